Background: an optimization exercise with open tools, aiming at small area. Do not read the settings as production practice. Where RTL was checked, it was by simulation tests only, not by an equivalence proof against the original. Order is by start time. A run may have started before the one above it ended, and the first run may already hold edits. Some runs may be left out. An edit can pass the tests and still lose a function that they never use. No functional check of the RTL was part of runs 13 and 14.

<file path="config.mk">
export PLATFORM = sky130hd
export DESIGN_NAME = sin_gen
export DESIGN_NICKNAME = sin_gen
export VERILOG_FILES = /design/flow/design.v
export SDC_FILE = /design/flow/constraint.sdc
export NUM_CORES = 4
export LEC_CHECK = 0
export CAP_MARGIN = 20
export CELL_PAD_IN_SITES_DETAIL_PLACEMENT = 2
export CELL_PAD_IN_SITES_GLOBAL_PLACEMENT = 4
export CORE_MARGIN = 2
export CORE_UTILIZATION = 30
export SLEW_MARGIN = 20
export SYNTH_MEMORY_MAX_BITS = 16384
</file>
<file path="constraint.sdc">
create_clock -name core_clock -period 10.0 [get_ports {clk}]
set_input_delay 2.0000 -clock core_clock [delete_from_list [all_inputs] [get_ports {clk}]]
set_output_delay 2.0000 -clock core_clock [all_outputs]
set_load 0.01 [all_outputs]
</file>
<file path="design.v">
module sin_gen #(
  parameter phase_width     = 9,
  parameter data_width      = 16,
  parameter sampling_f      = 4535,    
  parameter clock_cnt_width = 13
)(
  input                        clk,         
  input                        rst,         
  input      [phase_width-1:0] phase_incr,  
  output     [phase_width-1:0] phase_out,
  output reg [data_width-1:0]  signal_out,
  output                       fs_out       
);
  reg [phase_width-1:0] phase_cnt;
  reg [clock_cnt_width-1:0] clock_cnt;
  reg clock_out;
  reg [data_width-1:0] rom_data;
  always @* begin
    case (phase_cnt)
      9'd0: rom_data = 16'h0000;
      9'd1: rom_data = 16'h00c9;
      9'd2: rom_data = 16'h0192;
      9'd3: rom_data = 16'h025b;
      9'd4: rom_data = 16'h0324;
      9'd5: rom_data = 16'h03ed;
      9'd6: rom_data = 16'h04b5;
      9'd7: rom_data = 16'h057e;
      9'd8: rom_data = 16'h0646;
      9'd9: rom_data = 16'h070e;
      9'd10: rom_data = 16'h07d6;
      9'd11: rom_data = 16'h089d;
      9'd12: rom_data = 16'h0964;
      9'd13: rom_data = 16'h0a2b;
      9'd14: rom_data = 16'h0af1;
      9'd15: rom_data = 16'h0bb7;
      9'd16: rom_data = 16'h0c7c;
      9'd17: rom_data = 16'h0d41;
      9'd18: rom_data = 16'h0e06;
      9'd19: rom_data = 16'h0eca;
      9'd20: rom_data = 16'h0f8d;
      9'd21: rom_data = 16'h1050;
      9'd22: rom_data = 16'h1112;
      9'd23: rom_data = 16'h11d3;
      9'd24: rom_data = 16'h1294;
      9'd25: rom_data = 16'h1354;
      9'd26: rom_data = 16'h1413;
      9'd27: rom_data = 16'h14d2;
      9'd28: rom_data = 16'h1590;
      9'd29: rom_data = 16'h164d;
      9'd30: rom_data = 16'h1709;
      9'd31: rom_data = 16'h17c4;
      9'd32: rom_data = 16'h187e;
      9'd33: rom_data = 16'h1937;
      9'd34: rom_data = 16'h19f0;
      9'd35: rom_data = 16'h1aa7;
      9'd36: rom_data = 16'h1b5d;
      9'd37: rom_data = 16'h1c12;
      9'd38: rom_data = 16'h1cc7;
      9'd39: rom_data = 16'h1d7a;
      9'd40: rom_data = 16'h1e2b;
      9'd41: rom_data = 16'h1edc;
      9'd42: rom_data = 16'h1f8c;
      9'd43: rom_data = 16'h203a;
      9'd44: rom_data = 16'h20e7;
      9'd45: rom_data = 16'h2193;
      9'd46: rom_data = 16'h223e;
      9'd47: rom_data = 16'h22e7;
      9'd48: rom_data = 16'h238f;
      9'd49: rom_data = 16'h2435;
      9'd50: rom_data = 16'h24da;
      9'd51: rom_data = 16'h257e;
      9'd52: rom_data = 16'h2620;
      9'd53: rom_data = 16'h26c1;
      9'd54: rom_data = 16'h2760;
      9'd55: rom_data = 16'h27fe;
      9'd56: rom_data = 16'h289a;
      9'd57: rom_data = 16'h2935;
      9'd58: rom_data = 16'h29ce;
      9'd59: rom_data = 16'h2a65;
      9'd60: rom_data = 16'h2afb;
      9'd61: rom_data = 16'h2b8f;
      9'd62: rom_data = 16'h2c22;
      9'd63: rom_data = 16'h2cb2;
      9'd64: rom_data = 16'h2d41;
      9'd65: rom_data = 16'h2dcf;
      9'd66: rom_data = 16'h2e5a;
      9'd67: rom_data = 16'h2ee4;
      9'd68: rom_data = 16'h2f6c;
      9'd69: rom_data = 16'h2ff2;
      9'd70: rom_data = 16'h3076;
      9'd71: rom_data = 16'h30f9;
      9'd72: rom_data = 16'h3179;
      9'd73: rom_data = 16'h31f8;
      9'd74: rom_data = 16'h3274;
      9'd75: rom_data = 16'h32ef;
      9'd76: rom_data = 16'h3368;
      9'd77: rom_data = 16'h33df;
      9'd78: rom_data = 16'h3453;
      9'd79: rom_data = 16'h34c6;
      9'd80: rom_data = 16'h3537;
      9'd81: rom_data = 16'h35a6;
      9'd82: rom_data = 16'h3612;
      9'd83: rom_data = 16'h367d;
      9'd84: rom_data = 16'h36e5;
      9'd85: rom_data = 16'h374b;
      9'd86: rom_data = 16'h37b0;
      9'd87: rom_data = 16'h3812;
      9'd88: rom_data = 16'h3872;
      9'd89: rom_data = 16'h38cf;
      9'd90: rom_data = 16'h392b;
      9'd91: rom_data = 16'h3984;
      9'd92: rom_data = 16'h39db;
      9'd93: rom_data = 16'h3a30;
      9'd94: rom_data = 16'h3a83;
      9'd95: rom_data = 16'h3ad3;
      9'd96: rom_data = 16'h3b21;
      9'd97: rom_data = 16'h3b6d;
      9'd98: rom_data = 16'h3bb6;
      9'd99: rom_data = 16'h3bfd;
      9'd100: rom_data = 16'h3c42;
      9'd101: rom_data = 16'h3c85;
      9'd102: rom_data = 16'h3cc5;
      9'd103: rom_data = 16'h3d03;
      9'd104: rom_data = 16'h3d3f;
      9'd105: rom_data = 16'h3d78;
      9'd106: rom_data = 16'h3daf;
      9'd107: rom_data = 16'h3de3;
      9'd108: rom_data = 16'h3e15;
      9'd109: rom_data = 16'h3e45;
      9'd110: rom_data = 16'h3e72;
      9'd111: rom_data = 16'h3e9d;
      9'd112: rom_data = 16'h3ec5;
      9'd113: rom_data = 16'h3eeb;
      9'd114: rom_data = 16'h3f0f;
      9'd115: rom_data = 16'h3f30;
      9'd116: rom_data = 16'h3f4f;
      9'd117: rom_data = 16'h3f6b;
      9'd118: rom_data = 16'h3f85;
      9'd119: rom_data = 16'h3f9c;
      9'd120: rom_data = 16'h3fb1;
      9'd121: rom_data = 16'h3fc4;
      9'd122: rom_data = 16'h3fd4;
      9'd123: rom_data = 16'h3fe1;
      9'd124: rom_data = 16'h3fec;
      9'd125: rom_data = 16'h3ff5;
      9'd126: rom_data = 16'h3ffb;
      9'd127: rom_data = 16'h3fff;
      9'd128: rom_data = 16'h4000;
      9'd129: rom_data = 16'h3fff;
      9'd130: rom_data = 16'h3ffb;
      9'd131: rom_data = 16'h3ff5;
      9'd132: rom_data = 16'h3fec;
      9'd133: rom_data = 16'h3fe1;
      9'd134: rom_data = 16'h3fd4;
      9'd135: rom_data = 16'h3fc4;
      9'd136: rom_data = 16'h3fb1;
      9'd137: rom_data = 16'h3f9c;
      9'd138: rom_data = 16'h3f85;
      9'd139: rom_data = 16'h3f6b;
      9'd140: rom_data = 16'h3f4f;
      9'd141: rom_data = 16'h3f30;
      9'd142: rom_data = 16'h3f0f;
      9'd143: rom_data = 16'h3eeb;
      9'd144: rom_data = 16'h3ec5;
      9'd145: rom_data = 16'h3e9d;
      9'd146: rom_data = 16'h3e72;
      9'd147: rom_data = 16'h3e45;
      9'd148: rom_data = 16'h3e15;
      9'd149: rom_data = 16'h3de3;
      9'd150: rom_data = 16'h3daf;
      9'd151: rom_data = 16'h3d78;
      9'd152: rom_data = 16'h3d3f;
      9'd153: rom_data = 16'h3d03;
      9'd154: rom_data = 16'h3cc5;
      9'd155: rom_data = 16'h3c85;
      9'd156: rom_data = 16'h3c42;
      9'd157: rom_data = 16'h3bfd;
      9'd158: rom_data = 16'h3bb6;
      9'd159: rom_data = 16'h3b6d;
      9'd160: rom_data = 16'h3b21;
      9'd161: rom_data = 16'h3ad3;
      9'd162: rom_data = 16'h3a83;
      9'd163: rom_data = 16'h3a30;
      9'd164: rom_data = 16'h39db;
      9'd165: rom_data = 16'h3984;
      9'd166: rom_data = 16'h392b;
      9'd167: rom_data = 16'h38cf;
      9'd168: rom_data = 16'h3872;
      9'd169: rom_data = 16'h3812;
      9'd170: rom_data = 16'h37b0;
      9'd171: rom_data = 16'h374b;
      9'd172: rom_data = 16'h36e5;
      9'd173: rom_data = 16'h367d;
      9'd174: rom_data = 16'h3612;
      9'd175: rom_data = 16'h35a6;
      9'd176: rom_data = 16'h3537;
      9'd177: rom_data = 16'h34c6;
      9'd178: rom_data = 16'h3453;
      9'd179: rom_data = 16'h33df;
      9'd180: rom_data = 16'h3368;
      9'd181: rom_data = 16'h32ef;
      9'd182: rom_data = 16'h3274;
      9'd183: rom_data = 16'h31f8;
      9'd184: rom_data = 16'h3179;
      9'd185: rom_data = 16'h30f9;
      9'd186: rom_data = 16'h3076;
      9'd187: rom_data = 16'h2ff2;
      9'd188: rom_data = 16'h2f6c;
      9'd189: rom_data = 16'h2ee4;
      9'd190: rom_data = 16'h2e5a;
      9'd191: rom_data = 16'h2dcf;
      9'd192: rom_data = 16'h2d41;
      9'd193: rom_data = 16'h2cb2;
      9'd194: rom_data = 16'h2c22;
      9'd195: rom_data = 16'h2b8f;
      9'd196: rom_data = 16'h2afb;
      9'd197: rom_data = 16'h2a65;
      9'd198: rom_data = 16'h29ce;
      9'd199: rom_data = 16'h2935;
      9'd200: rom_data = 16'h289a;
      9'd201: rom_data = 16'h27fe;
      9'd202: rom_data = 16'h2760;
      9'd203: rom_data = 16'h26c1;
      9'd204: rom_data = 16'h2620;
      9'd205: rom_data = 16'h257e;
      9'd206: rom_data = 16'h24da;
      9'd207: rom_data = 16'h2435;
      9'd208: rom_data = 16'h238f;
      9'd209: rom_data = 16'h22e7;
      9'd210: rom_data = 16'h223e;
      9'd211: rom_data = 16'h2193;
      9'd212: rom_data = 16'h20e7;
      9'd213: rom_data = 16'h203a;
      9'd214: rom_data = 16'h1f8c;
      9'd215: rom_data = 16'h1edc;
      9'd216: rom_data = 16'h1e2b;
      9'd217: rom_data = 16'h1d7a;
      9'd218: rom_data = 16'h1cc7;
      9'd219: rom_data = 16'h1c12;
      9'd220: rom_data = 16'h1b5d;
      9'd221: rom_data = 16'h1aa7;
      9'd222: rom_data = 16'h19f0;
      9'd223: rom_data = 16'h1937;
      9'd224: rom_data = 16'h187e;
      9'd225: rom_data = 16'h17c4;
      9'd226: rom_data = 16'h1709;
      9'd227: rom_data = 16'h164d;
      9'd228: rom_data = 16'h1590;
      9'd229: rom_data = 16'h14d2;
      9'd230: rom_data = 16'h1413;
      9'd231: rom_data = 16'h1354;
      9'd232: rom_data = 16'h1294;
      9'd233: rom_data = 16'h11d3;
      9'd234: rom_data = 16'h1112;
      9'd235: rom_data = 16'h1050;
      9'd236: rom_data = 16'h0f8d;
      9'd237: rom_data = 16'h0eca;
      9'd238: rom_data = 16'h0e06;
      9'd239: rom_data = 16'h0d41;
      9'd240: rom_data = 16'h0c7c;
      9'd241: rom_data = 16'h0bb7;
      9'd242: rom_data = 16'h0af1;
      9'd243: rom_data = 16'h0a2b;
      9'd244: rom_data = 16'h0964;
      9'd245: rom_data = 16'h089d;
      9'd246: rom_data = 16'h07d6;
      9'd247: rom_data = 16'h070e;
      9'd248: rom_data = 16'h0646;
      9'd249: rom_data = 16'h057e;
      9'd250: rom_data = 16'h04b5;
      9'd251: rom_data = 16'h03ed;
      9'd252: rom_data = 16'h0324;
      9'd253: rom_data = 16'h025b;
      9'd254: rom_data = 16'h0192;
      9'd255: rom_data = 16'h00c9;
      9'd256: rom_data = 16'h0000;
      9'd257: rom_data = 16'hff37;
      9'd258: rom_data = 16'hfe6e;
      9'd259: rom_data = 16'hfda5;
      9'd260: rom_data = 16'hfcdc;
      9'd261: rom_data = 16'hfc13;
      9'd262: rom_data = 16'hfb4b;
      9'd263: rom_data = 16'hfa82;
      9'd264: rom_data = 16'hf9ba;
      9'd265: rom_data = 16'hf8f2;
      9'd266: rom_data = 16'hf82b;
      9'd267: rom_data = 16'hf763;
      9'd268: rom_data = 16'hf69c;
      9'd269: rom_data = 16'hf5d5;
      9'd270: rom_data = 16'hf50f;
      9'd271: rom_data = 16'hf449;
      9'd272: rom_data = 16'hf384;
      9'd273: rom_data = 16'hf2bf;
      9'd274: rom_data = 16'hf1fa;
      9'd275: rom_data = 16'hf136;
      9'd276: rom_data = 16'hf073;
      9'd277: rom_data = 16'hefb0;
      9'd278: rom_data = 16'heeee;
      9'd279: rom_data = 16'hee2d;
      9'd280: rom_data = 16'hed6c;
      9'd281: rom_data = 16'hecac;
      9'd282: rom_data = 16'hebed;
      9'd283: rom_data = 16'heb2e;
      9'd284: rom_data = 16'hea71;
      9'd285: rom_data = 16'he9b4;
      9'd286: rom_data = 16'he8f8;
      9'd287: rom_data = 16'he83c;
      9'd288: rom_data = 16'he782;
      9'd289: rom_data = 16'he6c9;
      9'd290: rom_data = 16'he611;
      9'd291: rom_data = 16'he559;
      9'd292: rom_data = 16'he4a3;
      9'd293: rom_data = 16'he3ee;
      9'd294: rom_data = 16'he33a;
      9'd295: rom_data = 16'he287;
      9'd296: rom_data = 16'he1d5;
      9'd297: rom_data = 16'he124;
      9'd298: rom_data = 16'he074;
      9'd299: rom_data = 16'hdfc6;
      9'd300: rom_data = 16'hdf19;
      9'd301: rom_data = 16'hde6d;
      9'd302: rom_data = 16'hddc3;
      9'd303: rom_data = 16'hdd1a;
      9'd304: rom_data = 16'hdc72;
      9'd305: rom_data = 16'hdbcb;
      9'd306: rom_data = 16'hdb26;
      9'd307: rom_data = 16'hda82;
      9'd308: rom_data = 16'hd9e0;
      9'd309: rom_data = 16'hd93f;
      9'd310: rom_data = 16'hd8a0;
      9'd311: rom_data = 16'hd802;
      9'd312: rom_data = 16'hd766;
      9'd313: rom_data = 16'hd6cc;
      9'd314: rom_data = 16'hd633;
      9'd315: rom_data = 16'hd59b;
      9'd316: rom_data = 16'hd505;
      9'd317: rom_data = 16'hd471;
      9'd318: rom_data = 16'hd3df;
      9'd319: rom_data = 16'hd34e;
      9'd320: rom_data = 16'hd2bf;
      9'd321: rom_data = 16'hd232;
      9'd322: rom_data = 16'hd1a6;
      9'd323: rom_data = 16'hd11c;
      9'd324: rom_data = 16'hd094;
      9'd325: rom_data = 16'hd00e;
      9'd326: rom_data = 16'hcf8a;
      9'd327: rom_data = 16'hcf08;
      9'd328: rom_data = 16'hce87;
      9'd329: rom_data = 16'hce09;
      9'd330: rom_data = 16'hcd8c;
      9'd331: rom_data = 16'hcd11;
      9'd332: rom_data = 16'hcc98;
      9'd333: rom_data = 16'hcc22;
      9'd334: rom_data = 16'hcbad;
      9'd335: rom_data = 16'hcb3a;
      9'd336: rom_data = 16'hcac9;
      9'd337: rom_data = 16'hca5b;
      9'd338: rom_data = 16'hc9ee;
      9'd339: rom_data = 16'hc984;
      9'd340: rom_data = 16'hc91b;
      9'd341: rom_data = 16'hc8b5;
      9'd342: rom_data = 16'hc851;
      9'd343: rom_data = 16'hc7ef;
      9'd344: rom_data = 16'hc78f;
      9'd345: rom_data = 16'hc731;
      9'd346: rom_data = 16'hc6d6;
      9'd347: rom_data = 16'hc67c;
      9'd348: rom_data = 16'hc625;
      9'd349: rom_data = 16'hc5d0;
      9'd350: rom_data = 16'hc57e;
      9'd351: rom_data = 16'hc52d;
      9'd352: rom_data = 16'hc4df;
      9'd353: rom_data = 16'hc493;
      9'd354: rom_data = 16'hc44a;
      9'd355: rom_data = 16'hc403;
      9'd356: rom_data = 16'hc3be;
      9'd357: rom_data = 16'hc37b;
      9'd358: rom_data = 16'hc33b;
      9'd359: rom_data = 16'hc2fd;
      9'd360: rom_data = 16'hc2c2;
      9'd361: rom_data = 16'hc288;
      9'd362: rom_data = 16'hc252;
      9'd363: rom_data = 16'hc21d;
      9'd364: rom_data = 16'hc1eb;
      9'd365: rom_data = 16'hc1bb;
      9'd366: rom_data = 16'hc18e;
      9'd367: rom_data = 16'hc163;
      9'd368: rom_data = 16'hc13b;
      9'd369: rom_data = 16'hc115;
      9'd370: rom_data = 16'hc0f1;
      9'd371: rom_data = 16'hc0d0;
      9'd372: rom_data = 16'hc0b1;
      9'd373: rom_data = 16'hc095;
      9'd374: rom_data = 16'hc07b;
      9'd375: rom_data = 16'hc064;
      9'd376: rom_data = 16'hc04f;
      9'd377: rom_data = 16'hc03d;
      9'd378: rom_data = 16'hc02d;
      9'd379: rom_data = 16'hc01f;
      9'd380: rom_data = 16'hc014;
      9'd381: rom_data = 16'hc00b;
      9'd382: rom_data = 16'hc005;
      9'd383: rom_data = 16'hc001;
      9'd384: rom_data = 16'hc000;
      9'd385: rom_data = 16'hc001;
      9'd386: rom_data = 16'hc005;
      9'd387: rom_data = 16'hc00b;
      9'd388: rom_data = 16'hc014;
      9'd389: rom_data = 16'hc01f;
      9'd390: rom_data = 16'hc02d;
      9'd391: rom_data = 16'hc03d;
      9'd392: rom_data = 16'hc04f;
      9'd393: rom_data = 16'hc064;
      9'd394: rom_data = 16'hc07b;
      9'd395: rom_data = 16'hc095;
      9'd396: rom_data = 16'hc0b1;
      9'd397: rom_data = 16'hc0d0;
      9'd398: rom_data = 16'hc0f1;
      9'd399: rom_data = 16'hc115;
      9'd400: rom_data = 16'hc13b;
      9'd401: rom_data = 16'hc163;
      9'd402: rom_data = 16'hc18e;
      9'd403: rom_data = 16'hc1bb;
      9'd404: rom_data = 16'hc1eb;
      9'd405: rom_data = 16'hc21d;
      9'd406: rom_data = 16'hc252;
      9'd407: rom_data = 16'hc288;
      9'd408: rom_data = 16'hc2c2;
      9'd409: rom_data = 16'hc2fd;
      9'd410: rom_data = 16'hc33b;
      9'd411: rom_data = 16'hc37b;
      9'd412: rom_data = 16'hc3be;
      9'd413: rom_data = 16'hc403;
      9'd414: rom_data = 16'hc44a;
      9'd415: rom_data = 16'hc493;
      9'd416: rom_data = 16'hc4df;
      9'd417: rom_data = 16'hc52d;
      9'd418: rom_data = 16'hc57e;
      9'd419: rom_data = 16'hc5d0;
      9'd420: rom_data = 16'hc625;
      9'd421: rom_data = 16'hc67c;
      9'd422: rom_data = 16'hc6d6;
      9'd423: rom_data = 16'hc731;
      9'd424: rom_data = 16'hc78f;
      9'd425: rom_data = 16'hc7ef;
      9'd426: rom_data = 16'hc851;
      9'd427: rom_data = 16'hc8b5;
      9'd428: rom_data = 16'hc91b;
      9'd429: rom_data = 16'hc984;
      9'd430: rom_data = 16'hc9ee;
      9'd431: rom_data = 16'hca5b;
      9'd432: rom_data = 16'hcac9;
      9'd433: rom_data = 16'hcb3a;
      9'd434: rom_data = 16'hcbad;
      9'd435: rom_data = 16'hcc22;
      9'd436: rom_data = 16'hcc98;
      9'd437: rom_data = 16'hcd11;
      9'd438: rom_data = 16'hcd8c;
      9'd439: rom_data = 16'hce09;
      9'd440: rom_data = 16'hce87;
      9'd441: rom_data = 16'hcf08;
      9'd442: rom_data = 16'hcf8a;
      9'd443: rom_data = 16'hd00e;
      9'd444: rom_data = 16'hd094;
      9'd445: rom_data = 16'hd11c;
      9'd446: rom_data = 16'hd1a6;
      9'd447: rom_data = 16'hd232;
      9'd448: rom_data = 16'hd2bf;
      9'd449: rom_data = 16'hd34e;
      9'd450: rom_data = 16'hd3df;
      9'd451: rom_data = 16'hd471;
      9'd452: rom_data = 16'hd505;
      9'd453: rom_data = 16'hd59b;
      9'd454: rom_data = 16'hd633;
      9'd455: rom_data = 16'hd6cc;
      9'd456: rom_data = 16'hd766;
      9'd457: rom_data = 16'hd802;
      9'd458: rom_data = 16'hd8a0;
      9'd459: rom_data = 16'hd93f;
      9'd460: rom_data = 16'hd9e0;
      9'd461: rom_data = 16'hda82;
      9'd462: rom_data = 16'hdb26;
      9'd463: rom_data = 16'hdbcb;
      9'd464: rom_data = 16'hdc72;
      9'd465: rom_data = 16'hdd1a;
      9'd466: rom_data = 16'hddc3;
      9'd467: rom_data = 16'hde6d;
      9'd468: rom_data = 16'hdf19;
      9'd469: rom_data = 16'hdfc6;
      9'd470: rom_data = 16'he074;
      9'd471: rom_data = 16'he124;
      9'd472: rom_data = 16'he1d5;
      9'd473: rom_data = 16'he287;
      9'd474: rom_data = 16'he33a;
      9'd475: rom_data = 16'he3ee;
      9'd476: rom_data = 16'he4a3;
      9'd477: rom_data = 16'he559;
      9'd478: rom_data = 16'he611;
      9'd479: rom_data = 16'he6c9;
      9'd480: rom_data = 16'he782;
      9'd481: rom_data = 16'he83c;
      9'd482: rom_data = 16'he8f8;
      9'd483: rom_data = 16'he9b4;
      9'd484: rom_data = 16'hea71;
      9'd485: rom_data = 16'heb2e;
      9'd486: rom_data = 16'hebed;
      9'd487: rom_data = 16'hecac;
      9'd488: rom_data = 16'hed6c;
      9'd489: rom_data = 16'hee2d;
      9'd490: rom_data = 16'heeee;
      9'd491: rom_data = 16'hefb0;
      9'd492: rom_data = 16'hf073;
      9'd493: rom_data = 16'hf136;
      9'd494: rom_data = 16'hf1fa;
      9'd495: rom_data = 16'hf2bf;
      9'd496: rom_data = 16'hf384;
      9'd497: rom_data = 16'hf449;
      9'd498: rom_data = 16'hf50f;
      9'd499: rom_data = 16'hf5d5;
      9'd500: rom_data = 16'hf69c;
      9'd501: rom_data = 16'hf763;
      9'd502: rom_data = 16'hf82b;
      9'd503: rom_data = 16'hf8f2;
      9'd504: rom_data = 16'hf9ba;
      9'd505: rom_data = 16'hfa82;
      9'd506: rom_data = 16'hfb4b;
      9'd507: rom_data = 16'hfc13;
      9'd508: rom_data = 16'hfcdc;
      9'd509: rom_data = 16'hfda5;
      9'd510: rom_data = 16'hfe6e;
      9'd511: rom_data = 16'hff37;
      default: rom_data = 16'h0000;
    endcase
  end
  assign phase_out = phase_cnt;
  assign fs_out = clock_out;
  always @(posedge clk) begin
    if (rst == 1'b1) begin
      phase_cnt <= {phase_width{1'b0}};
      clock_cnt <= {clock_cnt_width{1'b0}};
      clock_out <= 1'b1;
    end else begin
      if (clock_cnt <= sampling_f) begin
        clock_cnt <= clock_cnt + 1'b1;
        if (clock_cnt == (sampling_f - 1) / 2)
          clock_out <= ~clock_out;
      end else begin
        phase_cnt <= phase_cnt + phase_incr;
        clock_cnt <= {clock_cnt_width{1'b0}};
        clock_out <= ~clock_out;
      end
    end
  end
  always @(posedge clk) begin
    if (rst == 1'b1)
      signal_out <= {data_width{1'b0}};
    else
      signal_out <= rom_data;
  end
endmodule
</file>
<file path="run.sh">
#!/bin/bash
# synth_recipe.tcl (not shown) runs the flow's synth.tcl, then flattens the netlist and writes it again
# the make line also repeats each setting of config.mk as NAME=value (left out here)
make -C /OpenROAD-flow-scripts/flow DESIGN_CONFIG=/design/flow/config.mk WORK_HOME=/design/flow/orfs CLKGATE_MAP_FILE= SYNTH_SCRIPT=/design/flow/synth_recipe.tcl finish
</file>
==> summary.txt, run 1 <==
CTS
  – Post-CTS setup-driven buffer insertion count: 0
  – Number of resized instances in the post-cts repair step: 0
  – CTS H-tree depth: 2
  – CTS tree: built
  – Cell chosen for the clock root: clkbuf_16
  – CTS Hold Bufs: 0
  – Number of buffers created by CTS: 5
  – Sinks on the clock net: 39
  – Clock latency reported for the late side of the worst-skew pair: 340 ps
  – Max clock buf depth: 2
  – Worst-path clk slew: 100 ps

Setup path
  – Family with the most delay on the worst path: compound AO/OA/AOI/OAI gates
  – Cell with the largest stage delay on the worst path: a2111oi_0
  – Type of origin of the critical path: flop
  – Series of cell instances along the critical path: inv_1, ha_1, buf_4, nor2_2, nor3_1, a2111oi_0, nor3_1, a2111oi_2, o22ai_1
  – Biggest fanout along the worst timing path: 28
  – Delay of the slowest critical-path stage: ~720 ps
  – Cell seen most often among critical-path stages: nor3_1
  – Arrival @ worst endpoint: about 4500 ps
  – Path type of the worst setup path: flop to flop
  – Critical path capture point type: flop
  – Required time at the worst-slack endpoint: roughly 10000 ps
  – Sum of buffers and inverters on the critical path: 2

Yosys
  – Dominant combinational cell family by area after synthesis: compound AO/OA/AOI/OAI gates
  – Flip-flop cell with the highest count after synthesis: dfxtp_1
  – Area share of xor/xnor cells in the synthesized design: 1.94%
  – Cell area after synthesis: roughly 0.0095 mm²
  – EDFF count, synth: 0
  – Synthesized area per cell: between 6 and 7 µm²
  – Yosys synthesis warning count: 1
  – Async S/R FF share, synth: 0%
  – Post-synthesis share of cell area spent on and, or, nand and nor gates: between 20% and 30%
  – Area share of fa/ha/maj cells after synthesis: 4.92%
  – Mapped Nets: 1510
  – Mux cell area share after synthesis: less than 1%
  – Synthesized instance count: between 1000 and 1500
  – Complex-gate fraction of the synthesized area: between 40% and 50%
  – Number of distinct library cells after synthesis: 88
  – Number of storage elements in the synthesis netlist: 39
  – Fraction of the yosys area taken by sequential cells: 8.25%

Outcome
  – Result of the run: complete, no violations

Timing
  – Unrepaired setup endpoints after global routing: false
  – Worst Hold Slack: 467 ps
  – Setup Total Neg Slack: 0 ps
  – Final Cycle Share: 43.5%
  – Worst-margin pin slew: 1230 ps
  – Final worst clock skew: 23.8 ps
  – Total count of hold-check failures in the final report: 0
  – Slew margin rel.: 16.7%
  – Count of endpoints failing setup in the final report: 0
  – Min cycle time layout: approximately 4300 ps
  – Timing-limited maximum frequency: between 200 and 250 MHz
  – Max Transition Viols Final: 0

Global routing
  – Number of global-route vias before repair: about 13000
  – Global-route wire length before repair: roughly 110000 µm
  – Maximum number of pins on one net before global-route repair: approximately 150
  – Residual overflow from global routing: 0
  – Global-route usage over all layers: 45.0%
  – Number of antenna violations at the first check in global routing: 5

Floorplanning
  – Die H: between 150 and 200 µm
  – Number of core rows: 65
  – Starting density of the core: 30.2%
  – Die area: 0.0330 mm²
  – Area of the core: 0.0313 mm²
  – Die span in x: 182 µm
  – I/O pin count: 37

Finish
  – Total Nets Final: ~1400
  – Layout cells sized above 1: 7.33%
  – Area occupied by multi-input gates: 0.00772 mm²
  – Sequential cell area: roughly 800 µm²
  – Final non-filler cell area: 0.0100 mm²
  – Fillcell total: roughly 3900
  – Area overhead of the layout relative to synthesis: 6.08%

Route
  – DRC violation count after routing: 0
  – 1st-iter DRT viols: around 2300
  – Wire length after detailed routing: between 70000 and 80000 µm
  – Average wire per standard cell: ~43 µm
  – Via density: 7.62
  – Antenna-violating nets left: 0
  – Total iterations of the first detailed-routing run: 6
  – Routed via count: 13573

Placement
  – Post-place instance area: between 0.009 and 0.01 mm²
  – Routability Congestion: 1.06
  – Number of port buffers: 36
  – Total half-perimeter wirelength after legalization and detailed placement: 53200 µm

Min path
  – Hold Path Class: flop to flop

Job
  – Number of violations of the max-capacitance limit: 0
==> per-stage QoR <==
step | setup slack, ps | util, % | instances
2_1_floorplan | 6310 | - | 1464
3_3_place_gp | 5580 | 31.6 | 1771
3_5_place_dp | 5590 | 31.6 | 1771
4_1_cts | 5940 | 32.0 | 1779
5_1_grt | 5770 | 32.0 | 1779
6_report | 5650 | 32.0 | 1781
==> final cells by class <==
| type | count | area share, % |
|---|---|---|
| inverter | 22 | 0.823 |
| clock buffer | 5 | 1.25 |
| timing repair buffer | 88 | 7.73 |
| multi-input combinational | 1220 | 76.9 |
| clock inverter | 3 | 0.224 |
| tap | 402 | 5.01 |
| sequential | 39 | 7.98 |
| antenna | 2 | 0.0499 |
==> metal layers <==
layer	GRT usage (%)	vias to the layer above	part of all wire (%)
li1	-	5436	-
met1	59.7	6750	40
met2	63.9	1103	40
met3	15.0	280	13
met4	24.2	4	6.6
met5	0	-	0.030
==> layout by cell type (no fill, tap or decap), types with 10 or more instances in the layout <==
master and n:
buf_4 50, o22ai_1 22, o41ai_1 11, nand2b_1 47, nand4_1 12, nor2_1 127
nand3_1 57, a211oi_1 35, or3_1 11, o211ai_1 38, a2111oi_0 10, o311a_1 13
a311oi_1 29, ha_1 34, o221ai_1 15, o311ai_0 31, nor2b_1 40, a21oi_1 115
nand2_1 99, xnor2_1 12, and3_1 11, o21ai_0 129, dfxtp_1 31, or2_2 11
and2_1 21, o31ai_1 13, nor3_1 66, clkdlybuf4s50_1 36, a31oi_1 33, inv_1 18
==> flip-flops by register name, summed over array words and instances, names as in the netlist <==
register	flops
clock_cnt	13
signal_out	16
phase_cnt	9
clock_out	1
==> final timing paths <==
kind | from | to | slack [ps] | cells after the start
setup / recovery | phase_cnt[0] | signal_out[3] | 5650 | 9
hold / removal | clock_cnt[0] | clock_cnt[0] | 470 | 1
setup reg to reg | phase_cnt[0] | signal_out[3] | 5650 | 9
hold reg to reg | clock_cnt[0] | clock_cnt[0] | 470 | 1
==> synthesized netlist by cell type, drive strengths merged (13+ instances only) <==
library cell	count	area [µm²]
o31ai	13	97.6
a21oi	116	581
o221ai	15	131
o21ai	131	659
a31oi	33	206
and2	23	144
nor2b	42	263
nor2	128	483
a311oi	29	254
ha	34	425
inv	20	75.1
buf	111	614
clkbuf	72	270
nor3	66	330
or2	13	81.3
nand2b	47	294
dfxtp	39	781
nand3	57	285
a211oi	35	263
o22ai	22	138
o311a	13	130
o211ai	38	285
o311ai	31	272
nand2	99	372
==> kinds of logic after synthesis <==
kind of cell | after synthesis
mux | 7
flops | 39
fa+ha+maj | 37
compound gates | 603
simple gates | 552
xor+xnor | 21
buf+inv | 205
Power of run 1 is not shown: the default activity estimate is doubtful for this run.
==> run 2, diff against run 1 <==
==> design.v (replaced) <==
module sin_gen #(
  parameter phase_width     = 9,
  parameter data_width      = 16,
  parameter sampling_f      = 4535,    
  parameter clock_cnt_width = 13
)(
  input                        clk,         
  input                        rst,         
  input      [phase_width-1:0] phase_incr,  
  output     [phase_width-1:0] phase_out,
  output     [data_width-1:0]  signal_out,
  output                       fs_out       
);
  reg  [8:0]  phase_cnt;    
  reg  [8:0]  ph_d;         
  reg  [11:0] c;            
  reg         clock_out;    
  wire term = (c & 12'h27f) == 12'h07f;    
  wire fb   = ~(c[11] ^ c[10]);
  always @(posedge clk) begin
    if (rst) begin
      phase_cnt <= 9'd0;
      ph_d      <= 9'd0;
      c         <= 12'h0e5;
      clock_out <= 1'b1;
    end else begin
      ph_d <= phase_cnt;
      if (term) begin
        c         <= clock_out ? 12'h072 : 12'h0e5;
        clock_out <= ~clock_out;
        if (!clock_out)
          phase_cnt <= phase_cnt + phase_incr;
      end else begin
        c <= {c[10:0], fb};
      end
    end
  end
  assign phase_out = phase_cnt;
  assign fs_out    = clock_out;
  wire [8:0]  p = ph_d;
  wire [15:0] rom;
  wire n26, n27, n28, n29, n30, n31, n32, n33, n34, n35, n36, n37, n38, n39, n40, n41, n42, n43, n44, n45, n46, n47, n48, n49, n50, n51, n52, n53, n54, n55, n56, n57, n58, n59, n60, n61, n62, n63, n64, n65, n66, n67, n68, n69, n70, n71, n72, n73, n74, n75, n76, n77, n78, n79, n80, n81, n82, n83, n84, n85, n86, n87, n88, n89, n90, n91, n92, n93, n94, n95, n96, n97, n98, n99, n100, n101, n102, n103, n104, n105, n106, n107, n108, n109, n110, n111, n112, n113, n114, n115, n116, n117, n118, n119, n120, n121, n122, n123, n124, n125, n126, n127, n128, n129, n130, n131, n132, n133, n134, n135, n136, n137, n138, n139, n140, n141, n142, n143, n144, n145, n146, n147, n148, n149, n150, n151, n152, n153, n154, n155, n156, n157, n158, n159, n160, n161, n162, n163, n164, n165, n166, n167, n168, n169, n170, n171, n172, n173, n174, n175, n176, n177, n178, n179, n180, n181, n183, n184, n185, n186, n187, n188, n189, n190, n191, n192, n193, n194, n195, n196, n197, n198, n199, n200, n201, n202, n203, n204, n205, n206, n207, n208, n209, n210, n211, n212, n213, n214, n215, n216, n217, n218, n219, n220, n221, n222, n223, n224, n225, n226, n227, n228, n229, n230, n231, n232, n233, n234, n235, n237, n238, n239, n240, n241, n242, n243, n244, n245, n246, n247, n248, n249, n250, n251, n252, n253, n254, n255, n256, n257, n258, n259, n260, n261, n262, n263, n264, n265, n266, n267, n268, n269, n270, n271, n272, n273, n274, n275, n276, n277, n278, n279, n280, n281, n282, n283, n284, n286, n287, n288, n289, n290, n291, n292, n293, n294, n295, n296, n297, n298, n299, n300, n301, n302, n303, n304, n305, n306, n307, n308, n309, n310, n311, n312, n313, n314, n315, n316, n317, n318, n319, n320, n321, n322, n324, n325, n326, n327, n328, n329, n330, n331, n332, n333, n334, n335, n336, n337, n338, n339, n340, n341, n342, n343, n344, n345, n346, n347, n348, n349, n350, n351, n352, n353, n354, n355, n356, n357, n358, n359, n360, n361, n362, n363, n364, n365, n366, n367, n369, n370, n371, n372, n373, n374, n375, n376, n377, n378, n379, n380, n381, n382, n383, n384, n385, n386, n387, n388, n389, n390, n391, n392, n393, n394, n395, n397, n398, n399, n400, n401, n402, n403, n404, n405, n406, n407, n408, n409, n410, n411, n412, n413, n414, n415, n416, n417, n418, n419, n420, n421, n422, n424, n425, n426, n427, n428, n429, n430, n431, n432, n433, n434, n435, n436, n437, n438, n439, n440, n441, n442, n443, n444, n445, n446, n448, n449, n450, n451, n452, n453, n454, n455, n456, n457, n458, n459, n460, n461, n462, n463, n464, n465, n466, n467, n468, n469, n470, n471, n472, n473, n474, n476, n477, n478, n479, n480, n481, n482, n483, n484, n485, n486, n487, n488, n489, n490, n491, n492, n493, n494, n495, n496, n498, n499, n500, n501, n502, n503, n504, n505, n506, n507, n508, n509, n510, n511, n512, n513, n514, n515, n516, n517, n518, n519, n520, n521, n522, n523, n525, n526, n527, n528, n529, n530, n531, n532, n533, n534, n535, n537, n538, n539, n540, n542, n543, n545;
  assign n26 = ~p[0] & ~p[1];
  assign n27 = ~p[2] & n26;
  assign n28 = ~p[3] & n27;
  assign n29 = p[7] & ~n28;
  assign n30 = p[4] & ~n29;
  assign n31 = ~p[4] & n29;
  assign n32 = ~n30 & ~n31;
  assign n33 = p[7] & ~n27;
  assign n34 = p[3] & ~n33;
  assign n35 = ~p[3] & n33;
  assign n36 = ~n34 & ~n35;
  assign n37 = p[7] & ~n26;
  assign n38 = p[2] & ~n37;
  assign n39 = ~p[2] & n37;
  assign n40 = ~n38 & ~n39;
  assign n41 = p[1] & ~p[7];
  assign n42 = ~p[1] & p[7];
  assign n43 = ~n41 & ~n42;
  assign n44 = p[0] & ~n43;
  assign n45 = ~n40 & n44;
  assign n46 = n36 & ~n45;
  assign n47 = ~p[0] & p[1];
  assign n48 = ~n44 & ~n47;
  assign n49 = n40 & n48;
  assign n50 = n46 & ~n49;
  assign n51 = ~n26 & ~n44;
  assign n52 = n40 & n51;
  assign n53 = p[0] & n43;
  assign n54 = ~n40 & ~n53;
  assign n55 = ~n47 & n54;
  assign n56 = ~n52 & ~n55;
  assign n57 = ~n36 & ~n56;
  assign n58 = ~n50 & ~n57;
  assign n59 = n32 & ~n58;
  assign n60 = n40 & ~n44;
  assign n61 = ~n40 & ~n48;
  assign n62 = n36 & ~n61;
  assign n63 = ~n60 & n62;
  assign n64 = ~n32 & ~n63;
  assign n65 = ~n36 & n52;
  assign n66 = ~n36 & n54;
  assign n67 = ~n28 & ~n66;
  assign n68 = ~n65 & n67;
  assign n69 = n64 & n68;
  assign n70 = ~p[4] & n28;
  assign n71 = p[7] & ~n70;
  assign n72 = p[5] & p[7];
  assign n73 = ~n71 & ~n72;
  assign n74 = p[6] & ~n73;
  assign n75 = ~p[6] & n73;
  assign n76 = ~n74 & ~n75;
  assign n77 = ~n69 & n76;
  assign n78 = ~n59 & n77;
  assign n79 = ~n26 & ~n60;
  assign n80 = ~n36 & ~n79;
  assign n81 = ~p[0] & n40;
  assign n82 = ~n55 & ~n81;
  assign n83 = n36 & ~n82;
  assign n84 = ~n80 & ~n83;
  assign n85 = n32 & ~n84;
  assign n86 = n36 & ~n56;
  assign n87 = ~n81 & n86;
  assign n88 = p[0] & n40;
  assign n89 = ~n36 & ~n88;
  assign n90 = ~n32 & ~n89;
  assign n91 = ~n32 & ~n51;
  assign n92 = ~n90 & ~n91;
  assign n93 = ~n87 & ~n92;
  assign n94 = ~n76 & ~n93;
  assign n95 = ~n85 & n94;
  assign n96 = ~n78 & ~n95;
  assign n97 = p[5] & ~n71;
  assign n98 = ~p[5] & n71;
  assign n99 = ~n97 & ~n98;
  assign n100 = ~n96 & n99;
  assign n101 = n40 & n47;
  assign n102 = p[0] & ~n40;
  assign n103 = n36 & ~n102;
  assign n104 = ~n101 & n103;
  assign n105 = ~n27 & n104;
  assign n106 = ~n47 & n89;
  assign n107 = ~n105 & ~n106;
  assign n108 = n32 & ~n107;
  assign n109 = ~n26 & ~n40;
  assign n110 = n36 & ~n109;
  assign n111 = ~n49 & n110;
  assign n112 = ~n36 & n81;
  assign n113 = ~n32 & ~n61;
  assign n114 = ~n112 & n113;
  assign n115 = ~n111 & n114;
  assign n116 = ~n76 & ~n115;
  assign n117 = ~n108 & n116;
  assign n118 = ~n36 & n51;
  assign n119 = ~n102 & n118;
  assign n120 = ~n49 & ~n109;
  assign n121 = ~n44 & n120;
  assign n122 = n119 & ~n121;
  assign n123 = ~n44 & n111;
  assign n124 = n32 & ~n123;
  assign n125 = ~n122 & n124;
  assign n126 = n36 & n44;
  assign n127 = ~n32 & ~n126;
  assign n128 = ~n27 & n80;
  assign n129 = n127 & ~n128;
  assign n130 = n76 & ~n129;
  assign n131 = ~n125 & n130;
  assign n132 = ~n99 & ~n131;
  assign n133 = ~n117 & n132;
  assign n134 = ~n100 & ~n133;
  assign n135 = ~n40 & ~n44;
  assign n136 = ~n32 & ~n36;
  assign n137 = n135 & n136;
  assign n138 = n36 & n40;
  assign n139 = n32 & ~n138;
  assign n140 = n101 & n139;
  assign n141 = ~n137 & ~n140;
  assign n142 = n99 & ~n141;
  assign n143 = ~n45 & ~n47;
  assign n144 = n36 & ~n143;
  assign n145 = ~n36 & ~n40;
  assign n146 = ~n48 & n145;
  assign n147 = n32 & ~n146;
  assign n148 = ~n144 & n147;
  assign n149 = ~n28 & ~n32;
  assign n150 = ~n119 & n149;
  assign n151 = ~n99 & ~n150;
  assign n152 = ~n148 & n151;
  assign n153 = ~n142 & ~n152;
  assign n154 = ~n76 & ~n153;
  assign n155 = n36 & n61;
  assign n156 = ~n40 & ~n47;
  assign n157 = ~p[0] & n36;
  assign n158 = p[0] & ~n36;
  assign n159 = ~n157 & ~n158;
  assign n160 = ~n156 & n159;
  assign n161 = ~n155 & ~n160;
  assign n162 = ~n32 & ~n161;
  assign n163 = ~n49 & ~n55;
  assign n164 = n36 & n163;
  assign n165 = ~n36 & ~n48;
  assign n166 = ~n135 & n165;
  assign n167 = n32 & ~n166;
  assign n168 = ~n164 & n167;
  assign n169 = p[0] & n168;
  assign n170 = n99 & ~n169;
  assign n171 = ~n162 & n170;
  assign n172 = n32 & n112;
  assign n173 = n52 & n136;
  assign n174 = ~n99 & ~n173;
  assign n175 = ~n172 & n174;
  assign n176 = n76 & ~n175;
  assign n177 = ~n171 & n176;
  assign n178 = ~n154 & ~n177;
  assign n179 = p[8] & ~n178;
  assign n180 = n134 & ~n179;
  assign n181 = ~n134 & n179;
  assign rom[0] = ~n180 & ~n181;
  assign n183 = ~n134 & n178;
  assign n184 = p[8] & n183;
  assign n185 = ~n81 & ~n156;
  assign n186 = ~n27 & n36;
  assign n187 = ~n185 & n186;
  assign n188 = ~n56 & n187;
  assign n189 = ~n52 & ~n156;
  assign n190 = ~n36 & n189;
  assign n191 = n32 & ~n190;
  assign n192 = ~n112 & n191;
  assign n193 = ~n188 & n192;
  assign n194 = n40 & ~n51;
  assign n195 = n62 & ~n194;
  assign n196 = ~n32 & ~n146;
  assign n197 = ~n195 & n196;
  assign n198 = ~n99 & ~n197;
  assign n199 = ~n193 & n198;
  assign n200 = n36 & ~n189;
  assign n201 = ~n66 & ~n200;
  assign n202 = ~n110 & ~n201;
  assign n203 = ~n32 & ~n60;
  assign n204 = ~n202 & n203;
  assign n205 = ~n36 & n79;
  assign n206 = n36 & n51;
  assign n207 = n32 & ~n206;
  assign n208 = ~n205 & n207;
  assign n209 = n99 & ~n208;
  assign n210 = ~n204 & n209;
  assign n211 = ~n199 & ~n210;
  assign n212 = n76 & ~n211;
  assign n213 = ~n65 & n124;
  assign n214 = n88 & ~n111;
  assign n215 = n36 & n135;
  assign n216 = ~n32 & ~n215;
  assign n217 = ~n214 & n216;
  assign n218 = ~n99 & ~n217;
  assign n219 = ~n213 & n218;
  assign n220 = ~n36 & ~n60;
  assign n221 = ~n102 & n220;
  assign n222 = n32 & ~n215;
  assign n223 = n36 & n48;
  assign n224 = n222 & ~n223;
  assign n225 = ~n221 & n224;
  assign n226 = ~n36 & n109;
  assign n227 = ~n32 & ~n226;
  assign n228 = ~n48 & n227;
  assign n229 = n99 & ~n228;
  assign n230 = ~n225 & n229;
  assign n231 = ~n76 & ~n230;
  assign n232 = ~n219 & n231;
  assign n233 = ~n212 & ~n232;
  assign n234 = n184 & ~n233;
  assign n235 = ~n184 & n233;
  assign rom[1] = ~n234 & ~n235;
  assign n237 = ~n183 & n233;
  assign n238 = p[8] & ~n237;
  assign n239 = n157 & ~n185;
  assign n240 = ~n36 & ~n120;
  assign n241 = ~n221 & n240;
  assign n242 = ~n239 & ~n241;
  assign n243 = ~n32 & ~n242;
  assign n244 = ~n44 & n226;
  assign n245 = n139 & ~n244;
  assign n246 = ~n243 & ~n245;
  assign n247 = n99 & ~n246;
  assign n248 = n32 & ~n105;
  assign n249 = n68 & n248;
  assign n250 = n48 & n138;
  assign n251 = ~n27 & ~n36;
  assign n252 = ~n54 & n251;
  assign n253 = n127 & ~n252;
  assign n254 = ~n250 & n253;
  assign n255 = ~n99 & ~n254;
  assign n256 = ~n249 & n255;
  assign n257 = ~n247 & ~n256;
  assign n258 = ~n76 & ~n257;
  assign n259 = ~n54 & n118;
  assign n260 = n40 & n53;
  assign n261 = n259 & ~n260;
  assign n262 = ~n105 & ~n166;
  assign n263 = ~n261 & n262;
  assign n264 = n32 & ~n263;
  assign n265 = ~n60 & ~n109;
  assign n266 = n36 & ~n265;
  assign n267 = ~n49 & n266;
  assign n268 = n90 & ~n267;
  assign n269 = n99 & ~n268;
  assign n270 = ~n264 & n269;
  assign n271 = ~n32 & n36;
  assign n272 = ~n55 & n186;
  assign n273 = ~n47 & n145;
  assign n274 = ~n272 & ~n273;
  assign n275 = ~n271 & ~n274;
  assign n276 = p[0] & ~n54;
  assign n277 = n271 & ~n276;
  assign n278 = ~n275 & ~n277;
  assign n279 = n175 & n278;
  assign n280 = n76 & ~n279;
  assign n281 = ~n270 & n280;
  assign n282 = ~n258 & ~n281;
  assign n283 = ~n238 & n282;
  assign n284 = n238 & ~n282;
  assign rom[2] = ~n283 & ~n284;
  assign n286 = n237 & n282;
  assign n287 = p[8] & ~n286;
  assign n288 = p[0] & n164;
  assign n289 = ~n32 & ~n128;
  assign n290 = ~n288 & n289;
  assign n291 = n32 & ~n86;
  assign n292 = ~n36 & n143;
  assign n293 = n291 & ~n292;
  assign n294 = n99 & ~n293;
  assign n295 = ~n290 & n294;
  assign n296 = n32 & ~n159;
  assign n297 = ~n139 & ~n296;
  assign n298 = ~n51 & n110;
  assign n299 = ~n244 & ~n298;
  assign n300 = ~n61 & n220;
  assign n301 = ~n266 & ~n300;
  assign n302 = n299 & n301;
  assign n303 = ~n297 & ~n302;
  assign n304 = ~n32 & n201;
  assign n305 = ~n99 & ~n304;
  assign n306 = ~n303 & n305;
  assign n307 = ~n295 & ~n306;
  assign n308 = n76 & ~n307;
  assign n309 = ~n146 & n217;
  assign n310 = n32 & n274;
  assign n311 = ~n99 & ~n310;
  assign n312 = ~n309 & n311;
  assign n313 = ~n32 & ~n299;
  assign n314 = p[0] & n32;
  assign n315 = ~n146 & n314;
  assign n316 = n99 & ~n315;
  assign n317 = ~n313 & n316;
  assign n318 = ~n76 & ~n317;
  assign n319 = ~n312 & n318;
  assign n320 = ~n308 & ~n319;
  assign n321 = ~n287 & n320;
  assign n322 = n287 & ~n320;
  assign rom[3] = ~n321 & ~n322;
  assign n324 = n286 & n320;
  assign n325 = p[8] & ~n324;
  assign n326 = ~n112 & ~n118;
  assign n327 = n32 & n326;
  assign n328 = ~n267 & n327;
  assign n329 = ~n32 & ~n223;
  assign n330 = ~n251 & n329;
  assign n331 = ~n106 & n149;
  assign n332 = ~n330 & n331;
  assign n333 = n76 & ~n332;
  assign n334 = ~n328 & n333;
  assign n335 = n32 & ~n48;
  assign n336 = ~n109 & n186;
  assign n337 = n227 & ~n336;
  assign n338 = ~n335 & ~n337;
  assign n339 = ~n76 & ~n338;
  assign n340 = n99 & ~n339;
  assign n341 = ~n334 & n340;
  assign n342 = ~n87 & ~n223;
  assign n343 = n36 & n60;
  assign n344 = n32 & ~n343;
  assign n345 = ~n36 & n82;
  assign n346 = n344 & ~n345;
  assign n347 = n342 & n346;
  assign n348 = ~n36 & ~n163;
  assign n349 = ~n135 & n186;
  assign n350 = ~n32 & ~n349;
  assign n351 = ~n348 & n350;
  assign n352 = ~n76 & ~n351;
  assign n353 = ~n347 & n352;
  assign n354 = ~n49 & ~n61;
  assign n355 = n32 & ~n354;
  assign n356 = ~n139 & ~n355;
  assign n357 = ~n66 & ~n348;
  assign n358 = ~n356 & n357;
  assign n359 = n89 & ~n265;
  assign n360 = n127 & ~n359;
  assign n361 = n76 & ~n360;
  assign n362 = ~n358 & n361;
  assign n363 = ~n99 & ~n362;
  assign n364 = ~n353 & n363;
  assign n365 = ~n341 & ~n364;
  assign n366 = ~n325 & n365;
  assign n367 = n325 & ~n365;
  assign rom[4] = n366 | n367;
  assign n369 = n324 & ~n365;
  assign n370 = p[8] & ~n369;
  assign n371 = n32 & ~n40;
  assign n372 = ~n160 & n371;
  assign n373 = n174 & ~n277;
  assign n374 = ~n372 & n373;
  assign n375 = ~n104 & ~n359;
  assign n376 = n196 & ~n375;
  assign n377 = ~n226 & n344;
  assign n378 = ~n376 & ~n377;
  assign n379 = n99 & ~n378;
  assign n380 = n76 & ~n379;
  assign n381 = ~n374 & n380;
  assign n382 = ~n337 & ~n371;
  assign n383 = ~n32 & ~n110;
  assign n384 = n99 & ~n383;
  assign n385 = ~n382 & n384;
  assign n386 = ~n54 & ~n88;
  assign n387 = ~n32 & ~n386;
  assign n388 = n222 & ~n259;
  assign n389 = ~n387 & ~n388;
  assign n390 = ~n99 & ~n389;
  assign n391 = ~n76 & ~n390;
  assign n392 = ~n385 & n391;
  assign n393 = ~n381 & ~n392;
  assign n394 = ~n370 & n393;
  assign n395 = n370 & ~n393;
  assign rom[5] = n394 | n395;
  assign n397 = n369 & ~n393;
  assign n398 = p[8] & ~n397;
  assign n399 = ~p[0] & n149;
  assign n400 = ~n296 & ~n399;
  assign n401 = ~n76 & ~n400;
  assign n402 = n64 & n76;
  assign n403 = ~n348 & n402;
  assign n404 = n99 & ~n403;
  assign n405 = ~n401 & n404;
  assign n406 = n36 & n276;
  assign n407 = ~n244 & ~n406;
  assign n408 = n192 & n407;
  assign n409 = ~n111 & ~n240;
  assign n410 = ~n32 & n409;
  assign n411 = ~n40 & n410;
  assign n412 = ~n76 & ~n228;
  assign n413 = ~n411 & n412;
  assign n414 = ~n408 & n413;
  assign n415 = n248 & ~n345;
  assign n416 = ~n330 & ~n415;
  assign n417 = n76 & ~n416;
  assign n418 = ~n99 & ~n417;
  assign n419 = ~n414 & n418;
  assign n420 = ~n405 & ~n419;
  assign n421 = ~n398 & n420;
  assign n422 = n398 & ~n420;
  assign rom[6] = ~n421 & ~n422;
  assign n424 = n191 & n342;
  assign n425 = ~n32 & ~n185;
  assign n426 = ~n105 & n425;
  assign n427 = ~n99 & ~n426;
  assign n428 = ~n424 & n427;
  assign n429 = ~n165 & ~n206;
  assign n430 = n32 & ~n429;
  assign n431 = n91 & ~n343;
  assign n432 = n99 & ~n431;
  assign n433 = ~n430 & n432;
  assign n434 = ~n76 & ~n433;
  assign n435 = ~n428 & n434;
  assign n436 = n271 & n354;
  assign n437 = ~n168 & ~n436;
  assign n438 = ~n99 & ~n437;
  assign n439 = n127 & ~n386;
  assign n440 = n99 & ~n314;
  assign n441 = ~n439 & n440;
  assign n442 = n76 & ~n441;
  assign n443 = ~n438 & n442;
  assign n444 = ~n435 & ~n443;
  assign n445 = ~n398 & n444;
  assign n446 = n398 & ~n444;
  assign rom[7] = ~n445 & ~n446;
  assign n448 = ~n126 & n409;
  assign n449 = ~n32 & ~n448;
  assign n450 = n99 & ~n335;
  assign n451 = ~n449 & n450;
  assign n452 = ~n126 & n371;
  assign n453 = n49 & n271;
  assign n454 = ~n99 & ~n453;
  assign n455 = ~n452 & n454;
  assign n456 = n76 & ~n455;
  assign n457 = ~n451 & n456;
  assign n458 = ~n261 & n291;
  assign n459 = n36 & ~n195;
  assign n460 = ~n32 & ~n259;
  assign n461 = ~n459 & n460;
  assign n462 = ~n99 & ~n461;
  assign n463 = ~n458 & n462;
  assign n464 = n32 & ~n187;
  assign n465 = ~n57 & n464;
  assign n466 = ~n54 & ~n260;
  assign n467 = ~n32 & n466;
  assign n468 = n99 & ~n467;
  assign n469 = ~n465 & n468;
  assign n470 = ~n76 & ~n469;
  assign n471 = ~n463 & n470;
  assign n472 = ~n457 & ~n471;
  assign n473 = ~n398 & n472;
  assign n474 = n398 & ~n472;
  assign rom[8] = n473 | n474;
  assign n476 = ~n50 & n227;
  assign n477 = ~n355 & ~n476;
  assign n478 = n99 & ~n477;
  assign n479 = ~n99 & ~n145;
  assign n480 = n139 & n479;
  assign n481 = ~n478 & ~n480;
  assign n482 = n76 & ~n481;
  assign n483 = ~n63 & n326;
  assign n484 = n147 & n483;
  assign n485 = n99 & ~n410;
  assign n486 = ~n484 & n485;
  assign n487 = ~n52 & ~n301;
  assign n488 = n216 & ~n487;
  assign n489 = n32 & ~n301;
  assign n490 = ~n99 & ~n489;
  assign n491 = ~n488 & n490;
  assign n492 = ~n76 & ~n491;
  assign n493 = ~n486 & n492;
  assign n494 = ~n482 & ~n493;
  assign n495 = ~n398 & n494;
  assign n496 = n398 & ~n494;
  assign rom[9] = n495 | n496;
  assign n498 = n32 & n62;
  assign n499 = n99 & n498;
  assign n500 = n76 & ~n499;
  assign n501 = ~n32 & ~n46;
  assign n502 = ~n498 & ~n501;
  assign n503 = ~n147 & n502;
  assign n504 = ~n99 & ~n138;
  assign n505 = ~n503 & ~n504;
  assign n506 = n500 & n505;
  assign n507 = ~n110 & ~n145;
  assign n508 = ~n165 & n507;
  assign n509 = ~n32 & ~n508;
  assign n510 = n32 & ~n220;
  assign n511 = n99 & ~n510;
  assign n512 = ~n509 & n511;
  assign n513 = ~n146 & ~n186;
  assign n514 = ~n32 & ~n513;
  assign n515 = ~n110 & n510;
  assign n516 = ~n99 & ~n515;
  assign n517 = ~n514 & n516;
  assign n518 = ~n499 & ~n517;
  assign n519 = ~n512 & n518;
  assign n520 = ~n76 & ~n519;
  assign n521 = ~n506 & ~n520;
  assign n522 = n398 & ~n521;
  assign n523 = ~n398 & n521;
  assign rom[10] = n522 | n523;
  assign n525 = ~n383 & ~n510;
  assign n526 = n99 & ~n525;
  assign n527 = ~n99 & ~n510;
  assign n528 = ~n76 & ~n527;
  assign n529 = ~n136 & ~n528;
  assign n530 = ~n526 & ~n529;
  assign n531 = n99 & n502;
  assign n532 = n76 & ~n531;
  assign n533 = ~n530 & ~n532;
  assign n534 = ~n398 & n533;
  assign n535 = n398 & ~n533;
  assign rom[11] = ~n534 & ~n535;
  assign n537 = ~n384 & n528;
  assign n538 = ~n500 & ~n537;
  assign n539 = ~n398 & n538;
  assign n540 = n398 & ~n538;
  assign rom[12] = ~n539 & ~n540;
  assign n542 = ~n398 & n528;
  assign n543 = n398 & ~n528;
  assign rom[13] = ~n542 & ~n543;
  assign n545 = p[7] & n397;
  assign rom[14] = n398 | n545;
  assign rom[15] = p[8] & rom[14];
  assign signal_out = rom;
endmodule
--- a/config.mk
+++ b/config.mk
@@ -6,4 +6,5 @@
 export NUM_CORES = 4
 export LEC_CHECK = 0
+export ABC_AREA = 1
 export CAP_MARGIN = 20
 export CELL_PAD_IN_SITES_DETAIL_PLACEMENT = 2
==> summary.txt, run 2 <==
Outcome
  – Result of the run: complete, no violations

Global routing
  – Global-route wire length before repair: 27100 µm
  – Maximum number of pins on one net before global-route repair: 37
  – Number of antenna violations at the first check in global routing: 0
  – Number of global-route vias before repair: 4669
  – Global-route usage over all layers: 27.0%
  – Residual overflow from global routing: 0

Setup path
  – Biggest fanout along the worst timing path: 15
  – R2R cell count: 14
  – Launch instance of the worst register-to-register path: phase_cnt[2]
  – Critical path capture point type: output port
  – Arrival @ worst endpoint: ~4700 ps
  – Series of cell instances along the critical path: inv_1, nand2_1, nand3_1, ha_1, nand2_1, nand2_2, a21oi_1, o21ai_0, nand3_1, nand2_1, nand2_1, nand2_1, nor2_4, nand3_2, nand2_2, nand2_1, nand2_1, clkdlybuf4s50_1
  – Required time at the worst-slack endpoint: 8000 ps
  – Delay of the slowest critical-path stage: 790 ps
  – Type of origin of the critical path: flop
  – Cell with the largest stage delay on the worst path: dfxtp_1
  – Cell seen most often among critical-path stages: nand2_1
  – Origin of the worst setup path: ph_d[7]
  – Path type of the worst setup path: flop to output port

Min path
  – Hold Path Class: flop to flop
  – Cells on Worst Hold Path: 2
  – Worst Hold Launch: c[7]

Timing
  – Count of endpoints failing setup in the final report: 0
  – Max Transition Viols Final: 0
  – Total count of hold-check failures in the final report: 0
  – Setup Total Neg Slack: 0 ps
  – Final worst clock skew: 8.04 ps
  – Timing-limited maximum frequency: approximately 150 MHz
  – Slew margin rel.: 28.0%
  – Unrepaired setup endpoints after global routing: false
  – Final Cycle Share: 66.7%
  – Worst-margin pin slew: around 1100 ps
  – Min cycle time layout: approximately 6700 ps

Finish
  – Total Nets Final: between 600 and 700
  – Largest registers: c (12), ph_d (9), phase_cnt (9)
  – Fillcell total: 1531
  – N_diodes: 0
  – Layout cells sized above 1: roughly a tenth
  – Leading cell types in the layout, fill and taps excluded: nand2_1 (181), inv_1 (74), nand3_1 (74), nor2_1 (58), clkdlybuf4s50_1 (36)
  – Area overhead of the layout relative to synthesis: 16.2%
  – Number of flip-flops under the largest register name: 12
  – Most common cell after layout, fill and taps aside: nand2_1
  – Largest reg by FF count: c

Yosys
  – Flip-flop cell with the highest count after synthesis: dfxtp_1
  – Leading area contributor after synthesis: nand2_1
  – Most used standard cells in the synthesized netlist: nand2_1 (181), inv_1 (74), nand3_1 (74)
  – Synthesized instance count: 628
  – Top cells by area in the synthesized netlist: nand2_1 (18%), dfxtp_1 (17%), nand3_1 (10%)
  – EDFF count, synth: 0
  – Cell area after synthesis: 0.00368 mm²
  – Fraction of the yosys area taken by sequential cells: 16.8%
  – Top cell type's share of synthesized area: 18.4%
  – Synthesized area per cell: 5.87 µm²
  – Mapped Nets: 653
  – Number of distinct library cells after synthesis: 46
  – Most used standard cell by instance count after synthesis: nand2_1
  – Yosys synthesis warning count: 1
  – Async S/R FF share, synth: 0%
  – Number of storage elements in the synthesis netlist: 31

Route
  – Routed via count: 4396
  – Wire length after detailed routing: 17200 µm
  – Average wire per standard cell: 21.6 µm
  – 1st-iter DRT viols: roughly 220
  – Antenna-violating nets left: 0
  – Via density: 5.51
  – DRC violation count after routing: 0
  – Total iterations of the first detailed-routing run: 5

CTS
  – CTS tree: built
  – Max clock buf depth: 2
  – Number of buffers created by CTS: 5
  – CTS Hold Bufs: 0
  – Post-CTS setup-driven buffer insertion count: 0
  – Number of resized instances in the post-cts repair step: 0
  – Clock latency reported for the late side of the worst-skew pair: 280 ps
  – Cell chosen for the clock root: clkbuf_16
  – CTS H-tree depth: 2
  – Worst-path clk slew: around 50 ps
  – Sinks on the clock net: 31

Floorplanning
  – Number of core rows: 40
  – Die area: 0.0132 mm²
  – Die span in x: approximately 110 µm
  – Starting density of the core: 30.7%
  – Area of the core: 0.0120 mm²
  – Die H: approximately 110 µm
  – I/O pin count: 37

Job
  – Number of violations of the max-capacitance limit: 0

Placement
  – Number of port buffers: 36
  – Routability Congestion: around 0.95
  – Total half-perimeter wirelength after legalization and detailed placement: 13600 µm
## run 2: changes by cell type after synthesis, moves of 47 or more
| cell | previous run | this run |
|---|---|---|
| a21oi_1 | 116 | 31 |
| inv_1 | 19 | 74 |
| buf_2 | 80 | 8 |
| nor3_1 | 66 | 3 |
| nand2_1 | 99 | 181 |
| nand2b_1 | 47 | 0 |
| clkbuf_1 | 72 | 3 |
| o21ai_0 | 129 | 29 |
| nor2_1 | 127 | 58 |
## run 2: cells by family after synthesis
kind of cell	after synthesis	share of synthesized area (%)
AOI/OAI and AO/OA	93	14.5
xor gates and xnor gates	12	3.57
adders and majority gates	14	4.96
buffers and inverters	107	12.7
DFF	31	16.8
and+or+nand+nor	371	47.5
## run 2: critical path, delay by kind of cell (launching register included)
family | cells | cell delay (ps)
flip-flops | 1 | 790
adder cells (fa/ha/maj) | 1 | 380
buffers and inverters | 2 | 810
AO/OA/AOI/OAI | 2 | 520
AND/OR/NAND/NOR | 13 | 1870
## run 2: metal layers
layer / GRT usage [%] / share of wire, % / vias to the layer above
li1: - / - / 2078
met1: 33.5 / 42 / 2157
met2: 48.8 / 51 / 130
met3: 2.00 / 3.9 / 31
met4: 10.1 / 3.5 / 0
met5: 0 / 0 / -
## run 2: per-stage QoR
stage	setup WS [ps]	hold slack, ps	utilization [%]	std cells	instance area [µm²]
detailed placement	3570	413	34.1	790	4090
CTS	3280	422	35.6	798	4280
global route	2880	437	35.6	798	4280
floorplan	5590	394	-	628	3680
finish	3330	416	35.6	798	4280
global placement	3660	399	34.1	790	4090
## run 2: cell type report
type	instances	area (µm²)	area share, %
tap	147	184	4.30
sequential	31	621	14.5
inverter	85	323	7.54
multi-input combinational	490	2600	60.7
clock buffer	6	129	3.01
timing repair buffer	37	368	8.59
clock inverter	2	60.1	1.40
## run 2: worst paths after layout
| path | slack [ps] | end |
|---|---|---|
| setup / recovery | 3330 | signal_out[7] |
| setup reg to reg | 7600 | phase_cnt[7] |
| hold reg to reg | 420 | c[8] |
| hold / removal | 420 | c[8] |
Power of run 2 is not shown: the default activity estimate is doubtful for this run.
==> run 3, diff against run 2 <==
==> flow/run.sh (new file) <==
#!/bin/bash
set -euo pipefail
W=$PWD
mkdir -p "$W/myscripts"
cp -r "$FLOW_HOME/scripts/." "$W/myscripts/"
cp "$W/flow/abc_area.script" "$W/myscripts/abc_area.script"
bash standard.sh "SCRIPTS_DIR=$W/myscripts" "ADDER_MAP_FILE=" synth > "$W/synth.log" 2>&1
bash standard.sh "BUFFER_PORTS_ARGS=-buffer_cell sky130_fd_sc_hd__buf_1" \
  "CTS_ARGS=-sink_clustering_enable -repair_clock_nets -buf_list sky130_fd_sc_hd__clkbuf_4 -dont_use_dummy_load" \
  finish > "$W/layout.log" 2>&1
==> flow/abc_area.script (new file) <==
strash
&get -n
&dch -f
&nf -R 1000
&put
topo
==> standard.sh (new file) <==
#!/bin/bash
# synth_recipe.tcl (not shown) runs the flow's synth.tcl, then flattens the netlist and writes it again
# the make line also repeats each setting of config.mk as NAME=value (left out here)
make -C /OpenROAD-flow-scripts/flow DESIGN_CONFIG=/design/flow/config.mk WORK_HOME=/design/flow/orfs CLKGATE_MAP_FILE= SYNTH_SCRIPT=/design/flow/synth_recipe.tcl "${@:-finish}"
removed: run.sh
==> summary.txt, run 3 <==
Timing
  – Final worst clock skew: 17.2 ps
  – Unrepaired setup endpoints after global routing: false
  – Max Transition Viols Final: 0
  – Timing-limited maximum frequency: roughly 140 MHz
  – Min cycle time layout: roughly 7300 ps
  – Final Cycle Share: 73.1%
  – Setup Total Neg Slack: 0 ps
  – Total count of hold-check failures in the final report: 0
  – Count of endpoints failing setup in the final report: 0
  – Worst-margin pin slew: 1000 ps
  – Slew margin rel.: between 30% and 40%

Global routing
  – Number of global-route vias before repair: 3802
  – Number of antenna violations at the first check in global routing: 0
  – Met1 track demand over resource in global routing: roughly a third
  – Global-route wire length before repair: 21500 µm
  – Maximum number of pins on one net before global-route repair: 29
  – Global-route usage over all layers: 27.8%
  – GR Util met3: 2.58%
  – Layer with the highest usage after global routing: met2
  – Global-route track usage on met2: about half
  – Residual overflow from global routing: 0

Finish
  – Layout cells sized above 1: 5.16%
  – Area overhead of the layout relative to synthesis: 16.2%
  – Post-layout instance count excluding filler cells: about 580
  – Largest registers: c (12), ph_d (9), phase_cnt (9)
  – N_diodes: 0
  – Most common cell after layout, fill and taps aside: nand2_1
  – Largest reg by FF count: c
  – Number of flip-flops under the largest register name: 12
  – Leading cell types in the layout, fill and taps excluded: nand2_1 (65), nor2_1 (48), a21oi_1 (47), o21ai_0 (42), buf_1 (36)
  – Total Nets Final: 478

Setup path
  – Path type of the worst setup path: flop to output port
  – Cell with the largest stage delay on the worst path: xnor2_1
  – Sum of buffers and inverters on the critical path: 2
  – FF-to-FF setup slack: 6150 ps
  – Cell seen most often among critical-path stages: nand2_1
  – Arrival @ worst endpoint: 5310 ps
  – Family with the most delay on the worst path: simple AND/OR/NAND/NOR gates
  – Delay of the slowest critical-path stage: 840 ps
  – Type of origin of the critical path: flop
  – Series of cell instances along the critical path: buf_4, o21ai_0, xnor2_1, nand2_1, nand2_1, nor2_1, o31ai_1, nand3_1, a22o_1, or3_1, nor2_1, nand2_1, o21ai_2, o31ai_1, and2_0, buf_1
  – Critical path capture point type: output port
  – Required time at the worst-slack endpoint: 8000 ps
  – Biggest fanout along the worst timing path: 26

Route
  – 1st-iter DRT viols: 196
  – Via density: 6.20
  – Average wire per standard cell: 23.5 µm
  – Routed via count: 3573
  – Wire length after detailed routing: between 10000 and 15000 µm
  – Total iterations of the first detailed-routing run: 4
  – DRC violation count after routing: 0
  – Antenna-violating nets left: 0

Placement
  – Count of placed standard cells including taps: 571
  – Total half-perimeter wirelength after legalization and detailed placement: between 10000 and 15000 µm
  – Routability Congestion: 0.992
  – Number of port buffers: 36

CTS
  – CTS H-tree depth: 2
  – Number of buffers created by CTS: 5
  – Post-CTS setup-driven buffer insertion count: 0
  – Max clock buf depth: 2
  – Sinks on the clock net: 31
  – CTS Hold Bufs: 0
  – Worst-path clk slew: ~90 ps
  – Clock latency reported for the late side of the worst-skew pair: around 320 ps
  – CTS tree: built
  – Number of resized instances in the post-cts repair step: 0
  – Cell chosen for the clock root: clkbuf_4

Floorplanning
  – Die span in x: 100 µm
  – I/O pin count: 37
  – Die area: 0.0101 mm²
  – Die H: around 100 µm
  – Area of the core: between 0.009 and 0.01 mm²
  – Starting density of the core: a little under a third
  – Number of core rows: 35

Yosys
  – Top cells by area in the synthesized netlist: dfxtp_1 (22%), nand2_1 (8.8%), a21oi_1 (8.5%)
  – Mapped Nets: ~420
  – Number of storage elements in the synthesis netlist: 31
  – Number of distinct library cells after synthesis: 38
  – Async S/R FF share, synth: 0%
  – Synthesized instance count: 410
  – Leading area contributor after synthesis: dfxtp_1
  – Synthesized area per cell: 6.79 µm²
  – Cell area after synthesis: 0.00278 mm²
  – EDFF count, synth: 0
  – Top cell type's share of synthesized area: ~22%
  – Most used standard cell by instance count after synthesis: nand2_1
  – Yosys synthesis warning count: 1
  – Fraction of the yosys area taken by sequential cells: around 22%
  – Most used standard cells in the synthesized netlist: nand2_1 (65), nor2_1 (48), a21oi_1 (47)
  – Flip-flop cell with the highest count after synthesis: dfxtp_1

Job
  – Number of violations of the max-capacitance limit: 0

Outcome
  – Result of the run: complete, no violations

Min path
  – Hold Path Class: flop to flop
run 3: cell count changes after synthesis, moves of 9 or more:
| cell | change |
|---|---|
| xor2_1 | +12 |
| ha_1 | -13 |
| nor3_1 | +9 |
| nor2b_1 | +12 |
| xnor2_1 | +20 |
| and2_0 | +9 |
| nand2_1 | -116 |
| nand2_2 | -15 |
| nand3_1 | -61 |
| o21ai_0 | +14 |
| nor2_1 | -10 |
| a21oi_1 | +16 |
| nand2_4 | -9 |
| inv_1 | -74 |
run 3: path summary, 6_finish.rpt:
kind                     start              to  cells after the start
setup / recovery       ph_d[0]  signal_out[15]                     16
hold reg to reg           c[4]            c[5]                      1
setup reg to reg  phase_cnt[1]    phase_cnt[8]                     12
hold / removal            c[4]            c[5]                      1
run 3: worst reg2reg max path, cell delays in order (launching register included):
cell and delay [ps]:
dfxtp_1 350, xnor2_1 230, o21ai_0 170, maj3_1 420
maj3_1 400, maj3_1 430, maj3_1 420, maj3_1 410
maj3_1 390, o21ai_0 190, a21oi_1 90, a21oi_1 150
o21a_1 130
run 3: cells by family after synthesis:
family	after synthesis	share of synthesized area [%]
buffers and inverters	1	0.135
AO/OA/AOI/OAI	157	34.4
adder cells (fa/ha/maj)	6	2.16
flip-flops	31	22.3
XOR/XNOR	42	13.2
AND/OR/NAND/NOR	173	27.8
run 3: layout make-up:
type | instances | area (µm²)
multi-input combinational | 378 | 2190
clock buffer | 5 | 37.5
sequential | 31 | 621
tap | 111 | 139
timing repair buffer | 50 | 240
inverter | 1 | 3.75
fill | 1141 | 5880
run 3: routing by layer:
metal,wire length (µm),vias up
met5,0,-
met4,897,0
met3,607,52
met2,6670,150
met1,5350,1733
li1,-,1638
run 3: through the flow:
stage	utilization (%)	worst slack, ps	hold WS [ps]	cell area, µm²
2_1_floorplan	-	2130	407	2780
3_3_place_gp	35.0	2760	422	3190
3_5_place_dp	35.0	2710	428	3190
4_1_cts	35.5	2330	447	3230
5_1_grt	35.5	2270	455	3230
6_report	35.5	2690	436	3230
Power of run 3 is not shown: the default activity estimate is doubtful for this run.
==> run 4, diff against run 3 <==
==> flow/run.sh (replaced) <==
#!/bin/bash
set -euo pipefail
W=$PWD
mkdir -p "$W/myscripts"
cp -r "$FLOW_HOME/scripts/." "$W/myscripts/"
cp "$W/flow/abc_area.script" "$W/myscripts/abc_area.script"
bash standard.sh "SCRIPTS_DIR=$W/myscripts" "ADDER_MAP_FILE=" synth > "$W/synth.log" 2>&1
bash standard.sh "BUFFER_PORTS_ARGS=-buffer_cell sky130_fd_sc_hd__buf_1" \
  "CTS_ARGS=-sink_clustering_enable -repair_clock_nets -buf_list sky130_fd_sc_hd__clkbuf_8 -sink_clustering_size 50 -sink_clustering_max_diameter 300 -dont_use_dummy_load" \
  finish > "$W/layout.log" 2>&1
--- a/config.mk
+++ b/config.mk
@@ -12,4 +12,5 @@
 export CORE_MARGIN = 2
 export CORE_UTILIZATION = 30
+export GPL_TIMING_DRIVEN = 0
 export SLEW_MARGIN = 20
 export SYNTH_MEMORY_MAX_BITS = 16384
==> summary.txt, run 4 <==
Outcome
  – Result of the run: complete, no violations

CTS
  – Number of resized instances in the post-cts repair step: 0
  – Clock latency reported for the late side of the worst-skew pair: approximately 280 ps
  – CTS Hold Bufs: 0
  – CTS tree: built
  – Sinks on the clock net: 31
  – Cell chosen for the clock root: clkbuf_8
  – Max clock buf depth: 2
  – Worst-path clk slew: approximately 60 ps
  – CTS H-tree depth: 2
  – Post-CTS setup-driven buffer insertion count: 0
  – Number of buffers created by CTS: 5

Min path
  – Worst Hold Launch: c[8]
  – Cells on Worst Hold Path: 1
  – Endpoint of the worst hold path: c[9]
  – Hold Path Class: flop to flop

Route
  – Wire length after detailed routing: 13000 µm
  – Average wire per standard cell: about 23 µm
  – 1st-iter DRT viols: 182
  – DRC violation count after routing: 0
  – Antenna-violating nets left: 0
  – Total iterations of the first detailed-routing run: 4
  – Via density: 6.10
  – Routed via count: 3469

Yosys
  – Most used standard cell by instance count after synthesis: nand2_1
  – Number of storage elements in the synthesis netlist: 31
  – Leading area contributor after synthesis: dfxtp_1
  – Top cell type's share of synthesized area: 22.3%
  – Synthesized instance count: 410
  – Yosys synthesis warning count: 1
  – Mapped Nets: 421
  – Number of distinct library cells after synthesis: 38
  – Async S/R FF share, synth: 0%
  – Fraction of the yosys area taken by sequential cells: about 22%
  – Most used standard cells in the synthesized netlist: nand2_1 (65), nor2_1 (48), a21oi_1 (47)
  – Cell area after synthesis: about 0.0028 mm²
  – Flip-flop cell with the highest count after synthesis: dfxtp_1
  – Synthesized area per cell: 6.79 µm²
  – Top cells by area in the synthesized netlist: dfxtp_1 (22%), nand2_1 (8.8%), a21oi_1 (8.5%)
  – EDFF count, synth: 0

Finish
  – N_diodes: 0
  – Largest reg by FF count: c
  – Largest registers: c (12), ph_d (9), phase_cnt (9)
  – Total Nets Final: roughly 470
  – Area overhead of the layout relative to synthesis: 20.1%
  – Most common cell after layout, fill and taps aside: nand2_1
  – Layout cells sized above 1: under 10%
  – Leading cell types in the layout, fill and taps excluded: nand2_1 (65), a21oi_1 (47), nor2_1 (47), o21ai_0 (42), buf_1 (36)
  – Number of flip-flops under the largest register name: 12

Timing
  – Unrepaired setup endpoints after global routing: false
  – Count of endpoints failing setup in the final report: 0
  – Worst Hold Slack: 426 ps
  – Final worst clock skew: 6.59 ps
  – Max Transition Viols Final: 0
  – Min cycle time layout: approximately 7900 ps
  – Timing-limited maximum frequency: 126 MHz
  – Worst-margin pin slew: 968 ps
  – Final Cycle Share: 79.4%
  – Total count of hold-check failures in the final report: 0
  – Slew margin rel.: 35.4%

Setup path
  – Critical path capture point type: output port
  – FF-to-FF setup slack: slightly above 6000 ps
  – Series of cell instances along the critical path: o21ai_0, xor2_2, nor2_1, nor2_1, nand2_1, a41oi_1, o21ai_0, a21oi_1, a31oi_1, and2_0, or3_1, nor2_1, nand2_1, o21ai_2, o31ai_1, and2_0, buf_1
  – Launch instance of the worst register-to-register path: phase_cnt[1]
  – Cell with the largest stage delay on the worst path: dfxtp_1
  – Required time at the worst-slack endpoint: 8000 ps
  – Path type of the worst setup path: flop to output port
  – Arrival @ worst endpoint: a little under 6000 ps
  – Cell seen most often among critical-path stages: nor2_1
  – Delay of the slowest critical-path stage: approximately 950 ps
  – Type of origin of the critical path: flop
  – Endpoint of the most critical register-to-register path: phase_cnt[8]
  – R2R cell count: 12
  – Origin of the worst setup path: ph_d[0]
  – Biggest fanout along the worst timing path: 26

Global routing
  – Residual overflow from global routing: 0
  – Global-route usage over all layers: 27.0%
  – Number of antenna violations at the first check in global routing: 0
  – Number of global-route vias before repair: roughly 3700
  – Global-route wire length before repair: just over 20000 µm
  – Maximum number of pins on one net before global-route repair: 28

Floorplanning
  – Die span in x: 100 µm
  – I/O pin count: 37
  – Die H: 100 µm
  – Starting density of the core: 30.5%
  – Die area: 0.0101 mm²
  – Number of core rows: 35
  – Area of the core: 0.00911 mm²

Placement
  – Routability Congestion: 0.962
  – Total half-perimeter wirelength after legalization and detailed placement: 10200 µm
  – Number of port buffers: 36

Job
  – Number of violations of the max-capacitance limit: 0
-- run 4: cell types whose count changed in the layout (fill, tap and decap cells not counted), sizes merged --
cell and delta:
buf -7
-- run 4: layout make-up --
class | count | area, µm²
multi-input cells | 378 | 2270
inverters | 1 | 3.75
clock buffers | 5 | 68.8
flip-flops and latches | 31 | 621
repair buffers | 43 | 238
well taps | 111 | 139
fillers | 1128 | 5770
-- run 4: per-layer routing --
layer	share of wire, %	track usage [%]
met1	41	31.6
met2	51	48.3
met4	4.0	13.2
met3	4.2	3.41
met5	0	0
-- run 4: per-stage QoR --
stage | utilization (%) | cells | area [µm²] | setup TNS (ps) | worst slack, ps
floorplan | - | 410 | 2780 | 0 | 2130
global placement | 33.6 | 557 | 3060 | -3650 | -568
detailed placement | 35.9 | 564 | 3270 | 0 | 2500
CTS | 36.7 | 569 | 3340 | 0 | 2180
global route | 36.7 | 569 | 3340 | 0 | 1620
finish | 36.7 | 569 | 3340 | 0 | 2060
-- run 4: cells by family after synthesis --
logic type / after synthesis / synth area share [%]
buffers and inverters: 1 / 0.135
AO/OA/AOI/OAI: 157 / 34.4
adder cells (fa/ha/maj): 6 / 2.16
flip-flops: 31 / 22.3
XOR/XNOR: 42 / 13.2
AND/OR/NAND/NOR: 173 / 27.8
-- run 4: worst max path at each step --
stage / endpoint
after detailed placement: signal_out[15]
after global placement: signal_out[15]
after floorplan: signal_out[15]
after CTS: signal_out[15]
final: signal_out[15]
after global routing: signal_out[15]
-- run 4: critical path: cells and delay by family (launching register included) --
kind	cells	cell delay, ps
AND/OR/NAND/NOR	8	1920
AO/OA/AOI/OAI	7	1870
buffers and inverters	1	120
flip-flops	1	950
XOR/XNOR	1	780
Power of run 4 is not shown: the default activity estimate is doubtful for this run.
==> run 5, diff against run 4 <==
==> flow/run.sh (replaced) <==
#!/bin/bash
set -euo pipefail
W=$PWD
mkdir -p "$W/myscripts"
cp -r "$FLOW_HOME/scripts/." "$W/myscripts/"
cp "$W/flow/abc_area.script" "$W/myscripts/abc_area.script"
bash standard.sh "SCRIPTS_DIR=$W/myscripts" "ADDER_MAP_FILE=" synth > "$W/synth.log" 2>&1
bash standard.sh "BUFFER_PORTS_ARGS=-buffer_cell sky130_fd_sc_hd__buf_1" \
  "CTS_ARGS=-sink_clustering_enable -repair_clock_nets -buf_list sky130_fd_sc_hd__clkbuf_4 -dont_use_dummy_load" \
  finish > "$W/layout.log" 2>&1
--- a/config.mk
+++ b/config.mk
@@ -7,10 +7,9 @@
 export LEC_CHECK = 0
 export ABC_AREA = 1
-export CAP_MARGIN = 20
+export CAP_MARGIN = 0
 export CELL_PAD_IN_SITES_DETAIL_PLACEMENT = 2
 export CELL_PAD_IN_SITES_GLOBAL_PLACEMENT = 4
 export CORE_MARGIN = 2
 export CORE_UTILIZATION = 30
-export GPL_TIMING_DRIVEN = 0
-export SLEW_MARGIN = 20
+export SLEW_MARGIN = 0
 export SYNTH_MEMORY_MAX_BITS = 16384
==> summary.txt, run 5 <==
Route
  – Antenna-violating nets left: 0
  – 1st-iter DRT viols: between 200 and 250
  – Average wire per standard cell: roughly 24 µm
  – Via density: 6.21
  – DRC violation count after routing: 0
  – Wire length after detailed routing: 13500 µm
  – Routed via count: 3576
  – Total iterations of the first detailed-routing run: 5

Setup path
  – Critical path capture point type: output port
  – Path type of the worst setup path: flop to output port
  – Delay of the slowest critical-path stage: 880 ps
  – Endpoint of the most critical register-to-register path: phase_cnt[8]
  – Series of cell instances along the critical path: buf_4, o21ai_0, xnor2_1, nor2_1, o21ai_0, o32ai_1, a22oi_1, o21ai_0, a22o_1, or3_1, nor2_1, nand2_1, o21ai_1, o31ai_1, and2_0, buf_1
  – Cell seen most often among critical-path stages: o21ai_0
  – Cell with the largest stage delay on the worst path: o21ai_1
  – FF-to-FF setup slack: 6150 ps
  – Type of origin of the critical path: flop
  – Arrival @ worst endpoint: 5610 ps
  – Origin of the worst setup path: ph_d[0]
  – Worst Setup EP: signal_out[15]
  – R2R cell count: 12
  – Required time at the worst-slack endpoint: 8000 ps
  – Biggest fanout along the worst timing path: 26
  – Launch instance of the worst register-to-register path: phase_cnt[1]

Finish
  – Number of flip-flops under the largest register name: 12
  – Largest registers: c (12), ph_d (9), phase_cnt (9)
  – Layout cells sized above 1: 4.95%
  – Largest reg by FF count: c
  – Sequential cell area: 621 µm²
  – Area occupied by multi-input gates: 0.00219 mm²
  – Utilization of the core after routing: ~35%
  – N_diodes: 0
  – Fillcell total: 1139
  – Most common cell after layout, fill and taps aside: nand2_1
  – Total Nets Final: 478
  – Final non-filler cell area: 0.00323 mm²
  – Leading cell types in the layout, fill and taps excluded: nand2_1 (65), nor2_1 (48), a21oi_1 (47), o21ai_0 (42), buf_1 (36)
  – Area overhead of the layout relative to synthesis: 16.1%

Floorplanning
  – Die span in x: 100 µm
  – Number of core rows: 35
  – Die H: around 100 µm
  – Starting density of the core: 30.5%
  – I/O pin count: 37
  – Die area: 0.0101 mm²
  – Area of the core: 0.00911 mm²

Timing
  – Min cycle time layout: 7610 ps
  – Timing-limited maximum frequency: approximately 130 MHz
  – Max Transition Viols Final: 0
  – Total count of hold-check failures in the final report: 0
  – Final Cycle Share: 76.1%
  – Setup Total Neg Slack: 0 ps
  – Unrepaired setup endpoints after global routing: false
  – Count of endpoints failing setup in the final report: 0
  – Worst-margin pin slew: around 1100 ps
  – Slew margin rel.: 27.4%
  – Final worst clock skew: 17.2 ps

CTS
  – Clock latency reported for the late side of the worst-skew pair: 320 ps
  – CTS Hold Bufs: 0
  – Post-CTS setup-driven buffer insertion count: 0
  – Cell chosen for the clock root: clkbuf_4
  – Number of buffers created by CTS: 5
  – Number of resized instances in the post-cts repair step: 0
  – CTS tree: built
  – Worst-path clk slew: around 90 ps
  – Max clock buf depth: 2
  – CTS H-tree depth: 2
  – Sinks on the clock net: 31

Global routing
  – Global-route usage over all layers: 27.8%
  – Global-route wire length before repair: 21500 µm
  – Number of antenna violations at the first check in global routing: 0
  – Maximum number of pins on one net before global-route repair: 29
  – Number of global-route vias before repair: 3802
  – Residual overflow from global routing: 0

Min path
  – Hold Path Class: flop to flop
  – Worst Hold Launch: c[4]

Yosys
  – Fraction of the yosys area taken by sequential cells: 22.3%
  – Async S/R FF share, synth: 0%
  – Number of distinct library cells after synthesis: 38
  – EDFF count, synth: 0
  – Cell area after synthesis: 0.00278 mm²
  – Most used standard cell by instance count after synthesis: nand2_1
  – Synthesized instance count: 410
  – Yosys synthesis warning count: 1
  – Top cells by area in the synthesized netlist: dfxtp_1 (22%), nand2_1 (8.8%), a21oi_1 (8.5%)
  – Most used standard cells in the synthesized netlist: nand2_1 (65), nor2_1 (48), a21oi_1 (47)
  – Number of storage elements in the synthesis netlist: 31
  – Top cell type's share of synthesized area: 22.3%
  – Synthesized area per cell: 6.79 µm²
  – Leading area contributor after synthesis: dfxtp_1
  – Flip-flop cell with the highest count after synthesis: dfxtp_1
  – Mapped Nets: 421

Placement
  – Number of port buffers: 36
  – Post-place instance area: 0.00319 mm²
  – Total half-perimeter wirelength after legalization and detailed placement: 10400 µm
  – Routability Congestion: between 0.9 and 1

Job
  – Number of violations of the max-capacitance limit: 0

Outcome
  – Result of the run: complete, no violations
-- run 5: cell type report --
| class | count | area share [%] |
|---|---|---|
| well taps | 111 | 4.30 |
| flip-flops and latches | 31 | 19.2 |
| multi-input cells | 378 | 67.8 |
| clock buffers | 5 | 1.16 |
| repair buffers | 50 | 7.44 |
| inverters | 1 | 0.116 |
-- run 5: stage by stage --
stage	instances	setup slack, ps	hold WS [ps]
global placement	571	2760	422
global route	576	1910	455
finish	576	2390	436
CTS	576	2330	447
floorplan	410	2130	407
detailed placement	571	2710	428
-- run 5: per-layer routing --
layer | up-vias | GRT usage [%] | share of wire (%)
li1 | 1639 | - | -
met1 | 1741 | 33.0 | 40
met2 | 145 | 48.5 | 50
met3 | 51 | 2.58 | 4.3
met4 | 0 | 17.0 | 6.5
met5 | - | 0 | 0
-- run 5: worst max-delay path: cells and delay by family (launching register included) --
| kind | cells | cell delay (ps) |
|---|---|---|
| buffers and inverters | 2 | 400 |
| DFF | 1 | 310 |
| AOI/OAI and AO/OA | 8 | 2590 |
| and+or+nand+nor | 5 | 1160 |
| xor gates and xnor gates | 1 | 830 |
-- run 5: worst min path at each step --
| stage | to | slack [ps] | depth (start not counted) |
|---|---|---|---|
| floorplan | c[8] | 410 | 1 |
| global placement | c[8] | 420 | 1 |
| detailed placement | c[9] | 430 | 1 |
| CTS | c[5] | 450 | 1 |
| global route | c[8] | 460 | 1 |
| finish | c[5] | 440 | 1 |
-- run 5: cells by family (layout without fill, tap and decap cells) --
kind of cell / Yosys count / in the layout / share of synthesized area [%]
adders and majority gates: 6 / 6 / 2.16
and+or+nand+nor: 173 / 173 / 27.8
DFF: 31 / 31 / 22.3
AOI/OAI and AO/OA: 157 / 157 / 34.4
buffers and inverters: 1 / 56 / 0.135
xor gates and xnor gates: 42 / 42 / 13.2
Power of run 5 is not shown: the default activity estimate is doubtful for this run.
==> run 6, diff against run 5 <==
--- a/config.mk
+++ b/config.mk
@@ -7,9 +7,9 @@
 export LEC_CHECK = 0
 export ABC_AREA = 1
-export CAP_MARGIN = 0
+export CAP_MARGIN = 10
 export CELL_PAD_IN_SITES_DETAIL_PLACEMENT = 2
 export CELL_PAD_IN_SITES_GLOBAL_PLACEMENT = 4
 export CORE_MARGIN = 2
 export CORE_UTILIZATION = 30
-export SLEW_MARGIN = 0
+export SLEW_MARGIN = 10
 export SYNTH_MEMORY_MAX_BITS = 16384
==> summary.txt, run 6 <==
Outcome
  – Result of the run: complete, no violations

CTS
  – Max clock buf depth: 2
  – Number of buffers created by CTS: 5
  – CTS Hold Bufs: 0
  – Post-CTS setup-driven buffer insertion count: 0
  – Number of resized instances in the post-cts repair step: 0
  – Clock latency reported for the late side of the worst-skew pair: around 320 ps
  – CTS H-tree depth: 2
  – Worst-path clk slew: 90 ps
  – CTS tree: built
  – Cell chosen for the clock root: clkbuf_4
  – Sinks on the clock net: 31

Timing
  – Slew margin rel.: 27.4%
  – Unrepaired setup endpoints after global routing: false
  – Final Cycle Share: 76.1%
  – Final worst clock skew: 17.2 ps
  – Setup Total Neg Slack: 0 ps
  – Worst-margin pin slew: about 1100 ps
  – Total count of hold-check failures in the final report: 0
  – Timing-limited maximum frequency: between 100 and 150 MHz
  – Count of endpoints failing setup in the final report: 0
  – Max Transition Viols Final: 0
  – Min cycle time layout: 7610 ps

Setup path
  – Origin of the worst setup path: ph_d[0]
  – FF-to-FF setup slack: 6150 ps
  – Required time at the worst-slack endpoint: around 8000 ps
  – Path type of the worst setup path: flop to output port
  – Arrival @ worst endpoint: 5610 ps
  – R2R cell count: 12
  – Launch instance of the worst register-to-register path: phase_cnt[1]
  – Endpoint of the most critical register-to-register path: phase_cnt[8]
  – Biggest fanout along the worst timing path: 26
  – Critical path capture point type: output port
  – Worst Setup EP: signal_out[15]
  – Type of origin of the critical path: flop

Min path
  – Worst Hold Launch: c[4]
  – Hold Path Class: flop to flop

Yosys
  – Top cell type's share of synthesized area: 22.3%
  – Synthesized instance count: 410
  – Mapped Nets: 421
  – Flip-flop cell with the highest count after synthesis: dfxtp_1
  – Synthesized area per cell: 6.79 µm²
  – Fraction of the yosys area taken by sequential cells: roughly 22%
  – Async S/R FF share, synth: 0%
  – Most used standard cells in the synthesized netlist: nand2_1 (65), nor2_1 (48), a21oi_1 (47)
  – Number of distinct library cells after synthesis: 38
  – Yosys synthesis warning count: 1
  – Cell area after synthesis: 0.00278 mm²
  – Most used standard cell by instance count after synthesis: nand2_1
  – Top cells by area in the synthesized netlist: dfxtp_1 (22%), nand2_1 (8.8%), a21oi_1 (8.5%)
  – EDFF count, synth: 0
  – Leading area contributor after synthesis: dfxtp_1
  – Number of storage elements in the synthesis netlist: 31

Route
  – Via density: 6.21
  – Average wire per standard cell: 23.5 µm
  – 1st-iter DRT viols: approximately 220
  – DRC violation count after routing: 0
  – Wire length after detailed routing: 13500 µm
  – Total iterations of the first detailed-routing run: 5
  – Antenna-violating nets left: 0
  – Routed via count: 3576

Global routing
  – Global-route usage over all layers: between 20% and 30%
  – Residual overflow from global routing: 0
  – Maximum number of pins on one net before global-route repair: 29
  – Number of global-route vias before repair: 3802
  – Number of antenna violations at the first check in global routing: 0
  – Global-route wire length before repair: 21500 µm

Finish
  – Fillcell total: 1139
  – Number of flip-flops under the largest register name: 12
  – Layout cells sized above 1: under 10%
  – Leading cell types in the layout, fill and taps excluded: nand2_1 (65), nor2_1 (48), a21oi_1 (47), o21ai_0 (42), buf_1 (36)
  – Total Nets Final: 478
  – Area overhead of the layout relative to synthesis: 16.1%
  – N_diodes: 0
  – Most common cell after layout, fill and taps aside: nand2_1
  – Largest reg by FF count: c
  – Largest registers: c (12), ph_d (9), phase_cnt (9)

Job
  – Number of violations of the max-capacitance limit: 0

Floorplanning
  – Die area: roughly 0.010 mm²
  – Die span in x: 100 µm
  – Die H: 100 µm
  – I/O pin count: 37
  – Area of the core: 0.00911 mm²
  – Number of core rows: 35
  – Starting density of the core: a little under a third

Placement
  – Routability Congestion: 0.992
  – Number of port buffers: 36
  – Total half-perimeter wirelength after legalization and detailed placement: about 10000 µm
## run 6: cell counts after synthesis
Identical to the previous run, type by type.
## run 6: layout make-up
type                            count  area, µm²  area share [%]
Timing Repair Buffer               50        240            7.44
Tap cell                          111        139            4.30
Clock buffer                        5       37.5            1.16
Sequential cell                    31        621            19.2
Multi-Input combinational cell    378       2190            67.8
Inverter                            1       3.75           0.116
## run 6: kinds of logic (layout without fill, tap and decap cells)
logic type,count (synthesis),after routing,synth area share (%)
buffers and inverters,1,56,0.135
XOR/XNOR,42,42,13.2
adder cells (fa/ha/maj),6,6,2.16
AND/OR/NAND/NOR,173,173,27.8
AO/OA/AOI/OAI,157,157,34.4
flip-flops,31,31,22.3
## run 6: how the worst min path moves through the flow
stage          slack [ps]    to  depth (start not counted)
5_1_grt               460  c[8]                          1
6_report              440  c[5]                          1
3_5_place_dp          430  c[9]                          1
2_1_floorplan         410  c[8]                          1
3_3_place_gp          420  c[8]                          1
4_1_cts               450  c[5]                          1
## run 6: critical path, cell delays in order, from the launching register on
cell     delay [ps]
dfxtp_1         310
buf_4           280
o21ai_0         210
xnor2_1         830
nor2_1          340
o21ai_0         480
o32ai_1         170
a22oi_1         210
o21ai_0         140
a22o_1          290
or3_1           360
nor2_1          140
nand2_1         100
o21ai_1         880
o31ai_1         210
and2_0          220
buf_1           120
## run 6: per-stage QoR
step / util (%) / instance area [µm²] / std cells / hold WS [ps] / setup WS, ps
floorplan: - / 2780 / 410 / 407 / 2130
global placement: 35.0 / 3190 / 571 / 422 / 2760
detailed placement: 35.0 / 3190 / 571 / 428 / 2710
CTS: 35.5 / 3230 / 576 / 447 / 2330
global route: 35.5 / 3230 / 576 / 455 / 1910
finish: 35.5 / 3230 / 576 / 436 / 2390
## run 6: layer usage
layer | vias to the layer above | global-route usage (%) | part of all wire [%]
met5 | - | 0 | 0
met2 | 145 | 48.5 | 50
met3 | 51 | 2.58 | 4.3
met1 | 1741 | 33.0 | 40
met4 | 0 | 17.0 | 6.5
li1 | 1639 | - | -
Power of run 6 is not shown: the default activity estimate is doubtful for this run.
==> run 7, diff against run 6 <==
--- a/config.mk
+++ b/config.mk
@@ -7,9 +7,11 @@
 export LEC_CHECK = 0
 export ABC_AREA = 1
-export CAP_MARGIN = 10
+export CAP_MARGIN = 20
 export CELL_PAD_IN_SITES_DETAIL_PLACEMENT = 2
 export CELL_PAD_IN_SITES_GLOBAL_PLACEMENT = 4
 export CORE_MARGIN = 2
-export CORE_UTILIZATION = 30
-export SLEW_MARGIN = 10
+export CORE_UTILIZATION = 60
+export GPL_TIMING_DRIVEN = 1
+export PLACE_DENSITY = 0.75
+export SLEW_MARGIN = 20
 export SYNTH_MEMORY_MAX_BITS = 16384
==> summary.txt, run 7 <==
Outcome
  – Result of the run: stopped before the end
  – Step where the flow halted: global placement without I/O (3_1_place_gp_skip_io)
  – Error msg: [ERROR GPL-0301] Utilization 171.726 % exceeds 100%.

Yosys
  – Most used standard cell by instance count after synthesis: nand2_1
  – Number of storage elements in the synthesis netlist: 31
  – Fraction of the yosys area taken by sequential cells: 22.3%
  – Flip-flop cell with the highest count after synthesis: dfxtp_1
  – Dominant combinational cell family by area after synthesis: compound AO/OA/AOI/OAI gates
  – Top cell type's share of synthesized area: 22.3%
  – Number of distinct library cells after synthesis: 38
  – Leading area contributor after synthesis: dfxtp_1
  – Top cells by area in the synthesized netlist: dfxtp_1 (22%), nand2_1 (8.8%), a21oi_1 (8.5%)
  – EDFF count, synth: 0
  – Synthesized instance count: 410
  – Post-synthesis share of cell area spent on and, or, nand and nor gates: 27.8%
  – Mux cell area share after synthesis: 0%
  – Yosys synthesis warning count: 1
  – Complex-gate fraction of the synthesized area: approximately a third
  – Area share of fa/ha/maj cells after synthesis: 2.16%
  – Area share of xor/xnor cells in the synthesized design: 13.2%
  – Most used standard cells in the synthesized netlist: nand2_1 (65), nor2_1 (48), a21oi_1 (47)
  – Mapped Nets: around 420
  – Synthesized area per cell: just under 7 µm²
  – Async S/R FF share, synth: 0%
  – Cell area after synthesis: 0.00278 mm²

Floorplanning
  – Die H: 72.1 µm
  – Die span in x: 72.1 µm
  – Starting density of the core: 63.0%
  – Number of core rows: 24
run 7: cell counts after synthesis:
Identical to the previous run, type by type.
run 7: logic make-up after synthesis:
family,after synthesis
adders and majority gates,6
DFF,31
buffers and inverters,1
AOI/OAI and AO/OA,157
xor gates and xnor gates,42
and+or+nand+nor,173
==> run 8, diff against run 7 <==
--- a/config.mk
+++ b/config.mk
@@ -12,5 +12,5 @@
 export CORE_MARGIN = 2
 export CORE_UTILIZATION = 60
-export GPL_TIMING_DRIVEN = 1
+export GPL_TIMING_DRIVEN = 0
 export PLACE_DENSITY = 0.75
 export SLEW_MARGIN = 20
==> summary.txt, run 8 <==
Yosys
  – Most used standard cells in the synthesized netlist: nand2_1 (65), nor2_1 (48), a21oi_1 (47)
  – Async S/R FF share, synth: 0%
  – Synthesized area per cell: 6.79 µm²
  – Top cells by area in the synthesized netlist: dfxtp_1 (22%), nand2_1 (8.8%), a21oi_1 (8.5%)
  – Number of storage elements in the synthesis netlist: 31
  – Number of distinct library cells after synthesis: 38
  – Leading area contributor after synthesis: dfxtp_1
  – Yosys synthesis warning count: 1
  – Synthesized instance count: 410
  – Cell area after synthesis: 0.00278 mm²
  – Fraction of the yosys area taken by sequential cells: 22.3%
  – Most used standard cell by instance count after synthesis: nand2_1
  – Top cell type's share of synthesized area: 22.3%
  – EDFF count, synth: 0
  – Mapped Nets: 421
  – Flip-flop cell with the highest count after synthesis: dfxtp_1

Floorplanning
  – Die span in x: 72.1 µm
  – Number of core rows: 24
  – Die H: slightly above 70 µm
  – Starting density of the core: between 60% and 70%

Outcome
  – Result of the run: stopped before the end
  – Step where the flow halted: global placement without I/O (3_1_place_gp_skip_io)
  – Error msg: [ERROR GPL-0301] Utilization 171.726 % exceeds 100%.
run 8: cell families after synthesis:
| logic type | Yosys count | synth area share [%] |
|---|---|---|
| XOR/XNOR | 42 | 13.2 |
| AND/OR/NAND/NOR | 173 | 27.8 |
| buffers and inverters | 1 | 0.135 |
| AO/OA/AOI/OAI | 157 | 34.4 |
| adder cells (fa/ha/maj) | 6 | 2.16 |
| flip-flops | 31 | 22.3 |
==> run 9, diff against run 8 <==
==> config.mk (replaced) <==
export PLATFORM = sky130hd
export DESIGN_NAME = sin_gen
export DESIGN_NICKNAME = sin_gen
export VERILOG_FILES = /design/flow/design.v
export SDC_FILE = /design/flow/constraint.sdc
export NUM_CORES = 4
export LEC_CHECK = 0
export ABC_AREA = 1
export CAP_MARGIN = 20
export CELL_PAD_IN_SITES_DETAIL_PLACEMENT = 0
export CELL_PAD_IN_SITES_GLOBAL_PLACEMENT = 1
export CORE_MARGIN = 2
export CORE_UTILIZATION = 50
export GPL_TIMING_DRIVEN = 1
export SLEW_MARGIN = 20
export SYNTH_MEMORY_MAX_BITS = 16384
==> summary.txt, run 9 <==
Finish
  – Area overhead of the layout relative to synthesis: 13.4%
  – Area occupied by multi-input gates: between 0.002 and 0.0025 mm²
  – Sequential cell area: a little over 600 µm²
  – Post-layout instance count excluding filler cells: 534
  – Most common cell after layout, fill and taps aside: nand2_1
  – Number of flip-flops under the largest register name: 12
  – Largest registers: c (12), ph_d (9), phase_cnt (9)
  – Largest reg by FF count: c
  – Total Nets Final: around 480
  – N_diodes: 0
  – Layout cells sized above 1: 4.33%
  – Fillcell total: 565
  – Leading cell types in the layout, fill and taps excluded: nand2_1 (65), nor2_1 (48), a21oi_1 (47), o21ai_0 (42), buf_1 (36)

Yosys
  – Yosys synthesis warning count: 1
  – EDFF count, synth: 0
  – Post-synthesis share of cell area spent on and, or, nand and nor gates: 27.8%
  – Cell area after synthesis: around 0.0028 mm²
  – Fraction of the yosys area taken by sequential cells: between 20% and 30%
  – Area share of xor/xnor cells in the synthesized design: between 10% and 20%
  – Complex-gate fraction of the synthesized area: 34.4%
  – Area share of fa/ha/maj cells after synthesis: about 2.2%
  – Synthesized instance count: 410
  – Flip-flop cell with the highest count after synthesis: dfxtp_1
  – Mapped Nets: 421
  – Leading area contributor after synthesis: dfxtp_1
  – Synthesized area per cell: between 6 and 7 µm²
  – Number of storage elements in the synthesis netlist: 31
  – Mux cell area share after synthesis: 0%
  – Most used standard cell by instance count after synthesis: nand2_1
  – Dominant combinational cell family by area after synthesis: compound AO/OA/AOI/OAI gates
  – Number of distinct library cells after synthesis: 38
  – Most used standard cells in the synthesized netlist: nand2_1 (65), nor2_1 (48), a21oi_1 (47)
  – Top cell type's share of synthesized area: 22.3%
  – Top cells by area in the synthesized netlist: dfxtp_1 (22%), nand2_1 (8.8%), a21oi_1 (8.5%)
  – Async S/R FF share, synth: 0%

Route
  – Via density: between 6 and 7
  – Average wire per standard cell: 19.1 µm
  – Antenna-violating nets left: 0
  – DRC violation count after routing: 0
  – Routed via count: 3662
  – Total iterations of the first detailed-routing run: 10
  – Wire length after detailed routing: 10200 µm
  – 1st-iter DRT viols: ~760

Timing
  – Unrepaired setup endpoints after global routing: false
  – Final worst clock skew: slightly below 30 ps
  – Count of endpoints failing setup in the final report: 0
  – Worst-margin pin slew: 1040 ps
  – Slew margin rel.: 30.8%
  – Min cycle time layout: 7410 ps
  – Timing-limited maximum frequency: 135 MHz
  – Final Cycle Share: 74.1%
  – Setup Total Neg Slack: 0 ps
  – Total count of hold-check failures in the final report: 0
  – Max Transition Viols Final: 0

Setup path
  – Type of origin of the critical path: flop
  – Biggest fanout along the worst timing path: 26
  – Required time at the worst-slack endpoint: 8000 ps
  – Arrival @ worst endpoint: 5410 ps
  – Origin of the worst setup path: ph_d[0]
  – Critical path capture point type: output port
  – Launch instance of the worst register-to-register path: phase_cnt[1]
  – Path type of the worst setup path: flop to output port

Placement
  – Total half-perimeter wirelength after legalization and detailed placement: 7300 µm
  – Number of port buffers: 36
  – Routability Congestion: 1.18
  – Count of placed standard cells including taps: 529

Global routing
  – Maximum number of pins on one net before global-route repair: 38
  – Number of antenna violations at the first check in global routing: 0
  – Number of global-route vias before repair: 3181
  – Global-route usage over all layers: between 30% and 40%
  – Global-route wire length before repair: 16200 µm
  – Residual overflow from global routing: 0

CTS
  – Max clock buf depth: 2
  – CTS H-tree depth: 2
  – Sinks on the clock net: 31
  – CTS tree: built
  – Number of buffers created by CTS: 5
  – Cell chosen for the clock root: clkbuf_4
  – Post-CTS setup-driven buffer insertion count: 0
  – Number of resized instances in the post-cts repair step: 0
  – Worst-path clk slew: roughly 90 ps
  – Clock latency reported for the late side of the worst-skew pair: 330 ps
  – CTS Hold Bufs: 0

Outcome
  – Result of the run: complete, no violations

Min path
  – Hold Path Class: flop to flop
  – Worst Hold Launch: c[8]

Floorplanning
  – Die area: 0.00618 mm²
  – Die H: 78.6 µm
  – I/O pin count: 37
  – Die span in x: 78.6 µm
  – Area of the core: 0.00544 mm²
  – Starting density of the core: 51.2%
  – Number of core rows: 27

Job
  – Number of violations of the max-capacitance limit: 0
==> run 9: cell counts after synthesis <==
No cell type changed its count.
==> run 9: layout make-up <==
| class | instances | share of cell area, % |
|---|---|---|
| clock buffers | 5 | 1.19 |
| inverters | 1 | 0.119 |
| multi-input cells | 378 | 69.3 |
| flip-flops and latches | 31 | 19.7 |
| well taps | 72 | 2.86 |
| repair buffers | 47 | 6.90 |
==> run 9: final timing paths <==
path | endpoint | slack (ps) | cells after the start
setup / recovery | signal_out[15] | 2590 | 18
hold / removal | c[9] | 430 | 1
setup reg to reg | phase_cnt[8] | 6180 | 12
hold reg to reg | c[9] | 430 | 1
==> run 9: cells by family (layout without fill, tap and decap cells) <==
| logic type | count (synthesis) | count (layout) |
|---|---|---|
| AND/OR/NAND/NOR | 173 | 173 |
| AO/OA/AOI/OAI | 157 | 157 |
| XOR/XNOR | 42 | 42 |
| flip-flops | 31 | 31 |
| adder cells (fa/ha/maj) | 6 | 6 |
| buffers and inverters | 1 | 53 |
==> run 9: stage by stage <==
step	area, µm²	setup slack (ps)	utilization (%)	hold slack [ps]
detailed placement	3110	2750	57.2	417
finish	3150	2590	58.0	434
global placement	3110	2480	57.1	411
global route	3150	2220	58.0	475
floorplan	2780	2130	-	407
CTS	3150	2360	57.9	439
==> run 9: metal layers <==
metal / global-route usage, % / up-vias / share of wire (%)
met3: 5.52 / 92 / 11
met1: 40.7 / 1615 / 36
met2: 54.5 / 319 / 46
li1: - / 1636 / -
met4: 20.4 / 0 / 7.2
met5: 0 / - / 0
==> run 9: critical path, cell delays in order, from the launching register on <==
cell     delay, ps
dfxtp_1        300
buf_4          210
or3_1          410
nand2_1        150
xor2_2         820
nand2_1        320
nor2_1         230
a21oi_1        110
a221o_1        340
a21oi_1        150
a31oi_1         80
and2_0         220
or3_1          420
nor2_1         140
nand2_1        110
o21ai_2        570
o31ai_1        190
and2_0         190
buf_1          120
Power of run 9 is not shown: the default activity estimate is doubtful for this run.
==> run 10, diff against run 9 <==
==> flow/run.sh (replaced) <==
#!/bin/bash
set -euo pipefail
W=$PWD
mkdir -p "$W/myscripts"
cp -r "$FLOW_HOME/scripts/." "$W/myscripts/"
cp "$W/flow/abc_area.script" "$W/myscripts/abc_area.script"
bash standard.sh "SCRIPTS_DIR=$W/myscripts" "ADDER_MAP_FILE=" synth > "$W/synth.log" 2>&1
bash standard.sh "BUFFER_PORTS_ARGS=-buffer_cell sky130_fd_sc_hd__buf_1" \
  "CTS_ARGS=-sink_clustering_enable -sink_clustering_size 32 -sink_clustering_max_diameter 500 -repair_clock_nets -buf_list {sky130_fd_sc_hd__clkbuf_4 sky130_fd_sc_hd__clkbuf_8} -dont_use_dummy_load" \
  finish > "$W/layout.log" 2>&1
--- a/config.mk
+++ b/config.mk
@@ -8,8 +8,8 @@
 export ABC_AREA = 1
 export CAP_MARGIN = 20
-export CELL_PAD_IN_SITES_DETAIL_PLACEMENT = 0
-export CELL_PAD_IN_SITES_GLOBAL_PLACEMENT = 1
+export CELL_PAD_IN_SITES_DETAIL_PLACEMENT = 1
+export CELL_PAD_IN_SITES_GLOBAL_PLACEMENT = 2
 export CORE_MARGIN = 2
-export CORE_UTILIZATION = 50
+export CORE_UTILIZATION = 40
 export GPL_TIMING_DRIVEN = 1
 export SLEW_MARGIN = 20
==> summary.txt, run 10 <==
Outcome
  – Result of the run: complete, no violations

Yosys
  – Yosys synthesis warning count: 1
  – Most used standard cell by instance count after synthesis: nand2_1
  – Top cells by area in the synthesized netlist: dfxtp_1 (22%), nand2_1 (8.8%), a21oi_1 (8.5%)
  – Cell area after synthesis: 0.00278 mm²
  – Most used standard cells in the synthesized netlist: nand2_1 (65), nor2_1 (48), a21oi_1 (47)
  – EDFF count, synth: 0
  – Flip-flop cell with the highest count after synthesis: dfxtp_1
  – Top cell type's share of synthesized area: 22.3%
  – Leading area contributor after synthesis: dfxtp_1
  – Synthesized instance count: 410
  – Mapped Nets: 421
  – Number of storage elements in the synthesis netlist: 31
  – Async S/R FF share, synth: 0%
  – Number of distinct library cells after synthesis: 38
  – Fraction of the yosys area taken by sequential cells: 22.3%
  – Synthesized area per cell: 6.79 µm²

Finish
  – Area overhead of the layout relative to synthesis: 15.2%
  – Sequential cell area: 621 µm²
  – Leading cell types in the layout, fill and taps excluded: nand2_1 (65), nor2_1 (48), a21oi_1 (47), o21ai_0 (42), buf_1 (36)
  – Number of flip-flops under the largest register name: 12
  – Largest reg by FF count: c
  – Final non-filler cell area: 0.00321 mm²
  – Largest registers: c (12), ph_d (9), phase_cnt (9)
  – Layout cells sized above 1: 4.53%
  – Total Nets Final: ~480
  – N_diodes: 0
  – Most common cell after layout, fill and taps aside: nand2_1
  – Area occupied by multi-input gates: 0.00218 mm²
  – Fillcell total: 917

Floorplanning
  – Number of core rows: 30
  – Starting density of the core: 41.2%
  – I/O pin count: 37
  – Die span in x: 87.4 µm
  – Area of the core: between 0.006 and 0.007 mm²
  – Die H: slightly below 90 µm
  – Die area: 0.00764 mm²

CTS
  – CTS H-tree depth: 2
  – CTS tree: built
  – CTS Hold Bufs: 0
  – Number of resized instances in the post-cts repair step: 0
  – Worst-path clk slew: 60 ps
  – Max clock buf depth: 2
  – Sinks on the clock net: 31
  – Clock latency reported for the late side of the worst-skew pair: 280 ps
  – Cell chosen for the clock root: clkbuf_8
  – Number of buffers created by CTS: 5
  – Post-CTS setup-driven buffer insertion count: 0

Setup path
  – Cell seen most often among critical-path stages: o21ai_0
  – Biggest fanout along the worst timing path: 26
  – Required time at the worst-slack endpoint: 8000 ps
  – Critical path capture point type: output port
  – Origin of the worst setup path: ph_d[0]
  – Cell with the largest stage delay on the worst path: dfxtp_1
  – Launch instance of the worst register-to-register path: phase_cnt[1]
  – Series of cell instances along the critical path: o21ai_0, xnor2_1, buf_4, nor2_1, o21ai_0, o32ai_1, a22oi_1, o21ai_0, a22o_1, or3_1, nor2_1, nand2_1, o21ai_1, o31ai_1, and2_0, buf_1
  – Sum of buffers and inverters on the critical path: 2
  – Type of origin of the critical path: flop
  – Arrival @ worst endpoint: around 5700 ps
  – Delay of the slowest critical-path stage: 880 ps
  – Family with the most delay on the worst path: compound AO/OA/AOI/OAI gates
  – Path type of the worst setup path: flop to output port

Job
  – Number of violations of the max-capacitance limit: 0

Min path
  – Hold Path Class: flop to flop
  – Worst Hold Launch: c[7]

Route
  – 1st-iter DRT viols: 391
  – Routed via count: 3587
  – Antenna-violating nets left: 0
  – Total iterations of the first detailed-routing run: 5
  – Wire length after detailed routing: 11800 µm
  – Average wire per standard cell: 21.7 µm
  – Via density: ~6.6
  – DRC violation count after routing: 0

Placement
  – Routability Congestion: between 0.9 and 1
  – Number of port buffers: 36
  – Post-place instance area: 0.00314 mm²
  – Total half-perimeter wirelength after legalization and detailed placement: about 9000 µm

Global routing
  – Number of global-route vias before repair: 3671
  – Maximum number of pins on one net before global-route repair: 39
  – Number of antenna violations at the first check in global routing: 0
  – Global-route wire length before repair: approximately 19000 µm
  – Global-route usage over all layers: 32.2%
  – Residual overflow from global routing: 0

Timing
  – Setup Total Neg Slack: 0 ps
  – Count of endpoints failing setup in the final report: 0
  – Max Transition Viols Final: 0
  – Final Cycle Share: 77.3%
  – Unrepaired setup endpoints after global routing: false
  – Slew margin rel.: 29.1%
  – Total count of hold-check failures in the final report: 0
  – Timing-limited maximum frequency: 129 MHz
  – Final worst clock skew: 15.8 ps
  – Worst-margin pin slew: 1060 ps
  – Min cycle time layout: 7730 ps
==> run 10: cell count changes in the layout (fill, tap and decap cells not counted) <==
cell and delta:
o21ai_2 -1, buf_4 +2, clkbuf_4 -5, o21ai_1 +1
clkbuf_8 +5
==> run 10: worst paths after layout <==
check	to	slack, ps	depth (start not counted)
worst max-delay path	signal_out[15]	2270	16
worst min-delay path	c[8]	440	1
worst max register to register	phase_cnt[8]	6150	12
worst min register to register	c[8]	440	1
==> run 10: cells by family (layout without fill, tap and decap cells) <==
kind of cell | Yosys count | after routing | share of synthesized area, %
compound gates | 157 | 157 | 34.4
buf+inv | 1 | 55 | 0.135
xor+xnor | 42 | 42 | 13.2
simple gates | 173 | 173 | 27.8
flops | 31 | 31 | 22.3
fa+ha+maj | 6 | 6 | 2.16
==> run 10: metal layers <==
| metal | vias to the layer above | track usage [%] | wire [µm] |
|---|---|---|---|
| met2 | 208 | 55.1 | 5740 |
| met5 | - | 0 | 0 |
| met4 | 0 | 19.3 | 800 |
| met3 | 60 | 4.74 | 877 |
| met1 | 1673 | 37.8 | 4410 |
| li1 | 1646 | - | - |
==> run 10: layout make-up <==
type	count	share of cell area [%]
Clock buffer	5	2.15
Inverter	1	0.117
Multi-Input combinational cell	378	68.0
Sequential cell	31	19.4
Tap cell	80	3.12
Timing Repair Buffer	49	7.26
==> run 10: stage by stage <==
stage               hold WS [ps]  util, %  instances  setup slack, ps
floorplan                    407        -        410             2130
global placement             408     46.4        539             2660
detailed placement           425     46.4        539             2590
CTS                          439     47.5        544             2300
global route                 449     47.5        544             1820
finish                       439     47.5        544             2270
Power of run 10 is not shown: the default activity estimate is doubtful for this run.
==> run 11, diff against run 10 <==
==> flow/run.sh (replaced) <==
#!/bin/bash
set -euo pipefail
W=$PWD
mkdir -p "$W/myscripts"
cp -r "$FLOW_HOME/scripts/." "$W/myscripts/"
cp "$W/flow/abc_area.script" "$W/myscripts/abc_area.script"
bash standard.sh "SCRIPTS_DIR=$W/myscripts" "ADDER_MAP_FILE=" synth > "$W/synth.log" 2>&1
bash standard.sh "BUFFER_PORTS_ARGS=-buffer_cell sky130_fd_sc_hd__buf_1" \
  "CTS_ARGS=-repair_clock_nets -buf_list sky130_fd_sc_hd__clkbuf_8 -dont_use_dummy_load" \
  finish > "$W/layout.log" 2>&1
==> summary.txt, run 11 <==
Placement
  – Number of port buffers: 36
  – Total half-perimeter wirelength after legalization and detailed placement: 9010 µm
  – Routability Congestion: roughly 0.98

Finish
  – Leading cell types in the layout, fill and taps excluded: nand2_1 (65), nor2_1 (48), a21oi_1 (47), o21ai_0 (42), buf_1 (36)
  – Fillcell total: approximately 920
  – Number of flip-flops under the largest register name: 12
  – N_diodes: 0
  – Most common cell after layout, fill and taps aside: nand2_1
  – Total Nets Final: 477
  – Layout cells sized above 1: 4.53%
  – Largest reg by FF count: c
  – Utilization of the core after routing: 47.5%
  – Area overhead of the layout relative to synthesis: 15.2%
  – Largest registers: c (12), ph_d (9), phase_cnt (9)

Setup path
  – Required time at the worst-slack endpoint: 8000 ps
  – Family with the most delay on the worst path: compound AO/OA/AOI/OAI gates
  – R2R cell count: 12
  – Critical path capture point type: output port
  – Critical Path Stages: 16
  – FF-to-FF setup slack: 6150 ps
  – Sum of buffers and inverters on the critical path: 2
  – Endpoint of the most critical register-to-register path: phase_cnt[8]
  – Origin of the worst setup path: ph_d[0]
  – Biggest fanout along the worst timing path: 26
  – Cell seen most often among critical-path stages: o21ai_0
  – Worst Setup EP: signal_out[15]
  – Delay of the slowest critical-path stage: 880 ps
  – Launch instance of the worst register-to-register path: phase_cnt[1]
  – Arrival @ worst endpoint: 5730 ps
  – Type of origin of the critical path: flop
  – Cell with the largest stage delay on the worst path: dfxtp_1
  – Path type of the worst setup path: flop to output port
  – Series of cell instances along the critical path: o21ai_0, xnor2_1, buf_4, nor2_1, o21ai_0, o32ai_1, a22oi_1, o21ai_0, a22o_1, or3_1, nor2_1, nand2_1, o21ai_1, o31ai_1, and2_0, buf_1

Floorplanning
  – Area of the core: about 0.0068 mm²
  – Number of core rows: 30
  – Die area: 0.00764 mm²
  – I/O pin count: 37
  – Die H: 87.4 µm
  – Die span in x: ~87 µm
  – Starting density of the core: 41.2%

Yosys
  – Flip-flop cell with the highest count after synthesis: dfxtp_1
  – Synthesized area per cell: 6.79 µm²
  – EDFF count, synth: 0
  – Top cell type's share of synthesized area: roughly 22%
  – Mapped Nets: between 400 and 500
  – Top cells by area in the synthesized netlist: dfxtp_1 (22%), nand2_1 (8.8%), a21oi_1 (8.5%)
  – Leading area contributor after synthesis: dfxtp_1
  – Fraction of the yosys area taken by sequential cells: 22.3%
  – Most used standard cell by instance count after synthesis: nand2_1
  – Most used standard cells in the synthesized netlist: nand2_1 (65), nor2_1 (48), a21oi_1 (47)
  – Number of storage elements in the synthesis netlist: 31
  – Async S/R FF share, synth: 0%
  – Number of distinct library cells after synthesis: 38
  – Cell area after synthesis: between 0.002 and 0.003 mm²
  – Synthesized instance count: 410
  – Yosys synthesis warning count: 1

Timing
  – Final worst clock skew: about 16 ps
  – Worst Hold Slack: 439 ps
  – Setup Total Neg Slack: 0 ps
  – Timing-limited maximum frequency: around 130 MHz
  – Count of endpoints failing setup in the final report: 0
  – Final Cycle Share: 77.3%
  – Slew margin rel.: about 29%
  – Max Transition Viols Final: 0
  – Min cycle time layout: 7730 ps
  – Total count of hold-check failures in the final report: 0
  – Unrepaired setup endpoints after global routing: false
  – Worst-margin pin slew: between 1000 and 1500 ps

CTS
  – Number of resized instances in the post-cts repair step: 0
  – Clock latency reported for the late side of the worst-skew pair: ~280 ps
  – Sinks on the clock net: 31
  – CTS Hold Bufs: 0
  – CTS tree: built
  – CTS H-tree depth: 2
  – Post-CTS setup-driven buffer insertion count: 0
  – Cell chosen for the clock root: clkbuf_8
  – Number of buffers created by CTS: 5
  – Worst-path clk slew: 60 ps
  – Max clock buf depth: 2

Global routing
  – Global-route wire length before repair: about 19000 µm
  – Number of global-route vias before repair: 3671
  – Residual overflow from global routing: 0
  – Maximum number of pins on one net before global-route repair: 39
  – Global-route usage over all layers: 32.2%
  – Number of antenna violations at the first check in global routing: 0

Route
  – DRC violation count after routing: 0
  – Antenna-violating nets left: 0
  – 1st-iter DRT viols: 391
  – Routed via count: 3587
  – Average wire per standard cell: 21.7 µm
  – Total iterations of the first detailed-routing run: 5
  – Wire length after detailed routing: about 12000 µm
  – Via density: 6.59

Min path
  – Hold Path Class: flop to flop

Outcome
  – Result of the run: complete, no violations

Job
  – Number of violations of the max-capacitance limit: 0
## run 11: cell counts in the layout (fill, tap and decap cells not counted)
No cell type changed its count.
## run 11: metrics by stage
| step | cell area [µm²] | setup slack (ps) | std cells |
|---|---|---|---|
| finish | 3210 | 2270 | 544 |
| global route | 3210 | 1820 | 544 |
| CTS | 3210 | 2300 | 544 |
| detailed placement | 3140 | 2590 | 539 |
| global placement | 3140 | 2660 | 539 |
| floorplan | 2780 | 2130 | 410 |
## run 11: final cells by class
type | count | area (µm²) | share of cell area (%)
well taps | 80 | 100 | 3.12
multi-input cells | 378 | 2180 | 68.0
clock buffers | 5 | 68.8 | 2.15
inverters | 1 | 3.75 | 0.117
flip-flops and latches | 31 | 621 | 19.4
repair buffers | 49 | 233 | 7.26
## run 11: logic make-up (layout without fill, tap and decap cells)
family | Yosys count | count (layout) | synth area share, %
DFF | 31 | 31 | 22.3
buffers and inverters | 1 | 55 | 0.135
AOI/OAI and AO/OA | 157 | 157 | 34.4
and+or+nand+nor | 173 | 173 | 27.8
adders and majority gates | 6 | 6 | 2.16
xor gates and xnor gates | 42 | 42 | 13.2
## run 11: how the worst min path moves through the flow
stage | from | end | slack (ps) | cells past startpoint
after floorplan | c[7] | c[8] | 410 | 1
final | c[7] | c[8] | 440 | 1
after global placement | c[8] | c[9] | 410 | 1
after detailed placement | c[7] | c[8] | 420 | 1
after CTS | c[7] | c[8] | 440 | 1
after global routing | c[7] | c[8] | 450 | 1
## run 11: layer usage
metal / vias to the layer above / routed length (µm) / global-route usage, %
met4: 0 / 800 / 19.3
met5: - / 0 / 0
li1: 1646 / - / -
met2: 208 / 5740 / 55.1
met3: 60 / 877 / 4.74
met1: 1673 / 4410 / 37.8
Power of run 11 is not shown: the default activity estimate is doubtful for this run.
==> run 12, diff against run 11 <==
--- a/flow/run.sh
+++ b/flow/run.sh
@@ -7,4 +7,4 @@
 bash standard.sh "SCRIPTS_DIR=$W/myscripts" "ADDER_MAP_FILE=" synth > "$W/synth.log" 2>&1
 bash standard.sh "BUFFER_PORTS_ARGS=-buffer_cell sky130_fd_sc_hd__buf_1" \
-  "CTS_ARGS=-repair_clock_nets -buf_list sky130_fd_sc_hd__clkbuf_8 -dont_use_dummy_load" \
+  "CTS_ARGS=-sink_clustering_enable -repair_clock_nets -buf_list sky130_fd_sc_hd__clkbuf_4 -dont_use_dummy_load" \
   finish > "$W/layout.log" 2>&1
==> summary.txt, run 12 <==
Outcome
  – Result of the run: complete, no violations

Global routing
  – Number of global-route vias before repair: 3658
  – Maximum number of pins on one net before global-route repair: 39
  – Number of antenna violations at the first check in global routing: 0
  – Residual overflow from global routing: 0
  – Global-route usage over all layers: 31.9%
  – Global-route wire length before repair: around 19000 µm

Job
  – Number of violations of the max-capacitance limit: 0

CTS
  – Number of buffers created by CTS: 5
  – Cell chosen for the clock root: clkbuf_4
  – CTS Hold Bufs: 0
  – Post-CTS setup-driven buffer insertion count: 0
  – Number of resized instances in the post-cts repair step: 0
  – CTS tree: built
  – Clock latency reported for the late side of the worst-skew pair: 330 ps
  – CTS H-tree depth: 2
  – Max clock buf depth: 2
  – Worst-path clk slew: 100 ps
  – Sinks on the clock net: 31

Floorplanning
  – Number of core rows: 30
  – Starting density of the core: between 40 and 50%
  – Die H: 87.4 µm
  – Area of the core: 0.00676 mm²
  – Die area: approximately 0.0076 mm²
  – I/O pin count: 37
  – Die span in x: 87.4 µm

Setup path
  – Critical path capture point type: output port
  – Cell with the largest stage delay on the worst path: dfxtp_1
  – Delay of the slowest critical-path stage: 900 ps
  – Series of cell instances along the critical path: o21ai_0, xnor2_1, buf_4, nor2_1, o21ai_0, o32ai_1, a22oi_1, o21ai_0, a22o_1, or3_1, nor2_1, nand2_1, o21ai_1, o31ai_1, and2_0, buf_1
  – Type of origin of the critical path: flop
  – Required time at the worst-slack endpoint: around 8000 ps
  – Arrival @ worst endpoint: 5800 ps
  – Cell seen most often among critical-path stages: o21ai_0
  – Biggest fanout along the worst timing path: 26
  – Path type of the worst setup path: flop to output port

Timing
  – Final Cycle Share: 78.0%
  – Worst-margin pin slew: 1070 ps
  – Unrepaired setup endpoints after global routing: false
  – Max Transition Viols Final: 0
  – Total count of hold-check failures in the final report: 0
  – Setup Total Neg Slack: 0 ps
  – Slew margin rel.: 28.4%
  – Count of endpoints failing setup in the final report: 0
  – Final worst clock skew: 25.2 ps
  – Timing-limited maximum frequency: 128 MHz
  – Min cycle time layout: a little under 8000 ps

Yosys
  – Yosys synthesis warning count: 1
  – Mapped Nets: 421
  – Flip-flop cell with the highest count after synthesis: dfxtp_1
  – Leading area contributor after synthesis: dfxtp_1
  – Top cell type's share of synthesized area: 22.3%
  – Async S/R FF share, synth: 0%
  – Synthesized instance count: 410
  – Cell area after synthesis: 0.00278 mm²
  – Most used standard cells in the synthesized netlist: nand2_1 (65), nor2_1 (48), a21oi_1 (47)
  – Top cells by area in the synthesized netlist: dfxtp_1 (22%), nand2_1 (8.8%), a21oi_1 (8.5%)
  – Synthesized area per cell: a little under 7 µm²
  – EDFF count, synth: 0
  – Fraction of the yosys area taken by sequential cells: 22.3%
  – Most used standard cell by instance count after synthesis: nand2_1
  – Number of storage elements in the synthesis netlist: 31
  – Number of distinct library cells after synthesis: 38

Finish
  – Largest reg by FF count: c
  – Number of flip-flops under the largest register name: 12
  – Most common cell after layout, fill and taps aside: nand2_1
  – Total Nets Final: around 480
  – Leading cell types in the layout, fill and taps excluded: nand2_1 (65), nor2_1 (48), a21oi_1 (47), o21ai_0 (42), buf_1 (36)
  – Fillcell total: 924
  – Largest registers: c (12), ph_d (9), phase_cnt (9)
  – Area overhead of the layout relative to synthesis: 14.1%
  – Utilization of the core after routing: a little under half
  – N_diodes: 0
  – Layout cells sized above 1: 4.53%

Route
  – Wire length after detailed routing: 11700 µm
  – Average wire per standard cell: 21.6 µm
  – Total iterations of the first detailed-routing run: 5
  – Routed via count: 3625
  – Via density: 6.66
  – Antenna-violating nets left: 0
  – DRC violation count after routing: 0
  – 1st-iter DRT viols: between 300 and 400

Min path
  – Hold Path Class: flop to flop

Placement
  – Total half-perimeter wirelength after legalization and detailed placement: 9010 µm
  – Number of port buffers: 36
  – Routability Congestion: 0.979
==> run 12: worst max-delay path, delay by kind of cell (launching register included) <==
family | cells | cell delay (ps)
AO/OA/AOI/OAI | 8 | 2550
XOR/XNOR | 1 | 620
buffers and inverters | 2 | 440
flip-flops | 1 | 900
AND/OR/NAND/NOR | 5 | 970
==> run 12: final cells by class <==
type | count | area [µm²] | share of cell area, %
multi-input combinational | 378 | 2180 | 68.7
tap | 80 | 100 | 3.15
inverter | 1 | 3.75 | 0.118
timing repair buffer | 49 | 233 | 7.33
sequential | 31 | 621 | 19.5
clock buffer | 5 | 37.5 | 1.18
==> run 12: per-layer routing <==
metal	GRT usage, %	vias to the layer above	wire (µm)
met2	54.1	229	5780
met3	4.83	53	902
li1	-	1645	-
met4	19.6	0	714
met1	37.6	1698	4340
met5	0	-	0
==> run 12: kinds of logic (layout without fill, tap and decap cells) <==
kind of cell	Yosys count	after routing	synth area share (%)
xor gates and xnor gates	42	42	13.2
AOI/OAI and AO/OA	157	157	34.4
buffers and inverters	1	55	0.135
and+or+nand+nor	173	173	27.8
DFF	31	31	22.3
adders and majority gates	6	6	2.16
==> run 12: worst paths after layout <==
kind                start              to  slack, ps  cells past startpoint
max               ph_d[0]  signal_out[15]       2200                     16
min                  c[7]            c[8]        450                      1
max reg2reg  phase_cnt[1]    phase_cnt[8]       6140                     12
min reg2reg          c[7]            c[8]        450                      1
==> run 12: stage by stage <==
step / hold slack (ps) / setup slack [ps] / cell area [µm²] / cells
floorplan: 407 / 2130 / 2780 / 410
global placement: 408 / 2660 / 3140 / 539
detailed placement: 425 / 2590 / 3140 / 539
CTS: 447 / 2240 / 3180 / 544
global route: 460 / 1760 / 3180 / 544
finish: 445 / 2200 / 3180 / 544
Power of run 12 is not shown: the default activity estimate is doubtful for this run.
==> run 13, diff against run 12 <==
==> design.v (replaced) <==
module sin_gen #(
  parameter phase_width     = 9,
  parameter data_width      = 16,
  parameter sampling_f      = 4535,    
  parameter clock_cnt_width = 13
)(
  input                        clk,         
  input                        rst,         
  input      [phase_width-1:0] phase_incr,  
  output     [phase_width-1:0] phase_out,
  output     [data_width-1:0]  signal_out,
  output                       fs_out       
);
  reg  [8:0]  phase_cnt;    
  reg         ph_s;
  reg         ph_r;
  reg  [6:0]  ph_i;
  reg  [11:0] c;            
  reg         clock_out;    
  wire term = (c & 12'h27f) == 12'h07f;    
  wire fb   = ~(c[11] ^ c[10]);
  always @(posedge clk)
    ph_s <= phase_cnt[8];
  always @(posedge clk) begin
    if (rst) begin
      phase_cnt <= 9'd0;
      ph_r      <= 1'b0;
      ph_i      <= 7'd0;
      c         <= 12'h0e5;
      clock_out <= 1'b1;
    end else begin
      ph_r <= phase_cnt[7];
      ph_i <= phase_cnt[7] ? 7'd0 - phase_cnt[6:0] : phase_cnt[6:0];
      if (term) begin
        c         <= clock_out ? 12'h072 : 12'h0e5;
        clock_out <= ~clock_out;
        if (!clock_out)
          phase_cnt <= phase_cnt + phase_incr;
      end else begin
        c <= {c[10:0], fb};
      end
    end
  end
  assign phase_out = phase_cnt;
  assign fs_out    = clock_out;
  wire [8:0]  p = {ph_s, ph_r, ph_i};
  wire [15:0] rom;
  wire n26, n27, n28, n29, n30, n31, n32, n33, n34, n35, n36, n37, n38, n39, n40, n41, n42, n43, n44, n45, n46, n47, n48, n49, n50, n51, n52, n53, n54, n55, n56, n57, n58, n59, n60, n61, n62, n63, n64, n65, n66, n67, n68, n69, n70, n71, n72, n73, n74, n75, n76, n77, n78, n79, n80, n81, n82, n83, n84, n85, n86, n87, n88, n89, n90, n91, n92, n93, n94, n95, n96, n97, n98, n99, n100, n101, n102, n103, n104, n105, n106, n107, n108, n109, n110, n111, n112, n113, n114, n115, n116, n117, n118, n119, n120, n121, n122, n123, n124, n125, n126, n127, n128, n129, n130, n131, n132, n133, n134, n135, n136, n137, n138, n139, n140, n141, n142, n143, n144, n145, n146, n147, n148, n149, n151, n152, n153, n154, n155, n156, n157, n158, n159, n160, n161, n162, n163, n164, n165, n166, n167, n168, n169, n170, n171, n172, n173, n174, n175, n176, n177, n178, n179, n180, n181, n182, n183, n184, n185, n186, n187, n188, n189, n190, n191, n192, n193, n194, n195, n196, n197, n198, n200, n201, n202, n203, n204, n205, n206, n207, n208, n209, n210, n211, n212, n213, n214, n215, n216, n217, n218, n219, n220, n221, n222, n223, n224, n225, n226, n227, n228, n229, n230, n231, n232, n233, n234, n235, n236, n237, n238, n239, n240, n241, n243, n244, n245, n246, n247, n248, n249, n250, n251, n252, n253, n254, n255, n256, n257, n258, n259, n260, n261, n262, n263, n264, n265, n266, n267, n268, n269, n270, n271, n272, n273, n274, n275, n276, n277, n278, n280, n281, n282, n283, n284, n285, n286, n287, n288, n289, n290, n291, n292, n293, n294, n295, n296, n297, n298, n299, n300, n301, n302, n303, n304, n305, n306, n307, n308, n309, n310, n311, n312, n313, n314, n315, n316, n317, n319, n320, n321, n322, n323, n324, n325, n326, n327, n328, n329, n330, n331, n332, n333, n334, n335, n336, n337, n338, n339, n340, n341, n342, n343, n344, n345, n347, n348, n349, n350, n351, n352, n353, n354, n355, n356, n357, n358, n359, n360, n361, n362, n363, n364, n365, n366, n367, n368, n369, n370, n371, n372, n373, n374, n375, n376, n377, n378, n379, n380, n382, n383, n384, n385, n386, n387, n388, n389, n390, n391, n392, n393, n394, n395, n396, n397, n398, n399, n400, n401, n402, n403, n404, n405, n406, n407, n408, n409, n411, n412, n413, n414, n415, n416, n417, n418, n419, n420, n421, n422, n423, n424, n425, n426, n427, n428, n429, n430, n431, n432, n433, n434, n436, n437, n438, n439, n440, n441, n442, n443, n444, n445, n446, n447, n448, n449, n450, n451, n452, n453, n454, n455, n456, n457, n458, n459, n460, n462, n463, n464, n465, n466, n467, n468, n469, n470, n471, n472, n473, n474, n475, n476, n477, n478, n479, n480, n481, n482, n483, n484, n485, n487, n488, n489, n490, n491, n492, n493, n494, n495, n496, n497, n498, n499, n501, n502, n503, n504, n505, n506, n507, n509, n510, n511, n513;
  assign n26 = ~p[0] & p[1];
  assign n27 = p[0] & ~p[1];
  assign n28 = ~n26 & ~n27;
  assign n29 = p[3] & ~n28;
  assign n30 = ~p[1] & ~p[2];
  assign n31 = p[4] & ~n30;
  assign n32 = n29 & n31;
  assign n33 = ~p[0] & ~p[2];
  assign n34 = ~p[0] & ~p[1];
  assign n35 = ~p[4] & ~n34;
  assign n36 = p[0] & p[1];
  assign n37 = ~p[0] & p[2];
  assign n38 = p[0] & ~p[2];
  assign n39 = ~n37 & ~n38;
  assign n40 = ~n36 & n39;
  assign n41 = p[2] & p[3];
  assign n42 = ~p[1] & n41;
  assign n43 = ~p[3] & n36;
  assign n44 = ~n33 & ~n43;
  assign n45 = ~n42 & n44;
  assign n46 = ~n40 & ~n45;
  assign n47 = ~p[2] & n29;
  assign n48 = ~n46 & ~n47;
  assign n49 = n35 & n48;
  assign n50 = p[1] & p[2];
  assign n51 = ~n30 & ~n50;
  assign n52 = p[0] & n51;
  assign n53 = ~n26 & ~n52;
  assign n54 = ~p[3] & p[4];
  assign n55 = n53 & n54;
  assign n56 = ~p[3] & n35;
  assign n57 = p[2] & ~n26;
  assign n58 = ~n27 & n57;
  assign n59 = n56 & ~n58;
  assign n60 = ~n55 & ~n59;
  assign n61 = ~n49 & n60;
  assign n62 = ~n33 & ~n61;
  assign n63 = ~n32 & ~n62;
  assign n64 = ~p[5] & ~n63;
  assign n65 = ~p[3] & ~n39;
  assign n66 = ~p[4] & ~n65;
  assign n67 = p[3] & n28;
  assign n68 = p[1] & ~p[2];
  assign n69 = n67 & ~n68;
  assign n70 = ~n42 & ~n69;
  assign n71 = n66 & n70;
  assign n72 = ~p[2] & ~p[3];
  assign n73 = n34 & n72;
  assign n74 = p[4] & ~n73;
  assign n75 = p[3] & ~n50;
  assign n76 = ~n39 & n75;
  assign n77 = ~n27 & ~n76;
  assign n78 = n74 & n77;
  assign n79 = p[5] & ~n78;
  assign n80 = ~n71 & n79;
  assign n81 = ~n64 & ~n80;
  assign n82 = ~p[6] & ~n81;
  assign n83 = n29 & ~n39;
  assign n84 = ~p[0] & ~p[3];
  assign n85 = n51 & n84;
  assign n86 = ~p[4] & ~n85;
  assign n87 = ~n83 & n86;
  assign n88 = p[4] & n48;
  assign n89 = ~n87 & ~n88;
  assign n90 = p[5] & ~n89;
  assign n91 = ~n33 & n53;
  assign n92 = ~p[2] & n26;
  assign n93 = ~n91 & ~n92;
  assign n94 = p[3] & ~n93;
  assign n95 = p[1] & n72;
  assign n96 = p[2] & ~p[3];
  assign n97 = ~n36 & n96;
  assign n98 = ~n95 & ~n97;
  assign n99 = ~n94 & n98;
  assign n100 = ~p[4] & ~n99;
  assign n101 = ~n47 & ~n83;
  assign n102 = n74 & n101;
  assign n103 = ~p[2] & ~n36;
  assign n104 = ~p[3] & ~n50;
  assign n105 = ~n103 & n104;
  assign n106 = ~n94 & ~n105;
  assign n107 = n102 & n106;
  assign n108 = ~p[5] & ~n107;
  assign n109 = ~n100 & n108;
  assign n110 = ~n90 & ~n109;
  assign n111 = p[6] & ~n110;
  assign n112 = ~n82 & ~n111;
  assign n113 = ~p[4] & ~n50;
  assign n114 = n68 & n84;
  assign n115 = n113 & ~n114;
  assign n116 = ~n102 & ~n115;
  assign n117 = p[5] & ~n116;
  assign n118 = p[2] & ~n36;
  assign n119 = p[3] & p[4];
  assign n120 = n118 & n119;
  assign n121 = p[3] & ~p[4];
  assign n122 = n33 & n121;
  assign n123 = p[1] & n122;
  assign n124 = ~p[5] & ~n123;
  assign n125 = ~n120 & n124;
  assign n126 = ~n117 & ~n125;
  assign n127 = ~p[6] & ~n126;
  assign n128 = p[4] & n47;
  assign n129 = ~n122 & ~n128;
  assign n130 = p[5] & ~n129;
  assign n131 = ~p[2] & p[3];
  assign n132 = ~n38 & ~n50;
  assign n133 = ~n131 & n132;
  assign n134 = p[4] & ~p[5];
  assign n135 = p[0] & p[3];
  assign n136 = n134 & ~n135;
  assign n137 = ~n133 & n136;
  assign n138 = ~p[4] & ~p[5];
  assign n139 = p[0] & n138;
  assign n140 = p[1] & p[3];
  assign n141 = n139 & ~n140;
  assign n142 = n98 & n141;
  assign n143 = p[6] & ~n142;
  assign n144 = ~n137 & n143;
  assign n145 = ~n130 & n144;
  assign n146 = p[8] & ~n145;
  assign n147 = ~n127 & n146;
  assign n148 = n112 & n147;
  assign n149 = ~n112 & ~n147;
  assign rom[0] = n148 | n149;
  assign n151 = p[8] & n149;
  assign n152 = p[2] & ~n34;
  assign n153 = ~n103 & ~n152;
  assign n154 = ~n96 & ~n131;
  assign n155 = ~n153 & n154;
  assign n156 = p[1] & n155;
  assign n157 = ~p[1] & ~n33;
  assign n158 = n54 & ~n157;
  assign n159 = ~n119 & ~n158;
  assign n160 = ~n156 & ~n159;
  assign n161 = ~n26 & n154;
  assign n162 = n26 & n96;
  assign n163 = ~n27 & ~n162;
  assign n164 = ~n161 & n163;
  assign n165 = ~p[4] & ~n164;
  assign n166 = ~n160 & ~n165;
  assign n167 = p[5] & ~n166;
  assign n168 = p[4] & ~n37;
  assign n169 = ~n119 & ~n168;
  assign n170 = n52 & ~n96;
  assign n171 = ~n169 & ~n170;
  assign n172 = ~p[5] & ~n171;
  assign n173 = ~n49 & n172;
  assign n174 = ~n167 & ~n173;
  assign n175 = p[6] & ~n174;
  assign n176 = ~p[4] & n45;
  assign n177 = p[1] & ~n176;
  assign n178 = p[3] & ~n37;
  assign n179 = ~n68 & n178;
  assign n180 = ~n177 & ~n179;
  assign n181 = p[1] & ~p[3];
  assign n182 = p[4] & ~n181;
  assign n183 = ~n68 & n182;
  assign n184 = ~p[5] & ~n183;
  assign n185 = ~n180 & n184;
  assign n186 = ~n47 & n86;
  assign n187 = ~p[3] & ~n36;
  assign n188 = ~n33 & n187;
  assign n189 = p[4] & ~n38;
  assign n190 = ~n54 & ~n189;
  assign n191 = ~n188 & ~n190;
  assign n192 = ~n186 & ~n191;
  assign n193 = p[5] & ~n192;
  assign n194 = ~p[6] & ~n193;
  assign n195 = ~n185 & n194;
  assign n196 = ~n175 & ~n195;
  assign n197 = n151 & n196;
  assign n198 = ~n151 & ~n196;
  assign rom[1] = ~n197 & ~n198;
  assign n200 = p[8] & ~n198;
  assign n201 = ~p[3] & n34;
  assign n202 = n189 & ~n201;
  assign n203 = ~n30 & n178;
  assign n204 = n66 & ~n203;
  assign n205 = ~n202 & ~n204;
  assign n206 = ~p[5] & ~n205;
  assign n207 = ~n57 & n93;
  assign n208 = n119 & ~n207;
  assign n209 = ~p[3] & ~n52;
  assign n210 = n189 & n209;
  assign n211 = n57 & n121;
  assign n212 = p[5] & ~n211;
  assign n213 = ~n59 & n212;
  assign n214 = ~n122 & n213;
  assign n215 = ~n210 & n214;
  assign n216 = ~n208 & n215;
  assign n217 = ~n206 & ~n216;
  assign n218 = p[6] & ~n217;
  assign n219 = p[3] & n53;
  assign n220 = ~n95 & ~n219;
  assign n221 = ~n83 & n220;
  assign n222 = ~n188 & n221;
  assign n223 = n189 & ~n222;
  assign n224 = n66 & ~n201;
  assign n225 = n101 & n224;
  assign n226 = ~n94 & n225;
  assign n227 = p[5] & ~n226;
  assign n228 = ~n223 & n227;
  assign n229 = ~p[4] & n154;
  assign n230 = ~n219 & n229;
  assign n231 = p[4] & ~n85;
  assign n232 = ~p[3] & n33;
  assign n233 = ~n179 & ~n232;
  assign n234 = n231 & n233;
  assign n235 = ~p[5] & ~n234;
  assign n236 = ~n230 & n235;
  assign n237 = ~p[6] & ~n236;
  assign n238 = ~n228 & n237;
  assign n239 = ~n218 & ~n238;
  assign n240 = n200 & n239;
  assign n241 = ~n200 & ~n239;
  assign rom[2] = ~n240 & ~n241;
  assign n243 = p[8] & ~n241;
  assign n244 = p[4] & n45;
  assign n245 = n213 & ~n244;
  assign n246 = n154 & ~n187;
  assign n247 = ~n34 & ~n246;
  assign n248 = n134 & ~n247;
  assign n249 = ~n139 & ~n248;
  assign n250 = ~n69 & ~n249;
  assign n251 = ~n245 & ~n250;
  assign n252 = ~p[6] & ~n251;
  assign n253 = ~n91 & n168;
  assign n254 = ~n106 & n253;
  assign n255 = ~p[3] & ~n93;
  assign n256 = ~p[1] & p[3];
  assign n257 = ~n255 & ~n256;
  assign n258 = ~p[4] & ~n257;
  assign n259 = n76 & ~n253;
  assign n260 = ~p[5] & ~n259;
  assign n261 = ~n258 & n260;
  assign n262 = ~n254 & n261;
  assign n263 = p[2] & ~n84;
  assign n264 = ~n170 & n263;
  assign n265 = ~n255 & ~n264;
  assign n266 = p[4] & ~n265;
  assign n267 = ~n38 & n209;
  assign n268 = ~p[4] & ~n267;
  assign n269 = n75 & ~n103;
  assign n270 = ~n118 & ~n269;
  assign n271 = n268 & n270;
  assign n272 = p[5] & ~n271;
  assign n273 = ~n266 & n272;
  assign n274 = p[6] & ~n273;
  assign n275 = ~n262 & n274;
  assign n276 = ~n252 & ~n275;
  assign n277 = ~n243 & n276;
  assign n278 = n243 & ~n276;
  assign rom[3] = ~n277 & ~n278;
  assign n280 = p[8] & ~n277;
  assign n281 = p[4] & n37;
  assign n282 = ~n253 & ~n281;
  assign n283 = n220 & ~n282;
  assign n284 = n51 & ~n152;
  assign n285 = ~n154 & ~n284;
  assign n286 = n106 & ~n285;
  assign n287 = p[1] & ~n263;
  assign n288 = ~p[3] & ~n287;
  assign n289 = ~p[4] & ~n288;
  assign n290 = ~n83 & n289;
  assign n291 = ~n286 & n290;
  assign n292 = ~n283 & ~n291;
  assign n293 = p[5] & ~n292;
  assign n294 = ~n34 & n154;
  assign n295 = n231 & ~n294;
  assign n296 = p[1] & ~p[4];
  assign n297 = ~p[5] & ~n296;
  assign n298 = ~n295 & n297;
  assign n299 = ~n293 & ~n298;
  assign n300 = ~p[6] & ~n299;
  assign n301 = ~p[4] & ~n221;
  assign n302 = p[4] & ~n187;
  assign n303 = ~n76 & n302;
  assign n304 = p[5] & ~n303;
  assign n305 = ~n301 & n304;
  assign n306 = ~n26 & ~n29;
  assign n307 = ~n285 & n306;
  assign n308 = ~p[4] & ~n307;
  assign n309 = ~p[5] & ~n158;
  assign n310 = ~n308 & n309;
  assign n311 = ~n305 & ~n310;
  assign n312 = ~n70 & n134;
  assign n313 = p[6] & ~n312;
  assign n314 = ~n311 & n313;
  assign n315 = ~n300 & ~n314;
  assign n316 = ~n280 & ~n315;
  assign n317 = n280 & n315;
  assign rom[4] = ~n316 & ~n317;
  assign n319 = p[8] & ~n316;
  assign n320 = ~p[4] & ~n97;
  assign n321 = n29 & ~n37;
  assign n322 = n320 & ~n321;
  assign n323 = p[4] & ~n40;
  assign n324 = p[5] & ~n323;
  assign n325 = ~n322 & n324;
  assign n326 = p[4] & n73;
  assign n327 = p[2] & ~p[4];
  assign n328 = ~p[5] & ~n327;
  assign n329 = ~n326 & n328;
  assign n330 = ~n325 & ~n329;
  assign n331 = ~p[6] & ~n330;
  assign n332 = ~n83 & n327;
  assign n333 = ~n128 & ~n210;
  assign n334 = ~n332 & n333;
  assign n335 = p[5] & ~n334;
  assign n336 = ~n114 & ~n190;
  assign n337 = ~n264 & n336;
  assign n338 = ~p[4] & ~n155;
  assign n339 = ~p[5] & ~n338;
  assign n340 = ~n337 & n339;
  assign n341 = ~n335 & ~n340;
  assign n342 = p[6] & ~n341;
  assign n343 = ~n331 & ~n342;
  assign n344 = ~n319 & n343;
  assign n345 = n319 & ~n343;
  assign rom[5] = n344 | n345;
  assign n347 = ~p[6] & n138;
  assign n348 = n73 & n347;
  assign n349 = p[8] & ~n348;
  assign n350 = ~p[0] & ~n121;
  assign n351 = ~n326 & n350;
  assign n352 = p[0] & n121;
  assign n353 = ~p[5] & ~n352;
  assign n354 = ~n351 & n353;
  assign n355 = p[3] & ~n284;
  assign n356 = ~p[3] & ~n152;
  assign n357 = n51 & n356;
  assign n358 = ~n355 & ~n357;
  assign n359 = ~n337 & n358;
  assign n360 = n183 & ~n359;
  assign n361 = p[3] & n91;
  assign n362 = n268 & ~n361;
  assign n363 = p[5] & ~n362;
  assign n364 = ~n360 & n363;
  assign n365 = ~n354 & ~n364;
  assign n366 = ~p[6] & ~n365;
  assign n367 = ~n39 & ~n42;
  assign n368 = ~n170 & ~n367;
  assign n369 = ~p[4] & ~n368;
  assign n370 = n34 & n131;
  assign n371 = n182 & ~n370;
  assign n372 = p[5] & ~n371;
  assign n373 = ~n369 & n372;
  assign n374 = ~n105 & n134;
  assign n375 = ~n219 & n374;
  assign n376 = p[6] & ~n375;
  assign n377 = ~n373 & n376;
  assign n378 = ~n366 & ~n377;
  assign n379 = ~n349 & n378;
  assign n380 = n349 & ~n378;
  assign rom[6] = ~n379 & ~n380;
  assign n382 = ~n56 & ~n296;
  assign n383 = ~n43 & ~n382;
  assign n384 = n28 & n74;
  assign n385 = ~p[6] & ~n384;
  assign n386 = ~n383 & n385;
  assign n387 = n31 & ~n140;
  assign n388 = p[0] & ~n387;
  assign n389 = p[6] & ~n281;
  assign n390 = ~n388 & n389;
  assign n391 = ~n386 & ~n390;
  assign n392 = ~p[5] & ~n391;
  assign n393 = n51 & n54;
  assign n394 = n39 & n45;
  assign n395 = ~p[4] & ~n287;
  assign n396 = ~n394 & n395;
  assign n397 = ~n393 & ~n396;
  assign n398 = p[6] & ~n397;
  assign n399 = p[3] & n207;
  assign n400 = n289 & ~n399;
  assign n401 = n37 & ~n256;
  assign n402 = n189 & ~n401;
  assign n403 = ~p[6] & ~n402;
  assign n404 = ~n400 & n403;
  assign n405 = ~n398 & ~n404;
  assign n406 = p[5] & ~n405;
  assign n407 = ~n392 & ~n406;
  assign n408 = n349 & ~n407;
  assign n409 = ~n349 & n407;
  assign rom[7] = n408 | n409;
  assign n411 = ~n67 & n160;
  assign n412 = ~n122 & ~n258;
  assign n413 = ~n219 & ~n412;
  assign n414 = ~n411 & ~n413;
  assign n415 = p[5] & ~n414;
  assign n416 = p[2] & n368;
  assign n417 = n186 & ~n416;
  assign n418 = ~p[5] & ~n253;
  assign n419 = ~n417 & n418;
  assign n420 = ~n415 & ~n419;
  assign n421 = ~p[6] & ~n420;
  assign n422 = ~n43 & n358;
  assign n423 = p[4] & ~n422;
  assign n424 = ~n296 & ~n423;
  assign n425 = ~p[5] & ~n424;
  assign n426 = ~n41 & n320;
  assign n427 = p[5] & ~n119;
  assign n428 = ~n31 & n427;
  assign n429 = ~n426 & n428;
  assign n430 = p[6] & ~n429;
  assign n431 = ~n425 & n430;
  assign n432 = ~n421 & ~n431;
  assign n433 = ~n349 & n432;
  assign n434 = n349 & ~n432;
  assign rom[8] = ~n433 & ~n434;
  assign n436 = n86 & n133;
  assign n437 = n74 & ~n96;
  assign n438 = ~n269 & n437;
  assign n439 = ~n436 & ~n438;
  assign n440 = p[5] & ~n439;
  assign n441 = p[3] & ~n153;
  assign n442 = ~p[4] & ~n105;
  assign n443 = ~n441 & n442;
  assign n444 = n134 & n358;
  assign n445 = ~n443 & ~n444;
  assign n446 = ~n440 & n445;
  assign n447 = ~p[6] & ~n446;
  assign n448 = ~p[4] & p[5];
  assign n449 = ~n154 & n448;
  assign n450 = ~p[4] & ~n51;
  assign n451 = p[3] & n152;
  assign n452 = p[4] & n98;
  assign n453 = ~n451 & n452;
  assign n454 = ~n450 & ~n453;
  assign n455 = ~p[5] & ~n454;
  assign n456 = ~n449 & ~n455;
  assign n457 = p[6] & ~n456;
  assign n458 = ~n447 & ~n457;
  assign n459 = n349 & ~n458;
  assign n460 = ~n349 & n458;
  assign rom[9] = n459 | n460;
  assign n462 = p[3] & ~n103;
  assign n463 = ~p[4] & ~n462;
  assign n464 = p[4] & ~n285;
  assign n465 = ~n463 & ~n464;
  assign n466 = ~p[3] & n113;
  assign n467 = ~p[5] & ~n466;
  assign n468 = ~n465 & n467;
  assign n469 = ~n356 & n463;
  assign n470 = n74 & ~n75;
  assign n471 = ~n469 & ~n470;
  assign n472 = p[5] & ~n471;
  assign n473 = ~n468 & ~n472;
  assign n474 = ~p[6] & ~n473;
  assign n475 = n50 & ~n281;
  assign n476 = ~p[3] & ~n475;
  assign n477 = n140 & n327;
  assign n478 = ~p[5] & ~n477;
  assign n479 = ~n476 & n478;
  assign n480 = n72 & n448;
  assign n481 = p[6] & ~n480;
  assign n482 = ~n479 & n481;
  assign n483 = ~n474 & ~n482;
  assign n484 = n349 & ~n483;
  assign n485 = ~n349 & n483;
  assign rom[10] = ~n484 & ~n485;
  assign n487 = ~n119 & ~n463;
  assign n488 = p[4] & ~n356;
  assign n489 = ~p[5] & ~n488;
  assign n490 = n487 & n489;
  assign n491 = p[5] & ~n487;
  assign n492 = ~p[6] & ~n491;
  assign n493 = ~n490 & n492;
  assign n494 = ~n72 & n302;
  assign n495 = p[6] & n467;
  assign n496 = ~n494 & n495;
  assign n497 = ~n493 & ~n496;
  assign n498 = ~n349 & n497;
  assign n499 = n349 & ~n497;
  assign rom[11] = n498 | n499;
  assign n501 = p[5] & ~n463;
  assign n502 = ~n489 & ~n501;
  assign n503 = ~p[6] & ~n502;
  assign n504 = ~p[5] & n466;
  assign n505 = ~n503 & ~n504;
  assign n506 = n349 & ~n505;
  assign n507 = ~n349 & n505;
  assign rom[12] = n506 | n507;
  assign n509 = ~p[6] & ~n501;
  assign n510 = n349 & ~n509;
  assign n511 = ~n349 & n509;
  assign rom[13] = ~n510 & ~n511;
  assign n513 = p[7] & n348;
  assign rom[14] = n349 | n513;
  assign rom[15] = p[8] & rom[14];
  assign signal_out = rom;
endmodule
==> summary.txt, run 13 <==
Timing
  – Worst-margin pin slew: ~1000 ps
  – Setup Total Neg Slack: 0 ps
  – Final worst clock skew: between 20 and 30 ps
  – Worst Hold Slack: 394 ps
  – Unrepaired setup endpoints after global routing: false
  – Total count of hold-check failures in the final report: 0
  – Max Transition Viols Final: 0
  – Min cycle time layout: between 6000 and 7000 ps
  – Timing-limited maximum frequency: between 150 and 200 MHz
  – Final Cycle Share: 63.5%
  – Count of endpoints failing setup in the final report: 0
  – Slew margin rel.: 32.8%

Route
  – DRC violation count after routing: 0
  – Via density: 6.30
  – Total iterations of the first detailed-routing run: 5
  – 1st-iter DRT viols: between 400 and 500
  – Average wire per standard cell: 20.3 µm
  – Antenna-violating nets left: 0
  – Routed via count: between 3000 and 4000
  – Wire length after detailed routing: 11500 µm

Yosys
  – Cell area after synthesis: ~0.0029 mm²
  – Leading area contributor after synthesis: dfxtp_1
  – Number of storage elements in the synthesis netlist: 31
  – Async S/R FF share, synth: 0%
  – EDFF count, synth: 0
  – Mapped Nets: 431
  – Top cell type's share of synthesized area: 21.8%
  – Most used standard cells in the synthesized netlist: nand2_1 (57), nor2_1 (57), a21oi_1 (45)
  – Fraction of the yosys area taken by sequential cells: 21.8%
  – Synthesized instance count: 420
  – Yosys synthesis warning count: 1
  – Top cells by area in the synthesized netlist: dfxtp_1 (22%), a21oi_1 (7.9%), nand2_1 (7.5%)
  – Synthesized area per cell: slightly below 7 µm²
  – Number of distinct library cells after synthesis: a little under 50
  – Flip-flop cell with the highest count after synthesis: dfxtp_1

Setup path
  – Arrival @ worst endpoint: 4350 ps
  – R2R cell count: 13
  – Cell with the largest stage delay on the worst path: dfxtp_1
  – Cell seen most often among critical-path stages: o21ai_0
  – Required time at the worst-slack endpoint: roughly 8000 ps
  – Type of origin of the critical path: flop
  – Critical path capture point type: output port
  – Series of cell instances along the critical path: nor2_1, nor2_1, nand2_1, nand3_1, o21ai_0, and2_0, nor2_1, nand2_1, o21ai_0, a32oi_1, nand3_1, nand2_1, o21ai_0, nand2b_1, o21ai_0, xor2_1, buf_1
  – Delay of the slowest critical-path stage: roughly 840 ps
  – Launch instance of the worst register-to-register path: phase_cnt[1]
  – Path type of the worst setup path: flop to output port
  – FF-to-FF setup slack: 6200 ps
  – Endpoint of the most critical register-to-register path: phase_cnt[8]
  – Biggest fanout along the worst timing path: 22

CTS
  – Cell chosen for the clock root: clkbuf_4
  – Number of resized instances in the post-cts repair step: 0
  – Clock latency reported for the late side of the worst-skew pair: 320 ps
  – Sinks on the clock net: 31
  – Number of buffers created by CTS: 5
  – Max clock buf depth: 2
  – CTS Hold Bufs: 0
  – CTS tree: built
  – CTS H-tree depth: 2
  – Worst-path clk slew: approximately 90 ps
  – Post-CTS setup-driven buffer insertion count: 0

Placement
  – Total half-perimeter wirelength after legalization and detailed placement: 8480 µm
  – Number of port buffers: 36
  – Routability Congestion: 1.01

Finish
  – Largest reg by FF count: c
  – Total Nets Final: a little under 500
  – Leading cell types in the layout, fill and taps excluded: nand2_1 (57), nor2_1 (57), a21oi_1 (45), o21ai_0 (37), buf_1 (36)
  – Layout cells sized above 1: under 10%
  – Area overhead of the layout relative to synthesis: 12.6%
  – N_diodes: 0
  – Number of flip-flops under the largest register name: 12
  – Fillcell total: about 960
  – Largest registers: c (12), phase_cnt (9), ph_i (7)

Floorplanning
  – Starting density of the core: 41.8%
  – Die H: 88.5 µm
  – I/O pin count: 37
  – Die area: 0.00782 mm²
  – Die span in x: about 88 µm
  – Area of the core: 0.00683 mm²
  – Number of core rows: 30

Outcome
  – Result of the run: complete, no violations

Global routing
  – Met1 track demand over resource in global routing: slightly below 40%
  – GR Util met3: 3.26%
  – Number of antenna violations at the first check in global routing: 0
  – Global-route wire length before repair: 18600 µm
  – Number of global-route vias before repair: 3497
  – Global-route track usage on met2: between 50 and 60%
  – Maximum number of pins on one net before global-route repair: 57
  – Global-route usage over all layers: 30.8%
  – Residual overflow from global routing: 0
  – Layer with the highest usage after global routing: met2

Min path
  – Cells on Worst Hold Path: 0
  – Endpoint of the worst hold path: ph_s
  – Worst Hold Launch: phase_cnt[8]
  – Hold Path Class: flop to flop

Job
  – Number of violations of the max-capacitance limit: 0
==> run 13: cell types whose count changed in the layout (fill, tap and decap cells not counted), sizes merged, moves of 5 or more <==
cell	delta
nand2b	+11
nor2	+9
nand2	-8
xnor2	-7
and3	+6
o211ai	-6
o21ai	-6
buf	-5
==> run 13: area by class of cell <==
cell class | count | area [µm²] | area share, %
multi-input cells | 386 | 2230 | 69.4
clock buffers | 5 | 37.5 | 1.17
repair buffers | 44 | 195 | 6.07
flip-flops and latches | 31 | 621 | 19.3
inverters | 3 | 11.3 | 0.350
well taps | 96 | 120 | 3.74
==> run 13: how the worst max path moves through the flow <==
| stage | from | end | slack [ps] | cells after the start |
|---|---|---|---|---|
| after detailed placement | ph_i[1] | signal_out[5] | 4080 | 17 |
| after global routing | ph_i[1] | signal_out[5] | 3270 | 17 |
| after floorplan | ph_i[3] | signal_out[15] | 4800 | 5 |
| after CTS | ph_i[1] | signal_out[5] | 3730 | 17 |
| final | ph_i[1] | signal_out[5] | 3650 | 17 |
| after global placement | ph_i[1] | signal_out[5] | 4140 | 17 |
==> run 13: logic make-up (layout without fill, tap and decap cells) <==
kind of cell | count (synthesis) | after routing | share of synthesized area [%]
AO/OA/AOI/OAI | 152 | 152 | 34.0
buffers and inverters | 3 | 52 | 0.395
XOR/XNOR | 32 | 32 | 9.82
flip-flops | 31 | 31 | 21.8
AND/OR/NAND/NOR | 197 | 197 | 32.3
adder cells (fa/ha/maj) | 5 | 5 | 1.75
==> run 13: worst max-delay path: cells and delay by family, from the launching register on <==
kind	cells	cell delay, ps
compound gates	5	920
buf+inv	1	170
xor+xnor	1	160
simple gates	10	1960
flops	1	840
==> run 13: metrics by stage <==
| stage | util (%) | cells | area (µm²) | setup slack [ps] |
|---|---|---|---|---|
| detailed placement | 46.5 | 560 | 3180 | 4080 |
| finish | 47.0 | 565 | 3210 | 3650 |
| global route | 47.0 | 565 | 3210 | 3270 |
| CTS | 47.0 | 565 | 3210 | 3730 |
| floorplan | - | 420 | 2850 | 4800 |
| global placement | 46.5 | 560 | 3180 | 4140 |
==> run 13: routing by layer <==
layer | share of wire (%) | vias up
met5 | 0 | -
met4 | 4.7 | 0
met3 | 6.5 | 46
met2 | 48 | 180
met1 | 41 | 1676
li1 | - | 1656
Power of run 13 is not shown: the default activity estimate is doubtful for this run.
==> run 14, diff against run 13 <==
--- a/design.v
+++ b/design.v
@@ -20,4 +20,12 @@
   wire term = (c & 12'h27f) == 12'h07f;    
   wire fb   = ~(c[11] ^ c[10]);
+  wire [6:0] fold;
+  wire [6:0] low_or;
+  assign low_or[0] = 1'b0;
+  genvar gi;
+  generate for (gi = 1; gi < 7; gi = gi + 1) begin : g_fold
+    assign low_or[gi] = low_or[gi-1] | phase_cnt[gi-1];
+  end endgenerate
+  assign fold = phase_cnt[6:0] ^ ({7{phase_cnt[7]}} & low_or);
   always @(posedge clk)
     ph_s <= phase_cnt[8];
@@ -31,5 +39,5 @@
     end else begin
       ph_r <= phase_cnt[7];
-      ph_i <= phase_cnt[7] ? 7'd0 - phase_cnt[6:0] : phase_cnt[6:0];
+      ph_i <= fold;
       if (term) begin
         c         <= clock_out ? 12'h072 : 12'h0e5;
==> summary.txt, run 14 <==
Outcome
  – Result of the run: complete, no violations

CTS
  – Sinks on the clock net: 31
  – Clock latency reported for the late side of the worst-skew pair: roughly 320 ps
  – Cell chosen for the clock root: clkbuf_4
  – Number of resized instances in the post-cts repair step: 0
  – Max clock buf depth: 2
  – CTS Hold Bufs: 0
  – Post-CTS setup-driven buffer insertion count: 0
  – Number of buffers created by CTS: 5
  – CTS H-tree depth: 2
  – CTS tree: built
  – Worst-path clk slew: ~90 ps

Yosys
  – Most used standard cell by instance count after synthesis: nand2_1
  – Mapped Nets: ~420
  – Number of distinct library cells after synthesis: 44
  – Flip-flop cell with the highest count after synthesis: dfxtp_1
  – Synthesized area per cell: around 6.9 µm²
  – Synthesized instance count: 408
  – Fraction of the yosys area taken by sequential cells: 22.0%
  – EDFF count, synth: 0
  – Async S/R FF share, synth: 0%
  – Yosys synthesis warning count: 1
  – Most used standard cells in the synthesized netlist: nand2_1 (59), nor2_1 (48), a21oi_1 (38)
  – Leading area contributor after synthesis: dfxtp_1
  – Number of storage elements in the synthesis netlist: 31
  – Top cells by area in the synthesized netlist: dfxtp_1 (22%), nand2_1 (7.9%), a21oi_1 (6.7%)
  – Cell area after synthesis: 0.00282 mm²
  – Top cell type's share of synthesized area: 22.0%

Job
  – Number of violations of the max-capacitance limit: 0

Route
  – Met3 Routed Length: 808 µm
  – Met2 Wirelength: 5410 µm
  – Highest routed layer: met4
  – Wire length after detailed routing: between 10000 and 15000 µm
  – Antenna-violating nets left: 0
  – Average wire per standard cell: 20.5 µm
  – Met1 layer wirelength in the final routing: 4310 µm
  – Routed via count: 3545
  – DRC violation count after routing: 0
  – Via density: 6.46
  – 1st-iter DRT viols: around 460
  – Total iterations of the first detailed-routing run: 6

Placement
  – Post-place instance area: 0.00311 mm²
  – Total half-perimeter wirelength after legalization and detailed placement: 8230 µm
  – Number of port buffers: 36
  – Routability Congestion: 1.03
  – Setup Slack @ Placement: 4060 ps

Setup path
  – Series of cell instances along the critical path: nand2b_1, and2_0, nor2_1, a21oi_1, and3_1, a311oi_1, o22ai_1, a211oi_1, a31oi_1, nand3_1, nand2_1, nand2_1, nand2b_1, o31ai_1, xor2_1, buf_1
  – Endpoint of the most critical register-to-register path: phase_cnt[8]
  – Arrival @ worst endpoint: 4390 ps
  – Delay of the slowest critical-path stage: 860 ps
  – Critical path capture point type: output port
  – Critical Path Stages: 16
  – FF-to-FF setup slack: approximately 6200 ps
  – R2R cell count: 12
  – Launch instance of the worst register-to-register path: phase_cnt[1]
  – Required time at the worst-slack endpoint: roughly 8000 ps
  – Family with the most delay on the worst path: simple AND/OR/NAND/NOR gates
  – Sum of buffers and inverters on the critical path: 1
  – Path type of the worst setup path: flop to output port
  – Biggest fanout along the worst timing path: 24
  – Cell with the largest stage delay on the worst path: dfxtp_1
  – Type of origin of the critical path: flop

Finish
  – Most common cell after layout, fill and taps aside: nand2_1
  – Layout cells sized above 1: between 2 and 2.5%
  – Largest reg by FF count: c
  – Total Nets Final: 466
  – Final non-filler cell area: 0.00315 mm²
  – Utilization of the core after routing: 46.4%
  – Fillcell total: 919
  – Number of flip-flops under the largest register name: 12
  – Largest registers: c (12), phase_cnt (9), ph_i (7)
  – Area overhead of the layout relative to synthesis: 11.7%
  – N_diodes: 0
  – Leading cell types in the layout, fill and taps excluded: nand2_1 (59), nor2_1 (48), a21oi_1 (38), buf_1 (36), dfxtp_1 (31)

Timing
  – Final worst clock skew: 18.3 ps
  – Setup Total Neg Slack: 0 ps
  – Worst setup slack after layout: 3610 ps
  – Max Transition Viols Final: 0
  – Final Cycle Share: 63.9%
  – Total count of hold-check failures in the final report: 0
  – Count of endpoints failing setup in the final report: 0
  – Unrepaired setup endpoints after global routing: false
  – Worst-margin pin slew: 1000 ps
  – Min cycle time layout: 6390 ps
  – Timing-limited maximum frequency: 156 MHz
  – Slew margin rel.: 33.3%

Min path
  – Worst Hold Launch: phase_cnt[8]
  – Endpoint of the worst hold path: ph_s
  – Hold Path Class: flop to flop
  – Cells on Worst Hold Path: 0

Floorplanning
  – Area of the core: 0.00679 mm²
  – Starting density of the core: 41.5%
  – Die area: between 0.007 and 0.008 mm²
  – I/O pin count: 37
  – Number of core rows: 30
  – Die H: 88.0 µm
  – Die span in x: 88.0 µm

Global routing
  – Maximum number of pins on one net before global-route repair: 54
  – Global-route usage over all layers: 30.6%
  – Number of antenna violations at the first check in global routing: 0
  – Residual overflow from global routing: 0
  – Number of global-route vias before repair: 3490
  – Global-route wire length before repair: 18200 µm
-- run 14: changes by cell type after synthesis, sizes merged, moves of 3 or more --
cell,before,now
o21a,3,0
o22ai,3,6
nor2b,12,8
o21ai,37,30
a221oi,1,5
xor2,15,18
a21o,1,5
a221o,4,0
o211a,4,1
o211ai,2,7
a21oi,45,38
nor2,57,48
-- run 14: how the worst max path moves through the flow --
stage,start,end,slack [ps]
after global placement,ph_i[1],signal_out[5],4250
after floorplan,ph_i[4],signal_out[5],4660
final,ph_i[1],signal_out[5],3610
after global routing,ph_i[1],signal_out[5],3090
after detailed placement,ph_i[1],signal_out[5],4060
after CTS,ph_i[1],signal_out[5],3680
-- run 14: per-layer routing --
layer,GRT usage (%),vias to the layer above
li1,-,1621
met1,36.6,1666
met2,50.9,199
met3,5.75,59
met4,18.3,0
met5,0,-
-- run 14: per-stage QoR --
step	instances	hold WS (ps)
final	549	397
after global routing	549	410
after CTS	549	394
after detailed placement	544	382
after global placement	544	383
after floorplan	408	405
-- run 14: final cells by class --
type | count | area [µm²] | area share (%)
Multi-Input combinational cell | 372 | 2180 | 69.3
Sequential cell | 31 | 621 | 19.7
Inverter | 4 | 15.0 | 0.477
Timing Repair Buffer | 41 | 173 | 5.48
Clock buffer | 5 | 37.5 | 1.19
Tap cell | 96 | 120 | 3.81
-- run 14: cell families after synthesis --
family / count (synthesis) / share of synthesized area (%)
simple gates: 182 / 29.9
compound gates: 146 / 33.3
xor+xnor: 37 / 11.5
flops: 31 / 22.0
fa+ha+maj: 6 / 2.13
buf+inv: 5 / 0.799
mux: 1 / 0.355
Power of run 14 is not shown: the default activity estimate is doubtful for this run.
==> run 15, diff against run 14 <==
--- a/design.v
+++ b/design.v
@@ -28,9 +28,8 @@
   end endgenerate
   assign fold = phase_cnt[6:0] ^ ({7{phase_cnt[7]}} & low_or);
-  always @(posedge clk)
-    ph_s <= phase_cnt[8];
   always @(posedge clk) begin
     if (rst) begin
       phase_cnt <= 9'd0;
+      ph_s      <= 1'b0;
       ph_r      <= 1'b0;
       ph_i      <= 7'd0;
@@ -38,4 +37,5 @@
       clock_out <= 1'b1;
     end else begin
+      ph_s <= phase_cnt[8];
       ph_r <= phase_cnt[7];
       ph_i <= fold;
@@ -54,5 +54,44 @@
   wire [8:0]  p = {ph_s, ph_r, ph_i};
   wire [15:0] rom;
-  wire n26, n27, n28, n29, n30, n31, n32, n33, n34, n35, n36, n37, n38, n39, n40, n41, n42, n43, n44, n45, n46, n47, n48, n49, n50, n51, n52, n53, n54, n55, n56, n57, n58, n59, n60, n61, n62, n63, n64, n65, n66, n67, n68, n69, n70, n71, n72, n73, n74, n75, n76, n77, n78, n79, n80, n81, n82, n83, n84, n85, n86, n87, n88, n89, n90, n91, n92, n93, n94, n95, n96, n97, n98, n99, n100, n101, n102, n103, n104, n105, n106, n107, n108, n109, n110, n111, n112, n113, n114, n115, n116, n117, n118, n119, n120, n121, n122, n123, n124, n125, n126, n127, n128, n129, n130, n131, n132, n133, n134, n135, n136, n137, n138, n139, n140, n141, n142, n143, n144, n145, n146, n147, n148, n149, n151, n152, n153, n154, n155, n156, n157, n158, n159, n160, n161, n162, n163, n164, n165, n166, n167, n168, n169, n170, n171, n172, n173, n174, n175, n176, n177, n178, n179, n180, n181, n182, n183, n184, n185, n186, n187, n188, n189, n190, n191, n192, n193, n194, n195, n196, n197, n198, n200, n201, n202, n203, n204, n205, n206, n207, n208, n209, n210, n211, n212, n213, n214, n215, n216, n217, n218, n219, n220, n221, n222, n223, n224, n225, n226, n227, n228, n229, n230, n231, n232, n233, n234, n235, n236, n237, n238, n239, n240, n241, n243, n244, n245, n246, n247, n248, n249, n250, n251, n252, n253, n254, n255, n256, n257, n258, n259, n260, n261, n262, n263, n264, n265, n266, n267, n268, n269, n270, n271, n272, n273, n274, n275, n276, n277, n278, n280, n281, n282, n283, n284, n285, n286, n287, n288, n289, n290, n291, n292, n293, n294, n295, n296, n297, n298, n299, n300, n301, n302, n303, n304, n305, n306, n307, n308, n309, n310, n311, n312, n313, n314, n315, n316, n317, n319, n320, n321, n322, n323, n324, n325, n326, n327, n328, n329, n330, n331, n332, n333, n334, n335, n336, n337, n338, n339, n340, n341, n342, n343, n344, n345, n347, n348, n349, n350, n351, n352, n353, n354, n355, n356, n357, n358, n359, n360, n361, n362, n363, n364, n365, n366, n367, n368, n369, n370, n371, n372, n373, n374, n375, n376, n377, n378, n379, n380, n382, n383, n384, n385, n386, n387, n388, n389, n390, n391, n392, n393, n394, n395, n396, n397, n398, n399, n400, n401, n402, n403, n404, n405, n406, n407, n408, n409, n411, n412, n413, n414, n415, n416, n417, n418, n419, n420, n421, n422, n423, n424, n425, n426, n427, n428, n429, n430, n431, n432, n433, n434, n436, n437, n438, n439, n440, n441, n442, n443, n444, n445, n446, n447, n448, n449, n450, n451, n452, n453, n454, n455, n456, n457, n458, n459, n460, n462, n463, n464, n465, n466, n467, n468, n469, n470, n471, n472, n473, n474, n475, n476, n477, n478, n479, n480, n481, n482, n483, n484, n485, n487, n488, n489, n490, n491, n492, n493, n494, n495, n496, n497, n498, n499, n501, n502, n503, n504, n505, n506, n507, n509, n510, n511, n513;
+  wire n26, n27, n28, n29, n30, n31, n32, n33, n34, n35, n36, n37;
+  wire n38, n39, n40, n41, n42, n43, n44, n45, n46, n47, n48, n49;
+  wire n50, n51, n52, n53, n54, n55, n56, n57, n58, n59, n60, n61;
+  wire n62, n63, n64, n65, n66, n67, n68, n69, n70, n71, n72, n73;
+  wire n74, n75, n76, n77, n78, n79, n80, n81, n82, n83, n84, n85;
+  wire n86, n87, n88, n89, n90, n91, n92, n93, n94, n95, n96, n97;
+  wire n98, n99, n100, n101, n102, n103, n104, n105, n106, n107, n108, n109;
+  wire n110, n111, n112, n113, n114, n115, n116, n117, n118, n119, n120, n121;
+  wire n122, n123, n124, n125, n126, n127, n128, n129, n130, n131, n132, n133;
+  wire n134, n135, n136, n137, n138, n139, n140, n141, n142, n143, n144, n145;
+  wire n146, n147, n148, n149, n151, n152, n153, n154, n155, n156, n157, n158;
+  wire n159, n160, n161, n162, n163, n164, n165, n166, n167, n168, n169, n170;
+  wire n171, n172, n173, n174, n175, n176, n177, n178, n179, n180, n181, n182;
+  wire n183, n184, n185, n186, n187, n188, n189, n190, n191, n192, n193, n194;
+  wire n195, n196, n197, n198, n200, n201, n202, n203, n204, n205, n206, n207;
+  wire n208, n209, n210, n211, n212, n213, n214, n215, n216, n217, n218, n219;
+  wire n220, n221, n222, n223, n224, n225, n226, n227, n228, n229, n230, n231;
+  wire n232, n233, n234, n235, n236, n237, n238, n239, n240, n241, n243, n244;
+  wire n245, n246, n247, n248, n249, n250, n251, n252, n253, n254, n255, n256;
+  wire n257, n258, n259, n260, n261, n262, n263, n264, n265, n266, n267, n268;
+  wire n269, n270, n271, n272, n273, n274, n275, n276, n277, n278, n280, n281;
+  wire n282, n283, n284, n285, n286, n287, n288, n289, n290, n291, n292, n293;
+  wire n294, n295, n296, n297, n298, n299, n300, n301, n302, n303, n304, n305;
+  wire n306, n307, n308, n309, n310, n311, n312, n313, n314, n315, n316, n317;
+  wire n319, n320, n321, n322, n323, n324, n325, n326, n327, n328, n329, n330;
+  wire n331, n332, n333, n334, n335, n336, n337, n338, n339, n340, n341, n342;
+  wire n343, n344, n345, n347, n348, n349, n350, n351, n352, n353, n354, n355;
+  wire n356, n357, n358, n359, n360, n361, n362, n363, n364, n365, n366, n367;
+  wire n368, n369, n370, n371, n372, n373, n374, n375, n376, n377, n378, n379;
+  wire n380, n382, n383, n384, n385, n386, n387, n388, n389, n390, n391, n392;
+  wire n393, n394, n395, n396, n397, n398, n399, n400, n401, n402, n403, n404;
+  wire n405, n406, n407, n408, n409, n411, n412, n413, n414, n415, n416, n417;
+  wire n418, n419, n420, n421, n422, n423, n424, n425, n426, n427, n428, n429;
+  wire n430, n431, n432, n433, n434, n436, n437, n438, n439, n440, n441, n442;
+  wire n443, n444, n445, n446, n447, n448, n449, n450, n451, n452, n453, n454;
+  wire n455, n456, n457, n458, n459, n460, n462, n463, n464, n465, n466, n467;
+  wire n468, n469, n470, n471, n472, n473, n474, n475, n476, n477, n478, n479;
+  wire n480, n481, n482, n483, n484, n485, n487, n488, n489, n490, n491, n492;
+  wire n493, n494, n495, n496, n497, n498, n499, n501, n502, n503, n504, n505;
+  wire n506, n507, n509, n510, n511, n513;
   assign n26 = ~p[0] & p[1];
   assign n27 = p[0] & ~p[1];
==> summary.txt, run 15 <==
Route
  – Average wire per standard cell: 20.4 µm
  – DRC violation count after routing: 0
  – 1st-iter DRT viols: 472
  – Wire length after detailed routing: 11300 µm
  – Antenna-violating nets left: 0
  – Routed via count: 3581
  – Total iterations of the first detailed-routing run: 5
  – Via density: 6.43

Outcome
  – Result of the run: complete, no violations

Timing
  – Max Transition Viols Final: 0
  – Timing-limited maximum frequency: 152 MHz
  – Setup Total Neg Slack: 0 ps
  – Final worst clock skew: approximately 16 ps
  – Worst-margin pin slew: 979 ps
  – Count of endpoints failing setup in the final report: 0
  – Slew margin rel.: 34.5%
  – Min cycle time layout: 6580 ps
  – Total count of hold-check failures in the final report: 0
  – Final Cycle Share: 65.8%
  – Unrepaired setup endpoints after global routing: false

Finish
  – Most common cell after layout, fill and taps aside: nand2_1
  – Number of flip-flops under the largest register name: 12
  – Layout cells sized above 1: 3.25%
  – Leading cell types in the layout, fill and taps excluded: nand2_1 (58), nor2_1 (53), a21oi_1 (46), buf_1 (36), o21ai_0 (33)
  – Largest registers: c (12), phase_cnt (9), ph_i (7)
  – Total Nets Final: 474
  – N_diodes: 0
  – Area overhead of the layout relative to synthesis: 12.8%
  – Fillcell total: 925
  – Largest reg by FF count: c

Yosys
  – EDFF count, synth: 0
  – Flip-flop cell with the highest count after synthesis: dfxtp_1
  – Top cells by area in the synthesized netlist: dfxtp_1 (22%), a21oi_1 (8.2%), nand2_1 (7.8%)
  – Yosys synthesis warning count: 1
  – Mapped Nets: ~420
  – Cell area after synthesis: 0.00281 mm²
  – Most used standard cells in the synthesized netlist: nand2_1 (58), nor2_1 (53), a21oi_1 (46)
  – Top cell type's share of synthesized area: 22.1%
  – Number of storage elements in the synthesis netlist: 31
  – Async S/R FF share, synth: 0%
  – Leading area contributor after synthesis: dfxtp_1
  – Synthesized area per cell: between 6 and 7 µm²
  – Fraction of the yosys area taken by sequential cells: 22.1%
  – Synthesized instance count: 412
  – Number of distinct library cells after synthesis: 47
  – Most used standard cell by instance count after synthesis: nand2_1

CTS
  – Post-CTS setup-driven buffer insertion count: 0
  – Sinks on the clock net: 31
  – Number of buffers created by CTS: 5
  – CTS tree: built
  – Number of resized instances in the post-cts repair step: 0
  – Cell chosen for the clock root: clkbuf_4
  – Clock latency reported for the late side of the worst-skew pair: 330 ps
  – CTS Hold Bufs: 0
  – Max clock buf depth: 2
  – CTS H-tree depth: 2
  – Worst-path clk slew: 80 ps

Floorplanning
  – Die H: 87.8 µm
  – Area of the core: 0.00679 mm²
  – Number of core rows: 30
  – Die area: 0.00771 mm²
  – Starting density of the core: 41.3%
  – Die span in x: 87.8 µm
  – I/O pin count: 37

Setup path
  – Arrival @ worst endpoint: 4580 ps
  – Required time at the worst-slack endpoint: 8000 ps
  – Critical path capture point type: output port
  – Type of origin of the critical path: flop
  – Path type of the worst setup path: flop to output port
  – Biggest fanout along the worst timing path: 24

Job
  – Number of violations of the max-capacitance limit: 0

Placement
  – Total half-perimeter wirelength after legalization and detailed placement: 8230 µm
  – Routability Congestion: ~1.1
  – Number of port buffers: 36

Global routing
  – Number of antenna violations at the first check in global routing: 0
  – Global-route wire length before repair: about 18000 µm
  – Maximum number of pins on one net before global-route repair: 50
  – Residual overflow from global routing: 0
  – Global-route usage over all layers: between 20% and 30%
  – Number of global-route vias before repair: 3294

Min path
  – Hold Path Class: flop to flop
==> run 15: cell types whose count changed in the layout (fill, tap and decap cells not counted), sizes merged, moves of 4 or more <==
cell,change
nor2,+5
a21oi,+8
nand2b,-5
buf,+4
a31oi,-4
==> run 15: layer usage <==
metal | global-route usage (%) | share of wire (%) | up-vias
met3 | 3.96 | 8.4 | 58
met5 | 0 | 0 | -
li1 | - | - | 1639
met2 | 47.9 | 46 | 232
met1 | 38.9 | 41 | 1652
met4 | 16.2 | 5.0 | 0
==> run 15: kinds of logic (layout without fill, tap and decap cells) <==
family	after synthesis	after routing	share of synthesized area, %
buf+inv	8	57	1.20
compound gates	149	149	33.6
simple gates	181	181	29.3
flops	31	31	22.1
fa+ha+maj	6	6	2.14
mux	1	1	0.357
xor+xnor	36	36	11.2
==> run 15: layout make-up <==
class                   instances  area, µm²  share of cell area, %
flip-flops and latches         31        621                   19.6
repair buffers                 45        203                   6.40
inverters                       7       26.3                  0.829
well taps                      96        120                   3.79
multi-input cells             373       2160                   68.2
clock buffers                   5       37.5                   1.18
==> run 15: through the flow <==
step | cell area, µm² | hold slack, ps | setup WS, ps | util (%) | cells
after floorplan | 2810 | 407 | 4560 | - | 412
after global placement | 3130 | 412 | 3850 | 46.1 | 552
after detailed placement | 3130 | 423 | 3930 | 46.1 | 552
after CTS | 3170 | 447 | 3520 | 46.6 | 557
after global routing | 3170 | 460 | 3030 | 46.6 | 557
final | 3170 | 438 | 3420 | 46.6 | 557
==> run 15: worst max-delay path, stage by stage (launching register included) <==
cell	delay, ps
dfxtp_1	310
buf_4	290
clkinv_1	290
nor2_1	640
nor2_1	220
nand2_1	240
nand3_1	120
o21ai_0	310
a21o_1	270
nor3_1	50
or3_1	350
a21oi_1	210
nand3_1	150
nand2_1	90
nand2_1	80
nand2b_1	150
o21ai_0	120
xnor2_1	160
buf_1	160
==> run 15: worst paths after layout <==
check                    start            end  slack, ps  cells past startpoint
hold reg to reg           c[8]           c[9]        440                      1
setup / recovery       ph_i[2]  signal_out[4]       3420                     18
hold / removal            c[8]           c[9]        440                      1
setup reg to reg  phase_cnt[1]   phase_cnt[8]       6130                     12
Power of run 15 is not shown: the default activity estimate is doubtful for this run.
==> run 16, diff against run 15 <==
==> flow/run.sh (replaced) <==
#!/bin/bash
set -euo pipefail
W=$PWD
mkdir -p "$W/myscripts"
cp -r "$FLOW_HOME/scripts/." "$W/myscripts/"
cp "$W/flow/abc_area.script" "$W/myscripts/abc_area.script"
bash standard.sh "SCRIPTS_DIR=$W/myscripts" "ADDER_MAP_FILE=" synth > "$W/synth.log" 2>&1
R=$W/orfs/results/$FLOW_PLATFORM/sin_gen/base
python3 "$W/flow/upsize.py" "$R/1_2_yosys.v" > "$W/upsize.log" 2>&1
rm -f "$R/1_synth.odb" "$R/1_synth.sdc"
bash standard.sh "SCRIPTS_DIR=$W/myscripts" "ADDER_MAP_FILE=" synth > "$W/synth2.log" 2>&1
bash standard.sh "BUFFER_PORTS_ARGS=-buffer_cell sky130_fd_sc_hd__buf_1" \
  "CTS_ARGS=-sink_clustering_enable -sink_clustering_size 16 -sink_clustering_max_diameter 400 -repair_clock_nets -buf_list sky130_fd_sc_hd__clkbuf_4 -dont_use_dummy_load" \
  finish > "$W/layout.log" 2>&1
==> flow/upsize.py (new file) <==
#!/usr/bin/env python3
"""Give flip-flops that drive a large fanout a stronger drive (dfxtp_1 -> dfxtp_2/4)
in the synthesised netlist, instead of leaving the placer to buffer their nets.
Only the drive strength of a register's cell changes; its type and name stay."""
import re, sys
fn = sys.argv[1]
v = open(fn).read()
insts = re.findall(r'(sky130_fd_sc_hd__\w+)\s+(\\?\S+)\s*\((.*?)\);', v, re.S)
loads = {}
for typ, name, pins in insts:
    for pin, net in re.findall(r'\.(\w+)\(([^()]*)\)', pins):
        if pin not in ('X', 'Y', 'Q', 'Q_N', 'COUT', 'SUM'):
            loads[net.strip()] = loads.get(net.strip(), 0) + 1
out = v
for typ, name, pins in insts:
    if typ != 'sky130_fd_sc_hd__dfxtp_1':
        continue
    q = dict((a, b.strip()) for a, b in re.findall(r'\.(\w+)\(([^()]*)\)', pins))['Q']
    n = loads.get(q, 0)
    new = 'sky130_fd_sc_hd__dfxtp_4' if n > 24 else 'sky130_fd_sc_hd__dfxtp_2' if n > 12 else None
    if new:
        old = '%s %s' % (typ, name)
        assert out.count(old) == 1, old
        out = out.replace(old, '%s %s' % (new, name))
        print('%s: %d loads -> %s' % (name, n, new))
open(fn, 'w').write(out)
==> summary.txt, run 16 <==
Finish
  – Total Nets Final: 469
  – Layout cells sized above 1: 3.73%
  – Most common cell after layout, fill and taps aside: nand2_1
  – N_diodes: 0
  – Largest reg by FF count: c
  – Area overhead of the layout relative to synthesis: 11.4%
  – Post-layout instance count excluding filler cells: 552
  – Utilization of the core after routing: 46.1%
  – Fillcell total: 932
  – Number of flip-flops under the largest register name: 12
  – Largest registers: c (12), phase_cnt (9), ph_i (7)
  – Leading cell types in the layout, fill and taps excluded: nand2_1 (58), nor2_1 (53), a21oi_1 (46), buf_1 (36), o21ai_0 (33)

Setup path
  – Path type of the worst setup path: flop to output port
  – Required time at the worst-slack endpoint: ~8000 ps
  – Biggest fanout along the worst timing path: 24
  – Type of origin of the critical path: flop
  – Critical path capture point type: output port
  – Arrival @ worst endpoint: 4330 ps

Global routing
  – Global-route wire length before repair: 18200 µm
  – Global-route usage over all layers: 30.3%
  – Number of global-route vias before repair: 3460
  – Maximum number of pins on one net before global-route repair: 50
  – Number of antenna violations at the first check in global routing: 0
  – Residual overflow from global routing: 0

CTS
  – Post-CTS setup-driven buffer insertion count: 0
  – Worst-path clk slew: approximately 100 ps
  – CTS Hold Bufs: 0
  – Number of resized instances in the post-cts repair step: 0
  – CTS tree: built
  – Cell chosen for the clock root: clkbuf_4
  – Sinks on the clock net: 31
  – Max clock buf depth: 2
  – Clock latency reported for the late side of the worst-skew pair: 330 ps
  – Number of buffers created by CTS: 5
  – CTS H-tree depth: 2

Floorplanning
  – Die H: around 88 µm
  – Starting density of the core: 41.4%
  – Number of core rows: 30
  – Area of the core: approximately 0.0068 mm²
  – Die area: 0.00776 mm²
  – I/O pin count: 37
  – Die span in x: a little under 90 µm

Route
  – Routed via count: 3548
  – DRC violation count after routing: 0
  – Via density: roughly 6.4
  – Antenna-violating nets left: 0
  – Wire length after detailed routing: 11300 µm
  – Average wire per standard cell: 20.4 µm
  – Total iterations of the first detailed-routing run: 6
  – 1st-iter DRT viols: approximately 470

Yosys
  – Number of storage elements in the synthesis netlist: 31
  – Synthesized instance count: around 410
  – Cell area after synthesis: 0.00283 mm²
  – Most used standard cells in the synthesized netlist: nand2_1 (58), nor2_1 (53), a21oi_1 (46)
  – Fraction of the yosys area taken by sequential cells: 22.1%
  – YS chip area: 0.00281 mm²
  – Flip-flop cell with the highest count after synthesis: dfxtp_1
  – Synthesized area per cell: 6.87 µm²
  – Mapped Nets: 423
  – Most used standard cell by instance count after synthesis: nand2_1
  – Leading area contributor after synthesis: dfxtp_1
  – Top cell type's share of synthesized area: 22.1%
  – Async S/R FF share, synth: 0%
  – Top cells by area in the synthesized netlist: dfxtp_1 (22%), a21oi_1 (8.2%), nand2_1 (7.8%)
  – Number of distinct library cells after synthesis: 47
  – Yosys synthesis warning count: 1
  – EDFF count, synth: 0

Timing
  – Worst-margin pin slew: 983 ps
  – Final Cycle Share: 63.3%
  – Count of endpoints failing setup in the final report: 0
  – Min cycle time layout: between 6000 and 7000 ps
  – Timing-limited maximum frequency: between 150 and 200 MHz
  – Worst Hold Slack: between 400 and 500 ps
  – Slew margin rel.: between 30% and 40%
  – Max Transition Viols Final: 0
  – Setup Total Neg Slack: 0 ps
  – Unrepaired setup endpoints after global routing: false
  – Final worst clock skew: approximately 20 ps
  – Total count of hold-check failures in the final report: 0

Placement
  – Routability Congestion: 1.09
  – Count of placed standard cells including taps: roughly 550
  – Total half-perimeter wirelength after legalization and detailed placement: 8290 µm
  – Number of port buffers: 36

Outcome
  – Result of the run: complete, no violations

Job
  – Number of violations of the max-capacitance limit: 0

Min path
  – Hold Path Class: flop to flop
[run 16: cell count changes in the layout (fill, tap and decap cells not counted)]
cell / delta
dfxtp_1: -7
buf_4: -5
dfxtp_4: +5
dfxtp_2: +2
[run 16: cell type report]
cell class / instances / area, µm² / area share, %
well taps: 96 / 120 / 3.81
flip-flops and latches: 31 / 642 / 20.4
multi-input cells: 373 / 2160 / 68.6
inverters: 7 / 26.3 / 0.834
repair buffers: 40 / 165 / 5.24
clock buffers: 5 / 37.5 / 1.19
[run 16: cell families after synthesis]
group,Yosys count,share of synthesized area (%)
mux,1,0.357
xor+xnor,36,11.2
flops,31,22.1
compound gates,149,33.6
fa+ha+maj,6,2.14
simple gates,181,29.3
buf+inv,8,1.20
[run 16: path summary, 6_finish.rpt]
check | start | endpoint | slack [ps] | cells after the start
worst max-delay path | ph_i[2] | signal_out[5] | 3670 | 17
worst min-delay path | c[1] | c[2] | 450 | 2
worst max register to register | phase_cnt[1] | phase_cnt[8] | 6170 | 12
worst min register to register | c[1] | c[2] | 450 | 2
[run 16: stage by stage]
| step | cell area (µm²) | setup slack [ps] |
|---|---|---|
| after global placement | 3110 | 4240 |
| after floorplan | 2830 | 4830 |
| after detailed placement | 3110 | 4120 |
| after CTS | 3150 | 3700 |
| final | 3150 | 3670 |
| after global routing | 3150 | 3320 |
[run 16: worst max-delay path, stage by stage (launching register included)]
cell and delay [ps]:
dfxtp_2 640, clkinv_1 300, nor2_1 540, nor2_1 150, nand2_1 210, nand3_1 130
o21ai_0 250, a21o_1 230, nor3_1 50, or3_1 360, a21oi_1 220, nand3_1 150
nand2_1 90, nand2_1 80, nand2b_1 150, o31ai_1 110, xor2_1 180, buf_1 160
[run 16: layer usage]
metal,vias up,wire (µm),global-route usage [%]
met3,62,920,3.77
met4,0,743,20.1
met5,-,0,0
met1,1635,4560,39.0
li1,1631,-,-
met2,220,5070,47.5
Power of run 16 is not shown: the default activity estimate is doubtful for this run.
==> run 17, diff against run 16 <==
--- a/flow/run.sh
+++ b/flow/run.sh
@@ -11,4 +11,4 @@
 bash standard.sh "SCRIPTS_DIR=$W/myscripts" "ADDER_MAP_FILE=" synth > "$W/synth2.log" 2>&1
 bash standard.sh "BUFFER_PORTS_ARGS=-buffer_cell sky130_fd_sc_hd__buf_1" \
-  "CTS_ARGS=-sink_clustering_enable -sink_clustering_size 16 -sink_clustering_max_diameter 400 -repair_clock_nets -buf_list sky130_fd_sc_hd__clkbuf_4 -dont_use_dummy_load" \
+  "CTS_ARGS=-sink_clustering_enable -repair_clock_nets -buf_list sky130_fd_sc_hd__clkbuf_4 -dont_use_dummy_load" \
   finish > "$W/layout.log" 2>&1
==> summary.txt, run 17 <==
Yosys
  – Yosys synthesis warning count: 1
  – Number of distinct library cells after synthesis: 47
  – Fraction of the yosys area taken by sequential cells: 22.1%
  – Number of storage elements in the synthesis netlist: 31
  – Top cells by area in the synthesized netlist: dfxtp_1 (22%), a21oi_1 (8.2%), nand2_1 (7.8%)
  – Leading area contributor after synthesis: dfxtp_1
  – Async S/R FF share, synth: 0%
  – Cell area after synthesis: 0.00283 mm²
  – Top cell type's share of synthesized area: 22.1%
  – YS chip area: 0.00281 mm²
  – Most used standard cell by instance count after synthesis: nand2_1
  – Most used standard cells in the synthesized netlist: nand2_1 (58), nor2_1 (53), a21oi_1 (46)
  – EDFF count, synth: 0
  – Flip-flop cell with the highest count after synthesis: dfxtp_1
  – Synthesized instance count: 412
  – Synthesized area per cell: 6.87 µm²
  – Mapped Nets: 423

CTS
  – Number of buffers created by CTS: 5
  – Clock latency reported for the late side of the worst-skew pair: 330 ps
  – CTS H-tree depth: 2
  – Post-CTS setup-driven buffer insertion count: 0
  – Worst-path clk slew: 100 ps
  – Cell chosen for the clock root: clkbuf_4
  – Max clock buf depth: 2
  – Sinks on the clock net: 31
  – Number of resized instances in the post-cts repair step: 0
  – CTS tree: built
  – CTS Hold Bufs: 0

Route
  – Routed via count: 3548
  – Average wire per standard cell: 20.4 µm
  – Via density: 6.43
  – DRC violation count after routing: 0
  – Wire length after detailed routing: 11300 µm
  – Antenna-violating nets left: 0
  – Total iterations of the first detailed-routing run: 6
  – 1st-iter DRT viols: approximately 470

Global routing
  – Maximum number of pins on one net before global-route repair: 50
  – Number of antenna violations at the first check in global routing: 0
  – Number of global-route vias before repair: 3460
  – Global-route usage over all layers: 30.3%
  – Global-route wire length before repair: 18200 µm
  – Residual overflow from global routing: 0

Placement
  – Routability Congestion: 1.09
  – Post-place instance area: approximately 0.0031 mm²
  – Total half-perimeter wirelength after legalization and detailed placement: 8290 µm
  – Number of port buffers: 36

Timing
  – Min cycle time layout: roughly 6300 ps
  – Worst Hold Slack: between 400 and 500 ps
  – Final Cycle Share: 63.3%
  – Timing-limited maximum frequency: 158 MHz
  – Final worst clock skew: 19.5 ps
  – Slew margin rel.: 34.5%
  – Max Transition Viols Final: 0
  – Worst-margin pin slew: about 1000 ps
  – Count of endpoints failing setup in the final report: 0
  – Unrepaired setup endpoints after global routing: false
  – Setup Total Neg Slack: 0 ps
  – Total count of hold-check failures in the final report: 0

Finish
  – Layout cells sized above 1: under 10%
  – N_diodes: 0
  – Largest registers: c (12), phase_cnt (9), ph_i (7)
  – Final non-filler cell area: 0.00315 mm²
  – Area overhead of the layout relative to synthesis: 11.4%
  – Total Nets Final: between 400 and 500
  – Most common cell after layout, fill and taps aside: nand2_1
  – Leading cell types in the layout, fill and taps excluded: nand2_1 (58), nor2_1 (53), a21oi_1 (46), buf_1 (36), o21ai_0 (33)
  – Number of flip-flops under the largest register name: 12
  – Largest reg by FF count: c
  – Utilization of the core after routing: between 40% and 50%

Floorplanning
  – Die span in x: 88.1 µm
  – Area of the core: ~0.0068 mm²
  – I/O pin count: 37
  – Die H: 88.1 µm
  – Number of core rows: 30
  – Die area: between 0.007 and 0.008 mm²
  – Starting density of the core: approximately 41%

Setup path
  – Required time at the worst-slack endpoint: approximately 8000 ps
  – FF-to-FF setup slack: about 6200 ps
  – Launch instance of the worst register-to-register path: phase_cnt[1]
  – Endpoint of the most critical register-to-register path: phase_cnt[8]
  – Biggest fanout along the worst timing path: 24
  – Type of origin of the critical path: flop
  – Critical path capture point type: output port
  – Arrival @ worst endpoint: 4330 ps
  – Path type of the worst setup path: flop to output port
  – R2R cell count: 12

Min path
  – Endpoint of the worst hold path: c[2]
  – Worst Hold Launch: c[1]
  – Cells on Worst Hold Path: 2
  – Hold Path Class: flop to flop

Outcome
  – Result of the run: complete, no violations

Job
  – Number of violations of the max-capacitance limit: 0
==> run 17: routing by layer <==
metal  GRT usage, %  part of all wire, %  up-vias
met3           3.77                  8.2       62
met1           39.0                   40     1635
met4           20.1                  6.6        0
met2           47.5                   45      220
met5              0                    0        -
li1               -                    -     1631
==> run 17: critical path, stage by stage (launching register included) <==
cell	delay [ps]
dfxtp_2	640
clkinv_1	300
nor2_1	540
nor2_1	150
nand2_1	210
nand3_1	130
o21ai_0	250
a21o_1	230
nor3_1	50
or3_1	360
a21oi_1	220
nand3_1	150
nand2_1	90
nand2_1	80
nand2b_1	150
o31ai_1	110
xor2_1	180
buf_1	160
==> run 17: kinds of logic (layout without fill, tap and decap cells) <==
group | count (synthesis) | count (layout) | share of synthesized area (%)
and+or+nand+nor | 181 | 181 | 29.3
xor gates and xnor gates | 36 | 36 | 11.2
buffers and inverters | 8 | 52 | 1.20
DFF | 31 | 31 | 22.1
AOI/OAI and AO/OA | 149 | 149 | 33.6
muxes | 1 | 1 | 0.357
adders and majority gates | 6 | 6 | 2.14
==> run 17: area by class of cell <==
type	instances	area [µm²]
fillers	932	3680
inverters	7	26.3
flip-flops and latches	31	642
well taps	96	120
clock buffers	5	37.5
repair buffers	40	165
multi-input cells	373	2160
==> run 17: how the worst max path moves through the flow <==
stage / depth (start not counted) / from / end
detailed placement: 17 / ph_i[2] / signal_out[4]
global route: 17 / ph_i[2] / signal_out[4]
finish: 17 / ph_i[2] / signal_out[5]
global placement: 17 / ph_i[2] / signal_out[4]
floorplan: 12 / phase_incr[1] / phase_cnt[8]
CTS: 17 / ph_i[2] / signal_out[5]
==> run 17: through the flow <==
step,instances,worst slack [ps]
2_1_floorplan,412,4830
3_3_place_gp,547,4240
3_5_place_dp,547,4120
4_1_cts,552,3700
5_1_grt,552,3320
6_report,552,3670
Power of run 17 is not shown: the default activity estimate is doubtful for this run.
==> run 18, diff against run 17 <==
--- a/config.mk
+++ b/config.mk
@@ -11,5 +11,5 @@
 export CELL_PAD_IN_SITES_GLOBAL_PLACEMENT = 2
 export CORE_MARGIN = 2
-export CORE_UTILIZATION = 40
+export CORE_UTILIZATION = 50
 export GPL_TIMING_DRIVEN = 1
 export SLEW_MARGIN = 20
==> summary.txt, run 18 <==
Yosys
  – Fraction of the yosys area taken by sequential cells: 22.1%
  – YS chip area: 0.00281 mm²
  – Top cell type's share of synthesized area: 22.1%
  – EDFF count, synth: 0
  – Cell area after synthesis: ~0.0028 mm²
  – Number of storage elements in the synthesis netlist: 31
  – Number of distinct library cells after synthesis: 47
  – Async S/R FF share, synth: 0%
  – Flip-flop cell with the highest count after synthesis: dfxtp_1
  – Synthesized instance count: 412
  – Most used standard cell by instance count after synthesis: nand2_1
  – Leading area contributor after synthesis: dfxtp_1
  – Most used standard cells in the synthesized netlist: nand2_1 (58), nor2_1 (53), a21oi_1 (46)
  – Top cells by area in the synthesized netlist: dfxtp_1 (22%), a21oi_1 (8.2%), nand2_1 (7.8%)
  – Synthesized area per cell: 6.87 µm²
  – Mapped Nets: 423
  – Yosys synthesis warning count: 1

Floorplanning
  – Number of core rows: 27
  – Die H: 79.2 µm
  – Starting density of the core: 51.7%
  – Die span in x: about 79 µm

Outcome
  – Step where the flow halted: global placement without I/O (3_1_place_gp_skip_io)
  – Error msg: [ERROR GPL-0301] Utilization 101.172 % exceeds 100%.
  – Result of the run: stopped before the end
run 18: cell counts after synthesis:
No cell type changed its count.
run 18: kinds of logic after synthesis:
family	share of synthesized area, %
xor+xnor	11.2
simple gates	29.3
mux	0.357
flops	22.1
compound gates	33.6
fa+ha+maj	2.14
buf+inv	1.20
==> run 19, diff against run 18 <==
--- a/config.mk
+++ b/config.mk
@@ -11,6 +11,7 @@
 export CELL_PAD_IN_SITES_GLOBAL_PLACEMENT = 2
 export CORE_MARGIN = 2
-export CORE_UTILIZATION = 50
+export CORE_UTILIZATION = 40
 export GPL_TIMING_DRIVEN = 1
+export PLACE_DENSITY = 0.6
 export SLEW_MARGIN = 20
 export SYNTH_MEMORY_MAX_BITS = 16384
==> summary.txt, run 19 <==
Route
  – Total iterations of the first detailed-routing run: 6
  – 1st-iter DRT viols: 471
  – Routed via count: 3548
  – Via density: ~6.4
  – Average wire per standard cell: 20.4 µm
  – Wire length after detailed routing: 11300 µm
  – DRC violation count after routing: 0
  – Antenna-violating nets left: 0

Yosys
  – Most used standard cell by instance count after synthesis: nand2_1
  – Number of distinct library cells after synthesis: 47
  – Top cell type's share of synthesized area: between 20% and 30%
  – Number of storage elements in the synthesis netlist: 31
  – Synthesized instance count: 412
  – Fraction of the yosys area taken by sequential cells: 22.1%
  – Mapped Nets: between 400 and 500
  – Async S/R FF share, synth: 0%
  – Most used standard cells in the synthesized netlist: nand2_1 (58), nor2_1 (53), a21oi_1 (46)
  – Synthesized area per cell: 6.87 µm²
  – Top cells by area in the synthesized netlist: dfxtp_1 (22%), a21oi_1 (8.2%), nand2_1 (7.8%)
  – Cell area after synthesis: ~0.0028 mm²
  – Flip-flop cell with the highest count after synthesis: dfxtp_1
  – EDFF count, synth: 0
  – YS chip area: 0.00281 mm²
  – Yosys synthesis warning count: 1
  – Leading area contributor after synthesis: dfxtp_1

Setup path
  – R2R cell count: 12
  – Critical Path Stages: 17
  – Type of origin of the critical path: flop
  – Arrival @ worst endpoint: 4330 ps
  – Required time at the worst-slack endpoint: 8000 ps
  – Family with the most delay on the worst path: simple AND/OR/NAND/NOR gates
  – Delay of the slowest critical-path stage: approximately 640 ps
  – Series of cell instances along the critical path: clkinv_1, nor2_1, nor2_1, nand2_1, nand3_1, o21ai_0, a21o_1, nor3_1, or3_1, a21oi_1, nand3_1, nand2_1, nand2_1, nand2b_1, o31ai_1, xor2_1, buf_1
  – Critical path capture point type: output port
  – Cell with the largest stage delay on the worst path: dfxtp_2
  – Endpoint of the most critical register-to-register path: phase_cnt[8]
  – Launch instance of the worst register-to-register path: phase_cnt[1]
  – Path type of the worst setup path: flop to output port
  – Cell seen most often among critical-path stages: nand2_1
  – FF-to-FF setup slack: roughly 6200 ps
  – Biggest fanout along the worst timing path: 24
  – Sum of buffers and inverters on the critical path: 2

Job
  – Number of violations of the max-capacitance limit: 0

Finish
  – Area overhead of the layout relative to synthesis: 11.4%
  – Largest reg by FF count: c
  – Fillcell total: 932
  – N_diodes: 0
  – Leading cell types in the layout, fill and taps excluded: nand2_1 (58), nor2_1 (53), a21oi_1 (46), buf_1 (36), o21ai_0 (33)
  – Layout cells sized above 1: 3.73%
  – Area occupied by multi-input gates: around 0.0022 mm²
  – Total Nets Final: between 400 and 500
  – Final non-filler cell area: 0.00315 mm²
  – Largest registers: c (12), phase_cnt (9), ph_i (7)
  – Sequential cell area: around 640 µm²
  – Number of flip-flops under the largest register name: 12
  – Most common cell after layout, fill and taps aside: nand2_1

CTS
  – CTS H-tree depth: 2
  – Post-CTS setup-driven buffer insertion count: 0
  – Sinks on the clock net: 31
  – CTS tree: built
  – Clock latency reported for the late side of the worst-skew pair: roughly 330 ps
  – Number of resized instances in the post-cts repair step: 0
  – Number of buffers created by CTS: 5
  – Worst-path clk slew: roughly 100 ps
  – CTS Hold Bufs: 0
  – Max clock buf depth: 2
  – Cell chosen for the clock root: clkbuf_4

Global routing
  – Number of antenna violations at the first check in global routing: 0
  – Number of global-route vias before repair: 3460
  – Maximum number of pins on one net before global-route repair: 50
  – Global-route usage over all layers: 30.3%
  – Residual overflow from global routing: 0
  – Global-route wire length before repair: 18200 µm

Outcome
  – Result of the run: complete, no violations

Timing
  – Total count of hold-check failures in the final report: 0
  – Setup Total Neg Slack: 0 ps
  – Timing-limited maximum frequency: roughly 160 MHz
  – Min cycle time layout: ~6300 ps
  – Unrepaired setup endpoints after global routing: false
  – Final Cycle Share: a little over three fifths
  – Final worst clock skew: between 15 and 20 ps
  – Max Transition Viols Final: 0
  – Count of endpoints failing setup in the final report: 0
  – Worst-margin pin slew: 983 ps
  – Slew margin rel.: 34.5%

Floorplanning
  – Die H: 88.1 µm
  – Number of core rows: 30
  – Die span in x: 88.1 µm
  – I/O pin count: 37
  – Starting density of the core: ~41%
  – Area of the core: between 0.006 and 0.007 mm²
  – Die area: 0.00776 mm²

Placement
  – Routability Congestion: between 1 and 1.5
  – Total half-perimeter wirelength after legalization and detailed placement: 8290 µm
  – Number of port buffers: 36
  – Post-place instance area: 0.00311 mm²

Min path
  – Endpoint of the worst hold path: c[2]
  – Worst Hold Launch: c[1]
  – Cells on Worst Hold Path: 2
  – Hold Path Class: flop to flop
run 19: cell type report:
type	instances	area share, %
repair buffers	40	5.24
inverters	7	0.834
clock buffers	5	1.19
well taps	96	3.81
flip-flops and latches	31	20.4
multi-input cells	373	68.6
run 19: kinds of logic (layout without fill, tap and decap cells):
family | after synthesis | in the layout | share of synthesized area, %
compound gates | 149 | 149 | 33.6
xor+xnor | 36 | 36 | 11.2
fa+ha+maj | 6 | 6 | 2.14
buf+inv | 8 | 52 | 1.20
flops | 31 | 31 | 22.1
mux | 1 | 1 | 0.357
simple gates | 181 | 181 | 29.3
run 19: worst max path at each step:
stage | start | end | slack [ps]
finish | ph_i[2] | signal_out[5] | 3670
CTS | ph_i[2] | signal_out[5] | 3700
floorplan | phase_incr[1] | phase_cnt[8] | 4830
global route | ph_i[2] | signal_out[4] | 3320
global placement | ph_i[2] | signal_out[4] | 4240
detailed placement | ph_i[2] | signal_out[4] | 4120
run 19: routing by layer:
| metal | part of all wire (%) | track usage, % | up-vias |
|---|---|---|---|
| met5 | 0 | 0 | - |
| met1 | 40 | 39.0 | 1635 |
| met4 | 6.6 | 20.1 | 0 |
| met2 | 45 | 47.5 | 220 |
| li1 | - | - | 1631 |
| met3 | 8.2 | 3.77 | 62 |
run 19: through the flow:
stage                     util, %  cells  setup slack (ps)  hold slack (ps)
after global routing         46.1    552              3320              474
after detailed placement     45.6    547              4120              439
after global placement       45.6    547              4240              411
after floorplan                 -    412              4830              407
final                        46.1    552              3670              452
after CTS                    46.1    552              3700              454
run 19: worst min-delay path, stage by stage, from the launching register on:
cell     delay, ps
dfxtp_1        320
nand2_1         50
nand2_1         40
Power of run 19 is not shown: the default activity estimate is doubtful for this run.
==> run 20, diff against run 19 <==
--- a/flow/run.sh
+++ b/flow/run.sh
@@ -11,4 +11,4 @@
 bash standard.sh "SCRIPTS_DIR=$W/myscripts" "ADDER_MAP_FILE=" synth > "$W/synth2.log" 2>&1
 bash standard.sh "BUFFER_PORTS_ARGS=-buffer_cell sky130_fd_sc_hd__buf_1" \
-  "CTS_ARGS=-sink_clustering_enable -repair_clock_nets -buf_list sky130_fd_sc_hd__clkbuf_4 -dont_use_dummy_load" \
+  "CTS_ARGS=-sink_clustering_enable -sink_clustering_size 40 -repair_clock_nets -buf_list sky130_fd_sc_hd__clkbuf_16 -dont_use_dummy_load" \
   finish > "$W/layout.log" 2>&1
--- a/config.mk
+++ b/config.mk
@@ -13,5 +13,4 @@
 export CORE_UTILIZATION = 40
 export GPL_TIMING_DRIVEN = 1
-export PLACE_DENSITY = 0.6
 export SLEW_MARGIN = 20
 export SYNTH_MEMORY_MAX_BITS = 16384
==> summary.txt, run 20 <==
Outcome
  – Result of the run: complete, no violations

Global routing
  – Maximum number of pins on one net before global-route repair: 50
  – Number of antenna violations at the first check in global routing: 0
  – Residual overflow from global routing: 0
  – Global-route wire length before repair: 18400 µm
  – Global-route usage over all layers: 30.6%
  – Number of global-route vias before repair: 3443

Yosys
  – Yosys synthesis warning count: 1
  – Fraction of the yosys area taken by sequential cells: 22.1%
  – Top cell type's share of synthesized area: 22.1%
  – Leading area contributor after synthesis: dfxtp_1
  – Flip-flop cell with the highest count after synthesis: dfxtp_1
  – Synthesized area per cell: roughly 7 µm²
  – EDFF count, synth: 0
  – Most used standard cell by instance count after synthesis: nand2_1
  – Top cells by area in the synthesized netlist: dfxtp_1 (22%), a21oi_1 (8.2%), nand2_1 (7.8%)
  – Number of distinct library cells after synthesis: 47
  – Cell area after synthesis: 0.00283 mm²
  – Number of storage elements in the synthesis netlist: 31
  – YS chip area: 0.00281 mm²
  – Async S/R FF share, synth: 0%
  – Synthesized instance count: 412
  – Mapped Nets: 423
  – Most used standard cells in the synthesized netlist: nand2_1 (58), nor2_1 (53), a21oi_1 (46)

Finish
  – Largest reg by FF count: c
  – Leading cell types in the layout, fill and taps excluded: nand2_1 (58), nor2_1 (53), a21oi_1 (46), buf_1 (36), o21ai_0 (33)
  – Area overhead of the layout relative to synthesis: 14.5%
  – Final non-filler cell area: 0.00324 mm²
  – Total Nets Final: 469
  – Layout cells sized above 1: roughly 3.7%
  – Most common cell after layout, fill and taps aside: nand2_1
  – Number of flip-flops under the largest register name: 12
  – N_diodes: 0
  – Largest registers: c (12), phase_cnt (9), ph_i (7)
  – Fillcell total: 919
  – Area occupied by multi-input gates: 0.00216 mm²
  – Sequential cell area: 642 µm²

Timing
  – Slew margin rel.: 34.4%
  – Worst-margin pin slew: just under 1000 ps
  – Count of endpoints failing setup in the final report: 0
  – Timing-limited maximum frequency: ~160 MHz
  – Min cycle time layout: 6320 ps
  – Max Transition Viols Final: 0
  – Total count of hold-check failures in the final report: 0
  – Final worst clock skew: 11.7 ps
  – Unrepaired setup endpoints after global routing: false
  – Final Cycle Share: 63.2%
  – Setup Total Neg Slack: 0 ps

Floorplanning
  – Die area: between 0.007 and 0.008 mm²
  – I/O pin count: 37
  – Area of the core: 0.00683 mm²
  – Die span in x: ~90 µm
  – Number of core rows: 30
  – Die H: 88.1 µm
  – Starting density of the core: 41.4%

Route
  – Via density: 6.54
  – Average wire per standard cell: 20.7 µm
  – Routed via count: roughly 3600
  – DRC violation count after routing: 0
  – Met3 Routed Length: 935 µm
  – Antenna-violating nets left: 0
  – Met1 layer wirelength in the final routing: 4710 µm
  – Wire length after detailed routing: between 10000 and 15000 µm
  – Met2 Wirelength: just over 5000 µm
  – Total iterations of the first detailed-routing run: 5
  – Highest routed layer: met4
  – 1st-iter DRT viols: 405

Min path
  – Cells on Worst Hold Path: 1
  – Hold Path Class: flop to flop
  – Endpoint of the worst hold path: c[6]
  – Worst Hold Launch: c[5]

CTS
  – Number of resized instances in the post-cts repair step: 0
  – Number of buffers created by CTS: 5
  – Cell chosen for the clock root: clkbuf_16
  – CTS tree: built
  – CTS H-tree depth: 2
  – CTS Hold Bufs: 0
  – Max clock buf depth: 2
  – Worst-path clk slew: 50 ps
  – Clock latency reported for the late side of the worst-skew pair: 280 ps
  – Post-CTS setup-driven buffer insertion count: 0
  – Sinks on the clock net: 31

Setup path
  – Required time at the worst-slack endpoint: 8000 ps
  – Cell with the largest stage delay on the worst path: dfxtp_2
  – Arrival @ worst endpoint: 4320 ps
  – Path type of the worst setup path: flop to output port
  – Endpoint of the most critical register-to-register path: phase_cnt[8]
  – Cell seen most often among critical-path stages: nand2_1
  – FF-to-FF setup slack: 6150 ps
  – R2R cell count: 12
  – Delay of the slowest critical-path stage: between 600 and 700 ps
  – Biggest fanout along the worst timing path: 24
  – Type of origin of the critical path: flop
  – Launch instance of the worst register-to-register path: phase_cnt[1]
  – Series of cell instances along the critical path: clkinv_1, nor2_1, nor2_1, nand2_1, nand3_1, o21ai_0, a21o_1, nor3_1, or3_1, a21oi_1, nand3_1, nand2_1, nand2_1, nand2b_1, o31ai_1, xor2_1, buf_1
  – Critical path capture point type: output port

Placement
  – Routability Congestion: 1.09
  – Total half-perimeter wirelength after legalization and detailed placement: 8290 µm
  – Post-place instance area: slightly above 0.003 mm²
  – Number of port buffers: 36

Job
  – Number of violations of the max-capacitance limit: 0
[run 20: how the worst max path moves through the flow]
stage,startpoint,end,slack (ps),cells after the start
4_1_cts,ph_i[2],signal_out[5],3750,17
3_5_place_dp,ph_i[2],signal_out[4],4120,17
2_1_floorplan,phase_incr[1],phase_cnt[8],4830,12
3_3_place_gp,ph_i[2],signal_out[4],4240,17
6_report,ph_i[2],signal_out[5],3680,17
5_1_grt,ph_i[2],signal_out[4],3380,17
[run 20: kinds of logic (layout without fill, tap and decap cells)]
kind of cell | after synthesis | count (layout) | synth area share [%]
compound gates | 149 | 149 | 33.6
xor+xnor | 36 | 36 | 11.2
fa+ha+maj | 6 | 6 | 2.14
buf+inv | 8 | 52 | 1.20
flops | 31 | 31 | 22.1
mux | 1 | 1 | 0.357
simple gates | 181 | 181 | 29.3
[run 20: area by class of cell]
| type | count | area share [%] |
|---|---|---|
| multi-input cells | 373 | 66.7 |
| flip-flops and latches | 31 | 19.8 |
| repair buffers | 40 | 5.10 |
| clock buffers | 5 | 3.86 |
| well taps | 96 | 3.71 |
| inverters | 7 | 0.811 |
[run 20: metal layers]
layer | vias to the layer above | GRT usage [%]
li1 | 1630 | -
met1 | 1690 | 39.6
met2 | 227 | 47.0
met3 | 61 | 4.62
met4 | 0 | 20.5
met5 | - | 0
[run 20: stage by stage]
step                util, %  setup slack, ps  hold slack, ps  instances
floorplan                 -             4830             407        412
finish                 47.4             3680             448        552
CTS                    47.4             3750             445        552
global placement       45.6             4240             411        547
detailed placement     45.6             4120             439        547
global route           47.4             3380             446        552
[run 20: critical path, delay by kind of cell (launching register included)]
kind	cells	cell delay [ps]
AO/OA/AOI/OAI	4	830
XOR/XNOR	1	180
AND/OR/NAND/NOR	10	1940
flip-flops	1	620
buffers and inverters	2	460
Power of run 20 is not shown: the default activity estimate is doubtful for this run.
==> run 21, diff against run 20 <==
==> design.v (replaced) <==
module sin_gen #(
  parameter phase_width     = 9,
  parameter data_width      = 16,
  parameter sampling_f      = 4535,    
  parameter clock_cnt_width = 13
)(
  input                        clk,         
  input                        rst,         
  input      [phase_width-1:0] phase_incr,  
  output     [phase_width-1:0] phase_out,
  output     [data_width-1:0]  signal_out,
  output                       fs_out       
);
  reg  [8:0]  phase_cnt;    
  reg         ph_s;
  reg         ph_r;
  reg  [6:0]  ph_i;
  reg  [11:0] c;            
  reg         clock_out;    
  wire term = (c & 12'h27f) == 12'h07f;    
  wire fb   = ~(c[11] ^ c[10]);
  wire [6:0] fold;
  wire [6:0] low_or;
  assign low_or[0] = 1'b0;
  genvar gi;
  generate for (gi = 1; gi < 7; gi = gi + 1) begin : g_fold
    assign low_or[gi] = low_or[gi-1] | phase_cnt[gi-1];
  end endgenerate
  assign fold = phase_cnt[6:0] ^ ({7{phase_cnt[7]}} & low_or);
  always @(posedge clk) begin
    if (rst) begin
      phase_cnt <= 9'd0;
      ph_s      <= 1'b0;
      ph_r      <= 1'b0;
      ph_i      <= 7'd0;
      c         <= 12'h0e5;
      clock_out <= 1'b1;
    end else begin
      ph_s <= phase_cnt[8];
      ph_r <= phase_cnt[7];
      ph_i <= fold;
      if (term) begin
        c         <= clock_out ? 12'h072 : 12'h0e5;
        clock_out <= ~clock_out;
        if (!clock_out)
          phase_cnt <= phase_cnt + phase_incr;
      end else begin
        c <= {c[10:0], fb};
      end
    end
  end
  assign phase_out = phase_cnt;
  assign fs_out    = clock_out;
  wire [8:0]  p = {ph_s, ph_r, ph_i};
  wire [15:0] rom;
  wire n26, n27, n28, n29, n30, n31, n32, n33, n34, n35, n36, n37;
  wire n38, n39, n40, n41, n42, n43, n44, n45, n46, n47, n48, n49;
  wire n50, n51, n52, n53, n54, n55, n56, n57, n58, n59, n60, n61;
  wire n62, n63, n64, n65, n66, n67, n68, n69, n70, n71, n72, n73;
  wire n74, n75, n76, n77, n78, n79, n80, n81, n82, n83, n84, n85;
  wire n86, n87, n88, n89, n90, n91, n92, n93, n94, n95, n96, n97;
  wire n98, n99, n100, n101, n102, n103, n104, n105, n106, n107, n108, n109;
  wire n110, n111, n112, n113, n114, n115, n116, n117, n118, n119, n120, n121;
  wire n122, n123, n124, n125, n126, n127, n128, n129, n130, n131, n132, n133;
  wire n134, n135, n136, n137, n138, n139, n140, n141, n142, n143, n144, n145;
  wire n146, n147, n148, n149, n150, n151, n152, n153, n154, n155, n156, n158;
  wire n159, n160, n161, n162, n163, n164, n165, n166, n167, n168, n169, n170;
  wire n171, n172, n173, n174, n175, n176, n177, n178, n179, n180, n181, n182;
  wire n183, n184, n185, n186, n187, n188, n189, n190, n191, n192, n193, n194;
  wire n195, n196, n197, n198, n199, n200, n201, n202, n203, n205, n206, n207;
  wire n208, n209, n210, n211, n212, n213, n214, n215, n216, n217, n218, n219;
  wire n220, n221, n222, n223, n224, n225, n226, n227, n228, n229, n230, n231;
  wire n232, n233, n234, n235, n236, n237, n238, n239, n240, n241, n242, n244;
  wire n245, n246, n247, n248, n249, n250, n251, n252, n253, n254, n255, n256;
  wire n257, n258, n259, n260, n261, n262, n263, n264, n265, n266, n267, n268;
  wire n269, n270, n271, n272, n273, n274, n275, n276, n277, n278, n279, n280;
  wire n281, n282, n283, n284, n286, n287, n288, n289, n290, n291, n292, n293;
  wire n294, n295, n296, n297, n298, n299, n300, n301, n302, n303, n304, n305;
  wire n306, n307, n308, n309, n310, n311, n312, n313, n314, n315, n316, n317;
  wire n318, n319, n320, n322, n323, n324, n325, n326, n327, n328, n329, n330;
  wire n331, n332, n333, n334, n335, n336, n337, n338, n339, n340, n341, n342;
  wire n343, n344, n345, n346, n347, n349, n350, n351, n352, n353, n354, n355;
  wire n356, n357, n358, n359, n360, n361, n362, n363, n364, n365, n366, n367;
  wire n368, n369, n370, n371, n372, n373, n374, n375, n376, n377, n378, n379;
  wire n380, n382, n383, n384, n385, n386, n387, n388, n389, n390, n391, n392;
  wire n393, n394, n395, n396, n397, n398, n399, n400, n401, n402, n403, n404;
  wire n405, n406, n407, n408, n409, n410, n411, n413, n414, n415, n416, n417;
  wire n418, n419, n420, n421, n422, n423, n424, n425, n426, n427, n428, n429;
  wire n430, n431, n432, n433, n434, n435, n437, n438, n439, n440, n441, n442;
  wire n443, n444, n445, n446, n447, n448, n449, n450, n451, n452, n453, n454;
  wire n455, n456, n458, n459, n460, n461, n462, n463, n464, n465, n466, n467;
  wire n468, n469, n470, n471, n472, n473, n474, n475, n476, n477, n478, n479;
  wire n480, n481, n483, n484, n485, n486, n487, n488, n489, n490, n491, n492;
  wire n493, n494, n495, n496, n498, n499, n500, n501, n502, n504, n505, n506;
  wire n508;
  assign n26 = ~p[4] & ~p[5];
  assign n27 = ~p[0] & ~p[2];
  assign n28 = p[0] & p[2];
  assign n29 = ~p[1] & n28;
  assign n30 = p[1] & ~n28;
  assign n31 = ~n29 & ~n30;
  assign n32 = p[3] & n31;
  assign n33 = ~n27 & n32;
  assign n34 = p[0] & p[1];
  assign n35 = ~p[0] & ~p[1];
  assign n36 = ~n34 & ~n35;
  assign n37 = ~p[2] & p[3];
  assign n38 = n36 & n37;
  assign n39 = ~n33 & ~n38;
  assign n40 = ~p[1] & ~p[2];
  assign n41 = ~p[3] & ~n34;
  assign n42 = ~n27 & n41;
  assign n43 = p[3] & n36;
  assign n44 = ~p[0] & p[2];
  assign n45 = p[3] & ~n44;
  assign n46 = ~n40 & n45;
  assign n47 = n43 & ~n46;
  assign n48 = ~p[2] & ~p[3];
  assign n49 = p[1] & n48;
  assign n50 = ~n32 & ~n49;
  assign n51 = ~n47 & n50;
  assign n52 = ~n42 & n51;
  assign n53 = ~p[3] & ~n52;
  assign n54 = ~n40 & n53;
  assign n55 = n39 & ~n54;
  assign n56 = n26 & ~n55;
  assign n57 = ~p[3] & n34;
  assign n58 = ~p[1] & p[3];
  assign n59 = p[2] & n58;
  assign n60 = ~n27 & ~n59;
  assign n61 = ~n57 & n60;
  assign n62 = ~n27 & ~n29;
  assign n63 = ~n61 & n62;
  assign n64 = ~n38 & ~n63;
  assign n65 = p[4] & n64;
  assign n66 = ~p[0] & ~p[3];
  assign n67 = p[1] & p[2];
  assign n68 = ~n40 & ~n67;
  assign n69 = n66 & n68;
  assign n70 = ~p[4] & ~n69;
  assign n71 = ~n47 & n70;
  assign n72 = p[5] & ~n71;
  assign n73 = ~n65 & n72;
  assign n74 = ~n45 & ~n60;
  assign n75 = ~p[3] & ~n68;
  assign n76 = n34 & n37;
  assign n77 = ~n75 & ~n76;
  assign n78 = ~n74 & n77;
  assign n79 = ~p[3] & ~n40;
  assign n80 = n78 & n79;
  assign n81 = n39 & ~n80;
  assign n82 = n40 & n66;
  assign n83 = p[4] & ~n82;
  assign n84 = ~n28 & n43;
  assign n85 = n83 & ~n84;
  assign n86 = ~p[5] & n85;
  assign n87 = n81 & n86;
  assign n88 = ~n73 & ~n87;
  assign n89 = ~n56 & n88;
  assign n90 = p[6] & ~n89;
  assign n91 = p[0] & ~p[2];
  assign n92 = p[4] & ~n91;
  assign n93 = n43 & n92;
  assign n94 = ~p[4] & ~n35;
  assign n95 = n53 & n94;
  assign n96 = n64 & n94;
  assign n97 = ~p[3] & p[4];
  assign n98 = n31 & n97;
  assign n99 = ~n96 & ~n98;
  assign n100 = ~n95 & n99;
  assign n101 = ~n27 & ~n100;
  assign n102 = ~n93 & ~n101;
  assign n103 = ~p[5] & ~n102;
  assign n104 = p[3] & ~n36;
  assign n105 = n31 & n104;
  assign n106 = ~n59 & ~n105;
  assign n107 = ~p[3] & ~n27;
  assign n108 = ~n28 & n107;
  assign n109 = ~p[4] & ~n108;
  assign n110 = n106 & n109;
  assign n111 = p[3] & ~n67;
  assign n112 = n62 & n111;
  assign n113 = p[0] & ~p[1];
  assign n114 = n83 & ~n113;
  assign n115 = ~n112 & n114;
  assign n116 = p[5] & ~n115;
  assign n117 = ~n110 & n116;
  assign n118 = ~p[6] & ~n117;
  assign n119 = ~n103 & n118;
  assign n120 = ~n90 & ~n119;
  assign n121 = p[0] & n26;
  assign n122 = p[3] & ~p[4];
  assign n123 = p[1] & n122;
  assign n124 = n121 & ~n123;
  assign n125 = ~n54 & n124;
  assign n126 = n27 & n122;
  assign n127 = p[4] & n38;
  assign n128 = ~n126 & ~n127;
  assign n129 = p[5] & ~n128;
  assign n130 = ~n37 & ~n67;
  assign n131 = ~n91 & n130;
  assign n132 = p[0] & p[3];
  assign n133 = p[4] & ~p[5];
  assign n134 = ~n132 & n133;
  assign n135 = ~n131 & n134;
  assign n136 = p[6] & ~n135;
  assign n137 = ~n129 & n136;
  assign n138 = ~n125 & n137;
  assign n139 = ~p[2] & ~p[4];
  assign n140 = ~n66 & n139;
  assign n141 = ~p[1] & ~p[4];
  assign n142 = p[5] & ~n141;
  assign n143 = ~n140 & n142;
  assign n144 = ~n85 & n143;
  assign n145 = p[1] & n126;
  assign n146 = p[3] & p[4];
  assign n147 = p[2] & ~n34;
  assign n148 = n146 & n147;
  assign n149 = ~n145 & ~n148;
  assign n150 = ~p[5] & ~n149;
  assign n151 = ~p[6] & ~n150;
  assign n152 = ~n144 & n151;
  assign n153 = p[8] & ~n152;
  assign n154 = ~n138 & n153;
  assign n155 = n120 & ~n154;
  assign n156 = ~n120 & n154;
  assign rom[0] = n155 | n156;
  assign n158 = p[8] & n155;
  assign n159 = ~p[1] & ~n27;
  assign n160 = n97 & ~n159;
  assign n161 = ~n146 & ~n160;
  assign n162 = p[2] & ~p[3];
  assign n163 = ~n37 & ~n162;
  assign n164 = ~n63 & n163;
  assign n165 = p[1] & n164;
  assign n166 = ~n161 & ~n165;
  assign n167 = ~n36 & ~n163;
  assign n168 = ~p[0] & p[1];
  assign n169 = ~n162 & n168;
  assign n170 = ~p[4] & ~n169;
  assign n171 = ~n167 & n170;
  assign n172 = ~n166 & ~n171;
  assign n173 = p[5] & ~n172;
  assign n174 = p[0] & ~n67;
  assign n175 = p[2] & n106;
  assign n176 = n174 & ~n175;
  assign n177 = ~n40 & n176;
  assign n178 = p[2] & n66;
  assign n179 = p[4] & ~n178;
  assign n180 = ~n177 & n179;
  assign n181 = ~p[5] & ~n96;
  assign n182 = ~n180 & n181;
  assign n183 = ~n173 & ~n182;
  assign n184 = p[6] & ~n183;
  assign n185 = ~p[4] & n61;
  assign n186 = p[1] & ~n185;
  assign n187 = ~n30 & n45;
  assign n188 = ~n186 & ~n187;
  assign n189 = ~p[1] & p[4];
  assign n190 = p[2] & n146;
  assign n191 = ~n189 & ~n190;
  assign n192 = ~p[5] & n191;
  assign n193 = ~n188 & n192;
  assign n194 = ~n38 & n70;
  assign n195 = ~n92 & ~n97;
  assign n196 = ~n42 & ~n195;
  assign n197 = ~n194 & ~n196;
  assign n198 = p[5] & ~n197;
  assign n199 = ~p[6] & ~n198;
  assign n200 = ~n193 & n199;
  assign n201 = ~n184 & ~n200;
  assign n202 = ~n158 & ~n201;
  assign n203 = n158 & n201;
  assign rom[1] = ~n202 & ~n203;
  assign n205 = p[8] & ~n202;
  assign n206 = ~p[3] & n35;
  assign n207 = n92 & ~n206;
  assign n208 = ~n46 & n109;
  assign n209 = ~n207 & ~n208;
  assign n210 = ~p[5] & ~n209;
  assign n211 = p[2] & p[3];
  assign n212 = n170 & n211;
  assign n213 = p[5] & ~n212;
  assign n214 = ~n95 & n213;
  assign n215 = ~p[2] & n36;
  assign n216 = ~n28 & ~n159;
  assign n217 = ~n215 & n216;
  assign n218 = n146 & ~n217;
  assign n219 = ~p[3] & ~n174;
  assign n220 = p[4] & n219;
  assign n221 = ~n126 & ~n220;
  assign n222 = ~n218 & n221;
  assign n223 = n214 & n222;
  assign n224 = ~n210 & ~n223;
  assign n225 = p[6] & ~n224;
  assign n226 = ~n52 & n92;
  assign n227 = ~n84 & ~n206;
  assign n228 = n109 & n227;
  assign n229 = n39 & n228;
  assign n230 = p[5] & ~n229;
  assign n231 = ~n226 & n230;
  assign n232 = ~p[4] & n163;
  assign n233 = ~n32 & n232;
  assign n234 = ~n69 & ~n187;
  assign n235 = n83 & n234;
  assign n236 = ~p[5] & ~n235;
  assign n237 = ~n233 & n236;
  assign n238 = ~p[6] & ~n237;
  assign n239 = ~n231 & n238;
  assign n240 = ~n225 & ~n239;
  assign n241 = ~n205 & ~n240;
  assign n242 = n205 & n240;
  assign rom[2] = ~n241 & ~n242;
  assign n244 = p[8] & ~n241;
  assign n245 = ~n35 & ~n163;
  assign n246 = n133 & ~n215;
  assign n247 = ~n245 & n246;
  assign n248 = ~n121 & ~n247;
  assign n249 = ~n105 & ~n248;
  assign n250 = p[4] & n61;
  assign n251 = n214 & ~n250;
  assign n252 = ~n249 & ~n251;
  assign n253 = ~p[6] & ~n252;
  assign n254 = ~p[4] & p[5];
  assign n255 = n44 & ~n58;
  assign n256 = ~n176 & ~n255;
  assign n257 = p[2] & n256;
  assign n258 = p[1] & n211;
  assign n259 = p[5] & ~n258;
  assign n260 = ~p[3] & ~n29;
  assign n261 = ~n217 & n260;
  assign n262 = n259 & ~n261;
  assign n263 = ~n257 & n262;
  assign n264 = ~n254 & ~n263;
  assign n265 = ~p[4] & ~n219;
  assign n266 = ~n59 & ~n76;
  assign n267 = ~n147 & n266;
  assign n268 = n265 & n267;
  assign n269 = ~n264 & ~n268;
  assign n270 = ~p[2] & ~n113;
  assign n271 = ~n29 & ~n270;
  assign n272 = p[4] & ~n271;
  assign n273 = ~n81 & n272;
  assign n274 = ~n58 & ~n261;
  assign n275 = ~p[4] & ~n274;
  assign n276 = n112 & ~n272;
  assign n277 = ~p[5] & ~n276;
  assign n278 = ~n275 & n277;
  assign n279 = ~n273 & n278;
  assign n280 = p[6] & ~n279;
  assign n281 = ~n269 & n280;
  assign n282 = ~n253 & ~n281;
  assign n283 = ~n244 & n282;
  assign n284 = n244 & ~n282;
  assign rom[3] = ~n283 & ~n284;
  assign n286 = p[8] & ~n283;
  assign n287 = n106 & n133;
  assign n288 = ~n28 & n68;
  assign n289 = ~n163 & ~n288;
  assign n290 = ~n29 & n170;
  assign n291 = ~n289 & n290;
  assign n292 = ~n287 & ~n291;
  assign n293 = ~n160 & ~n292;
  assign n294 = p[4] & ~n41;
  assign n295 = ~n112 & n294;
  assign n296 = p[5] & ~n295;
  assign n297 = ~n293 & ~n296;
  assign n298 = ~n51 & n254;
  assign n299 = p[6] & ~n298;
  assign n300 = ~n297 & n299;
  assign n301 = n81 & ~n289;
  assign n302 = ~p[3] & ~n30;
  assign n303 = ~p[4] & ~n302;
  assign n304 = ~n113 & n303;
  assign n305 = ~n301 & n304;
  assign n306 = p[4] & n44;
  assign n307 = ~n272 & ~n306;
  assign n308 = n50 & ~n307;
  assign n309 = p[5] & ~n308;
  assign n310 = ~n305 & n309;
  assign n311 = ~n35 & n163;
  assign n312 = ~n69 & n133;
  assign n313 = ~n311 & n312;
  assign n314 = p[1] & n26;
  assign n315 = ~p[6] & ~n314;
  assign n316 = ~n313 & n315;
  assign n317 = ~n310 & n316;
  assign n318 = ~n300 & ~n317;
  assign n319 = ~n286 & ~n318;
  assign n320 = n286 & n318;
  assign rom[4] = ~n319 & ~n320;
  assign n322 = ~n165 & ~n195;
  assign n323 = ~n257 & n322;
  assign n324 = ~p[4] & ~n164;
  assign n325 = ~p[5] & ~n324;
  assign n326 = ~n323 & n325;
  assign n327 = p[2] & n170;
  assign n328 = ~n127 & ~n220;
  assign n329 = ~n327 & n328;
  assign n330 = p[5] & ~n329;
  assign n331 = p[6] & ~n330;
  assign n332 = ~n326 & n331;
  assign n333 = p[4] & ~n62;
  assign n334 = ~p[4] & ~n258;
  assign n335 = ~n34 & ~n48;
  assign n336 = n334 & n335;
  assign n337 = ~n105 & n336;
  assign n338 = ~n333 & ~n337;
  assign n339 = p[5] & ~n338;
  assign n340 = ~n83 & ~n139;
  assign n341 = ~p[5] & ~n340;
  assign n342 = ~p[6] & ~n341;
  assign n343 = ~n339 & n342;
  assign n344 = ~n332 & ~n343;
  assign n345 = p[8] & ~n319;
  assign n346 = n344 & ~n345;
  assign n347 = ~n344 & n345;
  assign rom[5] = ~n346 & ~n347;
  assign n349 = ~p[6] & n26;
  assign n350 = n82 & n349;
  assign n351 = p[8] & ~n350;
  assign n352 = n40 & n97;
  assign n353 = ~p[0] & n122;
  assign n354 = p[0] & ~n122;
  assign n355 = ~n353 & ~n354;
  assign n356 = ~n352 & n355;
  assign n357 = ~p[5] & ~n356;
  assign n358 = ~n35 & n211;
  assign n359 = ~n49 & ~n358;
  assign n360 = n234 & n359;
  assign n361 = ~n323 & n360;
  assign n362 = ~n191 & ~n361;
  assign n363 = ~n33 & n265;
  assign n364 = p[5] & ~n363;
  assign n365 = ~n362 & n364;
  assign n366 = ~n357 & ~n365;
  assign n367 = ~p[6] & ~n366;
  assign n368 = ~p[4] & ~n256;
  assign n369 = ~n146 & ~n189;
  assign n370 = n27 & n58;
  assign n371 = ~n369 & ~n370;
  assign n372 = p[5] & ~n371;
  assign n373 = ~n368 & n372;
  assign n374 = ~n32 & n133;
  assign n375 = ~n80 & n374;
  assign n376 = p[6] & ~n375;
  assign n377 = ~n373 & n376;
  assign n378 = ~n367 & ~n377;
  assign n379 = n351 & ~n378;
  assign n380 = ~n351 & n378;
  assign rom[6] = ~n379 & ~n380;
  assign n382 = p[3] & n217;
  assign n383 = n303 & ~n382;
  assign n384 = n92 & ~n255;
  assign n385 = p[5] & ~n384;
  assign n386 = ~n383 & n385;
  assign n387 = ~n36 & n83;
  assign n388 = ~p[4] & ~n58;
  assign n389 = n36 & n388;
  assign n390 = ~p[5] & ~n123;
  assign n391 = ~n389 & n390;
  assign n392 = ~n387 & n391;
  assign n393 = ~n386 & ~n392;
  assign n394 = ~p[6] & ~n393;
  assign n395 = n68 & n97;
  assign n396 = ~n66 & n106;
  assign n397 = n68 & n396;
  assign n398 = p[1] & ~n396;
  assign n399 = ~p[4] & ~n398;
  assign n400 = ~n397 & n399;
  assign n401 = ~n395 & ~n400;
  assign n402 = p[5] & ~n401;
  assign n403 = p[0] & ~n160;
  assign n404 = ~n333 & n403;
  assign n405 = ~p[5] & ~n306;
  assign n406 = ~n404 & n405;
  assign n407 = ~n402 & ~n406;
  assign n408 = p[6] & ~n407;
  assign n409 = ~n394 & ~n408;
  assign n410 = n351 & ~n409;
  assign n411 = ~n351 & n409;
  assign rom[7] = n410 | n411;
  assign n413 = ~n126 & ~n275;
  assign n414 = ~n32 & ~n413;
  assign n415 = ~n104 & n166;
  assign n416 = ~n414 & ~n415;
  assign n417 = p[5] & ~n416;
  assign n418 = n194 & ~n257;
  assign n419 = ~p[5] & ~n272;
  assign n420 = ~n418 & n419;
  assign n421 = ~n417 & ~n420;
  assign n422 = ~p[6] & ~n421;
  assign n423 = ~n57 & n360;
  assign n424 = n133 & ~n423;
  assign n425 = ~n97 & ~n258;
  assign n426 = ~n147 & n425;
  assign n427 = n259 & n352;
  assign n428 = ~n254 & ~n427;
  assign n429 = ~n426 & ~n428;
  assign n430 = p[6] & ~n314;
  assign n431 = ~n429 & n430;
  assign n432 = ~n424 & n431;
  assign n433 = ~n422 & ~n432;
  assign n434 = n351 & ~n433;
  assign n435 = ~n351 & n433;
  assign rom[8] = ~n434 & ~n435;
  assign n437 = n70 & n131;
  assign n438 = n83 & ~n162;
  assign n439 = n266 & n438;
  assign n440 = ~n437 & ~n439;
  assign n441 = p[5] & ~n440;
  assign n442 = ~p[4] & ~n78;
  assign n443 = n133 & n360;
  assign n444 = ~p[6] & ~n443;
  assign n445 = ~n442 & n444;
  assign n446 = ~n441 & n445;
  assign n447 = n133 & ~n358;
  assign n448 = ~n54 & n447;
  assign n449 = n26 & ~n68;
  assign n450 = ~n163 & n254;
  assign n451 = p[6] & ~n450;
  assign n452 = ~n449 & n451;
  assign n453 = ~n448 & n452;
  assign n454 = ~n446 & ~n453;
  assign n455 = n351 & ~n454;
  assign n456 = ~n351 & n454;
  assign rom[9] = ~n455 & ~n456;
  assign n458 = n48 & n254;
  assign n459 = ~n179 & ~n425;
  assign n460 = ~p[3] & ~n67;
  assign n461 = ~p[5] & ~n460;
  assign n462 = ~n459 & n461;
  assign n463 = ~n458 & ~n462;
  assign n464 = p[6] & ~n463;
  assign n465 = p[2] & ~n35;
  assign n466 = ~p[3] & ~n465;
  assign n467 = n266 & n334;
  assign n468 = ~n466 & n467;
  assign n469 = n83 & ~n111;
  assign n470 = p[5] & ~n469;
  assign n471 = ~n468 & n470;
  assign n472 = p[4] & ~n289;
  assign n473 = ~p[4] & n460;
  assign n474 = n467 & ~n473;
  assign n475 = ~p[5] & ~n474;
  assign n476 = ~n472 & n475;
  assign n477 = ~n471 & ~n476;
  assign n478 = ~p[6] & ~n477;
  assign n479 = ~n464 & ~n478;
  assign n480 = n351 & ~n479;
  assign n481 = ~n351 & n479;
  assign rom[10] = n480 | n481;
  assign n483 = p[4] & ~n466;
  assign n484 = ~p[5] & ~n483;
  assign n485 = ~n467 & n484;
  assign n486 = ~n146 & ~n467;
  assign n487 = p[5] & ~n486;
  assign n488 = ~p[6] & ~n487;
  assign n489 = ~n485 & n488;
  assign n490 = n179 & ~n460;
  assign n491 = p[6] & ~n473;
  assign n492 = ~p[5] & n491;
  assign n493 = ~n490 & n492;
  assign n494 = ~n489 & ~n493;
  assign n495 = n351 & ~n494;
  assign n496 = ~n351 & n494;
  assign rom[11] = n495 | n496;
  assign n498 = p[5] & ~n467;
  assign n499 = ~n484 & ~n498;
  assign n500 = ~n491 & ~n499;
  assign n501 = n351 & ~n500;
  assign n502 = ~n351 & n500;
  assign rom[12] = ~n501 & ~n502;
  assign n504 = ~p[6] & ~n498;
  assign n505 = n351 & ~n504;
  assign n506 = ~n351 & n504;
  assign rom[13] = ~n505 & ~n506;
  assign n508 = p[7] & n350;
  assign rom[14] = n351 | n508;
  assign rom[15] = p[8] & rom[14];
  assign signal_out = rom;
endmodule
--- a/flow/run.sh
+++ b/flow/run.sh
@@ -11,4 +11,4 @@
 bash standard.sh "SCRIPTS_DIR=$W/myscripts" "ADDER_MAP_FILE=" synth > "$W/synth2.log" 2>&1
 bash standard.sh "BUFFER_PORTS_ARGS=-buffer_cell sky130_fd_sc_hd__buf_1" \
-  "CTS_ARGS=-sink_clustering_enable -sink_clustering_size 40 -repair_clock_nets -buf_list sky130_fd_sc_hd__clkbuf_16 -dont_use_dummy_load" \
+  "CTS_ARGS=-sink_clustering_enable -repair_clock_nets -buf_list sky130_fd_sc_hd__clkbuf_4 -dont_use_dummy_load" \
   finish > "$W/layout.log" 2>&1
==> summary.txt, run 21 <==
Outcome
  – Result of the run: complete, no violations

Finish
  – Leading cell types in the layout, fill and taps excluded: nand2_1 (65), nor2_1 (54), a21oi_1 (43), o21ai_0 (36), buf_1 (36)
  – Largest reg by FF count: c
  – Layout cells sized above 1: 2.86%
  – N_diodes: 0
  – Largest registers: c (12), phase_cnt (9), ph_i (7)
  – Total Nets Final: between 400 and 500
  – Most common cell after layout, fill and taps aside: nand2_1
  – Number of flip-flops under the largest register name: 12
  – Fillcell total: 928
  – Area overhead of the layout relative to synthesis: 9.78%

Yosys
  – Complex-gate fraction of the synthesized area: around a third
  – Mux cell area share after synthesis: 0.362%
  – Async S/R FF share, synth: 0%
  – Mapped Nets: 425
  – Yosys synthesis warning count: 1
  – EDFF count, synth: 0
  – Most used standard cells in the synthesized netlist: nand2_1 (65), nor2_1 (54), a21oi_1 (43)
  – Top cell type's share of synthesized area: 22.5%
  – Area share of fa/ha/maj cells after synthesis: 1.45%
  – Leading area contributor after synthesis: dfxtp_1
  – Number of distinct library cells after synthesis: between 40 and 50
  – Fraction of the yosys area taken by sequential cells: between 20 and 25%
  – Top cells by area in the synthesized netlist: dfxtp_1 (22%), nand2_1 (8.8%), a21oi_1 (7.8%)
  – Cell area after synthesis: 0.00279 mm²
  – Synthesized area per cell: 6.73 µm²
  – Post-synthesis share of cell area spent on and, or, nand and nor gates: 32.7%
  – Dominant combinational cell family by area after synthesis: simple AND/OR/NAND/NOR gates
  – YS chip area: 0.00276 mm²
  – Area share of xor/xnor cells in the synthesized design: between 10 and 15%
  – Synthesized instance count: 414
  – Flip-flop cell with the highest count after synthesis: dfxtp_1
  – Number of storage elements in the synthesis netlist: 31
  – Most used standard cell by instance count after synthesis: nand2_1

Floorplanning
  – Die span in x: about 87 µm
  – Starting density of the core: roughly two fifths
  – Die H: between 80 and 90 µm
  – Number of core rows: 30
  – Area of the core: 0.00676 mm²
  – I/O pin count: 37
  – Die area: 0.00765 mm²

Job
  – Number of violations of the max-capacitance limit: 0

Timing
  – Timing-limited maximum frequency: 153 MHz
  – Final Cycle Share: 65.3%
  – Total count of hold-check failures in the final report: 0
  – Unrepaired setup endpoints after global routing: false
  – Count of endpoints failing setup in the final report: 0
  – Worst-margin pin slew: between 900 and 1000 ps
  – Setup Total Neg Slack: 0 ps
  – Slew margin rel.: 34.6%
  – Min cycle time layout: 6530 ps
  – Final worst clock skew: 18.0 ps
  – Max Transition Viols Final: 0

Route
  – DRC violation count after routing: 0
  – Wire length after detailed routing: 10900 µm
  – Average wire per standard cell: around 20 µm
  – Antenna-violating nets left: 0
  – Total iterations of the first detailed-routing run: 5
  – Routed via count: 3490
  – 1st-iter DRT viols: 417
  – Via density: 6.52

Setup path
  – Origin of the worst setup path: ph_i[0]
  – FF-to-FF setup slack: 6500 ps
  – Critical Path Stages: 19
  – Critical path capture point type: output port
  – Type of origin of the critical path: flop
  – Launch instance of the worst register-to-register path: phase_cnt[1]
  – Required time at the worst-slack endpoint: ~8000 ps
  – Endpoint of the most critical register-to-register path: phase_cnt[8]
  – Delay of the slowest critical-path stage: about 550 ps
  – Series of cell instances along the critical path: clkinv_1, nor2_1, nand2_1, nand3_1, nand3_1, a21oi_1, nor2_1, o21ai_0, clkinv_1, o21ai_0, o211ai_1, a21oi_1, nand3_1, nand2_1, a21oi_1, a21boi_0, o21ai_0, xnor2_1, buf_1
  – R2R cell count: 11
  – Cell with the largest stage delay on the worst path: dfxtp_2
  – Path type of the worst setup path: flop to output port
  – Worst Setup EP: signal_out[5]
  – Family with the most delay on the worst path: compound AO/OA/AOI/OAI gates
  – Arrival @ worst endpoint: 4530 ps
  – Biggest fanout along the worst timing path: 19
  – Sum of buffers and inverters on the critical path: 3

Global routing
  – Number of global-route vias before repair: 3370
  – Global-route usage over all layers: between 20 and 30%
  – Residual overflow from global routing: 0
  – Maximum number of pins on one net before global-route repair: 43
  – Global-route wire length before repair: between 15000 and 20000 µm
  – Number of antenna violations at the first check in global routing: 0

Placement
  – Total half-perimeter wirelength after legalization and detailed placement: just over 8000 µm
  – Routability Congestion: around 0.96
  – Number of port buffers: 36

CTS
  – Number of resized instances in the post-cts repair step: 0
  – Post-CTS setup-driven buffer insertion count: 0
  – CTS H-tree depth: 2
  – Number of buffers created by CTS: 5
  – Clock latency reported for the late side of the worst-skew pair: 320 ps
  – Worst-path clk slew: ~90 ps
  – Sinks on the clock net: 31
  – Cell chosen for the clock root: clkbuf_4
  – Max clock buf depth: 2
  – CTS tree: built
  – CTS Hold Bufs: 0

Min path
  – Hold Path Class: flop to flop
run 21: cell count changes in the layout (fill, tap and decap cells not counted), sizes merged, moves of 3 or more:
cell / delta
a211oi: -4
buf: -3
nand2: +7
a41oi: +3
xor2: -3
o22ai: -3
o211ai: -4
o32ai: -3
nand3: +8
nor3: -4
nor2b: +4
o21ai: +3
a21oi: -3
run 21: layer usage:
metal	vias up	routed length [µm]	global-route usage [%]
met5	-	0	0
met4	0	573	15.7
met3	48	651	4.55
met2	171	5280	49.0
met1	1660	4410	35.7
li1	1611	-	-
run 21: kinds of logic (layout without fill, tap and decap cells):
group / Yosys count / count (layout)
buf+inv: 8 / 49
compound gates: 140 / 140
flops: 31 / 31
simple gates: 198 / 198
mux: 1 / 1
fa+ha+maj: 4 / 4
xor+xnor: 32 / 32
run 21: through the flow:
| step | hold WS [ps] | area [µm²] | cells | worst slack, ps | utilization [%] |
|---|---|---|---|---|---|
| floorplan | 407 | 2790 | 414 | 4860 | - |
| global placement | 413 | 3020 | 530 | 4060 | 44.7 |
| detailed placement | 435 | 3020 | 530 | 3930 | 44.7 |
| CTS | 461 | 3060 | 535 | 3560 | 45.3 |
| global route | 482 | 3060 | 535 | 2970 | 45.3 |
| finish | 457 | 3060 | 535 | 3470 | 45.3 |
run 21: worst min-delay path by stage:
stage | start | to | cells past startpoint
6_report | c[8] | c[9] | 1
5_1_grt | c[6] | c[7] | 2
4_1_cts | c[8] | c[9] | 1
3_5_place_dp | c[4] | c[5] | 1
3_3_place_gp | c[7] | c[8] | 1
2_1_floorplan | c[7] | c[8] | 1
run 21: cell type report:
| class | instances | area [µm²] | area share (%) |
|---|---|---|---|
| clock buffers | 5 | 37.5 | 1.23 |
| inverters | 7 | 26.3 | 0.859 |
| multi-input cells | 375 | 2110 | 68.9 |
| flip-flops and latches | 31 | 644 | 21.1 |
| well taps | 80 | 100 | 3.27 |
| repair buffers | 37 | 143 | 4.66 |
Power of run 21 is not shown: the default activity estimate is doubtful for this run.
==> run 22, diff against run 21 <==
==> design.v (replaced) <==
module sin_gen #(
  parameter phase_width     = 9,
  parameter data_width      = 16,
  parameter sampling_f      = 4535,    
  parameter clock_cnt_width = 13
)(
  input                        clk,         
  input                        rst,         
  input      [phase_width-1:0] phase_incr,  
  output     [phase_width-1:0] phase_out,
  output     [data_width-1:0]  signal_out,
  output                       fs_out       
);
  reg  [8:0]  phase_cnt;    
  reg         ph_s;
  reg         ph_r;
  reg  [6:0]  ph_i;
  reg  [11:0] c;            
  reg         clock_out;    
  wire term = (c & 12'h27f) == 12'h07f;    
  wire fb   = ~(c[11] ^ c[10]);
  wire [6:0] fold;
  wire [6:0] low_or;
  assign low_or[0] = 1'b0;
  genvar gi;
  generate for (gi = 1; gi < 7; gi = gi + 1) begin : g_fold
    assign low_or[gi] = low_or[gi-1] | phase_cnt[gi-1];
  end endgenerate
  assign fold = phase_cnt[6:0] ^ ({7{phase_cnt[7]}} & low_or);
  always @(posedge clk) begin
    if (rst) begin
      phase_cnt <= 9'd0;
      ph_s      <= 1'b0;
      ph_r      <= 1'b0;
      ph_i      <= 7'd0;
      c         <= 12'h0e5;
      clock_out <= 1'b1;
    end else begin
      ph_s <= phase_cnt[8];
      ph_r <= phase_cnt[7];
      ph_i <= fold;
      if (term) begin
        c         <= clock_out ? 12'h072 : 12'h0e5;
        clock_out <= ~clock_out;
        if (!clock_out)
          phase_cnt <= phase_cnt + phase_incr;
      end else begin
        c <= {c[10:0], fb};
      end
    end
  end
  assign phase_out = phase_cnt;
  assign fs_out    = clock_out;
  wire [8:0]  p = {ph_s, ph_r, ph_i};
  wire [15:0] rom;
  wire n26, n27, n28, n29, n30, n31, n32, n33, n34, n35, n36, n37;
  wire n38, n39, n40, n41, n42, n43, n44, n45, n46, n47, n48, n49;
  wire n50, n51, n52, n53, n54, n55, n56, n57, n58, n59, n60, n61;
  wire n62, n63, n64, n65, n66, n67, n68, n69, n70, n71, n72, n73;
  wire n74, n75, n76, n77, n78, n79, n80, n81, n82, n83, n84, n85;
  wire n86, n87, n88, n89, n90, n91, n92, n93, n94, n95, n96, n97;
  wire n98, n99, n100, n101, n102, n103, n104, n105, n106, n107, n108, n109;
  wire n110, n111, n112, n113, n114, n115, n116, n117, n118, n119, n120, n121;
  wire n122, n123, n124, n125, n126, n127, n128, n129, n130, n131, n132, n133;
  wire n134, n135, n136, n137, n138, n139, n140, n141, n142, n143, n144, n145;
  wire n146, n147, n149, n150, n151, n152, n153, n154, n155, n156, n157, n158;
  wire n159, n160, n161, n162, n163, n164, n165, n166, n167, n168, n169, n170;
  wire n171, n172, n173, n174, n175, n176, n177, n178, n179, n180, n181, n182;
  wire n183, n184, n185, n186, n187, n188, n189, n190, n191, n192, n193, n194;
  wire n196, n197, n198, n199, n200, n201, n202, n203, n204, n205, n206, n207;
  wire n208, n209, n210, n211, n212, n213, n214, n215, n216, n217, n218, n219;
  wire n220, n221, n222, n223, n224, n225, n226, n227, n228, n229, n230, n231;
  wire n232, n233, n235, n236, n237, n238, n239, n240, n241, n242, n243, n244;
  wire n245, n246, n247, n248, n249, n250, n251, n252, n253, n254, n255, n256;
  wire n257, n258, n259, n260, n261, n262, n263, n264, n265, n266, n267, n268;
  wire n269, n270, n271, n272, n273, n274, n275, n277, n278, n279, n280, n281;
  wire n282, n283, n284, n285, n286, n287, n288, n289, n290, n291, n292, n293;
  wire n294, n295, n296, n297, n298, n299, n300, n301, n302, n303, n304, n305;
  wire n306, n307, n308, n309, n310, n312, n313, n314, n315, n316, n317, n318;
  wire n319, n320, n321, n322, n323, n324, n325, n326, n327, n328, n329, n330;
  wire n331, n332, n333, n334, n335, n336, n337, n338, n340, n341, n342, n343;
  wire n344, n345, n346, n347, n348, n349, n350, n351, n352, n353, n354, n355;
  wire n356, n357, n358, n359, n360, n361, n362, n363, n364, n365, n366, n367;
  wire n368, n369, n370, n372, n373, n374, n375, n376, n377, n378, n379, n380;
  wire n381, n382, n383, n384, n385, n386, n387, n388, n389, n390, n391, n392;
  wire n393, n394, n395, n396, n397, n398, n399, n400, n401, n402, n404, n405;
  wire n406, n407, n408, n409, n410, n411, n412, n413, n414, n415, n416, n417;
  wire n418, n419, n420, n421, n422, n423, n424, n425, n426, n427, n429, n430;
  wire n431, n432, n433, n434, n435, n436, n437, n438, n439, n440, n441, n442;
  wire n443, n444, n445, n446, n447, n448, n449, n450, n452, n453, n454, n455;
  wire n456, n457, n458, n459, n460, n461, n462, n463, n464, n465, n466, n467;
  wire n468, n469, n470, n471, n472, n474, n475, n476, n477, n478, n479, n480;
  wire n481, n482, n483, n484, n485, n486, n487, n488, n490, n491, n492, n493;
  wire n494, n496, n497, n498, n500;
  assign n26 = ~p[4] & ~p[5];
  assign n27 = ~p[0] & ~p[2];
  assign n28 = p[0] & p[2];
  assign n29 = p[1] & ~n28;
  assign n30 = p[0] & ~p[1];
  assign n31 = p[2] & n30;
  assign n32 = ~n29 & ~n31;
  assign n33 = p[3] & n32;
  assign n34 = ~n27 & n33;
  assign n35 = ~p[0] & ~p[1];
  assign n36 = p[0] & p[1];
  assign n37 = ~n35 & ~n36;
  assign n38 = p[3] & n37;
  assign n39 = ~p[2] & n38;
  assign n40 = ~n34 & ~n39;
  assign n41 = ~p[1] & ~p[2];
  assign n42 = ~p[0] & p[2];
  assign n43 = p[3] & ~n42;
  assign n44 = ~n41 & n43;
  assign n45 = n38 & ~n44;
  assign n46 = ~p[2] & ~p[3];
  assign n47 = p[1] & n46;
  assign n48 = ~n33 & ~n47;
  assign n49 = ~n45 & n48;
  assign n50 = ~p[3] & ~n27;
  assign n51 = ~n36 & n50;
  assign n52 = n49 & ~n51;
  assign n53 = ~p[3] & ~n52;
  assign n54 = ~n41 & n53;
  assign n55 = n40 & ~n54;
  assign n56 = n26 & ~n55;
  assign n57 = ~p[3] & n36;
  assign n58 = p[0] & ~p[2];
  assign n59 = ~p[1] & p[3];
  assign n60 = p[2] & ~n59;
  assign n61 = ~n58 & ~n60;
  assign n62 = ~n57 & ~n61;
  assign n63 = ~n27 & ~n31;
  assign n64 = ~n62 & n63;
  assign n65 = ~n39 & ~n64;
  assign n66 = p[4] & n65;
  assign n67 = p[1] & p[2];
  assign n68 = ~n41 & ~n67;
  assign n69 = ~p[0] & ~p[3];
  assign n70 = n68 & n69;
  assign n71 = ~p[4] & ~n70;
  assign n72 = ~n45 & n71;
  assign n73 = p[5] & ~n72;
  assign n74 = ~n66 & n73;
  assign n75 = n50 & n68;
  assign n76 = n40 & ~n75;
  assign n77 = n35 & n46;
  assign n78 = p[4] & ~n77;
  assign n79 = ~n28 & n38;
  assign n80 = n78 & ~n79;
  assign n81 = ~p[5] & n80;
  assign n82 = n76 & n81;
  assign n83 = ~n74 & ~n82;
  assign n84 = ~n56 & n83;
  assign n85 = p[6] & ~n84;
  assign n86 = p[4] & ~n58;
  assign n87 = n38 & n86;
  assign n88 = ~p[4] & ~n35;
  assign n89 = n53 & n88;
  assign n90 = n65 & n88;
  assign n91 = ~p[3] & p[4];
  assign n92 = n32 & n91;
  assign n93 = ~n90 & ~n92;
  assign n94 = ~n89 & n93;
  assign n95 = ~n27 & ~n94;
  assign n96 = ~n87 & ~n95;
  assign n97 = ~p[5] & ~n96;
  assign n98 = p[2] & n59;
  assign n99 = n33 & ~n37;
  assign n100 = ~n98 & ~n99;
  assign n101 = ~n28 & n50;
  assign n102 = ~p[4] & ~n101;
  assign n103 = n100 & n102;
  assign n104 = p[3] & ~n67;
  assign n105 = n63 & n104;
  assign n106 = ~n30 & n78;
  assign n107 = ~n105 & n106;
  assign n108 = p[5] & ~n107;
  assign n109 = ~n103 & n108;
  assign n110 = ~p[6] & ~n109;
  assign n111 = ~n97 & n110;
  assign n112 = ~n85 & ~n111;
  assign n113 = p[0] & n26;
  assign n114 = p[3] & ~p[4];
  assign n115 = p[1] & n114;
  assign n116 = n113 & ~n115;
  assign n117 = ~n54 & n116;
  assign n118 = n27 & n114;
  assign n119 = p[3] & p[4];
  assign n120 = ~p[2] & n37;
  assign n121 = n119 & n120;
  assign n122 = ~n118 & ~n121;
  assign n123 = p[5] & ~n122;
  assign n124 = ~p[2] & ~n69;
  assign n125 = ~n67 & ~n124;
  assign n126 = p[4] & ~p[5];
  assign n127 = p[0] & p[3];
  assign n128 = n126 & ~n127;
  assign n129 = ~n125 & n128;
  assign n130 = ~n123 & ~n129;
  assign n131 = ~n117 & n130;
  assign n132 = p[6] & ~n131;
  assign n133 = p[1] & ~n124;
  assign n134 = ~p[4] & ~n133;
  assign n135 = ~n80 & ~n134;
  assign n136 = p[5] & ~n135;
  assign n137 = p[1] & n118;
  assign n138 = p[2] & ~n36;
  assign n139 = n119 & n138;
  assign n140 = ~p[5] & ~n139;
  assign n141 = ~n137 & n140;
  assign n142 = ~p[6] & ~n141;
  assign n143 = ~n136 & n142;
  assign n144 = ~n132 & ~n143;
  assign n145 = p[8] & ~n144;
  assign n146 = n112 & ~n145;
  assign n147 = ~n112 & n145;
  assign rom[0] = n146 | n147;
  assign n149 = p[8] & n146;
  assign n150 = ~p[2] & p[3];
  assign n151 = p[2] & ~p[3];
  assign n152 = ~n150 & ~n151;
  assign n153 = ~n64 & n152;
  assign n154 = p[1] & n153;
  assign n155 = ~p[1] & ~n27;
  assign n156 = n91 & ~n155;
  assign n157 = ~n119 & ~n156;
  assign n158 = ~n154 & ~n157;
  assign n159 = ~n37 & ~n152;
  assign n160 = ~p[0] & p[1];
  assign n161 = ~n151 & n160;
  assign n162 = ~p[4] & ~n161;
  assign n163 = ~n159 & n162;
  assign n164 = ~n158 & ~n163;
  assign n165 = p[6] & ~n164;
  assign n166 = ~n39 & n71;
  assign n167 = ~n86 & ~n91;
  assign n168 = ~n51 & ~n167;
  assign n169 = ~p[6] & ~n168;
  assign n170 = ~n166 & n169;
  assign n171 = ~n165 & ~n170;
  assign n172 = p[5] & ~n171;
  assign n173 = p[0] & ~n60;
  assign n174 = ~n41 & n173;
  assign n175 = p[2] & n69;
  assign n176 = p[4] & ~n175;
  assign n177 = ~n174 & n176;
  assign n178 = ~n90 & ~n177;
  assign n179 = p[6] & ~n178;
  assign n180 = ~p[4] & n62;
  assign n181 = p[1] & ~n180;
  assign n182 = p[1] & ~p[2];
  assign n183 = n43 & ~n182;
  assign n184 = ~n181 & ~n183;
  assign n185 = p[1] & ~p[3];
  assign n186 = p[4] & ~n185;
  assign n187 = ~n182 & n186;
  assign n188 = ~p[6] & ~n187;
  assign n189 = ~n184 & n188;
  assign n190 = ~p[5] & ~n189;
  assign n191 = ~n179 & n190;
  assign n192 = ~n172 & ~n191;
  assign n193 = ~n149 & ~n192;
  assign n194 = n149 & n192;
  assign rom[1] = ~n193 & ~n194;
  assign n196 = p[8] & ~n193;
  assign n197 = ~p[3] & n35;
  assign n198 = n86 & ~n197;
  assign n199 = ~n44 & n102;
  assign n200 = ~n198 & ~n199;
  assign n201 = ~p[5] & ~n200;
  assign n202 = p[2] & p[3];
  assign n203 = n162 & n202;
  assign n204 = p[5] & ~n203;
  assign n205 = ~n89 & n204;
  assign n206 = ~n28 & ~n155;
  assign n207 = ~n120 & n206;
  assign n208 = n119 & ~n207;
  assign n209 = ~p[3] & ~n31;
  assign n210 = ~n58 & n209;
  assign n211 = p[4] & n210;
  assign n212 = ~n118 & ~n211;
  assign n213 = ~n208 & n212;
  assign n214 = n205 & n213;
  assign n215 = ~n201 & ~n214;
  assign n216 = p[6] & ~n215;
  assign n217 = ~n52 & n86;
  assign n218 = ~n79 & ~n197;
  assign n219 = n102 & n218;
  assign n220 = n40 & n219;
  assign n221 = p[5] & ~n220;
  assign n222 = ~n217 & n221;
  assign n223 = ~p[4] & n152;
  assign n224 = ~n33 & n223;
  assign n225 = ~n70 & ~n183;
  assign n226 = n78 & n225;
  assign n227 = ~p[5] & ~n226;
  assign n228 = ~n224 & n227;
  assign n229 = ~p[6] & ~n228;
  assign n230 = ~n222 & n229;
  assign n231 = ~n216 & ~n230;
  assign n232 = ~n196 & ~n231;
  assign n233 = n196 & n231;
  assign rom[2] = ~n232 & ~n233;
  assign n235 = p[8] & ~n232;
  assign n236 = p[4] & n62;
  assign n237 = n205 & ~n236;
  assign n238 = ~n35 & ~n152;
  assign n239 = ~n120 & n126;
  assign n240 = ~n238 & n239;
  assign n241 = ~n113 & ~n240;
  assign n242 = ~n99 & ~n241;
  assign n243 = ~n237 & ~n242;
  assign n244 = ~p[6] & ~n243;
  assign n245 = p[0] & ~n68;
  assign n246 = p[4] & ~n245;
  assign n247 = ~n42 & n246;
  assign n248 = ~n76 & n247;
  assign n249 = ~n207 & n209;
  assign n250 = ~n59 & ~n249;
  assign n251 = ~p[4] & ~n250;
  assign n252 = n105 & ~n247;
  assign n253 = ~p[5] & ~n252;
  assign n254 = ~n251 & n253;
  assign n255 = ~n248 & n254;
  assign n256 = ~p[4] & p[5];
  assign n257 = n42 & ~n59;
  assign n258 = ~n173 & ~n257;
  assign n259 = p[2] & n258;
  assign n260 = p[3] & n67;
  assign n261 = p[5] & ~n260;
  assign n262 = ~n249 & n261;
  assign n263 = ~n259 & n262;
  assign n264 = ~n256 & ~n263;
  assign n265 = ~p[4] & ~n210;
  assign n266 = ~p[2] & ~n36;
  assign n267 = n104 & ~n266;
  assign n268 = ~n138 & ~n267;
  assign n269 = n265 & n268;
  assign n270 = ~n264 & ~n269;
  assign n271 = p[6] & ~n270;
  assign n272 = ~n255 & n271;
  assign n273 = ~n244 & ~n272;
  assign n274 = ~n235 & n273;
  assign n275 = n235 & ~n273;
  assign rom[3] = ~n274 & ~n275;
  assign n277 = p[8] & ~n274;
  assign n278 = n100 & n126;
  assign n279 = ~n30 & n68;
  assign n280 = ~n152 & ~n279;
  assign n281 = ~n31 & n162;
  assign n282 = ~n280 & n281;
  assign n283 = ~n278 & ~n282;
  assign n284 = ~n156 & ~n283;
  assign n285 = ~n43 & n61;
  assign n286 = n168 & ~n285;
  assign n287 = p[5] & ~n286;
  assign n288 = ~n284 & ~n287;
  assign n289 = ~n49 & n256;
  assign n290 = p[6] & ~n289;
  assign n291 = ~n288 & n290;
  assign n292 = n76 & ~n280;
  assign n293 = n30 & ~n152;
  assign n294 = ~p[3] & ~n29;
  assign n295 = ~p[4] & ~n294;
  assign n296 = ~n293 & n295;
  assign n297 = ~n292 & n296;
  assign n298 = n48 & n246;
  assign n299 = p[5] & ~n298;
  assign n300 = ~n297 & n299;
  assign n301 = ~n35 & n152;
  assign n302 = ~n70 & n126;
  assign n303 = ~n301 & n302;
  assign n304 = p[1] & n26;
  assign n305 = ~p[6] & ~n304;
  assign n306 = ~n303 & n305;
  assign n307 = ~n300 & n306;
  assign n308 = ~n291 & ~n307;
  assign n309 = ~n277 & ~n308;
  assign n310 = n277 & n308;
  assign rom[4] = ~n309 & ~n310;
  assign n312 = p[8] & ~n309;
  assign n313 = ~n167 & ~n259;
  assign n314 = ~n154 & n313;
  assign n315 = ~p[4] & ~n153;
  assign n316 = p[6] & ~n315;
  assign n317 = ~n314 & n316;
  assign n318 = ~p[2] & ~p[4];
  assign n319 = ~n78 & ~n318;
  assign n320 = ~p[6] & ~n319;
  assign n321 = ~p[5] & ~n320;
  assign n322 = ~n317 & n321;
  assign n323 = p[4] & ~n63;
  assign n324 = ~p[4] & ~n260;
  assign n325 = ~n36 & ~n46;
  assign n326 = n324 & n325;
  assign n327 = ~n99 & n326;
  assign n328 = ~n323 & ~n327;
  assign n329 = ~p[6] & ~n328;
  assign n330 = p[2] & n162;
  assign n331 = ~n121 & ~n330;
  assign n332 = ~n211 & n331;
  assign n333 = p[6] & ~n332;
  assign n334 = p[5] & ~n333;
  assign n335 = ~n329 & n334;
  assign n336 = ~n322 & ~n335;
  assign n337 = ~n312 & n336;
  assign n338 = n312 & ~n336;
  assign rom[5] = ~n337 & ~n338;
  assign n340 = ~p[6] & n26;
  assign n341 = n77 & n340;
  assign n342 = p[8] & ~n341;
  assign n343 = p[0] & ~n114;
  assign n344 = n41 & n91;
  assign n345 = ~p[0] & n114;
  assign n346 = ~n344 & ~n345;
  assign n347 = ~n343 & n346;
  assign n348 = ~p[5] & ~n347;
  assign n349 = ~n35 & n202;
  assign n350 = ~n47 & ~n349;
  assign n351 = n225 & n350;
  assign n352 = ~n314 & n351;
  assign n353 = n187 & ~n352;
  assign n354 = ~n34 & n265;
  assign n355 = p[5] & ~n354;
  assign n356 = ~n353 & n355;
  assign n357 = ~n348 & ~n356;
  assign n358 = ~p[6] & ~n357;
  assign n359 = ~p[4] & ~n258;
  assign n360 = n35 & n150;
  assign n361 = n186 & ~n360;
  assign n362 = p[5] & ~n361;
  assign n363 = ~n359 & n362;
  assign n364 = ~n75 & n126;
  assign n365 = ~n33 & n364;
  assign n366 = p[6] & ~n365;
  assign n367 = ~n363 & n366;
  assign n368 = ~n358 & ~n367;
  assign n369 = n342 & ~n368;
  assign n370 = ~n342 & n368;
  assign rom[6] = ~n369 & ~n370;
  assign n372 = n68 & n91;
  assign n373 = ~n69 & n100;
  assign n374 = p[1] & ~n373;
  assign n375 = n68 & n373;
  assign n376 = ~p[4] & ~n375;
  assign n377 = ~n374 & n376;
  assign n378 = ~n372 & ~n377;
  assign n379 = p[5] & ~n378;
  assign n380 = p[0] & ~n156;
  assign n381 = ~n323 & n380;
  assign n382 = p[4] & n42;
  assign n383 = ~p[5] & ~n382;
  assign n384 = ~n381 & n383;
  assign n385 = p[6] & ~n384;
  assign n386 = ~n379 & n385;
  assign n387 = p[3] & n207;
  assign n388 = n295 & ~n387;
  assign n389 = n86 & ~n257;
  assign n390 = p[5] & ~n389;
  assign n391 = ~n388 & n390;
  assign n392 = ~n37 & n78;
  assign n393 = ~p[4] & ~n59;
  assign n394 = n37 & n393;
  assign n395 = ~p[5] & ~n115;
  assign n396 = ~n394 & n395;
  assign n397 = ~n392 & n396;
  assign n398 = ~p[6] & ~n397;
  assign n399 = ~n391 & n398;
  assign n400 = ~n386 & ~n399;
  assign n401 = n342 & ~n400;
  assign n402 = ~n342 & n400;
  assign rom[7] = ~n401 & ~n402;
  assign n404 = ~n118 & ~n251;
  assign n405 = ~n33 & ~n404;
  assign n406 = p[3] & ~n37;
  assign n407 = n158 & ~n406;
  assign n408 = ~n405 & ~n407;
  assign n409 = p[5] & ~n408;
  assign n410 = n166 & ~n259;
  assign n411 = ~p[5] & ~n247;
  assign n412 = ~n410 & n411;
  assign n413 = ~n409 & ~n412;
  assign n414 = ~p[6] & ~n413;
  assign n415 = ~n57 & n351;
  assign n416 = n126 & ~n415;
  assign n417 = n261 & n344;
  assign n418 = ~n256 & ~n417;
  assign n419 = ~n91 & ~n138;
  assign n420 = ~n260 & n419;
  assign n421 = ~n418 & ~n420;
  assign n422 = p[6] & ~n304;
  assign n423 = ~n421 & n422;
  assign n424 = ~n416 & n423;
  assign n425 = ~n414 & ~n424;
  assign n426 = n342 & ~n425;
  assign n427 = ~n342 & n425;
  assign rom[8] = ~n426 & ~n427;
  assign n429 = n71 & n125;
  assign n430 = n78 & ~n151;
  assign n431 = ~n267 & n430;
  assign n432 = ~n429 & ~n431;
  assign n433 = p[5] & ~n432;
  assign n434 = n126 & n351;
  assign n435 = ~p[4] & ~n75;
  assign n436 = ~n183 & n435;
  assign n437 = ~n79 & n436;
  assign n438 = ~p[6] & ~n437;
  assign n439 = ~n434 & n438;
  assign n440 = ~n433 & n439;
  assign n441 = n126 & ~n349;
  assign n442 = ~n54 & n441;
  assign n443 = ~n152 & n256;
  assign n444 = n26 & ~n68;
  assign n445 = p[6] & ~n444;
  assign n446 = ~n443 & n445;
  assign n447 = ~n442 & n446;
  assign n448 = ~n440 & ~n447;
  assign n449 = n342 & ~n448;
  assign n450 = ~n342 & n448;
  assign rom[9] = ~n449 & ~n450;
  assign n452 = ~p[3] & ~n67;
  assign n453 = ~p[5] & ~n452;
  assign n454 = ~n176 & ~n324;
  assign n455 = n453 & ~n454;
  assign n456 = n46 & n256;
  assign n457 = ~n455 & ~n456;
  assign n458 = p[6] & ~n457;
  assign n459 = ~n267 & n324;
  assign n460 = ~p[3] & ~n238;
  assign n461 = n459 & ~n460;
  assign n462 = n78 & ~n104;
  assign n463 = ~n461 & ~n462;
  assign n464 = p[5] & ~n463;
  assign n465 = n453 & n459;
  assign n466 = n126 & ~n280;
  assign n467 = ~p[6] & ~n466;
  assign n468 = ~n465 & n467;
  assign n469 = ~n464 & n468;
  assign n470 = ~n458 & ~n469;
  assign n471 = n342 & ~n470;
  assign n472 = ~n342 & n470;
  assign rom[10] = n471 | n472;
  assign n474 = p[4] & ~n460;
  assign n475 = ~p[5] & ~n474;
  assign n476 = ~n459 & n475;
  assign n477 = ~n119 & ~n459;
  assign n478 = p[5] & ~n477;
  assign n479 = ~p[6] & ~n478;
  assign n480 = ~n476 & n479;
  assign n481 = ~p[4] & n452;
  assign n482 = p[6] & ~n481;
  assign n483 = n176 & ~n452;
  assign n484 = ~p[5] & ~n483;
  assign n485 = n482 & n484;
  assign n486 = ~n480 & ~n485;
  assign n487 = n342 & ~n486;
  assign n488 = ~n342 & n486;
  assign rom[11] = n487 | n488;
  assign n490 = p[5] & ~n459;
  assign n491 = ~n475 & ~n490;
  assign n492 = ~n482 & ~n491;
  assign n493 = n342 & ~n492;
  assign n494 = ~n342 & n492;
  assign rom[12] = ~n493 & ~n494;
  assign n496 = ~p[6] & ~n490;
  assign n497 = n342 & ~n496;
  assign n498 = ~n342 & n496;
  assign rom[13] = ~n497 & ~n498;
  assign n500 = p[7] & n341;
  assign rom[14] = n342 | n500;
  assign rom[15] = p[8] & rom[14];
  assign signal_out = rom;
endmodule
==> summary.txt, run 22 <==
Outcome
  – Result of the run: complete, no violations

Floorplanning
  – Die area: 0.00758 mm²
  – Die span in x: around 87 µm
  – Number of core rows: 30
  – I/O pin count: 37
  – Die H: 87.1 µm
  – Starting density of the core: between 40% and 50%
  – Area of the core: 0.00672 mm²

Placement
  – Routability Congestion: about 1.0
  – Setup Slack @ Placement: 4010 ps
  – Number of port buffers: 36
  – Total half-perimeter wirelength after legalization and detailed placement: 8190 µm

Route
  – 1st-iter DRT viols: between 500 and 600
  – Met3 Routed Length: 884 µm
  – Met1 layer wirelength in the final routing: 4390 µm
  – Average wire per standard cell: 20.5 µm
  – Routed via count: 3482
  – Via density: roughly 6.5
  – Total iterations of the first detailed-routing run: 6
  – Highest routed layer: met4
  – Antenna-violating nets left: 0
  – DRC violation count after routing: 0
  – Met2 Wirelength: 4970 µm
  – Wire length after detailed routing: 11000 µm

Global routing
  – Global-route wire length before repair: around 18000 µm
  – Number of antenna violations at the first check in global routing: 0
  – Residual overflow from global routing: 0
  – Number of global-route vias before repair: 3346
  – Maximum number of pins on one net before global-route repair: 38
  – Global-route usage over all layers: a little under a third

Yosys
  – Leading area contributor after synthesis: dfxtp_1
  – Flip-flop cell with the highest count after synthesis: dfxtp_1
  – Synthesized instance count: ~420
  – Synthesized area per cell: around 6.6 µm²
  – Most used standard cells in the synthesized netlist: nand2_1 (78), nor2_1 (59), a21oi_1 (41)
  – Async S/R FF share, synth: 0%
  – Number of distinct library cells after synthesis: 45
  – Number of storage elements in the synthesis netlist: 31
  – Cell area after synthesis: roughly 0.0028 mm²
  – Top cell type's share of synthesized area: 22.6%
  – Fraction of the yosys area taken by sequential cells: 22.6%
  – EDFF count, synth: 0
  – Yosys synthesis warning count: 1
  – Top cells by area in the synthesized netlist: dfxtp_1 (23%), nand2_1 (11%), nor2_1 (8.1%)
  – Most used standard cell by instance count after synthesis: nand2_1
  – YS chip area: 0.00274 mm²
  – Mapped Nets: 427

CTS
  – Post-CTS setup-driven buffer insertion count: 0
  – Worst-path clk slew: 90 ps
  – Clock latency reported for the late side of the worst-skew pair: 320 ps
  – CTS Hold Bufs: 0
  – Number of resized instances in the post-cts repair step: 0
  – Sinks on the clock net: 31
  – Max clock buf depth: 2
  – Cell chosen for the clock root: clkbuf_4
  – CTS H-tree depth: 2
  – Number of buffers created by CTS: 5
  – CTS tree: built

Setup path
  – Arrival @ worst endpoint: about 4500 ps
  – R2R cell count: 12
  – Path type of the worst setup path: flop to output port
  – FF-to-FF setup slack: 6150 ps
  – Biggest fanout along the worst timing path: 21
  – Launch instance of the worst register-to-register path: phase_cnt[1]
  – Critical path capture point type: output port
  – Required time at the worst-slack endpoint: 8000 ps
  – Type of origin of the critical path: flop
  – Endpoint of the most critical register-to-register path: phase_cnt[8]

Finish
  – Area overhead of the layout relative to synthesis: 9.61%
  – Number of flip-flops under the largest register name: 12
  – N_diodes: 0
  – Layout cells sized above 1: 2.63%
  – Most common cell after layout, fill and taps aside: nand2_1
  – Largest registers: c (12), phase_cnt (9), ph_i (7)
  – Utilization of the core after routing: 45.0%
  – Largest reg by FF count: c
  – Total Nets Final: roughly 470
  – Leading cell types in the layout, fill and taps excluded: nand2_1 (78), nor2_1 (59), a21oi_1 (41), o21ai_0 (40), buf_1 (36)

Timing
  – Unrepaired setup endpoints after global routing: false
  – Total count of hold-check failures in the final report: 0
  – Min cycle time layout: around 6500 ps
  – Final Cycle Share: 65.4%
  – Timing-limited maximum frequency: 153 MHz
  – Final worst clock skew: about 17 ps
  – Count of endpoints failing setup in the final report: 0
  – Slew margin rel.: 35.6%
  – Worst-margin pin slew: 966 ps
  – Max Transition Viols Final: 0
  – Worst setup slack after layout: 3460 ps
  – Setup Total Neg Slack: 0 ps

Job
  – Number of violations of the max-capacitance limit: 0

Min path
  – Cells on Worst Hold Path: 1
  – Hold Path Class: flop to flop
  – Worst Hold Launch: c[8]
  – Endpoint of the worst hold path: c[9]
==> run 22: changes by cell type after synthesis, moves of 3 or more <==
cell      previous run  this run
nor2b_1              9         6
or3_1                3         0
nor2_1              54        59
nand2b_1             8         4
o21ai_0             36        40
nand3_1             21        16
nand2_1             65        78
a31oi_1              7        12
==> run 22: worst max path at each step <==
stage	to	depth (start not counted)	from
6_report	signal_out[5]	20	ph_i[1]
2_1_floorplan	signal_out[5]	19	ph_i[1]
3_3_place_gp	signal_out[5]	20	ph_i[1]
4_1_cts	signal_out[5]	20	ph_i[1]
5_1_grt	signal_out[5]	20	ph_i[1]
3_5_place_dp	signal_out[5]	20	ph_i[1]
==> run 22: stage by stage <==
step / hold WS (ps) / instances / instance area, µm²
after detailed placement: 431 / 531 / 2990
after global routing: 481 / 536 / 3030
after CTS: 454 / 536 / 3030
after global placement: 412 / 531 / 2990
final: 445 / 536 / 3030
after floorplan: 407 / 416 / 2760
==> run 22: kinds of logic after synthesis <==
kind of cell	Yosys count	synth area share, %
simple gates	200	32.1
flops	31	22.6
xor+xnor	34	10.9
compound gates	138	30.9
buf+inv	6	0.958
fa+ha+maj	6	2.19
mux	1	0.365
==> run 22: critical path, stage by stage (launching register included) <==
cell      delay, ps
dfxtp_2         620
clkinv_1        290
nand2_1         280
nand2_1         210
nor2_1          280
o21ai_0         190
nand3_1         160
a21oi_1          90
or4_1           470
a21oi_1         160
a31oi_1          60
nor2_1          110
a311oi_1         50
a21oi_1         220
nand3_1         140
o21ai_0         140
o21ai_0         180
nand2_1         120
o21ai_0         110
xnor2_1         170
buf_1           160
==> run 22: routing by layer <==
| metal | vias up | GRT usage, % |
|---|---|---|
| li1 | 1604 | - |
| met1 | 1605 | 37.6 |
| met2 | 212 | 49.3 |
| met3 | 61 | 4.55 |
| met4 | 0 | 18.0 |
| met5 | - | 0 |
==> run 22: layout make-up <==
| cell class | count | area (µm²) |
|---|---|---|
| inverters | 5 | 18.8 |
| repair buffers | 36 | 135 |
| clock buffers | 5 | 37.5 |
| well taps | 80 | 100 |
| flip-flops and latches | 31 | 639 |
| fillers | 906 | 3690 |
| multi-input cells | 379 | 2100 |
Power of run 22 is not shown: the default activity estimate is doubtful for this run.
==> run 23, diff against run 22 <==
==> flow/abc_area.script (replaced) <==
strash
dch -f
amap
topo
==> summary.txt, run 23 <==
CTS
  – Post-CTS setup-driven buffer insertion count: 0
  – Number of resized instances in the post-cts repair step: 0
  – CTS H-tree depth: 2
  – Worst-path clk slew: 110 ps
  – Sinks on the clock net: 31
  – CTS tree: built
  – Max clock buf depth: 2
  – CTS Hold Bufs: 0
  – Cell chosen for the clock root: clkbuf_4
  – Number of buffers created by CTS: 5
  – Clock latency reported for the late side of the worst-skew pair: 340 ps

Setup path
  – Arrival @ worst endpoint: about 5000 ps
  – Delay of the slowest critical-path stage: 510 ps
  – Type of origin of the critical path: flop
  – Required time at the worst-slack endpoint: 8000 ps
  – Endpoint of the most critical register-to-register path: phase_cnt[8]
  – Family with the most delay on the worst path: simple AND/OR/NAND/NOR gates
  – Sum of buffers and inverters on the critical path: 3
  – Path type of the worst setup path: flop to output port
  – Series of cell instances along the critical path: clkinv_1, nor2_1, o22ai_1, nor2_1, clkinv_1, o21ai_0, nor3_1, or2_0, nor2_1, nor3_1, o22a_1, o211ai_1, o21ai_0, nor3_1, nor2_1, nor2_1, nor2_1, nor2_1, nor2_1, nor2_1, o21ai_0, o21ai_0, buf_1
  – Critical path capture point type: output port
  – R2R cell count: 16
  – Launch instance of the worst register-to-register path: phase_cnt[1]
  – Cell with the largest stage delay on the worst path: dfxtp_2
  – Cell seen most often among critical-path stages: nor2_1
  – FF-to-FF setup slack: 6950 ps
  – Biggest fanout along the worst timing path: 17

Floorplanning
  – Area of the core: ~0.0067 mm²
  – Die area: 0.00754 mm²
  – Die span in x: 86.8 µm
  – Starting density of the core: between 40% and 50%
  – Number of core rows: 30
  – Die H: 86.8 µm
  – I/O pin count: 37

Yosys
  – Most used standard cell by instance count after synthesis: nor2_1
  – Cell area after synthesis: between 0.002 and 0.003 mm²
  – Top cells by area in the synthesized netlist: dfxtp_1 (23%), nor2_1 (16%), o21ai_0 (12%)
  – Async S/R FF share, synth: 0%
  – Number of storage elements in the synthesis netlist: 31
  – Leading area contributor after synthesis: dfxtp_1
  – Flip-flop cell with the highest count after synthesis: dfxtp_1
  – Number of distinct library cells after synthesis: 38
  – Fraction of the yosys area taken by sequential cells: 22.7%
  – Top cell type's share of synthesized area: 22.7%
  – Yosys synthesis warning count: 1
  – Mapped Nets: between 400 and 500
  – Most used standard cells in the synthesized netlist: nor2_1 (120), o21ai_0 (65), clkinv_1 (51), nand2_1 (51), dfxtp_1 (31)
  – YS chip area: 0.00274 mm²
  – EDFF count, synth: 0
  – Synthesized instance count: 456
  – Synthesized area per cell: 6.01 µm²

Min path
  – Worst Hold Launch: c[2]
  – Hold Path Class: flop to flop
  – Endpoint of the worst hold path: c[3]
  – Cells on Worst Hold Path: 2

Global routing
  – Number of global-route vias before repair: 3661
  – Layer with the highest usage after global routing: met2
  – Maximum number of pins on one net before global-route repair: 24
  – Number of antenna violations at the first check in global routing: 0
  – Residual overflow from global routing: 0
  – Global-route usage over all layers: 33.2%
  – Met1 track demand over resource in global routing: 38.7%
  – Global-route wire length before repair: about 19000 µm
  – GR Util met3: roughly 3.6%
  – Global-route track usage on met2: slightly below 60%

Timing
  – Setup Total Neg Slack: 0 ps
  – Final Cycle Share: between 70% and 80%
  – Max Transition Viols Final: 0
  – Total count of hold-check failures in the final report: 0
  – Min cycle time layout: 7000 ps
  – Timing-limited maximum frequency: 143 MHz
  – Worst-margin pin slew: ~780 ps
  – Final worst clock skew: 36.7 ps
  – Unrepaired setup endpoints after global routing: false
  – Slew margin rel.: 48.0%
  – Count of endpoints failing setup in the final report: 0

Placement
  – Total half-perimeter wirelength after legalization and detailed placement: 9470 µm
  – Routability Congestion: 1.15
  – Number of port buffers: 36

Route
  – 1st-iter DRT viols: 360
  – DRC violation count after routing: 0
  – Total iterations of the first detailed-routing run: 5
  – Average wire per standard cell: approximately 21 µm
  – Antenna-violating nets left: 0
  – Wire length after detailed routing: ~12000 µm
  – Routed via count: 3771
  – Via density: 6.55

Finish
  – Area occupied by multi-input gates: 0.00192 mm²
  – Fillcell total: 970
  – Number of flip-flops under the largest register name: 12
  – Area overhead of the layout relative to synthesis: 9.67%
  – Largest reg by FF count: c
  – Most common cell after layout, fill and taps aside: nor2_1
  – Sequential cell area: 626 µm²
  – N_diodes: 0
  – Leading cell types in the layout, fill and taps excluded: nor2_1 (120), o21ai_0 (65), clkinv_1 (51), nand2_1 (51), buf_1 (36)
  – Total Nets Final: 509
  – Layout cells sized above 1: under 10%
  – Largest registers: c (12), phase_cnt (9), ph_i (7)

Job
  – Number of violations of the max-capacitance limit: 0

Outcome
  – Result of the run: complete, no violations
-- run 23: cell count changes after synthesis, moves of 6 or more --
cell      before  now
nor2_1        59  120
clkinv_1       5   51
nand2_1       78   51
o21ai_0       40   65
a21oi_1       41   21
xnor2_1       20    0
nand3_1       16    1
xor2_1        14    0
and2_0         9    3
maj3_1         6    0
o21a_1         1    7
o22a_1         0    6
or3_1          0    6
-- run 23: stage by stage --
stage / utilization (%) / setup slack, ps / instance area, µm² / hold slack (ps) / cells
6_report: 44.8 / 3000 / 3010 / 431 / 576
5_1_grt: 44.8 / 2440 / 3010 / 464 / 576
4_1_cts: 44.8 / 3140 / 3010 / 434 / 576
3_5_place_dp: 44.2 / 3510 / 2970 / 418 / 571
3_3_place_gp: 44.2 / 3660 / 2970 / 410 / 571
2_1_floorplan: - / 4350 / 2740 / 403 / 456
-- run 23: worst min-delay path, cell delays in order (launching register included) --
cell and delay [ps]:
dfxtp_1 320, clkinv_1 50, nor3_1 40
-- run 23: cell type report --
type,instances,area share [%]
clock buffer,5,1.25
inverter,51,6.36
multi-input combinational,373,63.8
sequential,31,20.8
tap,80,3.33
timing repair buffer,36,4.49
-- run 23: worst max-delay path by stage --
stage	startpoint	to	cells after the start
floorplan	ph_i[2]	signal_out[5]	22
global placement	ph_i[0]	signal_out[5]	24
detailed placement	ph_i[2]	signal_out[5]	23
CTS	ph_i[2]	signal_out[5]	23
global route	ph_i[2]	signal_out[5]	23
finish	ph_i[2]	signal_out[5]	23
-- run 23: per-layer routing --
metal  share of wire [%]  routed length, µm
met4                 6.9                828
met5                   0                  0
met1                  38               4610
met3                 6.9                829
met2                  48               5780
-- run 23: kinds of logic (layout without fill, tap and decap cells) --
family	count (synthesis)	after routing	synth area share (%)
DFF	31	31	22.7
AOI/OAI and AO/OA	161	161	38.1
and+or+nand+nor	212	212	32.0
buffers and inverters	52	92	7.27
Power of run 23 is not shown: the default activity estimate is doubtful for this run.
==> run 24, diff against run 23 <==
==> design.v (replaced) <==
module sin_gen #(
  parameter phase_width     = 9,
  parameter data_width      = 16,
  parameter sampling_f      = 4535,    
  parameter clock_cnt_width = 13
)(
  input                        clk,         
  input                        rst,         
  input      [phase_width-1:0] phase_incr,  
  output     [phase_width-1:0] phase_out,
  output     [data_width-1:0]  signal_out,
  output                       fs_out       
);
  reg  [8:0]  phase_cnt;    
  reg         ph_s;
  reg         ph_r;
  reg  [6:0]  ph_i;
  reg  [11:0] c;            
  reg         clock_out;    
  wire term = (c & 12'h27f) == 12'h07f;    
  wire fb   = ~(c[11] ^ c[10]);
  wire [6:0] fold;
  wire [6:0] low_or;
  assign low_or[0] = 1'b0;
  genvar gi;
  generate for (gi = 1; gi < 7; gi = gi + 1) begin : g_fold
    assign low_or[gi] = low_or[gi-1] | phase_cnt[gi-1];
  end endgenerate
  assign fold = phase_cnt[6:0] ^ ({7{phase_cnt[7]}} & low_or);
  always @(posedge clk) begin
    if (rst) begin
      phase_cnt <= 9'd0;
      ph_s      <= 1'b0;
      ph_r      <= 1'b0;
      ph_i      <= 7'd0;
      c         <= 12'h0e5;
      clock_out <= 1'b1;
    end else begin
      ph_s <= phase_cnt[8];
      ph_r <= phase_cnt[7];
      ph_i <= fold;
      if (term) begin
        c         <= clock_out ? 12'h072 : 12'h0e5;
        clock_out <= ~clock_out;
        if (!clock_out)
          phase_cnt <= phase_cnt + phase_incr;
      end else begin
        c <= {c[10:0], fb};
      end
    end
  end
  assign phase_out = phase_cnt;
  assign fs_out    = clock_out;
  wire [8:0]  p = {ph_s, ph_r, ph_i};
  wire [15:0] rom;
  wire n26, n27, n28, n29, n30, n31, n32, n33, n34, n35, n36, n37;
  wire n38, n39, n40, n41, n42, n43, n44, n45, n46, n47, n48, n49;
  wire n50, n51, n52, n53, n54, n55, n56, n57, n58, n59, n60, n61;
  wire n62, n63, n64, n65, n66, n67, n68, n69, n70, n71, n72, n73;
  wire n74, n75, n76, n77, n78, n79, n80, n81, n82, n83, n84, n85;
  wire n86, n87, n88, n89, n90, n91, n92, n93, n94, n95, n96, n97;
  wire n98, n99, n100, n101, n102, n103, n104, n105, n106, n107, n108, n109;
  wire n110, n111, n112, n113, n114, n115, n116, n117, n118, n119, n120, n121;
  wire n122, n123, n124, n125, n126, n127, n128, n129, n130, n131, n132, n133;
  wire n134, n135, n136, n137, n138, n139, n140, n141, n142, n143, n144, n145;
  wire n146, n148, n149, n150, n151, n152, n153, n154, n155, n156, n157, n158;
  wire n159, n160, n161, n162, n163, n164, n165, n166, n167, n168, n169, n170;
  wire n171, n172, n173, n174, n175, n176, n177, n178, n179, n180, n181, n182;
  wire n183, n184, n185, n186, n187, n188, n189, n190, n191, n192, n193, n195;
  wire n196, n197, n198, n199, n200, n201, n202, n203, n204, n205, n206, n207;
  wire n208, n209, n210, n211, n212, n213, n214, n215, n216, n217, n218, n219;
  wire n220, n221, n222, n223, n224, n225, n226, n227, n228, n229, n230, n231;
  wire n232, n233, n235, n236, n237, n238, n239, n240, n241, n242, n243, n244;
  wire n245, n246, n247, n248, n249, n250, n251, n252, n253, n254, n255, n256;
  wire n257, n258, n259, n260, n261, n262, n263, n264, n265, n266, n267, n268;
  wire n269, n270, n271, n272, n273, n274, n276, n277, n278, n279, n280, n281;
  wire n282, n283, n284, n285, n286, n287, n288, n289, n290, n291, n292, n293;
  wire n294, n295, n296, n297, n298, n299, n300, n301, n302, n303, n304, n305;
  wire n306, n307, n308, n310, n311, n312, n313, n314, n315, n316, n317, n318;
  wire n319, n320, n321, n322, n323, n324, n325, n326, n327, n328, n329, n330;
  wire n331, n332, n334, n335, n336, n337, n338, n339, n340, n341, n342, n343;
  wire n344, n345, n346, n347, n348, n349, n350, n351, n352, n353, n354, n355;
  wire n356, n357, n358, n359, n360, n361, n362, n363, n364, n366, n367, n368;
  wire n369, n370, n371, n372, n373, n374, n375, n376, n377, n378, n379, n380;
  wire n381, n382, n383, n384, n385, n386, n387, n388, n389, n390, n391, n392;
  wire n393, n394, n396, n397, n398, n399, n400, n401, n402, n403, n404, n405;
  wire n406, n407, n408, n409, n410, n411, n412, n413, n414, n415, n416, n417;
  wire n418, n420, n421, n422, n423, n424, n425, n426, n427, n428, n429, n430;
  wire n431, n432, n433, n434, n435, n436, n437, n438, n439, n440, n442, n443;
  wire n444, n445, n446, n447, n448, n449, n450, n451, n452, n453, n454, n455;
  wire n456, n457, n458, n459, n460, n461, n462, n463, n465, n466, n467, n468;
  wire n469, n470, n471, n472, n473, n474, n475, n476, n477, n478, n479, n481;
  wire n482, n483, n484, n485, n487, n488, n489, n491;
  assign n26 = ~p[0] & ~p[1];
  assign n27 = p[0] & p[1];
  assign n28 = ~n26 & ~n27;
  assign n29 = p[3] & n28;
  assign n30 = ~p[2] & n29;
  assign n31 = ~p[0] & ~p[2];
  assign n32 = ~p[1] & ~p[2];
  assign n33 = p[1] & p[2];
  assign n34 = ~n32 & ~n33;
  assign n35 = p[0] & ~n34;
  assign n36 = ~n26 & ~n35;
  assign n37 = p[3] & ~n36;
  assign n38 = ~n31 & n37;
  assign n39 = ~n30 & ~n38;
  assign n40 = ~p[3] & ~n31;
  assign n41 = n34 & n40;
  assign n42 = n39 & ~n41;
  assign n43 = ~p[0] & ~p[3];
  assign n44 = n32 & n43;
  assign n45 = p[4] & ~n44;
  assign n46 = p[0] & p[2];
  assign n47 = n29 & ~n46;
  assign n48 = n45 & ~n47;
  assign n49 = ~p[5] & n48;
  assign n50 = n42 & n49;
  assign n51 = ~p[4] & ~p[5];
  assign n52 = ~p[2] & ~p[3];
  assign n53 = p[1] & n52;
  assign n54 = p[2] & ~n27;
  assign n55 = ~p[3] & n54;
  assign n56 = ~n53 & ~n55;
  assign n57 = n39 & n56;
  assign n58 = n51 & ~n57;
  assign n59 = ~p[3] & n27;
  assign n60 = ~n30 & ~n59;
  assign n61 = p[2] & p[3];
  assign n62 = ~p[1] & n61;
  assign n63 = ~p[0] & n62;
  assign n64 = n60 & ~n63;
  assign n65 = p[4] & n64;
  assign n66 = ~p[0] & p[2];
  assign n67 = p[3] & ~n66;
  assign n68 = ~n32 & n67;
  assign n69 = n29 & ~n68;
  assign n70 = n34 & n43;
  assign n71 = ~p[4] & ~n70;
  assign n72 = ~n69 & n71;
  assign n73 = p[5] & ~n72;
  assign n74 = ~n65 & n73;
  assign n75 = p[6] & ~n74;
  assign n76 = ~n58 & n75;
  assign n77 = ~n50 & n76;
  assign n78 = ~n37 & ~n53;
  assign n79 = ~n69 & n78;
  assign n80 = ~n27 & n40;
  assign n81 = n79 & ~n80;
  assign n82 = ~p[4] & ~n26;
  assign n83 = ~p[3] & n82;
  assign n84 = ~n81 & n83;
  assign n85 = ~p[3] & p[4];
  assign n86 = ~n36 & n85;
  assign n87 = n60 & n82;
  assign n88 = ~n86 & ~n87;
  assign n89 = ~n84 & n88;
  assign n90 = ~n31 & ~n89;
  assign n91 = p[0] & ~p[2];
  assign n92 = p[4] & ~n91;
  assign n93 = n29 & n92;
  assign n94 = ~p[5] & ~n93;
  assign n95 = ~n90 & n94;
  assign n96 = n40 & ~n46;
  assign n97 = ~p[4] & ~n96;
  assign n98 = p[3] & ~n28;
  assign n99 = ~n91 & n98;
  assign n100 = ~n62 & ~n99;
  assign n101 = n97 & n100;
  assign n102 = p[3] & ~n31;
  assign n103 = ~n52 & ~n61;
  assign n104 = ~n26 & ~n103;
  assign n105 = n102 & ~n104;
  assign n106 = p[0] & ~p[1];
  assign n107 = n45 & ~n106;
  assign n108 = ~n105 & n107;
  assign n109 = ~n101 & ~n108;
  assign n110 = p[5] & ~n109;
  assign n111 = ~p[6] & ~n110;
  assign n112 = ~n95 & n111;
  assign n113 = ~n77 & ~n112;
  assign n114 = ~p[2] & ~n43;
  assign n115 = p[1] & ~n114;
  assign n116 = ~p[4] & ~n115;
  assign n117 = ~n48 & ~n116;
  assign n118 = p[5] & ~n117;
  assign n119 = p[3] & ~p[4];
  assign n120 = p[1] & n119;
  assign n121 = n31 & n120;
  assign n122 = p[3] & p[4];
  assign n123 = n54 & n122;
  assign n124 = ~p[5] & ~n123;
  assign n125 = ~n121 & n124;
  assign n126 = ~n118 & ~n125;
  assign n127 = ~p[6] & ~n126;
  assign n128 = p[4] & n30;
  assign n129 = n31 & n119;
  assign n130 = ~n128 & ~n129;
  assign n131 = p[5] & ~n130;
  assign n132 = p[0] & n51;
  assign n133 = ~n120 & n132;
  assign n134 = n56 & n133;
  assign n135 = ~n33 & ~n114;
  assign n136 = p[4] & ~p[5];
  assign n137 = p[0] & p[3];
  assign n138 = n136 & ~n137;
  assign n139 = ~n135 & n138;
  assign n140 = p[6] & ~n139;
  assign n141 = ~n134 & n140;
  assign n142 = ~n131 & n141;
  assign n143 = p[8] & ~n142;
  assign n144 = ~n127 & n143;
  assign n145 = ~n113 & ~n144;
  assign n146 = n113 & n144;
  assign rom[0] = n145 | n146;
  assign n148 = p[8] & n145;
  assign n149 = ~p[1] & ~n31;
  assign n150 = n85 & ~n149;
  assign n151 = ~n122 & ~n150;
  assign n152 = n64 & ~n103;
  assign n153 = p[1] & n152;
  assign n154 = ~n151 & ~n153;
  assign n155 = ~n28 & n103;
  assign n156 = p[2] & ~p[3];
  assign n157 = ~p[0] & p[1];
  assign n158 = ~n156 & n157;
  assign n159 = ~p[4] & ~n158;
  assign n160 = ~n155 & n159;
  assign n161 = ~n154 & ~n160;
  assign n162 = p[5] & ~n161;
  assign n163 = ~n91 & ~n106;
  assign n164 = n106 & n156;
  assign n165 = ~n163 & ~n164;
  assign n166 = ~n32 & n165;
  assign n167 = ~p[3] & n66;
  assign n168 = p[4] & ~n167;
  assign n169 = ~n166 & n168;
  assign n170 = ~p[5] & ~n169;
  assign n171 = ~n87 & n170;
  assign n172 = p[6] & ~n171;
  assign n173 = ~n162 & n172;
  assign n174 = n34 & ~n106;
  assign n175 = n67 & ~n174;
  assign n176 = ~p[4] & ~n175;
  assign n177 = ~n31 & ~n59;
  assign n178 = p[1] & ~n177;
  assign n179 = n176 & ~n178;
  assign n180 = p[1] & ~n61;
  assign n181 = p[4] & ~n180;
  assign n182 = ~n179 & ~n181;
  assign n183 = ~p[5] & ~n182;
  assign n184 = ~n30 & n71;
  assign n185 = ~n85 & ~n92;
  assign n186 = ~n80 & ~n185;
  assign n187 = p[5] & ~n186;
  assign n188 = ~n184 & n187;
  assign n189 = ~p[6] & ~n188;
  assign n190 = ~n183 & n189;
  assign n191 = ~n173 & ~n190;
  assign n192 = ~n148 & n191;
  assign n193 = n148 & ~n191;
  assign rom[1] = ~n192 & ~n193;
  assign n195 = p[8] & ~n192;
  assign n196 = ~p[1] & n43;
  assign n197 = n92 & ~n196;
  assign n198 = ~n68 & n97;
  assign n199 = ~n197 & ~n198;
  assign n200 = ~p[5] & ~n199;
  assign n201 = p[2] & n159;
  assign n202 = p[5] & ~n201;
  assign n203 = ~p[4] & p[5];
  assign n204 = n103 & n203;
  assign n205 = ~n202 & ~n204;
  assign n206 = ~n84 & ~n205;
  assign n207 = n34 & ~n91;
  assign n208 = ~n35 & ~n207;
  assign n209 = n122 & ~n208;
  assign n210 = ~p[3] & n163;
  assign n211 = p[4] & n210;
  assign n212 = ~n129 & ~n211;
  assign n213 = ~n209 & n212;
  assign n214 = n206 & n213;
  assign n215 = ~n200 & ~n214;
  assign n216 = p[6] & ~n215;
  assign n217 = ~n81 & n92;
  assign n218 = ~n47 & ~n196;
  assign n219 = n97 & n218;
  assign n220 = ~n38 & n219;
  assign n221 = p[5] & ~n220;
  assign n222 = ~n217 & n221;
  assign n223 = ~p[4] & ~n103;
  assign n224 = ~n37 & n223;
  assign n225 = ~n70 & ~n175;
  assign n226 = n45 & n225;
  assign n227 = ~p[5] & ~n226;
  assign n228 = ~n224 & n227;
  assign n229 = ~p[6] & ~n228;
  assign n230 = ~n222 & n229;
  assign n231 = ~n216 & ~n230;
  assign n232 = ~n195 & ~n231;
  assign n233 = n195 & n231;
  assign rom[2] = ~n232 & ~n233;
  assign n235 = p[8] & ~n232;
  assign n236 = ~p[3] & n35;
  assign n237 = ~n70 & ~n236;
  assign n238 = ~n103 & n237;
  assign n239 = ~n26 & ~n238;
  assign n240 = n136 & ~n239;
  assign n241 = ~n132 & ~n240;
  assign n242 = ~n99 & ~n241;
  assign n243 = p[4] & ~n62;
  assign n244 = n177 & n243;
  assign n245 = n206 & ~n244;
  assign n246 = ~n242 & ~n245;
  assign n247 = ~p[6] & ~n246;
  assign n248 = ~p[1] & p[3];
  assign n249 = n66 & ~n248;
  assign n250 = ~n165 & ~n249;
  assign n251 = p[2] & n250;
  assign n252 = ~n153 & ~n251;
  assign n253 = p[5] & n237;
  assign n254 = n252 & n253;
  assign n255 = ~n203 & ~n254;
  assign n256 = ~p[4] & ~n210;
  assign n257 = n34 & n102;
  assign n258 = ~n54 & ~n257;
  assign n259 = n256 & n258;
  assign n260 = ~n255 & ~n259;
  assign n261 = p[4] & ~n35;
  assign n262 = ~n66 & n261;
  assign n263 = ~n42 & n262;
  assign n264 = n237 & ~n248;
  assign n265 = ~p[4] & ~n264;
  assign n266 = n105 & ~n262;
  assign n267 = ~p[5] & ~n266;
  assign n268 = ~n265 & n267;
  assign n269 = ~n263 & n268;
  assign n270 = p[6] & ~n269;
  assign n271 = ~n260 & n270;
  assign n272 = ~n247 & ~n271;
  assign n273 = ~n235 & n272;
  assign n274 = n235 & ~n272;
  assign rom[3] = ~n273 & ~n274;
  assign n276 = p[8] & ~n273;
  assign n277 = n103 & ~n174;
  assign n278 = n42 & ~n277;
  assign n279 = ~n46 & n180;
  assign n280 = ~p[3] & ~n279;
  assign n281 = ~p[4] & ~n280;
  assign n282 = ~n106 & n281;
  assign n283 = ~n278 & n282;
  assign n284 = n78 & n261;
  assign n285 = p[5] & ~n284;
  assign n286 = ~n283 & n285;
  assign n287 = ~n70 & n136;
  assign n288 = ~n104 & n287;
  assign n289 = p[1] & n51;
  assign n290 = ~p[6] & ~n289;
  assign n291 = ~n288 & n290;
  assign n292 = ~n286 & n291;
  assign n293 = n100 & n136;
  assign n294 = ~n29 & n159;
  assign n295 = ~n277 & n294;
  assign n296 = ~n293 & ~n295;
  assign n297 = ~n150 & ~n296;
  assign n298 = ~n29 & ~n55;
  assign n299 = n135 & n298;
  assign n300 = n186 & ~n299;
  assign n301 = p[5] & ~n300;
  assign n302 = ~n297 & ~n301;
  assign n303 = ~n79 & n203;
  assign n304 = p[6] & ~n303;
  assign n305 = ~n302 & n304;
  assign n306 = ~n292 & ~n305;
  assign n307 = ~n276 & ~n306;
  assign n308 = n276 & n306;
  assign rom[4] = ~n307 & ~n308;
  assign n310 = p[8] & ~n307;
  assign n311 = ~p[2] & ~p[4];
  assign n312 = ~p[5] & ~n311;
  assign n313 = ~n45 & n312;
  assign n314 = ~n91 & n262;
  assign n315 = p[1] & n61;
  assign n316 = ~p[4] & ~n315;
  assign n317 = ~n298 & n316;
  assign n318 = p[5] & ~n317;
  assign n319 = ~n314 & n318;
  assign n320 = ~n313 & ~n319;
  assign n321 = ~p[6] & ~n320;
  assign n322 = ~n185 & n252;
  assign n323 = ~p[4] & ~n152;
  assign n324 = ~n322 & ~n323;
  assign n325 = ~p[5] & ~n324;
  assign n326 = ~n128 & ~n211;
  assign n327 = n202 & n326;
  assign n328 = ~n325 & ~n327;
  assign n329 = p[6] & ~n328;
  assign n330 = ~n321 & ~n329;
  assign n331 = n310 & ~n330;
  assign n332 = ~n310 & n330;
  assign rom[5] = ~n331 & ~n332;
  assign n334 = ~p[6] & n51;
  assign n335 = n44 & n334;
  assign n336 = p[8] & ~n335;
  assign n337 = ~n53 & ~n315;
  assign n338 = n225 & n337;
  assign n339 = ~n322 & n338;
  assign n340 = n181 & ~n339;
  assign n341 = ~n38 & n256;
  assign n342 = ~n340 & ~n341;
  assign n343 = p[5] & ~n342;
  assign n344 = ~p[0] & n119;
  assign n345 = ~p[5] & ~n344;
  assign n346 = p[0] & ~n119;
  assign n347 = n32 & n85;
  assign n348 = ~n346 & ~n347;
  assign n349 = n345 & n348;
  assign n350 = ~p[6] & ~n349;
  assign n351 = ~n343 & n350;
  assign n352 = ~n40 & n264;
  assign n353 = ~n149 & ~n352;
  assign n354 = p[4] & ~n353;
  assign n355 = ~p[4] & ~n250;
  assign n356 = p[5] & ~n355;
  assign n357 = ~n354 & n356;
  assign n358 = ~n41 & n136;
  assign n359 = ~n37 & n358;
  assign n360 = p[6] & ~n359;
  assign n361 = ~n357 & n360;
  assign n362 = ~n351 & ~n361;
  assign n363 = n336 & ~n362;
  assign n364 = ~n336 & n362;
  assign rom[6] = ~n363 & ~n364;
  assign n366 = p[0] & ~n150;
  assign n367 = ~n314 & n366;
  assign n368 = p[4] & n66;
  assign n369 = ~p[5] & ~n368;
  assign n370 = ~n367 & n369;
  assign n371 = p[3] & n27;
  assign n372 = ~n164 & n203;
  assign n373 = ~n371 & n372;
  assign n374 = ~n279 & n373;
  assign n375 = p[5] & n85;
  assign n376 = n34 & n375;
  assign n377 = ~n374 & ~n376;
  assign n378 = ~n370 & n377;
  assign n379 = p[6] & ~n378;
  assign n380 = p[3] & n208;
  assign n381 = n281 & ~n380;
  assign n382 = n92 & ~n249;
  assign n383 = p[5] & ~n382;
  assign n384 = ~n381 & n383;
  assign n385 = ~n27 & n83;
  assign n386 = ~n28 & n45;
  assign n387 = ~p[5] & ~n120;
  assign n388 = ~n386 & n387;
  assign n389 = ~n385 & n388;
  assign n390 = ~n384 & ~n389;
  assign n391 = ~p[6] & ~n390;
  assign n392 = ~n379 & ~n391;
  assign n393 = n336 & ~n392;
  assign n394 = ~n336 & n392;
  assign rom[7] = n393 | n394;
  assign n396 = ~n98 & n154;
  assign n397 = ~n129 & ~n265;
  assign n398 = ~n37 & ~n397;
  assign n399 = ~n396 & ~n398;
  assign n400 = p[5] & ~n399;
  assign n401 = n184 & ~n251;
  assign n402 = ~p[5] & ~n262;
  assign n403 = ~n401 & n402;
  assign n404 = ~n400 & ~n403;
  assign n405 = ~p[6] & ~n404;
  assign n406 = ~n59 & n338;
  assign n407 = n136 & ~n406;
  assign n408 = ~n54 & ~n85;
  assign n409 = ~n315 & n408;
  assign n410 = p[4] & ~n347;
  assign n411 = p[5] & ~n410;
  assign n412 = ~n409 & n411;
  assign n413 = p[6] & ~n289;
  assign n414 = ~n412 & n413;
  assign n415 = ~n407 & n414;
  assign n416 = ~n405 & ~n415;
  assign n417 = n336 & ~n416;
  assign n418 = ~n336 & n416;
  assign rom[8] = ~n417 & ~n418;
  assign n420 = n71 & n135;
  assign n421 = n45 & ~n156;
  assign n422 = ~n257 & n421;
  assign n423 = ~n420 & ~n422;
  assign n424 = p[5] & ~n423;
  assign n425 = n136 & n338;
  assign n426 = ~n41 & ~n47;
  assign n427 = n176 & n426;
  assign n428 = ~p[6] & ~n427;
  assign n429 = ~n425 & n428;
  assign n430 = ~n424 & n429;
  assign n431 = ~n26 & n61;
  assign n432 = n136 & ~n431;
  assign n433 = n56 & n432;
  assign n434 = ~n34 & n51;
  assign n435 = p[6] & ~n204;
  assign n436 = ~n434 & n435;
  assign n437 = ~n433 & n436;
  assign n438 = ~n430 & ~n437;
  assign n439 = n336 & ~n438;
  assign n440 = ~n336 & n438;
  assign rom[9] = ~n439 & ~n440;
  assign n442 = p[3] & ~n33;
  assign n443 = n45 & ~n442;
  assign n444 = ~n257 & n316;
  assign n445 = ~n52 & ~n196;
  assign n446 = n444 & n445;
  assign n447 = ~n443 & ~n446;
  assign n448 = p[5] & ~n447;
  assign n449 = n136 & ~n277;
  assign n450 = ~p[3] & ~n33;
  assign n451 = n444 & ~n450;
  assign n452 = ~n449 & ~n451;
  assign n453 = ~n448 & n452;
  assign n454 = ~p[6] & ~n453;
  assign n455 = ~n168 & ~n316;
  assign n456 = ~p[5] & ~n450;
  assign n457 = ~n455 & n456;
  assign n458 = n52 & n203;
  assign n459 = p[6] & ~n458;
  assign n460 = ~n457 & n459;
  assign n461 = ~n454 & ~n460;
  assign n462 = n336 & ~n461;
  assign n463 = ~n336 & n461;
  assign rom[10] = ~n462 & ~n463;
  assign n465 = p[4] & n445;
  assign n466 = ~p[5] & ~n465;
  assign n467 = ~n444 & n466;
  assign n468 = ~n122 & ~n444;
  assign n469 = p[5] & ~n468;
  assign n470 = ~p[6] & ~n469;
  assign n471 = ~n467 & n470;
  assign n472 = ~p[4] & n450;
  assign n473 = p[6] & ~n472;
  assign n474 = n168 & ~n450;
  assign n475 = ~p[5] & ~n474;
  assign n476 = n473 & n475;
  assign n477 = ~n471 & ~n476;
  assign n478 = n336 & ~n477;
  assign n479 = ~n336 & n477;
  assign rom[11] = n478 | n479;
  assign n481 = p[5] & ~n444;
  assign n482 = ~n466 & ~n481;
  assign n483 = ~n473 & ~n482;
  assign n484 = n336 & ~n483;
  assign n485 = ~n336 & n483;
  assign rom[12] = ~n484 & ~n485;
  assign n487 = ~p[6] & ~n481;
  assign n488 = n336 & ~n487;
  assign n489 = ~n336 & n487;
  assign rom[13] = ~n488 & ~n489;
  assign n491 = p[7] & n335;
  assign rom[14] = n336 | n491;
  assign rom[15] = p[8] & rom[14];
  assign signal_out = rom;
endmodule
==> summary.txt, run 24 <==
Outcome
  – Result of the run: complete, no violations

Global routing
  – Met1 track demand over resource in global routing: 39.7%
  – GR Util met3: under 10%
  – Number of global-route vias before repair: 3636
  – Global-route track usage on met2: between 50% and 60%
  – Layer with the highest usage after global routing: met2
  – Number of antenna violations at the first check in global routing: 0
  – Global-route usage over all layers: ~33%
  – Residual overflow from global routing: 0
  – Maximum number of pins on one net before global-route repair: 28
  – Global-route wire length before repair: 18900 µm

Finish
  – Number of flip-flops under the largest register name: 12
  – Leading cell types in the layout, fill and taps excluded: nor2_1 (132), o21ai_0 (60), clkinv_1 (51), nand2_1 (47), buf_1 (36)
  – Total Nets Final: around 510
  – Area overhead of the layout relative to synthesis: 10.0%
  – Fillcell total: slightly below 1000
  – Largest registers: c (12), phase_cnt (9), ph_i (7)
  – N_diodes: 0
  – Largest reg by FF count: c
  – Layout cells sized above 1: 2.00%
  – Most common cell after layout, fill and taps aside: nor2_1

Yosys
  – Post-synthesis share of cell area spent on and, or, nand and nor gates: 33.2%
  – Top cell type's share of synthesized area: 22.8%
  – Fraction of the yosys area taken by sequential cells: a little under a quarter
  – Dominant combinational cell family by area after synthesis: compound AO/OA/AOI/OAI gates
  – YS chip area: 0.00272 mm²
  – EDFF count, synth: 0
  – Synthesized area per cell: 5.92 µm²
  – Number of storage elements in the synthesis netlist: 31
  – Leading area contributor after synthesis: dfxtp_1
  – Complex-gate fraction of the synthesized area: a little over a third
  – Top cells by area in the synthesized netlist: dfxtp_1 (23%), nor2_1 (18%), o21ai_0 (11%)
  – Most used standard cell by instance count after synthesis: nor2_1
  – Yosys synthesis warning count: 1
  – Most used standard cells in the synthesized netlist: nor2_1 (132), o21ai_0 (60), clkinv_1 (51)
  – Async S/R FF share, synth: 0%
  – Synthesized instance count: 460
  – Area share of fa/ha/maj cells after synthesis: 0%
  – Area share of xor/xnor cells in the synthesized design: 0%
  – Cell area after synthesis: 0.00273 mm²
  – Number of distinct library cells after synthesis: 35
  – Flip-flop cell with the highest count after synthesis: dfxtp_1
  – Mapped Nets: approximately 470
  – Mux cell area share after synthesis: 0%

CTS
  – Max clock buf depth: 2
  – Sinks on the clock net: 31
  – Number of buffers created by CTS: 5
  – Clock latency reported for the late side of the worst-skew pair: 320 ps
  – Worst-path clk slew: 80 ps
  – Number of resized instances in the post-cts repair step: 0
  – CTS Hold Bufs: 0
  – CTS tree: built
  – Post-CTS setup-driven buffer insertion count: 0
  – Cell chosen for the clock root: clkbuf_4
  – CTS H-tree depth: 2

Floorplanning
  – Starting density of the core: roughly 40%
  – Number of core rows: 30
  – Die area: 0.00749 mm²
  – Die H: 86.5 µm
  – I/O pin count: 37
  – Die span in x: roughly 87 µm
  – Area of the core: 0.00668 mm²

Placement
  – Routability Congestion: 1.10
  – Number of port buffers: 36
  – Total half-perimeter wirelength after legalization and detailed placement: 9240 µm

Timing
  – Min cycle time layout: 7020 ps
  – Total count of hold-check failures in the final report: 0
  – Setup Total Neg Slack: 0 ps
  – Final Cycle Share: 70.2%
  – Max Transition Viols Final: 0
  – Worst-margin pin slew: 813 ps
  – Timing-limited maximum frequency: around 140 MHz
  – Final worst clock skew: 13.5 ps
  – Slew margin rel.: roughly 46%
  – Unrepaired setup endpoints after global routing: false
  – Count of endpoints failing setup in the final report: 0

Setup path
  – Delay of the slowest critical-path stage: just over 600 ps
  – Cell seen most often among critical-path stages: nor2_1
  – Sum of buffers and inverters on the critical path: 2
  – Arrival @ worst endpoint: about 5000 ps
  – Type of origin of the critical path: flop
  – Series of cell instances along the critical path: clkinv_1, nor2_1, nor2_1, nor2_1, nor2_1, nor2_1, a21oi_1, o21ai_0, nor2_1, o221a_1, nor2_1, o221a_1, a31oi_1, nor3_1, nor2_1, nor2_1, nor2_1, nor2_1, nor2_1, nor2_1, o21ai_0, o21ai_0, buf_1
  – Path type of the worst setup path: flop to output port
  – Family with the most delay on the worst path: simple AND/OR/NAND/NOR gates
  – Cell with the largest stage delay on the worst path: dfxtp_1
  – Critical path capture point type: output port
  – Required time at the worst-slack endpoint: 8000 ps
  – Biggest fanout along the worst timing path: 13

Route
  – Via density: roughly 6.4
  – Total iterations of the first detailed-routing run: 5
  – Wire length after detailed routing: 11800 µm
  – 1st-iter DRT viols: between 400 and 500
  – Routed via count: 3742
  – DRC violation count after routing: 0
  – Average wire per standard cell: 20.3 µm
  – Antenna-violating nets left: 0

Min path
  – Hold Path Class: flop to flop

Job
  – Number of violations of the max-capacitance limit: 0
## run 24: cell count changes after synthesis, moves of 3 or more
cell,change
nor2_1,+12
o21ai_0,-5
o22a_1,-5
or3_1,-4
nand3_1,+3
and2_0,-3
a21oi_1,+8
o221a_1,+4
o221ai_1,-3
nand2_1,-4
nor3_1,+5
## run 24: path summary, 6_finish.rpt
check | startpoint | to | slack (ps) | cells after the start
worst max-delay path | ph_i[1] | signal_out[5] | 2980 | 23
worst min register to register | c[3] | c[4] | 430 | 2
worst max register to register | c[0] | phase_cnt[8] | 7210 | 8
worst min-delay path | c[3] | c[4] | 430 | 2
## run 24: cell type report
class	count	area (µm²)	share of cell area, %
Clock buffer	5	37.5	1.25
Inverter	51	191	6.39
Multi-Input combinational cell	377	1900	63.3
Sequential cell	31	628	21.0
Tap cell	80	100	3.34
Timing Repair Buffer	37	143	4.76
## run 24: logic make-up after synthesis
logic type             Yosys count
DFF                             31
AOI/OAI and AO/OA              156
and+or+nand+nor                221
buffers and inverters           52
## run 24: metal layers
layer | part of all wire, % | wire (µm) | vias to the layer above
li1 | - | - | 1738
met1 | 40 | 4690 | 1715
met2 | 46 | 5380 | 215
met3 | 7.7 | 907 | 74
met4 | 7.0 | 822 | 0
met5 | 0 | 0 | -
## run 24: worst min-delay path: cells and delay by family, from the launching register on
family | cells | cell delay, ps
AND/OR/NAND/NOR | 1 | 40
buffers and inverters | 1 | 50
flip-flops | 1 | 310
## run 24: metrics by stage
stage               std cells  instance area (µm²)  hold WS, ps  utilization (%)  setup WS [ps]
floorplan                 460                 2730          402                -           4420
global placement          576                 2960          417             44.3           3870
detailed placement        576                 2960          426             44.3           3560
CTS                       581                 3000          441             44.9           3180
global route              581                 3000          459             44.9           2570
finish                    581                 3000          434             44.9           2980
Power of run 24 is not shown: the default activity estimate is doubtful for this run.
==> run 25, diff against run 24 <==
==> design.v (replaced) <==
module sin_gen #(
  parameter phase_width     = 9,
  parameter data_width      = 16,
  parameter sampling_f      = 4535,    
  parameter clock_cnt_width = 13
)(
  input                        clk,         
  input                        rst,         
  input      [phase_width-1:0] phase_incr,  
  output     [phase_width-1:0] phase_out,
  output     [data_width-1:0]  signal_out,
  output                       fs_out       
);
  reg  [8:0]  phase_cnt;    
  reg         ph_s;
  reg         ph_r;
  reg  [6:0]  ph_i;
  reg  [11:0] c;            
  reg         clock_out;    
  wire term = (c & 12'h27f) == 12'h07f;    
  wire fb   = ~(c[11] ^ c[10]);
  wire [6:0] fold;
  wire [6:0] low_or;
  assign low_or[0] = 1'b0;
  genvar gi;
  generate for (gi = 1; gi < 7; gi = gi + 1) begin : g_fold
    assign low_or[gi] = low_or[gi-1] | phase_cnt[gi-1];
  end endgenerate
  assign fold = phase_cnt[6:0] ^ ({7{phase_cnt[7]}} & low_or);
  always @(posedge clk) begin
    if (rst) begin
      phase_cnt <= 9'd0;
      ph_s      <= 1'b0;
      ph_r      <= 1'b0;
      ph_i      <= 7'd0;
      c         <= 12'h0e5;
      clock_out <= 1'b1;
    end else begin
      ph_s <= phase_cnt[8];
      ph_r <= phase_cnt[7];
      ph_i <= fold;
      if (term) begin
        c         <= clock_out ? 12'h072 : 12'h0e5;
        clock_out <= ~clock_out;
        if (!clock_out)
          phase_cnt <= phase_cnt + phase_incr;
      end else begin
        c <= {c[10:0], fb};
      end
    end
  end
  assign phase_out = phase_cnt;
  assign fs_out    = clock_out;
  wire [8:0]  p = {ph_s, ph_r, ph_i};
  wire [15:0] rom;
  wire n26, n27, n28, n29, n30, n31, n32, n33, n34, n35, n36, n37;
  wire n38, n39, n40, n41, n42, n43, n44, n45, n46, n47, n48, n49;
  wire n50, n51, n52, n53, n54, n55, n56, n57, n58, n59, n60, n61;
  wire n62, n63, n64, n65, n66, n67, n68, n69, n70, n71, n72, n73;
  wire n74, n75, n76, n77, n78, n79, n80, n81, n82, n83, n84, n85;
  wire n86, n87, n88, n89, n90, n91, n92, n93, n94, n95, n96, n97;
  wire n98, n99, n100, n101, n102, n103, n104, n105, n106, n107, n108, n109;
  wire n110, n111, n112, n113, n114, n115, n116, n117, n118, n119, n120, n121;
  wire n122, n123, n124, n125, n126, n127, n128, n129, n130, n131, n132, n133;
  wire n134, n135, n136, n137, n138, n139, n140, n141, n142, n143, n144, n145;
  wire n146, n147, n148, n149, n150, n151, n152, n153, n154, n155, n156, n157;
  wire n158, n160, n161, n162, n163, n164, n165, n166, n167, n168, n169, n170;
  wire n171, n172, n173, n174, n175, n176, n177, n178, n179, n180, n181, n182;
  wire n183, n184, n185, n186, n187, n188, n189, n190, n191, n192, n193, n194;
  wire n195, n196, n197, n198, n199, n200, n201, n203, n204, n205, n206, n207;
  wire n208, n209, n210, n211, n212, n213, n214, n215, n216, n217, n218, n219;
  wire n220, n221, n222, n223, n224, n225, n226, n227, n228, n229, n230, n231;
  wire n232, n234, n235, n236, n237, n238, n239, n240, n241, n242, n243, n244;
  wire n245, n246, n247, n248, n249, n250, n251, n252, n253, n254, n255, n256;
  wire n257, n258, n259, n260, n261, n262, n263, n264, n265, n266, n267, n268;
  wire n269, n270, n271, n272, n273, n274, n275, n277, n278, n279, n280, n281;
  wire n282, n283, n284, n285, n286, n287, n288, n289, n290, n291, n292, n293;
  wire n294, n295, n296, n297, n298, n299, n300, n301, n302, n303, n304, n305;
  wire n306, n307, n308, n309, n310, n311, n312, n314, n315, n316, n317, n318;
  wire n319, n320, n321, n322, n323, n324, n325, n326, n327, n328, n329, n330;
  wire n331, n332, n333, n334, n335, n336, n337, n338, n339, n340, n342, n343;
  wire n344, n345, n346, n347, n348, n349, n350, n351, n352, n353, n354, n355;
  wire n356, n357, n358, n359, n360, n361, n362, n363, n364, n365, n366, n367;
  wire n368, n369, n370, n372, n373, n374, n375, n376, n377, n378, n379, n380;
  wire n381, n382, n383, n384, n385, n386, n387, n388, n389, n390, n391, n392;
  wire n393, n394, n395, n396, n397, n398, n399, n400, n401, n403, n404, n405;
  wire n406, n407, n408, n409, n410, n411, n412, n413, n414, n415, n416, n417;
  wire n418, n419, n420, n421, n422, n424, n425, n426, n427, n428, n429, n430;
  wire n431, n432, n433, n434, n435, n436, n437, n438, n439, n440, n441, n442;
  wire n443, n444, n446, n447, n448, n449, n450, n451, n452, n453, n454, n455;
  wire n456, n457, n458, n459, n460, n461, n462, n463, n465, n466, n467, n468;
  wire n469, n470, n471, n472, n473, n474, n475, n476, n477, n478, n479, n481;
  wire n482, n483, n484, n485, n487, n488, n489, n491;
  assign n26 = ~p[4] & ~p[5];
  assign n27 = ~p[0] & ~p[2];
  assign n28 = ~p[0] & ~p[1];
  assign n29 = ~p[1] & ~p[2];
  assign n30 = p[1] & p[2];
  assign n31 = ~n29 & ~n30;
  assign n32 = p[0] & ~n31;
  assign n33 = ~n28 & ~n32;
  assign n34 = p[3] & ~n33;
  assign n35 = ~n27 & n34;
  assign n36 = p[0] & p[1];
  assign n37 = ~p[2] & ~p[3];
  assign n38 = n36 & n37;
  assign n39 = p[2] & ~p[3];
  assign n40 = ~p[1] & n39;
  assign n41 = ~n38 & ~n40;
  assign n42 = ~p[2] & p[3];
  assign n43 = ~n28 & ~n36;
  assign n44 = n42 & n43;
  assign n45 = n41 & ~n44;
  assign n46 = ~n35 & n45;
  assign n47 = ~p[0] & p[1];
  assign n48 = ~p[3] & n47;
  assign n49 = n46 & ~n48;
  assign n50 = n26 & ~n49;
  assign n51 = ~p[0] & p[2];
  assign n52 = p[1] & p[3];
  assign n53 = n51 & n52;
  assign n54 = ~n44 & ~n53;
  assign n55 = n28 & n37;
  assign n56 = p[4] & ~n55;
  assign n57 = ~p[5] & n56;
  assign n58 = n54 & n57;
  assign n59 = n46 & n58;
  assign n60 = ~p[3] & n36;
  assign n61 = ~p[3] & n28;
  assign n62 = ~n37 & ~n61;
  assign n63 = ~n29 & ~n62;
  assign n64 = ~n60 & n63;
  assign n65 = ~p[4] & ~n64;
  assign n66 = ~n27 & ~n54;
  assign n67 = n65 & ~n66;
  assign n68 = p[2] & p[3];
  assign n69 = n28 & n68;
  assign n70 = ~n60 & ~n69;
  assign n71 = ~n44 & n70;
  assign n72 = p[4] & n71;
  assign n73 = p[5] & ~n72;
  assign n74 = ~n67 & n73;
  assign n75 = ~n59 & ~n74;
  assign n76 = ~n50 & n75;
  assign n77 = p[6] & ~n76;
  assign n78 = p[1] & n37;
  assign n79 = ~n34 & ~n78;
  assign n80 = ~n66 & n79;
  assign n81 = ~p[3] & ~n36;
  assign n82 = ~n27 & n81;
  assign n83 = n80 & ~n82;
  assign n84 = ~p[4] & ~n28;
  assign n85 = ~p[3] & n84;
  assign n86 = ~n83 & n85;
  assign n87 = n71 & n84;
  assign n88 = ~p[3] & p[4];
  assign n89 = ~n33 & n88;
  assign n90 = ~n87 & ~n89;
  assign n91 = ~n86 & n90;
  assign n92 = ~n27 & ~n91;
  assign n93 = p[0] & ~p[2];
  assign n94 = p[4] & ~n93;
  assign n95 = ~n88 & ~n94;
  assign n96 = ~n81 & ~n95;
  assign n97 = n43 & n96;
  assign n98 = ~n92 & ~n97;
  assign n99 = ~p[5] & ~n98;
  assign n100 = ~n39 & ~n42;
  assign n101 = ~p[0] & ~n100;
  assign n102 = ~p[1] & ~n101;
  assign n103 = ~n95 & ~n102;
  assign n104 = n34 & ~n93;
  assign n105 = p[0] & p[3];
  assign n106 = p[2] & n105;
  assign n107 = ~n104 & ~n106;
  assign n108 = ~p[3] & n93;
  assign n109 = ~p[0] & n39;
  assign n110 = ~p[4] & ~n109;
  assign n111 = ~n108 & n110;
  assign n112 = n107 & n111;
  assign n113 = ~n103 & ~n112;
  assign n114 = p[5] & n113;
  assign n115 = ~p[6] & ~n114;
  assign n116 = ~n99 & n115;
  assign n117 = ~n77 & ~n116;
  assign n118 = p[3] & p[4];
  assign n119 = p[3] & ~n43;
  assign n120 = ~p[2] & n119;
  assign n121 = ~n53 & ~n120;
  assign n122 = n118 & n121;
  assign n123 = p[3] & ~p[4];
  assign n124 = n27 & n123;
  assign n125 = p[0] & ~n30;
  assign n126 = n88 & ~n125;
  assign n127 = ~n124 & ~n126;
  assign n128 = ~n122 & n127;
  assign n129 = p[5] & n42;
  assign n130 = ~n128 & n129;
  assign n131 = p[0] & n26;
  assign n132 = ~n52 & n131;
  assign n133 = n41 & n132;
  assign n134 = ~n30 & ~n93;
  assign n135 = ~n42 & n134;
  assign n136 = p[4] & ~p[5];
  assign n137 = ~n105 & n136;
  assign n138 = ~n135 & n137;
  assign n139 = p[6] & ~n138;
  assign n140 = ~n133 & n139;
  assign n141 = ~n130 & n140;
  assign n142 = p[5] & n56;
  assign n143 = n54 & n142;
  assign n144 = ~p[4] & p[5];
  assign n145 = ~n30 & n144;
  assign n146 = ~n48 & n145;
  assign n147 = p[1] & n124;
  assign n148 = p[2] & ~n36;
  assign n149 = n118 & n148;
  assign n150 = ~p[5] & ~n149;
  assign n151 = ~n147 & n150;
  assign n152 = ~n146 & ~n151;
  assign n153 = ~n143 & n152;
  assign n154 = ~p[6] & ~n153;
  assign n155 = p[8] & ~n154;
  assign n156 = ~n141 & n155;
  assign n157 = n117 & ~n156;
  assign n158 = ~n117 & n156;
  assign rom[0] = n157 | n158;
  assign n160 = p[8] & n157;
  assign n161 = ~n44 & n65;
  assign n162 = ~n82 & ~n95;
  assign n163 = ~n161 & ~n162;
  assign n164 = ~p[6] & ~n163;
  assign n165 = n70 & n100;
  assign n166 = p[1] & n165;
  assign n167 = ~p[1] & ~n27;
  assign n168 = n88 & ~n167;
  assign n169 = ~n118 & ~n168;
  assign n170 = ~n166 & ~n169;
  assign n171 = ~n39 & n47;
  assign n172 = ~p[4] & ~n171;
  assign n173 = ~n43 & ~n100;
  assign n174 = n172 & ~n173;
  assign n175 = p[6] & ~n174;
  assign n176 = ~n170 & n175;
  assign n177 = ~n164 & ~n176;
  assign n178 = p[5] & ~n177;
  assign n179 = ~p[1] & p[3];
  assign n180 = ~p[2] & n179;
  assign n181 = ~n106 & ~n180;
  assign n182 = ~p[4] & n181;
  assign n183 = ~n39 & n134;
  assign n184 = ~n60 & ~n183;
  assign n185 = p[1] & ~n184;
  assign n186 = n182 & ~n185;
  assign n187 = p[1] & ~n68;
  assign n188 = p[4] & ~n187;
  assign n189 = ~n186 & ~n188;
  assign n190 = ~p[6] & ~n189;
  assign n191 = p[4] & ~n109;
  assign n192 = ~n36 & ~n105;
  assign n193 = n31 & ~n192;
  assign n194 = n191 & ~n193;
  assign n195 = p[6] & ~n194;
  assign n196 = ~n87 & n195;
  assign n197 = ~p[5] & ~n196;
  assign n198 = ~n190 & n197;
  assign n199 = ~n178 & ~n198;
  assign n200 = ~n160 & n199;
  assign n201 = n160 & ~n199;
  assign rom[1] = ~n200 & ~n201;
  assign n203 = p[8] & ~n200;
  assign n204 = ~n83 & n94;
  assign n205 = n54 & ~n61;
  assign n206 = n111 & n205;
  assign n207 = ~n35 & n206;
  assign n208 = ~n204 & ~n207;
  assign n209 = p[5] & ~n208;
  assign n210 = n56 & n181;
  assign n211 = ~n64 & n210;
  assign n212 = ~p[4] & n100;
  assign n213 = ~n34 & n212;
  assign n214 = ~n211 & ~n213;
  assign n215 = ~p[5] & ~n214;
  assign n216 = ~p[6] & ~n215;
  assign n217 = ~n209 & n216;
  assign n218 = n68 & n172;
  assign n219 = p[5] & ~n218;
  assign n220 = ~n86 & n219;
  assign n221 = n128 & n220;
  assign n222 = ~n61 & n94;
  assign n223 = p[3] & ~n29;
  assign n224 = ~n51 & n223;
  assign n225 = n111 & ~n224;
  assign n226 = ~n222 & ~n225;
  assign n227 = ~p[5] & ~n226;
  assign n228 = p[6] & ~n227;
  assign n229 = ~n221 & n228;
  assign n230 = ~n217 & ~n229;
  assign n231 = ~n203 & n230;
  assign n232 = n203 & ~n230;
  assign rom[2] = ~n231 & ~n232;
  assign n234 = p[8] & ~n231;
  assign n235 = p[4] & n184;
  assign n236 = n220 & ~n235;
  assign n237 = ~n28 & ~n68;
  assign n238 = ~n38 & n237;
  assign n239 = n136 & ~n238;
  assign n240 = ~n131 & ~n239;
  assign n241 = ~n104 & ~n240;
  assign n242 = ~n236 & ~n241;
  assign n243 = ~p[6] & ~n242;
  assign n244 = p[4] & ~n32;
  assign n245 = ~n51 & n244;
  assign n246 = ~n46 & n245;
  assign n247 = ~n42 & ~n179;
  assign n248 = ~n27 & ~n247;
  assign n249 = ~n245 & n248;
  assign n250 = ~n37 & n43;
  assign n251 = ~n39 & ~n43;
  assign n252 = ~n250 & ~n251;
  assign n253 = ~n179 & ~n252;
  assign n254 = ~p[4] & ~n253;
  assign n255 = ~p[5] & ~n254;
  assign n256 = ~n249 & n255;
  assign n257 = ~n246 & n256;
  assign n258 = n51 & ~n179;
  assign n259 = ~n39 & n125;
  assign n260 = ~n258 & ~n259;
  assign n261 = p[2] & n260;
  assign n262 = n170 & ~n261;
  assign n263 = p[4] & ~n262;
  assign n264 = ~p[4] & n125;
  assign n265 = ~n123 & ~n264;
  assign n266 = ~n29 & n248;
  assign n267 = ~n148 & ~n266;
  assign n268 = ~n265 & n267;
  assign n269 = p[5] & ~n268;
  assign n270 = ~n263 & n269;
  assign n271 = p[6] & ~n270;
  assign n272 = ~n257 & n271;
  assign n273 = ~n243 & ~n272;
  assign n274 = ~n234 & n273;
  assign n275 = n234 & ~n273;
  assign rom[3] = ~n274 & ~n275;
  assign n277 = p[8] & ~n274;
  assign n278 = ~n69 & n96;
  assign n279 = p[5] & ~n278;
  assign n280 = n107 & n136;
  assign n281 = ~n28 & n39;
  assign n282 = ~n180 & ~n281;
  assign n283 = n172 & ~n250;
  assign n284 = n282 & n283;
  assign n285 = ~n280 & ~n284;
  assign n286 = ~n168 & ~n285;
  assign n287 = ~n279 & ~n286;
  assign n288 = ~n80 & n144;
  assign n289 = p[6] & ~n288;
  assign n290 = ~n287 & n289;
  assign n291 = ~p[1] & ~p[3];
  assign n292 = n84 & n192;
  assign n293 = n265 & ~n292;
  assign n294 = ~n291 & ~n293;
  assign n295 = ~n46 & n282;
  assign n296 = n46 & ~n282;
  assign n297 = ~n295 & ~n296;
  assign n298 = n294 & ~n297;
  assign n299 = n79 & n244;
  assign n300 = p[5] & ~n299;
  assign n301 = ~n298 & n300;
  assign n302 = ~n28 & n68;
  assign n303 = n136 & ~n302;
  assign n304 = ~n108 & n303;
  assign n305 = ~n63 & n304;
  assign n306 = p[1] & n26;
  assign n307 = ~p[6] & ~n306;
  assign n308 = ~n305 & n307;
  assign n309 = ~n301 & n308;
  assign n310 = ~n290 & ~n309;
  assign n311 = ~n277 & ~n310;
  assign n312 = n277 & n310;
  assign rom[4] = ~n311 & ~n312;
  assign n314 = p[8] & ~n311;
  assign n315 = ~n95 & ~n166;
  assign n316 = ~n261 & n315;
  assign n317 = ~p[5] & ~n316;
  assign n318 = ~p[2] & ~p[4];
  assign n319 = p[5] & ~n318;
  assign n320 = ~n44 & ~n126;
  assign n321 = ~n172 & n320;
  assign n322 = n319 & ~n321;
  assign n323 = ~n317 & ~n322;
  assign n324 = n26 & ~n165;
  assign n325 = p[6] & ~n324;
  assign n326 = ~n323 & n325;
  assign n327 = ~n93 & n245;
  assign n328 = p[3] & n30;
  assign n329 = ~p[4] & ~n328;
  assign n330 = ~n40 & ~n250;
  assign n331 = n329 & ~n330;
  assign n332 = p[5] & ~n331;
  assign n333 = ~n327 & n332;
  assign n334 = ~p[5] & ~n318;
  assign n335 = ~n56 & n334;
  assign n336 = ~p[6] & ~n335;
  assign n337 = ~n333 & n336;
  assign n338 = ~n326 & ~n337;
  assign n339 = ~n314 & n338;
  assign n340 = n314 & ~n338;
  assign rom[5] = n339 | n340;
  assign n342 = ~p[6] & n26;
  assign n343 = n55 & n342;
  assign n344 = p[8] & ~n343;
  assign n345 = n29 & n88;
  assign n346 = p[0] & n123;
  assign n347 = ~p[0] & ~n123;
  assign n348 = ~n346 & ~n347;
  assign n349 = ~n345 & ~n348;
  assign n350 = ~p[5] & ~n349;
  assign n351 = n181 & ~n328;
  assign n352 = ~n63 & n351;
  assign n353 = ~n316 & n352;
  assign n354 = n188 & ~n353;
  assign n355 = ~n35 & ~n265;
  assign n356 = p[5] & ~n355;
  assign n357 = ~n354 & n356;
  assign n358 = ~n350 & ~n357;
  assign n359 = ~p[6] & ~n358;
  assign n360 = n41 & n136;
  assign n361 = ~n34 & n360;
  assign n362 = ~n52 & ~n167;
  assign n363 = n142 & n362;
  assign n364 = n144 & n260;
  assign n365 = p[6] & ~n364;
  assign n366 = ~n363 & n365;
  assign n367 = ~n361 & n366;
  assign n368 = ~n359 & ~n367;
  assign n369 = n344 & n368;
  assign n370 = ~n344 & ~n368;
  assign rom[6] = n369 | n370;
  assign n372 = n31 & ~n113;
  assign n373 = p[1] & n113;
  assign n374 = n144 & ~n373;
  assign n375 = ~n372 & n374;
  assign n376 = p[0] & ~n168;
  assign n377 = ~n327 & n376;
  assign n378 = p[4] & ~n345;
  assign n379 = p[5] & ~n378;
  assign n380 = n51 & n136;
  assign n381 = ~n37 & ~n291;
  assign n382 = n319 & n381;
  assign n383 = ~n380 & ~n382;
  assign n384 = ~n379 & n383;
  assign n385 = ~n377 & n384;
  assign n386 = p[6] & ~n385;
  assign n387 = ~n375 & n386;
  assign n388 = n121 & n294;
  assign n389 = n94 & ~n258;
  assign n390 = p[5] & ~n389;
  assign n391 = ~n388 & n390;
  assign n392 = ~n43 & n56;
  assign n393 = ~p[5] & ~n52;
  assign n394 = ~n136 & ~n393;
  assign n395 = ~n292 & ~n394;
  assign n396 = ~n392 & n395;
  assign n397 = ~p[6] & ~n396;
  assign n398 = ~n391 & n397;
  assign n399 = ~n387 & ~n398;
  assign n400 = ~n344 & n399;
  assign n401 = n344 & ~n399;
  assign rom[7] = ~n400 & ~n401;
  assign n403 = ~n60 & n352;
  assign n404 = n136 & ~n403;
  assign n405 = ~n148 & n329;
  assign n406 = n379 & ~n405;
  assign n407 = p[6] & ~n306;
  assign n408 = ~n406 & n407;
  assign n409 = ~n404 & n408;
  assign n410 = n161 & ~n261;
  assign n411 = ~n245 & ~n410;
  assign n412 = ~p[5] & ~n411;
  assign n413 = ~n124 & ~n254;
  assign n414 = ~n34 & ~n413;
  assign n415 = ~n119 & n170;
  assign n416 = p[5] & ~n415;
  assign n417 = ~n414 & n416;
  assign n418 = ~p[6] & ~n417;
  assign n419 = ~n412 & n418;
  assign n420 = ~n409 & ~n419;
  assign n421 = ~n344 & n420;
  assign n422 = n344 & ~n420;
  assign rom[8] = ~n421 & ~n422;
  assign n424 = n65 & n135;
  assign n425 = ~n39 & n56;
  assign n426 = ~n266 & n425;
  assign n427 = ~n424 & ~n426;
  assign n428 = p[5] & ~n427;
  assign n429 = n136 & n352;
  assign n430 = n41 & n54;
  assign n431 = n182 & n430;
  assign n432 = ~p[6] & ~n431;
  assign n433 = ~n429 & n432;
  assign n434 = ~n428 & n433;
  assign n435 = n41 & ~n48;
  assign n436 = n303 & n435;
  assign n437 = n26 & ~n31;
  assign n438 = ~n100 & n144;
  assign n439 = p[6] & ~n438;
  assign n440 = ~n437 & n439;
  assign n441 = ~n436 & n440;
  assign n442 = ~n434 & ~n441;
  assign n443 = ~n344 & n442;
  assign n444 = n344 & ~n442;
  assign rom[9] = ~n443 & ~n444;
  assign n446 = ~p[5] & n381;
  assign n447 = p[5] & n62;
  assign n448 = ~n446 & ~n447;
  assign n449 = ~n266 & n329;
  assign n450 = ~n448 & n449;
  assign n451 = n142 & n247;
  assign n452 = n136 & n282;
  assign n453 = ~n451 & ~n452;
  assign n454 = ~n450 & n453;
  assign n455 = ~p[6] & ~n454;
  assign n456 = ~n191 & ~n329;
  assign n457 = n446 & ~n456;
  assign n458 = n37 & n144;
  assign n459 = p[6] & ~n458;
  assign n460 = ~n457 & n459;
  assign n461 = ~n455 & ~n460;
  assign n462 = ~n344 & n461;
  assign n463 = n344 & ~n461;
  assign rom[10] = ~n462 & ~n463;
  assign n465 = ~p[4] & ~n381;
  assign n466 = p[6] & ~n465;
  assign n467 = n191 & n381;
  assign n468 = ~p[5] & ~n467;
  assign n469 = n466 & n468;
  assign n470 = ~n118 & ~n449;
  assign n471 = p[5] & ~n470;
  assign n472 = p[4] & n62;
  assign n473 = ~p[5] & ~n472;
  assign n474 = ~n449 & n473;
  assign n475 = ~p[6] & ~n474;
  assign n476 = ~n471 & n475;
  assign n477 = ~n469 & ~n476;
  assign n478 = ~n344 & n477;
  assign n479 = n344 & ~n477;
  assign rom[11] = n478 | n479;
  assign n481 = p[5] & ~n449;
  assign n482 = ~n473 & ~n481;
  assign n483 = ~n466 & ~n482;
  assign n484 = ~n344 & n483;
  assign n485 = n344 & ~n483;
  assign rom[12] = ~n484 & ~n485;
  assign n487 = ~p[6] & ~n481;
  assign n488 = ~n344 & n487;
  assign n489 = n344 & ~n487;
  assign rom[13] = ~n488 & ~n489;
  assign n491 = p[7] & n343;
  assign rom[14] = n344 | n491;
  assign rom[15] = p[8] & rom[14];
  assign signal_out = rom;
endmodule
==> summary.txt, run 25 <==
Yosys
  – Fraction of the yosys area taken by sequential cells: 23.0%
  – Cell area after synthesis: 0.00270 mm²
  – Mapped Nets: ~470
  – Async S/R FF share, synth: 0%
  – Leading area contributor after synthesis: dfxtp_1
  – Synthesized area per cell: 5.95 µm²
  – Most used standard cells in the synthesized netlist: nor2_1 (111), o21ai_0 (67), nand2_1 (53)
  – Top cell type's share of synthesized area: a little under a quarter
  – Yosys synthesis warning count: 1
  – Number of storage elements in the synthesis netlist: 31
  – EDFF count, synth: 0
  – YS chip area: 0.00270 mm²
  – Most used standard cell by instance count after synthesis: nor2_1
  – Flip-flop cell with the highest count after synthesis: dfxtp_1
  – Synthesized instance count: 454
  – Top cells by area in the synthesized netlist: dfxtp_1 (23%), nor2_1 (15%), o21ai_0 (12%)
  – Number of distinct library cells after synthesis: 39

CTS
  – CTS H-tree depth: 2
  – CTS tree: built
  – Worst-path clk slew: 90 ps
  – Sinks on the clock net: 31
  – Max clock buf depth: 2
  – Number of resized instances in the post-cts repair step: 0
  – CTS Hold Bufs: 0
  – Clock latency reported for the late side of the worst-skew pair: 330 ps
  – Number of buffers created by CTS: 5
  – Cell chosen for the clock root: clkbuf_4
  – Post-CTS setup-driven buffer insertion count: 0

Floorplanning
  – I/O pin count: 37
  – Die area: 0.00743 mm²
  – Die H: between 80 and 90 µm
  – Number of core rows: 29
  – Die span in x: 86.2 µm
  – Starting density of the core: between 40% and 50%
  – Area of the core: 0.00646 mm²

Timing
  – Count of endpoints failing setup in the final report: 0
  – Timing-limited maximum frequency: 129 MHz
  – Final worst clock skew: 18.0 ps
  – Min cycle time layout: 7740 ps
  – Setup Total Neg Slack: 0 ps
  – Total count of hold-check failures in the final report: 0
  – Unrepaired setup endpoints after global routing: false
  – Slew margin rel.: 41.9%
  – Worst-margin pin slew: 871 ps
  – Final Cycle Share: 77.4%
  – Max Transition Viols Final: 0

Route
  – Wire length after detailed routing: 11600 µm
  – DRC violation count after routing: 0
  – Routed via count: 3715
  – Antenna-violating nets left: 0
  – Average wire per standard cell: 20.2 µm
  – Total iterations of the first detailed-routing run: 5
  – Via density: roughly 6.5
  – 1st-iter DRT viols: 358

Global routing
  – Number of global-route vias before repair: about 3700
  – Global-route usage over all layers: 31.9%
  – Residual overflow from global routing: 0
  – Maximum number of pins on one net before global-route repair: 24
  – Global-route wire length before repair: 18500 µm
  – Number of antenna violations at the first check in global routing: 0

Finish
  – Fillcell total: 954
  – Layout cells sized above 1: 2.02%
  – N_diodes: 0
  – Total Nets Final: 507
  – Most common cell after layout, fill and taps aside: nor2_1
  – Area occupied by multi-input gates: 0.00188 mm²
  – Largest registers: c (12), phase_cnt (9), ph_i (7)
  – Largest reg by FF count: c
  – Number of flip-flops under the largest register name: 12
  – Sequential cell area: 627 µm²
  – Area overhead of the layout relative to synthesis: 9.68%
  – Leading cell types in the layout, fill and taps excluded: nor2_1 (111), o21ai_0 (67), nand2_1 (53), clkinv_1 (51), buf_1 (36)

Setup path
  – Biggest fanout along the worst timing path: 9
  – Type of origin of the critical path: flop
  – Path type of the worst setup path: flop to output port
  – Critical path capture point type: output port
  – Arrival @ worst endpoint: 5740 ps
  – Required time at the worst-slack endpoint: 8000 ps

Min path
  – Hold Path Class: flop to flop

Placement
  – Number of port buffers: 36
  – Routability Congestion: 1.20
  – Total half-perimeter wirelength after legalization and detailed placement: 8890 µm

Job
  – Number of violations of the max-capacitance limit: 0

Outcome
  – Result of the run: complete, no violations
run 25: changes by cell type after synthesis, sizes merged, moves of 6 or more:
cell / before / now
or3: 2 / 8
o21ai: 60 / 67
nand2: 47 / 53
nor2: 132 / 111
run 25: logic make-up after synthesis:
group / Yosys count / synth area share, %
flops: 31 / 23.0
compound gates: 160 / 36.9
buf+inv: 52 / 7.38
simple gates: 211 / 32.7
run 25: worst max-delay path, stage by stage, from the launching register on:
cell and delay (ps):
dfxtp_1 510, clkinv_1 400, nor2_1 680, nor2_1 290, nor2_1 160, nor2_1 70
nor2_1 260, clkinv_1 300, o21ai_0 260, nor3_1 180, nor3_1 220, nor3_1 90
o22a_1 240, o221ai_1 160, o21ai_0 170, nor3_1 250, nor2_1 90, nor2_1 130
nor2_1 70, nor2_1 130, nor2_1 70, nor2_1 180, o21ai_0 150, o21ai_0 170
buf_1 170
run 25: layout make-up:
cell class,count,area share (%)
clock buffer,5,1.27
inverter,51,6.46
multi-input combinational,371,63.3
sequential,31,21.2
tap,77,3.25
timing repair buffer,36,4.56
run 25: final timing paths:
path,start,to,slack (ps),depth (start not counted)
worst max-delay path,ph_i[2],signal_out[5],2260,24
worst min-delay path,c[3],c[4],440,2
worst max register to register,c[0],phase_cnt[8],7240,8
worst min register to register,c[3],c[4],440,2
run 25: through the flow:
stage	hold slack (ps)	cell area, µm²	utilization (%)	std cells	worst slack [ps]
2_1_floorplan	402	2700	-	454	4320
3_3_place_gp	413	2930	45.3	566	2780
3_5_place_dp	428	2930	45.3	566	2800
4_1_cts	450	2960	45.9	571	2420
5_1_grt	469	2960	45.9	571	1780
6_report	442	2960	45.9	571	2260
run 25: per-layer routing:
| metal | part of all wire, % | routed length, µm | up-vias | global-route usage, % |
|---|---|---|---|---|
| met5 | 0 | 0 | - | 0 |
| met4 | 6.2 | 711 | 0 | 20.6 |
| met3 | 7.8 | 896 | 66 | 4.10 |
| met2 | 47 | 5440 | 224 | 54.4 |
| met1 | 39 | 4510 | 1706 | 37.6 |
| li1 | - | - | 1719 | - |
Power of run 25 is not shown: the default activity estimate is doubtful for this run.

separate check: timing with driven ports:
In the flow no input, the clock included, has a driving cell. The finished layouts below were timed again as built, in two steps. Step 1, drivers: a clkbuf_16 drives clk and a buf_2 each remaining input, both assumed. Step 2 adds t to the input delays and takes it off the output delays; t is the mean of the earliest and latest rising clock arrival at the registers after step 1. Input paths then give back, and output paths get back, about the clock's delay inside the block. Slacks: ideal / step 1 / step 2; pairs: ideal / step 1.
run | shift t [ns] | slack for setup (ns) | worst setup path after step 2
run 1 | 0.381 | 5.654 / 5.654 / 5.479 | input to register
run 2 | 0.310 | 3.335 / 3.300 / 3.610 | register to output
run 3 | 0.337 | 2.693 / 2.668 / 3.005 | register to output
run 4 | 0.305 | 2.061 / 2.031 / 2.336 | register to output
run 5 | 0.338 | 2.386 / 2.361 / 2.698 | register to output
run 6 | 0.338 | 2.386 / 2.361 / 2.698 | register to output
run 9 | 0.339 | 2.586 / 2.561 / 2.899 | register to output
run 10 | 0.294 | 2.272 / 2.246 / 2.540 | register to output
run 11 | 0.294 | 2.272 / 2.246 / 2.540 | register to output
run 12 | 0.338 | 2.201 / 2.177 / 2.515 | register to output
run 13 | 0.334 | 3.646 / 3.622 / 3.956 | register to output
run 14 | 0.333 | 3.607 / 3.586 / 3.919 | register to output
run 15 | 0.347 | 3.418 / 3.391 / 3.738 | register to output
run 16 | 0.345 | 3.671 / 3.647 / 3.992 | register to output
run 17 | 0.345 | 3.671 / 3.647 / 3.992 | register to output
run 19 | 0.345 | 3.671 / 3.647 / 3.992 | register to output
run 20 | 0.302 | 3.681 / 3.648 / 3.950 | register to output
run 21 | 0.331 | 3.471 / 3.450 / 3.781 | register to output
run 22 | 0.337 | 3.461 / 3.438 / 3.774 | register to output
run 23 | 0.345 | 2.996 / 2.973 / 3.317 | register to output
run 24 | 0.336 | 2.983 / 2.959 / 3.294 | register to output
run 25 | 0.349 | 2.260 / 2.235 / 2.584 | register to output
After both steps setup and hold are still met in every run listed. The setup slack of run 1, which loses most, moves by 0.000 ns with the drivers and by -0.175 ns with both steps.
